What follows belongs to an exercise in optimizing a design on an open flow for small area and a short achievable clock period; a production flow would make more cautious choices. Where RTL was checked, it was by simulation tests only, not by an equivalence proof against the original. Order is by start time. A run may have started before the one above it ended, and the first run may already hold edits. Some runs may be left out. An edit can pass the tests and still lose a function that they never use. The RTL of runs 2 to 5, 7 to 10, 12, 13 and 15 to 17 was laid out without a check of its function. Power is estimated from default activity; no workload was simulated.

==> design/flow/design.v <==
module register #
(
    parameter N = 32  
)
(
    input clk,
    input reset,
    input enable,
    input [N-1:0] dataIn,
    output [N-1:0] dataOut
);
    reg [N-1:0] my_register;  
    always @(posedge clk or posedge reset) begin
        if (reset) begin
            my_register <= 0;  
        end
        else if (enable) begin
            my_register <= dataIn;  
        end
    end
    assign dataOut = my_register;  
endmodule
module alu #(
    parameter dataSize = 8
) (
    input logic [2:0] operation_select,
    input logic [dataSize-1:0] operand1, operand2,
    output logic [dataSize-1:0] result,
    output logic negFlag, zeroFlag
);
    logic [dataSize-1:0] sum_res, sub_res, mult_res, rshift_res, lshift_res, 
        xor_res, inc_res;
    assign sum_res = operand1 + operand2;
    assign sub_res = operand1 - operand2; 
    assign mult_res = operand1 * operand2;
	 assign rshift_res = (operand1 >> (operand2 % 8)) | (operand1 << (8 - (operand2 % 8)));
    assign lshift_res = (operand1 << (operand2 % 8)) | (operand1 >> (8 - (operand2 % 8)));
    assign xor_res = operand1 ^ operand2;
    assign inc_res = operand1 + 4; 
    assign result = operation_select == 3'b001 ? xor_res :
                    operation_select == 3'b010 ? sum_res :
                    operation_select == 3'b011 ? sub_res :
                    operation_select == 3'b100 ? mult_res :
                    operation_select == 3'b101 ? rshift_res :
                    operation_select == 3'b110 ? lshift_res :
                    operation_select == 3'b111 ? inc_res :
                    3'b0;
    assign zeroFlag = result == 0;
    assign negFlag = (operand1[dataSize-1] != result[dataSize-1]) && !zeroFlag;
endmodule
module execute #(
	parameter regSize = 32,
	parameter vecSize = 4
)
(
	input logic clk, reset, overwriteFlags,
    input logic [2:0] pcWrEn,
    input logic [2:0] ExecuteOp,
	input logic [vecSize-1:0] [regSize-1:0] vect1, vect2,
	output logic [vecSize-1:0] [regSize-1:0] vectOut,
    output logic pcWrEnOut
);
    logic [1:0] NZ_flags;
    logic [vecSize-1:0] negativeFlags, zeroFlags;
    generate  
        genvar i;
        for (i = 0; i < vecSize; i = i + 1) begin : alu_block
            alu #(
                .dataSize(regSize)
            ) alu (
                .operation_select(ExecuteOp), .operand1(vect1[i]),
                .operand2(vect2[i]), .result(vectOut[i]),
                .negFlag(negativeFlags[i]), .zeroFlag(zeroFlags[i])
            );
        end
    endgenerate
    register #(1) negative_flag_register (
        .clk(clk), .reset(reset), .enable(overwriteFlags),
        .dataIn(|negativeFlags), .dataOut(NZ_flags[0])
    );
    register #(1) zeroFlag_register (
        .clk(clk), .reset(reset), .enable(overwriteFlags),
        .dataIn(&zeroFlags), .dataOut(NZ_flags[1])
    );
    assign pcWrEnOut = pcWrEn == 3'b100 ? ~NZ_flags[1] :
                        pcWrEn == 3'b010 ? NZ_flags[1] :
                        pcWrEn == 3'b001 ? NZ_flags[0] :
                        0;
endmodule
module simd_alu_top (
    input  logic         clk,
    input  logic         rst,
    input  logic         overwriteFlags,
    input  logic [2:0]   pcWrEn,
    input  logic [2:0]   ExecuteOp,
    input  logic [127:0] vect1,
    input  logic [127:0] vect2,
    output logic [127:0] vectOut,
    output logic         pcWrEnOut
);
    logic         overwriteFlags_q;
    logic [2:0]   pcWrEn_q, ExecuteOp_q;
    logic [127:0] vect1_q, vect2_q;
    logic [127:0] vectOut_d;
    always_ff @(posedge clk) begin
        overwriteFlags_q <= overwriteFlags;
        pcWrEn_q         <= pcWrEn;
        ExecuteOp_q      <= ExecuteOp;
        vect1_q          <= vect1;
        vect2_q          <= vect2;
        vectOut          <= vectOut_d;
    end
    execute #(
        .regSize(32),
        .vecSize(4)
    ) execute_stage (
        .clk(clk),
        .reset(rst),
        .overwriteFlags(overwriteFlags_q),
        .ExecuteOp(ExecuteOp_q),
        .pcWrEn(pcWrEn_q),
        .vect1(vect1_q),
        .vect2(vect2_q),
        .vectOut(vectOut_d),
        .pcWrEnOut(pcWrEnOut)
    );
endmodule
==> design/flow/run.sh <==
#!/bin/bash
# synth_recipe.tcl (not shown) runs the flow's synth.tcl, then flattens the netlist and writes it again
# the make line also repeats each setting of config.mk as NAME=value (left out here)
make -C /OpenROAD-flow-scripts/flow DESIGN_CONFIG=/design/flow/config.mk WORK_HOME=/design/flow/orfs CLKGATE_MAP_FILE= SYNTH_SCRIPT=/design/flow/synth_recipe.tcl finish
==> design/flow/config.mk <==
export PLATFORM = sky130hd
export DESIGN_NAME = simd_alu_top
export DESIGN_NICKNAME = simd_alu_top
export VERILOG_FILES = /design/flow/design.v
export SDC_FILE = /design/flow/constraint.sdc
export NUM_CORES = 4
export LEC_CHECK = 0
export CAP_MARGIN = 20
export CELL_PAD_IN_SITES_DETAIL_PLACEMENT = 2
export CELL_PAD_IN_SITES_GLOBAL_PLACEMENT = 4
export CORE_MARGIN = 2
export CORE_UTILIZATION = 30
export SLEW_MARGIN = 20
==> design/flow/constraint.sdc <==
create_clock -name core_clock -period 12.0 [get_ports {clk}]
set_input_delay 2.4000 -clock core_clock [delete_from_list [all_inputs] [get_ports {clk}]]
set_output_delay 2.4000 -clock core_clock [all_outputs]
set_load 0.01 [all_outputs]
==> run summary, run 1 <==
Slew Viols, Final=0; DR vias/cell=5.79; Hold Startpoint=ExecuteOp_q[2]$_DFF_P_; Yosys reg bits=393; fin crit share=93.9%; status=no timing/DRC/antenna violations; reg2reg path depth=30; clock latency (worst-skew pair)=0.83 ns; Clock transition at path regs=0.08 ns; Die Ht=618 um; Setup violations, final=0; sequential fraction of the synthesis area=6.97%; Remaining DRCs=0; hold endpoint=vectOut[35]$_DFF_P_; via count=108,679; core region area=376,000 um^2; adder-cell share of the synthesized area=37.4%; Worst Setup Start Kind=flop; clock root buffer=clkbuf_16; drt first-iter violations=8,717; routability cong.=0.932; Initial Utilization=30.1%; share of cells above drive strength 1=7.77%; RSZ-0062 raised after global routing=false; H-tree depth=2; Slew Limit Headroom=12.0%; Synth top area share=29.0%; crit path DAT=11.96 ns; asr flop ratio synth=0.509%; Ys Warns=2; area fraction in compound gates after synthesis=14.9%; nets@finish=16,320; Num CTS Buffers=60; CTS tree=built; port bufs=393; Layout area overhead=10.5%; total die area=382,000 um^2; CTS Sinks=393; Synth Area in XOR/XNOR=4.06%; Worst path slowest cell=nor4b_1; drt wl/cell=36.1 um; Remaining Overflow, GRT=0; CP endpoint kind=flop; HP Class=flop to flop; CP Max Fanout=18; Post-CTS Setup Repair Bufs=0; # IOs=394; Fmax=88.7 MHz; synthesized instance count=13,841; Syn Area/Cell=8.17 um^2; GRT Util Overall=35.0%; area leader, netlist=fa_1; drt pass-1 iters=5; max incr delay on CP=0.95 ns; synth top area cells=fa_1 29%, ha_1 8.3%, dfxtp_1 6.9%; Crit Path Class=flop to flop; Slew @ Worst Pin=1.30 ns; Worst Clk Skew=0.0568 ns; WL final=678,000 um; area share of and/or/nand/nor cells after synthesis=17.8%; PostCTS Resize Cnt=0; number of max-cap violations=0; Yosys cell types=98; most used flip-flop cell after synthesis=dfxtp_1; Crit path top cell by count=ha_1; min Tclk post-route=11.27 ns; CTS Hold Buffers Added=0; DP HPWL=520,000 um; initial antenna violation count=70; ANT nets after route=0; vias in the first global route=120,444; Setup TNS=0 ns; Worst Path Required=12.69 ns; first-pass GRT wire length=955,000 um; RR Endpoint=execute_stage.negative_flag_register.my_register$_DFFE_PP0P_; die span in x=618 um; Cell Rows=225; largest net degree at the start of global routing=76; post-synthesis net count=16,498; mux share of post-synthesis cell area=9.17%; Post-synth EDFFs=0; Reg-to-Reg Start=vect1_q[65]$_DFF_P_; Hold Path Depth=2; largest family of logic cells by synthesized area=adder cells; final hold violation count=0; Reg2Reg Setup Slack=0.73 ns; mapped cell area=113,000 um^2; Clock Tree Buf Depth=3
[flip-flops by register name (all words and copies together), names as in the netlist]
register / count
execute_stage.negative_flag_register.my_register: 1
vectOut: 128
ExecuteOp_q: 3
overwriteFlags_q: 1
vect2_q: 128
vect1_q: 128
pcWrEn_q: 3
execute_stage.zeroFlag_register.my_register: 1
[metal layers]
layer / part of all wire [%] / wire length (um) / global-route usage, % / vias up
met5: 0.021 / 143 / 0 / -
met4: 4.9 / 32900 / 15.0 / 22
met3: 5.4 / 36800 / 4.35 / 907
met2: 46 / 309000 / 56.2 / 3640
met1: 44 / 299000 / 47.1 / 58659
li1: - / - / - / 45451
[how the worst max path moves through the flow]
| stage | start | to | slack, ns | cells past startpoint |
|---|---|---|---|---|
| after floorplan | vect2_q[34]$_DFF_P_ | execute_stage.negative_flag_register.my_register$_DFFE_PP0P_ | 1.69 | 38 |
| after global placement | vect1_q[70]$_DFF_P_ | execute_stage.negative_flag_register.my_register$_DFFE_PP0P_ | 0.86 | 31 |
| after detailed placement | vect2_q[103]$_DFF_P_ | execute_stage.negative_flag_register.my_register$_DFFE_PP0P_ | 0.88 | 28 |
| after CTS | vect1_q[70]$_DFF_P_ | execute_stage.negative_flag_register.my_register$_DFFE_PP0P_ | 0.86 | 31 |
| after global routing | vect1_q[65]$_DFF_P_ | execute_stage.negative_flag_register.my_register$_DFFE_PP0P_ | 0.56 | 30 |
| final | vect1_q[65]$_DFF_P_ | execute_stage.negative_flag_register.my_register$_DFFE_PP0P_ | 0.73 | 30 |
[through the flow]
step / area, um^2 / worst slack [ns] / util, % / hold slack [ns] / instances
3_5_place_dp: 123000 / 0.876 / 32.7 / 0.747 / 18595
5_1_grt: 125000 / 0.564 / 33.3 / 0.786 / 18747
3_3_place_gp: 123000 / 0.864 / 32.7 / 0.750 / 18593
6_report: 125000 / 0.731 / 33.3 / 0.751 / 18769
4_1_cts: 125000 / 0.865 / 33.2 / 0.752 / 18708
2_1_floorplan: 113000 / 1.69 / - / 0.486 / 13841
[synth_stat cells (123+ instances only)]
library cell	instances
a211oi_1	148
a21oi_1	614
a31oi_1	123
and2_1	795
buf_1	148
clkbuf_1	838
dfxtp_1	391
fa_1	1640
ha_1	752
inv_1	1833
mux2_2	154
mux2i_1	397
mux4_2	204
nand2_1	1532
nand3_1	186
nor2_1	1109
nor3_1	171
o211ai_1	145
o21ai_0	553
xnor2_1	395
xor2_1	127
[cell type report]
| type | instances | area (um^2) |
|---|---|---|
| Inverter | 1865 | 7000 |
| Multi-Input combinational cell | 10543 | 94600 |
| Antenna cell | 61 | 153 |
| Fill cell | 42596 | 251000 |
| Sequential cell | 393 | 7980 |
| Timing Repair Buffer | 800 | 7030 |
| Clock inverter | 30 | 294 |
| Tap cell | 4994 | 6250 |
| Clock buffer | 83 | 1710 |
[critical path: cells and delay by family, from the launching register on]
family / cells / cell delay [ns]
AOI/OAI and AO/OA: 9 / 2.84
and+or+nand+nor: 6 / 2.73
DFF: 1 / 0.31
buffers and inverters: 5 / 1.65
adders and majority gates: 9 / 3.33
xor gates and xnor gates: 1 / 0.27
[cells in the final DEF (no fill, tap or decap), types with 145 or more instances in the layout]
cell             synthesis  routed
a211oi_1               148     148
a21oi_1                614     614
and2_1                 795     794
buf_4                    2     402
clkdlybuf4s50_1          0     393
dfxtp_1                391     338
fa_1                  1640    1640
ha_1                   752     748
inv_1                 1833    1823
mux2_2                 154     154
mux2i_1                397     397
mux4_2                 204     204
nand2_1               1532    1524
nand3_1                186     186
nor2_1                1109    1097
nor3_1                 171     168
o211ai_1               145     145
o21ai_0                553     550
xnor2_1                395     391
[logic make-up (layout without fill, tap and decap cells)]
logic type | count (synthesis) | after routing
XOR/XNOR | 523 | 523
AND/OR/NAND/NOR | 4307 | 4307
AO/OA/AOI/OAI | 2561 | 2561
flip-flops | 393 | 393
buffers and inverters | 2905 | 2778
other | 0 | 61
adder cells (fa/ha/maj) | 2392 | 2392
multiplexers | 760 | 760
Power of run 1 is not shown: default switching activity piles up to over one toggle a cycle in this logic, so the estimate is an artifact.
==> run 2, diff against run 1 <==
==> design/flow/design.v (replaced) <==
module register #(
    parameter N = 32
) (
    input  logic         clk,
    input  logic         reset,
    input  logic         enable,
    input  logic [N-1:0] dataIn,
    output logic [N-1:0] dataOut
);
    always_ff @(posedge clk or posedge reset) begin
        if (reset)       dataOut <= '0;
        else if (enable) dataOut <= dataIn;
    end
endmodule
module alu (
    input  logic [31:0] a, b,
    input  logic en_mul, en_xor, en_add, en_shr, en_shl, sub, inc,
    output logic [31:0] result
);
    logic [15:0] one, two, neg;
    wire [32:0] bx = {b, 1'b0};
    genvar j;
    generate for (j = 0; j < 16; j = j + 1) begin : enc
        wire b1 = bx[2*j+2], b0 = bx[2*j+1], bm = bx[2*j];
        assign one[j] = b0 ^ bm;
        assign two[j] = (b1 & ~b0 & ~bm) | (~b1 & b0 & bm);
        assign neg[j] = b1 & ~(b0 & bm);
    end endgenerate
    wire [32:0] ax = {a, 1'b0};
    wire [31:0] pp0 = (({32{one[0]}} & ax[32:1]) | ({32{two[0]}} & ax[31:0])) ^ {32{neg[0]}};
    wire [29:0] pp1 = (({30{one[1]}} & ax[30:1]) | ({30{two[1]}} & ax[29:0])) ^ {30{neg[1]}};
    wire [27:0] pp2 = (({28{one[2]}} & ax[28:1]) | ({28{two[2]}} & ax[27:0])) ^ {28{neg[2]}};
    wire [25:0] pp3 = (({26{one[3]}} & ax[26:1]) | ({26{two[3]}} & ax[25:0])) ^ {26{neg[3]}};
    wire [23:0] pp4 = (({24{one[4]}} & ax[24:1]) | ({24{two[4]}} & ax[23:0])) ^ {24{neg[4]}};
    wire [21:0] pp5 = (({22{one[5]}} & ax[22:1]) | ({22{two[5]}} & ax[21:0])) ^ {22{neg[5]}};
    wire [19:0] pp6 = (({20{one[6]}} & ax[20:1]) | ({20{two[6]}} & ax[19:0])) ^ {20{neg[6]}};
    wire [17:0] pp7 = (({18{one[7]}} & ax[18:1]) | ({18{two[7]}} & ax[17:0])) ^ {18{neg[7]}};
    wire [15:0] pp8 = (({16{one[8]}} & ax[16:1]) | ({16{two[8]}} & ax[15:0])) ^ {16{neg[8]}};
    wire [13:0] pp9 = (({14{one[9]}} & ax[14:1]) | ({14{two[9]}} & ax[13:0])) ^ {14{neg[9]}};
    wire [11:0] pp10 = (({12{one[10]}} & ax[12:1]) | ({12{two[10]}} & ax[11:0])) ^ {12{neg[10]}};
    wire [9:0] pp11 = (({10{one[11]}} & ax[10:1]) | ({10{two[11]}} & ax[9:0])) ^ {10{neg[11]}};
    wire [7:0] pp12 = (({8{one[12]}} & ax[8:1]) | ({8{two[12]}} & ax[7:0])) ^ {8{neg[12]}};
    wire [5:0] pp13 = (({6{one[13]}} & ax[6:1]) | ({6{two[13]}} & ax[5:0])) ^ {6{neg[13]}};
    wire [3:0] pp14 = (({4{one[14]}} & ax[4:1]) | ({4{two[14]}} & ax[3:0])) ^ {4{neg[14]}};
    wire [1:0] pp15 = (({2{one[15]}} & ax[2:1]) | ({2{two[15]}} & ax[1:0])) ^ {2{neg[15]}};
    logic [31:0] ms, mc;
    wire hs0, hc0;
    assign hs0 = neg[12] ^ pp0[24];
    assign hc0 = neg[12] & pp0[24];
    wire hs1, hc1;
    assign hs1 = pp0[25] ^ pp10[5];
    assign hc1 = pp0[25] & pp10[5];
    wire fs2, fc2;
    assign fs2 = neg[13] ^ pp0[26] ^ pp10[6];
    assign fc2 = (neg[13] & pp0[26]) | (pp10[6] & (neg[13] | pp0[26]));
    wire hs3, hc3;
    assign hs3 = pp11[4] ^ pp12[2];
    assign hc3 = pp11[4] & pp12[2];
    wire fs4, fc4;
    assign fs4 = pp0[27] ^ pp10[7] ^ pp11[5];
    assign fc4 = (pp0[27] & pp10[7]) | (pp11[5] & (pp0[27] | pp10[7]));
    wire hs5, hc5;
    assign hs5 = pp12[3] ^ pp13[1];
    assign hc5 = pp12[3] & pp13[1];
    wire fs6, fc6;
    assign fs6 = neg[14] ^ pp0[28] ^ pp10[8];
    assign fc6 = (neg[14] & pp0[28]) | (pp10[8] & (neg[14] | pp0[28]));
    wire fs7, fc7;
    assign fs7 = pp11[6] ^ pp12[4] ^ pp13[2];
    assign fc7 = (pp11[6] & pp12[4]) | (pp13[2] & (pp11[6] | pp12[4]));
    wire hs8, hc8;
    assign hs8 = pp14[0] ^ pp1[26];
    assign hc8 = pp14[0] & pp1[26];
    wire fs9, fc9;
    assign fs9 = pp0[29] ^ pp10[9] ^ pp11[7];
    assign fc9 = (pp0[29] & pp10[9]) | (pp11[7] & (pp0[29] | pp10[9]));
    wire fs10, fc10;
    assign fs10 = pp12[5] ^ pp13[3] ^ pp14[1];
    assign fc10 = (pp12[5] & pp13[3]) | (pp14[1] & (pp12[5] | pp13[3]));
    wire hs11, hc11;
    assign hs11 = pp1[27] ^ pp2[25];
    assign hc11 = pp1[27] & pp2[25];
    wire fs12, fc12;
    assign fs12 = neg[15] ^ pp0[30] ^ pp10[10];
    assign fc12 = (neg[15] & pp0[30]) | (pp10[10] & (neg[15] | pp0[30]));
    wire fs13, fc13;
    assign fs13 = pp11[8] ^ pp12[6] ^ pp13[4];
    assign fc13 = (pp11[8] & pp12[6]) | (pp13[4] & (pp11[8] | pp12[6]));
    wire fs14, fc14;
    assign fs14 = pp14[2] ^ pp15[0] ^ pp1[28];
    assign fc14 = (pp14[2] & pp15[0]) | (pp1[28] & (pp14[2] | pp15[0]));
    wire hs15, hc15;
    assign hs15 = pp2[26] ^ pp3[24];
    assign hc15 = pp2[26] & pp3[24];
    wire fs16, fc16;
    assign fs16 = pp0[31] ^ pp10[11] ^ pp11[9];
    assign fc16 = (pp0[31] & pp10[11]) | (pp11[9] & (pp0[31] | pp10[11]));
    wire fs17, fc17;
    assign fs17 = pp12[7] ^ pp13[5] ^ pp14[3];
    assign fc17 = (pp12[7] & pp13[5]) | (pp14[3] & (pp12[7] | pp13[5]));
    wire fs18, fc18;
    assign fs18 = pp15[1] ^ pp1[29] ^ pp2[27];
    assign fc18 = (pp15[1] & pp1[29]) | (pp2[27] & (pp15[1] | pp1[29]));
    wire hs19, hc19;
    assign hs19 = pp3[25] ^ pp4[23];
    assign hc19 = pp3[25] & pp4[23];
    wire hs20, hc20;
    assign hs20 = neg[8] ^ pp0[16];
    assign hc20 = neg[8] & pp0[16];
    wire hs21, hc21;
    assign hs21 = pp0[17] ^ pp1[15];
    assign hc21 = pp0[17] & pp1[15];
    wire fs22, fc22;
    assign fs22 = neg[9] ^ pp0[18] ^ pp1[16];
    assign fc22 = (neg[9] & pp0[18]) | (pp1[16] & (neg[9] | pp0[18]));
    wire hs23, hc23;
    assign hs23 = pp2[14] ^ pp3[12];
    assign hc23 = pp2[14] & pp3[12];
    wire fs24, fc24;
    assign fs24 = pp0[19] ^ pp1[17] ^ pp2[15];
    assign fc24 = (pp0[19] & pp1[17]) | (pp2[15] & (pp0[19] | pp1[17]));
    wire hs25, hc25;
    assign hs25 = pp3[13] ^ pp4[11];
    assign hc25 = pp3[13] & pp4[11];
    wire fs26, fc26;
    assign fs26 = neg[10] ^ pp0[20] ^ pp10[0];
    assign fc26 = (neg[10] & pp0[20]) | (pp10[0] & (neg[10] | pp0[20]));
    wire fs27, fc27;
    assign fs27 = pp1[18] ^ pp2[16] ^ pp3[14];
    assign fc27 = (pp1[18] & pp2[16]) | (pp3[14] & (pp1[18] | pp2[16]));
    wire hs28, hc28;
    assign hs28 = pp4[12] ^ pp5[10];
    assign hc28 = pp4[12] & pp5[10];
    wire fs29, fc29;
    assign fs29 = pp0[21] ^ pp10[1] ^ pp1[19];
    assign fc29 = (pp0[21] & pp10[1]) | (pp1[19] & (pp0[21] | pp10[1]));
    wire fs30, fc30;
    assign fs30 = pp2[17] ^ pp3[15] ^ pp4[13];
    assign fc30 = (pp2[17] & pp3[15]) | (pp4[13] & (pp2[17] | pp3[15]));
    wire hs31, hc31;
    assign hs31 = pp5[11] ^ pp6[9];
    assign hc31 = pp5[11] & pp6[9];
    wire fs32, fc32;
    assign fs32 = neg[11] ^ pp0[22] ^ pp10[2];
    assign fc32 = (neg[11] & pp0[22]) | (pp10[2] & (neg[11] | pp0[22]));
    wire fs33, fc33;
    assign fs33 = pp11[0] ^ pp1[20] ^ pp2[18];
    assign fc33 = (pp11[0] & pp1[20]) | (pp2[18] & (pp11[0] | pp1[20]));
    wire fs34, fc34;
    assign fs34 = pp3[16] ^ pp4[14] ^ pp5[12];
    assign fc34 = (pp3[16] & pp4[14]) | (pp5[12] & (pp3[16] | pp4[14]));
    wire hs35, hc35;
    assign hs35 = pp6[10] ^ pp7[8];
    assign hc35 = pp6[10] & pp7[8];
    wire fs36, fc36;
    assign fs36 = pp0[23] ^ pp10[3] ^ pp11[1];
    assign fc36 = (pp0[23] & pp10[3]) | (pp11[1] & (pp0[23] | pp10[3]));
    wire fs37, fc37;
    assign fs37 = pp1[21] ^ pp2[19] ^ pp3[17];
    assign fc37 = (pp1[21] & pp2[19]) | (pp3[17] & (pp1[21] | pp2[19]));
    wire fs38, fc38;
    assign fs38 = pp4[15] ^ pp5[13] ^ pp6[11];
    assign fc38 = (pp4[15] & pp5[13]) | (pp6[11] & (pp4[15] | pp5[13]));
    wire hs39, hc39;
    assign hs39 = pp7[9] ^ pp8[7];
    assign hc39 = pp7[9] & pp8[7];
    wire fs40, fc40;
    assign fs40 = pp10[4] ^ pp11[2] ^ pp12[0];
    assign fc40 = (pp10[4] & pp11[2]) | (pp12[0] & (pp10[4] | pp11[2]));
    wire fs41, fc41;
    assign fs41 = pp1[22] ^ pp2[20] ^ pp3[18];
    assign fc41 = (pp1[22] & pp2[20]) | (pp3[18] & (pp1[22] | pp2[20]));
    wire fs42, fc42;
    assign fs42 = pp4[16] ^ pp5[14] ^ pp6[12];
    assign fc42 = (pp4[16] & pp5[14]) | (pp6[12] & (pp4[16] | pp5[14]));
    wire fs43, fc43;
    assign fs43 = pp7[10] ^ pp8[8] ^ pp9[6];
    assign fc43 = (pp7[10] & pp8[8]) | (pp9[6] & (pp7[10] | pp8[8]));
    wire fs44, fc44;
    assign fs44 = pp11[3] ^ pp12[1] ^ pp1[23];
    assign fc44 = (pp11[3] & pp12[1]) | (pp1[23] & (pp11[3] | pp12[1]));
    wire fs45, fc45;
    assign fs45 = pp2[21] ^ pp3[19] ^ pp4[17];
    assign fc45 = (pp2[21] & pp3[19]) | (pp4[17] & (pp2[21] | pp3[19]));
    wire fs46, fc46;
    assign fs46 = pp5[15] ^ pp6[13] ^ pp7[11];
    assign fc46 = (pp5[15] & pp6[13]) | (pp7[11] & (pp5[15] | pp6[13]));
    wire fs47, fc47;
    assign fs47 = pp8[9] ^ pp9[7] ^ hc0;
    assign fc47 = (pp8[9] & pp9[7]) | (hc0 & (pp8[9] | pp9[7]));
    wire fs48, fc48;
    assign fs48 = pp13[0] ^ pp1[24] ^ pp2[22];
    assign fc48 = (pp13[0] & pp1[24]) | (pp2[22] & (pp13[0] | pp1[24]));
    wire fs49, fc49;
    assign fs49 = pp3[20] ^ pp4[18] ^ pp5[16];
    assign fc49 = (pp3[20] & pp4[18]) | (pp5[16] & (pp3[20] | pp4[18]));
    wire fs50, fc50;
    assign fs50 = pp6[14] ^ pp7[12] ^ pp8[10];
    assign fc50 = (pp6[14] & pp7[12]) | (pp8[10] & (pp6[14] | pp7[12]));
    wire fs51, fc51;
    assign fs51 = pp9[8] ^ hc1 ^ fs2;
    assign fc51 = (pp9[8] & hc1) | (fs2 & (pp9[8] | hc1));
    wire fs52, fc52;
    assign fs52 = pp1[25] ^ pp2[23] ^ pp3[21];
    assign fc52 = (pp1[25] & pp2[23]) | (pp3[21] & (pp1[25] | pp2[23]));
    wire fs53, fc53;
    assign fs53 = pp4[19] ^ pp5[17] ^ pp6[15];
    assign fc53 = (pp4[19] & pp5[17]) | (pp6[15] & (pp4[19] | pp5[17]));
    wire fs54, fc54;
    assign fs54 = pp7[13] ^ pp8[11] ^ pp9[9];
    assign fc54 = (pp7[13] & pp8[11]) | (pp9[9] & (pp7[13] | pp8[11]));
    wire fs55, fc55;
    assign fs55 = fc2 ^ hc3 ^ fs4;
    assign fc55 = (fc2 & hc3) | (fs4 & (fc2 | hc3));
    wire fs56, fc56;
    assign fs56 = pp2[24] ^ pp3[22] ^ pp4[20];
    assign fc56 = (pp2[24] & pp3[22]) | (pp4[20] & (pp2[24] | pp3[22]));
    wire fs57, fc57;
    assign fs57 = pp5[18] ^ pp6[16] ^ pp7[14];
    assign fc57 = (pp5[18] & pp6[16]) | (pp7[14] & (pp5[18] | pp6[16]));
    wire fs58, fc58;
    assign fs58 = pp8[12] ^ pp9[10] ^ fc4;
    assign fc58 = (pp8[12] & pp9[10]) | (fc4 & (pp8[12] | pp9[10]));
    wire fs59, fc59;
    assign fs59 = hc5 ^ fs6 ^ fs7;
    assign fc59 = (hc5 & fs6) | (fs7 & (hc5 | fs6));
    wire fs60, fc60;
    assign fs60 = pp3[23] ^ pp4[21] ^ pp5[19];
    assign fc60 = (pp3[23] & pp4[21]) | (pp5[19] & (pp3[23] | pp4[21]));
    wire fs61, fc61;
    assign fs61 = pp6[17] ^ pp7[15] ^ pp8[13];
    assign fc61 = (pp6[17] & pp7[15]) | (pp8[13] & (pp6[17] | pp7[15]));
    wire fs62, fc62;
    assign fs62 = pp9[11] ^ fc6 ^ fc7;
    assign fc62 = (pp9[11] & fc6) | (fc7 & (pp9[11] | fc6));
    wire fs63, fc63;
    assign fs63 = hc8 ^ fs10 ^ fs9;
    assign fc63 = (hc8 & fs10) | (fs9 & (hc8 | fs10));
    wire fs64, fc64;
    assign fs64 = pp4[22] ^ pp5[20] ^ pp6[18];
    assign fc64 = (pp4[22] & pp5[20]) | (pp6[18] & (pp4[22] | pp5[20]));
    wire fs65, fc65;
    assign fs65 = pp7[16] ^ pp8[14] ^ pp9[12];
    assign fc65 = (pp7[16] & pp8[14]) | (pp9[12] & (pp7[16] | pp8[14]));
    wire fs66, fc66;
    assign fs66 = fc10 ^ fc9 ^ hc11;
    assign fc66 = (fc10 & fc9) | (hc11 & (fc10 | fc9));
    wire fs67, fc67;
    assign fs67 = fs12 ^ fs13 ^ fs14;
    assign fc67 = (fs12 & fs13) | (fs14 & (fs12 | fs13));
    wire fs68, fc68;
    assign fs68 = pp5[21] ^ pp6[19] ^ pp7[17];
    assign fc68 = (pp5[21] & pp6[19]) | (pp7[17] & (pp5[21] | pp6[19]));
    wire fs69, fc69;
    assign fs69 = pp8[15] ^ pp9[13] ^ fc12;
    assign fc69 = (pp8[15] & pp9[13]) | (fc12 & (pp8[15] | pp9[13]));
    wire fs70, fc70;
    assign fs70 = fc13 ^ fc14 ^ hc15;
    assign fc70 = (fc13 & fc14) | (hc15 & (fc13 | fc14));
    wire fs71, fc71;
    assign fs71 = fs16 ^ fs17 ^ fs18;
    assign fc71 = (fs16 & fs17) | (fs18 & (fs16 | fs17));
    wire hs72, hc72;
    assign hs72 = neg[5] ^ pp0[10];
    assign hc72 = neg[5] & pp0[10];
    wire hs73, hc73;
    assign hs73 = pp0[11] ^ pp1[9];
    assign hc73 = pp0[11] & pp1[9];
    wire fs74, fc74;
    assign fs74 = neg[6] ^ pp0[12] ^ pp1[10];
    assign fc74 = (neg[6] & pp0[12]) | (pp1[10] & (neg[6] | pp0[12]));
    wire hs75, hc75;
    assign hs75 = pp2[8] ^ pp3[6];
    assign hc75 = pp2[8] & pp3[6];
    wire fs76, fc76;
    assign fs76 = pp0[13] ^ pp1[11] ^ pp2[9];
    assign fc76 = (pp0[13] & pp1[11]) | (pp2[9] & (pp0[13] | pp1[11]));
    wire hs77, hc77;
    assign hs77 = pp3[7] ^ pp4[5];
    assign hc77 = pp3[7] & pp4[5];
    wire fs78, fc78;
    assign fs78 = neg[7] ^ pp0[14] ^ pp1[12];
    assign fc78 = (neg[7] & pp0[14]) | (pp1[12] & (neg[7] | pp0[14]));
    wire fs79, fc79;
    assign fs79 = pp2[10] ^ pp3[8] ^ pp4[6];
    assign fc79 = (pp2[10] & pp3[8]) | (pp4[6] & (pp2[10] | pp3[8]));
    wire hs80, hc80;
    assign hs80 = pp5[4] ^ pp6[2];
    assign hc80 = pp5[4] & pp6[2];
    wire fs81, fc81;
    assign fs81 = pp0[15] ^ pp1[13] ^ pp2[11];
    assign fc81 = (pp0[15] & pp1[13]) | (pp2[11] & (pp0[15] | pp1[13]));
    wire fs82, fc82;
    assign fs82 = pp3[9] ^ pp4[7] ^ pp5[5];
    assign fc82 = (pp3[9] & pp4[7]) | (pp5[5] & (pp3[9] | pp4[7]));
    wire hs83, hc83;
    assign hs83 = pp6[3] ^ pp7[1];
    assign hc83 = pp6[3] & pp7[1];
    wire fs84, fc84;
    assign fs84 = pp1[14] ^ pp2[12] ^ pp3[10];
    assign fc84 = (pp1[14] & pp2[12]) | (pp3[10] & (pp1[14] | pp2[12]));
    wire fs85, fc85;
    assign fs85 = pp4[8] ^ pp5[6] ^ pp6[4];
    assign fc85 = (pp4[8] & pp5[6]) | (pp6[4] & (pp4[8] | pp5[6]));
    wire fs86, fc86;
    assign fs86 = pp7[2] ^ pp8[0] ^ hs20;
    assign fc86 = (pp7[2] & pp8[0]) | (hs20 & (pp7[2] | pp8[0]));
    wire fs87, fc87;
    assign fs87 = pp2[13] ^ pp3[11] ^ pp4[9];
    assign fc87 = (pp2[13] & pp3[11]) | (pp4[9] & (pp2[13] | pp3[11]));
    wire fs88, fc88;
    assign fs88 = pp5[7] ^ pp6[5] ^ pp7[3];
    assign fc88 = (pp5[7] & pp6[5]) | (pp7[3] & (pp5[7] | pp6[5]));
    wire fs89, fc89;
    assign fs89 = pp8[1] ^ hc20 ^ hs21;
    assign fc89 = (pp8[1] & hc20) | (hs21 & (pp8[1] | hc20));
    wire fs90, fc90;
    assign fs90 = pp4[10] ^ pp5[8] ^ pp6[6];
    assign fc90 = (pp4[10] & pp5[8]) | (pp6[6] & (pp4[10] | pp5[8]));
    wire fs91, fc91;
    assign fs91 = pp7[4] ^ pp8[2] ^ pp9[0];
    assign fc91 = (pp7[4] & pp8[2]) | (pp9[0] & (pp7[4] | pp8[2]));
    wire fs92, fc92;
    assign fs92 = hc21 ^ fs22 ^ hs23;
    assign fc92 = (hc21 & fs22) | (hs23 & (hc21 | fs22));
    wire fs93, fc93;
    assign fs93 = pp5[9] ^ pp6[7] ^ pp7[5];
    assign fc93 = (pp5[9] & pp6[7]) | (pp7[5] & (pp5[9] | pp6[7]));
    wire fs94, fc94;
    assign fs94 = pp8[3] ^ pp9[1] ^ fc22;
    assign fc94 = (pp8[3] & pp9[1]) | (fc22 & (pp8[3] | pp9[1]));
    wire fs95, fc95;
    assign fs95 = hc23 ^ fs24 ^ hs25;
    assign fc95 = (hc23 & fs24) | (hs25 & (hc23 | fs24));
    wire fs96, fc96;
    assign fs96 = pp6[8] ^ pp7[6] ^ pp8[4];
    assign fc96 = (pp6[8] & pp7[6]) | (pp8[4] & (pp6[8] | pp7[6]));
    wire fs97, fc97;
    assign fs97 = pp9[2] ^ fc24 ^ hc25;
    assign fc97 = (pp9[2] & fc24) | (hc25 & (pp9[2] | fc24));
    wire fs98, fc98;
    assign fs98 = fs26 ^ fs27 ^ hs28;
    assign fc98 = (fs26 & fs27) | (hs28 & (fs26 | fs27));
    wire fs99, fc99;
    assign fs99 = pp7[7] ^ pp8[5] ^ pp9[3];
    assign fc99 = (pp7[7] & pp8[5]) | (pp9[3] & (pp7[7] | pp8[5]));
    wire fs100, fc100;
    assign fs100 = fc26 ^ fc27 ^ hc28;
    assign fc100 = (fc26 & fc27) | (hc28 & (fc26 | fc27));
    wire fs101, fc101;
    assign fs101 = fs29 ^ fs30 ^ hs31;
    assign fc101 = (fs29 & fs30) | (hs31 & (fs29 | fs30));
    wire fs102, fc102;
    assign fs102 = pp8[6] ^ pp9[4] ^ fc29;
    assign fc102 = (pp8[6] & pp9[4]) | (fc29 & (pp8[6] | pp9[4]));
    wire fs103, fc103;
    assign fs103 = fc30 ^ hc31 ^ fs32;
    assign fc103 = (fc30 & hc31) | (fs32 & (fc30 | hc31));
    wire fs104, fc104;
    assign fs104 = fs33 ^ fs34 ^ hs35;
    assign fc104 = (fs33 & fs34) | (hs35 & (fs33 | fs34));
    wire fs105, fc105;
    assign fs105 = pp9[5] ^ fc32 ^ fc33;
    assign fc105 = (pp9[5] & fc32) | (fc33 & (pp9[5] | fc32));
    wire fs106, fc106;
    assign fs106 = fc34 ^ hc35 ^ fs36;
    assign fc106 = (fc34 & hc35) | (fs36 & (fc34 | hc35));
    wire fs107, fc107;
    assign fs107 = fs37 ^ fs38 ^ hs39;
    assign fc107 = (fs37 & fs38) | (hs39 & (fs37 | fs38));
    wire fs108, fc108;
    assign fs108 = fc36 ^ fc37 ^ fc38;
    assign fc108 = (fc36 & fc37) | (fc38 & (fc36 | fc37));
    wire fs109, fc109;
    assign fs109 = hc39 ^ fs40 ^ fs41;
    assign fc109 = (hc39 & fs40) | (fs41 & (hc39 | fs40));
    wire fs110, fc110;
    assign fs110 = fs42 ^ fs43 ^ hs0;
    assign fc110 = (fs42 & fs43) | (hs0 & (fs42 | fs43));
    wire fs111, fc111;
    assign fs111 = fc40 ^ fc41 ^ fc42;
    assign fc111 = (fc40 & fc41) | (fc42 & (fc40 | fc41));
    wire fs112, fc112;
    assign fs112 = fc43 ^ fs44 ^ fs45;
    assign fc112 = (fc43 & fs44) | (fs45 & (fc43 | fs44));
    wire fs113, fc113;
    assign fs113 = fs46 ^ hs1 ^ fs47;
    assign fc113 = (fs46 & hs1) | (fs47 & (fs46 | hs1));
    wire fs114, fc114;
    assign fs114 = fc44 ^ fc45 ^ fc46;
    assign fc114 = (fc44 & fc45) | (fc46 & (fc44 | fc45));
    wire fs115, fc115;
    assign fs115 = fs48 ^ fs49 ^ fs50;
    assign fc115 = (fs48 & fs49) | (fs50 & (fs48 | fs49));
    wire fs116, fc116;
    assign fs116 = hs3 ^ fc47 ^ fs51;
    assign fc116 = (hs3 & fc47) | (fs51 & (hs3 | fc47));
    wire fs117, fc117;
    assign fs117 = fc48 ^ fc49 ^ fc50;
    assign fc117 = (fc48 & fc49) | (fc50 & (fc48 | fc49));
    wire fs118, fc118;
    assign fs118 = fs52 ^ fs53 ^ fs54;
    assign fc118 = (fs52 & fs53) | (fs54 & (fs52 | fs53));
    wire fs119, fc119;
    assign fs119 = hs5 ^ fc51 ^ fs55;
    assign fc119 = (hs5 & fc51) | (fs55 & (hs5 | fc51));
    wire fs120, fc120;
    assign fs120 = fc52 ^ fc53 ^ fc54;
    assign fc120 = (fc52 & fc53) | (fc54 & (fc52 | fc53));
    wire fs121, fc121;
    assign fs121 = fs56 ^ fs57 ^ hs8;
    assign fc121 = (fs56 & fs57) | (hs8 & (fs56 | fs57));
    wire fs122, fc122;
    assign fs122 = fc55 ^ fs58 ^ fs59;
    assign fc122 = (fc55 & fs58) | (fs59 & (fc55 | fs58));
    wire fs123, fc123;
    assign fs123 = fc56 ^ fc57 ^ fs60;
    assign fc123 = (fc56 & fc57) | (fs60 & (fc56 | fc57));
    wire fs124, fc124;
    assign fs124 = fs61 ^ hs11 ^ fc58;
    assign fc124 = (fs61 & hs11) | (fc58 & (fs61 | hs11));
    wire fs125, fc125;
    assign fs125 = fc59 ^ fs62 ^ fs63;
    assign fc125 = (fc59 & fs62) | (fs63 & (fc59 | fs62));
    wire fs126, fc126;
    assign fs126 = fc60 ^ fc61 ^ fs64;
    assign fc126 = (fc60 & fc61) | (fs64 & (fc60 | fc61));
    wire fs127, fc127;
    assign fs127 = fs65 ^ hs15 ^ fc62;
    assign fc127 = (fs65 & hs15) | (fc62 & (fs65 | hs15));
    wire fs128, fc128;
    assign fs128 = fc63 ^ fs66 ^ fs67;
    assign fc128 = (fc63 & fs66) | (fs67 & (fc63 | fs66));
    wire fs129, fc129;
    assign fs129 = fc64 ^ fc65 ^ fs68;
    assign fc129 = (fc64 & fc65) | (fs68 & (fc64 | fc65));
    wire fs130, fc130;
    assign fs130 = hs19 ^ fc66 ^ fc67;
    assign fc130 = (hs19 & fc66) | (fc67 & (hs19 | fc66));
    wire fs131, fc131;
    assign fs131 = fs69 ^ fs70 ^ fs71;
    assign fc131 = (fs69 & fs70) | (fs71 & (fs69 | fs70));
    wire hs132, hc132;
    assign hs132 = neg[3] ^ pp0[6];
    assign hc132 = neg[3] & pp0[6];
    wire hs133, hc133;
    assign hs133 = pp0[7] ^ pp1[5];
    assign hc133 = pp0[7] & pp1[5];
    wire fs134, fc134;
    assign fs134 = neg[4] ^ pp0[8] ^ pp1[6];
    assign fc134 = (neg[4] & pp0[8]) | (pp1[6] & (neg[4] | pp0[8]));
    wire hs135, hc135;
    assign hs135 = pp2[4] ^ pp3[2];
    assign hc135 = pp2[4] & pp3[2];
    wire fs136, fc136;
    assign fs136 = pp0[9] ^ pp1[7] ^ pp2[5];
    assign fc136 = (pp0[9] & pp1[7]) | (pp2[5] & (pp0[9] | pp1[7]));
    wire hs137, hc137;
    assign hs137 = pp3[3] ^ pp4[1];
    assign hc137 = pp3[3] & pp4[1];
    wire fs138, fc138;
    assign fs138 = pp1[8] ^ pp2[6] ^ pp3[4];
    assign fc138 = (pp1[8] & pp2[6]) | (pp3[4] & (pp1[8] | pp2[6]));
    wire fs139, fc139;
    assign fs139 = pp4[2] ^ pp5[0] ^ hs72;
    assign fc139 = (pp4[2] & pp5[0]) | (hs72 & (pp4[2] | pp5[0]));
    wire fs140, fc140;
    assign fs140 = pp2[7] ^ pp3[5] ^ pp4[3];
    assign fc140 = (pp2[7] & pp3[5]) | (pp4[3] & (pp2[7] | pp3[5]));
    wire fs141, fc141;
    assign fs141 = pp5[1] ^ hc72 ^ hs73;
    assign fc141 = (pp5[1] & hc72) | (hs73 & (pp5[1] | hc72));
    wire fs142, fc142;
    assign fs142 = pp4[4] ^ pp5[2] ^ pp6[0];
    assign fc142 = (pp4[4] & pp5[2]) | (pp6[0] & (pp4[4] | pp5[2]));
    wire fs143, fc143;
    assign fs143 = hc73 ^ fs74 ^ hs75;
    assign fc143 = (hc73 & fs74) | (hs75 & (hc73 | fs74));
    wire fs144, fc144;
    assign fs144 = pp5[3] ^ pp6[1] ^ fc74;
    assign fc144 = (pp5[3] & pp6[1]) | (fc74 & (pp5[3] | pp6[1]));
    wire fs145, fc145;
    assign fs145 = hc75 ^ fs76 ^ hs77;
    assign fc145 = (hc75 & fs76) | (hs77 & (hc75 | fs76));
    wire fs146, fc146;
    assign fs146 = pp7[0] ^ fc76 ^ hc77;
    assign fc146 = (pp7[0] & fc76) | (hc77 & (pp7[0] | fc76));
    wire fs147, fc147;
    assign fs147 = fs78 ^ fs79 ^ hs80;
    assign fc147 = (fs78 & fs79) | (hs80 & (fs78 | fs79));
    wire fs148, fc148;
    assign fs148 = fc78 ^ fc79 ^ hc80;
    assign fc148 = (fc78 & fc79) | (hc80 & (fc78 | fc79));
    wire fs149, fc149;
    assign fs149 = fs81 ^ fs82 ^ hs83;
    assign fc149 = (fs81 & fs82) | (hs83 & (fs81 | fs82));
    wire fs150, fc150;
    assign fs150 = fc81 ^ fc82 ^ hc83;
    assign fc150 = (fc81 & fc82) | (hc83 & (fc81 | fc82));
    wire fs151, fc151;
    assign fs151 = fs84 ^ fs85 ^ fs86;
    assign fc151 = (fs84 & fs85) | (fs86 & (fs84 | fs85));
    wire fs152, fc152;
    assign fs152 = fc84 ^ fc85 ^ fs87;
    assign fc152 = (fc84 & fc85) | (fs87 & (fc84 | fc85));
    wire fs153, fc153;
    assign fs153 = fs88 ^ fc86 ^ fs89;
    assign fc153 = (fs88 & fc86) | (fs89 & (fs88 | fc86));
    wire fs154, fc154;
    assign fs154 = fc87 ^ fc88 ^ fs90;
    assign fc154 = (fc87 & fc88) | (fs90 & (fc87 | fc88));
    wire fs155, fc155;
    assign fs155 = fs91 ^ fc89 ^ fs92;
    assign fc155 = (fs91 & fc89) | (fs92 & (fs91 | fc89));
    wire fs156, fc156;
    assign fs156 = fc90 ^ fc91 ^ fs93;
    assign fc156 = (fc90 & fc91) | (fs93 & (fc90 | fc91));
    wire fs157, fc157;
    assign fs157 = fc92 ^ fs94 ^ fs95;
    assign fc157 = (fc92 & fs94) | (fs95 & (fc92 | fs94));
    wire fs158, fc158;
    assign fs158 = fc93 ^ fs96 ^ fc94;
    assign fc158 = (fc93 & fs96) | (fc94 & (fc93 | fs96));
    wire fs159, fc159;
    assign fs159 = fc95 ^ fs97 ^ fs98;
    assign fc159 = (fc95 & fs97) | (fs98 & (fc95 | fs97));
    wire fs160, fc160;
    assign fs160 = fc96 ^ fs99 ^ fc97;
    assign fc160 = (fc96 & fs99) | (fc97 & (fc96 | fs99));
    wire fs161, fc161;
    assign fs161 = fc98 ^ fs100 ^ fs101;
    assign fc161 = (fc98 & fs100) | (fs101 & (fc98 | fs100));
    wire fs162, fc162;
    assign fs162 = fc99 ^ fc100 ^ fc101;
    assign fc162 = (fc99 & fc100) | (fc101 & (fc99 | fc100));
    wire fs163, fc163;
    assign fs163 = fs102 ^ fs103 ^ fs104;
    assign fc163 = (fs102 & fs103) | (fs104 & (fs102 | fs103));
    wire fs164, fc164;
    assign fs164 = fc102 ^ fc103 ^ fc104;
    assign fc164 = (fc102 & fc103) | (fc104 & (fc102 | fc103));
    wire fs165, fc165;
    assign fs165 = fs105 ^ fs106 ^ fs107;
    assign fc165 = (fs105 & fs106) | (fs107 & (fs105 | fs106));
    wire fs166, fc166;
    assign fs166 = fc105 ^ fc106 ^ fc107;
    assign fc166 = (fc105 & fc106) | (fc107 & (fc105 | fc106));
    wire fs167, fc167;
    assign fs167 = fs108 ^ fs109 ^ fs110;
    assign fc167 = (fs108 & fs109) | (fs110 & (fs108 | fs109));
    wire fs168, fc168;
    assign fs168 = fc108 ^ fc109 ^ fc110;
    assign fc168 = (fc108 & fc109) | (fc110 & (fc108 | fc109));
    wire fs169, fc169;
    assign fs169 = fs111 ^ fs112 ^ fs113;
    assign fc169 = (fs111 & fs112) | (fs113 & (fs111 | fs112));
    wire fs170, fc170;
    assign fs170 = fc111 ^ fc112 ^ fs114;
    assign fc170 = (fc111 & fc112) | (fs114 & (fc111 | fc112));
    wire fs171, fc171;
    assign fs171 = fs115 ^ fc113 ^ fs116;
    assign fc171 = (fs115 & fc113) | (fs116 & (fs115 | fc113));
    wire fs172, fc172;
    assign fs172 = fc114 ^ fc115 ^ fs117;
    assign fc172 = (fc114 & fc115) | (fs117 & (fc114 | fc115));
    wire fs173, fc173;
    assign fs173 = fs118 ^ fc116 ^ fs119;
    assign fc173 = (fs118 & fc116) | (fs119 & (fs118 | fc116));
    wire fs174, fc174;
    assign fs174 = fc117 ^ fc118 ^ fs120;
    assign fc174 = (fc117 & fc118) | (fs120 & (fc117 | fc118));
    wire fs175, fc175;
    assign fs175 = fs121 ^ fc119 ^ fs122;
    assign fc175 = (fs121 & fc119) | (fs122 & (fs121 | fc119));
    wire fs176, fc176;
    assign fs176 = fc120 ^ fc121 ^ fs123;
    assign fc176 = (fc120 & fc121) | (fs123 & (fc120 | fc121));
    wire fs177, fc177;
    assign fs177 = fs124 ^ fc122 ^ fs125;
    assign fc177 = (fs124 & fc122) | (fs125 & (fs124 | fc122));
    wire fs178, fc178;
    assign fs178 = fc123 ^ fs126 ^ fc124;
    assign fc178 = (fc123 & fs126) | (fc124 & (fc123 | fs126));
    wire fs179, fc179;
    assign fs179 = fs127 ^ fc125 ^ fs128;
    assign fc179 = (fs127 & fc125) | (fs128 & (fs127 | fc125));
    wire fs180, fc180;
    assign fs180 = fc126 ^ fs129 ^ fc127;
    assign fc180 = (fc126 & fs129) | (fc127 & (fc126 | fs129));
    wire fs181, fc181;
    assign fs181 = fc128 ^ fs130 ^ fs131;
    assign fc181 = (fc128 & fs130) | (fs131 & (fc128 | fs130));
    wire hs182, hc182;
    assign hs182 = neg[2] ^ pp0[4];
    assign hc182 = neg[2] & pp0[4];
    wire hs183, hc183;
    assign hs183 = pp0[5] ^ pp1[3];
    assign hc183 = pp0[5] & pp1[3];
    wire fs184, fc184;
    assign fs184 = pp1[4] ^ pp2[2] ^ pp3[0];
    assign fc184 = (pp1[4] & pp2[2]) | (pp3[0] & (pp1[4] | pp2[2]));
    wire fs185, fc185;
    assign fs185 = pp2[3] ^ pp3[1] ^ hc132;
    assign fc185 = (pp2[3] & pp3[1]) | (hc132 & (pp2[3] | pp3[1]));
    wire fs186, fc186;
    assign fs186 = pp4[0] ^ hc133 ^ fs134;
    assign fc186 = (pp4[0] & hc133) | (fs134 & (pp4[0] | hc133));
    wire fs187, fc187;
    assign fs187 = fc134 ^ hc135 ^ fs136;
    assign fc187 = (fc134 & hc135) | (fs136 & (fc134 | hc135));
    wire fs188, fc188;
    assign fs188 = fc136 ^ hc137 ^ fs138;
    assign fc188 = (fc136 & hc137) | (fs138 & (fc136 | hc137));
    wire fs189, fc189;
    assign fs189 = fc138 ^ fs140 ^ fc139;
    assign fc189 = (fc138 & fs140) | (fc139 & (fc138 | fs140));
    wire fs190, fc190;
    assign fs190 = fc140 ^ fs142 ^ fc141;
    assign fc190 = (fc140 & fs142) | (fc141 & (fc140 | fs142));
    wire fs191, fc191;
    assign fs191 = fc142 ^ fc143 ^ fs144;
    assign fc191 = (fc142 & fc143) | (fs144 & (fc142 | fc143));
    wire fs192, fc192;
    assign fs192 = fc144 ^ fc145 ^ fs146;
    assign fc192 = (fc144 & fc145) | (fs146 & (fc144 | fc145));
    wire fs193, fc193;
    assign fs193 = fc146 ^ fc147 ^ fs148;
    assign fc193 = (fc146 & fc147) | (fs148 & (fc146 | fc147));
    wire fs194, fc194;
    assign fs194 = fc148 ^ fc149 ^ fs150;
    assign fc194 = (fc148 & fc149) | (fs150 & (fc148 | fc149));
    wire fs195, fc195;
    assign fs195 = fc150 ^ fs152 ^ fc151;
    assign fc195 = (fc150 & fs152) | (fc151 & (fc150 | fs152));
    wire fs196, fc196;
    assign fs196 = fc152 ^ fs154 ^ fc153;
    assign fc196 = (fc152 & fs154) | (fc153 & (fc152 | fs154));
    wire fs197, fc197;
    assign fs197 = fc154 ^ fs156 ^ fc155;
    assign fc197 = (fc154 & fs156) | (fc155 & (fc154 | fs156));
    wire fs198, fc198;
    assign fs198 = fc156 ^ fs158 ^ fc157;
    assign fc198 = (fc156 & fs158) | (fc157 & (fc156 | fs158));
    wire fs199, fc199;
    assign fs199 = fc158 ^ fs160 ^ fc159;
    assign fc199 = (fc158 & fs160) | (fc159 & (fc158 | fs160));
    wire fs200, fc200;
    assign fs200 = fc160 ^ fc161 ^ fs162;
    assign fc200 = (fc160 & fc161) | (fs162 & (fc160 | fc161));
    wire fs201, fc201;
    assign fs201 = fc162 ^ fc163 ^ fs164;
    assign fc201 = (fc162 & fc163) | (fs164 & (fc162 | fc163));
    wire fs202, fc202;
    assign fs202 = fc164 ^ fc165 ^ fs166;
    assign fc202 = (fc164 & fc165) | (fs166 & (fc164 | fc165));
    wire fs203, fc203;
    assign fs203 = fc166 ^ fc167 ^ fs168;
    assign fc203 = (fc166 & fc167) | (fs168 & (fc166 | fc167));
    wire fs204, fc204;
    assign fs204 = fc168 ^ fs170 ^ fc169;
    assign fc204 = (fc168 & fs170) | (fc169 & (fc168 | fs170));
    wire fs205, fc205;
    assign fs205 = fc170 ^ fs172 ^ fc171;
    assign fc205 = (fc170 & fs172) | (fc171 & (fc170 | fs172));
    wire fs206, fc206;
    assign fs206 = fc172 ^ fs174 ^ fc173;
    assign fc206 = (fc172 & fs174) | (fc173 & (fc172 | fs174));
    wire fs207, fc207;
    assign fs207 = fc174 ^ fs176 ^ fc175;
    assign fc207 = (fc174 & fs176) | (fc175 & (fc174 | fs176));
    wire fs208, fc208;
    assign fs208 = fc176 ^ fs178 ^ fc177;
    assign fc208 = (fc176 & fs178) | (fc177 & (fc176 | fs178));
    wire fs209, fc209;
    assign fs209 = fc178 ^ fs180 ^ fc179;
    assign fc209 = (fc178 & fs180) | (fc179 & (fc178 | fs180));
    wire hs210, hc210;
    assign hs210 = neg[1] ^ pp0[2];
    assign hc210 = neg[1] & pp0[2];
    wire hs211, hc211;
    assign hs211 = pp0[3] ^ pp1[1];
    assign hc211 = pp0[3] & pp1[1];
    wire fs212, fc212;
    assign fs212 = pp1[2] ^ pp2[0] ^ hs182;
    assign fc212 = (pp1[2] & pp2[0]) | (hs182 & (pp1[2] | pp2[0]));
    wire fs213, fc213;
    assign fs213 = pp2[1] ^ hc182 ^ hs183;
    assign fc213 = (pp2[1] & hc182) | (hs183 & (pp2[1] | hc182));
    wire fs214, fc214;
    assign fs214 = hc183 ^ fs184 ^ hs132;
    assign fc214 = (hc183 & fs184) | (hs132 & (hc183 | fs184));
    wire fs215, fc215;
    assign fs215 = fc184 ^ hs133 ^ fs185;
    assign fc215 = (fc184 & hs133) | (fs185 & (fc184 | hs133));
    wire fs216, fc216;
    assign fs216 = hs135 ^ fc185 ^ fs186;
    assign fc216 = (hs135 & fc185) | (fs186 & (hs135 | fc185));
    wire fs217, fc217;
    assign fs217 = hs137 ^ fc186 ^ fs187;
    assign fc217 = (hs137 & fc186) | (fs187 & (hs137 | fc186));
    wire fs218, fc218;
    assign fs218 = fc187 ^ fs139 ^ fs188;
    assign fc218 = (fc187 & fs139) | (fs188 & (fc187 | fs139));
    wire fs219, fc219;
    assign fs219 = fc188 ^ fs141 ^ fs189;
    assign fc219 = (fc188 & fs141) | (fs189 & (fc188 | fs141));
    wire fs220, fc220;
    assign fs220 = fs143 ^ fc189 ^ fs190;
    assign fc220 = (fs143 & fc189) | (fs190 & (fs143 | fc189));
    wire fs221, fc221;
    assign fs221 = fs145 ^ fc190 ^ fs191;
    assign fc221 = (fs145 & fc190) | (fs191 & (fs145 | fc190));
    wire fs222, fc222;
    assign fs222 = fs147 ^ fc191 ^ fs192;
    assign fc222 = (fs147 & fc191) | (fs192 & (fs147 | fc191));
    wire fs223, fc223;
    assign fs223 = fs149 ^ fc192 ^ fs193;
    assign fc223 = (fs149 & fc192) | (fs193 & (fs149 | fc192));
    wire fs224, fc224;
    assign fs224 = fc193 ^ fs194 ^ fs151;
    assign fc224 = (fc193 & fs194) | (fs151 & (fc193 | fs194));
    wire fs225, fc225;
    assign fs225 = fc194 ^ fs153 ^ fs195;
    assign fc225 = (fc194 & fs153) | (fs195 & (fc194 | fs153));
    wire fs226, fc226;
    assign fs226 = fs155 ^ fc195 ^ fs196;
    assign fc226 = (fs155 & fc195) | (fs196 & (fs155 | fc195));
    wire fs227, fc227;
    assign fs227 = fs157 ^ fc196 ^ fs197;
    assign fc227 = (fs157 & fc196) | (fs197 & (fs157 | fc196));
    wire fs228, fc228;
    assign fs228 = fs159 ^ fc197 ^ fs198;
    assign fc228 = (fs159 & fc197) | (fs198 & (fs159 | fc197));
    wire fs229, fc229;
    assign fs229 = fs161 ^ fc198 ^ fs199;
    assign fc229 = (fs161 & fc198) | (fs199 & (fs161 | fc198));
    wire fs230, fc230;
    assign fs230 = fs163 ^ fc199 ^ fs200;
    assign fc230 = (fs163 & fc199) | (fs200 & (fs163 | fc199));
    wire fs231, fc231;
    assign fs231 = fs165 ^ fc200 ^ fs201;
    assign fc231 = (fs165 & fc200) | (fs201 & (fs165 | fc200));
    wire fs232, fc232;
    assign fs232 = fs167 ^ fc201 ^ fs202;
    assign fc232 = (fs167 & fc201) | (fs202 & (fs167 | fc201));
    wire fs233, fc233;
    assign fs233 = fc202 ^ fs169 ^ fs203;
    assign fc233 = (fc202 & fs169) | (fs203 & (fc202 | fs169));
    wire fs234, fc234;
    assign fs234 = fc203 ^ fs171 ^ fs204;
    assign fc234 = (fc203 & fs171) | (fs204 & (fc203 | fs171));
    wire fs235, fc235;
    assign fs235 = fs173 ^ fc204 ^ fs205;
    assign fc235 = (fs173 & fc204) | (fs205 & (fs173 | fc204));
    wire fs236, fc236;
    assign fs236 = fs175 ^ fc205 ^ fs206;
    assign fc236 = (fs175 & fc205) | (fs206 & (fs175 | fc205));
    wire fs237, fc237;
    assign fs237 = fs177 ^ fc206 ^ fs207;
    assign fc237 = (fs177 & fc206) | (fs207 & (fs177 | fc206));
    wire fs238, fc238;
    assign fs238 = fs179 ^ fc207 ^ fs208;
    assign fc238 = (fs179 & fc207) | (fs208 & (fs179 | fc207));
    wire fs239, fc239;
    assign fs239 = fs181 ^ fc208 ^ fs209;
    assign fc239 = (fs181 & fc208) | (fs209 & (fs181 | fc208));
    assign ms[0] = neg[0];
    assign mc[0] = pp0[0];
    assign ms[1] = pp0[1];
    assign mc[1] = 1'b0;
    assign ms[2] = pp1[0];
    assign mc[2] = hs210;
    assign ms[3] = hc210;
    assign mc[3] = hs211;
    assign ms[4] = hc211;
    assign mc[4] = fs212;
    assign ms[5] = fc212;
    assign mc[5] = fs213;
    assign ms[6] = fc213;
    assign mc[6] = fs214;
    assign ms[7] = fc214;
    assign mc[7] = fs215;
    assign ms[8] = fc215;
    assign mc[8] = fs216;
    assign ms[9] = fc216;
    assign mc[9] = fs217;
    assign ms[10] = fc217;
    assign mc[10] = fs218;
    assign ms[11] = fc218;
    assign mc[11] = fs219;
    assign ms[12] = fc219;
    assign mc[12] = fs220;
    assign ms[13] = fc220;
    assign mc[13] = fs221;
    assign ms[14] = fc221;
    assign mc[14] = fs222;
    assign ms[15] = fc222;
    assign mc[15] = fs223;
    assign ms[16] = fc223;
    assign mc[16] = fs224;
    assign ms[17] = fc224;
    assign mc[17] = fs225;
    assign ms[18] = fc225;
    assign mc[18] = fs226;
    assign ms[19] = fc226;
    assign mc[19] = fs227;
    assign ms[20] = fc227;
    assign mc[20] = fs228;
    assign ms[21] = fc228;
    assign mc[21] = fs229;
    assign ms[22] = fc229;
    assign mc[22] = fs230;
    assign ms[23] = fc230;
    assign mc[23] = fs231;
    assign ms[24] = fc231;
    assign mc[24] = fs232;
    assign ms[25] = fc232;
    assign mc[25] = fs233;
    assign ms[26] = fc233;
    assign mc[26] = fs234;
    assign ms[27] = fc234;
    assign mc[27] = fs235;
    assign ms[28] = fc235;
    assign mc[28] = fs236;
    assign ms[29] = fc236;
    assign mc[29] = fs237;
    assign ms[30] = fc237;
    assign mc[30] = fs238;
    assign ms[31] = fc238;
    assign mc[31] = fs239;
    wire [31:0] m_p = ms ^ mc;
    wire [31:0] m_g0 = ms & mc;
    wire m_G0_1 = m_g0[1] | (m_p[1] & m_g0[0]);
    wire m_P0_1 = m_p[1] & m_p[0];
    wire m_G0_3 = m_g0[3] | (m_p[3] & m_g0[2]);
    wire m_P0_3 = m_p[3] & m_p[2];
    wire m_G0_5 = m_g0[5] | (m_p[5] & m_g0[4]);
    wire m_P0_5 = m_p[5] & m_p[4];
    wire m_G0_7 = m_g0[7] | (m_p[7] & m_g0[6]);
    wire m_P0_7 = m_p[7] & m_p[6];
    wire m_G0_9 = m_g0[9] | (m_p[9] & m_g0[8]);
    wire m_P0_9 = m_p[9] & m_p[8];
    wire m_G0_11 = m_g0[11] | (m_p[11] & m_g0[10]);
    wire m_P0_11 = m_p[11] & m_p[10];
    wire m_G0_13 = m_g0[13] | (m_p[13] & m_g0[12]);
    wire m_P0_13 = m_p[13] & m_p[12];
    wire m_G0_15 = m_g0[15] | (m_p[15] & m_g0[14]);
    wire m_P0_15 = m_p[15] & m_p[14];
    wire m_G0_17 = m_g0[17] | (m_p[17] & m_g0[16]);
    wire m_P0_17 = m_p[17] & m_p[16];
    wire m_G0_19 = m_g0[19] | (m_p[19] & m_g0[18]);
    wire m_P0_19 = m_p[19] & m_p[18];
    wire m_G0_21 = m_g0[21] | (m_p[21] & m_g0[20]);
    wire m_P0_21 = m_p[21] & m_p[20];
    wire m_G0_23 = m_g0[23] | (m_p[23] & m_g0[22]);
    wire m_P0_23 = m_p[23] & m_p[22];
    wire m_G0_25 = m_g0[25] | (m_p[25] & m_g0[24]);
    wire m_P0_25 = m_p[25] & m_p[24];
    wire m_G0_27 = m_g0[27] | (m_p[27] & m_g0[26]);
    wire m_P0_27 = m_p[27] & m_p[26];
    wire m_G0_29 = m_g0[29] | (m_p[29] & m_g0[28]);
    wire m_P0_29 = m_p[29] & m_p[28];
    wire m_G0_31 = m_g0[31] | (m_p[31] & m_g0[30]);
    wire m_P0_31 = m_p[31] & m_p[30];
    wire m_G1_2 = m_g0[2] | (m_p[2] & m_G0_1);
    wire m_P1_2 = m_p[2] & m_P0_1;
    wire m_G1_3 = m_G0_3 | (m_P0_3 & m_G0_1);
    wire m_P1_3 = m_P0_3 & m_P0_1;
    wire m_G1_6 = m_g0[6] | (m_p[6] & m_G0_5);
    wire m_P1_6 = m_p[6] & m_P0_5;
    wire m_G1_7 = m_G0_7 | (m_P0_7 & m_G0_5);
    wire m_P1_7 = m_P0_7 & m_P0_5;
    wire m_G1_10 = m_g0[10] | (m_p[10] & m_G0_9);
    wire m_P1_10 = m_p[10] & m_P0_9;
    wire m_G1_11 = m_G0_11 | (m_P0_11 & m_G0_9);
    wire m_P1_11 = m_P0_11 & m_P0_9;
    wire m_G1_14 = m_g0[14] | (m_p[14] & m_G0_13);
    wire m_P1_14 = m_p[14] & m_P0_13;
    wire m_G1_15 = m_G0_15 | (m_P0_15 & m_G0_13);
    wire m_P1_15 = m_P0_15 & m_P0_13;
    wire m_G1_18 = m_g0[18] | (m_p[18] & m_G0_17);
    wire m_P1_18 = m_p[18] & m_P0_17;
    wire m_G1_19 = m_G0_19 | (m_P0_19 & m_G0_17);
    wire m_P1_19 = m_P0_19 & m_P0_17;
    wire m_G1_22 = m_g0[22] | (m_p[22] & m_G0_21);
    wire m_P1_22 = m_p[22] & m_P0_21;
    wire m_G1_23 = m_G0_23 | (m_P0_23 & m_G0_21);
    wire m_P1_23 = m_P0_23 & m_P0_21;
    wire m_G1_26 = m_g0[26] | (m_p[26] & m_G0_25);
    wire m_P1_26 = m_p[26] & m_P0_25;
    wire m_G1_27 = m_G0_27 | (m_P0_27 & m_G0_25);
    wire m_P1_27 = m_P0_27 & m_P0_25;
    wire m_G1_30 = m_g0[30] | (m_p[30] & m_G0_29);
    wire m_P1_30 = m_p[30] & m_P0_29;
    wire m_G1_31 = m_G0_31 | (m_P0_31 & m_G0_29);
    wire m_P1_31 = m_P0_31 & m_P0_29;
    wire m_G2_4 = m_g0[4] | (m_p[4] & m_G1_3);
    wire m_P2_4 = m_p[4] & m_P1_3;
    wire m_G2_5 = m_G0_5 | (m_P0_5 & m_G1_3);
    wire m_P2_5 = m_P0_5 & m_P1_3;
    wire m_G2_6 = m_G1_6 | (m_P1_6 & m_G1_3);
    wire m_P2_6 = m_P1_6 & m_P1_3;
    wire m_G2_7 = m_G1_7 | (m_P1_7 & m_G1_3);
    wire m_P2_7 = m_P1_7 & m_P1_3;
    wire m_G2_12 = m_g0[12] | (m_p[12] & m_G1_11);
    wire m_P2_12 = m_p[12] & m_P1_11;
    wire m_G2_13 = m_G0_13 | (m_P0_13 & m_G1_11);
    wire m_P2_13 = m_P0_13 & m_P1_11;
    wire m_G2_14 = m_G1_14 | (m_P1_14 & m_G1_11);
    wire m_P2_14 = m_P1_14 & m_P1_11;
    wire m_G2_15 = m_G1_15 | (m_P1_15 & m_G1_11);
    wire m_P2_15 = m_P1_15 & m_P1_11;
    wire m_G2_20 = m_g0[20] | (m_p[20] & m_G1_19);
    wire m_P2_20 = m_p[20] & m_P1_19;
    wire m_G2_21 = m_G0_21 | (m_P0_21 & m_G1_19);
    wire m_P2_21 = m_P0_21 & m_P1_19;
    wire m_G2_22 = m_G1_22 | (m_P1_22 & m_G1_19);
    wire m_P2_22 = m_P1_22 & m_P1_19;
    wire m_G2_23 = m_G1_23 | (m_P1_23 & m_G1_19);
    wire m_P2_23 = m_P1_23 & m_P1_19;
    wire m_G2_28 = m_g0[28] | (m_p[28] & m_G1_27);
    wire m_P2_28 = m_p[28] & m_P1_27;
    wire m_G2_29 = m_G0_29 | (m_P0_29 & m_G1_27);
    wire m_P2_29 = m_P0_29 & m_P1_27;
    wire m_G2_30 = m_G1_30 | (m_P1_30 & m_G1_27);
    wire m_P2_30 = m_P1_30 & m_P1_27;
    wire m_G2_31 = m_G1_31 | (m_P1_31 & m_G1_27);
    wire m_P2_31 = m_P1_31 & m_P1_27;
    wire m_G3_8 = m_g0[8] | (m_p[8] & m_G2_7);
    wire m_P3_8 = m_p[8] & m_P2_7;
    wire m_G3_9 = m_G0_9 | (m_P0_9 & m_G2_7);
    wire m_P3_9 = m_P0_9 & m_P2_7;
    wire m_G3_10 = m_G1_10 | (m_P1_10 & m_G2_7);
    wire m_P3_10 = m_P1_10 & m_P2_7;
    wire m_G3_11 = m_G1_11 | (m_P1_11 & m_G2_7);
    wire m_P3_11 = m_P1_11 & m_P2_7;
    wire m_G3_12 = m_G2_12 | (m_P2_12 & m_G2_7);
    wire m_P3_12 = m_P2_12 & m_P2_7;
    wire m_G3_13 = m_G2_13 | (m_P2_13 & m_G2_7);
    wire m_P3_13 = m_P2_13 & m_P2_7;
    wire m_G3_14 = m_G2_14 | (m_P2_14 & m_G2_7);
    wire m_P3_14 = m_P2_14 & m_P2_7;
    wire m_G3_15 = m_G2_15 | (m_P2_15 & m_G2_7);
    wire m_P3_15 = m_P2_15 & m_P2_7;
    wire m_G3_24 = m_g0[24] | (m_p[24] & m_G2_23);
    wire m_P3_24 = m_p[24] & m_P2_23;
    wire m_G3_25 = m_G0_25 | (m_P0_25 & m_G2_23);
    wire m_P3_25 = m_P0_25 & m_P2_23;
    wire m_G3_26 = m_G1_26 | (m_P1_26 & m_G2_23);
    wire m_P3_26 = m_P1_26 & m_P2_23;
    wire m_G3_27 = m_G1_27 | (m_P1_27 & m_G2_23);
    wire m_P3_27 = m_P1_27 & m_P2_23;
    wire m_G3_28 = m_G2_28 | (m_P2_28 & m_G2_23);
    wire m_P3_28 = m_P2_28 & m_P2_23;
    wire m_G3_29 = m_G2_29 | (m_P2_29 & m_G2_23);
    wire m_P3_29 = m_P2_29 & m_P2_23;
    wire m_G3_30 = m_G2_30 | (m_P2_30 & m_G2_23);
    wire m_P3_30 = m_P2_30 & m_P2_23;
    wire m_G3_31 = m_G2_31 | (m_P2_31 & m_G2_23);
    wire m_P3_31 = m_P2_31 & m_P2_23;
    wire m_G4_16 = m_g0[16] | (m_p[16] & m_G3_15);
    wire m_P4_16 = m_p[16] & m_P3_15;
    wire m_G4_17 = m_G0_17 | (m_P0_17 & m_G3_15);
    wire m_P4_17 = m_P0_17 & m_P3_15;
    wire m_G4_18 = m_G1_18 | (m_P1_18 & m_G3_15);
    wire m_P4_18 = m_P1_18 & m_P3_15;
    wire m_G4_19 = m_G1_19 | (m_P1_19 & m_G3_15);
    wire m_P4_19 = m_P1_19 & m_P3_15;
    wire m_G4_20 = m_G2_20 | (m_P2_20 & m_G3_15);
    wire m_P4_20 = m_P2_20 & m_P3_15;
    wire m_G4_21 = m_G2_21 | (m_P2_21 & m_G3_15);
    wire m_P4_21 = m_P2_21 & m_P3_15;
    wire m_G4_22 = m_G2_22 | (m_P2_22 & m_G3_15);
    wire m_P4_22 = m_P2_22 & m_P3_15;
    wire m_G4_23 = m_G2_23 | (m_P2_23 & m_G3_15);
    wire m_P4_23 = m_P2_23 & m_P3_15;
    wire m_G4_24 = m_G3_24 | (m_P3_24 & m_G3_15);
    wire m_P4_24 = m_P3_24 & m_P3_15;
    wire m_G4_25 = m_G3_25 | (m_P3_25 & m_G3_15);
    wire m_P4_25 = m_P3_25 & m_P3_15;
    wire m_G4_26 = m_G3_26 | (m_P3_26 & m_G3_15);
    wire m_P4_26 = m_P3_26 & m_P3_15;
    wire m_G4_27 = m_G3_27 | (m_P3_27 & m_G3_15);
    wire m_P4_27 = m_P3_27 & m_P3_15;
    wire m_G4_28 = m_G3_28 | (m_P3_28 & m_G3_15);
    wire m_P4_28 = m_P3_28 & m_P3_15;
    wire m_G4_29 = m_G3_29 | (m_P3_29 & m_G3_15);
    wire m_P4_29 = m_P3_29 & m_P3_15;
    wire m_G4_30 = m_G3_30 | (m_P3_30 & m_G3_15);
    wire m_P4_30 = m_P3_30 & m_P3_15;
    wire m_G4_31 = m_G3_31 | (m_P3_31 & m_G3_15);
    wire m_P4_31 = m_P3_31 & m_P3_15;
    wire [31:0] m_s = m_p ^ {m_G4_30, m_G4_29, m_G4_28, m_G4_27, m_G4_26, m_G4_25, m_G4_24, m_G4_23, m_G4_22, m_G4_21, m_G4_20, m_G4_19, m_G4_18, m_G4_17, m_G4_16, m_G3_15, m_G3_14, m_G3_13, m_G3_12, m_G3_11, m_G3_10, m_G3_9, m_G3_8, m_G2_7, m_G2_6, m_G2_5, m_G2_4, m_G1_3, m_G1_2, m_G0_1, m_g0[0], 1'b0};
    wire [31:0] bb = inc ? 32'd4 : (b ^ {32{sub}});
    wire [31:0] ad_p = a ^ bb;
    wire [31:0] ad_g0 = a & bb;
    wire ad_gc0 = ad_g0[0] | (ad_p[0] & sub);
    wire ad_G0_1 = ad_g0[1] | (ad_p[1] & ad_gc0);
    wire ad_P0_1 = ad_p[1] & ad_p[0];
    wire ad_G0_3 = ad_g0[3] | (ad_p[3] & ad_g0[2]);
    wire ad_P0_3 = ad_p[3] & ad_p[2];
    wire ad_G0_5 = ad_g0[5] | (ad_p[5] & ad_g0[4]);
    wire ad_P0_5 = ad_p[5] & ad_p[4];
    wire ad_G0_7 = ad_g0[7] | (ad_p[7] & ad_g0[6]);
    wire ad_P0_7 = ad_p[7] & ad_p[6];
    wire ad_G0_9 = ad_g0[9] | (ad_p[9] & ad_g0[8]);
    wire ad_P0_9 = ad_p[9] & ad_p[8];
    wire ad_G0_11 = ad_g0[11] | (ad_p[11] & ad_g0[10]);
    wire ad_P0_11 = ad_p[11] & ad_p[10];
    wire ad_G0_13 = ad_g0[13] | (ad_p[13] & ad_g0[12]);
    wire ad_P0_13 = ad_p[13] & ad_p[12];
    wire ad_G0_15 = ad_g0[15] | (ad_p[15] & ad_g0[14]);
    wire ad_P0_15 = ad_p[15] & ad_p[14];
    wire ad_G0_17 = ad_g0[17] | (ad_p[17] & ad_g0[16]);
    wire ad_P0_17 = ad_p[17] & ad_p[16];
    wire ad_G0_19 = ad_g0[19] | (ad_p[19] & ad_g0[18]);
    wire ad_P0_19 = ad_p[19] & ad_p[18];
    wire ad_G0_21 = ad_g0[21] | (ad_p[21] & ad_g0[20]);
    wire ad_P0_21 = ad_p[21] & ad_p[20];
    wire ad_G0_23 = ad_g0[23] | (ad_p[23] & ad_g0[22]);
    wire ad_P0_23 = ad_p[23] & ad_p[22];
    wire ad_G0_25 = ad_g0[25] | (ad_p[25] & ad_g0[24]);
    wire ad_P0_25 = ad_p[25] & ad_p[24];
    wire ad_G0_27 = ad_g0[27] | (ad_p[27] & ad_g0[26]);
    wire ad_P0_27 = ad_p[27] & ad_p[26];
    wire ad_G0_29 = ad_g0[29] | (ad_p[29] & ad_g0[28]);
    wire ad_P0_29 = ad_p[29] & ad_p[28];
    wire ad_G0_31 = ad_g0[31] | (ad_p[31] & ad_g0[30]);
    wire ad_P0_31 = ad_p[31] & ad_p[30];
    wire ad_G1_2 = ad_g0[2] | (ad_p[2] & ad_G0_1);
    wire ad_P1_2 = ad_p[2] & ad_P0_1;
    wire ad_G1_3 = ad_G0_3 | (ad_P0_3 & ad_G0_1);
    wire ad_P1_3 = ad_P0_3 & ad_P0_1;
    wire ad_G1_6 = ad_g0[6] | (ad_p[6] & ad_G0_5);
    wire ad_P1_6 = ad_p[6] & ad_P0_5;
    wire ad_G1_7 = ad_G0_7 | (ad_P0_7 & ad_G0_5);
    wire ad_P1_7 = ad_P0_7 & ad_P0_5;
    wire ad_G1_10 = ad_g0[10] | (ad_p[10] & ad_G0_9);
    wire ad_P1_10 = ad_p[10] & ad_P0_9;
    wire ad_G1_11 = ad_G0_11 | (ad_P0_11 & ad_G0_9);
    wire ad_P1_11 = ad_P0_11 & ad_P0_9;
    wire ad_G1_14 = ad_g0[14] | (ad_p[14] & ad_G0_13);
    wire ad_P1_14 = ad_p[14] & ad_P0_13;
    wire ad_G1_15 = ad_G0_15 | (ad_P0_15 & ad_G0_13);
    wire ad_P1_15 = ad_P0_15 & ad_P0_13;
    wire ad_G1_18 = ad_g0[18] | (ad_p[18] & ad_G0_17);
    wire ad_P1_18 = ad_p[18] & ad_P0_17;
    wire ad_G1_19 = ad_G0_19 | (ad_P0_19 & ad_G0_17);
    wire ad_P1_19 = ad_P0_19 & ad_P0_17;
    wire ad_G1_22 = ad_g0[22] | (ad_p[22] & ad_G0_21);
    wire ad_P1_22 = ad_p[22] & ad_P0_21;
    wire ad_G1_23 = ad_G0_23 | (ad_P0_23 & ad_G0_21);
    wire ad_P1_23 = ad_P0_23 & ad_P0_21;
    wire ad_G1_26 = ad_g0[26] | (ad_p[26] & ad_G0_25);
    wire ad_P1_26 = ad_p[26] & ad_P0_25;
    wire ad_G1_27 = ad_G0_27 | (ad_P0_27 & ad_G0_25);
    wire ad_P1_27 = ad_P0_27 & ad_P0_25;
    wire ad_G1_30 = ad_g0[30] | (ad_p[30] & ad_G0_29);
    wire ad_P1_30 = ad_p[30] & ad_P0_29;
    wire ad_G1_31 = ad_G0_31 | (ad_P0_31 & ad_G0_29);
    wire ad_P1_31 = ad_P0_31 & ad_P0_29;
    wire ad_G2_4 = ad_g0[4] | (ad_p[4] & ad_G1_3);
    wire ad_P2_4 = ad_p[4] & ad_P1_3;
    wire ad_G2_5 = ad_G0_5 | (ad_P0_5 & ad_G1_3);
    wire ad_P2_5 = ad_P0_5 & ad_P1_3;
    wire ad_G2_6 = ad_G1_6 | (ad_P1_6 & ad_G1_3);
    wire ad_P2_6 = ad_P1_6 & ad_P1_3;
    wire ad_G2_7 = ad_G1_7 | (ad_P1_7 & ad_G1_3);
    wire ad_P2_7 = ad_P1_7 & ad_P1_3;
    wire ad_G2_12 = ad_g0[12] | (ad_p[12] & ad_G1_11);
    wire ad_P2_12 = ad_p[12] & ad_P1_11;
    wire ad_G2_13 = ad_G0_13 | (ad_P0_13 & ad_G1_11);
    wire ad_P2_13 = ad_P0_13 & ad_P1_11;
    wire ad_G2_14 = ad_G1_14 | (ad_P1_14 & ad_G1_11);
    wire ad_P2_14 = ad_P1_14 & ad_P1_11;
    wire ad_G2_15 = ad_G1_15 | (ad_P1_15 & ad_G1_11);
    wire ad_P2_15 = ad_P1_15 & ad_P1_11;
    wire ad_G2_20 = ad_g0[20] | (ad_p[20] & ad_G1_19);
    wire ad_P2_20 = ad_p[20] & ad_P1_19;
    wire ad_G2_21 = ad_G0_21 | (ad_P0_21 & ad_G1_19);
    wire ad_P2_21 = ad_P0_21 & ad_P1_19;
    wire ad_G2_22 = ad_G1_22 | (ad_P1_22 & ad_G1_19);
    wire ad_P2_22 = ad_P1_22 & ad_P1_19;
    wire ad_G2_23 = ad_G1_23 | (ad_P1_23 & ad_G1_19);
    wire ad_P2_23 = ad_P1_23 & ad_P1_19;
    wire ad_G2_28 = ad_g0[28] | (ad_p[28] & ad_G1_27);
    wire ad_P2_28 = ad_p[28] & ad_P1_27;
    wire ad_G2_29 = ad_G0_29 | (ad_P0_29 & ad_G1_27);
    wire ad_P2_29 = ad_P0_29 & ad_P1_27;
    wire ad_G2_30 = ad_G1_30 | (ad_P1_30 & ad_G1_27);
    wire ad_P2_30 = ad_P1_30 & ad_P1_27;
    wire ad_G2_31 = ad_G1_31 | (ad_P1_31 & ad_G1_27);
    wire ad_P2_31 = ad_P1_31 & ad_P1_27;
    wire ad_G3_8 = ad_g0[8] | (ad_p[8] & ad_G2_7);
    wire ad_P3_8 = ad_p[8] & ad_P2_7;
    wire ad_G3_9 = ad_G0_9 | (ad_P0_9 & ad_G2_7);
    wire ad_P3_9 = ad_P0_9 & ad_P2_7;
    wire ad_G3_10 = ad_G1_10 | (ad_P1_10 & ad_G2_7);
    wire ad_P3_10 = ad_P1_10 & ad_P2_7;
    wire ad_G3_11 = ad_G1_11 | (ad_P1_11 & ad_G2_7);
    wire ad_P3_11 = ad_P1_11 & ad_P2_7;
    wire ad_G3_12 = ad_G2_12 | (ad_P2_12 & ad_G2_7);
    wire ad_P3_12 = ad_P2_12 & ad_P2_7;
    wire ad_G3_13 = ad_G2_13 | (ad_P2_13 & ad_G2_7);
    wire ad_P3_13 = ad_P2_13 & ad_P2_7;
    wire ad_G3_14 = ad_G2_14 | (ad_P2_14 & ad_G2_7);
    wire ad_P3_14 = ad_P2_14 & ad_P2_7;
    wire ad_G3_15 = ad_G2_15 | (ad_P2_15 & ad_G2_7);
    wire ad_P3_15 = ad_P2_15 & ad_P2_7;
    wire ad_G3_24 = ad_g0[24] | (ad_p[24] & ad_G2_23);
    wire ad_P3_24 = ad_p[24] & ad_P2_23;
    wire ad_G3_25 = ad_G0_25 | (ad_P0_25 & ad_G2_23);
    wire ad_P3_25 = ad_P0_25 & ad_P2_23;
    wire ad_G3_26 = ad_G1_26 | (ad_P1_26 & ad_G2_23);
    wire ad_P3_26 = ad_P1_26 & ad_P2_23;
    wire ad_G3_27 = ad_G1_27 | (ad_P1_27 & ad_G2_23);
    wire ad_P3_27 = ad_P1_27 & ad_P2_23;
    wire ad_G3_28 = ad_G2_28 | (ad_P2_28 & ad_G2_23);
    wire ad_P3_28 = ad_P2_28 & ad_P2_23;
    wire ad_G3_29 = ad_G2_29 | (ad_P2_29 & ad_G2_23);
    wire ad_P3_29 = ad_P2_29 & ad_P2_23;
    wire ad_G3_30 = ad_G2_30 | (ad_P2_30 & ad_G2_23);
    wire ad_P3_30 = ad_P2_30 & ad_P2_23;
    wire ad_G3_31 = ad_G2_31 | (ad_P2_31 & ad_G2_23);
    wire ad_P3_31 = ad_P2_31 & ad_P2_23;
    wire ad_G4_16 = ad_g0[16] | (ad_p[16] & ad_G3_15);
    wire ad_P4_16 = ad_p[16] & ad_P3_15;
    wire ad_G4_17 = ad_G0_17 | (ad_P0_17 & ad_G3_15);
    wire ad_P4_17 = ad_P0_17 & ad_P3_15;
    wire ad_G4_18 = ad_G1_18 | (ad_P1_18 & ad_G3_15);
    wire ad_P4_18 = ad_P1_18 & ad_P3_15;
    wire ad_G4_19 = ad_G1_19 | (ad_P1_19 & ad_G3_15);
    wire ad_P4_19 = ad_P1_19 & ad_P3_15;
    wire ad_G4_20 = ad_G2_20 | (ad_P2_20 & ad_G3_15);
    wire ad_P4_20 = ad_P2_20 & ad_P3_15;
    wire ad_G4_21 = ad_G2_21 | (ad_P2_21 & ad_G3_15);
    wire ad_P4_21 = ad_P2_21 & ad_P3_15;
    wire ad_G4_22 = ad_G2_22 | (ad_P2_22 & ad_G3_15);
    wire ad_P4_22 = ad_P2_22 & ad_P3_15;
    wire ad_G4_23 = ad_G2_23 | (ad_P2_23 & ad_G3_15);
    wire ad_P4_23 = ad_P2_23 & ad_P3_15;
    wire ad_G4_24 = ad_G3_24 | (ad_P3_24 & ad_G3_15);
    wire ad_P4_24 = ad_P3_24 & ad_P3_15;
    wire ad_G4_25 = ad_G3_25 | (ad_P3_25 & ad_G3_15);
    wire ad_P4_25 = ad_P3_25 & ad_P3_15;
    wire ad_G4_26 = ad_G3_26 | (ad_P3_26 & ad_G3_15);
    wire ad_P4_26 = ad_P3_26 & ad_P3_15;
    wire ad_G4_27 = ad_G3_27 | (ad_P3_27 & ad_G3_15);
    wire ad_P4_27 = ad_P3_27 & ad_P3_15;
    wire ad_G4_28 = ad_G3_28 | (ad_P3_28 & ad_G3_15);
    wire ad_P4_28 = ad_P3_28 & ad_P3_15;
    wire ad_G4_29 = ad_G3_29 | (ad_P3_29 & ad_G3_15);
    wire ad_P4_29 = ad_P3_29 & ad_P3_15;
    wire ad_G4_30 = ad_G3_30 | (ad_P3_30 & ad_G3_15);
    wire ad_P4_30 = ad_P3_30 & ad_P3_15;
    wire ad_G4_31 = ad_G3_31 | (ad_P3_31 & ad_G3_15);
    wire ad_P4_31 = ad_P3_31 & ad_P3_15;
    wire [31:0] ad_s = ad_p ^ {ad_G4_30, ad_G4_29, ad_G4_28, ad_G4_27, ad_G4_26, ad_G4_25, ad_G4_24, ad_G4_23, ad_G4_22, ad_G4_21, ad_G4_20, ad_G4_19, ad_G4_18, ad_G4_17, ad_G4_16, ad_G3_15, ad_G3_14, ad_G3_13, ad_G3_12, ad_G3_11, ad_G3_10, ad_G3_9, ad_G3_8, ad_G2_7, ad_G2_6, ad_G2_5, ad_G2_4, ad_G1_3, ad_G1_2, ad_G0_1, ad_gc0, sub};
    wire [39:0] X = {a, 8'b0} | {8'b0, a};
    wire [39:0] xr = X >> b[2:0];
    wire [47:0] xl = {8'b0, X} << b[2:0];
    wire [31:0] other = ({32{en_xor}} & ad_p) | ({32{en_add}} & ad_s)
                      | ({32{en_shr}} & xr[31:0]) | ({32{en_shl}} & xl[39:8]);
    assign result = ({32{en_mul}} & m_s) | other;
endmodule
module execute (
    input  logic         clk, reset,
    input  logic         en_mul, en_xor, en_add, en_shr, en_shl, sub, inc,
    input  logic [127:0] vect1, vect2,
    output logic [127:0] vectOut_d,
    input  logic [127:0] vectOut_q,
    input  logic [3:0]   a31_q,
    input  logic         pend,
    input  logic         selNZ, selZ, selN,
    output logic         pcWrEnOut
);
    genvar i;
    generate for (i = 0; i < 4; i = i + 1) begin : alu_block
        alu alu (
            .a(vect1[32*i +: 32]), .b(vect2[32*i +: 32]),
            .en_mul(en_mul), .en_xor(en_xor), .en_add(en_add),
            .en_shr(en_shr), .en_shl(en_shl), .sub(sub), .inc(inc),
            .result(vectOut_d[32*i +: 32])
        );
    end endgenerate
    logic [3:0] zero, negf;
    generate for (i = 0; i < 4; i = i + 1) begin : flags
        assign zero[i] = vectOut_q[32*i +: 32] == 32'd0;
        assign negf[i] = (a31_q[i] != vectOut_q[32*i + 31]) && !zero[i];
    end endgenerate
    logic [1:0] NZ_new, NZ_stored, NZ;
    assign NZ_new = {&zero, |negf};
    assign NZ = pend ? NZ_new : NZ_stored;
    register #(2) nz_register (
        .clk(clk), .reset(reset), .enable(pend),
        .dataIn(NZ_new), .dataOut(NZ_stored)
    );
    assign pcWrEnOut = (selNZ & ~NZ[1]) | (selZ & NZ[1]) | (selN & NZ[0]);
endmodule
module simd_alu_top (
    input  logic         clk,
    input  logic         rst,
    input  logic         overwriteFlags,
    input  logic [2:0]   pcWrEn,
    input  logic [2:0]   ExecuteOp,
    input  logic [127:0] vect1,
    input  logic [127:0] vect2,
    output logic [127:0] vectOut,
    output logic         pcWrEnOut
);
    logic         ow_q;
    logic         en_mul, en_xor, en_add, en_shr, en_shl, sub, inc;
    logic         selNZ, selZ, selN;
    logic [127:0] vect1_q, vect2_q, vectOut_d;
    logic [3:0]   a31_q;
    logic         pend;
    always_ff @(posedge clk) begin
        ow_q    <= overwriteFlags;
        en_mul  <= ExecuteOp == 3'd4;
        en_xor  <= ExecuteOp == 3'd1;
        en_add  <= ExecuteOp == 3'd2 || ExecuteOp == 3'd3 || ExecuteOp == 3'd7;
        en_shr  <= ExecuteOp == 3'd5;
        en_shl  <= ExecuteOp == 3'd6;
        sub     <= ExecuteOp == 3'd3;
        inc     <= ExecuteOp == 3'd7;
        selNZ   <= pcWrEn == 3'b100;
        selZ    <= pcWrEn == 3'b010;
        selN    <= pcWrEn == 3'b001;
        vect1_q <= vect1;
        vect2_q <= vect2;
        vectOut <= vectOut_d;
        a31_q   <= {vect1_q[127], vect1_q[95], vect1_q[63], vect1_q[31]};
    end
    always_ff @(posedge clk or posedge rst) begin
        if (rst) pend <= 1'b0;
        else     pend <= ow_q;
    end
    execute execute_stage (
        .clk(clk), .reset(rst),
        .en_mul(en_mul), .en_xor(en_xor), .en_add(en_add),
        .en_shr(en_shr), .en_shl(en_shl), .sub(sub), .inc(inc),
        .vect1(vect1_q), .vect2(vect2_q), .vectOut_d(vectOut_d),
        .vectOut_q(vectOut), .a31_q(a31_q), .pend(pend),
        .selNZ(selNZ), .selZ(selZ), .selN(selN),
        .pcWrEnOut(pcWrEnOut)
    );
endmodule
==> run summary, run 2 <==
via count=70,065 (-36%); clock root buffer=clkbuf_16; Reg2Reg Setup Slack=4.04 ns (+3.31 ns); Setup TNS=0 ns (unchanged); number of max-cap violations=0 (unchanged); die span in x=503 um (-19%); drt pass-1 iters=7 (+2); status=no timing/DRC/antenna violations; CTS Hold Buffers Added=0 (unchanged); most frequent cells after synthesis=1,082 x xnor2_1, 934 x a22oi_1, 933 x inv_1, 820 x fa_1, 571 x clkbuf_1; initial antenna violation count=15 (-79%); area leader, netlist=fa_1; most frequent cells in the layout=1,082 x xnor2_1, 934 x a22oi_1, 928 x inv_1; Fmax=126 MHz (+42%); DR vias/cell=5.73 (-1.1%); first-pass GRT wire length=579,000 um (-39%); WL final=405,000 um (-40%); design area=84,100 um^2 (-33%); Cell Rows=183 (-19%); synthesized instance count=8,910 (-36%); Ys Warns=2 (unchanged); CTS tree=built; CP Max Fanout=38 (+20); largest family of logic cells by synthesized area=adder cells; Yosys reg bits=402 (+2.3%); HP Class=flop to flop; port bufs=393 (unchanged); synth top area cells=fa_1 22%, xnor2_1 13%, dfxtp_1 11%; area share of and/or/nand/nor cells after synthesis=10.6% (-7.1 points); PostCTS Resize Cnt=0 (unchanged); mux share of post-synthesis cell area=3.35% (-5.8 points); min Tclk post-route=7.96 ns (-3.31 ns); crit path DAT=8.55 ns (-3.41 ns); ANT nets after route=0 (unchanged); Syn Area/Cell=8.38 um^2 (+2.5%); Hold Path Depth=0 (-2); H-tree depth=2 (unchanged); vias in the first global route=76,403 (-37%); biggest regs=vect1_q (128), vect2_q (128), vectOut (128); GRT Util Overall=31.5% (-3.5 points); routability cong.=0.849 (-8.9%); Remaining DRCs=0 (unchanged); Remaining Overflow, GRT=0 (unchanged); Post-synth EDFFs=0 (unchanged); Final Util=33.9% (+0.63 points); nets@finish=10,353 (-37%); Synth Area in XOR/XNOR=16.3% (+12 points); Place WS=4.04 ns (+3.16 ns); asr flop ratio synth=0.746% (+0.24 points); Worst Setup Start Kind=flop; sequential fraction of the synthesis area=10.8% (+3.8 points); Yosys cell types=96 (-2.0%); Synth top area share=22.0% (-7.0 points); Clock Tree Buf Depth=3 (unchanged); Worst Clk Skew=0.0358 ns (-0.0210 ns); CP endpoint kind=flop; # IOs=394 (unchanged); RSZ-0062 raised after global routing=false; largest net degree at the start of global routing=68 (-11%); core region area=248,000 um^2 (-34%); area fraction in compound gates after synthesis=20.9% (+6.0 points); Setup violations, final=0 (unchanged); CTS Sinks=402 (+2.3%); Clock transition at path regs=0.06 ns (-0.02 ns); Worst Path Required=12.59 ns (-0.10 ns); most used flip-flop cell after synthesis=dfxtp_1; final hold violation count=0 (unchanged); Num CTS Buffers=59 (-1.7%); total die area=253,000 um^2 (-34%); Crit Path Class=flop to flop; post-synthesis net count=10,417 (-37%); mapped cell area=74,700 um^2 (-34%); adder-cell share of the synthesized area=29.1% (-8.3 points); count leader, synth=xnor2_1; clock latency (worst-skew pair)=0.75 ns (-0.08 ns); drt first-iter violations=5,659 (-35%); Slew Limit Headroom=22.6% (+11 points); fin crit share=66.3% (-28 points); Area after DPL=82,000 um^2 (-33%); Post-CTS Setup Repair Bufs=0 (unchanged); drt wl/cell=33.1 um (-8.3%); commonest non-fill, non-tap cell in the layout=xnor2_1; Slew Viols, Final=0 (unchanged); DP HPWL=295,000 um (-43%); share of cells above drive strength 1=6.85% (-0.93 points); Initial Utilization=30.1% (about the same); Layout area overhead=12.6%; fin worst setup slack=4.04 ns (+3.31 ns); Die Ht=503 um (-19%); Slew @ Worst Pin=1.16 ns (-0.142 ns); reg2reg path depth=21 (-30%)
## run 2: cell types whose count changed after synthesis, sizes merged, moves of 623 or more
cell   before   now
nand2    1532   537
inv      1841   951
a22oi      60   937
fa       1640   820
and2      796    14
xnor2     395  1083
nor2     1109   486
## run 2: worst paths after layout
path	start	to
setup / recovery	vect2_q[98]$_DFF_P_	vectOut[126]$_DFF_P_
hold / removal	ow_q$_DFF_P_	pend$_DFF_PP0_
setup reg to reg	vect2_q[98]$_DFF_P_	vectOut[126]$_DFF_P_
hold reg to reg	ow_q$_DFF_P_	pend$_DFF_PP0_
max in group asynchronous	rst	execute_stage.nz_register.dataOut[0]$_DFF_PP0_
min in group asynchronous	rst	execute_stage.nz_register.dataOut[1]$_DFF_PP0_
## run 2: layout make-up
type                    instances  area, um^2
diodes                          7        17.5
inverters                     963        3620
repair buffers                654        5890
clock buffers                  68        1570
multi-input cells            6766       60200
clock inverters                43         538
well taps                    3330        4170
fillers                     28015      164000
flip-flops and latches        402        8140
## run 2: per-stage QoR
step,instances,hold WS (ns)
floorplan,8910,0.316
global placement,12115,0.320
detailed placement,12115,0.329
CTS,12226,0.344
global route,12231,0.359
finish,12233,0.337
## run 2: logic make-up after synthesis
kind of cell               count (synthesis)
adders and majority gates               1242
xor gates and xnor gates                1392
and+or+nand+nor                         1714
AOI/OAI and AO/OA                       2199
buffers and inverters                   1742
DFF                                      402
muxes                                    219
## run 2: layer usage
layer | vias to the layer above | part of all wire [%] | global-route usage, % | routed length, um
met3 | 481 | 4.7 | 2.88 | 19000
met2 | 2123 | 48 | 52.6 | 192000
met4 | 2 | 3.7 | 10.8 | 15100
li1 | 30127 | - | - | -
met5 | - | 0.0032 | 0 | 13
met1 | 37332 | 44 | 42.3 | 178000
## run 2: worst max-delay path, cell delays in order, from the launching register on
cell and delay [ns]:
dfxtp_2 0.84, ha_1 0.26, nand2b_1 0.53, clkinv_1 0.73, xnor2_1 0.44, fa_1 0.46
inv_1 0.08, fa_1 0.43, fa_1 0.39, fa_1 0.49, inv_1 0.05, fa_1 0.52
ha_1 0.35, and3_1 0.21, and3_1 0.23, and4_1 0.20, a32oi_1 0.42, o211ai_1 0.18
a31oi_1 0.35, xnor2_1 0.20, a221oi_1 0.27, o21ai_0 0.12
Power of run 2 is not shown: the default activity estimate is doubtful for this run.
## Run 3: large edit since run 2, in outline
design/flow/design.v: 1247 -> 1209 lines; modules unchanged: 1
  booth_enc: new, 18 lines
  alu: edited, 1151 -> 1079 lines, shown in part
  execute: edited, 34 -> 36 lines
  simd_alu_top: edited, 48 -> 62 lines
==> module booth_enc as of run 3 <==
module booth_enc (
    input  logic [31:0] b,
    input  logic [2:0]  op,
    output logic [15:0] one, two, neg,
    output logic [31:0] bq
);
    wire is_mul = op == 3'd4;
    assign bq = is_mul ? 32'd0 : op == 3'd3 ? ~b : op == 3'd7 ? 32'd4 : b;
    wire [31:0] bm = is_mul ? b : 32'd1;
    wire [32:0] bx = {bm, 1'b0};
    genvar j;
    generate for (j = 0; j < 16; j = j + 1) begin : enc
        wire b1 = bx[2*j+2], b0 = bx[2*j+1], bl = bx[2*j];
        assign one[j] = b0 ^ bl;
        assign two[j] = (b1 & ~b0 & ~bl) | (~b1 & b0 & bl);
        assign neg[j] = b1 & ~(b0 & bl);
    end endgenerate
endmodule
==> module alu, changes in run 3, first 45 of 1678 lines <==
@@ -1,17 +1,11 @@
 module alu (
     input  logic [31:0] a, b,
-    input  logic en_mul, en_xor, en_add, en_shr, en_shl, sub, inc,
+    input  logic [15:0] one, two, neg,
+    input  logic en_mul, en_add, en_xor, en_shr, en_shl, sub, inc,
     output logic [31:0] result
 );
-    logic [15:0] one, two, neg;
-    wire [32:0] bx = {b, 1'b0};
-    genvar j;
-    generate for (j = 0; j < 16; j = j + 1) begin : enc
-        wire b1 = bx[2*j+2], b0 = bx[2*j+1], bm = bx[2*j];
-        assign one[j] = b0 ^ bm;
-        assign two[j] = (b1 & ~b0 & ~bm) | (~b1 & b0 & bm);
-        assign neg[j] = b1 & ~(b0 & bm);
-    end endgenerate
+    wire [31:0] bb = b;
+    wire cin = sub;
     wire [32:0] ax = {a, 1'b0};
     wire [31:0] pp0 = (({32{one[0]}} & ax[32:1]) | ({32{two[0]}} & ax[31:0])) ^ {32{neg[0]}};
     wire [29:0] pp1 = (({30{one[1]}} & ax[30:1]) | ({30{two[1]}} & ax[29:0])) ^ {30{neg[1]}};
@@ -30,790 +24,886 @@
     wire [3:0] pp14 = (({4{one[14]}} & ax[4:1]) | ({4{two[14]}} & ax[3:0])) ^ {4{neg[14]}};
     wire [1:0] pp15 = (({2{one[15]}} & ax[2:1]) | ({2{two[15]}} & ax[1:0])) ^ {2{neg[15]}};
     logic [31:0] ms, mc;
-    wire hs0, hc0;
-    assign hs0 = neg[12] ^ pp0[24];
-    assign hc0 = neg[12] & pp0[24];
+    wire fs0, fc0;
+    assign fs0 = bb[0] ^ cin ^ neg[0];
+    assign fc0 = (bb[0] & cin) | (neg[0] & (bb[0] | cin));
+    assign ms[0] = pp0[0];
+    assign mc[0] = fs0;
     wire hs1, hc1;
-    assign hs1 = pp0[25] ^ pp10[5];
-    assign hc1 = pp0[25] & pp10[5];
+    assign hs1 = bb[1] ^ fc0;
+    assign hc1 = bb[1] & fc0;
+    assign ms[1] = pp0[1];
+    assign mc[1] = hs1;
     wire fs2, fc2;
-    assign fs2 = neg[13] ^ pp0[26] ^ pp10[6];
-    assign fc2 = (neg[13] & pp0[26]) | (pp10[6] & (neg[13] | pp0[26]));
+    assign fs2 = bb[2] ^ neg[1] ^ pp0[2];
==> module execute, changes in run 3 <==
@@ -1,7 +1,8 @@
 module execute (
     input  logic         clk, reset,
-    input  logic         en_mul, en_xor, en_add, en_shr, en_shl, sub, inc,
+    input  logic         en_mul, en_add, en_xor, en_shr, en_shl, sub, inc,
     input  logic [127:0] vect1, vect2,
+    input  logic [63:0]  one, two, neg,
     output logic [127:0] vectOut_d,
     input  logic [127:0] vectOut_q,
     input  logic [3:0]   a31_q,
@@ -13,7 +14,8 @@
     generate for (i = 0; i < 4; i = i + 1) begin : alu_block
         alu alu (
             .a(vect1[32*i +: 32]), .b(vect2[32*i +: 32]),
-            .en_mul(en_mul), .en_xor(en_xor), .en_add(en_add),
+            .one(one[16*i +: 16]), .two(two[16*i +: 16]), .neg(neg[16*i +: 16]),
+            .en_mul(en_mul), .en_add(en_add), .en_xor(en_xor),
             .en_shr(en_shr), .en_shl(en_shl), .sub(sub), .inc(inc),
             .result(vectOut_d[32*i +: 32])
         );
==> module simd_alu_top as of run 3 <==
module simd_alu_top (
    input  logic         clk,
    input  logic         rst,
    input  logic         overwriteFlags,
    input  logic [2:0]   pcWrEn,
    input  logic [2:0]   ExecuteOp,
    input  logic [127:0] vect1,
    input  logic [127:0] vect2,
    output logic [127:0] vectOut,
    output logic         pcWrEnOut
);
    logic         ow_q;
    logic         en_mul, en_add, en_xor, en_shr, en_shl, sub, inc;
    logic         selNZ, selZ, selN;
    logic [127:0] vect1_q, vect2_q, vectOut_d, bq_d;
    logic [63:0]  one_d, two_d, neg_d, one_q, two_q, neg_q;
    logic [3:0]   a31_q;
    logic         pend;
    genvar i;
    generate for (i = 0; i < 4; i = i + 1) begin : enc
        booth_enc booth_enc (
            .b(vect2[32*i +: 32]), .op(ExecuteOp),
            .one(one_d[16*i +: 16]), .two(two_d[16*i +: 16]), .neg(neg_d[16*i +: 16]),
            .bq(bq_d[32*i +: 32])
        );
    end endgenerate
    always_ff @(posedge clk) begin
        ow_q    <= overwriteFlags;
        en_mul  <= ExecuteOp == 3'd4;
        en_add  <= ExecuteOp == 3'd2 || ExecuteOp == 3'd3 || ExecuteOp == 3'd7;
        en_xor  <= ExecuteOp == 3'd1;
        en_shr  <= ExecuteOp == 3'd5;
        en_shl  <= ExecuteOp == 3'd6;
        sub     <= ExecuteOp == 3'd3;
        inc     <= ExecuteOp == 3'd7;
        selNZ   <= pcWrEn == 3'b100;
        selZ    <= pcWrEn == 3'b010;
        selN    <= pcWrEn == 3'b001;
        vect1_q <= vect1;
        vect2_q <= bq_d;
        one_q   <= one_d;
        two_q   <= two_d;
        neg_q   <= neg_d;
        vectOut <= vectOut_d;
        a31_q   <= {vect1_q[127], vect1_q[95], vect1_q[63], vect1_q[31]};
    end
    always_ff @(posedge clk or posedge rst) begin
        if (rst) pend <= 1'b0;
        else     pend <= ow_q;
    end
    execute execute_stage (
        .clk(clk), .reset(rst),
        .en_mul(en_mul), .en_add(en_add), .en_xor(en_xor),
        .en_shr(en_shr), .en_shl(en_shl), .sub(sub), .inc(inc),
        .vect1(vect1_q), .vect2(vect2_q),
        .one(one_q), .two(two_q), .neg(neg_q),
        .vectOut_d(vectOut_d),
        .vectOut_q(vectOut), .a31_q(a31_q), .pend(pend),
        .selNZ(selNZ), .selZ(selZ), .selN(selN),
        .pcWrEnOut(pcWrEnOut)
    );
endmodule
--- a/design/flow/config.mk
+++ b/design/flow/config.mk
@@ -9,5 +9,6 @@
 export CELL_PAD_IN_SITES_DETAIL_PLACEMENT = 2
 export CELL_PAD_IN_SITES_GLOBAL_PLACEMENT = 4
 export CORE_MARGIN = 2
-export CORE_UTILIZATION = 30
+export CORE_UTILIZATION = 55
+export SETUP_SLACK_MARGIN = 5
 export SLEW_MARGIN = 20
==> run summary, run 3 <==
Synth top area share=24.0% (+2.0 points); Last stage=3_1_place_gp_skip_io; Yosys reg bits=593 (+48%); synth top area cells=fa_1 24%, dfxtp_1 15%, xnor2_1 11%; die span in x=378 um (-25%); stop err=[ERROR GPL-0301] Utilization 125.953 % exceeds 100%.; synthesized instance count=8,501 (-4.6%); Post-synth EDFFs=0 (unchanged); status=did not finish; asr flop ratio synth=0.506% (-0.24 points); post-synthesis net count=9,990 (-4.1%); most used flip-flop cell after synthesis=dfxtp_1; count leader, synth=a22oi_1; Syn Area/Cell=9.06 um^2 (+8.1%); sequential fraction of the synthesis area=15.4% (+4.6 points); Initial Utilization=55.3% (+25 points); most frequent cells after synthesis=1,026 x a22oi_1, 1,001 x xnor2_1, 924 x fa_1, 807 x inv_1, 590 x dfxtp_1; mapped cell area=77,000 um^2 (+3.1%); Ys Warns=3 (+1); Yosys cell types=80 (-17%); area leader, netlist=fa_1; Die Ht=378 um (-25%); Cell Rows=137 (-25%)
[run 3: cell types whose count changed after synthesis, moves of 82 or more]
cell      change
a21oi_1      +84
a22oi_1      +92
and2_1      +117
dfxtp_1     +191
fa_1        +104
ha_1        -122
inv_1       -126
mux2_2       +93
mux2i_1      +98
nand2_1     -160
nand2b_1    -196
nor2_1       -82
o21ai_0      -93
xor2_1      +119
[run 3: kinds of logic after synthesis]
| logic type | Yosys count | share of synthesized area [%] |
|---|---|---|
| multiplexers | 442 | 6.82 |
| XOR/XNOR | 1429 | 16.3 |
| flip-flops | 593 | 15.4 |
| AND/OR/NAND/NOR | 1222 | 7.26 |
| buffers and inverters | 1664 | 8.21 |
| AO/OA/AOI/OAI | 1927 | 17.1 |
| adder cells (fa/ha/maj) | 1224 | 28.9 |
--- run 4: outline of the changes from run 3 ---
design/flow/design.v: 1209 -> 883 lines; modules unchanged: 1
  alu_pre: new, 599 lines, shown in part
  alu_post: new, 197 lines, not shown
  execute: edited, 36 -> 29 lines
  simd_alu_top: edited, 62 -> 44 lines
  removed: booth_enc, alu
==> module alu_pre as of run 4, first 43 of 599 lines <==
module alu_pre (
    input  logic [31:0] a, b,
    input  logic [2:0]  op,
    output logic [124:0] q
);
    wire is_mul = op == 3'd4;
    wire is_add = op == 3'd2 || op == 3'd3 || op == 3'd7;
    wire [31:0] bm = is_mul ? b : {31'd0, is_add};
    wire [32:0] bx = {bm, 1'b0};
    logic [15:0] one, two, neg;
    genvar j;
    generate for (j = 0; j < 16; j = j + 1) begin : enc
        wire b1 = bx[2*j+2], b0 = bx[2*j+1], bl = bx[2*j];
        assign one[j] = b0 ^ bl;
        assign two[j] = (b1 & ~b0 & ~bl) | (~b1 & b0 & bl);
        assign neg[j] = b1 & ~(b0 & bl);
    end endgenerate
    wire [32:0] ax = {a, 1'b0};
    wire [39:0] X = {a, 8'b0} | {8'b0, a};
    logic [39:0] Xr;
    always_comb for (int m = 0; m < 40; m++) Xr[m] = X[39-m];
    wire [39:0] Y = op == 3'd6 ? Xr : X;
    wire [39:0] sh = Y >> b[2:0];
    logic [31:0] shl;
    always_comb for (int i = 0; i < 32; i++) shl[i] = sh[31-i];
    logic [31:0] bb;
    always_comb
        case (op)
            3'd1: bb = a ^ b;
            3'd2: bb = b;
            3'd3: bb = ~b;
            3'd5: bb = sh[31:0];
            3'd6: bb = shl;
            3'd7: bb = 32'd4;
            default: bb = 32'd0;
        endcase
    wire cin = op == 3'd3;
    wire [31:0] pp0 = (({32{one[0]}} & ax[32:1]) | ({32{two[0]}} & ax[31:0])) ^ {32{neg[0]}};
    wire [29:0] pp1 = (({30{one[1]}} & ax[30:1]) | ({30{two[1]}} & ax[29:0])) ^ {30{neg[1]}};
    wire [27:0] pp2 = (({28{one[2]}} & ax[28:1]) | ({28{two[2]}} & ax[27:0])) ^ {28{neg[2]}};
    wire [25:0] pp3 = (({26{one[3]}} & ax[26:1]) | ({26{two[3]}} & ax[25:0])) ^ {26{neg[3]}};
    wire [23:0] pp4 = (({24{one[4]}} & ax[24:1]) | ({24{two[4]}} & ax[23:0])) ^ {24{neg[4]}};
    wire [21:0] pp5 = (({22{one[5]}} & ax[22:1]) | ({22{two[5]}} & ax[21:0])) ^ {22{neg[5]}};
==> module execute as of run 4 <==
module execute #(
    parameter NQ = 125
) (
    input  logic            clk, reset, overwriteFlags,
    input  logic [2:0]      pcWrEn,
    input  logic [4*NQ-1:0] q,         
    input  logic [3:0]      a31,       
    output logic [127:0]    vectOut,
    output logic            pcWrEnOut
);
    logic [1:0] NZ_flags;
    logic [3:0] negativeFlags, zeroFlags;
    genvar i;
    generate for (i = 0; i < 4; i = i + 1) begin : alu_block
        alu_post alu (.q(q[NQ*i +: NQ]), .result(vectOut[32*i +: 32]));
        assign zeroFlags[i] = vectOut[32*i +: 32] == 32'd0;
        assign negativeFlags[i] = (a31[i] != vectOut[32*i + 31]) && !zeroFlags[i];
    end endgenerate
    register #(1) negative_flag_register (
        .clk(clk), .reset(reset), .enable(overwriteFlags),
        .dataIn(|negativeFlags), .dataOut(NZ_flags[0])
    );
    register #(1) zeroFlag_register (
        .clk(clk), .reset(reset), .enable(overwriteFlags),
        .dataIn(&zeroFlags), .dataOut(NZ_flags[1])
    );
    assign pcWrEnOut = (pcWrEn[2] & ~NZ_flags[1]) | (pcWrEn[1] & NZ_flags[1]) |
                       (pcWrEn[0] & NZ_flags[0]);
endmodule
==> module simd_alu_top as of run 4 <==
module simd_alu_top (
    input  logic         clk,
    input  logic         rst,
    input  logic         overwriteFlags,
    input  logic [2:0]   pcWrEn,
    input  logic [2:0]   ExecuteOp,
    input  logic [127:0] vect1,
    input  logic [127:0] vect2,
    output logic [127:0] vectOut,
    output logic         pcWrEnOut
);
    localparam NQ = 125;
    logic            overwriteFlags_q;
    logic [2:0]      pcWrEn_q;
    logic [4*NQ-1:0] q_d, q_q;
    logic [3:0]      a31_q;
    logic [127:0]    vectOut_d;
    genvar i;
    generate for (i = 0; i < 4; i = i + 1) begin : lane
        alu_pre alu_pre (
            .a(vect1[32*i +: 32]), .b(vect2[32*i +: 32]), .op(ExecuteOp),
            .q(q_d[NQ*i +: NQ])
        );
    end endgenerate
    always_ff @(posedge clk) begin
        overwriteFlags_q <= overwriteFlags;
        pcWrEn_q         <= {pcWrEn == 3'b100, pcWrEn == 3'b010, pcWrEn == 3'b001};
        q_q              <= q_d;
        a31_q            <= {vect1[127], vect1[95], vect1[63], vect1[31]};
        vectOut          <= vectOut_d;
    end
    execute #(
        .NQ(NQ)
    ) execute_stage (
        .clk(clk),
        .reset(rst),
        .overwriteFlags(overwriteFlags_q),
        .pcWrEn(pcWrEn_q),
        .q(q_q),
        .a31(a31_q),
        .vectOut(vectOut_d),
        .pcWrEnOut(pcWrEnOut)
    );
endmodule
--- a/design/flow/config.mk
+++ b/design/flow/config.mk
@@ -9,6 +9,6 @@
 export CELL_PAD_IN_SITES_DETAIL_PLACEMENT = 2
 export CELL_PAD_IN_SITES_GLOBAL_PLACEMENT = 4
 export CORE_MARGIN = 2
-export CORE_UTILIZATION = 55
+export CORE_UTILIZATION = 30
 export SETUP_SLACK_MARGIN = 5
 export SLEW_MARGIN = 20
==> run summary, run 4 <==
Slew @ Worst Pin=1.21 ns; status=no timing/DRC/antenna violations; drt first-iter violations=4,757; Reg-to-Reg Start=q_q[375]$_DFF_P_; hold endpoint=execute_stage.negative_flag_register.dataOut$_DFFE_PP0P_; GRT Util Overall=28.2%; synth top area cells=fa_1 22%, dfxtp_1 15%, xnor2_1 10%; sequential fraction of the synthesis area=15.5% (+0.091 points); Setup violations, final=0; most frequent cells in the layout=1,474 x inv_1, 965 x xnor2_1, 934 x a22oi_1; # IOs=394; power per standard cell area=206 nW/um^2; drt pass-1 iters=7; Post-synth EDFFs=0 (unchanged); Yosys cell types=92 (+15%); Hold Startpoint=overwriteFlags_q$_DFF_P_; area share of and/or/nand/nor cells after synthesis=8.75% (+1.5 points); fin crit share=57.1%; mapped cell area=81,900 um^2 (+6.4%); Remaining Overflow, GRT=0; DR vias/cell=5.48; Num CTS Buffers=97; crit path DAT=7.56 ns; biggest regs=q_q (497), vectOut (128), a31_q (4); share of cells above drive strength 1=7.43%; WL final=399,000 um; asr flop ratio synth=0.315% (-0.19 points); drt wl/cell=30.2 um; DP HPWL=292,000 um; Design Power=19,200 uW; vias in the first global route=79,253; total die area=277,000 um^2; CTS tree=built; routability cong.=0.855; synthesized instance count=9,632 (+13%); ANT nets after route=0; Syn Area/Cell=8.51 um^2 (-6.1%); Clock Tree Buf Depth=4; Hold Path Depth=2; Clock transition at path regs=0.07 ns; initial antenna violation count=47; final hold violation count=0; port bufs=393; CTS Sinks=635; Reg2Reg Setup Slack=5.33 ns; area leader, netlist=fa_1; Cell Rows=191 (+39%); clock root buffer=clkbuf_16; commonest non-fill, non-tap cell in the layout=inv_1; HP Class=flop to flop; Worst Path Required=12.71 ns; Crit Path Class=primary input to flop; Initial Utilization=30.2% (-25 points); Ys Warns=3 (unchanged); Lkg Pwr=0.0382 uW; VDD IR max=0.285 mV; Fmax=146 MHz; die span in x=527 um (+39%); clock latency (worst-skew pair)=0.88 ns; Die Ht=527 um (+39%); CP endpoint kind=flop; via count=72,477; Yosys reg bits=635 (+7.1%); largest family of logic cells by synthesized area=adder cells; Layout area overhead=14.1%; Synth Area in XOR/XNOR=13.3% (-3.0 points); count leader, synth=inv_1; first-pass GRT wire length=576,000 um; Slew Limit Headroom=18.8%; Synth top area share=22.1% (-1.9 points); post-synthesis net count=11,109 (+11%); most used flip-flop cell after synthesis=dfxtp_1; area fraction in compound gates after synthesis=18.6% (+1.4 points); CTS Hold Buffers Added=0; reg2reg path depth=15; Biggest register=q_q; RR Endpoint=execute_stage.negative_flag_register.dataOut$_DFFE_PP0P_; mux share of post-synthesis cell area=6.30% (-0.52 points); Worst Setup Start Kind=primary input; RSZ-0062 raised after global routing=true; most frequent cells after synthesis=1,478 x inv_1, 970 x xnor2_1, 936 x a22oi_1, 904 x fa_1, 733 x clkbuf_1; CP Max Fanout=69; crit path launch=ExecuteOp[1]; number of max-cap violations=0; core region area=271,000 um^2; max reg flops=497; design area=93,500 um^2; H-tree depth=3; Area after DPL=89,500 um^2; largest net degree at the start of global routing=81; Remaining DRCs=0; nets@finish=11,041; Slew Viols, Final=0; Worst Clk Skew=0.0689 ns; min Tclk post-route=6.85 ns; adder-cell share of the synthesized area=26.8% (-2.1 points); Setup TNS=0 ns
[run 4: final cells by class]
class                   count  area [um^2]
multi-input cells        6655        60900
fillers                 30168       178000
repair buffers            688         6330
well taps                3570         4470
repair inverters            2         10.0
inverters                1485         5600
flip-flops and latches    635        12700
clock buffers             133         2810
diodes                     18         45.0
clock inverters            38          559
[run 4: how the worst max path moves through the flow]
stage	to	slack (ns)	depth (start not counted)
after floorplan	q_q[124]$_DFF_P_	5.00	24
after global placement	q_q[374]$_DFF_P_	3.18	20
after detailed placement	q_q[374]$_DFF_P_	3.01	20
after CTS	q_q[374]$_DFF_P_	4.92	22
after global routing	q_q[374]$_DFF_P_	4.97	22
final	q_q[374]$_DFF_P_	5.15	22
[run 4: cell families (layout without fill, tap and decap cells)]
kind of cell	Yosys count	after routing
buffers and inverters	2345	2346
other	0	18
muxes	467	467
and+or+nand+nor	1521	1524
xor gates and xnor gates	1244	1244
AOI/OAI and AO/OA	2208	2208
DFF	635	635
adders and majority gates	1212	1212
[run 4: worst max-delay path, cell delays in order]
cell and delay, ns:
clkbuf_16 0.26, clkinv_2 0.21, nand2b_4 0.23, buf_16 0.25
nor2_1 0.08, ha_1 0.32, buf_8 0.23, a22oi_2 0.14
xnor2_2 0.25, fa_1 0.47, fa_1 0.56, inv_1 0.06
fa_2 0.35, xnor2_2 0.15, xnor2_1 0.22, xnor2_1 0.13
xnor2_1 0.22, xnor2_1 0.16, xnor2_1 0.17, xnor2_1 0.17
xnor2_1 0.16, xnor2_1 0.10
[run 4: through the flow]
| stage | instances | utilization, % | hold WS, ns | setup slack (ns) |
|---|---|---|---|---|
| 6_report | 13224 | 34.5 | 0.500 | 5.15 |
| 5_1_grt | 13214 | 34.4 | 0.522 | 4.97 |
| 4_1_cts | 13199 | 34.3 | 0.507 | 4.92 |
| 3_5_place_dp | 13016 | 33.0 | 0.500 | 3.01 |
| 3_3_place_gp | 13016 | 33.0 | 0.487 | 3.18 |
| 2_1_floorplan | 9632 | - | 0.457 | 5.00 |
[run 4: what timing repair did]
| action | CTS | global route |
|---|---|---|
| endpoints found under the setup margin | 75 | 13 |
| gates resized for setup | 27 | 57 |
| pin swaps | 1 | 5 |
| buffers inserted | 8 | 3 |
| cloned | 4 | 3 |
[run 4: power breakdown]
part           internal, uW  leakage (uW)  switching, uW  total, uW
sequential             2880       0.00529            236       3120
combinational          4780        0.0313           8200      13000
clock                  1880       0.00164           1230       3110
[run 4: layer usage]
layer	up-vias	part of all wire [%]	GRT usage (%)
met5	-	0.030	0
met4	20	2.9	7.49
met3	479	4.8	3.29
met2	1910	47	46.7
met1	38439	46	38.7
li1	31629	-	-
==> run 5, diff against run 4 <==
==> design/flow/config.mk (replaced) <==
export PLATFORM = sky130hd
export DESIGN_NAME = simd_alu_top
export DESIGN_NICKNAME = simd_alu_top
export VERILOG_FILES = /design/flow/design.v
export SDC_FILE = /design/flow/constraint.sdc
export NUM_CORES = 4
export LEC_CHECK = 0
export CAP_MARGIN = 20
export CELL_PAD_IN_SITES_DETAIL_PLACEMENT = 1
export CELL_PAD_IN_SITES_GLOBAL_PLACEMENT = 1
export CORE_MARGIN = 2
export CORE_UTILIZATION = 50
export SETUP_SLACK_MARGIN = 5
export SLEW_MARGIN = 20
==> run summary, run 5 <==
post-synthesis net count=11,109 (unchanged); Area after DPL=87,600 um^2 (-2.1%); # IOs=394 (unchanged); Clock transition at path regs=0.06 ns (about the same); port bufs=393 (unchanged); Die Ht=409 um (-22%); share of cells above drive strength 1=7.06% (-0.37 points); drt pass-1 iters=8 (+1); Synth top area share=22.1% (unchanged); Yosys cell types=92 (unchanged); Reg2Reg Setup Slack=5.27 ns (-0.06 ns); via count=74,324 (+2.5%); Yosys reg bits=635 (unchanged); GRT Util Overall=39.8% (+12 points); CP Max Fanout=34 (-51%); Post-synth EDFFs=0 (unchanged); Largest delay share family, worst path=adder cells; Reg-to-Reg Start=q_q[375]$_DFF_P_; Setup TNS=0 ns (unchanged); count leader, synth=inv_1; Clock Tree Buf Depth=3 (-1); Layout area overhead=11.5%; most frequent cells in the layout=1,474 x inv_1, 967 x xnor2_1, 934 x a22oi_1; WL final=339,000 um (-15%); Cell Rows=148 (-23%); fin crit share=58.2% (+1.1 points); Crit path top cell by count=xnor2_1; H-tree depth=3 (unchanged); Worst Clk Skew=0.0547 ns (-0.0143 ns); DP HPWL=240,000 um (-18%); Ys Warns=3 (unchanged); Biggest register=q_q; Crit Path Class=primary input to flop; Slew @ Worst Pin=1.21 ns (+0.0000410 ns); RSZ-0062 raised after global routing=true; Hold Startpoint=overwriteFlags_q$_DFF_P_; status=no timing/DRC/antenna violations; VDD IR max=0.424 mV (+49%); most frequent cells after synthesis=1,478 x inv_1, 970 x xnor2_1, 936 x a22oi_1, 904 x fa_1, 733 x clkbuf_1; clock latency (worst-skew pair)=0.78 ns (-0.10 ns); Remaining Overflow, GRT=0 (unchanged); final hold violation count=0 (unchanged); ANT nets after route=0 (unchanged); Hold Path Depth=2 (unchanged); CTS Sinks=635 (unchanged); routability cong.=0.957 (+12%); drt first-iter violations=7,428 (+56%); RR Endpoint=execute_stage.negative_flag_register.dataOut$_DFFE_PP0P_; Setup violations, final=0 (unchanged); Hold WS=0.494 ns (-0.00640 ns); crit path DAT=7.59 ns (+0.03 ns); reg2reg path depth=14 (-1); Remaining DRCs=0 (unchanged); most used flip-flop cell after synthesis=dfxtp_1; vias in the first global route=79,206 (-0.059%); clock root buffer=clkbuf_16; commonest non-fill, non-tap cell in the layout=inv_1; Slew Viols, Final=0 (unchanged); Initial Utilization=50.3% (+20 points); CTS tree=built; asr flop ratio synth=0.315% (unchanged); initial antenna violation count=42 (-11%); largest net degree at the start of global routing=205 (+150%); Lkg Pwr=0.0380 uW (-0.60%); CP Buf/Inv Count=3 (-2); Slew Limit Headroom=19.4% (+0.59 points); design area=91,400 um^2 (-2.2%); biggest regs=q_q (497), vectOut (128), a31_q (4); total die area=167,000 um^2 (-40%); die span in x=409 um (-22%); drt wl/cell=28.7 um (-5.0%); CP endpoint kind=flop; Fmax=143 MHz (-1.9%); Worst path slowest cell=ha_1; synth top area cells=fa_1 22%, dfxtp_1 15%, xnor2_1 10%; core region area=163,000 um^2 (-40%); Syn Area/Cell=8.51 um^2 (unchanged); Worst Setup Start Kind=primary input; max reg flops=497 (unchanged); Num CTS Buffers=83 (-14%); hold endpoint=execute_stage.negative_flag_register.dataOut$_DFFE_PP0P_; Worst Path Required=12.61 ns (-0.10 ns); DR vias/cell=6.29 (+15%); synthesized instance count=9,632 (unchanged); mapped cell area=81,900 um^2 (unchanged); area leader, netlist=fa_1; min Tclk post-route=6.98 ns (+0.132 ns); HP Class=flop to flop; number of max-cap violations=0 (unchanged); nets@finish=11,019 (-0.20%); max incr delay on CP=0.66 ns (+0.10 ns); sequential fraction of the synthesis area=15.5% (unchanged); power per standard cell area=203 nW/um^2 (-1.1%); CP cell instances=buf_6 > nand2b_4 > nor2_4 > buf_4 > and2_1 > ha_1 > a22oi_1 > xnor2_1 > fa_1 > fa_1 > inv_1 > fa_1 > xnor2_1 > xnor2_1 > xnor2_1 > xnor2_1 > xnor2_1 > xnor2_1 > xnor2_1 > xnor2_1 > xnor2_1; first-pass GRT wire length=506,000 um (-12%)
## run 5: stage by stage
| step | worst slack, ns | std cells | power (uW) | utilization [%] |
|---|---|---|---|---|
| finish | 5.02 | 11809 | 18600 | 56.1 |
| global route | 4.82 | 11804 | 19900 | 56.1 |
| CTS | 4.91 | 11769 | 18500 | 55.9 |
| detailed placement | 3.30 | 11594 | 15300 | 53.8 |
| global placement | 3.35 | 11594 | 15000 | 53.8 |
| floorplan | 5.00 | 9632 | 11100 | - |
## run 5: where the power goes
| group | switching, uW | total, uW | internal, uW |
|---|---|---|---|
| Sequential | 229 | 3110 | 2880 |
| Clock | 1130 | 2870 | 1740 |
| Combinational | 7840 | 12600 | 4770 |
## run 5: final cells by class
type / count / area (um^2)
Antenna cell: 23 / 57.6
Clock buffer: 114 / 2420
Clock inverter: 40 / 648
Fill cell: 18805 / 71400
Inverter: 1485 / 5600
Multi-Input combinational cell: 6659 / 61000
Sequential cell: 635 / 12700
Tap cell: 2175 / 2720
Timing Repair Buffer: 676 / 6240
Timing Repair inverter: 2 / 10.0
## run 5: metal layers
metal	vias to the layer above	GRT usage, %	part of all wire, %
met4	22	21.9	6.2
met1	37610	50.5	39
met3	1084	8.68	9.7
met5	-	0	0.038
li1	31637	-	-
met2	3971	63.2	45
## run 5: how the worst max path moves through the flow
stage                                  end         start  slack, ns  cells past startpoint
after floorplan           q_q[124]$_DFF_P_  ExecuteOp[0]       5.00                     24
after global placement    q_q[499]$_DFF_P_     vect2[97]       3.35                     21
after detailed placement  q_q[499]$_DFF_P_     vect2[97]       3.30                     21
after CTS                 q_q[499]$_DFF_P_  ExecuteOp[0]       4.91                     22
after global routing      q_q[499]$_DFF_P_  ExecuteOp[0]       4.82                     22
final                     q_q[499]$_DFF_P_  ExecuteOp[0]       5.02                     21
## run 5: tightest hold or removal path, delay by kind of cell (launching register included)
family / cells / cell delay, ns
AOI/OAI and AO/OA: 1 / 0.05
DFF: 1 / 0.32
and+or+nand+nor: 1 / 0.08
## run 5: kinds of logic (layout without fill, tap and decap cells)
group	count (synthesis)	after routing	share of synthesized area [%]
buffers and inverters	2345	2317	10.8
and+or+nand+nor	1521	1527	8.75
adders and majority gates	1212	1212	26.8
muxes	467	467	6.30
xor gates and xnor gates	1244	1244	13.3
AOI/OAI and AO/OA	2208	2209	18.6
DFF	635	635	15.5
other	0	23	0
## run 5: timing repair
| item | 4_1_cts | 5_1_grt |
|---|---|---|
| buffers inserted | 12 | 16 |
| pin swaps | 4 | 2 |
| setup endpoints to repair | 97 | 32 |
| hold buffers | 0 | 0 |
| gates cloned | 9 | 1 |
| gates resized for setup | 40 | 50 |
--- run 6: outline of the changes from run 5 ---
design/flow/design.v: 883 -> 1205 lines; modules unchanged: 1
  booth_enc: new, 15 lines
  alu: new, 1079 lines, shown in part
  execute: edited, 29 -> 36 lines
  simd_alu_top: edited, 44 -> 61 lines
  removed: alu_pre, alu_post
==> module booth_enc as of run 6 <==
module booth_enc (
    input  logic [31:0] b,
    input  logic        is_mul,
    output logic [15:0] one, two, neg
);
    wire [31:0] bm = is_mul ? b : 32'd1;
    wire [32:0] bx = {bm, 1'b0};
    genvar j;
    generate for (j = 0; j < 16; j = j + 1) begin : enc
        wire b1 = bx[2*j+2], b0 = bx[2*j+1], bl = bx[2*j];
        assign one[j] = b0 ^ bl;
        assign two[j] = (b1 & ~b0 & ~bl) | (~b1 & b0 & bl);
        assign neg[j] = b1 & ~(b0 & bl);
    end endgenerate
endmodule
==> module alu as of run 6, first 24 of 1079 lines <==
module alu (
    input  logic [31:0] a, b,
    input  logic [15:0] one, two, neg,
    input  logic en_mul, en_add, en_xor, en_shr, en_shl, sub, inc,
    output logic [31:0] result
);
    wire [31:0] bb = inc ? 32'd4 : ({32{en_add}} & (b ^ {32{sub}}));
    wire cin = sub;
    wire [32:0] ax = {a, 1'b0};
    wire [31:0] pp0 = (({32{one[0]}} & ax[32:1]) | ({32{two[0]}} & ax[31:0])) ^ {32{neg[0]}};
    wire [29:0] pp1 = (({30{one[1]}} & ax[30:1]) | ({30{two[1]}} & ax[29:0])) ^ {30{neg[1]}};
    wire [27:0] pp2 = (({28{one[2]}} & ax[28:1]) | ({28{two[2]}} & ax[27:0])) ^ {28{neg[2]}};
    wire [25:0] pp3 = (({26{one[3]}} & ax[26:1]) | ({26{two[3]}} & ax[25:0])) ^ {26{neg[3]}};
    wire [23:0] pp4 = (({24{one[4]}} & ax[24:1]) | ({24{two[4]}} & ax[23:0])) ^ {24{neg[4]}};
    wire [21:0] pp5 = (({22{one[5]}} & ax[22:1]) | ({22{two[5]}} & ax[21:0])) ^ {22{neg[5]}};
    wire [19:0] pp6 = (({20{one[6]}} & ax[20:1]) | ({20{two[6]}} & ax[19:0])) ^ {20{neg[6]}};
    wire [17:0] pp7 = (({18{one[7]}} & ax[18:1]) | ({18{two[7]}} & ax[17:0])) ^ {18{neg[7]}};
    wire [15:0] pp8 = (({16{one[8]}} & ax[16:1]) | ({16{two[8]}} & ax[15:0])) ^ {16{neg[8]}};
    wire [13:0] pp9 = (({14{one[9]}} & ax[14:1]) | ({14{two[9]}} & ax[13:0])) ^ {14{neg[9]}};
    wire [11:0] pp10 = (({12{one[10]}} & ax[12:1]) | ({12{two[10]}} & ax[11:0])) ^ {12{neg[10]}};
    wire [9:0] pp11 = (({10{one[11]}} & ax[10:1]) | ({10{two[11]}} & ax[9:0])) ^ {10{neg[11]}};
    wire [7:0] pp12 = (({8{one[12]}} & ax[8:1]) | ({8{two[12]}} & ax[7:0])) ^ {8{neg[12]}};
    wire [5:0] pp13 = (({6{one[13]}} & ax[6:1]) | ({6{two[13]}} & ax[5:0])) ^ {6{neg[13]}};
    wire [3:0] pp14 = (({4{one[14]}} & ax[4:1]) | ({4{two[14]}} & ax[3:0])) ^ {4{neg[14]}};
==> module execute as of run 6 <==
module execute (
    input  logic         clk, reset,
    input  logic         en_mul, en_add, en_xor, en_shr, en_shl, sub, inc,
    input  logic [127:0] vect1, vect2,
    input  logic [63:0]  one, two, neg,
    output logic [127:0] vectOut_d,
    input  logic [127:0] vectOut_q,
    input  logic [3:0]   a31_q,
    input  logic         pend,
    input  logic         selNZ, selZ, selN,
    output logic         pcWrEnOut
);
    genvar i;
    generate for (i = 0; i < 4; i = i + 1) begin : alu_block
        alu alu (
            .a(vect1[32*i +: 32]), .b(vect2[32*i +: 32]),
            .one(one[16*i +: 16]), .two(two[16*i +: 16]), .neg(neg[16*i +: 16]),
            .en_mul(en_mul), .en_add(en_add), .en_xor(en_xor),
            .en_shr(en_shr), .en_shl(en_shl), .sub(sub), .inc(inc),
            .result(vectOut_d[32*i +: 32])
        );
    end endgenerate
    logic [3:0] zero, negf;
    generate for (i = 0; i < 4; i = i + 1) begin : flags
        assign zero[i] = vectOut_q[32*i +: 32] == 32'd0;
        assign negf[i] = (a31_q[i] != vectOut_q[32*i + 31]) && !zero[i];
    end endgenerate
    logic [1:0] NZ_new, NZ_stored, NZ;
    assign NZ_new = {&zero, |negf};
    assign NZ = pend ? NZ_new : NZ_stored;
    register #(2) nz_register (
        .clk(clk), .reset(reset), .enable(pend),
        .dataIn(NZ_new), .dataOut(NZ_stored)
    );
    assign pcWrEnOut = (selNZ & ~NZ[1]) | (selZ & NZ[1]) | (selN & NZ[0]);
endmodule
==> module simd_alu_top as of run 6 <==
module simd_alu_top (
    input  logic         clk,
    input  logic         rst,
    input  logic         overwriteFlags,
    input  logic [2:0]   pcWrEn,
    input  logic [2:0]   ExecuteOp,
    input  logic [127:0] vect1,
    input  logic [127:0] vect2,
    output logic [127:0] vectOut,
    output logic         pcWrEnOut
);
    logic         ow_q;
    logic         en_mul, en_add, en_xor, en_shr, en_shl, sub, inc;
    logic         selNZ, selZ, selN;
    logic [127:0] vect1_q, vect2_q, vectOut_d;
    logic [63:0]  one_d, two_d, neg_d, one_q, two_q, neg_q;
    logic [3:0]   a31_q;
    logic         pend;
    genvar i;
    generate for (i = 0; i < 4; i = i + 1) begin : enc
        booth_enc booth_enc (
            .b(vect2[32*i +: 32]), .is_mul(ExecuteOp == 3'd4),
            .one(one_d[16*i +: 16]), .two(two_d[16*i +: 16]), .neg(neg_d[16*i +: 16])
        );
    end endgenerate
    always_ff @(posedge clk) begin
        ow_q    <= overwriteFlags;
        en_mul  <= ExecuteOp == 3'd4;
        en_add  <= ExecuteOp == 3'd2 || ExecuteOp == 3'd3 || ExecuteOp == 3'd7;
        en_xor  <= ExecuteOp == 3'd1;
        en_shr  <= ExecuteOp == 3'd5;
        en_shl  <= ExecuteOp == 3'd6;
        sub     <= ExecuteOp == 3'd3;
        inc     <= ExecuteOp == 3'd7;
        selNZ   <= pcWrEn == 3'b100;
        selZ    <= pcWrEn == 3'b010;
        selN    <= pcWrEn == 3'b001;
        vect1_q <= vect1;
        vect2_q <= vect2;
        one_q   <= one_d;
        two_q   <= two_d;
        neg_q   <= neg_d;
        vectOut <= vectOut_d;
        a31_q   <= {vect1_q[127], vect1_q[95], vect1_q[63], vect1_q[31]};
    end
    always_ff @(posedge clk or posedge rst) begin
        if (rst) pend <= 1'b0;
        else     pend <= ow_q;
    end
    execute execute_stage (
        .clk(clk), .reset(rst),
        .en_mul(en_mul), .en_add(en_add), .en_xor(en_xor),
        .en_shr(en_shr), .en_shl(en_shl), .sub(sub), .inc(inc),
        .vect1(vect1_q), .vect2(vect2_q),
        .one(one_q), .two(two_q), .neg(neg_q),
        .vectOut_d(vectOut_d),
        .vectOut_q(vectOut), .a31_q(a31_q), .pend(pend),
        .selNZ(selNZ), .selZ(selZ), .selN(selN),
        .pcWrEnOut(pcWrEnOut)
    );
endmodule
==> design/flow/config.mk (replaced) <==
export PLATFORM = sky130hd
export DESIGN_NAME = simd_alu_top
export DESIGN_NICKNAME = simd_alu_top
export VERILOG_FILES = /design/flow/design.v
export SDC_FILE = /design/flow/constraint.sdc
export NUM_CORES = 4
export LEC_CHECK = 0
export CAP_MARGIN = 20
export CELL_PAD_IN_SITES_DETAIL_PLACEMENT = 2
export CELL_PAD_IN_SITES_GLOBAL_PLACEMENT = 4
export CORE_MARGIN = 2
export CORE_UTILIZATION = 30
export SETUP_SLACK_MARGIN = 5
export SLEW_MARGIN = 20
==> run summary, run 6 <==
Worst path slowest cell=nor4_1; Multi-input gate area=58,000 um^2 (-4.8%); most frequent cells after synthesis=1,030 x a22oi_1, 940 x xnor2_1, 924 x fa_1, 697 x inv_1, 619 x xor2_1; HP Class=flop to flop; Clock Tree Buf Depth=3 (unchanged); Setup violations, final=0 (unchanged); Syn Area/Cell=9.31 um^2 (+9.5%); post-synthesis net count=9,610 (-13%); CP cell instances=nor4_1 > nand4_1 > nor2_2 > o22ai_1 > o32a_1 > a221o_1 > clkdlybuf4s50_1; mapped cell area=75,600 um^2 (-7.7%); power per standard cell area=204 nW/um^2 (+0.43%); commonest non-fill, non-tap cell in the layout=a22oi_1; status=no timing/DRC/antenna violations; drt pass-1 iters=8 (unchanged); Synth top area share=24.5% (+2.4 points); GRT Util Overall=30.6% (-9.2 points); Crit path depth=7 (-67%); via count=64,587 (-13%); Post-synth EDFFs=0 (unchanged); most used flip-flop cell after synthesis=dfxtp_1; # IOs=394 (unchanged); synth top area cells=fa_1 24%, dfxtp_1 16%, xnor2_1 11%; H-tree depth=3 (unchanged); Ys Warns=3 (unchanged); initial antenna violation count=9 (-79%); VDD IR max=0.202 mV (-52%); Yosys reg bits=594 (-6.5%); Initial Utilization=30.1% (-20 points); Num CTS Buffers=85 (+2.4%); CTS tree=built; ANT nets after route=0 (unchanged); Hold WS=0.365 ns (-0.129 ns); Clock transition at path regs=0.06 ns (about the same); Cell Rows=184 (+24%); WL final=400,000 um (+18%); Slew @ Worst Pin=1.11 ns (-0.0950 ns); largest net degree at the start of global routing=81 (-60%); nets@finish=9,511 (-14%); drt wl/cell=34.9 um (+22%); asr flop ratio synth=0.505% (+0.19 points); Remaining DRCs=0 (unchanged); Design Power=17,500 uW (-5.8%); Setup TNS=0 ns (unchanged); most frequent cells in the layout=1,030 x a22oi_1, 940 x xnor2_1, 924 x fa_1; crit path DAT=4.53 ns (-3.06 ns); routability cong.=0.852 (-11%); biggest regs=vect1_q (128), vect2_q (128), vectOut (128); final hold violation count=0 (unchanged); number of max-cap violations=0 (unchanged); Die Ht=506 um (+24%); Crit Path Class=flop to output port; CP Buf/Inv Count=1 (-2); reg2reg path depth=18 (+4); clock latency (worst-skew pair)=0.78 ns (about the same); Worst Clk Skew=0.0395 ns (-0.0152 ns); synthesized instance count=8,121 (-16%); Place WS=4.24 ns (+0.949 ns); DR vias/cell=5.64 (-10%); die span in x=506 um (+24%); port bufs=393 (unchanged); area leader, netlist=fa_1; Fmax=144 MHz (+0.68%); drt first-iter violations=5,184 (-30%); vias in the first global route=72,017 (-9.1%); Slew Limit Headroom=25.8% (+6.5 points); Remaining Overflow, GRT=0 (unchanged); Hold Path Depth=0 (-2); register area=12,000 um^2 (-5.5%); Worst Path Required=9.60 ns (-3.01 ns); core region area=251,000 um^2 (+54%); Lkg Pwr=0.0335 uW (-12%); Layout area overhead=13.4%; CP endpoint kind=output port; Worst Setup Start Kind=flop; RSZ-0062 raised after global routing=false; DP HPWL=281,000 um (+17%); sequential fraction of the synthesis area=15.7% (+0.22 points); Yosys cell types=69 (-25%); CTS Sinks=594 (-6.5%); fin worst setup slack=5.07 ns (+0.0474 ns); final-layout fill cell count=27,342 (+45%); Slew Viols, Final=0 (unchanged); fin crit share=57.8% (-0.39 points); CTS Hold Buffers Added=0 (unchanged); min Tclk post-route=6.93 ns (-0.0474 ns); total die area=256,000 um^2 (+53%); Finished Layout Cells=11,451 (-3.0%); count leader, synth=a22oi_1; CP Max Fanout=2 (-94%); share of cells above drive strength 1=7.45% (+0.39 points); clock root buffer=clkbuf_16; first-pass GRT wire length=564,000 um (+11%); Largest delay share family, worst path=simple AND/OR/NAND/NOR gates; max incr delay on CP=0.71 ns (+0.05 ns); placed cells=11,271 (-2.8%)
==> run 6: cells by family (layout without fill, tap and decap cells) <==
family | after synthesis | count (layout) | share of synthesized area [%]
AO/OA/AOI/OAI | 1820 | 1820 | 16.8
XOR/XNOR | 1559 | 1559 | 18.1
adder cells (fa/ha/maj) | 1224 | 1224 | 29.4
buffers and inverters | 1523 | 1491 | 7.61
flip-flops | 594 | 594 | 15.7
multiplexers | 327 | 327 | 5.04
other | 0 | 12 | 0
AND/OR/NAND/NOR | 1074 | 1076 | 7.33
==> run 6: per-stage QoR <==
stage / instance area, um^2 / util (%)
floorplan: 75600 / -
global placement: 82400 / 32.8
detailed placement: 82400 / 32.8
CTS: 85600 / 34.1
global route: 85700 / 34.2
finish: 85700 / 34.2
==> run 6: routing by layer <==
layer  vias to the layer above  wire length [um]  part of all wire, %  track usage [%]
met1                     34831            177000                   44             41.1
li1                      27187                 -                    -                -
met3                       529             19200                  4.8             3.42
met4                         0             15200                  3.8             11.1
met5                         -                 0                    0                0
met2                      2040            188000                   47             50.6
==> run 6: final timing paths <==
| path | startpoint | endpoint | slack, ns |
|---|---|---|---|
| worst max-delay path | vectOut[0]$_DFF_P_ | pcWrEnOut | 5.07 |
| worst min-delay path | ow_q$_DFF_P_ | pend$_DFF_PP0_ | 0.36 |
| worst max register to register | one_q[34]$_DFF_P_ | vectOut[95]$_DFF_P_ | 5.19 |
| worst min register to register | ow_q$_DFF_P_ | pend$_DFF_PP0_ | 0.36 |
| max in group asynchronous | rst | pend$_DFF_PP0_ | 10.03 |
| min in group asynchronous | rst | execute_stage.nz_register.dataOut[1]$_DFF_PP0_ | 1.82 |
==> run 6: repair_timing <==
action / 4_1_cts / 5_1_grt
setup buffers: 3 / 7
gates cloned: 2 / 0
pin swaps: 0 / 0
resized for setup: 12 / 21
setup endpoints to repair: 36 / 12
==> run 6: cell type report <==
type	instances	area share, %
antenna	12	0.0350
clock inverter	46	0.820
sequential	594	14.0
timing repair buffer	618	6.63
clock buffer	110	2.75
tap	3348	4.89
multi-input combinational	6006	67.7
inverter	717	3.15
==> run 6: power breakdown <==
group / internal, uW / leakage (uW) / switching [uW]
logic: 5020 / 0.0271 / 6950
clock network: 1620 / 0.00148 / 1200
registers: 2290 / 0.00498 / 436
total: 8930 / 0.0335 / 8590
==> run 7, diff against run 6 <==
==> design/flow/design.v (replaced) <==
module register #(
    parameter N = 32
) (
    input  logic         clk,
    input  logic         reset,
    input  logic         enable,
    input  logic [N-1:0] dataIn,
    output logic [N-1:0] dataOut
);
    always_ff @(posedge clk or posedge reset) begin
        if (reset)       dataOut <= '0;
        else if (enable) dataOut <= dataIn;
    end
endmodule
module alu_pre (
    input  logic [31:0] a, b,
    input  logic [2:0]  op,
    output logic [135:0] q
);
    wire is_mul = op == 3'd4;
    wire is_add = op == 3'd2 || op == 3'd3 || op == 3'd7;
    wire [32:0] bx = {b, 1'b0};
    logic [15:0] one, two, neg;
    genvar j;
    generate for (j = 0; j < 16; j = j + 1) begin : enc
        wire b1 = bx[2*j+2], b0 = bx[2*j+1], bl = bx[2*j];
        if (j == 0) assign one[j] = (is_mul & (b0 ^ bl)) | is_add;
        else        assign one[j] = is_mul & (b0 ^ bl);
        assign two[j] = is_mul & ((b1 & ~b0 & ~bl) | (~b1 & b0 & bl));
        assign neg[j] = is_mul & b1 & ~(b0 & bl);
    end endgenerate
    wire [32:0] ax = {a, 1'b0};
    wire [39:0] X = {a, 8'b0} | {8'b0, a};
    logic [39:0] Xr;
    always_comb for (int m = 0; m < 40; m++) Xr[m] = X[39-m];
    wire [39:0] Y = op == 3'd6 ? Xr : X;
    wire [39:0] sh = Y >> b[2:0];
    logic [31:0] shl;
    always_comb for (int i = 0; i < 32; i++) shl[i] = sh[31-i];
    logic [31:0] bb;
    always_comb
        case (op)
            3'd1: bb = a ^ b;
            3'd2: bb = b;
            3'd3: bb = ~b;
            3'd5: bb = sh[31:0];
            3'd6: bb = shl;
            3'd7: bb = 32'd4;
            default: bb = 32'd0;
        endcase
    wire cin = op == 3'd3;
    wire [31:0] pp0 = (({32{one[0]}} & ax[32:1]) | ({32{two[0]}} & ax[31:0])) ^ {32{neg[0]}};
    wire [29:0] pp1 = (({30{one[1]}} & ax[30:1]) | ({30{two[1]}} & ax[29:0])) ^ {30{neg[1]}};
    wire [27:0] pp2 = (({28{one[2]}} & ax[28:1]) | ({28{two[2]}} & ax[27:0])) ^ {28{neg[2]}};
    wire [25:0] pp3 = (({26{one[3]}} & ax[26:1]) | ({26{two[3]}} & ax[25:0])) ^ {26{neg[3]}};
    wire [23:0] pp4 = (({24{one[4]}} & ax[24:1]) | ({24{two[4]}} & ax[23:0])) ^ {24{neg[4]}};
    wire [21:0] pp5 = (({22{one[5]}} & ax[22:1]) | ({22{two[5]}} & ax[21:0])) ^ {22{neg[5]}};
    wire [19:0] pp6 = (({20{one[6]}} & ax[20:1]) | ({20{two[6]}} & ax[19:0])) ^ {20{neg[6]}};
    wire [17:0] pp7 = (({18{one[7]}} & ax[18:1]) | ({18{two[7]}} & ax[17:0])) ^ {18{neg[7]}};
    wire [15:0] pp8 = (({16{one[8]}} & ax[16:1]) | ({16{two[8]}} & ax[15:0])) ^ {16{neg[8]}};
    wire [13:0] pp9 = (({14{one[9]}} & ax[14:1]) | ({14{two[9]}} & ax[13:0])) ^ {14{neg[9]}};
    wire [11:0] pp10 = (({12{one[10]}} & ax[12:1]) | ({12{two[10]}} & ax[11:0])) ^ {12{neg[10]}};
    wire [9:0] pp11 = (({10{one[11]}} & ax[10:1]) | ({10{two[11]}} & ax[9:0])) ^ {10{neg[11]}};
    wire [7:0] pp12 = (({8{one[12]}} & ax[8:1]) | ({8{two[12]}} & ax[7:0])) ^ {8{neg[12]}};
    wire [5:0] pp13 = (({6{one[13]}} & ax[6:1]) | ({6{two[13]}} & ax[5:0])) ^ {6{neg[13]}};
    wire [3:0] pp14 = (({4{one[14]}} & ax[4:1]) | ({4{two[14]}} & ax[3:0])) ^ {4{neg[14]}};
    wire [1:0] pp15 = (({2{one[15]}} & ax[2:1]) | ({2{two[15]}} & ax[1:0])) ^ {2{neg[15]}};
    wire hs0 = neg[2] ^ pp0[4];
    wire hc0 = neg[2] & pp0[4];
    wire hs1 = pp0[5] ^ pp1[3];
    wire hc1 = pp0[5] & pp1[3];
    wire fs2 = neg[3] ^ pp0[6] ^ pp1[4];
    wire fc2 = (neg[3] & pp0[6]) | (pp1[4] & (neg[3] | pp0[6]));
    wire hs3 = pp2[2] ^ pp3[0];
    wire hc3 = pp2[2] & pp3[0];
    wire fs4 = pp0[7] ^ pp1[5] ^ pp2[3];
    wire fc4 = (pp0[7] & pp1[5]) | (pp2[3] & (pp0[7] | pp1[5]));
    wire hs5 = pp3[1] ^ hc3;
    wire hc5 = pp3[1] & hc3;
    wire fs6 = neg[4] ^ pp0[8] ^ pp1[6];
    wire fc6 = (neg[4] & pp0[8]) | (pp1[6] & (neg[4] | pp0[8]));
    wire fs7 = pp2[4] ^ pp3[2] ^ pp4[0];
    wire fc7 = (pp2[4] & pp3[2]) | (pp4[0] & (pp2[4] | pp3[2]));
    wire hs8 = bb[8] ^ fc4;
    wire hc8 = bb[8] & fc4;
    wire fs9 = pp0[9] ^ pp1[7] ^ pp2[5];
    wire fc9 = (pp0[9] & pp1[7]) | (pp2[5] & (pp0[9] | pp1[7]));
    wire fs10 = pp3[3] ^ pp4[1] ^ bb[9];
    wire fc10 = (pp3[3] & pp4[1]) | (bb[9] & (pp3[3] | pp4[1]));
    wire hs11 = fc6 ^ fc7;
    wire hc11 = fc6 & fc7;
    wire fs12 = neg[5] ^ pp0[10] ^ pp1[8];
    wire fc12 = (neg[5] & pp0[10]) | (pp1[8] & (neg[5] | pp0[10]));
    wire fs13 = pp2[6] ^ pp3[4] ^ pp4[2];
    wire fc13 = (pp2[6] & pp3[4]) | (pp4[2] & (pp2[6] | pp3[4]));
    wire fs14 = pp5[0] ^ bb[10] ^ fc9;
    wire fc14 = (pp5[0] & bb[10]) | (fc9 & (pp5[0] | bb[10]));
    wire hs15 = fs12 ^ fs13;
    wire hc15 = fs12 & fs13;
    wire fs16 = pp0[11] ^ pp1[9] ^ pp2[7];
    wire fc16 = (pp0[11] & pp1[9]) | (pp2[7] & (pp0[11] | pp1[9]));
    wire fs17 = pp3[5] ^ pp4[3] ^ pp5[1];
    wire fc17 = (pp3[5] & pp4[3]) | (pp5[1] & (pp3[5] | pp4[3]));
    wire fs18 = bb[11] ^ fc12 ^ fc13;
    wire fc18 = (bb[11] & fc12) | (fc13 & (bb[11] | fc12));
    wire hs19 = fs16 ^ fs17;
    wire hc19 = fs16 & fs17;
    wire fs20 = neg[6] ^ pp0[12] ^ pp1[10];
    wire fc20 = (neg[6] & pp0[12]) | (pp1[10] & (neg[6] | pp0[12]));
    wire fs21 = pp2[8] ^ pp3[6] ^ pp4[4];
    wire fc21 = (pp2[8] & pp3[6]) | (pp4[4] & (pp2[8] | pp3[6]));
    wire fs22 = pp5[2] ^ pp6[0] ^ bb[12];
    wire fc22 = (pp5[2] & pp6[0]) | (bb[12] & (pp5[2] | pp6[0]));
    wire fs23 = fc16 ^ fc17 ^ fs20;
    wire fc23 = (fc16 & fc17) | (fs20 & (fc16 | fc17));
    wire hs24 = fs21 ^ hc19;
    wire hc24 = fs21 & hc19;
    wire fs25 = pp0[13] ^ pp1[11] ^ pp2[9];
    wire fc25 = (pp0[13] & pp1[11]) | (pp2[9] & (pp0[13] | pp1[11]));
    wire fs26 = pp3[7] ^ pp4[5] ^ pp5[3];
    wire fc26 = (pp3[7] & pp4[5]) | (pp5[3] & (pp3[7] | pp4[5]));
    wire fs27 = pp6[1] ^ bb[13] ^ fc20;
    wire fc27 = (pp6[1] & bb[13]) | (fc20 & (pp6[1] | bb[13]));
    wire fs28 = fc21 ^ fs25 ^ fs26;
    wire fc28 = (fc21 & fs25) | (fs26 & (fc21 | fs25));
    wire hs29 = fc22 ^ fc23;
    wire hc29 = fc22 & fc23;
    wire fs30 = neg[7] ^ pp0[14] ^ pp1[12];
    wire fc30 = (neg[7] & pp0[14]) | (pp1[12] & (neg[7] | pp0[14]));
    wire fs31 = pp2[10] ^ pp3[8] ^ pp4[6];
    wire fc31 = (pp2[10] & pp3[8]) | (pp4[6] & (pp2[10] | pp3[8]));
    wire fs32 = pp5[4] ^ pp6[2] ^ pp7[0];
    wire fc32 = (pp5[4] & pp6[2]) | (pp7[0] & (pp5[4] | pp6[2]));
    wire fs33 = bb[14] ^ fc25 ^ fc26;
    wire fc33 = (bb[14] & fc25) | (fc26 & (bb[14] | fc25));
    wire fs34 = fs30 ^ fs31 ^ fs32;
    wire fc34 = (fs30 & fs31) | (fs32 & (fs30 | fs31));
    wire hs35 = fc27 ^ fc28;
    wire hc35 = fc27 & fc28;
    wire fs36 = pp0[15] ^ pp1[13] ^ pp2[11];
    wire fc36 = (pp0[15] & pp1[13]) | (pp2[11] & (pp0[15] | pp1[13]));
    wire fs37 = pp3[9] ^ pp4[7] ^ pp5[5];
    wire fc37 = (pp3[9] & pp4[7]) | (pp5[5] & (pp3[9] | pp4[7]));
    wire fs38 = pp6[3] ^ pp7[1] ^ bb[15];
    wire fc38 = (pp6[3] & pp7[1]) | (bb[15] & (pp6[3] | pp7[1]));
    wire fs39 = fc30 ^ fc31 ^ fc32;
    wire fc39 = (fc30 & fc31) | (fc32 & (fc30 | fc31));
    wire fs40 = fs36 ^ fs37 ^ fs38;
    wire fc40 = (fs36 & fs37) | (fs38 & (fs36 | fs37));
    wire hs41 = fc33 ^ fc34;
    wire hc41 = fc33 & fc34;
    wire fs42 = neg[8] ^ pp0[16] ^ pp1[14];
    wire fc42 = (neg[8] & pp0[16]) | (pp1[14] & (neg[8] | pp0[16]));
    wire fs43 = pp2[12] ^ pp3[10] ^ pp4[8];
    wire fc43 = (pp2[12] & pp3[10]) | (pp4[8] & (pp2[12] | pp3[10]));
    wire fs44 = pp5[6] ^ pp6[4] ^ pp7[2];
    wire fc44 = (pp5[6] & pp6[4]) | (pp7[2] & (pp5[6] | pp6[4]));
    wire fs45 = pp8[0] ^ bb[16] ^ fc36;
    wire fc45 = (pp8[0] & bb[16]) | (fc36 & (pp8[0] | bb[16]));
    wire fs46 = fc37 ^ fs42 ^ fs43;
    wire fc46 = (fc37 & fs42) | (fs43 & (fc37 | fs42));
    wire fs47 = fs44 ^ fc38 ^ fc39;
    wire fc47 = (fs44 & fc38) | (fc39 & (fs44 | fc38));
    wire hs48 = fs45 ^ fs46;
    wire hc48 = fs45 & fs46;
    wire fs49 = pp0[17] ^ pp1[15] ^ pp2[13];
    wire fc49 = (pp0[17] & pp1[15]) | (pp2[13] & (pp0[17] | pp1[15]));
    wire fs50 = pp3[11] ^ pp4[9] ^ pp5[7];
    wire fc50 = (pp3[11] & pp4[9]) | (pp5[7] & (pp3[11] | pp4[9]));
    wire fs51 = pp6[5] ^ pp7[3] ^ pp8[1];
    wire fc51 = (pp6[5] & pp7[3]) | (pp8[1] & (pp6[5] | pp7[3]));
    wire fs52 = bb[17] ^ fc42 ^ fc43;
    wire fc52 = (bb[17] & fc42) | (fc43 & (bb[17] | fc42));
    wire fs53 = fc44 ^ fs49 ^ fs50;
    wire fc53 = (fc44 & fs49) | (fs50 & (fc44 | fs49));
    wire fs54 = fs51 ^ fc45 ^ fc46;
    wire fc54 = (fs51 & fc45) | (fc46 & (fs51 | fc45));
    wire hs55 = fs52 ^ fs53;
    wire hc55 = fs52 & fs53;
    wire fs56 = neg[9] ^ pp0[18] ^ pp1[16];
    wire fc56 = (neg[9] & pp0[18]) | (pp1[16] & (neg[9] | pp0[18]));
    wire fs57 = pp2[14] ^ pp3[12] ^ pp4[10];
    wire fc57 = (pp2[14] & pp3[12]) | (pp4[10] & (pp2[14] | pp3[12]));
    wire fs58 = pp5[8] ^ pp6[6] ^ pp7[4];
    wire fc58 = (pp5[8] & pp6[6]) | (pp7[4] & (pp5[8] | pp6[6]));
    wire fs59 = pp8[2] ^ pp9[0] ^ bb[18];
    wire fc59 = (pp8[2] & pp9[0]) | (bb[18] & (pp8[2] | pp9[0]));
    wire fs60 = fc49 ^ fc50 ^ fc51;
    wire fc60 = (fc49 & fc50) | (fc51 & (fc49 | fc50));
    wire fs61 = fs56 ^ fs57 ^ fs58;
    wire fc61 = (fs56 & fs57) | (fs58 & (fs56 | fs57));
    wire fs62 = fs59 ^ fc52 ^ fc53;
    wire fc62 = (fs59 & fc52) | (fc53 & (fs59 | fc52));
    wire hs63 = fs60 ^ fs61;
    wire hc63 = fs60 & fs61;
    wire fs64 = pp0[19] ^ pp1[17] ^ pp2[15];
    wire fc64 = (pp0[19] & pp1[17]) | (pp2[15] & (pp0[19] | pp1[17]));
    wire fs65 = pp3[13] ^ pp4[11] ^ pp5[9];
    wire fc65 = (pp3[13] & pp4[11]) | (pp5[9] & (pp3[13] | pp4[11]));
    wire fs66 = pp6[7] ^ pp7[5] ^ pp8[3];
    wire fc66 = (pp6[7] & pp7[5]) | (pp8[3] & (pp6[7] | pp7[5]));
    wire fs67 = pp9[1] ^ bb[19] ^ fc56;
    wire fc67 = (pp9[1] & bb[19]) | (fc56 & (pp9[1] | bb[19]));
    wire fs68 = fc57 ^ fc58 ^ fs64;
    wire fc68 = (fc57 & fc58) | (fs64 & (fc57 | fc58));
    wire fs69 = fs65 ^ fs66 ^ fc59;
    wire fc69 = (fs65 & fs66) | (fc59 & (fs65 | fs66));
    wire fs70 = fc60 ^ fc61 ^ fs67;
    wire fc70 = (fc60 & fc61) | (fs67 & (fc60 | fc61));
    wire hs71 = fs68 ^ hc63;
    wire hc71 = fs68 & hc63;
    wire fs72 = neg[10] ^ pp0[20] ^ pp10[0];
    wire fc72 = (neg[10] & pp0[20]) | (pp10[0] & (neg[10] | pp0[20]));
    wire fs73 = pp1[18] ^ pp2[16] ^ pp3[14];
    wire fc73 = (pp1[18] & pp2[16]) | (pp3[14] & (pp1[18] | pp2[16]));
    wire fs74 = pp4[12] ^ pp5[10] ^ pp6[8];
    wire fc74 = (pp4[12] & pp5[10]) | (pp6[8] & (pp4[12] | pp5[10]));
    wire fs75 = pp7[6] ^ pp8[4] ^ pp9[2];
    wire fc75 = (pp7[6] & pp8[4]) | (pp9[2] & (pp7[6] | pp8[4]));
    wire fs76 = bb[20] ^ fc64 ^ fc65;
    wire fc76 = (bb[20] & fc64) | (fc65 & (bb[20] | fc64));
    wire fs77 = fc66 ^ fs72 ^ fs73;
    wire fc77 = (fc66 & fs72) | (fs73 & (fc66 | fs72));
    wire fs78 = fs74 ^ fs75 ^ fc67;
    wire fc78 = (fs74 & fs75) | (fc67 & (fs74 | fs75));
    wire fs79 = fc68 ^ fs76 ^ fs77;
    wire fc79 = (fc68 & fs76) | (fs77 & (fc68 | fs76));
    wire hs80 = fc69 ^ fc70;
    wire hc80 = fc69 & fc70;
    wire fs81 = pp0[21] ^ pp10[1] ^ pp1[19];
    wire fc81 = (pp0[21] & pp10[1]) | (pp1[19] & (pp0[21] | pp10[1]));
    wire fs82 = pp2[17] ^ pp3[15] ^ pp4[13];
    wire fc82 = (pp2[17] & pp3[15]) | (pp4[13] & (pp2[17] | pp3[15]));
    wire fs83 = pp5[11] ^ pp6[9] ^ pp7[7];
    wire fc83 = (pp5[11] & pp6[9]) | (pp7[7] & (pp5[11] | pp6[9]));
    wire fs84 = pp8[5] ^ pp9[3] ^ bb[21];
    wire fc84 = (pp8[5] & pp9[3]) | (bb[21] & (pp8[5] | pp9[3]));
    wire fs85 = fc72 ^ fc73 ^ fc74;
    wire fc85 = (fc72 & fc73) | (fc74 & (fc72 | fc73));
    wire fs86 = fc75 ^ fs81 ^ fs82;
    wire fc86 = (fc75 & fs81) | (fs82 & (fc75 | fs81));
    wire fs87 = fs83 ^ fs84 ^ fc76;
    wire fc87 = (fs83 & fs84) | (fc76 & (fs83 | fs84));
    wire fs88 = fc77 ^ fs85 ^ fs86;
    wire fc88 = (fc77 & fs85) | (fs86 & (fc77 | fs85));
    wire hs89 = fc78 ^ fs87;
    wire hc89 = fc78 & fs87;
    wire fs90 = neg[11] ^ pp0[22] ^ pp10[2];
    wire fc90 = (neg[11] & pp0[22]) | (pp10[2] & (neg[11] | pp0[22]));
    wire fs91 = pp11[0] ^ pp1[20] ^ pp2[18];
    wire fc91 = (pp11[0] & pp1[20]) | (pp2[18] & (pp11[0] | pp1[20]));
    wire fs92 = pp3[16] ^ pp4[14] ^ pp5[12];
    wire fc92 = (pp3[16] & pp4[14]) | (pp5[12] & (pp3[16] | pp4[14]));
    wire fs93 = pp6[10] ^ pp7[8] ^ pp8[6];
    wire fc93 = (pp6[10] & pp7[8]) | (pp8[6] & (pp6[10] | pp7[8]));
    wire fs94 = pp9[4] ^ bb[22] ^ fc81;
    wire fc94 = (pp9[4] & bb[22]) | (fc81 & (pp9[4] | bb[22]));
    wire fs95 = fc82 ^ fc83 ^ fs90;
    wire fc95 = (fc82 & fc83) | (fs90 & (fc82 | fc83));
    wire fs96 = fs91 ^ fs92 ^ fs93;
    wire fc96 = (fs91 & fs92) | (fs93 & (fs91 | fs92));
    wire fs97 = fc84 ^ fc85 ^ fc86;
    wire fc97 = (fc84 & fc85) | (fc86 & (fc84 | fc85));
    wire fs98 = fs94 ^ fs95 ^ fs96;
    wire fc98 = (fs94 & fs95) | (fs96 & (fs94 | fs95));
    wire hs99 = fc87 ^ fc88;
    wire hc99 = fc87 & fc88;
    wire fs100 = pp0[23] ^ pp10[3] ^ pp11[1];
    wire fc100 = (pp0[23] & pp10[3]) | (pp11[1] & (pp0[23] | pp10[3]));
    wire fs101 = pp1[21] ^ pp2[19] ^ pp3[17];
    wire fc101 = (pp1[21] & pp2[19]) | (pp3[17] & (pp1[21] | pp2[19]));
    wire fs102 = pp4[15] ^ pp5[13] ^ pp6[11];
    wire fc102 = (pp4[15] & pp5[13]) | (pp6[11] & (pp4[15] | pp5[13]));
    wire fs103 = pp7[9] ^ pp8[7] ^ pp9[5];
    wire fc103 = (pp7[9] & pp8[7]) | (pp9[5] & (pp7[9] | pp8[7]));
    wire fs104 = bb[23] ^ fc90 ^ fc91;
    wire fc104 = (bb[23] & fc90) | (fc91 & (bb[23] | fc90));
    wire fs105 = fc92 ^ fc93 ^ fs100;
    wire fc105 = (fc92 & fc93) | (fs100 & (fc92 | fc93));
    wire fs106 = fs101 ^ fs102 ^ fs103;
    wire fc106 = (fs101 & fs102) | (fs103 & (fs101 | fs102));
    wire fs107 = fc94 ^ fc95 ^ fc96;
    wire fc107 = (fc94 & fc95) | (fc96 & (fc94 | fc95));
    wire fs108 = fs104 ^ fs105 ^ fs106;
    wire fc108 = (fs104 & fs105) | (fs106 & (fs104 | fs105));
    wire hs109 = fc97 ^ fc98;
    wire hc109 = fc97 & fc98;
    wire fs110 = neg[12] ^ pp0[24] ^ pp10[4];
    wire fc110 = (neg[12] & pp0[24]) | (pp10[4] & (neg[12] | pp0[24]));
    wire fs111 = pp11[2] ^ pp12[0] ^ pp1[22];
    wire fc111 = (pp11[2] & pp12[0]) | (pp1[22] & (pp11[2] | pp12[0]));
    wire fs112 = pp2[20] ^ pp3[18] ^ pp4[16];
    wire fc112 = (pp2[20] & pp3[18]) | (pp4[16] & (pp2[20] | pp3[18]));
    wire fs113 = pp5[14] ^ pp6[12] ^ pp7[10];
    wire fc113 = (pp5[14] & pp6[12]) | (pp7[10] & (pp5[14] | pp6[12]));
    wire fs114 = pp8[8] ^ pp9[6] ^ bb[24];
    wire fc114 = (pp8[8] & pp9[6]) | (bb[24] & (pp8[8] | pp9[6]));
    wire fs115 = fc100 ^ fc101 ^ fc102;
    wire fc115 = (fc100 & fc101) | (fc102 & (fc100 | fc101));
    wire fs116 = fc103 ^ fs110 ^ fs111;
    wire fc116 = (fc103 & fs110) | (fs111 & (fc103 | fs110));
    wire fs117 = fs112 ^ fs113 ^ fs114;
    wire fc117 = (fs112 & fs113) | (fs114 & (fs112 | fs113));
    wire fs118 = fc104 ^ fc105 ^ fc106;
    wire fc118 = (fc104 & fc105) | (fc106 & (fc104 | fc105));
    wire fs119 = fs115 ^ fs116 ^ fs117;
    wire fc119 = (fs115 & fs116) | (fs117 & (fs115 | fs116));
    wire hs120 = fc107 ^ fc108;
    wire hc120 = fc107 & fc108;
    wire fs121 = pp0[25] ^ pp10[5] ^ pp11[3];
    wire fc121 = (pp0[25] & pp10[5]) | (pp11[3] & (pp0[25] | pp10[5]));
    wire fs122 = pp12[1] ^ pp1[23] ^ pp2[21];
    wire fc122 = (pp12[1] & pp1[23]) | (pp2[21] & (pp12[1] | pp1[23]));
    wire fs123 = pp3[19] ^ pp4[17] ^ pp5[15];
    wire fc123 = (pp3[19] & pp4[17]) | (pp5[15] & (pp3[19] | pp4[17]));
    wire fs124 = pp6[13] ^ pp7[11] ^ pp8[9];
    wire fc124 = (pp6[13] & pp7[11]) | (pp8[9] & (pp6[13] | pp7[11]));
    wire fs125 = pp9[7] ^ bb[25] ^ fc110;
    wire fc125 = (pp9[7] & bb[25]) | (fc110 & (pp9[7] | bb[25]));
    wire fs126 = fc111 ^ fc112 ^ fc113;
    wire fc126 = (fc111 & fc112) | (fc113 & (fc111 | fc112));
    wire fs127 = fs121 ^ fs122 ^ fs123;
    wire fc127 = (fs121 & fs122) | (fs123 & (fs121 | fs122));
    wire fs128 = fs124 ^ fc114 ^ fc115;
    wire fc128 = (fs124 & fc114) | (fc115 & (fs124 | fc114));
    wire fs129 = fc116 ^ fs125 ^ fs126;
    wire fc129 = (fc116 & fs125) | (fs126 & (fc116 | fs125));
    wire fs130 = fs127 ^ fc117 ^ fc118;
    wire fc130 = (fs127 & fc117) | (fc118 & (fs127 | fc117));
    wire hs131 = fs128 ^ fs129;
    wire hc131 = fs128 & fs129;
    wire fs132 = neg[13] ^ pp0[26] ^ pp10[6];
    wire fc132 = (neg[13] & pp0[26]) | (pp10[6] & (neg[13] | pp0[26]));
    wire fs133 = pp11[4] ^ pp12[2] ^ pp13[0];
    wire fc133 = (pp11[4] & pp12[2]) | (pp13[0] & (pp11[4] | pp12[2]));
    wire fs134 = pp1[24] ^ pp2[22] ^ pp3[20];
    wire fc134 = (pp1[24] & pp2[22]) | (pp3[20] & (pp1[24] | pp2[22]));
    wire fs135 = pp4[18] ^ pp5[16] ^ pp6[14];
    wire fc135 = (pp4[18] & pp5[16]) | (pp6[14] & (pp4[18] | pp5[16]));
    wire fs136 = pp7[12] ^ pp8[10] ^ pp9[8];
    wire fc136 = (pp7[12] & pp8[10]) | (pp9[8] & (pp7[12] | pp8[10]));
    wire fs137 = bb[26] ^ fc121 ^ fc122;
    wire fc137 = (bb[26] & fc121) | (fc122 & (bb[26] | fc121));
    wire fs138 = fc123 ^ fc124 ^ fs132;
    wire fc138 = (fc123 & fc124) | (fs132 & (fc123 | fc124));
    wire fs139 = fs133 ^ fs134 ^ fs135;
    wire fc139 = (fs133 & fs134) | (fs135 & (fs133 | fs134));
    wire fs140 = fs136 ^ fc125 ^ fc126;
    wire fc140 = (fs136 & fc125) | (fc126 & (fs136 | fc125));
    wire fs141 = fc127 ^ fs137 ^ fs138;
    wire fc141 = (fc127 & fs137) | (fs138 & (fc127 | fs137));
    wire fs142 = fs139 ^ fc128 ^ fc129;
    wire fc142 = (fs139 & fc128) | (fc129 & (fs139 | fc128));
    wire hs143 = fs140 ^ fs141;
    wire hc143 = fs140 & fs141;
    wire fs144 = pp0[27] ^ pp10[7] ^ pp11[5];
    wire fc144 = (pp0[27] & pp10[7]) | (pp11[5] & (pp0[27] | pp10[7]));
    wire fs145 = pp12[3] ^ pp13[1] ^ pp1[25];
    wire fc145 = (pp12[3] & pp13[1]) | (pp1[25] & (pp12[3] | pp13[1]));
    wire fs146 = pp2[23] ^ pp3[21] ^ pp4[19];
    wire fc146 = (pp2[23] & pp3[21]) | (pp4[19] & (pp2[23] | pp3[21]));
    wire fs147 = pp5[17] ^ pp6[15] ^ pp7[13];
    wire fc147 = (pp5[17] & pp6[15]) | (pp7[13] & (pp5[17] | pp6[15]));
    wire fs148 = pp8[11] ^ pp9[9] ^ bb[27];
    wire fc148 = (pp8[11] & pp9[9]) | (bb[27] & (pp8[11] | pp9[9]));
    wire fs149 = fc132 ^ fc133 ^ fc134;
    wire fc149 = (fc132 & fc133) | (fc134 & (fc132 | fc133));
    wire fs150 = fc135 ^ fc136 ^ fs144;
    wire fc150 = (fc135 & fc136) | (fs144 & (fc135 | fc136));
    wire fs151 = fs145 ^ fs146 ^ fs147;
    wire fc151 = (fs145 & fs146) | (fs147 & (fs145 | fs146));
    wire fs152 = fs148 ^ fc137 ^ fc138;
    wire fc152 = (fs148 & fc137) | (fc138 & (fs148 | fc137));
    wire fs153 = fc139 ^ fs149 ^ fs150;
    wire fc153 = (fc139 & fs149) | (fs150 & (fc139 | fs149));
    wire fs154 = fs151 ^ fc140 ^ fc141;
    wire fc154 = (fs151 & fc140) | (fc141 & (fs151 | fc140));
    wire hs155 = fs152 ^ fs153;
    wire hc155 = fs152 & fs153;
    wire fs156 = neg[14] ^ pp0[28] ^ pp10[8];
    wire fc156 = (neg[14] & pp0[28]) | (pp10[8] & (neg[14] | pp0[28]));
    wire fs157 = pp11[6] ^ pp12[4] ^ pp13[2];
    wire fc157 = (pp11[6] & pp12[4]) | (pp13[2] & (pp11[6] | pp12[4]));
    wire fs158 = pp14[0] ^ pp1[26] ^ pp2[24];
    wire fc158 = (pp14[0] & pp1[26]) | (pp2[24] & (pp14[0] | pp1[26]));
    wire fs159 = pp3[22] ^ pp4[20] ^ pp5[18];
    wire fc159 = (pp3[22] & pp4[20]) | (pp5[18] & (pp3[22] | pp4[20]));
    wire fs160 = pp6[16] ^ pp7[14] ^ pp8[12];
    wire fc160 = (pp6[16] & pp7[14]) | (pp8[12] & (pp6[16] | pp7[14]));
    wire fs161 = pp9[10] ^ bb[28] ^ fc144;
    wire fc161 = (pp9[10] & bb[28]) | (fc144 & (pp9[10] | bb[28]));
    wire fs162 = fc145 ^ fc146 ^ fc147;
    wire fc162 = (fc145 & fc146) | (fc147 & (fc145 | fc146));
    wire fs163 = fs156 ^ fs157 ^ fs158;
    wire fc163 = (fs156 & fs157) | (fs158 & (fs156 | fs157));
    wire fs164 = fs159 ^ fs160 ^ fc148;
    wire fc164 = (fs159 & fs160) | (fc148 & (fs159 | fs160));
    wire fs165 = fc149 ^ fc150 ^ fc151;
    wire fc165 = (fc149 & fc150) | (fc151 & (fc149 | fc150));
    wire fs166 = fs161 ^ fs162 ^ fs163;
    wire fc166 = (fs161 & fs162) | (fs163 & (fs161 | fs162));
    wire fs167 = fs164 ^ fc152 ^ fc153;
    wire fc167 = (fs164 & fc152) | (fc153 & (fs164 | fc152));
    wire hs168 = fs165 ^ fs166;
    wire hc168 = fs165 & fs166;
    wire fs169 = pp0[29] ^ pp10[9] ^ pp11[7];
    wire fc169 = (pp0[29] & pp10[9]) | (pp11[7] & (pp0[29] | pp10[9]));
    wire fs170 = pp12[5] ^ pp13[3] ^ pp14[1];
    wire fc170 = (pp12[5] & pp13[3]) | (pp14[1] & (pp12[5] | pp13[3]));
    wire fs171 = pp1[27] ^ pp2[25] ^ pp3[23];
    wire fc171 = (pp1[27] & pp2[25]) | (pp3[23] & (pp1[27] | pp2[25]));
    wire fs172 = pp4[21] ^ pp5[19] ^ pp6[17];
    wire fc172 = (pp4[21] & pp5[19]) | (pp6[17] & (pp4[21] | pp5[19]));
    wire fs173 = pp7[15] ^ pp8[13] ^ pp9[11];
    wire fc173 = (pp7[15] & pp8[13]) | (pp9[11] & (pp7[15] | pp8[13]));
    wire fs174 = bb[29] ^ fc156 ^ fc157;
    wire fc174 = (bb[29] & fc156) | (fc157 & (bb[29] | fc156));
    wire fs175 = fc158 ^ fc159 ^ fc160;
    wire fc175 = (fc158 & fc159) | (fc160 & (fc158 | fc159));
    wire fs176 = fs169 ^ fs170 ^ fs171;
    wire fc176 = (fs169 & fs170) | (fs171 & (fs169 | fs170));
    wire fs177 = fs172 ^ fs173 ^ fc161;
    wire fc177 = (fs172 & fs173) | (fc161 & (fs172 | fs173));
    wire fs178 = fc162 ^ fc163 ^ fs174;
    wire fc178 = (fc162 & fc163) | (fs174 & (fc162 | fc163));
    wire fs179 = fs175 ^ fs176 ^ fc164;
    wire fc179 = (fs175 & fs176) | (fc164 & (fs175 | fs176));
    wire fs180 = fc165 ^ fs177 ^ fc166;
    wire fc180 = (fc165 & fs177) | (fc166 & (fc165 | fs177));
    wire hs181 = fs178 ^ fs179;
    wire hc181 = fs178 & fs179;
    wire fs182 = neg[15] ^ pp0[30] ^ pp10[10];
    wire fc182 = (neg[15] & pp0[30]) | (pp10[10] & (neg[15] | pp0[30]));
    wire fs183 = pp11[8] ^ pp12[6] ^ pp13[4];
    wire fc183 = (pp11[8] & pp12[6]) | (pp13[4] & (pp11[8] | pp12[6]));
    wire fs184 = pp14[2] ^ pp15[0] ^ pp1[28];
    wire fc184 = (pp14[2] & pp15[0]) | (pp1[28] & (pp14[2] | pp15[0]));
    wire fs185 = pp2[26] ^ pp3[24] ^ pp4[22];
    wire fc185 = (pp2[26] & pp3[24]) | (pp4[22] & (pp2[26] | pp3[24]));
    wire fs186 = pp5[20] ^ pp6[18] ^ pp7[16];
    wire fc186 = (pp5[20] & pp6[18]) | (pp7[16] & (pp5[20] | pp6[18]));
    wire fs187 = pp8[14] ^ pp9[12] ^ bb[30];
    wire fc187 = (pp8[14] & pp9[12]) | (bb[30] & (pp8[14] | pp9[12]));
    wire fs188 = fc169 ^ fc170 ^ fc171;
    wire fc188 = (fc169 & fc170) | (fc171 & (fc169 | fc170));
    wire fs189 = fc172 ^ fc173 ^ fs182;
    wire fc189 = (fc172 & fc173) | (fs182 & (fc172 | fc173));
    wire fs190 = fs183 ^ fs184 ^ fs185;
    wire fc190 = (fs183 & fs184) | (fs185 & (fs183 | fs184));
    wire fs191 = fs186 ^ fs187 ^ fc174;
    wire fc191 = (fs186 & fs187) | (fc174 & (fs186 | fs187));
    wire fs192 = fc175 ^ fc176 ^ fs188;
    wire fc192 = (fc175 & fc176) | (fs188 & (fc175 | fc176));
    wire fs193 = fs189 ^ fs190 ^ fc177;
    wire fc193 = (fs189 & fs190) | (fc177 & (fs189 | fs190));
    wire fs194 = fc178 ^ fs191 ^ fs192;
    wire fc194 = (fc178 & fs191) | (fs192 & (fc178 | fs191));
    wire hs195 = fc179 ^ fs193;
    wire hc195 = fc179 & fs193;
    wire xs196 = pp0[31] ^ pp10[11] ^ pp11[9];
    wire xs197 = pp12[7] ^ pp13[5] ^ pp14[3];
    wire xs198 = pp15[1] ^ pp1[29] ^ pp2[27];
    wire xs199 = pp3[25] ^ pp4[23] ^ pp5[21];
    wire xs200 = pp6[19] ^ pp7[17] ^ pp8[15];
    wire xs201 = pp9[13] ^ bb[31] ^ xs196;
    wire xs202 = xs197 ^ xs198 ^ xs199;
    wire xs203 = xs200 ^ xs201 ^ xs202;
    assign q[0] = cin;
    assign q[1] = neg[0];
    assign q[2] = pp0[0];
    assign q[3] = bb[0];
    assign q[4] = pp0[1];
    assign q[5] = bb[1];
    assign q[6] = neg[1];
    assign q[7] = pp0[2];
    assign q[8] = pp1[0];
    assign q[9] = bb[2];
    assign q[10] = pp0[3];
    assign q[11] = pp1[1];
    assign q[12] = bb[3];
    assign q[13] = pp1[2];
    assign q[14] = pp2[0];
    assign q[15] = bb[4];
    assign q[16] = hs0;
    assign q[17] = pp2[1];
    assign q[18] = hc0;
    assign q[19] = bb[5];
    assign q[20] = hs1;
    assign q[21] = hc1;
    assign q[22] = bb[6];
    assign q[23] = hs3;
    assign q[24] = fs2;
    assign q[25] = bb[7];
    assign q[26] = fc2;
    assign q[27] = fs4;
    assign q[28] = hs5;
    assign q[29] = fs6;
    assign q[30] = fs7;
    assign q[31] = hc5;
    assign q[32] = hs8;
    assign q[33] = fs9;
    assign q[34] = hc8;
    assign q[35] = hs11;
    assign q[36] = fs10;
    assign q[37] = hc11;
    assign q[38] = fc10;
    assign q[39] = hs15;
    assign q[40] = fs14;
    assign q[41] = hc15;
    assign q[42] = hs19;
    assign q[43] = fc14;
    assign q[44] = fs18;
    assign q[45] = fs22;
    assign q[46] = fc18;
    assign q[47] = fs23;
    assign q[48] = hs24;
    assign q[49] = fs27;
    assign q[50] = fs28;
    assign q[51] = hc24;
    assign q[52] = hs29;
    assign q[53] = fs33;
    assign q[54] = fs34;
    assign q[55] = hc29;
    assign q[56] = hs35;
    assign q[57] = fs39;
    assign q[58] = hc35;
    assign q[59] = hs41;
    assign q[60] = fs40;
    assign q[61] = hc41;
    assign q[62] = fc40;
    assign q[63] = hs48;
    assign q[64] = fs47;
    assign q[65] = hc48;
    assign q[66] = fc47;
    assign q[67] = hs55;
    assign q[68] = fs54;
    assign q[69] = hc55;
    assign q[70] = hs63;
    assign q[71] = fc54;
    assign q[72] = fs62;
    assign q[73] = fs69;
    assign q[74] = fc62;
    assign q[75] = fs70;
    assign q[76] = hs71;
    assign q[77] = fs78;
    assign q[78] = fs79;
    assign q[79] = hc71;
    assign q[80] = hs80;
    assign q[81] = fc79;
    assign q[82] = fs88;
    assign q[83] = hc80;
    assign q[84] = hs89;
    assign q[85] = fs97;
    assign q[86] = fs98;
    assign q[87] = hc89;
    assign q[88] = hs99;
    assign q[89] = fs107;
    assign q[90] = fs108;
    assign q[91] = hc99;
    assign q[92] = hs109;
    assign q[93] = fs118;
    assign q[94] = hc109;
    assign q[95] = hs120;
    assign q[96] = fs119;
    assign q[97] = hc120;
    assign q[98] = fc119;
    assign q[99] = hs131;
    assign q[100] = fs130;
    assign q[101] = hc131;
    assign q[102] = fc130;
    assign q[103] = hs143;
    assign q[104] = fs142;
    assign q[105] = hc143;
    assign q[106] = fc142;
    assign q[107] = hs155;
    assign q[108] = fs154;
    assign q[109] = hc155;
    assign q[110] = hs168;
    assign q[111] = fc154;
    assign q[112] = fs167;
    assign q[113] = hc168;
    assign q[114] = fc167;
    assign q[115] = fs180;
    assign q[116] = hs181;
    assign q[117] = fc180;
    assign q[118] = fs194;
    assign q[119] = hc181;
    assign q[120] = hs195;
    assign q[121] = fc182;
    assign q[122] = fc183;
    assign q[123] = fc184;
    assign q[124] = fc185;
    assign q[125] = fc186;
    assign q[126] = fc187;
    assign q[127] = fc188;
    assign q[128] = fc189;
    assign q[129] = fc190;
    assign q[130] = fc191;
    assign q[131] = xs203;
    assign q[132] = fc192;
    assign q[133] = fc193;
    assign q[134] = fc194;
    assign q[135] = hc195;
endmodule
module alu_post (
    input  logic [135:0] q,
    output logic [31:0] result,
    output logic        zero
);
    wire hs204 = q[0] ^ q[1];
    wire hc204 = q[0] & q[1];
    wire hs205 = q[6] ^ q[7];
    wire hc205 = q[6] & q[7];
    wire hs206 = q[10] ^ q[11];
    wire hc206 = q[10] & q[11];
    wire fs207 = q[13] ^ q[14] ^ q[15];
    wire fc207 = (q[13] & q[14]) | (q[15] & (q[13] | q[14]));
    wire fs208 = q[17] ^ q[18] ^ q[19];
    wire fc208 = (q[17] & q[18]) | (q[19] & (q[17] | q[18]));
    wire fs209 = q[21] ^ q[22] ^ q[23];
    wire fc209 = (q[21] & q[22]) | (q[23] & (q[21] | q[22]));
    wire fs210 = q[25] ^ q[26] ^ q[27];
    wire fc210 = (q[25] & q[26]) | (q[27] & (q[25] | q[26]));
    wire fs211 = q[29] ^ q[30] ^ q[31];
    wire fc211 = (q[29] & q[30]) | (q[31] & (q[29] | q[30]));
    wire fs212 = q[33] ^ q[34] ^ q[35];
    wire fc212 = (q[33] & q[34]) | (q[35] & (q[33] | q[34]));
    wire fs213 = q[37] ^ q[38] ^ q[39];
    wire fc213 = (q[37] & q[38]) | (q[39] & (q[37] | q[38]));
    wire fs214 = q[41] ^ q[42] ^ q[43];
    wire fc214 = (q[41] & q[42]) | (q[43] & (q[41] | q[42]));
    wire fs215 = q[45] ^ q[46] ^ q[47];
    wire fc215 = (q[45] & q[46]) | (q[47] & (q[45] | q[46]));
    wire fs216 = q[49] ^ q[50] ^ q[51];
    wire fc216 = (q[49] & q[50]) | (q[51] & (q[49] | q[50]));
    wire fs217 = q[53] ^ q[54] ^ q[55];
    wire fc217 = (q[53] & q[54]) | (q[55] & (q[53] | q[54]));
    wire fs218 = q[57] ^ q[58] ^ q[59];
    wire fc218 = (q[57] & q[58]) | (q[59] & (q[57] | q[58]));
    wire fs219 = q[61] ^ q[62] ^ q[63];
    wire fc219 = (q[61] & q[62]) | (q[63] & (q[61] | q[62]));
    wire fs220 = q[65] ^ q[66] ^ q[67];
    wire fc220 = (q[65] & q[66]) | (q[67] & (q[65] | q[66]));
    wire fs221 = q[69] ^ q[70] ^ q[71];
    wire fc221 = (q[69] & q[70]) | (q[71] & (q[69] | q[70]));
    wire fs222 = q[73] ^ q[74] ^ q[75];
    wire fc222 = (q[73] & q[74]) | (q[75] & (q[73] | q[74]));
    wire fs223 = q[77] ^ q[78] ^ q[79];
    wire fc223 = (q[77] & q[78]) | (q[79] & (q[77] | q[78]));
    wire fs224 = q[81] ^ q[82] ^ q[83];
    wire fc224 = (q[81] & q[82]) | (q[83] & (q[81] | q[82]));
    wire fs225 = q[85] ^ q[86] ^ q[87];
    wire fc225 = (q[85] & q[86]) | (q[87] & (q[85] | q[86]));
    wire fs226 = q[89] ^ q[90] ^ q[91];
    wire fc226 = (q[89] & q[90]) | (q[91] & (q[89] | q[90]));
    wire fs227 = q[93] ^ q[94] ^ q[95];
    wire fc227 = (q[93] & q[94]) | (q[95] & (q[93] | q[94]));
    wire fs228 = q[100] ^ q[97] ^ q[98];
    wire fc228 = (q[100] & q[97]) | (q[98] & (q[100] | q[97]));
    wire fs229 = q[101] ^ q[102] ^ q[103];
    wire fc229 = (q[101] & q[102]) | (q[103] & (q[101] | q[102]));
    wire fs230 = q[105] ^ q[106] ^ q[107];
    wire fc230 = (q[105] & q[106]) | (q[107] & (q[105] | q[106]));
    wire fs231 = q[109] ^ q[110] ^ q[111];
    wire fc231 = (q[109] & q[110]) | (q[111] & (q[109] | q[110]));
    wire fs232 = q[113] ^ q[114] ^ q[115];
    wire fc232 = (q[113] & q[114]) | (q[115] & (q[113] | q[114]));
    wire fs233 = q[117] ^ q[118] ^ q[119];
    wire fc233 = (q[117] & q[118]) | (q[119] & (q[117] | q[118]));
    wire hs234 = q[2] ^ q[3];
    wire hc234 = q[2] & q[3];
    wire fs235 = q[4] ^ q[5] ^ hc204;
    wire fc235 = (q[4] & q[5]) | (hc204 & (q[4] | q[5]));
    wire fs236 = q[8] ^ q[9] ^ hs205;
    wire fc236 = (q[8] & q[9]) | (hs205 & (q[8] | q[9]));
    wire fs237 = q[12] ^ hc205 ^ hs206;
    wire fc237 = (q[12] & hc205) | (hs206 & (q[12] | hc205));
    wire fs238 = q[16] ^ hc206 ^ fs207;
    wire fc238 = (q[16] & hc206) | (fs207 & (q[16] | hc206));
    wire fs239 = q[20] ^ fc207 ^ fs208;
    wire fc239 = (q[20] & fc207) | (fs208 & (q[20] | fc207));
    wire fs240 = q[24] ^ fc208 ^ fs209;
    wire fc240 = (q[24] & fc208) | (fs209 & (q[24] | fc208));
    wire fs241 = q[28] ^ fc209 ^ fs210;
    wire fc241 = (q[28] & fc209) | (fs210 & (q[28] | fc209));
    wire fs242 = q[32] ^ fc210 ^ fs211;
    wire fc242 = (q[32] & fc210) | (fs211 & (q[32] | fc210));
    wire fs243 = q[36] ^ fc211 ^ fs212;
    wire fc243 = (q[36] & fc211) | (fs212 & (q[36] | fc211));
    wire fs244 = q[40] ^ fc212 ^ fs213;
    wire fc244 = (q[40] & fc212) | (fs213 & (q[40] | fc212));
    wire fs245 = q[44] ^ fc213 ^ fs214;
    wire fc245 = (q[44] & fc213) | (fs214 & (q[44] | fc213));
    wire fs246 = q[48] ^ fc214 ^ fs215;
    wire fc246 = (q[48] & fc214) | (fs215 & (q[48] | fc214));
    wire fs247 = q[52] ^ fc215 ^ fs216;
    wire fc247 = (q[52] & fc215) | (fs216 & (q[52] | fc215));
    wire fs248 = q[56] ^ fc216 ^ fs217;
    wire fc248 = (q[56] & fc216) | (fs217 & (q[56] | fc216));
    wire fs249 = q[60] ^ fc217 ^ fs218;
    wire fc249 = (q[60] & fc217) | (fs218 & (q[60] | fc217));
    wire fs250 = q[64] ^ fc218 ^ fs219;
    wire fc250 = (q[64] & fc218) | (fs219 & (q[64] | fc218));
    wire fs251 = q[68] ^ fc219 ^ fs220;
    wire fc251 = (q[68] & fc219) | (fs220 & (q[68] | fc219));
    wire fs252 = q[72] ^ fc220 ^ fs221;
    wire fc252 = (q[72] & fc220) | (fs221 & (q[72] | fc220));
    wire fs253 = q[76] ^ fc221 ^ fs222;
    wire fc253 = (q[76] & fc221) | (fs222 & (q[76] | fc221));
    wire fs254 = q[80] ^ fc222 ^ fs223;
    wire fc254 = (q[80] & fc222) | (fs223 & (q[80] | fc222));
    wire fs255 = q[84] ^ fc223 ^ fs224;
    wire fc255 = (q[84] & fc223) | (fs224 & (q[84] | fc223));
    wire fs256 = q[88] ^ fc224 ^ fs225;
    wire fc256 = (q[88] & fc224) | (fs225 & (q[88] | fc224));
    wire fs257 = q[92] ^ fc225 ^ fs226;
    wire fc257 = (q[92] & fc225) | (fs226 & (q[92] | fc225));
    wire fs258 = q[96] ^ fc226 ^ fs227;
    wire fc258 = (q[96] & fc226) | (fs227 & (q[96] | fc226));
    wire fs259 = q[99] ^ fc227 ^ fs228;
    wire fc259 = (q[99] & fc227) | (fs228 & (q[99] | fc227));
    wire fs260 = q[104] ^ fc228 ^ fs229;
    wire fc260 = (q[104] & fc228) | (fs229 & (q[104] | fc228));
    wire fs261 = q[108] ^ fc229 ^ fs230;
    wire fc261 = (q[108] & fc229) | (fs230 & (q[108] | fc229));
    wire fs262 = q[112] ^ fc230 ^ fs231;
    wire fc262 = (q[112] & fc230) | (fs231 & (q[112] | fc230));
    wire fs263 = q[116] ^ fc231 ^ fs232;
    wire fc263 = (q[116] & fc231) | (fs232 & (q[116] | fc231));
    wire fs264 = q[120] ^ fc232 ^ fs233;
    wire fc264 = (q[120] & fc232) | (fs233 & (q[120] | fc232));
    logic [31:0] ms, mc;
    wire top_par = q[121] ^ q[122] ^ q[123] ^ q[124] ^ q[125] ^ q[126] ^ q[127] ^ q[128] ^ q[129] ^ q[130] ^ q[131] ^ q[132] ^ q[133] ^ q[134] ^ q[135] ^ fc233 ^ fc264;
    assign ms[0] = hs204;
    assign mc[0] = hs234;
    assign ms[1] = hc234;
    assign mc[1] = fs235;
    assign ms[2] = fc235;
    assign mc[2] = fs236;
    assign ms[3] = fc236;
    assign mc[3] = fs237;
    assign ms[4] = fc237;
    assign mc[4] = fs238;
    assign ms[5] = fc238;
    assign mc[5] = fs239;
    assign ms[6] = fc239;
    assign mc[6] = fs240;
    assign ms[7] = fc240;
    assign mc[7] = fs241;
    assign ms[8] = fc241;
    assign mc[8] = fs242;
    assign ms[9] = fc242;
    assign mc[9] = fs243;
    assign ms[10] = fc243;
    assign mc[10] = fs244;
    assign ms[11] = fc244;
    assign mc[11] = fs245;
    assign ms[12] = fc245;
    assign mc[12] = fs246;
    assign ms[13] = fc246;
    assign mc[13] = fs247;
    assign ms[14] = fc247;
    assign mc[14] = fs248;
    assign ms[15] = fc248;
    assign mc[15] = fs249;
    assign ms[16] = fc249;
    assign mc[16] = fs250;
    assign ms[17] = fc250;
    assign mc[17] = fs251;
    assign ms[18] = fc251;
    assign mc[18] = fs252;
    assign ms[19] = fc252;
    assign mc[19] = fs253;
    assign ms[20] = fc253;
    assign mc[20] = fs254;
    assign ms[21] = fc254;
    assign mc[21] = fs255;
    assign ms[22] = fc255;
    assign mc[22] = fs256;
    assign ms[23] = fc256;
    assign mc[23] = fs257;
    assign ms[24] = fc257;
    assign mc[24] = fs258;
    assign ms[25] = fc258;
    assign mc[25] = fs259;
    assign ms[26] = fc259;
    assign mc[26] = fs260;
    assign ms[27] = fc260;
    assign mc[27] = fs261;
    assign ms[28] = fc261;
    assign mc[28] = fs262;
    assign ms[29] = fc262;
    assign mc[29] = fs263;
    assign ms[30] = fc263;
    assign mc[30] = fs264;
    assign ms[31] = top_par;
    assign mc[31] = 1'b0;
    assign result = ms + mc;
    assign zero = (ms ^ mc) == {ms[30:0] | mc[30:0], 1'b0};
endmodule
module execute #(
    parameter NQ = 136
) (
    input  logic            clk, reset, overwriteFlags,
    input  logic [2:0]      pcWrEn,
    input  logic [4*NQ-1:0] q,         
    input  logic [3:0]      a31,       
    output logic [127:0]    vectOut,
    output logic            pcWrEnOut
);
    logic [1:0] NZ_flags;
    logic [3:0] negativeFlags, zeroFlags;
    genvar i;
    generate for (i = 0; i < 4; i = i + 1) begin : alu_block
        alu_post alu (
            .q(q[NQ*i +: NQ]), .result(vectOut[32*i +: 32]), .zero(zeroFlags[i])
        );
        assign negativeFlags[i] = (a31[i] != vectOut[32*i + 31]) && !zeroFlags[i];
    end endgenerate
    register #(1) negative_flag_register (
        .clk(clk), .reset(reset), .enable(overwriteFlags),
        .dataIn(|negativeFlags), .dataOut(NZ_flags[0])
    );
    register #(1) zeroFlag_register (
        .clk(clk), .reset(reset), .enable(overwriteFlags),
        .dataIn(&zeroFlags), .dataOut(NZ_flags[1])
    );
    assign pcWrEnOut = (pcWrEn[2] & ~NZ_flags[1]) | (pcWrEn[1] & NZ_flags[1]) |
                       (pcWrEn[0] & NZ_flags[0]);
endmodule
module simd_alu_top (
    input  logic         clk,
    input  logic         rst,
    input  logic         overwriteFlags,
    input  logic [2:0]   pcWrEn,
    input  logic [2:0]   ExecuteOp,
    input  logic [127:0] vect1,
    input  logic [127:0] vect2,
    output logic [127:0] vectOut,
    output logic         pcWrEnOut
);
    localparam NQ = 136;
    logic            overwriteFlags_q;
    logic [2:0]      pcWrEn_q;
    logic [4*NQ-1:0] q_d, q_q;
    logic [3:0]      a31_q;
    logic [127:0]    vectOut_d;
    genvar i;
    generate for (i = 0; i < 4; i = i + 1) begin : lane
        alu_pre alu_pre (
            .a(vect1[32*i +: 32]), .b(vect2[32*i +: 32]), .op(ExecuteOp),
            .q(q_d[NQ*i +: NQ])
        );
    end endgenerate
    always_ff @(posedge clk) begin
        overwriteFlags_q <= overwriteFlags;
        pcWrEn_q         <= {pcWrEn == 3'b100, pcWrEn == 3'b010, pcWrEn == 3'b001};
        q_q              <= q_d;
        a31_q            <= {vect1[127], vect1[95], vect1[63], vect1[31]};
        vectOut          <= vectOut_d;
    end
    execute #(
        .NQ(NQ)
    ) execute_stage (
        .clk(clk),
        .reset(rst),
        .overwriteFlags(overwriteFlags_q),
        .pcWrEn(pcWrEn_q),
        .q(q_q),
        .a31(a31_q),
        .vectOut(vectOut_d),
        .pcWrEnOut(pcWrEnOut)
    );
endmodule
==> run summary, run 7 <==
nets@finish=10,951 (+15%); min Tclk post-route=6.79 ns (-0.143 ns); largest net degree at the start of global routing=171 (+110%); first-pass GRT wire length=594,000 um (+5.4%); Yosys cell types=88 (+28%); biggest regs=q_q (541), vectOut (128), a31_q (4); sequential fraction of the synthesis area=16.2% (+0.42 points); Remaining DRCs=0 (unchanged); port bufs=393 (unchanged); CP endpoint kind=flop; DR vias/cell=5.48 (-2.9%); clock root buffer=clkbuf_16; GRT Util Overall=28.6% (-2.0 points); most frequent cells after synthesis=1,386 x inv_1, 1,080 x xnor2_1, 910 x a22oi_1, 904 x fa_1, 717 x clkbuf_1; drt first-iter violations=5,143 (-0.79%); CP cell instances=buf_8 > inv_2 > buf_4 > nor2_2 > a21o_1 > buf_4 > and2_1 > buf_4 > a21oi_1 > fa_1 > inv_1 > fa_1 > fa_1 > ha_1; max incr delay on CP=0.58 ns (-0.13 ns); Initial Utilization=30.1% (about the same); most frequent cells in the layout=1,381 x inv_1, 1,080 x xnor2_1, 910 x a22oi_1; Setup violations, final=0 (unchanged); Slew Viols, Final=0 (unchanged); fin crit share=56.6% (-1.2 points); CP Max Fanout=37 (+35); drt wl/cell=31.7 um (-9.3%); RSZ-0062 raised after global routing=false; vias in the first global route=78,887 (+9.5%); drt pass-1 iters=6 (-2); HP Class=flop to flop; max reg flops=541; initial antenna violation count=41 (+32); Fmax=147 MHz (+2.1%); Cell Rows=194 (+5.4%); Post-synth EDFFs=0 (unchanged); mapped cell area=84,100 um^2 (+11%); Remaining Overflow, GRT=0 (unchanged); Yosys reg bits=679 (+14%); Biggest register=q_q; Worst Setup Start Kind=primary input; clock latency (worst-skew pair)=0.88 ns (+0.10 ns); Num CTS Buffers=102 (+20%); power per standard cell area=192 nW/um^2 (-6.1%); Slew @ Worst Pin=1.17 ns (+0.0633 ns); share of cells above drive strength 1=7.44% (-0.016 points); crit path DAT=7.56 ns (+3.03 ns); asr flop ratio synth=0.295% (-0.21 points); Die Ht=534 um (+5.4%); final hold violation count=0 (unchanged); Syn Area/Cell=8.92 um^2 (-4.2%); status=no timing/DRC/antenna violations; Setup TNS=0 ns (unchanged); most used flip-flop cell after synthesis=dfxtp_1; synthesized instance count=9,435 (+16%); Crit Path Class=primary input to flop; WL final=417,000 um (+4.3%); Lkg Pwr=0.0398 uW (+19%); H-tree depth=3 (unchanged); number of max-cap violations=0 (unchanged); VDD IR max=0.246 mV (+22%); DP HPWL=304,000 um (+8.0%); Clock transition at path regs=0.06 ns (about the same); post-synthesis net count=11,036 (+15%); CTS Sinks=679 (+14%); Worst path slowest cell=nor2_2; Ys Warns=3 (unchanged); die span in x=534 um (+5.4%); synth top area cells=fa_1 22%, dfxtp_1 16%, xnor2_1 11%; Final Util=34.1% (-0.040 points); count leader, synth=inv_1; CTS Hold Buffers Added=0 (unchanged); total die area=285,000 um^2 (+11%); routability cong.=0.834 (-2.1%); Worst Clk Skew=0.0837 ns (+0.0442 ns); via count=72,108 (+12%); Clock Tree Buf Depth=4 (+1); core region area=279,000 um^2 (+11%); ANT nets after route=0 (unchanged); # IOs=394 (unchanged); Worst Path Required=12.77 ns (+3.17 ns); area leader, netlist=fa_1; Synth top area share=21.5% (-3.0 points); CTS tree=built; Layout area overhead=13.2%; commonest non-fill, non-tap cell in the layout=inv_1; Slew Limit Headroom=21.7% (-4.1 points)
[run 7: changes by cell type after synthesis, sizes merged, moves of 91 or more]
cell	delta
xor2	-255
buf	-93
nor2	+134
a221oi	+129
clkbuf	+180
xnor2	+141
mux2i	+137
a22oi	-120
a21o	+91
inv	+684
ha	+132
o22ai	+163
[run 7: through the flow]
step / instance area [um^2] / total power [uW] / hold WS [ns] / cells / setup WS (ns)
finish: 95300 / 18300 / 0.543 / 13163 / 5.21
global route: 95200 / 19800 / 0.560 / 13158 / 5.01
CTS: 95100 / 18700 / 0.549 / 13139 / 5.07
detailed placement: 91700 / 15400 / 0.537 / 12959 / 3.91
global placement: 91700 / 15200 / 0.540 / 12958 / 3.92
floorplan: 84100 / 10300 / 0.456 / 9435 / 5.54
[run 7: worst max-delay path: cells and delay by family]
family,cells,cell delay [ns]
buf+inv,6,1.84
fa+ha+maj,4,1.73
simple gates,2,1.13
compound gates,2,0.35
[run 7: layout make-up]
type / count / area [um^2]
flip-flops and latches: 679 / 13600
well taps: 3724 / 4660
diodes: 13 / 32.5
multi-input cells: 6463 / 62000
inverters: 1400 / 5260
repair buffers: 704 / 6220
clock inverters: 55 / 659
clock buffers: 125 / 2790
fillers: 30775 / 184000
[run 7: report_power, final]
part / internal (uW) / switching [uW]
registers: 2950 / 208
clock network: 1890 / 1290
logic: 4520 / 7410
total: 9370 / 8910
[run 7: final timing paths]
kind | startpoint | to | slack [ns] | cells after the start
max in group asynchronous | rst | execute_stage.negative_flag_register.dataOut$_DFFE_PP0P_ | 10.17 | 2
min in group asynchronous | rst | execute_stage.zeroFlag_register.dataOut$_DFFE_PP0P_ | 1.72 | 2
worst max-delay path | ExecuteOp[1] | q_q[224]$_DFF_P_ | 5.21 | 14
worst min register to register | execute_stage.negative_flag_register.dataOut$_DFFE_PP0P_ | execute_stage.negative_flag_register.dataOut$_DFFE_PP0P_ | 0.54 | 1
worst max register to register | q_q[408]$_DFF_P_ | execute_stage.negative_flag_register.dataOut$_DFFE_PP0P_ | 5.79 | 14
worst min-delay path | execute_stage.negative_flag_register.dataOut$_DFFE_PP0P_ | execute_stage.negative_flag_register.dataOut$_DFFE_PP0P_ | 0.54 | 1
[run 7: logic make-up (layout without fill, tap and decap cells)]
kind of cell / count (synthesis) / count (layout) / synth area share [%]
adder cells (fa/ha/maj): 1336 / 1336 / 27.9
AND/OR/NAND/NOR: 1091 / 1091 / 6.23
AO/OA/AOI/OAI: 2117 / 2117 / 17.8
buffers and inverters: 2293 / 2284 / 10.4
flip-flops: 679 / 679 / 16.2
XOR/XNOR: 1450 / 1450 / 15.2
multiplexers: 469 / 469 / 6.33
other: 0 / 13 / 0
[run 7: routing by layer]
metal / part of all wire [%] / vias to the layer above / track usage, %
met5: 0.013 / - / 0
li1: - / 31147 / -
met1: 45 / 38287 / 38.9
met3: 5.0 / 517 / 3.41
met4: 3.1 / 8 / 8.51
met2: 47 / 2149 / 47.4
[run 7: what timing repair did]
item | CTS | global route
setup endpoints to repair | 10 | 18
pin swaps | 0 | 3
gates resized for setup | 2 | 4
setup buffers | 0 | 11
==> run 8, diff against run 7 <==
==> design/flow/flow/run.sh (new file) <==
#!/bin/bash
# Standard layout, with one netlist clean-up between synthesis and floorplan:
# flow/fixinv.py removes the inverters that Yosys's full-adder extraction
# leaves between full adders (a full adder is self-dual, so flipping the
# polarity of some adders cancels them). Registers are not touched.
set -euo pipefail
RES=orfs/results/$FLOW_PLATFORM/simd_alu_top/base
bash standard.sh synth > synth.log 2>&1
python3 flow/fixinv.py $RES/1_2_yosys.v $RES/1_2_yosys.fixinv.v > fixinv.log 2>&1
cp $RES/1_2_yosys.v $RES/1_2_yosys.orig.v
mv $RES/1_2_yosys.fixinv.v $RES/1_2_yosys.v
rm -f $RES/1_synth.odb $RES/1_synth.sdc
bash standard.sh > layout.log 2>&1
==> design/flow/flow/fixinv.py (new file) <==
#!/usr/bin/env python3
"""Removes inverters between full adders in a flat sky130 netlist written by Yosys.

A full adder is self-dual: FA(~a, ~b, ~c) = (~cout, ~sum). Each fa cell may
therefore be "flipped" (its outputs then carry the complements of their
values, and its inputs must be fed complemented) without changing the
circuit. This picks flips greedily to minimise the number of nets that need
an inverted copy, then rewrites the netlist with one inverter per such net.

usage: fixinv.py IN.v OUT.v"""
import re
import sys

INV = re.compile(r"sky130_fd_sc_hd__(clk)?inv_\d+$")
FA = re.compile(r"sky130_fd_sc_hd__fa_\d+$")
OUT_PINS = {"X", "Y", "Q", "Q_N", "SUM", "COUT", "HI", "LO"}

src = open(sys.argv[1]).read()
m = re.search(r"^module\s+(\S+)\s*\((.*?)\);", src, re.S | re.M)
head_end = src.index(";", m.end() - 1) + 1
end = src.rindex("endmodule")
body = re.sub(r"\(\*.*?\*\)", "", src[head_end:end], flags=re.S)

# split the body into statements
stmts = [s.strip() for s in re.split(r";\s*\n", body) if s.strip()]
cells = []          # [type, name, [(pin, net)]]
others = []         # declarations and assigns, kept verbatim
ports_out = set()
cell_re = re.compile(r"^(sky130_fd_sc_hd__\w+)\s+(\S+)\s*\((.*)\)\s*$", re.S)
pin_re = re.compile(r"\.(\w+)\(\s*((?:\\\S+\s)|[^()]*?)\s*\)")
for s in stmts:
    s2 = s.rstrip(";").strip()
    cm = cell_re.match(s2)
    if cm:
        pins = [(p, n.strip()) for p, n in pin_re.findall(cm.group(3))]
        cells.append([cm.group(1), cm.group(2), pins])
    else:
        others.append(s2)
        om = re.match(r"output\s+(?:\[(\d+):(\d+)\]\s+)?(\S+)", s2)
        if om:
            if om.group(1):
                hi, lo = int(om.group(1)), int(om.group(2))
                for i in range(min(hi, lo), max(hi, lo) + 1):
                    ports_out.add(f"{om.group(3)}[{i}]")
            else:
                ports_out.add(om.group(3))
# nets used by assign statements count as fixed loads/drivers: keep them untouched
assign_nets = set()
for s in others:
    if s.startswith("assign"):
        for tok in re.findall(r"\\\S+|[A-Za-z_][\w$]*(?:\[\d+\])?", s[6:]):
            assign_nets.add(tok)

# inverters we may remove: output not a port and not used by an assign
inv_of = {}
removable = set()
for i, (t, name, pins) in enumerate(cells):
    if INV.match(t):
        d = dict(pins)
        y, a = d.get("Y"), d.get("A")
        if y and a and y not in ports_out and y not in assign_nets and a not in assign_nets:
            inv_of[y] = a
            removable.add(i)

def lit(net):
    pol = 0
    seen = 0
    while net in inv_of and seen < 100:
        net = inv_of[net]
        pol ^= 1
        seen += 1
    return net, pol

driver_fa = {}      # base net -> fa cell index
fa_ids = []
for i, (t, name, pins) in enumerate(cells):
    if FA.match(t):
        fa_ids.append(i)
        for p, n in pins:
            if p in ("SUM", "COUT"):
                driver_fa[n] = i

# loads: (cell index, pin, base, pol)
loads = []
for i, (t, name, pins) in enumerate(cells):
    if i in removable:
        continue
    for p, n in pins:
        if p in OUT_PINS:
            continue
        b, pol = lit(n)
        loads.append((i, p, b, pol))

x = {i: 0 for i in fa_ids}
loads_by_net = {}
for k, (i, p, b, pol) in enumerate(loads):
    loads_by_net.setdefault(b, []).append(k)
nets_of_fa = {i: set() for i in fa_ids}
for k, (i, p, b, pol) in enumerate(loads):
    if i in x:
        nets_of_fa[i].add(b)
for b, i in driver_fa.items():
    nets_of_fa[i].add(b)

def need_inv(k):
    i, p, b, pol = loads[k]
    par = pol ^ x.get(driver_fa.get(b, -1), 0)
    if i in x:
        par ^= x[i]
    return par

def net_cost(b):
    return 1 if any(need_inv(k) for k in loads_by_net.get(b, ())) else 0

def total():
    return sum(net_cost(b) for b in loads_by_net)

before = total()
improved = True
rounds = 0
while improved and rounds < 50:
    improved = False
    rounds += 1
    for f in fa_ids:
        nets = nets_of_fa[f]
        c0 = sum(net_cost(b) for b in nets)
        x[f] ^= 1
        c1 = sum(net_cost(b) for b in nets)
        if c1 < c0:
            improved = True
        else:
            x[f] ^= 1
after = total()

# rewrite
new_inv = {}
out_cells = []
for i, (t, name, pins) in enumerate(cells):
    if i in removable:
        continue
    newpins = []
    for p, n in pins:
        if p in OUT_PINS:
            newpins.append((p, n))
            continue
        b, pol = lit(n)
        par = pol ^ x.get(driver_fa.get(b, -1), 0)
        if i in x:
            par ^= x[i]
        if par:
            if b not in new_inv:
                new_inv[b] = f"fixinv_n{len(new_inv)}"
            newpins.append((p, new_inv[b]))
        else:
            newpins.append((p, b))
    out_cells.append((t, name, newpins))

lines = [src[:head_end]]
for s in others:
    lines.append("  " + s + " ;")
for b, nn in new_inv.items():
    lines.append(f"  wire {nn};")
for t, name, pins in out_cells:
    ps = ",\n".join(f"    .{p}({n}{' ' if n.startswith(chr(92)) else ''})" for p, n in pins)
    lines.append(f"  {t} {name} (\n{ps}\n  );")
for k, (b, nn) in enumerate(new_inv.items()):
    bb = b + (" " if b.startswith("\\") else "")
    lines.append(f"  sky130_fd_sc_hd__inv_1 fixinv_{k} (\n    .A({bb}),\n    .Y({nn})\n  );")
lines.append("endmodule")
open(sys.argv[2], "w").write("\n".join(lines) + "\n")
sys.stderr.write(f"fixinv: {len(fa_ids)} full adders, {sum(x.values())} flipped; "
                 f"{len(removable)} inverters removed, {len(new_inv)} inserted "
                 f"(nets needing inversion {before} -> {after})\n")
==> design/flow/standard.sh (new file) <==
#!/bin/bash
# synth_recipe.tcl (not shown) runs the flow's synth.tcl, then flattens the netlist and writes it again
# the make line also repeats each setting of config.mk as NAME=value (left out here)
make -C /OpenROAD-flow-scripts/flow DESIGN_CONFIG=/design/flow/config.mk WORK_HOME=/design/flow/orfs CLKGATE_MAP_FILE= SYNTH_SCRIPT=/design/flow/synth_recipe.tcl "${@:-finish}"
removed: design/flow/run.sh
==> run summary, run 8 <==
max incr delay on CP=0.77 ns (+0.19 ns); Clock Tree Buf Depth=4 (unchanged); biggest regs=q_q (541), vectOut (128), a31_q (4); final hold violation count=0 (unchanged); CP Max Fanout=78 (+110%); GRT Util Overall=29.2% (+0.52 points); RSZ-0062 raised after global routing=true; Initial Utilization=30.1% (about the same); Crit Path Class=primary input to flop; Cell Rows=191 (-1.5%); CP Buf/Inv Count=3 (-3); fin worst setup slack=5.12 ns (-0.0864 ns); mapped cell area=81,400 um^2 (-3.3%); Largest delay share family, worst path=adder cells; Layout area overhead=13.6%; Slew @ Worst Pin=1.22 ns (+0.0471 ns); Remaining DRCs=0 (unchanged); number of max-cap violations=0 (unchanged); Design Power=18,100 uW (-0.77%); status=no timing/DRC/antenna violations; Hold Startpoint=execute_stage.negative_flag_register.dataOut$_DFFE_PP0P_; Die Ht=525 um (-1.6%); Worst Clk Skew=0.0783 ns (-0.00541 ns); sw power=8700 uW (-2.3%); commonest non-fill, non-tap cell in the layout=xnor2_1; drt wl/cell=33.5 um (+5.7%); crit path DAT=7.58 ns (+0.02 ns); port bufs=393 (unchanged); Comb pwr share=63.7% (-1.6 points); CTS Sinks=679 (unchanged); drt first-iter violations=5,088 (-1.1%); max reg flops=541 (unchanged); Clock power frac=18.2% (+0.8 points); largest net degree at the start of global routing=118 (-31%); Slew Limit Headroom=18.4% (-3.3 points); Fmax=145 MHz (-1.3%); post-synthesis net count=10,305 (-6.6%); via count=69,235 (-4.0%); Flop pwr share=18.1% (+0.8 points); Remaining Overflow, GRT=0 (unchanged); die span in x=525 um (-1.6%); Biggest register=q_q; CP cell instances=buf_8 > inv_2 > nand2_8 > or3_1 > inv_1 > xnor2_1 > fa_1 > fa_1 > fa_1 > fa_1; Worst Setup Start Kind=primary input; H-tree depth=3 (unchanged); Multi-input gate area=62,100 um^2 (about the same); Net Sw Frac=48.0% (-0.74 points); WL final=411,000 um (-1.4%); total internal power=9430 uW (+0.66%); Place WS=3.51 ns (-0.403 ns); fin crit share=57.3% (+0.72 points); CTS Hold Buffers Added=0 (unchanged); routability cong.=0.850 (+1.9%); Worst Path Required=12.70 ns (-0.07 ns); most frequent cells in the layout=1,080 x xnor2_1, 910 x a22oi_1, 904 x fa_1; Reg-to-Reg Start=q_q[408]$_DFF_P_; clock latency (worst-skew pair)=0.88 ns (about the same); CP endpoint kind=flop; initial antenna violation count=48 (+17%); Slew Viols, Final=0 (unchanged); DR vias/cell=5.64 (+2.9%); HP Class=flop to flop; ANT nets after route=0 (unchanged); Clock transition at path regs=0.06 ns (about the same); VDD IR max=0.623 mV (+150%); synthesized instance count=8,704 (-7.7%); Crit path top cell by count=fa_1; Lkg Pwr=0.0385 uW (-3.3%); Setup TNS=0 ns (unchanged); Syn Area/Cell=9.35 um^2 (+4.9%); share of cells above drive strength 1=7.77% (+0.33 points); crit path launch=ExecuteOp[1]; nets@finish=10,214 (-6.7%); drt pass-1 iters=6 (unchanged); vias in the first global route=75,783 (-3.9%); DP HPWL=298,000 um (-1.8%); Hold WS=0.520 ns (-0.0227 ns); core region area=270,000 um^2 (-3.2%); Ys Warns=3 (unchanged); min Tclk post-route=6.88 ns (+0.0864 ns); Num CTS Buffers=102 (unchanged); first-pass GRT wire length=585,000 um (-1.7%); Worst path slowest cell=or3_1; register area=13,600 um^2 (unchanged); total die area=275,000 um^2 (-3.2%); Setup violations, final=0 (unchanged); CTS tree=built; final-layout fill cell count=29,296 (-4.8%); # IOs=394 (unchanged); clock root buffer=clkbuf_16; power per standard cell area=196 nW/um^2 (+2.2%); Final Util=34.2% (+0.081 points)
==> run 8: changes by cell type in the layout (fill, tap and decap cells not counted), moves of 3 or more <==
cell	delta
clkdlybuf4s50_1	+4
buf_6	+4
a21oi_2	-3
clkbuf_8	+5
a21oi_4	+3
clkinvlp_4	-3
bufinv_16	+4
inv_1	-718
inv_2	-10
buf_4	-12
diode_2	+5
clkbuf_1	+4
clkinv_2	-10
buf_2	-3
==> run 8: path summary, 6_finish.rpt <==
| kind | to | slack [ns] | cells after the start |
|---|---|---|---|
| setup / recovery | q_q[251]$_DFF_P_ | 5.12 | 10 |
| hold / removal | execute_stage.negative_flag_register.dataOut$_DFFE_PP0P_ | 0.52 | 1 |
| setup reg to reg | execute_stage.negative_flag_register.dataOut$_DFFE_PP0P_ | 5.98 | 14 |
| hold reg to reg | execute_stage.negative_flag_register.dataOut$_DFFE_PP0P_ | 0.52 | 1 |
| max in group asynchronous | execute_stage.negative_flag_register.dataOut$_DFFE_PP0P_ | 10.13 | 2 |
| min in group asynchronous | execute_stage.zeroFlag_register.dataOut$_DFFE_PP0P_ | 1.75 | 2 |
==> run 8: power groups by stage <==
stage | clock, uW | sequential, uW | combinational [uW]
floorplan | 0 | 3350 | 6830
global placement | 0 | 3320 | 11500
detailed placement | 0 | 3340 | 11700
CTS | 3420 | 3300 | 11800
global route | 3500 | 3350 | 12700
finish | 3310 | 3270 | 11600
==> run 8: cell type report <==
| cell class | count | area share (%) |
|---|---|---|
| timing repair buffer | 695 | 6.68 |
| tap | 3570 | 4.83 |
| clock buffer | 134 | 3.11 |
| sequential | 679 | 14.7 |
| multi-input combinational | 6466 | 67.1 |
| inverter | 669 | 2.72 |
| antenna | 18 | 0.0487 |
| clock inverter | 49 | 0.774 |
==> run 8: stage by stage <==
step	instances	instance area, um^2
global route	12266	92400
detailed placement	12071	88700
global placement	12070	88700
finish	12280	92500
CTS	12261	92400
floorplan	8704	81400
==> run 8: routing by layer <==
layer | vias to the layer above | GRT usage, % | share of wire [%]
met5 | - | 0 | 0.026
met2 | 2148 | 48.8 | 48
met4 | 16 | 8.29 | 3.0
met3 | 529 | 3.38 | 5.0
li1 | 29674 | - | -
met1 | 36868 | 39.3 | 44
==> run 8: repair_timing <==
action,CTS,global route
setup buffers,5,0
pin swaps,2,1
cloned,2,1
setup endpoints to repair,114,32
resized for setup,3,8
==> run 9, diff against run 8 <==
==> design/flow/flow/run.sh (replaced) <==
#!/bin/bash
# Standard layout, with one netlist clean-up between synthesis and floorplan:
# flow/fixinv.py removes the inverters that Yosys's full-adder extraction
# leaves between full adders (a full adder is self-dual, so flipping the
# polarity of some adders cancels them). Registers are not touched.
# Timing repair aims at a setup slack of $MARGIN ns at the design's clock.
set -euo pipefail
MARGIN=6.5
RES=orfs/results/$FLOW_PLATFORM/simd_alu_top/base
bash standard.sh synth > synth.log 2>&1
python3 flow/fixinv.py $RES/1_2_yosys.v $RES/1_2_yosys.fixinv.v > fixinv.log 2>&1
cp $RES/1_2_yosys.v $RES/1_2_yosys.orig.v
mv $RES/1_2_yosys.fixinv.v $RES/1_2_yosys.v
rm -f $RES/1_synth.odb $RES/1_synth.sdc
bash standard.sh SETUP_SLACK_MARGIN=$MARGIN finish > layout.log 2>&1
--- a/design/flow/config.mk
+++ b/design/flow/config.mk
@@ -10,5 +10,4 @@
 export CELL_PAD_IN_SITES_GLOBAL_PLACEMENT = 4
 export CORE_MARGIN = 2
 export CORE_UTILIZATION = 30
-export SETUP_SLACK_MARGIN = 5
 export SLEW_MARGIN = 20
==> run summary, run 9 <==
status=no timing/DRC/antenna violations; Slew @ Worst Pin=1.08 ns (-0.142 ns); Lkg Pwr=0.0428 uW (+11%); register area=13,600 um^2 (unchanged); fin crit share=46.5% (-11 points); Num CTS Buffers=94 (-7.8%); Setup TNS=0 ns (unchanged); synthesized instance count=8,704 (unchanged); initial antenna violation count=54 (+13%); die span in x=525 um (unchanged); nets@finish=10,610 (+3.9%); clock root buffer=clkbuf_16; CP endpoint kind=flop; Cell Rows=191 (unchanged); number of max-cap violations=0 (unchanged); Die Ht=525 um (unchanged); Crit Path Class=primary input to flop; Worst Setup Start Kind=primary input; port bufs=393 (unchanged); largest net degree at the start of global routing=88 (-25%); via count=73,627 (+6.3%); VDD IR max=0.376 mV (-40%); drt first-iter violations=6,419 (+26%); max reg flops=541 (unchanged); first-pass GRT wire length=623,000 um (+6.5%); biggest regs=q_q (541), vectOut (128), a31_q (4); CTS Sinks=679 (unchanged); RSZ-0062 raised after global routing=true; CTS tree=built; mapped cell area=81,400 um^2 (unchanged); vias in the first global route=78,597 (+3.7%); Worst Clk Skew=0.0684 ns (-0.00995 ns); core region area=270,000 um^2 (unchanged); Remaining Overflow, GRT=0 (unchanged); H-tree depth=3 (unchanged); final hold violation count=0 (unchanged); routability cong.=0.852 (+0.31%); post-synthesis net count=10,305 (unchanged); placed cells=12,055 (-0.13%); drt wl/cell=35.8 um (+7.0%); Biggest register=q_q; Ys Warns=3 (unchanged); most frequent cells in the layout=1,061 x xnor2_1, 861 x a22oi_1, 768 x fa_1; Layout area overhead=26.7%; share of cells above drive strength 1=19.1% (+11 points); Worst Path Required=12.64 ns (-0.06 ns); Clock Tree Buf Depth=3 (-1); min Tclk post-route=5.58 ns (-1.30 ns); Slew Viols, Final=0 (unchanged); Syn Area/Cell=9.35 um^2 (unchanged); GRT Util Overall=31.4% (+2.2 points); drt pass-1 iters=6 (unchanged); Finished Layout Cells=12,671 (+3.2%); ANT nets after route=0 (unchanged); Remaining DRCs=0 (unchanged); # IOs=394 (unchanged); total die area=275,000 um^2 (unchanged); HP Class=flop to flop; clock latency (worst-skew pair)=0.79 ns (-0.09 ns); Initial Utilization=30.1% (unchanged); final-layout fill cell count=28,481 (-2.8%); DR vias/cell=5.81 (+3.1%); Multi-input gate area=65,200 um^2 (+5.1%); Setup violations, final=0 (unchanged); Fmax=179 MHz (+23%); WL final=454,000 um (+10%); commonest non-fill, non-tap cell in the layout=xnor2_1; CP Max Fanout=36 (-54%); power per standard cell area=180 nW/um^2 (-8.0%); Slew Limit Headroom=27.8% (+9.4 points); DP HPWL=293,000 um (-1.7%); CTS Hold Buffers Added=0 (unchanged); crit path DAT=6.21 ns (-1.37 ns); Clock transition at path regs=0.06 ns (about the same)
run 9: final timing paths:
kind | start | endpoint | slack [ns] | cells past startpoint
setup / recovery | vect1[2] | q_q[116]$_DFF_P_ | 6.42 | 16
hold / removal | overwriteFlags_q$_DFF_P_ | execute_stage.zeroFlag_register.dataOut$_DFFE_PP0P_ | 0.49 | 1
setup reg to reg | q_q[19]$_DFF_P_ | execute_stage.negative_flag_register.dataOut$_DFFE_PP0P_ | 6.54 | 13
hold reg to reg | overwriteFlags_q$_DFF_P_ | execute_stage.zeroFlag_register.dataOut$_DFFE_PP0P_ | 0.49 | 1
max in group asynchronous | rst | execute_stage.negative_flag_register.dataOut$_DFFE_PP0P_ | 10.04 | 2
min in group asynchronous | rst | execute_stage.zeroFlag_register.dataOut$_DFFE_PP0P_ | 1.84 | 2
run 9: per-stage QoR:
step	cell area, um^2	power, uW	utilization [%]	hold slack, ns	setup slack (ns)
floorplan	83300	10200	-	0.456	6.13
global placement	89400	14800	33.1	0.477	3.59
detailed placement	89400	15100	33.1	0.486	3.64
CTS	99900	18700	37.0	0.491	6.44
global route	103000	19900	38.1	0.519	6.38
finish	103000	18600	38.2	0.489	6.42
run 9: per-layer routing:
layer	track usage, %	routed length, um
met1	43.4	200000
met2	50.6	207000
met3	4.35	30800
met4	9.52	16800
met5	0	217
run 9: critical path: stages:
cell and delay [ns]:
buf_2 0.09, buf_4 0.52, nor2_1 0.19, a21oi_2 0.28, mux2i_2 0.15, nand2_1 0.12
o21ai_2 0.09, mux2i_2 0.31, nand2_1 0.11, o21ai_0 0.11, a22oi_2 0.19, fa_2 0.44
fa_2 0.41, inv_2 0.08, fa_1 0.39, ha_2 0.29
run 9: power breakdown:
part           switching [uW]  internal, uW  total [uW]
combinational            7410          4780       12200
sequential                331          2960        3290
clock                    1260          1860        3120
run 9: timing repair:
item | in CTS | in global routing
setup buffers | 199 | 106
resized for setup | 900 | 490
gates cloned | 90 | 33
pin swaps | 72 | 123
endpoints found under the setup margin | 434 | 129
run 9: cell type report:
class                   instances  share of cell area, %
clock inverters                49                  0.656
clock buffers                 123                   2.57
flip-flops and latches        679                   13.2
inverters                     669                   2.59
well taps                    3570                   4.33
repair buffers               1084                   13.3
multi-input cells            6475                   63.2
diodes                         16                 0.0388
repair inverters                6                 0.0425
==> run 10, diff against run 9 <==
--- a/design/flow/design.v
+++ b/design/flow/design.v
@@ -81,134 +81,134 @@
     wire fc6 = (neg[4] & pp0[8]) | (pp1[6] & (neg[4] | pp0[8]));
     wire fs7 = pp2[4] ^ pp3[2] ^ pp4[0];
     wire fc7 = (pp2[4] & pp3[2]) | (pp4[0] & (pp2[4] | pp3[2]));
-    wire hs8 = bb[8] ^ fc4;
-    wire hc8 = bb[8] & fc4;
+    wire hs8 = fc4 ^ fs6;
+    wire hc8 = fc4 & fs6;
     wire fs9 = pp0[9] ^ pp1[7] ^ pp2[5];
     wire fc9 = (pp0[9] & pp1[7]) | (pp2[5] & (pp0[9] | pp1[7]));
-    wire fs10 = pp3[3] ^ pp4[1] ^ bb[9];
-    wire fc10 = (pp3[3] & pp4[1]) | (bb[9] & (pp3[3] | pp4[1]));
-    wire hs11 = fc6 ^ fc7;
-    wire hc11 = fc6 & fc7;
+    wire fs10 = pp3[3] ^ pp4[1] ^ fc6;
+    wire fc10 = (pp3[3] & pp4[1]) | (fc6 & (pp3[3] | pp4[1]));
+    wire hs11 = fc7 ^ fs9;
+    wire hc11 = fc7 & fs9;
     wire fs12 = neg[5] ^ pp0[10] ^ pp1[8];
     wire fc12 = (neg[5] & pp0[10]) | (pp1[8] & (neg[5] | pp0[10]));
     wire fs13 = pp2[6] ^ pp3[4] ^ pp4[2];
     wire fc13 = (pp2[6] & pp3[4]) | (pp4[2] & (pp2[6] | pp3[4]));
-    wire fs14 = pp5[0] ^ bb[10] ^ fc9;
-    wire fc14 = (pp5[0] & bb[10]) | (fc9 & (pp5[0] | bb[10]));
-    wire hs15 = fs12 ^ fs13;
-    wire hc15 = fs12 & fs13;
+    wire fs14 = pp5[0] ^ fc9 ^ fs12;
+    wire fc14 = (pp5[0] & fc9) | (fs12 & (pp5[0] | fc9));
+    wire hs15 = fs13 ^ hc11;
+    wire hc15 = fs13 & hc11;
     wire fs16 = pp0[11] ^ pp1[9] ^ pp2[7];
     wire fc16 = (pp0[11] & pp1[9]) | (pp2[7] & (pp0[11] | pp1[9]));
     wire fs17 = pp3[5] ^ pp4[3] ^ pp5[1];
     wire fc17 = (pp3[5] & pp4[3]) | (pp5[1] & (pp3[5] | pp4[3]));
-    wire fs18 = bb[11] ^ fc12 ^ fc13;
-    wire fc18 = (bb[11] & fc12) | (fc13 & (bb[11] | fc12));
-    wire hs19 = fs16 ^ fs17;
-    wire hc19 = fs16 & fs17;
+    wire fs18 = fc12 ^ fc13 ^ fs16;
+    wire fc18 = (fc12 & fc13) | (fs16 & (fc12 | fc13));
+    wire hs19 = fs17 ^ fc14;
+    wire hc19 = fs17 & fc14;
     wire fs20 = neg[6] ^ pp0[12] ^ pp1[10];
     wire fc20 = (neg[6] & pp0[12]) | (pp1[10] & (neg[6] | pp0[12]));
     wire fs21 = pp2[8] ^ pp3[6] ^ pp4[4];
     wire fc21 = (pp2[8] & pp3[6]) | (pp4[4] & (pp2[8] | pp3[6]));
-    wire fs22 = pp5[2] ^ pp6[0] ^ bb[12];
-    wire fc22 = (pp5[2] & pp6[0]) | (bb[12] & (pp5[2] | pp6[0]));
-    wire fs23 = fc16 ^ fc17 ^ fs20;
-    wire fc23 = (fc16 & fc17) | (fs20 & (fc16 | fc17));
-    wire hs24 = fs21 ^ hc19;
-    wire hc24 = fs21 & hc19;
+    wire fs22 = pp5[2] ^ pp6[0] ^ fc16;
+    wire fc22 = (pp5[2] & pp6[0]) | (fc16 & (pp5[2] | pp6[0]));
+    wire fs23 = fc17 ^ fs20 ^ fs21;
+    wire fc23 = (fc17 & fs20) | (fs21 & (fc17 | fs20));
+    wire hs24 = fc18 ^ fs22;
+    wire hc24 = fc18 & fs22;
     wire fs25 = pp0[13] ^ pp1[11] ^ pp2[9];
     wire fc25 = (pp0[13] & pp1[11]) | (pp2[9] & (pp0[13] | pp1[11]));
     wire fs26 = pp3[7] ^ pp4[5] ^ pp5[3];
     wire fc26 = (pp3[7] & pp4[5]) | (pp5[3] & (pp3[7] | pp4[5]));
-    wire fs27 = pp6[1] ^ bb[13] ^ fc20;
-    wire fc27 = (pp6[1] & bb[13]) | (fc20 & (pp6[1] | bb[13]));
-    wire fs28 = fc21 ^ fs25 ^ fs26;
-    wire fc28 = (fc21 & fs25) | (fs26 & (fc21 | fs25));
-    wire hs29 = fc22 ^ fc23;
-    wire hc29 = fc22 & fc23;
+    wire fs27 = pp6[1] ^ fc20 ^ fc21;
+    wire fc27 = (pp6[1] & fc20) | (fc21 & (pp6[1] | fc20));
+    wire fs28 = fs25 ^ fs26 ^ fc22;
+    wire fc28 = (fs25 & fs26) | (fc22 & (fs25 | fs26));
+    wire hs29 = fc23 ^ fs27;
+    wire hc29 = fc23 & fs27;
     wire fs30 = neg[7] ^ pp0[14] ^ pp1[12];
     wire fc30 = (neg[7] & pp0[14]) | (pp1[12] & (neg[7] | pp0[14]));
     wire fs31 = pp2[10] ^ pp3[8] ^ pp4[6];
     wire fc31 = (pp2[10] & pp3[8]) | (pp4[6] & (pp2[10] | pp3[8]));
     wire fs32 = pp5[4] ^ pp6[2] ^ pp7[0];
     wire fc32 = (pp5[4] & pp6[2]) | (pp7[0] & (pp5[4] | pp6[2]));
-    wire fs33 = bb[14] ^ fc25 ^ fc26;
-    wire fc33 = (bb[14] & fc25) | (fc26 & (bb[14] | fc25));
-    wire fs34 = fs30 ^ fs31 ^ fs32;
-    wire fc34 = (fs30 & fs31) | (fs32 & (fs30 | fs31));
-    wire hs35 = fc27 ^ fc28;
-    wire hc35 = fc27 & fc28;
+    wire fs33 = fc25 ^ fc26 ^ fs30;
+    wire fc33 = (fc25 & fc26) | (fs30 & (fc25 | fc26));
+    wire fs34 = fs31 ^ fs32 ^ fc27;
+    wire fc34 = (fs31 & fs32) | (fc27 & (fs31 | fs32));
+    wire hs35 = fs33 ^ bb[14];
+    wire hc35 = fs33 & bb[14];
     wire fs36 = pp0[15] ^ pp1[13] ^ pp2[11];
     wire fc36 = (pp0[15] & pp1[13]) | (pp2[11] & (pp0[15] | pp1[13]));
     wire fs37 = pp3[9] ^ pp4[7] ^ pp5[5];
     wire fc37 = (pp3[9] & pp4[7]) | (pp5[5] & (pp3[9] | pp4[7]));
-    wire fs38 = pp6[3] ^ pp7[1] ^ bb[15];
-    wire fc38 = (pp6[3] & pp7[1]) | (bb[15] & (pp6[3] | pp7[1]));
-    wire fs39 = fc30 ^ fc31 ^ fc32;
-    wire fc39 = (fc30 & fc31) | (fc32 & (fc30 | fc31));
-    wire fs40 = fs36 ^ fs37 ^ fs38;
-    wire fc40 = (fs36 & fs37) | (fs38 & (fs36 | fs37));
-    wire hs41 = fc33 ^ fc34;
-    wire hc41 = fc33 & fc34;
+    wire fs38 = pp6[3] ^ pp7[1] ^ fc30;
+    wire fc38 = (pp6[3] & pp7[1]) | (fc30 & (pp6[3] | pp7[1]));
+    wire fs39 = fc31 ^ fc32 ^ fs36;
+    wire fc39 = (fc31 & fc32) | (fs36 & (fc31 | fc32));
+    wire fs40 = fs37 ^ fc33 ^ fs38;
+    wire fc40 = (fs37 & fc33) | (fs38 & (fs37 | fc33));
+    wire hs41 = fs39 ^ bb[15];
+    wire hc41 = fs39 & bb[15];
     wire fs42 = neg[8] ^ pp0[16] ^ pp1[14];
     wire fc42 = (neg[8] & pp0[16]) | (pp1[14] & (neg[8] | pp0[16]));
     wire fs43 = pp2[12] ^ pp3[10] ^ pp4[8];
     wire fc43 = (pp2[12] & pp3[10]) | (pp4[8] & (pp2[12] | pp3[10]));
     wire fs44 = pp5[6] ^ pp6[4] ^ pp7[2];
     wire fc44 = (pp5[6] & pp6[4]) | (pp7[2] & (pp5[6] | pp6[4]));
-    wire fs45 = pp8[0] ^ bb[16] ^ fc36;
-    wire fc45 = (pp8[0] & bb[16]) | (fc36 & (pp8[0] | bb[16]));
-    wire fs46 = fc37 ^ fs42 ^ fs43;
-    wire fc46 = (fc37 & fs42) | (fs43 & (fc37 | fs42));
-    wire fs47 = fs44 ^ fc38 ^ fc39;
-    wire fc47 = (fs44 & fc38) | (fc39 & (fs44 | fc38));
-    wire hs48 = fs45 ^ fs46;
-    wire hc48 = fs45 & fs46;
+    wire fs45 = pp8[0] ^ fc36 ^ fc37;
+    wire fc45 = (pp8[0] & fc36) | (fc37 & (pp8[0] | fc36));
+    wire fs46 = fs42 ^ fs43 ^ fs44;
+    wire fc46 = (fs42 & fs43) | (fs44 & (fs42 | fs43));
+    wire fs47 = fc38 ^ fc39 ^ fs45;
+    wire fc47 = (fc38 & fc39) | (fs45 & (fc38 | fc39));
+    wire hs48 = fs46 ^ bb[16];
+    wire hc48 = fs46 & bb[16];
     wire fs49 = pp0[17] ^ pp1[15] ^ pp2[13];
     wire fc49 = (pp0[17] & pp1[15]) | (pp2[13] & (pp0[17] | pp1[15]));
     wire fs50 = pp3[11] ^ pp4[9] ^ pp5[7];
     wire fc50 = (pp3[11] & pp4[9]) | (pp5[7] & (pp3[11] | pp4[9]));
     wire fs51 = pp6[5] ^ pp7[3] ^ pp8[1];
     wire fc51 = (pp6[5] & pp7[3]) | (pp8[1] & (pp6[5] | pp7[3]));
-    wire fs52 = bb[17] ^ fc42 ^ fc43;
-    wire fc52 = (bb[17] & fc42) | (fc43 & (bb[17] | fc42));
-    wire fs53 = fc44 ^ fs49 ^ fs50;
-    wire fc53 = (fc44 & fs49) | (fs50 & (fc44 | fs49));
-    wire fs54 = fs51 ^ fc45 ^ fc46;
-    wire fc54 = (fs51 & fc45) | (fc46 & (fs51 | fc45));
-    wire hs55 = fs52 ^ fs53;
-    wire hc55 = fs52 & fs53;
+    wire fs52 = fc42 ^ fc43 ^ fc44;
+    wire fc52 = (fc42 & fc43) | (fc44 & (fc42 | fc43));
+    wire fs53 = fs49 ^ fs50 ^ fs51;
+    wire fc53 = (fs49 & fs50) | (fs51 & (fs49 | fs50));
+    wire fs54 = fc45 ^ fc46 ^ fs52;
+    wire fc54 = (fc45 & fc46) | (fs52 & (fc45 | fc46));
+    wire hs55 = fs53 ^ bb[17];
+    wire hc55 = fs53 & bb[17];
     wire fs56 = neg[9] ^ pp0[18] ^ pp1[16];
     wire fc56 = (neg[9] & pp0[18]) | (pp1[16] & (neg[9] | pp0[18]));
     wire fs57 = pp2[14] ^ pp3[12] ^ pp4[10];
     wire fc57 = (pp2[14] & pp3[12]) | (pp4[10] & (pp2[14] | pp3[12]));
     wire fs58 = pp5[8] ^ pp6[6] ^ pp7[4];
     wire fc58 = (pp5[8] & pp6[6]) | (pp7[4] & (pp5[8] | pp6[6]));
-    wire fs59 = pp8[2] ^ pp9[0] ^ bb[18];
-    wire fc59 = (pp8[2] & pp9[0]) | (bb[18] & (pp8[2] | pp9[0]));
-    wire fs60 = fc49 ^ fc50 ^ fc51;
-    wire fc60 = (fc49 & fc50) | (fc51 & (fc49 | fc50));
-    wire fs61 = fs56 ^ fs57 ^ fs58;
-    wire fc61 = (fs56 & fs57) | (fs58 & (fs56 | fs57));
-    wire fs62 = fs59 ^ fc52 ^ fc53;
-    wire fc62 = (fs59 & fc52) | (fc53 & (fs59 | fc52));
-    wire hs63 = fs60 ^ fs61;
-    wire hc63 = fs60 & fs61;
+    wire fs59 = pp8[2] ^ pp9[0] ^ fc49;
+    wire fc59 = (pp8[2] & pp9[0]) | (fc49 & (pp8[2] | pp9[0]));
+    wire fs60 = fc50 ^ fc51 ^ fs56;
+    wire fc60 = (fc50 & fc51) | (fs56 & (fc50 | fc51));
+    wire fs61 = fs57 ^ fs58 ^ fc52;
+    wire fc61 = (fs57 & fs58) | (fc52 & (fs57 | fs58));
+    wire fs62 = fc53 ^ fs59 ^ fs60;
+    wire fc62 = (fc53 & fs59) | (fs60 & (fc53 | fs59));
+    wire hs63 = bb[18] ^ fc54;
+    wire hc63 = bb[18] & fc54;
     wire fs64 = pp0[19] ^ pp1[17] ^ pp2[15];
     wire fc64 = (pp0[19] & pp1[17]) | (pp2[15] & (pp0[19] | pp1[17]));
     wire fs65 = pp3[13] ^ pp4[11] ^ pp5[9];
     wire fc65 = (pp3[13] & pp4[11]) | (pp5[9] & (pp3[13] | pp4[11]));
     wire fs66 = pp6[7] ^ pp7[5] ^ pp8[3];
     wire fc66 = (pp6[7] & pp7[5]) | (pp8[3] & (pp6[7] | pp7[5]));
-    wire fs67 = pp9[1] ^ bb[19] ^ fc56;
-    wire fc67 = (pp9[1] & bb[19]) | (fc56 & (pp9[1] | bb[19]));
-    wire fs68 = fc57 ^ fc58 ^ fs64;
-    wire fc68 = (fc57 & fc58) | (fs64 & (fc57 | fc58));
-    wire fs69 = fs65 ^ fs66 ^ fc59;
-    wire fc69 = (fs65 & fs66) | (fc59 & (fs65 | fs66));
-    wire fs70 = fc60 ^ fc61 ^ fs67;
-    wire fc70 = (fc60 & fc61) | (fs67 & (fc60 | fc61));
-    wire hs71 = fs68 ^ hc63;
-    wire hc71 = fs68 & hc63;
+    wire fs67 = pp9[1] ^ fc56 ^ fc57;
+    wire fc67 = (pp9[1] & fc56) | (fc57 & (pp9[1] | fc56));
+    wire fs68 = fc58 ^ fs64 ^ fs65;
+    wire fc68 = (fc58 & fs64) | (fs65 & (fc58 | fs64));
+    wire fs69 = fs66 ^ fc59 ^ fc60;
+    wire fc69 = (fs66 & fc59) | (fc60 & (fs66 | fc59));
+    wire fs70 = fs67 ^ fs68 ^ bb[19];
+    wire fc70 = (fs67 & fs68) | (bb[19] & (fs67 | fs68));
+    wire hs71 = fc61 ^ fc62;
+    wire hc71 = fc61 & fc62;
     wire fs72 = neg[10] ^ pp0[20] ^ pp10[0];
     wire fc72 = (neg[10] & pp0[20]) | (pp10[0] & (neg[10] | pp0[20]));
     wire fs73 = pp1[18] ^ pp2[16] ^ pp3[14];
@@ -217,32 +217,32 @@
     wire fc74 = (pp4[12] & pp5[10]) | (pp6[8] & (pp4[12] | pp5[10]));
     wire fs75 = pp7[6] ^ pp8[4] ^ pp9[2];
     wire fc75 = (pp7[6] & pp8[4]) | (pp9[2] & (pp7[6] | pp8[4]));
-    wire fs76 = bb[20] ^ fc64 ^ fc65;
-    wire fc76 = (bb[20] & fc64) | (fc65 & (bb[20] | fc64));
-    wire fs77 = fc66 ^ fs72 ^ fs73;
-    wire fc77 = (fc66 & fs72) | (fs73 & (fc66 | fs72));
-    wire fs78 = fs74 ^ fs75 ^ fc67;
-    wire fc78 = (fs74 & fs75) | (fc67 & (fs74 | fs75));
-    wire fs79 = fc68 ^ fs76 ^ fs77;
-    wire fc79 = (fc68 & fs76) | (fs77 & (fc68 | fs76));
-    wire hs80 = fc69 ^ fc70;
-    wire hc80 = fc69 & fc70;
+    wire fs76 = fc64 ^ fc65 ^ fc66;
+    wire fc76 = (fc64 & fc65) | (fc66 & (fc64 | fc65));
+    wire fs77 = fs72 ^ fs73 ^ fs74;
+    wire fc77 = (fs72 & fs73) | (fs74 & (fs72 | fs73));
+    wire fs78 = fs75 ^ fc67 ^ fc68;
+    wire fc78 = (fs75 & fc67) | (fc68 & (fs75 | fc67));
+    wire fs79 = fs76 ^ fs77 ^ bb[20];
+    wire fc79 = (fs76 & fs77) | (bb[20] & (fs76 | fs77));
+    wire hs80 = fc69 ^ fs78;
+    wire hc80 = fc69 & fs78;
     wire fs81 = pp0[21] ^ pp10[1] ^ pp1[19];
     wire fc81 = (pp0[21] & pp10[1]) | (pp1[19] & (pp0[21] | pp10[1]));
     wire fs82 = pp2[17] ^ pp3[15] ^ pp4[13];
     wire fc82 = (pp2[17] & pp3[15]) | (pp4[13] & (pp2[17] | pp3[15]));
     wire fs83 = pp5[11] ^ pp6[9] ^ pp7[7];
     wire fc83 = (pp5[11] & pp6[9]) | (pp7[7] & (pp5[11] | pp6[9]));
-    wire fs84 = pp8[5] ^ pp9[3] ^ bb[21];
-    wire fc84 = (pp8[5] & pp9[3]) | (bb[21] & (pp8[5] | pp9[3]));
-    wire fs85 = fc72 ^ fc73 ^ fc74;
-    wire fc85 = (fc72 & fc73) | (fc74 & (fc72 | fc73));
-    wire fs86 = fc75 ^ fs81 ^ fs82;
-    wire fc86 = (fc75 & fs81) | (fs82 & (fc75 | fs81));
-    wire fs87 = fs83 ^ fs84 ^ fc76;
-    wire fc87 = (fs83 & fs84) | (fc76 & (fs83 | fs84));
-    wire fs88 = fc77 ^ fs85 ^ fs86;
-    wire fc88 = (fc77 & fs85) | (fs86 & (fc77 | fs85));
+    wire fs84 = pp8[5] ^ pp9[3] ^ fc72;
+    wire fc84 = (pp8[5] & pp9[3]) | (fc72 & (pp8[5] | pp9[3]));
+    wire fs85 = fc73 ^ fc74 ^ fc75;
+    wire fc85 = (fc73 & fc74) | (fc75 & (fc73 | fc74));
+    wire fs86 = fs81 ^ fs82 ^ fs83;
+    wire fc86 = (fs81 & fs82) | (fs83 & (fs81 | fs82));
+    wire fs87 = fc76 ^ fc77 ^ fs84;
+    wire fc87 = (fc76 & fc77) | (fs84 & (fc76 | fc77));
+    wire fs88 = fs85 ^ fs86 ^ bb[21];
+    wire fc88 = (fs85 & fs86) | (bb[21] & (fs85 | fs86));
     wire hs89 = fc78 ^ fs87;
     wire hc89 = fc78 & fs87;
     wire fs90 = neg[11] ^ pp0[22] ^ pp10[2];
@@ -253,18 +253,18 @@
     wire fc92 = (pp3[16] & pp4[14]) | (pp5[12] & (pp3[16] | pp4[14]));
     wire fs93 = pp6[10] ^ pp7[8] ^ pp8[6];
     wire fc93 = (pp6[10] & pp7[8]) | (pp8[6] & (pp6[10] | pp7[8]));
-    wire fs94 = pp9[4] ^ bb[22] ^ fc81;
-    wire fc94 = (pp9[4] & bb[22]) | (fc81 & (pp9[4] | bb[22]));
-    wire fs95 = fc82 ^ fc83 ^ fs90;
-    wire fc95 = (fc82 & fc83) | (fs90 & (fc82 | fc83));
-    wire fs96 = fs91 ^ fs92 ^ fs93;
-    wire fc96 = (fs91 & fs92) | (fs93 & (fs91 | fs92));
-    wire fs97 = fc84 ^ fc85 ^ fc86;
-    wire fc97 = (fc84 & fc85) | (fc86 & (fc84 | fc85));
-    wire fs98 = fs94 ^ fs95 ^ fs96;
-    wire fc98 = (fs94 & fs95) | (fs96 & (fs94 | fs95));
-    wire hs99 = fc87 ^ fc88;
-    wire hc99 = fc87 & fc88;
+    wire fs94 = pp9[4] ^ fc81 ^ fc82;
+    wire fc94 = (pp9[4] & fc81) | (fc82 & (pp9[4] | fc81));
+    wire fs95 = fc83 ^ fs90 ^ fs91;
+    wire fc95 = (fc83 & fs90) | (fs91 & (fc83 | fs90));
+    wire fs96 = fs92 ^ fs93 ^ fc84;
+    wire fc96 = (fs92 & fs93) | (fc84 & (fs92 | fs93));
+    wire fs97 = fc85 ^ fc86 ^ fs94;
+    wire fc97 = (fc85 & fc86) | (fs94 & (fc85 | fc86));
+    wire fs98 = fs95 ^ bb[22] ^ fc87;
+    wire fc98 = (fs95 & bb[22]) | (fc87 & (fs95 | bb[22]));
+    wire hs99 = fs96 ^ fs97;
+    wire hc99 = fs96 & fs97;
     wire fs100 = pp0[23] ^ pp10[3] ^ pp11[1];
     wire fc100 = (pp0[23] & pp10[3]) | (pp11[1] & (pp0[23] | pp10[3]));
     wire fs101 = pp1[21] ^ pp2[19] ^ pp3[17];
@@ -273,18 +273,18 @@
     wire fc102 = (pp4[15] & pp5[13]) | (pp6[11] & (pp4[15] | pp5[13]));
     wire fs103 = pp7[9] ^ pp8[7] ^ pp9[5];
     wire fc103 = (pp7[9] & pp8[7]) | (pp9[5] & (pp7[9] | pp8[7]));
-    wire fs104 = bb[23] ^ fc90 ^ fc91;
-    wire fc104 = (bb[23] & fc90) | (fc91 & (bb[23] | fc90));
-    wire fs105 = fc92 ^ fc93 ^ fs100;
-    wire fc105 = (fc92 & fc93) | (fs100 & (fc92 | fc93));
-    wire fs106 = fs101 ^ fs102 ^ fs103;
-    wire fc106 = (fs101 & fs102) | (fs103 & (fs101 | fs102));
-    wire fs107 = fc94 ^ fc95 ^ fc96;
-    wire fc107 = (fc94 & fc95) | (fc96 & (fc94 | fc95));
-    wire fs108 = fs104 ^ fs105 ^ fs106;
-    wire fc108 = (fs104 & fs105) | (fs106 & (fs104 | fs105));
-    wire hs109 = fc97 ^ fc98;
-    wire hc109 = fc97 & fc98;
+    wire fs104 = fc90 ^ fc91 ^ fc92;
+    wire fc104 = (fc90 & fc91) | (fc92 & (fc90 | fc91));
+    wire fs105 = fc93 ^ fs100 ^ fs101;
+    wire fc105 = (fc93 & fs100) | (fs101 & (fc93 | fs100));
+    wire fs106 = fs102 ^ fs103 ^ fc94;
+    wire fc106 = (fs102 & fs103) | (fc94 & (fs102 | fs103));
+    wire fs107 = fc95 ^ fs104 ^ fs105;
+    wire fc107 = (fc95 & fs104) | (fs105 & (fc95 | fs104));
+    wire fs108 = bb[23] ^ fc96 ^ fc97;
+    wire fc108 = (bb[23] & fc96) | (fc97 & (bb[23] | fc96));
+    wire hs109 = fs106 ^ fs107;
+    wire hc109 = fs106 & fs107;
     wire fs110 = neg[12] ^ pp0[24] ^ pp10[4];
     wire fc110 = (neg[12] & pp0[24]) | (pp10[4] & (neg[12] | pp0[24]));
     wire fs111 = pp11[2] ^ pp12[0] ^ pp1[22];
@@ -293,20 +293,20 @@
     wire fc112 = (pp2[20] & pp3[18]) | (pp4[16] & (pp2[20] | pp3[18]));
     wire fs113 = pp5[14] ^ pp6[12] ^ pp7[10];
     wire fc113 = (pp5[14] & pp6[12]) | (pp7[10] & (pp5[14] | pp6[12]));
-    wire fs114 = pp8[8] ^ pp9[6] ^ bb[24];
-    wire fc114 = (pp8[8] & pp9[6]) | (bb[24] & (pp8[8] | pp9[6]));
-    wire fs115 = fc100 ^ fc101 ^ fc102;
-    wire fc115 = (fc100 & fc101) | (fc102 & (fc100 | fc101));
-    wire fs116 = fc103 ^ fs110 ^ fs111;
-    wire fc116 = (fc103 & fs110) | (fs111 & (fc103 | fs110));
-    wire fs117 = fs112 ^ fs113 ^ fs114;
-    wire fc117 = (fs112 & fs113) | (fs114 & (fs112 | fs113));
-    wire fs118 = fc104 ^ fc105 ^ fc106;
-    wire fc118 = (fc104 & fc105) | (fc106 & (fc104 | fc105));
-    wire fs119 = fs115 ^ fs116 ^ fs117;
-    wire fc119 = (fs115 & fs116) | (fs117 & (fs115 | fs116));
-    wire hs120 = fc107 ^ fc108;
-    wire hc120 = fc107 & fc108;
+    wire fs114 = pp8[8] ^ pp9[6] ^ fc100;
+    wire fc114 = (pp8[8] & pp9[6]) | (fc100 & (pp8[8] | pp9[6]));
+    wire fs115 = fc101 ^ fc102 ^ fc103;
+    wire fc115 = (fc101 & fc102) | (fc103 & (fc101 | fc102));
+    wire fs116 = fs110 ^ fs111 ^ fs112;
+    wire fc116 = (fs110 & fs111) | (fs112 & (fs110 | fs111));
+    wire fs117 = fs113 ^ fc104 ^ fc105;
+    wire fc117 = (fs113 & fc104) | (fc105 & (fs113 | fc104));
+    wire fs118 = fs114 ^ fs115 ^ fs116;
+    wire fc118 = (fs114 & fs115) | (fs116 & (fs114 | fs115));
+    wire fs119 = bb[24] ^ fc106 ^ fc107;
+    wire fc119 = (bb[24] & fc106) | (fc107 & (bb[24] | fc106));
+    wire hs120 = fs117 ^ fs118;
+    wire hc120 = fs117 & fs118;
     wire fs121 = pp0[25] ^ pp10[5] ^ pp11[3];
     wire fc121 = (pp0[25] & pp10[5]) | (pp11[3] & (pp0[25] | pp10[5]));
     wire fs122 = pp12[1] ^ pp1[23] ^ pp2[21];
@@ -315,18 +315,18 @@
     wire fc123 = (pp3[19] & pp4[17]) | (pp5[15] & (pp3[19] | pp4[17]));
     wire fs124 = pp6[13] ^ pp7[11] ^ pp8[9];
     wire fc124 = (pp6[13] & pp7[11]) | (pp8[9] & (pp6[13] | pp7[11]));
-    wire fs125 = pp9[7] ^ bb[25] ^ fc110;
-    wire fc125 = (pp9[7] & bb[25]) | (fc110 & (pp9[7] | bb[25]));
-    wire fs126 = fc111 ^ fc112 ^ fc113;
-    wire fc126 = (fc111 & fc112) | (fc113 & (fc111 | fc112));
-    wire fs127 = fs121 ^ fs122 ^ fs123;
-    wire fc127 = (fs121 & fs122) | (fs123 & (fs121 | fs122));
-    wire fs128 = fs124 ^ fc114 ^ fc115;
-    wire fc128 = (fs124 & fc114) | (fc115 & (fs124 | fc114));
-    wire fs129 = fc116 ^ fs125 ^ fs126;
-    wire fc129 = (fc116 & fs125) | (fs126 & (fc116 | fs125));
-    wire fs130 = fs127 ^ fc117 ^ fc118;
-    wire fc130 = (fs127 & fc117) | (fc118 & (fs127 | fc117));
+    wire fs125 = pp9[7] ^ fc110 ^ fc111;
+    wire fc125 = (pp9[7] & fc110) | (fc111 & (pp9[7] | fc110));
+    wire fs126 = fc112 ^ fc113 ^ fs121;
+    wire fc126 = (fc112 & fc113) | (fs121 & (fc112 | fc113));
+    wire fs127 = fs122 ^ fs123 ^ fs124;
+    wire fc127 = (fs122 & fs123) | (fs124 & (fs122 | fs123));
+    wire fs128 = fc114 ^ fc115 ^ fc116;
+    wire fc128 = (fc114 & fc115) | (fc116 & (fc114 | fc115));
+    wire fs129 = fs125 ^ fs126 ^ fs127;
+    wire fc129 = (fs125 & fs126) | (fs127 & (fs125 | fs126));
+    wire fs130 = bb[25] ^ fc117 ^ fc118;
+    wire fc130 = (bb[25] & fc117) | (fc118 & (bb[25] | fc117));
     wire hs131 = fs128 ^ fs129;
     wire hc131 = fs128 & fs129;
     wire fs132 = neg[13] ^ pp0[26] ^ pp10[6];
@@ -339,18 +339,18 @@
     wire fc135 = (pp4[18] & pp5[16]) | (pp6[14] & (pp4[18] | pp5[16]));
     wire fs136 = pp7[12] ^ pp8[10] ^ pp9[8];
     wire fc136 = (pp7[12] & pp8[10]) | (pp9[8] & (pp7[12] | pp8[10]));
-    wire fs137 = bb[26] ^ fc121 ^ fc122;
-    wire fc137 = (bb[26] & fc121) | (fc122 & (bb[26] | fc121));
-    wire fs138 = fc123 ^ fc124 ^ fs132;
-    wire fc138 = (fc123 & fc124) | (fs132 & (fc123 | fc124));
-    wire fs139 = fs133 ^ fs134 ^ fs135;
-    wire fc139 = (fs133 & fs134) | (fs135 & (fs133 | fs134));
-    wire fs140 = fs136 ^ fc125 ^ fc126;
-    wire fc140 = (fs136 & fc125) | (fc126 & (fs136 | fc125));
-    wire fs141 = fc127 ^ fs137 ^ fs138;
-    wire fc141 = (fc127 & fs137) | (fs138 & (fc127 | fs137));
-    wire fs142 = fs139 ^ fc128 ^ fc129;
-    wire fc142 = (fs139 & fc128) | (fc129 & (fs139 | fc128));
+    wire fs137 = fc121 ^ fc122 ^ fc123;
+    wire fc137 = (fc121 & fc122) | (fc123 & (fc121 | fc122));
+    wire fs138 = fc124 ^ fs132 ^ fs133;
+    wire fc138 = (fc124 & fs132) | (fs133 & (fc124 | fs132));
+    wire fs139 = fs134 ^ fs135 ^ fs136;
+    wire fc139 = (fs134 & fs135) | (fs136 & (fs134 | fs135));
+    wire fs140 = fc125 ^ fc126 ^ fc127;
+    wire fc140 = (fc125 & fc126) | (fc127 & (fc125 | fc126));
+    wire fs141 = fs137 ^ fs138 ^ fs139;
+    wire fc141 = (fs137 & fs138) | (fs139 & (fs137 | fs138));
+    wire fs142 = bb[26] ^ fc128 ^ fc129;
+    wire fc142 = (bb[26] & fc128) | (fc129 & (bb[26] | fc128));
     wire hs143 = fs140 ^ fs141;
     wire hc143 = fs140 & fs141;
     wire fs144 = pp0[27] ^ pp10[7] ^ pp11[5];
@@ -361,20 +361,20 @@
     wire fc146 = (pp2[23] & pp3[21]) | (pp4[19] & (pp2[23] | pp3[21]));
     wire fs147 = pp5[17] ^ pp6[15] ^ pp7[13];
     wire fc147 = (pp5[17] & pp6[15]) | (pp7[13] & (pp5[17] | pp6[15]));
-    wire fs148 = pp8[11] ^ pp9[9] ^ bb[27];
-    wire fc148 = (pp8[11] & pp9[9]) | (bb[27] & (pp8[11] | pp9[9]));
-    wire fs149 = fc132 ^ fc133 ^ fc134;
-    wire fc149 = (fc132 & fc133) | (fc134 & (fc132 | fc133));
-    wire fs150 = fc135 ^ fc136 ^ fs144;
-    wire fc150 = (fc135 & fc136) | (fs144 & (fc135 | fc136));
-    wire fs151 = fs145 ^ fs146 ^ fs147;
-    wire fc151 = (fs145 & fs146) | (fs147 & (fs145 | fs146));
-    wire fs152 = fs148 ^ fc137 ^ fc138;
-    wire fc152 = (fs148 & fc137) | (fc138 & (fs148 | fc137));
-    wire fs153 = fc139 ^ fs149 ^ fs150;
-    wire fc153 = (fc139 & fs149) | (fs150 & (fc139 | fs149));
-    wire fs154 = fs151 ^ fc140 ^ fc141;
-    wire fc154 = (fs151 & fc140) | (fc141 & (fs151 | fc140));
+    wire fs148 = pp8[11] ^ pp9[9] ^ fc132;
+    wire fc148 = (pp8[11] & pp9[9]) | (fc132 & (pp8[11] | pp9[9]));
+    wire fs149 = fc133 ^ fc134 ^ fc135;
+    wire fc149 = (fc133 & fc134) | (fc135 & (fc133 | fc134));
+    wire fs150 = fc136 ^ fs144 ^ fs145;
+    wire fc150 = (fc136 & fs144) | (fs145 & (fc136 | fs144));
+    wire fs151 = fs146 ^ fs147 ^ fc137;
+    wire fc151 = (fs146 & fs147) | (fc137 & (fs146 | fs147));
+    wire fs152 = fc138 ^ fc139 ^ fs148;
+    wire fc152 = (fc138 & fc139) | (fs148 & (fc138 | fc139));
+    wire fs153 = fs149 ^ fs150 ^ bb[27];
+    wire fc153 = (fs149 & fs150) | (bb[27] & (fs149 | fs150));
+    wire fs154 = fc140 ^ fs151 ^ fc141;
+    wire fc154 = (fc140 & fs151) | (fc141 & (fc140 | fs151));
     wire hs155 = fs152 ^ fs153;
     wire hc155 = fs152 & fs153;
     wire fs156 = neg[14] ^ pp0[28] ^ pp10[8];
@@ -387,22 +387,22 @@
     wire fc159 = (pp3[22] & pp4[20]) | (pp5[18] & (pp3[22] | pp4[20]));
     wire fs160 = pp6[16] ^ pp7[14] ^ pp8[12];
     wire fc160 = (pp6[16] & pp7[14]) | (pp8[12] & (pp6[16] | pp7[14]));
-    wire fs161 = pp9[10] ^ bb[28] ^ fc144;
-    wire fc161 = (pp9[10] & bb[28]) | (fc144 & (pp9[10] | bb[28]));
-    wire fs162 = fc145 ^ fc146 ^ fc147;
-    wire fc162 = (fc145 & fc146) | (fc147 & (fc145 | fc146));
-    wire fs163 = fs156 ^ fs157 ^ fs158;
-    wire fc163 = (fs156 & fs157) | (fs158 & (fs156 | fs157));
-    wire fs164 = fs159 ^ fs160 ^ fc148;
-    wire fc164 = (fs159 & fs160) | (fc148 & (fs159 | fs160));
-    wire fs165 = fc149 ^ fc150 ^ fc151;
-    wire fc165 = (fc149 & fc150) | (fc151 & (fc149 | fc150));
-    wire fs166 = fs161 ^ fs162 ^ fs163;
-    wire fc166 = (fs161 & fs162) | (fs163 & (fs161 | fs162));
-    wire fs167 = fs164 ^ fc152 ^ fc153;
-    wire fc167 = (fs164 & fc152) | (fc153 & (fs164 | fc152));
-    wire hs168 = fs165 ^ fs166;
-    wire hc168 = fs165 & fs166;
+    wire fs161 = pp9[10] ^ fc144 ^ fc145;
+    wire fc161 = (pp9[10] & fc144) | (fc145 & (pp9[10] | fc144));
+    wire fs162 = fc146 ^ fc147 ^ fs156;
+    wire fc162 = (fc146 & fc147) | (fs156 & (fc146 | fc147));
+    wire fs163 = fs157 ^ fs158 ^ fs159;
+    wire fc163 = (fs157 & fs158) | (fs159 & (fs157 | fs158));
+    wire fs164 = fs160 ^ fc148 ^ fc149;
+    wire fc164 = (fs160 & fc148) | (fc149 & (fs160 | fc148));
+    wire fs165 = fc150 ^ fs161 ^ fs162;
+    wire fc165 = (fc150 & fs161) | (fs162 & (fc150 | fs161));
+    wire fs166 = fs163 ^ bb[28] ^ fc151;
+    wire fc166 = (fs163 & bb[28]) | (fc151 & (fs163 | bb[28]));
+    wire fs167 = fc152 ^ fs164 ^ fs165;
+    wire fc167 = (fc152 & fs164) | (fs165 & (fc152 | fs164));
+    wire hs168 = fc153 ^ fs166;
+    wire hc168 = fc153 & fs166;
     wire fs169 = pp0[29] ^ pp10[9] ^ pp11[7];
     wire fc169 = (pp0[29] & pp10[9]) | (pp11[7] & (pp0[29] | pp10[9]));
     wire fs170 = pp12[5] ^ pp13[3] ^ pp14[1];
@@ -413,22 +413,22 @@
     wire fc172 = (pp4[21] & pp5[19]) | (pp6[17] & (pp4[21] | pp5[19]));
     wire fs173 = pp7[15] ^ pp8[13] ^ pp9[11];
     wire fc173 = (pp7[15] & pp8[13]) | (pp9[11] & (pp7[15] | pp8[13]));
-    wire fs174 = bb[29] ^ fc156 ^ fc157;
-    wire fc174 = (bb[29] & fc156) | (fc157 & (bb[29] | fc156));
-    wire fs175 = fc158 ^ fc159 ^ fc160;
-    wire fc175 = (fc158 & fc159) | (fc160 & (fc158 | fc159));
-    wire fs176 = fs169 ^ fs170 ^ fs171;
-    wire fc176 = (fs169 & fs170) | (fs171 & (fs169 | fs170));
-    wire fs177 = fs172 ^ fs173 ^ fc161;
-    wire fc177 = (fs172 & fs173) | (fc161 & (fs172 | fs173));
-    wire fs178 = fc162 ^ fc163 ^ fs174;
-    wire fc178 = (fc162 & fc163) | (fs174 & (fc162 | fc163));
-    wire fs179 = fs175 ^ fs176 ^ fc164;
-    wire fc179 = (fs175 & fs176) | (fc164 & (fs175 | fs176));
-    wire fs180 = fc165 ^ fs177 ^ fc166;
-    wire fc180 = (fc165 & fs177) | (fc166 & (fc165 | fs177));
-    wire hs181 = fs178 ^ fs179;
-    wire hc181 = fs178 & fs179;
+    wire fs174 = fc156 ^ fc157 ^ fc158;
+    wire fc174 = (fc156 & fc157) | (fc158 & (fc156 | fc157));
+    wire fs175 = fc159 ^ fc160 ^ fs169;
+    wire fc175 = (fc159 & fc160) | (fs169 & (fc159 | fc160));
+    wire fs176 = fs170 ^ fs171 ^ fs172;
+    wire fc176 = (fs170 & fs171) | (fs172 & (fs170 | fs171));
+    wire fs177 = fs173 ^ fc161 ^ fc162;
+    wire fc177 = (fs173 & fc161) | (fc162 & (fs173 | fc161));
+    wire fs178 = fc163 ^ fs174 ^ fs175;
+    wire fc178 = (fc163 & fs174) | (fs175 & (fc163 | fs174));
+    wire fs179 = fs176 ^ bb[29] ^ fc164;
+    wire fc179 = (fs176 & bb[29]) | (fc164 & (fs176 | bb[29]));
+    wire fs180 = fc165 ^ fs177 ^ fs178;
+    wire fc180 = (fc165 & fs177) | (fs178 & (fc165 | fs177));
+    wire hs181 = fc166 ^ fs179;
+    wire hc181 = fc166 & fs179;
     wire fs182 = neg[15] ^ pp0[30] ^ pp10[10];
     wire fc182 = (neg[15] & pp0[30]) | (pp10[10] & (neg[15] | pp0[30]));
     wire fs183 = pp11[8] ^ pp12[6] ^ pp13[4];
@@ -439,20 +439,20 @@
     wire fc185 = (pp2[26] & pp3[24]) | (pp4[22] & (pp2[26] | pp3[24]));
     wire fs186 = pp5[20] ^ pp6[18] ^ pp7[16];
     wire fc186 = (pp5[20] & pp6[18]) | (pp7[16] & (pp5[20] | pp6[18]));
-    wire fs187 = pp8[14] ^ pp9[12] ^ bb[30];
-    wire fc187 = (pp8[14] & pp9[12]) | (bb[30] & (pp8[14] | pp9[12]));
-    wire fs188 = fc169 ^ fc170 ^ fc171;
-    wire fc188 = (fc169 & fc170) | (fc171 & (fc169 | fc170));
-    wire fs189 = fc172 ^ fc173 ^ fs182;
-    wire fc189 = (fc172 & fc173) | (fs182 & (fc172 | fc173));
-    wire fs190 = fs183 ^ fs184 ^ fs185;
-    wire fc190 = (fs183 & fs184) | (fs185 & (fs183 | fs184));
-    wire fs191 = fs186 ^ fs187 ^ fc174;
-    wire fc191 = (fs186 & fs187) | (fc174 & (fs186 | fs187));
-    wire fs192 = fc175 ^ fc176 ^ fs188;
-    wire fc192 = (fc175 & fc176) | (fs188 & (fc175 | fc176));
-    wire fs193 = fs189 ^ fs190 ^ fc177;
-    wire fc193 = (fs189 & fs190) | (fc177 & (fs189 | fs190));
+    wire fs187 = pp8[14] ^ pp9[12] ^ fc169;
+    wire fc187 = (pp8[14] & pp9[12]) | (fc169 & (pp8[14] | pp9[12]));
+    wire fs188 = fc170 ^ fc171 ^ fc172;
+    wire fc188 = (fc170 & fc171) | (fc172 & (fc170 | fc171));
+    wire fs189 = fc173 ^ fs182 ^ fs183;
+    wire fc189 = (fc173 & fs182) | (fs183 & (fc173 | fs182));
+    wire fs190 = fs184 ^ fs185 ^ fs186;
+    wire fc190 = (fs184 & fs185) | (fs186 & (fs184 | fs185));
+    wire fs191 = fc174 ^ fc175 ^ fc176;
+    wire fc191 = (fc174 & fc175) | (fc176 & (fc174 | fc175));
+    wire fs192 = fs187 ^ fs188 ^ fs189;
+    wire fc192 = (fs187 & fs188) | (fs189 & (fs187 | fs188));
+    wire fs193 = fs190 ^ bb[30] ^ fc177;
+    wire fc193 = (fs190 & bb[30]) | (fc177 & (fs190 | bb[30]));
     wire fs194 = fc178 ^ fs191 ^ fs192;
     wire fc194 = (fc178 & fs191) | (fs192 & (fc178 | fs191));
     wire hs195 = fc179 ^ fs193;
@@ -462,9 +462,9 @@
     wire xs198 = pp15[1] ^ pp1[29] ^ pp2[27];
     wire xs199 = pp3[25] ^ pp4[23] ^ pp5[21];
     wire xs200 = pp6[19] ^ pp7[17] ^ pp8[15];
-    wire xs201 = pp9[13] ^ bb[31] ^ xs196;
-    wire xs202 = xs197 ^ xs198 ^ xs199;
-    wire xs203 = xs200 ^ xs201 ^ xs202;
+    wire xs201 = pp9[13] ^ xs196 ^ xs197;
+    wire xs202 = xs198 ^ xs199 ^ xs200;
+    wire xs203 = xs201 ^ xs202 ^ bb[31];
     assign q[0] = cin;
     assign q[1] = neg[0];
     assign q[2] = pp0[0];
@@ -480,69 +480,69 @@
     assign q[12] = bb[3];
     assign q[13] = pp1[2];
     assign q[14] = pp2[0];
-    assign q[15] = bb[4];
-    assign q[16] = hs0;
+    assign q[15] = hs0;
+    assign q[16] = bb[4];
     assign q[17] = pp2[1];
     assign q[18] = hc0;
-    assign q[19] = bb[5];
-    assign q[20] = hs1;
+    assign q[19] = hs1;
+    assign q[20] = bb[5];
     assign q[21] = hc1;
-    assign q[22] = bb[6];
-    assign q[23] = hs3;
-    assign q[24] = fs2;
-    assign q[25] = bb[7];
-    assign q[26] = fc2;
-    assign q[27] = fs4;
-    assign q[28] = hs5;
-    assign q[29] = fs6;
-    assign q[30] = fs7;
-    assign q[31] = hc5;
-    assign q[32] = hs8;
-    assign q[33] = fs9;
-    assign q[34] = hc8;
-    assign q[35] = hs11;
-    assign q[36] = fs10;
-    assign q[37] = hc11;
-    assign q[38] = fc10;
+    assign q[22] = hs3;
+    assign q[23] = fs2;
+    assign q[24] = bb[6];
+    assign q[25] = fc2;
+    assign q[26] = fs4;
+    assign q[27] = hs5;
+    assign q[28] = bb[7];
+    assign q[29] = fs7;
+    assign q[30] = hc5;
+    assign q[31] = hs8;
+    assign q[32] = bb[8];
+    assign q[33] = hc8;
+    assign q[34] = hs11;
+    assign q[35] = fs10;
+    assign q[36] = bb[9];
+    assign q[37] = fc10;
+    assign q[38] = fs14;
     assign q[39] = hs15;
-    assign q[40] = fs14;
-    assign q[41] = hc15;
-    assign q[42] = hs19;
-    assign q[43] = fc14;
-    assign q[44] = fs18;
-    assign q[45] = fs22;
-    assign q[46] = fc18;
-    assign q[47] = fs23;
+    assign q[40] = bb[10];
+    assign q[41] = fs18;
+    assign q[42] = hc15;
+    assign q[43] = bb[11];
+    assign q[44] = hs19;
+    assign q[45] = fs23;
+    assign q[46] = bb[12];
+    assign q[47] = hc19;
     assign q[48] = hs24;
-    assign q[49] = fs27;
-    assign q[50] = fs28;
-    assign q[51] = hc24;
-    assign q[52] = hs29;
-    assign q[53] = fs33;
-    assign q[54] = fs34;
-    assign q[55] = hc29;
+    assign q[49] = bb[13];
+    assign q[50] = hc24;
+    assign q[51] = hs29;
+    assign q[52] = fs28;
+    assign q[53] = hc29;
+    assign q[54] = fc28;
+    assign q[55] = fs34;
     assign q[56] = hs35;
-    assign q[57] = fs39;
-    assign q[58] = hc35;
-    assign q[59] = hs41;
-    assign q[60] = fs40;
-    assign q[61] = hc41;
-    assign q[62] = fc40;
-    assign q[63] = hs48;
-    assign q[64] = fs47;
-    assign q[65] = hc48;
-    assign q[66] = fc47;
-    assign q[67] = hs55;
-    assign q[68] = fs54;
-    assign q[69] = hc55;
-    assign q[70] = hs63;
-    assign q[71] = fc54;
-    assign q[72] = fs62;
+    assign q[57] = fc34;
+    assign q[58] = fs40;
+    assign q[59] = hc35;
+    assign q[60] = hs41;
+    assign q[61] = fc40;
+    assign q[62] = fs47;
+    assign q[63] = hc41;
+    assign q[64] = hs48;
+    assign q[65] = fc47;
+    assign q[66] = fs54;
+    assign q[67] = hc48;
+    assign q[68] = hs55;
+    assign q[69] = fs61;
+    assign q[70] = fs62;
+    assign q[71] = hc55;
+    assign q[72] = hs63;
     assign q[73] = fs69;
-    assign q[74] = fc62;
+    assign q[74] = hc63;
     assign q[75] = fs70;
     assign q[76] = hs71;
-    assign q[77] = fs78;
+    assign q[77] = fc70;
     assign q[78] = fs79;
     assign q[79] = hc71;
     assign q[80] = hs80;
@@ -550,37 +550,37 @@
     assign q[82] = fs88;
     assign q[83] = hc80;
     assign q[84] = hs89;
-    assign q[85] = fs97;
-    assign q[86] = fs98;
-    assign q[87] = hc89;
-    assign q[88] = hs99;
-    assign q[89] = fs107;
-    assign q[90] = fs108;
-    assign q[91] = hc99;
-    assign q[92] = hs109;
-    assign q[93] = fs118;
-    assign q[94] = hc109;
+    assign q[85] = fc88;
+    assign q[86] = hc89;
+    assign q[87] = hs99;
+    assign q[88] = fs98;
+    assign q[89] = hc99;
+    assign q[90] = fc98;
+    assign q[91] = hs109;
+    assign q[92] = fs108;
+    assign q[93] = hc109;
+    assign q[94] = fc108;
     assign q[95] = hs120;
     assign q[96] = fs119;
     assign q[97] = hc120;
-    assign q[98] = fc119;
-    assign q[99] = hs131;
+    assign q[98] = hs131;
+    assign q[99] = fc119;
     assign q[100] = fs130;
     assign q[101] = hc131;
-    assign q[102] = fc130;
-    assign q[103] = hs143;
+    assign q[102] = hs143;
+    assign q[103] = fc130;
     assign q[104] = fs142;
     assign q[105] = hc143;
     assign q[106] = fc142;
-    assign q[107] = hs155;
-    assign q[108] = fs154;
-    assign q[109] = hc155;
-    assign q[110] = hs168;
-    assign q[111] = fc154;
-    assign q[112] = fs167;
-    assign q[113] = hc168;
-    assign q[114] = fc167;
-    assign q[115] = fs180;
+    assign q[107] = fs154;
+    assign q[108] = hs155;
+    assign q[109] = fc154;
+    assign q[110] = fs167;
+    assign q[111] = hc155;
+    assign q[112] = hs168;
+    assign q[113] = fc167;
+    assign q[114] = fs180;
+    assign q[115] = hc168;
     assign q[116] = hs181;
     assign q[117] = fc180;
     assign q[118] = fs194;
@@ -596,8 +596,8 @@
     assign q[128] = fc189;
     assign q[129] = fc190;
     assign q[130] = fc191;
-    assign q[131] = xs203;
-    assign q[132] = fc192;
+    assign q[131] = fc192;
+    assign q[132] = xs203;
     assign q[133] = fc193;
     assign q[134] = fc194;
     assign q[135] = hc195;
--- a/design/flow/flow/run.sh
+++ b/design/flow/flow/run.sh
@@ -3,6 +3,8 @@
 # flow/fixinv.py removes the inverters that Yosys's full-adder extraction
 # leaves between full adders (a full adder is self-dual, so flipping the
 # polarity of some adders cancels them). Registers are not touched.
+# Every port is buffered as in the standard flow, with the library's smallest
+# buffer (buf_1) rather than buffer_ports' default pick.
 # Timing repair aims at a setup slack of $MARGIN ns at the design's clock.
 set -euo pipefail
 MARGIN=6.5
@@ -12,4 +14,4 @@
 cp $RES/1_2_yosys.v $RES/1_2_yosys.orig.v
 mv $RES/1_2_yosys.fixinv.v $RES/1_2_yosys.v
 rm -f $RES/1_synth.odb $RES/1_synth.sdc
-bash standard.sh SETUP_SLACK_MARGIN=$MARGIN finish > layout.log 2>&1
+bash standard.sh SETUP_SLACK_MARGIN=$MARGIN "BUFFER_PORTS_ARGS=-buffer_cell sky130_fd_sc_hd__buf_1" finish > layout.log 2>&1
==> run summary, run 10 <==
Biggest register=q_q; post-synthesis net count=10,243 (-0.60%); synthesized instance count=8,642 (-0.71%); Worst Clk Skew=0.0857 ns (+0.0173 ns); commonest non-fill, non-tap cell in the layout=xnor2_1; Worst path slowest cell=clkbuf_2; most frequent cells in the layout=1,069 x xnor2_1, 781 x a22oi_1, 706 x fa_1; status=no timing/DRC/antenna violations; GRT Util Overall=30.4% (-1.1 points); H-tree depth=3 (unchanged); Die Ht=523 um (-0.37%); VDD IR max=0.342 mV (-9.1%); CP endpoint kind=flop; clock root buffer=clkbuf_16; Flop pwr share=18.5% (+0.8 points); final-layout fill cell count=29,080 (+2.1%); HP Class=flop to flop; Hold WS=0.503 ns (+0.0134 ns); Place WS=4.01 ns (+0.373 ns); min Tclk post-route=5.52 ns (-0.0540 ns); DP HPWL=297,000 um (+1.3%); Setup TNS=0 ns (unchanged); fin crit share=46.0% (-0.45 points); CTS tree=built; power per standard cell area=187 nW/um^2 (+3.5%); crit path DAT=6.28 ns (+0.07 ns); total internal power=8990 uW (-6.2%); CP cell instances=clkbuf_2 > inv_4 > buf_6 > mux2_2 > mux2i_1 > nand2_1 > o21ai_0 > nand2_1 > o21ai_0 > o2bb2ai_2 > fa_1 > ha_1; drt first-iter violations=5,571 (-13%); drt pass-1 iters=5 (-1); Syn Area/Cell=9.35 um^2 (about the same); WL final=426,000 um (-6.2%); final hold violation count=0 (unchanged); CTS Sinks=679 (unchanged); max reg flops=541 (unchanged); first-pass GRT wire length=598,000 um (-4.0%); Slew Viols, Final=0 (unchanged); Remaining DRCs=0 (unchanged); die span in x=523 um (-0.37%); CP Max Fanout=39 (+8.3%); routability cong.=0.826 (-3.1%); Clock power frac=17.2% (+0.4 points); largest net degree at the start of global routing=101 (+15%); vias in the first global route=77,158 (-1.8%); Initial Utilization=30.2% (+0.042 points); port bufs=393 (unchanged); Lkg Pwr=0.0390 uW (-8.9%); number of max-cap violations=0 (unchanged); via count=70,797 (-3.8%); DR vias/cell=5.70 (-1.9%); # IOs=394 (unchanged); Layout area overhead=17.2%; Slew Limit Headroom=20.9% (-6.9 points); Ys Warns=3 (unchanged); max incr delay on CP=0.51 ns (about the same); Cell Rows=190 (-0.52%); ANT nets after route=0 (unchanged); Fmax=181 MHz (+0.98%); Setup violations, final=0 (unchanged); Worst Path Required=12.75 ns (+0.11 ns); fin worst setup slack=6.48 ns (+0.0540 ns); Remaining Overflow, GRT=0 (unchanged); Num CTS Buffers=97 (+3.2%); Slew @ Worst Pin=1.19 ns (+0.108 ns); Clock transition at path regs=0.06 ns (about the same); nets@finish=10,366 (-2.3%); Clock Tree Buf Depth=4 (+1); Net Sw Frac=49.1% (+0.65 points); mapped cell area=80,800 um^2 (-0.74%); Crit Path Class=primary input to flop; sw power=8670 uW (-3.7%); CTS Hold Buffers Added=0 (unchanged); drt wl/cell=34.3 um (-4.3%); share of cells above drive strength 1=15.7% (-3.4 points); clock latency (worst-skew pair)=0.87 ns (+0.08 ns); RSZ-0062 raised after global routing=true; biggest regs=q_q (541), vectOut (128), a31_q (4); total die area=273,000 um^2 (-0.73%); Worst Setup Start Kind=primary input; Comb pwr share=64.3% (-1.3 points); initial antenna violation count=41 (-24%); core region area=268,000 um^2 (-0.88%)
run 10: layout make-up:
type / count / area, um^2 / share of cell area, %
diodes: 25 / 62.6 / 0.0661
clock inverters: 47 / 549 / 0.580
repair buffers: 890 / 7070 / 7.47
flip-flops and latches: 679 / 13600 / 14.4
inverters: 614 / 2500 / 2.64
multi-input cells: 6482 / 63700 / 67.3
well taps: 3552 / 4440 / 4.69
repair inverters: 1 / 8.76 / 0.00925
clock buffers: 127 / 2710 / 2.86
run 10: metal layers:
layer / share of wire (%) / track usage (%) / vias up
met1: 45 / 41.5 / 37890
met2: 47 / 49.8 / 2346
met5: 0.032 / 0 / -
met3: 5.3 / 4.10 / 527
li1: - / - / 30014
met4: 2.9 / 8.66 / 20
run 10: repair_timing:
item,CTS,global route
cloned,27,16
gates resized for setup,243,166
pin swaps,35,31
setup buffers,144,68
endpoints found under the setup margin,408,119
run 10: worst max-delay path, delay by kind of cell:
family          cells  cell delay, ns
mux                 2            0.67
fa+ha+maj           2            0.80
buf+inv             3            1.39
compound gates      3            0.67
simple gates        2            0.22
run 10: path summary, 6_finish.rpt:
check,startpoint,endpoint,slack [ns],cells after the start
worst max register to register,q_q[454]$_DFF_P_,execute_stage.negative_flag_register.dataOut$_DFFE_PP0P_,6.65,15
max in group asynchronous,rst,execute_stage.negative_flag_register.dataOut$_DFFE_PP0P_,10.50,2
worst min-delay path,overwriteFlags_q$_DFF_P_,execute_stage.zeroFlag_register.dataOut$_DFFE_PP0P_,0.50,1
worst min register to register,overwriteFlags_q$_DFF_P_,execute_stage.zeroFlag_register.dataOut$_DFFE_PP0P_,0.50,1
worst max-delay path,vect2[32],q_q[248]$_DFF_P_,6.48,12
min in group asynchronous,rst,execute_stage.zeroFlag_register.dataOut$_DFFE_PP0P_,1.39,2
run 10: through the flow:
| step | power, uW | instance area [um^2] | utilization (%) | cells |
|---|---|---|---|---|
| 5_1_grt | 19000 | 94600 | 35.3 | 12405 |
| 6_report | 17700 | 94700 | 35.3 | 12417 |
| 4_1_cts | 17900 | 93000 | 34.7 | 12307 |
| 2_1_floorplan | 10100 | 83400 | - | 8642 |
| 3_5_place_dp | 14400 | 86800 | 32.4 | 11962 |
| 3_3_place_gp | 14200 | 86800 | 32.4 | 11962 |
run 10: power groups by stage:
| stage | registers, uW | clock network (uW) | logic, uW |
|---|---|---|---|
| floorplan | 3340 | 0 | 6770 |
| detailed placement | 3330 | 0 | 11100 |
| finish | 3270 | 3040 | 11400 |
| CTS | 3290 | 3150 | 11400 |
| global placement | 3320 | 0 | 10900 |
| global route | 3340 | 3250 | 12400 |
==> run 11, diff against run 10 <==
==> design/flow/design.v: back to that of run 6 <==
==> design/flow/flow/run.sh (replaced) <==
#!/bin/bash
# Standard layout, with one netlist clean-up between synthesis and floorplan:
# flow/fixinv.py removes the inverters that Yosys's full-adder extraction
# leaves between full adders (a full adder is self-dual, so flipping the
# polarity of some adders cancels them). Registers are not touched.
# Every port is buffered as in the standard flow, with the library's smallest
# buffer (buf_1) rather than buffer_ports' default pick.
set -euo pipefail
RES=orfs/results/$FLOW_PLATFORM/simd_alu_top/base
bash standard.sh synth > synth.log 2>&1
python3 flow/fixinv.py $RES/1_2_yosys.v $RES/1_2_yosys.fixinv.v > fixinv.log 2>&1
cp $RES/1_2_yosys.v $RES/1_2_yosys.orig.v
mv $RES/1_2_yosys.fixinv.v $RES/1_2_yosys.v
rm -f $RES/1_synth.odb $RES/1_synth.sdc
bash standard.sh "BUFFER_PORTS_ARGS=-buffer_cell sky130_fd_sc_hd__buf_1" finish > layout.log 2>&1
--- a/design/flow/config.mk
+++ b/design/flow/config.mk
@@ -10,4 +10,5 @@
 export CELL_PAD_IN_SITES_GLOBAL_PLACEMENT = 4
 export CORE_MARGIN = 2
 export CORE_UTILIZATION = 30
+export SETUP_SLACK_MARGIN = 5
 export SLEW_MARGIN = 20
==> run summary, run 11 <==
Lkg Pwr=0.0314 uW (-19%); initial antenna violation count=23 (-44%); Num CTS Buffers=83 (-14%); Net Sw Frac=50.1% (+0.95 points); crit path DAT=7.54 ns (+1.26 ns); mapped cell area=74,600 um^2 (-7.6%); Die Ht=503 um (-3.9%); total die area=253,000 um^2 (-7.6%); Setup TNS=0 ns (unchanged); Flop pwr share=16.1% (-2.4 points); Comb pwr share=68.6% (+4.3 points); clock root buffer=clkbuf_16; routability cong.=0.840 (+1.6%); number of max-cap violations=0 (unchanged); sw power=8470 uW (-2.4%); min Tclk post-route=6.90 ns (+1.38 ns); Crit path top cell by count=fa_1; Clock Tree Buf Depth=3 (-1); # IOs=394 (unchanged); Slew Limit Headroom=28.8% (+7.9 points); CP Buf/Inv Count=2 (-1); Reg-to-Reg Start=en_add$_DFF_P_; Worst Setup Start Kind=flop; crit path launch=en_add$_DFF_P_; via count=63,117 (-11%); fin crit share=57.5% (+11 points); RSZ-0062 raised after global routing=true; first-pass GRT wire length=549,000 um (-8.1%); final hold violation count=0 (unchanged); Slew Viols, Final=0 (unchanged); HP Class=flop to flop; drt pass-1 iters=12 (+7); Initial Utilization=30.1% (-0.060 points); Hold WS=0.341 ns (-0.161 ns); drt first-iter violations=4,718 (-15%); nets@finish=9,253 (-11%); Worst Clk Skew=0.0365 ns (-0.0492 ns); Setup violations, final=0 (unchanged); CP endpoint kind=flop; CTS Sinks=594 (-13%); Cell Rows=183 (-3.7%); Fmax=145 MHz (-20%); Syn Area/Cell=9.50 um^2 (+1.6%); CP Max Fanout=26 (-33%); commonest non-fill, non-tap cell in the layout=a22oi_1; port bufs=393 (unchanged); Layout area overhead=9.87%; largest net degree at the start of global routing=77 (-24%); Largest delay share family, worst path=adder cells; ANT nets after route=0 (unchanged); Worst Path Required=12.64 ns (-0.11 ns); synthesized instance count=7,857 (-9.1%); biggest regs=vect1_q (128), vect2_q (128), vectOut (128); clock latency (worst-skew pair)=0.77 ns (-0.10 ns); Remaining DRCs=0 (unchanged); drt wl/cell=34.9 um (+1.7%); GRT Util Overall=30.3% (about the same); Clock transition at path regs=0.06 ns (about the same); Crit Path Class=flop to flop; Slew @ Worst Pin=1.06 ns (-0.130 ns); vias in the first global route=70,554 (-8.6%); core region area=248,000 um^2 (-7.4%); die span in x=503 um (-3.9%); VDD IR max=0.187 mV (-45%); Ys Warns=3 (unchanged); post-synthesis net count=9,346 (-8.8%); Clock power frac=15.2% (-2.0 points); Hold Startpoint=ow_q$_DFF_P_; DR vias/cell=5.65 (-0.85%); max incr delay on CP=0.56 ns (+0.05 ns); WL final=389,000 um (-8.6%); final-layout fill cell count=27,140 (-6.7%); CTS tree=built; share of cells above drive strength 1=7.51% (-8.2 points); Remaining Overflow, GRT=0 (unchanged); power per standard cell area=206 nW/um^2 (+11%); total internal power=8450 uW (-6.0%); CP cell instances=nor2b_4 > clkbuf_16 > nand2_1 > fa_1 > inv_1 > fa_1 > fa_1 > fa_1 > fa_1 > ha_1 > ha_1 > and2_4 > a221o_1 > a221o_1 > and3_1 > a221o_1 > o41ai_4 > nor2b_1 > or3_1 > a31o_1; status=no timing/DRC/antenna violations; most frequent cells in the layout=1,030 x a22oi_1, 940 x xnor2_1, 924 x fa_1; Worst path slowest cell=fa_1; H-tree depth=3 (unchanged); DP HPWL=277,000 um (-6.8%)
## run 11: layout make-up
class | instances | area [um^2] | share of cell area, %
Antenna cell | 5 | 12.5 | 0.0153
Multi-Input combinational cell | 6004 | 58000 | 70.7
Timing Repair Buffer | 628 | 3320 | 4.05
Clock inverter | 46 | 533 | 0.650
Clock buffer | 105 | 2220 | 2.71
Tap cell | 3330 | 4170 | 5.08
Inverter | 453 | 1720 | 2.10
Sequential cell | 594 | 12000 | 14.7
## run 11: power by group through the flow
stage               Clock [uW]  Sequential, uW  Combinational [uW]
global placement             0            2770               11500
detailed placement           0            2770               11600
CTS                       2660            2730               11700
finish                    2580            2730               11600
floorplan                    0            2550                7690
global route              2730            2750               12800
## run 11: what timing repair did
item	CTS	global route
hold buffers	0	0
setup endpoints to repair	7	24
setup buffers	1	23
gates cloned	0	1
hold endpoints to repair	0	0
gates resized for setup	1	29
## run 11: path summary, 6_finish.rpt
kind                       slack, ns                                        endpoint  cells past startpoint
setup / recovery                5.10                            vectOut[125]$_DFF_P_                     20
hold / removal                  0.34                                  pend$_DFF_PP0_                      0
setup reg to reg                5.10                            vectOut[125]$_DFF_P_                     20
hold reg to reg                 0.34                                  pend$_DFF_PP0_                      0
max in group asynchronous      10.38  execute_stage.nz_register.dataOut[0]$_DFF_PP0_                      2
min in group asynchronous       1.49                                  pend$_DFF_PP0_                      2
## run 11: worst register-to-register path, stage by stage (launching register included)
cell	delay (ns)
dfxtp_2	0.46
nor2b_4	0.34
clkbuf_16	0.39
nand2_1	0.16
fa_1	0.56
inv_1	0.06
fa_1	0.45
fa_1	0.45
fa_1	0.56
fa_1	0.42
ha_1	0.30
ha_1	0.32
and2_4	0.18
a221o_1	0.31
a221o_1	0.33
and3_1	0.18
a221o_1	0.32
o41ai_4	0.35
nor2b_1	0.10
or3_1	0.32
a31o_1	0.22
## run 11: per-stage QoR
| stage | area, um^2 | total power, uW | setup WS (ns) | std cells | util [%] |
|---|---|---|---|---|---|
| after floorplan | 74600 | 10200 | 5.15 | 7857 | - |
| after global placement | 78900 | 14200 | 4.74 | 10984 | 31.8 |
| after detailed placement | 78900 | 14400 | 4.60 | 10984 | 31.8 |
| after CTS | 81700 | 17100 | 4.91 | 11136 | 32.9 |
| after global routing | 82000 | 18300 | 4.86 | 11165 | 33.1 |
| final | 82000 | 16900 | 5.10 | 11165 | 33.1 |
## run 11: per-layer routing
metal | wire [um] | track usage [%]
met2 | 183000 | 50.4
met5 | 24 | 0
met1 | 175000 | 40.9
met3 | 16500 | 3.14
met4 | 15000 | 10.2
==> run 12, diff against run 11 <==
==> design/flow/design.v: back to that of run 10 <==
--- a/design/flow/flow/run.sh
+++ b/design/flow/flow/run.sh
@@ -5,11 +5,13 @@
 # polarity of some adders cancels them). Registers are not touched.
 # Every port is buffered as in the standard flow, with the library's smallest
 # buffer (buf_1) rather than buffer_ports' default pick.
+# Timing repair aims at a setup slack of $MARGIN ns at the design's clock.
 set -euo pipefail
+MARGIN=7.0
 RES=orfs/results/$FLOW_PLATFORM/simd_alu_top/base
 bash standard.sh synth > synth.log 2>&1
 python3 flow/fixinv.py $RES/1_2_yosys.v $RES/1_2_yosys.fixinv.v > fixinv.log 2>&1
 cp $RES/1_2_yosys.v $RES/1_2_yosys.orig.v
 mv $RES/1_2_yosys.fixinv.v $RES/1_2_yosys.v
 rm -f $RES/1_synth.odb $RES/1_synth.sdc
-bash standard.sh "BUFFER_PORTS_ARGS=-buffer_cell sky130_fd_sc_hd__buf_1" finish > layout.log 2>&1
+bash standard.sh SETUP_SLACK_MARGIN=$MARGIN "BUFFER_PORTS_ARGS=-buffer_cell sky130_fd_sc_hd__buf_1" finish > layout.log 2>&1
--- a/design/flow/config.mk
+++ b/design/flow/config.mk
@@ -10,5 +10,4 @@
 export CELL_PAD_IN_SITES_GLOBAL_PLACEMENT = 4
 export CORE_MARGIN = 2
 export CORE_UTILIZATION = 30
-export SETUP_SLACK_MARGIN = 5
 export SLEW_MARGIN = 20
==> run summary, run 12 <==
Setup violations, final=0 (unchanged); crit path launch=ExecuteOp[2]; power per standard cell area=178 nW/um^2 (-14%); share of cells above drive strength 1=27.1% (+20 points); min Tclk post-route=5.46 ns (-1.44 ns); clock latency (worst-skew pair)=0.91 ns (+0.14 ns); sw power=8940 uW (+5.5%); initial antenna violation count=45 (+96%); CP Max Fanout=5 (-81%); met3 usage=4.12% (+0.98 points); Slew Viols, Final=0 (unchanged); Setup TNS=0 ns (unchanged); clock root buffer=clkbuf_16; Flop pwr share=17.7% (+1.6 points); status=no timing/DRC/antenna violations; first-pass GRT wire length=628,000 um (+14%); # IOs=394 (unchanged); crit path DAT=6.24 ns (-1.30 ns); CTS Sinks=679 (+14%); Comb pwr share=64.4% (-4.2 points); post-synthesis net count=10,243 (+9.6%); HP Class=flop to flop; Reg-to-Reg Start=q_q[157]$_DFF_P_; Fmax=183 MHz (+26%); Initial Utilization=30.2% (+0.060 points); Syn Area/Cell=9.35 um^2 (-1.6%); Net Sw Frac=48.3% (-1.7 points); drt first-iter violations=5,808 (+23%); Worst path slowest cell=fa_2; Largest delay share family, worst path=adder cells; Num CTS Buffers=100 (+20%); met1 Usage GRT=43.4% (+2.5 points); Clock transition at path regs=0.06 ns (about the same); Cell Rows=190 (+3.8%); design area=104,000 um^2 (+27%); CP cell instances=clkbuf_16 > nor2b_4 > buf_4 > buf_12 > buf_16 > buf_12 > buf_6 > buf_6 > and3_4 > buf_12 > a22oi_2 > xor2_1 > fa_2 > inv_2 > fa_2 > fa_2 > fa_2; Ys Warns=3 (unchanged); synthesized instance count=8,642 (+10%); register area=13,600 um^2 (+13%); final-layout fill cell count=28,235 (+4.0%); Slew Limit Headroom=14.4% (-14 points); Clock Tree Buf Depth=4 (+1); max reg flops=541; H-tree depth=3 (unchanged); die span in x=523 um (+4.0%); DP HPWL=296,000 um (+7.0%); Lkg Pwr=0.0422 uW (+34%); ANT nets after route=0 (unchanged); Worst Clk Skew=0.104 ns (+0.0677 ns); Remaining DRCs=0 (unchanged); drt wl/cell=35.4 um (+1.4%); fin crit share=45.5% (-12 points); drt pass-1 iters=6 (-6); Design Power=18,500 uW (+9.3%); Crit Path Class=primary input to flop; most frequent cells in the layout=967 x xnor2_1, 676 x dfxtp_1, 661 x a22oi_1; Worst Path Required=12.78 ns (+0.14 ns); Slew @ Worst Pin=1.28 ns (+0.226 ns); nets@finish=10,752 (+16%); Hold Startpoint=overwriteFlags_q$_DFF_P_; CP endpoint kind=flop; Biggest register=q_q; Multi-input gate area=67,600 um^2 (+17%); Die Ht=523 um (+4.0%); Clock power frac=17.9% (+2.7 points); final hold violation count=0 (unchanged); GRT Util Overall=32.2% (+1.9 points); VDD IR max=0.247 mV (+32%); Area after DPL=87,100 um^2 (+10%); via count=73,365 (+16%); CP Buf/Inv Count=9 (+7); total die area=273,000 um^2 (+8.2%); Remaining Overflow, GRT=0 (unchanged); routability cong.=0.836 (-0.43%); commonest non-fill, non-tap cell in the layout=xnor2_1; most crowded layer after global routing=met2; total internal power=9550 uW (+13%); vias in the first global route=79,566 (+13%); number of max-cap violations=0 (unchanged); DR vias/cell=5.73 (+1.4%); core region area=268,000 um^2 (+8.0%); biggest regs=q_q (541), vectOut (128), a31_q (4); largest net degree at the start of global routing=92 (+19%); Crit path top cell by count=fa_2; Worst Setup Start Kind=primary input; max incr delay on CP=0.60 ns (+0.04 ns); CTS Hold Buffers Added=0 (unchanged); mapped cell area=80,800 um^2 (+8.3%); GR met2 Demand/Resource=52.9% (+2.6 points); WL final=453,000 um (+16%); Final Util=38.9% (+5.8 points); CTS tree=built; Layout area overhead=28.9%; port bufs=393 (unchanged); RSZ-0062 raised after global routing=true
run 12: per-layer routing:
layer  part of all wire (%)  vias up  wire (um)
met5                  0.021        -         94
met1                     43    39123     197000
met4                    4.1       16      18500
met3                    5.7      731      25900
li1                       -    30821          -
met2                     47     2674     211000
run 12: what timing repair did:
item | CTS | global route
pin swaps | 426 | 326
setup endpoints to repair | 524 | 272
gates resized for setup | 1040 | 399
buffers inserted | 417 | 127
cloned | 80 | 15
run 12: through the flow:
step           hold slack [ns]  setup WS [ns]  cells
2_1_floorplan            0.441           6.09   8642
5_1_grt                  0.520           6.51  12790
3_3_place_gp             0.477           3.67  11961
4_1_cts                  0.500           6.59  12639
6_report                 0.494           6.54  12801
3_5_place_dp             0.483           3.51  11962
run 12: worst paths after layout:
kind / end / slack (ns) / cells after the start
max in group asynchronous: execute_stage.zeroFlag_register.dataOut$_DFFE_PP0P_ / 10.46 / 2
min in group asynchronous: execute_stage.negative_flag_register.dataOut$_DFFE_PP0P_ / 1.42 / 2
worst max register to register: execute_stage.negative_flag_register.dataOut$_DFFE_PP0P_ / 7.16 / 13
worst min register to register: execute_stage.zeroFlag_register.dataOut$_DFFE_PP0P_ / 0.49 / 1
worst min-delay path: execute_stage.zeroFlag_register.dataOut$_DFFE_PP0P_ / 0.49 / 1
worst max-delay path: q_q[368]$_DFF_P_ / 6.54 / 17
run 12: area by class of cell:
type / instances / area share (%)
Timing Repair Buffer: 1261 / 11.8
Antenna cell: 20 / 0.0481
Sequential cell: 679 / 13.1
Clock buffer: 126 / 2.61
Clock inverter: 54 / 0.793
Timing Repair inverter: 3 / 0.0240
Tap cell: 3552 / 4.27
Inverter: 614 / 2.44
Multi-Input combinational cell: 6492 / 64.9
run 12: power groups by stage:
stage	combinational, uW	sequential [uW]	clock (uW)
final	11900	3270	3310
after detailed placement	11200	3330	0
after floorplan	6790	3340	0
after CTS	11900	3290	3410
after global routing	13000	3340	3500
after global placement	11000	3310	0
==> run 13, diff against run 12 <==
--- a/design/flow/flow/run.sh
+++ b/design/flow/flow/run.sh
@@ -7,7 +7,7 @@
 # buffer (buf_1) rather than buffer_ports' default pick.
 # Timing repair aims at a setup slack of $MARGIN ns at the design's clock.
 set -euo pipefail
-MARGIN=7.0
+MARGIN=6.5
 RES=orfs/results/$FLOW_PLATFORM/simd_alu_top/base
 bash standard.sh synth > synth.log 2>&1
 python3 flow/fixinv.py $RES/1_2_yosys.v $RES/1_2_yosys.fixinv.v > fixinv.log 2>&1
==> design/flow/config.mk (replaced) <==
export PLATFORM = sky130hd
export DESIGN_NAME = simd_alu_top
export DESIGN_NICKNAME = simd_alu_top
export VERILOG_FILES = /design/flow/design.v
export SDC_FILE = /design/flow/constraint.sdc
export NUM_CORES = 4
export LEC_CHECK = 0
export CAP_MARGIN = 20
export CELL_PAD_IN_SITES_DETAIL_PLACEMENT = 1
export CELL_PAD_IN_SITES_GLOBAL_PLACEMENT = 2
export CORE_MARGIN = 2
export CORE_UTILIZATION = 45
export SLEW_MARGIN = 20
==> run summary, run 13 <==
number of max-cap violations=0 (unchanged); CP Max Fanout=6 (+1); Setup TNS=0 ns (unchanged); total die area=183,000 um^2 (-33%); top layer in use=met5; CP cell instances=clkbuf_16 > buf_6 > nor2b_4 > buf_12 > nand2_8 > buf_12 > buf_16 > buf_12 > a21oi_4 > buf_4 > a22oi_1 > xor2_1 > fa_1 > inv_1 > fa_1 > fa_2 > fa_2; sw power=8070 uW (-9.7%); Hold Startpoint=overwriteFlags_q$_DFF_P_; fin worst setup slack=6.44 ns (-0.102 ns); HP Class=flop to flop; Flop pwr share=19.3% (+1.6 points); Biggest register=q_q; GRT Util Overall=39.4% (+7.3 points); reg2reg path depth=16 (+3); Worst Path Required=12.70 ns (-0.08 ns); vias in the first global route=75,718 (-4.8%); Setup violations, final=0 (unchanged); Crit Path Class=primary input to flop; Worst Clk Skew=0.0626 ns (-0.0415 ns); Lkg Pwr=0.0389 uW (-8.0%); routability cong.=0.917 (+9.7%); biggest regs=q_q (541), vectOut (128), a31_q (4); die span in x=428 um (-18%); ANT nets after route=0 (unchanged); Cell Rows=155 (-18%); Die Ht=428 um (-18%); core region area=178,000 um^2 (-33%); DR vias/cell=6.43 (+12%); Worst path slowest cell=fa_1; initial antenna violation count=48 (+6.7%); Remaining DRCs=0 (unchanged); via count=72,095 (-1.7%); max incr delay on CP=0.59 ns (about the same); status=no timing/DRC/antenna violations; Clock power frac=17.1% (-0.8 points); Remaining Overflow, GRT=0 (unchanged); Syn Area/Cell=9.35 um^2 (unchanged); Finished Layout Cells=11,204 (-12%); metal2 WL=168,000 um (-21%); RR Endpoint=execute_stage.negative_flag_register.dataOut$_DFFE_PP0P_; port bufs=393 (unchanged); CP Buf/Inv Count=8 (-1); Hold Path Depth=1 (unchanged); Ys Warns=3 (unchanged); Initial Utilization=45.3% (+15 points); commonest non-fill, non-tap cell in the layout=xnor2_1; H-tree depth=3 (unchanged); final-layout fill cell count=19,777 (-30%); drt wl/cell=32.8 um (-7.2%); Net Sw Frac=47.8% (-0.58 points); power per standard cell area=181 nW/um^2 (+1.8%); Worst Setup Start Kind=primary input; crit path DAT=6.26 ns (+0.02 ns); met1 WL=140,000 um (-29%); Largest delay share family, worst path=adder cells; Crit path top cell by count=buf_12; routed length on met3=35,500 um (+37%); Reg-to-Reg Start=q_q[408]$_DFF_P_; CP endpoint kind=flop; total internal power=8820 uW (-7.6%); WL final=367,000 um (-19%); largest net degree at the start of global routing=134 (+46%); Fmax=180 MHz (-1.8%); CTS Sinks=679 (unchanged); CTS Hold Buffers Added=0 (unchanged); clock latency (worst-skew pair)=0.80 ns (-0.11 ns); Place WS=3.56 ns (+0.0479 ns); most frequent cells in the layout=1,070 x xnor2_1, 780 x a22oi_1, 708 x fa_1; clock root buffer=clkbuf_16; RSZ-0062 raised after global routing=true; fin crit share=46.4% (+0.85 points); share of cells above drive strength 1=15.1% (-12 points); mapped cell area=80,800 um^2 (unchanged); Comb pwr share=63.7% (-0.7 points); Hold WS=0.492 ns (-0.00215 ns); Num CTS Buffers=85 (-15%); max reg flops=541 (unchanged); final hold violation count=0 (unchanged); Layout area overhead=15.6%; CTS tree=built; VDD IR max=0.444 mV (+80%); hold endpoint=execute_stage.zeroFlag_register.dataOut$_DFFE_PP0P_; Slew Viols, Final=0 (unchanged); placed cells=10,741 (-10%); Slew Limit Headroom=27.0% (+13 points); drt pass-1 iters=6 (unchanged); first-pass GRT wire length=528,000 um (-16%); Clock Tree Buf Depth=3 (-1); DP HPWL=245,000 um (-17%); Slew @ Worst Pin=1.10 ns (-0.188 ns); nets@finish=10,346 (-3.8%); min Tclk post-route=5.56 ns (+0.102 ns); post-synthesis net count=10,243 (unchanged); Reg2Reg Setup Slack=6.65 ns (-0.51 ns); drt first-iter violations=7,844 (+35%); Clock transition at path regs=0.06 ns (about the same); Final Util=52.3% (+13 points); synthesized instance count=8,642 (unchanged); # IOs=394 (unchanged)
[run 13: cell types whose count changed in the layout (fill, tap and decap cells not counted), moves of 66 or more]
cell / previous run / this run
a22oi_1: 661 / 780
a22oi_2: 195 / 76
buf_12: 155 / 89
buf_4: 499 / 323
buf_6: 105 / 25
fa_1: 478 / 708
fa_2: 426 / 196
xnor2_1: 967 / 1070
xnor2_2: 120 / 18
[run 13: how the worst max path moves through the flow]
stage / start / endpoint / slack [ns] / cells past startpoint
2_1_floorplan: ExecuteOp[2] / q_q[246]$_DFF_P_ / 6.09 / 17
3_3_place_gp: ExecuteOp[2] / q_q[256]$_DFF_P_ / 3.63 / 16
3_5_place_dp: ExecuteOp[2] / q_q[256]$_DFF_P_ / 3.56 / 16
4_1_cts: vect2[3] / q_q[104]$_DFF_P_ / 6.49 / 12
5_1_grt: ExecuteOp[0] / q_q[256]$_DFF_P_ / 6.38 / 18
6_report: ExecuteOp[0] / q_q[232]$_DFF_P_ / 6.44 / 17
[run 13: cell type report]
| class | instances | area (um^2) | area share (%) |
|---|---|---|---|
| sequential | 679 | 13600 | 14.6 |
| tap | 2355 | 2950 | 3.15 |
| antenna | 35 | 87.6 | 0.0938 |
| clock inverter | 43 | 638 | 0.683 |
| clock buffer | 113 | 2420 | 2.59 |
| timing repair buffer | 880 | 7380 | 7.90 |
| multi-input combinational | 6484 | 63800 | 68.4 |
| timing repair inverter | 1 | 8.76 | 0.00938 |
| inverter | 614 | 2480 | 2.65 |
[run 13: layer usage]
metal | GRT usage, % | vias to the layer above
met5 | 0 | -
met4 | 22.9 | 22
met3 | 8.95 | 1134
met2 | 62.1 | 4147
met1 | 49.6 | 36809
li1 | - | 29983
[run 13: timing repair]
action                                  4_1_cts  5_1_grt
gates resized for setup                     297      165
pin swaps                                    50       60
endpoints found under the setup margin      474      119
hold endpoints to repair                      0        0
setup buffers                               153       67
gates cloned                                 45        6
[run 13: power by group through the flow]
| stage | logic [uW] | registers [uW] | clock network [uW] |
|---|---|---|---|
| finish | 10800 | 3250 | 2880 |
| global route | 11800 | 3330 | 3020 |
| CTS | 10700 | 3260 | 2940 |
| detailed placement | 10400 | 3310 | 0 |
| global placement | 10200 | 3290 | 0 |
| floorplan | 6770 | 3340 | 0 |
[run 13: through the flow]
stage | instance area, um^2 | power [uW]
2_1_floorplan | 83400 | 10100
3_3_place_gp | 85100 | 13500
3_5_place_dp | 85100 | 13700
4_1_cts | 91900 | 16900
5_1_grt | 93400 | 18100
6_report | 93400 | 16900
[run 13: worst register-to-register path, delay by kind of cell (launching register included)]
kind	cells	cell delay (ns)
xor gates and xnor gates	2	1.03
buffers and inverters	2	0.38
adders and majority gates	3	0.99
and+or+nand+nor	1	0.09
DFF	1	0.66
AOI/OAI and AO/OA	8	2.06
==> run 14, diff against run 13 <==
--- a/design/flow/design.v
+++ b/design/flow/design.v
@@ -31,22 +31,22 @@
     end endgenerate
     wire [32:0] ax = {a, 1'b0};
     wire [39:0] X = {a, 8'b0} | {8'b0, a};
-    logic [39:0] Xr;
-    always_comb for (int m = 0; m < 40; m++) Xr[m] = X[39-m];
-    wire [39:0] Y = op == 3'd6 ? Xr : X;
-    wire [39:0] sh = Y >> b[2:0];
-    logic [31:0] shl;
-    always_comb for (int i = 0; i < 32; i++) shl[i] = sh[31-i];
+    logic [8:0] sel;
+    always_comb for (int k = 0; k < 9; k++)
+        sel[k] = (op == 3'd5 && b[2:0] == k) || (op == 3'd6 && 4'd8 - b[2:0] == k);
+    logic [31:0] sh;
+    always_comb for (int i = 0; i < 32; i++) begin
+        sh[i] = 1'b0;
+        for (int k = 0; k < 9; k++) sh[i] = sh[i] | (sel[k] & X[i+k]);
+    end
     logic [31:0] bb;
     always_comb
         case (op)
             3'd1: bb = a ^ b;
             3'd2: bb = b;
             3'd3: bb = ~b;
-            3'd5: bb = sh[31:0];
-            3'd6: bb = shl;
             3'd7: bb = 32'd4;
-            default: bb = 32'd0;
+            default: bb = sh;
         endcase
     wire cin = op == 3'd3;
     wire [31:0] pp0 = (({32{one[0]}} & ax[32:1]) | ({32{two[0]}} & ax[31:0])) ^ {32{neg[0]}};
==> design/flow/config.mk (replaced) <==
export PLATFORM = sky130hd
export DESIGN_NAME = simd_alu_top
export DESIGN_NICKNAME = simd_alu_top
export VERILOG_FILES = /design/flow/design.v
export SDC_FILE = /design/flow/constraint.sdc
export NUM_CORES = 4
export LEC_CHECK = 0
export CAP_MARGIN = 20
export CELL_PAD_IN_SITES_DETAIL_PLACEMENT = 2
export CELL_PAD_IN_SITES_GLOBAL_PLACEMENT = 4
export CORE_MARGIN = 2
export CORE_UTILIZATION = 30
export SLEW_MARGIN = 20
==> run summary, run 14 <==
Multi-input gate area=62,800 um^2 (-1.6%); Worst Clk Skew=0.0636 ns (+0.000969 ns); core region area=267,000 um^2 (+50%); status=no timing/DRC/antenna violations; HP Class=flop to flop; initial antenna violation count=59 (+23%); Crit Path Class=primary input to flop; Reg-to-Reg Start=q_q[454]$_DFF_P_; largest net degree at the start of global routing=95 (-29%); Slew Viols, Final=0 (unchanged); vias in the first global route=80,841 (+6.8%); Remaining Overflow, GRT=0 (unchanged); routability cong.=0.853 (-6.9%); via count=75,201 (+4.3%); register area=13,600 um^2 (about the same); Slew Limit Headroom=17.8% (-9.2 points); DP HPWL=298,000 um (+22%); Setup violations, final=0 (unchanged); Design Power=18,300 uW (+8.3%); drt first-iter violations=6,381 (-19%); Final Util=35.4% (-17 points); share of cells above drive strength 1=14.4% (-0.72 points); Initial Utilization=30.1% (-15 points); Die Ht=522 um (+22%); fin crit share=45.9% (-0.42 points); CTS Sinks=679 (unchanged); CP Max Fanout=13 (+7); Cell Rows=190 (+23%); die span in x=522 um (+22%); Setup TNS=0 ns (unchanged); synthesized instance count=9,044 (+4.7%); Worst Setup Start Kind=primary input; WL final=438,000 um (+19%); Hold Startpoint=execute_stage.negative_flag_register.dataOut$_DFFE_PP0P_; Num CTS Buffers=98 (+15%); final hold violation count=0 (unchanged); drt pass-1 iters=6 (unchanged); VDD IR max=0.298 mV (-33%); Syn Area/Cell=8.90 um^2 (-4.8%); # IOs=394 (unchanged); DR vias/cell=5.86 (-9.0%); number of max-cap violations=0 (unchanged); GRT Util Overall=31.1% (-8.4 points); power per standard cell area=193 nW/um^2 (+6.8%); CP endpoint kind=flop; Fmax=181 MHz (+0.91%); H-tree depth=3 (unchanged); crit path launch=ExecuteOp[1]; Lkg Pwr=0.0377 uW (-3.1%); max reg flops=541 (unchanged); final-layout fill cell count=29,287 (+48%); ANT nets after route=0 (unchanged); crit path DAT=6.23 ns (-0.03 ns); CTS tree=built; CTS Hold Buffers Added=0 (unchanged); port bufs=393 (unchanged); clock root buffer=clkbuf_16; biggest regs=q_q (541), vectOut (128), a31_q (4); most frequent cells in the layout=967 x xnor2_1, 857 x a22oi_1, 770 x fa_1; Hold WS=0.513 ns (+0.0206 ns); post-synthesis net count=10,657 (+4.0%); Biggest register=q_q; drt wl/cell=34.1 um (+4.1%); min Tclk post-route=5.51 ns (-0.0499 ns); commonest non-fill, non-tap cell in the layout=xnor2_1; Remaining DRCs=0 (unchanged); mapped cell area=80,500 um^2 (-0.34%); clock latency (worst-skew pair)=0.88 ns (+0.08 ns); Ys Warns=3 (unchanged); Layout area overhead=17.7%; nets@finish=10,795 (+4.3%); Clock transition at path regs=0.06 ns (about the same); Clock Tree Buf Depth=4 (+1); first-pass GRT wire length=616,000 um (+17%); total die area=273,000 um^2 (+49%); Slew @ Worst Pin=1.20 ns (+0.106 ns); Worst Path Required=12.71 ns (about the same); RSZ-0062 raised after global routing=true
## run 14: cell count changes in the layout (fill, tap and decap cells not counted), sizes merged, moves of 47 or more
cell    previous run  this run
a21oi            367       474
mux4              47         0
o22ai            170       263
inv              610       689
xnor2           1089       998
o221ai             0        76
nor3             107       167
o21ai            151       358
mux2i            382         5
a22o              85         9
nor2             407       488
## run 14: power breakdown
part	internal, uW	switching [uW]
Clock	1940	1280
Combinational	4460	7330
Sequential	2970	321
Total	9370	8930
## run 14: layout make-up
type,instances,share of cell area (%)
Timing Repair Buffer,947,8.07
Sequential cell,679,14.4
Inverter,694,2.86
Antenna cell,31,0.0819
Clock inverter,52,0.760
Tap cell,3552,4.69
Clock buffer,125,2.92
Multi-Input combinational cell,6762,66.3
## run 14: timing repair
action | 4_1_cts | 5_1_grt
pin swaps | 33 | 66
setup endpoints to repair | 403 | 113
cloned | 27 | 21
buffers inserted | 141 | 74
gates resized for setup | 294 | 189
## run 14: final timing paths
| path | to | slack (ns) | cells after the start |
|---|---|---|---|
| setup reg to reg | execute_stage.negative_flag_register.dataOut$_DFFE_PP0P_ | 6.64 | 13 |
| min in group asynchronous | execute_stage.zeroFlag_register.dataOut$_DFFE_PP0P_ | 1.41 | 2 |
| hold reg to reg | execute_stage.negative_flag_register.dataOut$_DFFE_PP0P_ | 0.51 | 1 |
| setup / recovery | q_q[344]$_DFF_P_ | 6.49 | 14 |
| max in group asynchronous | execute_stage.negative_flag_register.dataOut$_DFFE_PP0P_ | 10.48 | 2 |
| hold / removal | execute_stage.negative_flag_register.dataOut$_DFFE_PP0P_ | 0.51 | 1 |
## run 14: worst max-delay path, cell delays in order
cell,delay [ns]
clkbuf_16,0.15
and2b_4,0.27
buf_12,0.15
nand2_8,0.13
buf_12,0.18
clkbuf_16,0.19
buf_4,0.16
a21oi_4,0.49
a22oi_1,0.20
xnor2_1,0.20
fa_1,0.43
fa_1,0.53
fa_2,0.42
ha_1,0.28
## run 14: through the flow
step	cell area, um^2	worst slack, ns	instances
after global routing	94700	6.45	12825
after detailed placement	86300	3.91	12371
after CTS	92900	6.45	12716
final	94800	6.49	12842
after floorplan	82400	6.10	9044
after global placement	86300	3.74	12371
## run 14: layer usage
layer / part of all wire, % / GRT usage (%) / up-vias
met1: 44 / 41.7 / 40132
li1: - / - / 31753
met4: 3.6 / 10.9 / 34
met3: 5.7 / 4.08 / 617
met2: 47 / 51.1 / 2665
met5: 0.045 / 0 / -
==> run 15, diff against run 14 <==
==> design/flow/design.v (replaced) <==
module register #(
    parameter N = 32
) (
    input  logic         clk,
    input  logic         reset,
    input  logic         enable,
    input  logic [N-1:0] dataIn,
    output logic [N-1:0] dataOut
);
    always_ff @(posedge clk or posedge reset) begin
        if (reset)       dataOut <= '0;
        else if (enable) dataOut <= dataIn;
    end
endmodule
module alu_pre (
    input  logic [31:0] a, b,
    input  logic [2:0]  op,
    output logic [107:0] q
);
    wire is_mul = op == 3'd4;
    wire is_add = op == 3'd2 || op == 3'd3 || op == 3'd7;
    wire [32:0] bx = {b, 1'b0};
    logic [15:0] one, two, neg;
    genvar j;
    generate for (j = 0; j < 16; j = j + 1) begin : enc
        wire b1 = bx[2*j+2], b0 = bx[2*j+1], bl = bx[2*j];
        if (j == 0) assign one[j] = (is_mul & (b0 ^ bl)) | is_add;
        else        assign one[j] = is_mul & (b0 ^ bl);
        assign two[j] = is_mul & ((b1 & ~b0 & ~bl) | (~b1 & b0 & bl));
        assign neg[j] = is_mul & b1 & ~(b0 & bl);
    end endgenerate
    wire [32:0] ax = {a, 1'b0};
    wire [39:0] X = {a, 8'b0} | {8'b0, a};
    logic [8:0] sel;
    always_comb for (int k = 0; k < 9; k++)
        sel[k] = (op == 3'd5 && b[2:0] == k) || (op == 3'd6 && 4'd8 - b[2:0] == k);
    logic [31:0] sh;
    always_comb for (int i = 0; i < 32; i++) begin
        sh[i] = 1'b0;
        for (int k = 0; k < 9; k++) sh[i] = sh[i] | (sel[k] & X[i+k]);
    end
    logic [31:0] bb;
    always_comb
        case (op)
            3'd1: bb = a ^ b;
            3'd2: bb = b;
            3'd3: bb = ~b;
            3'd7: bb = 32'd4;
            default: bb = sh;
        endcase
    wire cin = op == 3'd3;
    wire [31:0] pp0 = (({32{one[0]}} & ax[32:1]) | ({32{two[0]}} & ax[31:0])) ^ {32{neg[0]}};
    wire [29:0] pp1 = (({30{one[1]}} & ax[30:1]) | ({30{two[1]}} & ax[29:0])) ^ {30{neg[1]}};
    wire [27:0] pp2 = (({28{one[2]}} & ax[28:1]) | ({28{two[2]}} & ax[27:0])) ^ {28{neg[2]}};
    wire [25:0] pp3 = (({26{one[3]}} & ax[26:1]) | ({26{two[3]}} & ax[25:0])) ^ {26{neg[3]}};
    wire [23:0] pp4 = (({24{one[4]}} & ax[24:1]) | ({24{two[4]}} & ax[23:0])) ^ {24{neg[4]}};
    wire [21:0] pp5 = (({22{one[5]}} & ax[22:1]) | ({22{two[5]}} & ax[21:0])) ^ {22{neg[5]}};
    wire [19:0] pp6 = (({20{one[6]}} & ax[20:1]) | ({20{two[6]}} & ax[19:0])) ^ {20{neg[6]}};
    wire [17:0] pp7 = (({18{one[7]}} & ax[18:1]) | ({18{two[7]}} & ax[17:0])) ^ {18{neg[7]}};
    wire [15:0] pp8 = (({16{one[8]}} & ax[16:1]) | ({16{two[8]}} & ax[15:0])) ^ {16{neg[8]}};
    wire [13:0] pp9 = (({14{one[9]}} & ax[14:1]) | ({14{two[9]}} & ax[13:0])) ^ {14{neg[9]}};
    wire [11:0] pp10 = (({12{one[10]}} & ax[12:1]) | ({12{two[10]}} & ax[11:0])) ^ {12{neg[10]}};
    wire [9:0] pp11 = (({10{one[11]}} & ax[10:1]) | ({10{two[11]}} & ax[9:0])) ^ {10{neg[11]}};
    wire [7:0] pp12 = (({8{one[12]}} & ax[8:1]) | ({8{two[12]}} & ax[7:0])) ^ {8{neg[12]}};
    wire [5:0] pp13 = (({6{one[13]}} & ax[6:1]) | ({6{two[13]}} & ax[5:0])) ^ {6{neg[13]}};
    wire [3:0] pp14 = (({4{one[14]}} & ax[4:1]) | ({4{two[14]}} & ax[3:0])) ^ {4{neg[14]}};
    wire [1:0] pp15 = (({2{one[15]}} & ax[2:1]) | ({2{two[15]}} & ax[1:0])) ^ {2{neg[15]}};
    wire fs0 = cin ^ neg[0] ^ pp0[0];
    wire fc0 = (cin & neg[0]) | (pp0[0] & (cin | neg[0]));
    wire fs1 = pp0[1] ^ fc0 ^ bb[1];
    wire fc1 = (pp0[1] & fc0) | (bb[1] & (pp0[1] | fc0));
    wire hs2 = neg[1] ^ pp0[2];
    wire hc2 = neg[1] & pp0[2];
    wire fs3 = pp1[0] ^ hs2 ^ bb[2];
    wire fc3 = (pp1[0] & hs2) | (bb[2] & (pp1[0] | hs2));
    wire hs4 = pp0[3] ^ pp1[1];
    wire hc4 = pp0[3] & pp1[1];
    wire fs5 = hc2 ^ hs4 ^ bb[3];
    wire fc5 = (hc2 & hs4) | (bb[3] & (hc2 | hs4));
    wire fs6 = neg[2] ^ pp0[4] ^ pp1[2];
    wire fc6 = (neg[2] & pp0[4]) | (pp1[2] & (neg[2] | pp0[4]));
    wire hs7 = pp2[0] ^ hc4;
    wire hc7 = pp2[0] & hc4;
    wire fs8 = fs6 ^ hs7 ^ bb[4];
    wire fc8 = (fs6 & hs7) | (bb[4] & (fs6 | hs7));
    wire fs9 = pp0[5] ^ pp1[3] ^ pp2[1];
    wire fc9 = (pp0[5] & pp1[3]) | (pp2[1] & (pp0[5] | pp1[3]));
    wire hs10 = fc6 ^ fs9;
    wire hc10 = fc6 & fs9;
    wire fs11 = hc7 ^ hs10 ^ bb[5];
    wire fc11 = (hc7 & hs10) | (bb[5] & (hc7 | hs10));
    wire fs12 = neg[3] ^ pp0[6] ^ pp1[4];
    wire fc12 = (neg[3] & pp0[6]) | (pp1[4] & (neg[3] | pp0[6]));
    wire fs13 = pp2[2] ^ pp3[0] ^ fc9;
    wire fc13 = (pp2[2] & pp3[0]) | (fc9 & (pp2[2] | pp3[0]));
    wire hs14 = fs12 ^ hc10;
    wire hc14 = fs12 & hc10;
    wire fs15 = fs13 ^ hs14 ^ bb[6];
    wire fc15 = (fs13 & hs14) | (bb[6] & (fs13 | hs14));
    wire fs16 = pp0[7] ^ pp1[5] ^ pp2[3];
    wire fc16 = (pp0[7] & pp1[5]) | (pp2[3] & (pp0[7] | pp1[5]));
    wire fs17 = pp3[1] ^ fc12 ^ fs16;
    wire fc17 = (pp3[1] & fc12) | (fs16 & (pp3[1] | fc12));
    wire hs18 = fc13 ^ fs17;
    wire hc18 = fc13 & fs17;
    wire fs19 = hc14 ^ bb[7] ^ hs18;
    wire fc19 = (hc14 & bb[7]) | (hs18 & (hc14 | bb[7]));
    wire fs20 = neg[4] ^ pp0[8] ^ pp1[6];
    wire fc20 = (neg[4] & pp0[8]) | (pp1[6] & (neg[4] | pp0[8]));
    wire fs21 = pp2[4] ^ pp3[2] ^ pp4[0];
    wire fc21 = (pp2[4] & pp3[2]) | (pp4[0] & (pp2[4] | pp3[2]));
    wire fs22 = fc16 ^ fs20 ^ fs21;
    wire fc22 = (fc16 & fs20) | (fs21 & (fc16 | fs20));
    wire hs23 = fc17 ^ fs22;
    wire hc23 = fc17 & fs22;
    wire fs24 = bb[8] ^ hc18 ^ hs23;
    wire fc24 = (bb[8] & hc18) | (hs23 & (bb[8] | hc18));
    wire fs25 = pp0[9] ^ pp1[7] ^ pp2[5];
    wire fc25 = (pp0[9] & pp1[7]) | (pp2[5] & (pp0[9] | pp1[7]));
    wire fs26 = pp3[3] ^ pp4[1] ^ fc20;
    wire fc26 = (pp3[3] & pp4[1]) | (fc20 & (pp3[3] | pp4[1]));
    wire fs27 = fc21 ^ fs25 ^ fc22;
    wire fc27 = (fc21 & fs25) | (fc22 & (fc21 | fs25));
    wire hs28 = fs26 ^ bb[9];
    wire hc28 = fs26 & bb[9];
    wire fs29 = hc23 ^ fs27 ^ hs28;
    wire fc29 = (hc23 & fs27) | (hs28 & (hc23 | fs27));
    wire fs30 = neg[5] ^ pp0[10] ^ pp1[8];
    wire fc30 = (neg[5] & pp0[10]) | (pp1[8] & (neg[5] | pp0[10]));
    wire fs31 = pp2[6] ^ pp3[4] ^ pp4[2];
    wire fc31 = (pp2[6] & pp3[4]) | (pp4[2] & (pp2[6] | pp3[4]));
    wire fs32 = pp5[0] ^ fc25 ^ fs30;
    wire fc32 = (pp5[0] & fc25) | (fs30 & (pp5[0] | fc25));
    wire fs33 = fs31 ^ fc26 ^ fs32;
    wire fc33 = (fs31 & fc26) | (fs32 & (fs31 | fc26));
    wire hs34 = bb[10] ^ fc27;
    wire hc34 = bb[10] & fc27;
    wire fs35 = fs33 ^ hc28 ^ hs34;
    wire fc35 = (fs33 & hc28) | (hs34 & (fs33 | hc28));
    wire fs36 = pp0[11] ^ pp1[9] ^ pp2[7];
    wire fc36 = (pp0[11] & pp1[9]) | (pp2[7] & (pp0[11] | pp1[9]));
    wire fs37 = pp3[5] ^ pp4[3] ^ pp5[1];
    wire fc37 = (pp3[5] & pp4[3]) | (pp5[1] & (pp3[5] | pp4[3]));
    wire fs38 = fc30 ^ fc31 ^ fs36;
    wire fc38 = (fc30 & fc31) | (fs36 & (fc30 | fc31));
    wire fs39 = fs37 ^ fc32 ^ fs38;
    wire fc39 = (fs37 & fc32) | (fs38 & (fs37 | fc32));
    wire hs40 = bb[11] ^ fc33;
    wire hc40 = bb[11] & fc33;
    wire fs41 = neg[6] ^ pp0[12] ^ pp1[10];
    wire fc41 = (neg[6] & pp0[12]) | (pp1[10] & (neg[6] | pp0[12]));
    wire fs42 = pp2[8] ^ pp3[6] ^ pp4[4];
    wire fc42 = (pp2[8] & pp3[6]) | (pp4[4] & (pp2[8] | pp3[6]));
    wire fs43 = pp5[2] ^ pp6[0] ^ fc36;
    wire fc43 = (pp5[2] & pp6[0]) | (fc36 & (pp5[2] | pp6[0]));
    wire fs44 = fc37 ^ fs41 ^ fs42;
    wire fc44 = (fc37 & fs41) | (fs42 & (fc37 | fs41));
    wire fs45 = fc38 ^ fs43 ^ fs44;
    wire fc45 = (fc38 & fs43) | (fs44 & (fc38 | fs43));
    wire fs46 = bb[12] ^ fc39 ^ fs45;
    wire fc46 = (bb[12] & fc39) | (fs45 & (bb[12] | fc39));
    wire fs47 = pp0[13] ^ pp1[11] ^ pp2[9];
    wire fc47 = (pp0[13] & pp1[11]) | (pp2[9] & (pp0[13] | pp1[11]));
    wire fs48 = pp3[7] ^ pp4[5] ^ pp5[3];
    wire fc48 = (pp3[7] & pp4[5]) | (pp5[3] & (pp3[7] | pp4[5]));
    wire fs49 = pp6[1] ^ fc41 ^ fc42;
    wire fc49 = (pp6[1] & fc41) | (fc42 & (pp6[1] | fc41));
    wire fs50 = fs47 ^ fs48 ^ fc43;
    wire fc50 = (fs47 & fs48) | (fc43 & (fs47 | fs48));
    wire fs51 = fc44 ^ fs49 ^ bb[13];
    wire fc51 = (fc44 & fs49) | (bb[13] & (fc44 | fs49));
    wire fs52 = neg[7] ^ pp0[14] ^ pp1[12];
    wire fc52 = (neg[7] & pp0[14]) | (pp1[12] & (neg[7] | pp0[14]));
    wire fs53 = pp2[10] ^ pp3[8] ^ pp4[6];
    wire fc53 = (pp2[10] & pp3[8]) | (pp4[6] & (pp2[10] | pp3[8]));
    wire fs54 = pp5[4] ^ pp6[2] ^ pp7[0];
    wire fc54 = (pp5[4] & pp6[2]) | (pp7[0] & (pp5[4] | pp6[2]));
    wire fs55 = fc47 ^ fc48 ^ fs52;
    wire fc55 = (fc47 & fc48) | (fs52 & (fc47 | fc48));
    wire fs56 = fs53 ^ fs54 ^ fc49;
    wire fc56 = (fs53 & fs54) | (fc49 & (fs53 | fs54));
    wire hs57 = fs55 ^ bb[14];
    wire hc57 = fs55 & bb[14];
    wire fs58 = fc50 ^ fs56 ^ hs57;
    wire fc58 = (fc50 & fs56) | (hs57 & (fc50 | fs56));
    wire fs59 = pp0[15] ^ pp1[13] ^ pp2[11];
    wire fc59 = (pp0[15] & pp1[13]) | (pp2[11] & (pp0[15] | pp1[13]));
    wire fs60 = pp3[9] ^ pp4[7] ^ pp5[5];
    wire fc60 = (pp3[9] & pp4[7]) | (pp5[5] & (pp3[9] | pp4[7]));
    wire fs61 = pp6[3] ^ pp7[1] ^ fc52;
    wire fc61 = (pp6[3] & pp7[1]) | (fc52 & (pp6[3] | pp7[1]));
    wire fs62 = fc53 ^ fc54 ^ fs59;
    wire fc62 = (fc53 & fc54) | (fs59 & (fc53 | fc54));
    wire fs63 = fs60 ^ fc55 ^ fs61;
    wire fc63 = (fs60 & fc55) | (fs61 & (fs60 | fc55));
    wire fs64 = fs62 ^ bb[15] ^ fc56;
    wire fc64 = (fs62 & bb[15]) | (fc56 & (fs62 | bb[15]));
    wire fs65 = neg[8] ^ pp0[16] ^ pp1[14];
    wire fc65 = (neg[8] & pp0[16]) | (pp1[14] & (neg[8] | pp0[16]));
    wire fs66 = pp2[12] ^ pp3[10] ^ pp4[8];
    wire fc66 = (pp2[12] & pp3[10]) | (pp4[8] & (pp2[12] | pp3[10]));
    wire fs67 = pp5[6] ^ pp6[4] ^ pp7[2];
    wire fc67 = (pp5[6] & pp6[4]) | (pp7[2] & (pp5[6] | pp6[4]));
    wire fs68 = pp8[0] ^ fc59 ^ fc60;
    wire fc68 = (pp8[0] & fc59) | (fc60 & (pp8[0] | fc59));
    wire fs69 = fs65 ^ fs66 ^ fs67;
    wire fc69 = (fs65 & fs66) | (fs67 & (fs65 | fs66));
    wire fs70 = fc61 ^ fc62 ^ fs68;
    wire fc70 = (fc61 & fc62) | (fs68 & (fc61 | fc62));
    wire hs71 = fs69 ^ bb[16];
    wire hc71 = fs69 & bb[16];
    wire fs72 = fc63 ^ fs70 ^ hs71;
    wire fc72 = (fc63 & fs70) | (hs71 & (fc63 | fs70));
    wire fs73 = pp0[17] ^ pp1[15] ^ pp2[13];
    wire fc73 = (pp0[17] & pp1[15]) | (pp2[13] & (pp0[17] | pp1[15]));
    wire fs74 = pp3[11] ^ pp4[9] ^ pp5[7];
    wire fc74 = (pp3[11] & pp4[9]) | (pp5[7] & (pp3[11] | pp4[9]));
    wire fs75 = pp6[5] ^ pp7[3] ^ pp8[1];
    wire fc75 = (pp6[5] & pp7[3]) | (pp8[1] & (pp6[5] | pp7[3]));
    wire fs76 = fc65 ^ fc66 ^ fc67;
    wire fc76 = (fc65 & fc66) | (fc67 & (fc65 | fc66));
    wire fs77 = fs73 ^ fs74 ^ fs75;
    wire fc77 = (fs73 & fs74) | (fs75 & (fs73 | fs74));
    wire fs78 = fc68 ^ fc69 ^ fs76;
    wire fc78 = (fc68 & fc69) | (fs76 & (fc68 | fc69));
    wire fs79 = fs77 ^ bb[17] ^ fc70;
    wire fc79 = (fs77 & bb[17]) | (fc70 & (fs77 | bb[17]));
    wire fs80 = neg[9] ^ pp0[18] ^ pp1[16];
    wire fc80 = (neg[9] & pp0[18]) | (pp1[16] & (neg[9] | pp0[18]));
    wire fs81 = pp2[14] ^ pp3[12] ^ pp4[10];
    wire fc81 = (pp2[14] & pp3[12]) | (pp4[10] & (pp2[14] | pp3[12]));
    wire fs82 = pp5[8] ^ pp6[6] ^ pp7[4];
    wire fc82 = (pp5[8] & pp6[6]) | (pp7[4] & (pp5[8] | pp6[6]));
    wire fs83 = pp8[2] ^ pp9[0] ^ fc73;
    wire fc83 = (pp8[2] & pp9[0]) | (fc73 & (pp8[2] | pp9[0]));
    wire fs84 = fc74 ^ fc75 ^ fs80;
    wire fc84 = (fc74 & fc75) | (fs80 & (fc74 | fc75));
    wire fs85 = fs81 ^ fs82 ^ fc76;
    wire fc85 = (fs81 & fs82) | (fc76 & (fs81 | fs82));
    wire fs86 = fc77 ^ fs83 ^ fs84;
    wire fc86 = (fc77 & fs83) | (fs84 & (fc77 | fs83));
    wire hs87 = bb[18] ^ fc78;
    wire hc87 = bb[18] & fc78;
    wire fs88 = fs85 ^ fs86 ^ hs87;
    wire fc88 = (fs85 & fs86) | (hs87 & (fs85 | fs86));
    wire fs89 = pp0[19] ^ pp1[17] ^ pp2[15];
    wire fc89 = (pp0[19] & pp1[17]) | (pp2[15] & (pp0[19] | pp1[17]));
    wire fs90 = pp3[13] ^ pp4[11] ^ pp5[9];
    wire fc90 = (pp3[13] & pp4[11]) | (pp5[9] & (pp3[13] | pp4[11]));
    wire fs91 = pp6[7] ^ pp7[5] ^ pp8[3];
    wire fc91 = (pp6[7] & pp7[5]) | (pp8[3] & (pp6[7] | pp7[5]));
    wire fs92 = pp9[1] ^ fc80 ^ fc81;
    wire fc92 = (pp9[1] & fc80) | (fc81 & (pp9[1] | fc80));
    wire fs93 = fc82 ^ fs89 ^ fs90;
    wire fc93 = (fc82 & fs89) | (fs90 & (fc82 | fs89));
    wire fs94 = fs91 ^ fc83 ^ fc84;
    wire fc94 = (fs91 & fc83) | (fc84 & (fs91 | fc83));
    wire fs95 = fs92 ^ fs93 ^ bb[19];
    wire fc95 = (fs92 & fs93) | (bb[19] & (fs92 | fs93));
    wire fs96 = fc85 ^ fc86 ^ fs94;
    wire fc96 = (fc85 & fc86) | (fs94 & (fc85 | fc86));
    wire fs97 = neg[10] ^ pp0[20] ^ pp10[0];
    wire fc97 = (neg[10] & pp0[20]) | (pp10[0] & (neg[10] | pp0[20]));
    wire fs98 = pp1[18] ^ pp2[16] ^ pp3[14];
    wire fc98 = (pp1[18] & pp2[16]) | (pp3[14] & (pp1[18] | pp2[16]));
    wire fs99 = pp4[12] ^ pp5[10] ^ pp6[8];
    wire fc99 = (pp4[12] & pp5[10]) | (pp6[8] & (pp4[12] | pp5[10]));
    wire fs100 = pp7[6] ^ pp8[4] ^ pp9[2];
    wire fc100 = (pp7[6] & pp8[4]) | (pp9[2] & (pp7[6] | pp8[4]));
    wire fs101 = fc89 ^ fc90 ^ fc91;
    wire fc101 = (fc89 & fc90) | (fc91 & (fc89 | fc90));
    wire fs102 = fs100 ^ fs97 ^ fs98;
    wire fc102 = (fs100 & fs97) | (fs98 & (fs100 | fs97));
    wire fs103 = fs99 ^ fc92 ^ fc93;
    wire fc103 = (fs99 & fc92) | (fc93 & (fs99 | fc92));
    wire fs104 = fs101 ^ fs102 ^ bb[20];
    wire fc104 = (fs101 & fs102) | (bb[20] & (fs101 | fs102));
    wire hs105 = fc94 ^ fs103;
    wire hc105 = fc94 & fs103;
    wire fs106 = pp0[21] ^ pp10[1] ^ pp1[19];
    wire fc106 = (pp0[21] & pp10[1]) | (pp1[19] & (pp0[21] | pp10[1]));
    wire fs107 = pp2[17] ^ pp3[15] ^ pp4[13];
    wire fc107 = (pp2[17] & pp3[15]) | (pp4[13] & (pp2[17] | pp3[15]));
    wire fs108 = pp5[11] ^ pp6[9] ^ pp7[7];
    wire fc108 = (pp5[11] & pp6[9]) | (pp7[7] & (pp5[11] | pp6[9]));
    wire fs109 = pp8[5] ^ pp9[3] ^ fc100;
    wire fc109 = (pp8[5] & pp9[3]) | (fc100 & (pp8[5] | pp9[3]));
    wire fs110 = fc97 ^ fc98 ^ fc99;
    wire fc110 = (fc97 & fc98) | (fc99 & (fc97 | fc98));
    wire fs111 = fs106 ^ fs107 ^ fs108;
    wire fc111 = (fs106 & fs107) | (fs108 & (fs106 | fs107));
    wire fs112 = fc101 ^ fc102 ^ fs109;
    wire fc112 = (fc101 & fc102) | (fs109 & (fc101 | fc102));
    wire fs113 = fs110 ^ fs111 ^ bb[21];
    wire fc113 = (fs110 & fs111) | (bb[21] & (fs110 | fs111));
    wire hs114 = fc103 ^ fs112;
    wire hc114 = fc103 & fs112;
    wire fs115 = neg[11] ^ pp0[22] ^ pp10[2];
    wire fc115 = (neg[11] & pp0[22]) | (pp10[2] & (neg[11] | pp0[22]));
    wire fs116 = pp11[0] ^ pp1[20] ^ pp2[18];
    wire fc116 = (pp11[0] & pp1[20]) | (pp2[18] & (pp11[0] | pp1[20]));
    wire fs117 = pp3[16] ^ pp4[14] ^ pp5[12];
    wire fc117 = (pp3[16] & pp4[14]) | (pp5[12] & (pp3[16] | pp4[14]));
    wire fs118 = pp6[10] ^ pp7[8] ^ pp8[6];
    wire fc118 = (pp6[10] & pp7[8]) | (pp8[6] & (pp6[10] | pp7[8]));
    wire fs119 = pp9[4] ^ fc106 ^ fc107;
    wire fc119 = (pp9[4] & fc106) | (fc107 & (pp9[4] | fc106));
    wire fs120 = fc108 ^ fs115 ^ fs116;
    wire fc120 = (fc108 & fs115) | (fs116 & (fc108 | fs115));
    wire fs121 = fs117 ^ fs118 ^ fc109;
    wire fc121 = (fs117 & fs118) | (fc109 & (fs117 | fs118));
    wire fs122 = fc110 ^ fc111 ^ fs119;
    wire fc122 = (fc110 & fc111) | (fs119 & (fc110 | fc111));
    wire fs123 = fs120 ^ bb[22] ^ fc112;
    wire fc123 = (fs120 & bb[22]) | (fc112 & (fs120 | bb[22]));
    wire hs124 = fs121 ^ fs122;
    wire hc124 = fs121 & fs122;
    wire fs125 = pp0[23] ^ pp10[3] ^ pp11[1];
    wire fc125 = (pp0[23] & pp10[3]) | (pp11[1] & (pp0[23] | pp10[3]));
    wire fs126 = pp1[21] ^ pp2[19] ^ pp3[17];
    wire fc126 = (pp1[21] & pp2[19]) | (pp3[17] & (pp1[21] | pp2[19]));
    wire fs127 = pp4[15] ^ pp5[13] ^ pp6[11];
    wire fc127 = (pp4[15] & pp5[13]) | (pp6[11] & (pp4[15] | pp5[13]));
    wire fs128 = pp7[9] ^ pp8[7] ^ pp9[5];
    wire fc128 = (pp7[9] & pp8[7]) | (pp9[5] & (pp7[9] | pp8[7]));
    wire fs129 = fc115 ^ fc116 ^ fc117;
    wire fc129 = (fc115 & fc116) | (fc117 & (fc115 | fc116));
    wire fs130 = fc118 ^ fs125 ^ fs126;
    wire fc130 = (fc118 & fs125) | (fs126 & (fc118 | fs125));
    wire fs131 = fs127 ^ fs128 ^ fc119;
    wire fc131 = (fs127 & fs128) | (fc119 & (fs127 | fs128));
    wire fs132 = fc120 ^ fs129 ^ fs130;
    wire fc132 = (fc120 & fs129) | (fs130 & (fc120 | fs129));
    wire fs133 = bb[23] ^ fc121 ^ fc122;
    wire fc133 = (bb[23] & fc121) | (fc122 & (bb[23] | fc121));
    wire hs134 = fs131 ^ fs132;
    wire hc134 = fs131 & fs132;
    wire fs135 = neg[12] ^ pp0[24] ^ pp10[4];
    wire fc135 = (neg[12] & pp0[24]) | (pp10[4] & (neg[12] | pp0[24]));
    wire fs136 = pp11[2] ^ pp12[0] ^ pp1[22];
    wire fc136 = (pp11[2] & pp12[0]) | (pp1[22] & (pp11[2] | pp12[0]));
    wire fs137 = pp2[20] ^ pp3[18] ^ pp4[16];
    wire fc137 = (pp2[20] & pp3[18]) | (pp4[16] & (pp2[20] | pp3[18]));
    wire fs138 = pp5[14] ^ pp6[12] ^ pp7[10];
    wire fc138 = (pp5[14] & pp6[12]) | (pp7[10] & (pp5[14] | pp6[12]));
    wire fs139 = pp8[8] ^ pp9[6] ^ fc125;
    wire fc139 = (pp8[8] & pp9[6]) | (fc125 & (pp8[8] | pp9[6]));
    wire fs140 = fc126 ^ fc127 ^ fc128;
    wire fc140 = (fc126 & fc127) | (fc128 & (fc126 | fc127));
    wire fs141 = fs135 ^ fs136 ^ fs137;
    wire fc141 = (fs135 & fs136) | (fs137 & (fs135 | fs136));
    wire fs142 = fs138 ^ fc129 ^ fc130;
    wire fc142 = (fs138 & fc129) | (fc130 & (fs138 | fc129));
    wire fs143 = fs139 ^ fs140 ^ fs141;
    wire fc143 = (fs139 & fs140) | (fs141 & (fs139 | fs140));
    wire fs144 = bb[24] ^ fc131 ^ fc132;
    wire fc144 = (bb[24] & fc131) | (fc132 & (bb[24] | fc131));
    wire hs145 = fs142 ^ fs143;
    wire hc145 = fs142 & fs143;
    wire fs146 = pp0[25] ^ pp10[5] ^ pp11[3];
    wire fc146 = (pp0[25] & pp10[5]) | (pp11[3] & (pp0[25] | pp10[5]));
    wire fs147 = pp12[1] ^ pp1[23] ^ pp2[21];
    wire fc147 = (pp12[1] & pp1[23]) | (pp2[21] & (pp12[1] | pp1[23]));
    wire fs148 = pp3[19] ^ pp4[17] ^ pp5[15];
    wire fc148 = (pp3[19] & pp4[17]) | (pp5[15] & (pp3[19] | pp4[17]));
    wire fs149 = pp6[13] ^ pp7[11] ^ pp8[9];
    wire fc149 = (pp6[13] & pp7[11]) | (pp8[9] & (pp6[13] | pp7[11]));
    wire fs150 = pp9[7] ^ fc135 ^ fc136;
    wire fc150 = (pp9[7] & fc135) | (fc136 & (pp9[7] | fc135));
    wire fs151 = fc137 ^ fc138 ^ fs146;
    wire fc151 = (fc137 & fc138) | (fs146 & (fc137 | fc138));
    wire fs152 = fs147 ^ fs148 ^ fs149;
    wire fc152 = (fs147 & fs148) | (fs149 & (fs147 | fs148));
    wire fs153 = fc139 ^ fc140 ^ fc141;
    wire fc153 = (fc139 & fc140) | (fc141 & (fc139 | fc140));
    wire fs154 = fs150 ^ fs151 ^ fs152;
    wire fc154 = (fs150 & fs151) | (fs152 & (fs150 | fs151));
    wire fs155 = bb[25] ^ fc142 ^ fc143;
    wire fc155 = (bb[25] & fc142) | (fc143 & (bb[25] | fc142));
    wire hs156 = fs153 ^ fs154;
    wire hc156 = fs153 & fs154;
    wire fs157 = neg[13] ^ pp0[26] ^ pp10[6];
    wire fc157 = (neg[13] & pp0[26]) | (pp10[6] & (neg[13] | pp0[26]));
    wire fs158 = pp11[4] ^ pp12[2] ^ pp13[0];
    wire fc158 = (pp11[4] & pp12[2]) | (pp13[0] & (pp11[4] | pp12[2]));
    wire fs159 = pp1[24] ^ pp2[22] ^ pp3[20];
    wire fc159 = (pp1[24] & pp2[22]) | (pp3[20] & (pp1[24] | pp2[22]));
    wire fs160 = pp4[18] ^ pp5[16] ^ pp6[14];
    wire fc160 = (pp4[18] & pp5[16]) | (pp6[14] & (pp4[18] | pp5[16]));
    wire fs161 = pp7[12] ^ pp8[10] ^ pp9[8];
    wire fc161 = (pp7[12] & pp8[10]) | (pp9[8] & (pp7[12] | pp8[10]));
    wire fs162 = fc146 ^ fc147 ^ fc148;
    wire fc162 = (fc146 & fc147) | (fc148 & (fc146 | fc147));
    wire fs163 = fc149 ^ fs157 ^ fs158;
    wire fc163 = (fc149 & fs157) | (fs158 & (fc149 | fs157));
    wire fs164 = fs159 ^ fs160 ^ fs161;
    wire fc164 = (fs159 & fs160) | (fs161 & (fs159 | fs160));
    wire fs165 = fc150 ^ fc151 ^ fc152;
    wire fc165 = (fc150 & fc151) | (fc152 & (fc150 | fc151));
    wire fs166 = fs162 ^ fs163 ^ fs164;
    wire fc166 = (fs162 & fs163) | (fs164 & (fs162 | fs163));
    wire fs167 = bb[26] ^ fc153 ^ fc154;
    wire fc167 = (bb[26] & fc153) | (fc154 & (bb[26] | fc153));
    wire hs168 = fs165 ^ fs166;
    wire hc168 = fs165 & fs166;
    wire fs169 = pp0[27] ^ pp10[7] ^ pp11[5];
    wire fc169 = (pp0[27] & pp10[7]) | (pp11[5] & (pp0[27] | pp10[7]));
    wire fs170 = pp12[3] ^ pp13[1] ^ pp1[25];
    wire fc170 = (pp12[3] & pp13[1]) | (pp1[25] & (pp12[3] | pp13[1]));
    wire fs171 = pp2[23] ^ pp3[21] ^ pp4[19];
    wire fc171 = (pp2[23] & pp3[21]) | (pp4[19] & (pp2[23] | pp3[21]));
    wire fs172 = pp5[17] ^ pp6[15] ^ pp7[13];
    wire fc172 = (pp5[17] & pp6[15]) | (pp7[13] & (pp5[17] | pp6[15]));
    wire fs173 = pp8[11] ^ pp9[9] ^ fc157;
    wire fc173 = (pp8[11] & pp9[9]) | (fc157 & (pp8[11] | pp9[9]));
    wire fs174 = fc158 ^ fc159 ^ fc160;
    wire fc174 = (fc158 & fc159) | (fc160 & (fc158 | fc159));
    wire fs175 = fc161 ^ fs169 ^ fs170;
    wire fc175 = (fc161 & fs169) | (fs170 & (fc161 | fs169));
    wire fs176 = fs171 ^ fs172 ^ fc162;
    wire fc176 = (fs171 & fs172) | (fc162 & (fs171 | fs172));
    wire fs177 = fc163 ^ fc164 ^ fs173;
    wire fc177 = (fc163 & fc164) | (fs173 & (fc163 | fc164));
    wire fs178 = fs174 ^ fs175 ^ bb[27];
    wire fc178 = (fs174 & fs175) | (bb[27] & (fs174 | fs175));
    wire fs179 = fc165 ^ fs176 ^ fc166;
    wire fc179 = (fc165 & fs176) | (fc166 & (fc165 | fs176));
    wire hs180 = fs177 ^ fs178;
    wire hc180 = fs177 & fs178;
    wire fs181 = neg[14] ^ pp0[28] ^ pp10[8];
    wire fc181 = (neg[14] & pp0[28]) | (pp10[8] & (neg[14] | pp0[28]));
    wire fs182 = pp11[6] ^ pp12[4] ^ pp13[2];
    wire fc182 = (pp11[6] & pp12[4]) | (pp13[2] & (pp11[6] | pp12[4]));
    wire fs183 = pp14[0] ^ pp1[26] ^ pp2[24];
    wire fc183 = (pp14[0] & pp1[26]) | (pp2[24] & (pp14[0] | pp1[26]));
    wire fs184 = pp3[22] ^ pp4[20] ^ pp5[18];
    wire fc184 = (pp3[22] & pp4[20]) | (pp5[18] & (pp3[22] | pp4[20]));
    wire fs185 = pp6[16] ^ pp7[14] ^ pp8[12];
    wire fc185 = (pp6[16] & pp7[14]) | (pp8[12] & (pp6[16] | pp7[14]));
    wire fs186 = pp9[10] ^ fc169 ^ fc170;
    wire fc186 = (pp9[10] & fc169) | (fc170 & (pp9[10] | fc169));
    wire fs187 = fc171 ^ fc172 ^ fs181;
    wire fc187 = (fc171 & fc172) | (fs181 & (fc171 | fc172));
    wire fs188 = fs182 ^ fs183 ^ fs184;
    wire fc188 = (fs182 & fs183) | (fs184 & (fs182 | fs183));
    wire fs189 = fs185 ^ fc173 ^ fc174;
    wire fc189 = (fs185 & fc173) | (fc174 & (fs185 | fc173));
    wire fs190 = fc175 ^ fs186 ^ fs187;
    wire fc190 = (fc175 & fs186) | (fs187 & (fc175 | fs186));
    wire fs191 = fs188 ^ bb[28] ^ fc176;
    wire fc191 = (fs188 & bb[28]) | (fc176 & (fs188 | bb[28]));
    wire fs192 = fc177 ^ fs189 ^ fs190;
    wire fc192 = (fc177 & fs189) | (fs190 & (fc177 | fs189));
    wire hs193 = fc178 ^ fs191;
    wire hc193 = fc178 & fs191;
    wire fs194 = pp0[29] ^ pp10[9] ^ pp11[7];
    wire fc194 = (pp0[29] & pp10[9]) | (pp11[7] & (pp0[29] | pp10[9]));
    wire fs195 = pp12[5] ^ pp13[3] ^ pp14[1];
    wire fc195 = (pp12[5] & pp13[3]) | (pp14[1] & (pp12[5] | pp13[3]));
    wire fs196 = pp1[27] ^ pp2[25] ^ pp3[23];
    wire fc196 = (pp1[27] & pp2[25]) | (pp3[23] & (pp1[27] | pp2[25]));
    wire fs197 = pp4[21] ^ pp5[19] ^ pp6[17];
    wire fc197 = (pp4[21] & pp5[19]) | (pp6[17] & (pp4[21] | pp5[19]));
    wire fs198 = pp7[15] ^ pp8[13] ^ pp9[11];
    wire fc198 = (pp7[15] & pp8[13]) | (pp9[11] & (pp7[15] | pp8[13]));
    wire fs199 = fc181 ^ fc182 ^ fc183;
    wire fc199 = (fc181 & fc182) | (fc183 & (fc181 | fc182));
    wire fs200 = fc184 ^ fc185 ^ fs194;
    wire fc200 = (fc184 & fc185) | (fs194 & (fc184 | fc185));
    wire fs201 = fs195 ^ fs196 ^ fs197;
    wire fc201 = (fs195 & fs196) | (fs197 & (fs195 | fs196));
    wire fs202 = fs198 ^ fc186 ^ fc187;
    wire fc202 = (fs198 & fc186) | (fc187 & (fs198 | fc186));
    wire fs203 = fc188 ^ fs199 ^ fs200;
    wire fc203 = (fc188 & fs199) | (fs200 & (fc188 | fs199));
    wire fs204 = fs201 ^ bb[29] ^ fc189;
    wire fc204 = (fs201 & bb[29]) | (fc189 & (fs201 | bb[29]));
    wire fs205 = fc190 ^ fs202 ^ fs203;
    wire fc205 = (fc190 & fs202) | (fs203 & (fc190 | fs202));
    wire hs206 = fc191 ^ fs204;
    wire hc206 = fc191 & fs204;
    wire fs207 = neg[15] ^ pp0[30] ^ pp10[10];
    wire fc207 = (neg[15] & pp0[30]) | (pp10[10] & (neg[15] | pp0[30]));
    wire fs208 = pp11[8] ^ pp12[6] ^ pp13[4];
    wire fc208 = (pp11[8] & pp12[6]) | (pp13[4] & (pp11[8] | pp12[6]));
    wire fs209 = pp14[2] ^ pp15[0] ^ pp1[28];
    wire fc209 = (pp14[2] & pp15[0]) | (pp1[28] & (pp14[2] | pp15[0]));
    wire fs210 = pp2[26] ^ pp3[24] ^ pp4[22];
    wire fc210 = (pp2[26] & pp3[24]) | (pp4[22] & (pp2[26] | pp3[24]));
    wire fs211 = pp5[20] ^ pp6[18] ^ pp7[16];
    wire fc211 = (pp5[20] & pp6[18]) | (pp7[16] & (pp5[20] | pp6[18]));
    wire fs212 = pp8[14] ^ pp9[12] ^ fc194;
    wire fc212 = (pp8[14] & pp9[12]) | (fc194 & (pp8[14] | pp9[12]));
    wire fs213 = fc195 ^ fc196 ^ fc197;
    wire fc213 = (fc195 & fc196) | (fc197 & (fc195 | fc196));
    wire fs214 = fc198 ^ fs207 ^ fs208;
    wire fc214 = (fc198 & fs207) | (fs208 & (fc198 | fs207));
    wire fs215 = fs209 ^ fs210 ^ fs211;
    wire fc215 = (fs209 & fs210) | (fs211 & (fs209 | fs210));
    wire fs216 = fc199 ^ fc200 ^ fc201;
    wire fc216 = (fc199 & fc200) | (fc201 & (fc199 | fc200));
    wire fs217 = fs212 ^ fs213 ^ fs214;
    wire fc217 = (fs212 & fs213) | (fs214 & (fs212 | fs213));
    wire fs218 = fs215 ^ bb[30] ^ fc202;
    wire fc218 = (fs215 & bb[30]) | (fc202 & (fs215 | bb[30]));
    wire fs219 = fc203 ^ fs216 ^ fs217;
    wire fc219 = (fc203 & fs216) | (fs217 & (fc203 | fs216));
    wire hs220 = fc204 ^ fs218;
    wire hc220 = fc204 & fs218;
    wire xs221 = pp0[31] ^ pp10[11] ^ pp11[9];
    wire xs222 = pp12[7] ^ pp13[5] ^ pp14[3];
    wire xs223 = pp15[1] ^ pp1[29] ^ pp2[27];
    wire xs224 = pp3[25] ^ pp4[23] ^ pp5[21];
    wire xs225 = pp6[19] ^ pp7[17] ^ pp8[15];
    wire xs226 = pp9[13] ^ xs221 ^ xs222;
    wire xs227 = xs223 ^ xs224 ^ xs225;
    wire xs228 = xs226 ^ xs227 ^ bb[31];
    assign q[0] = fs0;
    assign q[1] = bb[0];
    assign q[2] = fs1;
    assign q[3] = fc1;
    assign q[4] = fs3;
    assign q[5] = fc3;
    assign q[6] = fs5;
    assign q[7] = fc5;
    assign q[8] = fs8;
    assign q[9] = fc8;
    assign q[10] = fs11;
    assign q[11] = fc11;
    assign q[12] = fs15;
    assign q[13] = fc15;
    assign q[14] = fs19;
    assign q[15] = fc19;
    assign q[16] = fs24;
    assign q[17] = fc24;
    assign q[18] = fs29;
    assign q[19] = fc29;
    assign q[20] = fs35;
    assign q[21] = fs39;
    assign q[22] = hc34;
    assign q[23] = hs40;
    assign q[24] = fc35;
    assign q[25] = hc40;
    assign q[26] = fs46;
    assign q[27] = fs50;
    assign q[28] = fc45;
    assign q[29] = fs51;
    assign q[30] = fc46;
    assign q[31] = fc51;
    assign q[32] = fs58;
    assign q[33] = fs63;
    assign q[34] = hc57;
    assign q[35] = fs64;
    assign q[36] = fc58;
    assign q[37] = fc64;
    assign q[38] = fs72;
    assign q[39] = fs78;
    assign q[40] = hc71;
    assign q[41] = fs79;
    assign q[42] = fc72;
    assign q[43] = fc79;
    assign q[44] = fs88;
    assign q[45] = hc87;
    assign q[46] = fs95;
    assign q[47] = fs96;
    assign q[48] = fc88;
    assign q[49] = fc95;
    assign q[50] = fs104;
    assign q[51] = hs105;
    assign q[52] = fc96;
    assign q[53] = fc104;
    assign q[54] = fs113;
    assign q[55] = hc105;
    assign q[56] = hs114;
    assign q[57] = fc113;
    assign q[58] = hc114;
    assign q[59] = hs124;
    assign q[60] = fs123;
    assign q[61] = hc124;
    assign q[62] = fc123;
    assign q[63] = hs134;
    assign q[64] = fs133;
    assign q[65] = hc134;
    assign q[66] = fc133;
    assign q[67] = hs145;
    assign q[68] = fs144;
    assign q[69] = hc145;
    assign q[70] = hs156;
    assign q[71] = fc144;
    assign q[72] = fs155;
    assign q[73] = hc156;
    assign q[74] = hs168;
    assign q[75] = fc155;
    assign q[76] = fs167;
    assign q[77] = hc168;
    assign q[78] = fc167;
    assign q[79] = fs179;
    assign q[80] = hs180;
    assign q[81] = fc179;
    assign q[82] = fs192;
    assign q[83] = hc180;
    assign q[84] = hs193;
    assign q[85] = fc192;
    assign q[86] = fs205;
    assign q[87] = hc193;
    assign q[88] = hs206;
    assign q[89] = fc205;
    assign q[90] = fs219;
    assign q[91] = hc206;
    assign q[92] = hs220;
    assign q[93] = fc207;
    assign q[94] = fc208;
    assign q[95] = fc209;
    assign q[96] = fc210;
    assign q[97] = fc211;
    assign q[98] = fc212;
    assign q[99] = fc213;
    assign q[100] = fc214;
    assign q[101] = fc215;
    assign q[102] = fc216;
    assign q[103] = fc217;
    assign q[104] = xs228;
    assign q[105] = fc218;
    assign q[106] = fc219;
    assign q[107] = hc220;
endmodule
module alu_post (
    input  logic [107:0] q,
    output logic [31:0] result,
    output logic        zero
);
    wire hs229 = q[21] ^ q[22];
    wire hc229 = q[21] & q[22];
    wire hs230 = q[27] ^ q[28];
    wire hc230 = q[27] & q[28];
    wire hs231 = q[33] ^ q[34];
    wire hc231 = q[33] & q[34];
    wire hs232 = q[39] ^ q[40];
    wire hc232 = q[39] & q[40];
    wire hs233 = q[45] ^ q[46];
    wire hc233 = q[45] & q[46];
    wire fs234 = q[49] ^ q[50] ^ q[51];
    wire fc234 = (q[49] & q[50]) | (q[51] & (q[49] | q[50]));
    wire fs235 = q[53] ^ q[54] ^ q[55];
    wire fc235 = (q[53] & q[54]) | (q[55] & (q[53] | q[54]));
    wire fs236 = q[57] ^ q[58] ^ q[59];
    wire fc236 = (q[57] & q[58]) | (q[59] & (q[57] | q[58]));
    wire fs237 = q[61] ^ q[62] ^ q[63];
    wire fc237 = (q[61] & q[62]) | (q[63] & (q[61] | q[62]));
    wire fs238 = q[65] ^ q[66] ^ q[67];
    wire fc238 = (q[65] & q[66]) | (q[67] & (q[65] | q[66]));
    wire fs239 = q[69] ^ q[70] ^ q[71];
    wire fc239 = (q[69] & q[70]) | (q[71] & (q[69] | q[70]));
    wire fs240 = q[73] ^ q[74] ^ q[75];
    wire fc240 = (q[73] & q[74]) | (q[75] & (q[73] | q[74]));
    wire fs241 = q[77] ^ q[78] ^ q[79];
    wire fc241 = (q[77] & q[78]) | (q[79] & (q[77] | q[78]));
    wire fs242 = q[81] ^ q[82] ^ q[83];
    wire fc242 = (q[81] & q[82]) | (q[83] & (q[81] | q[82]));
    wire fs243 = q[85] ^ q[86] ^ q[87];
    wire fc243 = (q[85] & q[86]) | (q[87] & (q[85] | q[86]));
    wire fs244 = q[89] ^ q[90] ^ q[91];
    wire fc244 = (q[89] & q[90]) | (q[91] & (q[89] | q[90]));
    wire hs245 = q[23] ^ q[24];
    wire hc245 = q[23] & q[24];
    wire fs246 = q[25] ^ q[26] ^ hc229;
    wire fc246 = (q[25] & q[26]) | (hc229 & (q[25] | q[26]));
    wire fs247 = q[29] ^ q[30] ^ hs230;
    wire fc247 = (q[29] & q[30]) | (hs230 & (q[29] | q[30]));
    wire fs248 = q[31] ^ q[32] ^ hc230;
    wire fc248 = (q[31] & q[32]) | (hc230 & (q[31] | q[32]));
    wire fs249 = q[35] ^ q[36] ^ hs231;
    wire fc249 = (q[35] & q[36]) | (hs231 & (q[35] | q[36]));
    wire fs250 = q[37] ^ q[38] ^ hc231;
    wire fc250 = (q[37] & q[38]) | (hc231 & (q[37] | q[38]));
    wire fs251 = q[41] ^ q[42] ^ hs232;
    wire fc251 = (q[41] & q[42]) | (hs232 & (q[41] | q[42]));
    wire fs252 = q[43] ^ q[44] ^ hc232;
    wire fc252 = (q[43] & q[44]) | (hc232 & (q[43] | q[44]));
    wire fs253 = q[47] ^ q[48] ^ hs233;
    wire fc253 = (q[47] & q[48]) | (hs233 & (q[47] | q[48]));
    wire fs254 = q[52] ^ hc233 ^ fs234;
    wire fc254 = (q[52] & hc233) | (fs234 & (q[52] | hc233));
    wire fs255 = q[56] ^ fc234 ^ fs235;
    wire fc255 = (q[56] & fc234) | (fs235 & (q[56] | fc234));
    wire fs256 = q[60] ^ fc235 ^ fs236;
    wire fc256 = (q[60] & fc235) | (fs236 & (q[60] | fc235));
    wire fs257 = q[64] ^ fc236 ^ fs237;
    wire fc257 = (q[64] & fc236) | (fs237 & (q[64] | fc236));
    wire fs258 = q[68] ^ fc237 ^ fs238;
    wire fc258 = (q[68] & fc237) | (fs238 & (q[68] | fc237));
    wire fs259 = q[72] ^ fc238 ^ fs239;
    wire fc259 = (q[72] & fc238) | (fs239 & (q[72] | fc238));
    wire fs260 = q[76] ^ fc239 ^ fs240;
    wire fc260 = (q[76] & fc239) | (fs240 & (q[76] | fc239));
    wire fs261 = q[80] ^ fc240 ^ fs241;
    wire fc261 = (q[80] & fc240) | (fs241 & (q[80] | fc240));
    wire fs262 = q[84] ^ fc241 ^ fs242;
    wire fc262 = (q[84] & fc241) | (fs242 & (q[84] | fc241));
    wire fs263 = q[88] ^ fc242 ^ fs243;
    wire fc263 = (q[88] & fc242) | (fs243 & (q[88] | fc242));
    wire fs264 = q[92] ^ fc243 ^ fs244;
    wire fc264 = (q[92] & fc243) | (fs244 & (q[92] | fc243));
    logic [31:0] ms, mc;
    wire top_par = q[100] ^ q[101] ^ q[102] ^ q[103] ^ q[104] ^ q[105] ^ q[106] ^ q[107] ^ q[93] ^ q[94] ^ q[95] ^ q[96] ^ q[97] ^ q[98] ^ q[99] ^ fc244 ^ fc264;
    assign ms[0] = q[0];
    assign mc[0] = q[1];
    assign ms[1] = q[2];
    assign mc[1] = 1'b0;
    assign ms[2] = q[3];
    assign mc[2] = q[4];
    assign ms[3] = q[5];
    assign mc[3] = q[6];
    assign ms[4] = q[7];
    assign mc[4] = q[8];
    assign ms[5] = q[10];
    assign mc[5] = q[9];
    assign ms[6] = q[11];
    assign mc[6] = q[12];
    assign ms[7] = q[13];
    assign mc[7] = q[14];
    assign ms[8] = q[15];
    assign mc[8] = q[16];
    assign ms[9] = q[17];
    assign mc[9] = q[18];
    assign ms[10] = q[19];
    assign mc[10] = q[20];
    assign ms[11] = hs229;
    assign mc[11] = hs245;
    assign ms[12] = hc245;
    assign mc[12] = fs246;
    assign ms[13] = fc246;
    assign mc[13] = fs247;
    assign ms[14] = fc247;
    assign mc[14] = fs248;
    assign ms[15] = fc248;
    assign mc[15] = fs249;
    assign ms[16] = fc249;
    assign mc[16] = fs250;
    assign ms[17] = fc250;
    assign mc[17] = fs251;
    assign ms[18] = fc251;
    assign mc[18] = fs252;
    assign ms[19] = fc252;
    assign mc[19] = fs253;
    assign ms[20] = fc253;
    assign mc[20] = fs254;
    assign ms[21] = fc254;
    assign mc[21] = fs255;
    assign ms[22] = fc255;
    assign mc[22] = fs256;
    assign ms[23] = fc256;
    assign mc[23] = fs257;
    assign ms[24] = fc257;
    assign mc[24] = fs258;
    assign ms[25] = fc258;
    assign mc[25] = fs259;
    assign ms[26] = fc259;
    assign mc[26] = fs260;
    assign ms[27] = fc260;
    assign mc[27] = fs261;
    assign ms[28] = fc261;
    assign mc[28] = fs262;
    assign ms[29] = fc262;
    assign mc[29] = fs263;
    assign ms[30] = fc263;
    assign mc[30] = fs264;
    assign ms[31] = top_par;
    assign mc[31] = 1'b0;
    assign result = ms + mc;
    assign zero = (ms ^ mc) == {ms[30:0] | mc[30:0], 1'b0};
endmodule
module execute #(
    parameter NQ = 108
) (
    input  logic            clk, reset, overwriteFlags,
    input  logic [2:0]      pcWrEn,
    input  logic [4*NQ-1:0] q,         
    input  logic [3:0]      a31,       
    output logic [127:0]    vectOut,
    output logic            pcWrEnOut
);
    logic [1:0] NZ_flags;
    logic [3:0] negativeFlags, zeroFlags;
    genvar i;
    generate for (i = 0; i < 4; i = i + 1) begin : alu_block
        alu_post alu (
            .q(q[NQ*i +: NQ]), .result(vectOut[32*i +: 32]), .zero(zeroFlags[i])
        );
        assign negativeFlags[i] = (a31[i] != vectOut[32*i + 31]) && !zeroFlags[i];
    end endgenerate
    register #(1) negative_flag_register (
        .clk(clk), .reset(reset), .enable(overwriteFlags),
        .dataIn(|negativeFlags), .dataOut(NZ_flags[0])
    );
    register #(1) zeroFlag_register (
        .clk(clk), .reset(reset), .enable(overwriteFlags),
        .dataIn(&zeroFlags), .dataOut(NZ_flags[1])
    );
    assign pcWrEnOut = (pcWrEn[2] & ~NZ_flags[1]) | (pcWrEn[1] & NZ_flags[1]) |
                       (pcWrEn[0] & NZ_flags[0]);
endmodule
module simd_alu_top (
    input  logic         clk,
    input  logic         rst,
    input  logic         overwriteFlags,
    input  logic [2:0]   pcWrEn,
    input  logic [2:0]   ExecuteOp,
    input  logic [127:0] vect1,
    input  logic [127:0] vect2,
    output logic [127:0] vectOut,
    output logic         pcWrEnOut
);
    localparam NQ = 108;
    logic            overwriteFlags_q;
    logic [2:0]      pcWrEn_q;
    logic [4*NQ-1:0] q_d, q_q;
    logic [3:0]      a31_q;
    logic [127:0]    vectOut_d;
    genvar i;
    generate for (i = 0; i < 4; i = i + 1) begin : lane
        alu_pre alu_pre (
            .a(vect1[32*i +: 32]), .b(vect2[32*i +: 32]), .op(ExecuteOp),
            .q(q_d[NQ*i +: NQ])
        );
    end endgenerate
    always_ff @(posedge clk) begin
        overwriteFlags_q <= overwriteFlags;
        pcWrEn_q         <= {pcWrEn == 3'b100, pcWrEn == 3'b010, pcWrEn == 3'b001};
        q_q              <= q_d;
        a31_q            <= {vect1[127], vect1[95], vect1[63], vect1[31]};
        vectOut          <= vectOut_d;
    end
    execute #(
        .NQ(NQ)
    ) execute_stage (
        .clk(clk),
        .reset(rst),
        .overwriteFlags(overwriteFlags_q),
        .pcWrEn(pcWrEn_q),
        .q(q_q),
        .a31(a31_q),
        .vectOut(vectOut_d),
        .pcWrEnOut(pcWrEnOut)
    );
endmodule
==> run summary, run 15 <==
status=no timing/DRC/antenna violations; Initial Utilization=30.2% (+0.11 points); Num CTS Buffers=82 (-16%); number of max-cap violations=0 (unchanged); Worst Path Required=12.71 ns (about the same); H-tree depth=3 (unchanged); most frequent cells in the layout=1,019 x xnor2_1, 847 x a22oi_1, 650 x inv_1; Clock transition at path regs=0.06 ns (about the same); post-synthesis net count=10,519 (-1.3%); Biggest register=q_q; Crit Path Class=primary input to flop; # IOs=394 (unchanged); largest net degree at the start of global routing=143 (+51%); Clock Tree Buf Depth=3 (-1); die span in x=516 um (-1.2%); ANT nets after route=0 (unchanged); Layout area overhead=25.8%; Syn Area/Cell=8.81 um^2 (-1.0%); CP Max Fanout=5 (-8); mapped cell area=78,500 um^2 (-2.5%); Worst setup endpoint=q_q[368]$_DFF_P_; CTS tree=built; Net Sw Frac=49.9% (+1.1 points); total die area=266,000 um^2 (-2.4%); Lkg Pwr=0.0391 uW (+3.8%); Worst path slowest cell=fa_2; CP cell instances=clkbuf_16 > nand2b_4 > or2_4 > buf_12 > buf_12 > buf_16 > buf_12 > buf_8 > nor2_8 > clkinvlp_4 > fa_1 > inv_1 > fa_2 > fa_2 > fa_2; total internal power=8840 uW (-5.7%); synthesized instance count=8,914 (-1.4%); nets@finish=11,011 (+2.0%); WL final=454,000 um (+3.5%); min Tclk post-route=5.67 ns (+0.155 ns); crit path launch=ExecuteOp[0]; biggest regs=q_q (432), vectOut (128), a31_q (4); initial antenna violation count=53 (-10%); first-pass GRT wire length=629,000 um (+2.2%); via count=76,627 (+1.9%); core region area=260,000 um^2 (-2.8%); Worst Clk Skew=0.0540 ns (-0.00952 ns); fin crit share=47.2% (+1.3 points); final-layout fill cell count=28,132 (-3.9%); Ys Warns=3 (unchanged); vias in the first global route=81,500 (+0.82%); max reg flops=432 (-20%); placed cells=12,192 (-1.4%); sw power=8790 uW (-1.5%); Flop pwr share=17.0% (-1.0 points); Worst Setup Start Kind=primary input; drt wl/cell=34.9 um (+2.2%); RR Endpoint=execute_stage.negative_flag_register.dataOut$_DFFE_PP0P_; VDD IR max=0.405 mV (+36%); power per standard cell area=178 nW/um^2 (-7.6%); Setup TNS=0 ns (unchanged); Clock power frac=15.6% (-2.0 points); GRT Util Overall=32.8% (+1.7 points); DR vias/cell=5.89 (+0.64%); Slew @ Worst Pin=1.17 ns (-0.0299 ns); Remaining DRCs=0 (unchanged); Comb pwr share=67.4% (+3.0 points); RSZ-0062 raised after global routing=true; Remaining Overflow, GRT=0 (unchanged); crit path DAT=6.37 ns (+0.14 ns); routability cong.=0.860 (+0.75%); Reg-to-Reg Start=q_q[49]$_DFF_P_; CTS Sinks=570 (-16%); DP HPWL=289,000 um (-2.9%); Cell Rows=187 (-1.6%); drt first-iter violations=6,947 (+8.9%); Slew Viols, Final=0 (unchanged); Reg2Reg Setup Slack=6.72 ns (+0.08 ns); max incr delay on CP=0.55 ns (+0.02 ns); HP Class=flop to flop; share of cells above drive strength 1=22.6% (+8.2 points); Fmax=176 MHz (-2.7%); Die Ht=516 um (-1.2%); port bufs=393 (unchanged); drt pass-1 iters=5 (-1); clock latency (worst-skew pair)=0.80 ns (-0.08 ns); final hold violation count=0 (unchanged); Slew Limit Headroom=21.3% (+3.5 points); Finished Layout Cells=13,002 (+1.2%); clock root buffer=clkbuf_16; reg2reg path depth=14 (+1); commonest non-fill, non-tap cell in the layout=xnor2_1; CP endpoint kind=flop; Setup violations, final=0 (unchanged)
## run 15: cell types whose count changed in the layout (fill, tap and decap cells not counted), sizes merged, moves of 31 or more
cell    previous run  this run
xnor2            998      1100
clkbuf           213       181
and3              71        14
xor2             364       307
inv              689       721
and2              28        86
dfxtp            677       568
a221oi           162       122
a21o             131        90
buf              845      1179
a21oi            474       414
a22oi            891       967
o21ai            358       327
## run 15: worst min path at each step
| stage | from | to | slack [ns] | cells past startpoint |
|---|---|---|---|---|
| final | overwriteFlags_q$_DFF_P_ | execute_stage.zeroFlag_register.dataOut$_DFFE_PP0P_ | 0.50 | 1 |
| after global routing | overwriteFlags_q$_DFF_P_ | execute_stage.zeroFlag_register.dataOut$_DFFE_PP0P_ | 0.52 | 1 |
| after CTS | overwriteFlags_q$_DFF_P_ | execute_stage.zeroFlag_register.dataOut$_DFFE_PP0P_ | 0.50 | 1 |
| after detailed placement | overwriteFlags_q$_DFF_P_ | execute_stage.zeroFlag_register.dataOut$_DFFE_PP0P_ | 0.49 | 1 |
| after global placement | overwriteFlags_q$_DFF_P_ | execute_stage.zeroFlag_register.dataOut$_DFFE_PP0P_ | 0.49 | 1 |
| after floorplan | overwriteFlags_q$_DFF_P_ | execute_stage.zeroFlag_register.dataOut$_DFFE_PP0P_ | 0.46 | 1 |
## run 15: final cells by class
type | count | area [um^2] | share of cell area, %
Tap cell | 3496 | 4370 | 4.43
Antenna cell | 30 | 75.1 | 0.0760
Timing Repair Buffer | 1270 | 12100 | 12.2
Multi-Input combinational cell | 6745 | 65000 | 65.8
Sequential cell | 570 | 11400 | 11.6
Clock buffer | 106 | 2250 | 2.28
Clock inverter | 48 | 719 | 0.728
Inverter | 737 | 2900 | 2.94
## run 15: worst max-delay path, delay by kind of cell
| kind | cells | cell delay [ns] |
|---|---|---|
| adders and majority gates | 4 | 2.06 |
| and+or+nand+nor | 3 | 0.71 |
| buffers and inverters | 8 | 1.15 |
## run 15: what timing repair did
| item | in CTS | in global routing |
|---|---|---|
| pin swaps | 225 | 443 |
| gates resized for setup | 531 | 482 |
| buffers inserted | 359 | 174 |
| gates cloned | 65 | 27 |
| hold buffers | 0 | 0 |
| endpoints found under the setup margin | 391 | 185 |
| endpoints found under the hold margin | 0 | 0 |
## run 15: power groups by stage
stage / clock network [uW] / logic, uW / registers (uW)
2_1_floorplan: 0 / 7150 / 3050
3_3_place_gp: 0 / 11300 / 3030
3_5_place_dp: 0 / 11600 / 3050
4_1_cts: 2840 / 11900 / 3010
5_1_grt: 2910 / 13100 / 3070
6_report: 2750 / 11900 / 3000
## run 15: layer usage
layer	up-vias	wire [um]	track usage, %
met4	32	20600	12.4
met3	791	30800	5.01
met2	3173	211000	53.6
li1	31987	-	-
met5	-	206	0
met1	40644	191000	43.4
## run 15: stage by stage
stage	total power (uW)	instance area [um^2]	hold WS [ns]	utilization (%)	worst slack [ns]
floorplan	10200	80500	0.455	-	5.75
global placement	14400	84500	0.485	32.5	4.43
detailed placement	14600	84500	0.491	32.5	4.22
CTS	17800	94400	0.498	36.3	6.31
global route	19100	98800	0.518	38.0	6.29
finish	17600	98800	0.499	38.0	6.33
==> run 16: too many edits to list; what changed since run 15 <==
design/flow/design.v: 846 -> 879 lines; modules unchanged: 1
  alu_pre: edited, 612 -> 569 lines, shown in part
  alu_post: edited, 146 -> 212 lines, not shown
  execute: edited, 30 -> 39 lines
  simd_alu_top: edited, 44 -> 45 lines
==> module alu_pre as of run 16, first 42 of 569 lines <==
module alu_pre (
    input  logic [31:0] a, b,
    input  logic [2:0]  op,
    output logic [132:0] q
);
    wire is_mul = op == 3'd4;
    wire is_add = op == 3'd2 || op == 3'd3 || op == 3'd7;
    wire [32:0] bx = {b, 1'b0};
    logic [15:0] one, two, neg;
    genvar j;
    generate for (j = 0; j < 16; j = j + 1) begin : enc
        wire b1 = bx[2*j+2], b0 = bx[2*j+1], bl = bx[2*j];
        if (j == 0) assign one[j] = (is_mul & (b0 ^ bl)) | is_add;
        else        assign one[j] = is_mul & (b0 ^ bl);
        assign two[j] = is_mul & ((b1 & ~b0 & ~bl) | (~b1 & b0 & bl));
        assign neg[j] = is_mul & b1 & ~(b0 & bl);
    end endgenerate
    wire [32:0] ax = {a, 1'b0};
    wire [39:0] X = {a, 8'b0} | {8'b0, a};
    logic [8:0] sel;
    always_comb for (int k = 0; k < 9; k++)
        sel[k] = (op == 3'd5 && b[2:0] == k) || (op == 3'd6 && 4'd8 - b[2:0] == k);
    logic [31:0] sh;
    always_comb for (int i = 0; i < 32; i++) begin
        sh[i] = 1'b0;
        for (int k = 0; k < 9; k++) sh[i] = sh[i] | (sel[k] & X[i+k]);
    end
    logic [31:0] bb;
    always_comb
        case (op)
            3'd1: bb = a ^ b;
            3'd2: bb = b;
            3'd3: bb = ~b;
            3'd7: bb = 32'd4;
            default: bb = sh;
        endcase
    wire cin = op == 3'd3;
    wire [31:0] pp0 = (({32{one[0]}} & ax[32:1]) | ({32{two[0]}} & ax[31:0])) ^ {32{neg[0]}};
    wire [29:0] pp1 = (({30{one[1]}} & ax[30:1]) | ({30{two[1]}} & ax[29:0])) ^ {30{neg[1]}};
    wire [27:0] pp2 = (({28{one[2]}} & ax[28:1]) | ({28{two[2]}} & ax[27:0])) ^ {28{neg[2]}};
    wire [25:0] pp3 = (({26{one[3]}} & ax[26:1]) | ({26{two[3]}} & ax[25:0])) ^ {26{neg[3]}};
    wire [23:0] pp4 = (({24{one[4]}} & ax[24:1]) | ({24{two[4]}} & ax[23:0])) ^ {24{neg[4]}};
==> module execute as of run 16 <==
module execute #(
    parameter NQ = 133
) (
    input  logic            clk, reset, overwriteFlags,
    input  logic [2:0]      pcWrEn,    
    input  logic [4*NQ-1:0] q,         
    input  logic [3:0]      a31,       
    output logic [127:0]    vectOut_d,
    input  logic [127:0]    vectOut_q,
    output logic            pcWrEnOut
);
    logic [3:0] zeroFlags, zero_q, a31_q, negativeFlags;
    logic       Z, N_stored, N, pendN;
    genvar i;
    generate for (i = 0; i < 4; i = i + 1) begin : alu_block
        alu_post alu (
            .q(q[NQ*i +: NQ]), .result(vectOut_d[32*i +: 32]), .zero(zeroFlags[i])
        );
        assign negativeFlags[i] = (a31_q[i] != vectOut_q[32*i + 31]) && !zero_q[i];
    end endgenerate
    always_ff @(posedge clk) begin
        zero_q <= zeroFlags;
        a31_q  <= a31;
    end
    register #(1) zeroFlag_register (
        .clk(clk), .reset(reset), .enable(overwriteFlags),
        .dataIn(&zeroFlags), .dataOut(Z)
    );
    register #(1) pend_register (
        .clk(clk), .reset(reset), .enable(1'b1),
        .dataIn(overwriteFlags), .dataOut(pendN)
    );
    assign N = pendN ? |negativeFlags : N_stored;
    register #(1) negative_flag_register (
        .clk(clk), .reset(reset), .enable(pendN),
        .dataIn(|negativeFlags), .dataOut(N_stored)
    );
    assign pcWrEnOut = (pcWrEn[2] & ~Z) | (pcWrEn[1] & Z) | (pcWrEn[0] & N);
endmodule
==> module simd_alu_top, changes in run 16 <==
@@ -9,7 +9,7 @@
     output logic [127:0] vectOut,
     output logic         pcWrEnOut
 );
-    localparam NQ = 108;
+    localparam NQ = 133;
     logic            overwriteFlags_q;
     logic [2:0]      pcWrEn_q;
     logic [4*NQ-1:0] q_d, q_q;
@@ -38,7 +38,8 @@
         .pcWrEn(pcWrEn_q),
         .q(q_q),
         .a31(a31_q),
-        .vectOut(vectOut_d),
+        .vectOut_d(vectOut_d),
+        .vectOut_q(vectOut),
         .pcWrEnOut(pcWrEnOut)
     );
 endmodule
==> run summary, run 16 <==
nets@finish=10,556 (-4.1%); Cell Rows=189 (+1.1%); Slew @ Worst Pin=1.06 ns (-0.113 ns); Reg-to-Reg Start=q_q[22]$_DFF_P_; vias in the first global route=80,238 (-1.5%); min Tclk post-route=5.52 ns (-0.150 ns); clock latency (worst-skew pair)=0.91 ns (+0.11 ns); Setup violations, final=0 (unchanged); Crit path depth=11 (-4); CP Max Fanout=51 (+46); placed cells=12,257 (+0.53%); register area=13,600 um^2 (+19%); GRT Util Overall=30.6% (-2.2 points); HP Class=flop to flop; Num CTS Buffers=100 (+22%); Worst path slowest cell=or3b_4; crit path launch=ExecuteOp[0]; initial antenna violation count=58 (+9.4%); Layout area overhead=14.1%; status=no timing/DRC/antenna violations; RSZ-0062 raised after global routing=true; clock root buffer=clkbuf_16; Crit Path Class=primary input to flop; Hold Path Depth=0 (-1); VDD IR max=0.412 mV (+1.9%); CP Buf/Inv Count=4 (-4); max incr delay on CP=0.56 ns (about the same); CTS Hold Buffers Added=0 (unchanged); Worst setup endpoint=q_q[478]$_DFF_P_; Largest delay share family, worst path=adder cells; most frequent cells in the layout=896 x a22oi_1, 882 x xnor2_1, 804 x fa_1; power per standard cell area=207 nW/um^2 (+16%); # IOs=394 (unchanged); Clock transition at path regs=0.06 ns (about the same); Crit path top cell by count=fa_1; drt pass-1 iters=6 (+1); number of max-cap violations=0 (unchanged); fin crit share=46.0% (-1.2 points); Initial Utilization=30.2% (about the same); largest net degree at the start of global routing=81 (-43%); crit path DAT=6.30 ns (-0.07 ns); first-pass GRT wire length=607,000 um (-3.6%); max reg flops=532 (+23%); final-layout fill cell count=29,275 (+4.1%); DR vias/cell=5.86 (-0.64%); Biggest register=q_q; DP HPWL=295,000 um (+1.9%); Slew Viols, Final=0 (unchanged); Die Ht=521 um (+1.1%); H-tree depth=3 (unchanged); CTS Sinks=679 (+19%); CP endpoint kind=flop; routability cong.=0.828 (-3.7%); Clock Tree Buf Depth=4 (+1); Worst Setup Start Kind=primary input; Remaining DRCs=0 (unchanged); Worst Clk Skew=0.0973 ns (+0.0432 ns); Setup TNS=0 ns (unchanged); synthesized instance count=8,956 (+0.47%); Final Util=34.5% (-3.5 points); WL final=426,000 um (-6.1%); RR Endpoint=vectOut[28]$_DFF_P_; Worst Path Required=12.78 ns (+0.07 ns); drt first-iter violations=5,978 (-14%); Slew Limit Headroom=29.4% (+8.1 points); die span in x=521 um (+1.1%); port bufs=393 (unchanged); Syn Area/Cell=8.96 um^2 (+1.7%); Remaining Overflow, GRT=0 (unchanged); Finished Layout Cells=12,598 (-3.1%); reg2reg path depth=11 (-3); Multi-input gate area=62,100 um^2 (-4.5%); core region area=266,000 um^2 (+2.2%); Lkg Pwr=0.0363 uW (-7.0%); drt wl/cell=33.8 um (-3.0%); biggest regs=q_q (532), vectOut (128); via count=73,770 (-3.7%); total die area=272,000 um^2 (+2.1%); Ys Warns=4 (+1); commonest non-fill, non-tap cell in the layout=a22oi_1; post-synthesis net count=10,553 (+0.32%); ANT nets after route=0 (unchanged); CP cell instances=clkbuf_16 > or3b_4 > buf_12 > buf_16 > a21oi_4 > a22oi_1 > xnor2_2 > fa_1 > fa_1 > inv_1 > fa_2; Reg2Reg Setup Slack=6.89 ns (+0.17 ns); CTS tree=built; mapped cell area=80,200 um^2 (+2.1%); final hold violation count=0 (unchanged); Fmax=181 MHz (+2.7%); share of cells above drive strength 1=11.4% (-11 points)
==> run 16: layer usage <==
metal / share of wire, % / routed length [um] / GRT usage, %
met5: 0.027 / 113 / 0
met4: 3.0 / 13000 / 9.10
met3: 5.4 / 23200 / 3.57
met2: 47 / 200000 / 50.2
met1: 45 / 190000 / 41.9
==> run 16: area by class of cell <==
class	instances	area share (%)
Clock inverter	55	0.862
Timing Repair Buffer	801	5.83
Antenna cell	31	0.0847
Tap cell	3533	4.83
Sequential cell	679	14.9
Multi-Input combinational cell	6723	67.8
Clock buffer	122	2.98
Inverter	654	2.73
==> run 16: power breakdown <==
| group | internal, uW | leakage (uW) | total (uW) | switching, uW |
|---|---|---|---|---|
| Clock | 1970 | 0.00171 | 3280 | 1310 |
| Combinational | 4510 | 0.0290 | 12300 | 7790 |
| Sequential | 2990 | 0.00565 | 3330 | 339 |
| Total | 9470 | 0.0363 | 18900 | 9440 |
==> run 16: how the worst min path moves through the flow <==
stage | start | end | slack (ns)
global route | a31_q[1]$_DFF_P_ | execute_stage.a31_q[1]$_DFF_P_ | 0.34
detailed placement | a31_q[2]$_DFF_P_ | execute_stage.a31_q[2]$_DFF_P_ | 0.32
global placement | a31_q[2]$_DFF_P_ | execute_stage.a31_q[2]$_DFF_P_ | 0.31
floorplan | a31_q[0]$_DFF_P_ | execute_stage.a31_q[0]$_DFF_P_ | 0.31
finish | a31_q[2]$_DFF_P_ | execute_stage.a31_q[2]$_DFF_P_ | 0.33
CTS | a31_q[2]$_DFF_P_ | execute_stage.a31_q[2]$_DFF_P_ | 0.33
==> run 16: what timing repair did <==
item | 4_1_cts | 5_1_grt
cloned | 8 | 4
gates resized for setup | 110 | 54
hold endpoints to repair | 0 | 0
setup endpoints to repair | 480 | 112
buffers inserted | 62 | 59
pin swaps | 15 | 10
==> run 16: per-stage QoR <==
stage	power, uW	area (um^2)	hold slack (ns)	setup WS, ns
final	18900	91600	0.326	6.48
after global routing	20500	91500	0.342	6.45
after CTS	19300	90600	0.329	6.50
after detailed placement	15800	85900	0.315	3.98
after global placement	15500	85900	0.311	4.13
after floorplan	11000	82000	0.310	6.20
==> run 17: too many edits to list; what changed since run 16 <==
design/flow/design.v: 879 -> 884 lines; modules unchanged: 1
  alu_pre: edited, 569 -> 590 lines, shown in part
  alu_post: edited, 212 -> 196 lines, not shown
  execute: edited, 39 -> 39 lines
  simd_alu_top: edited, 45 -> 45 lines
==> module alu_pre as of run 17, first 42 of 590 lines <==
module alu_pre (
    input  logic [31:0] a, b,
    input  logic [2:0]  op,
    output logic [135:0] q
);
    wire is_mul = op == 3'd4;
    wire is_add = op == 3'd2 || op == 3'd3 || op == 3'd7;
    wire [32:0] bx = {b, 1'b0};
    logic [15:0] one, two, neg;
    genvar j;
    generate for (j = 0; j < 16; j = j + 1) begin : enc
        wire b1 = bx[2*j+2], b0 = bx[2*j+1], bl = bx[2*j];
        if (j == 0) assign one[j] = (is_mul & (b0 ^ bl)) | is_add;
        else        assign one[j] = is_mul & (b0 ^ bl);
        assign two[j] = is_mul & ((b1 & ~b0 & ~bl) | (~b1 & b0 & bl));
        assign neg[j] = is_mul & b1 & ~(b0 & bl);
    end endgenerate
    wire [32:0] ax = {a, 1'b0};
    wire [39:0] X = {a, 8'b0} | {8'b0, a};
    logic [8:0] sel;
    always_comb for (int k = 0; k < 9; k++)
        sel[k] = (op == 3'd5 && b[2:0] == k) || (op == 3'd6 && 4'd8 - b[2:0] == k);
    logic [31:0] sh;
    always_comb for (int i = 0; i < 32; i++) begin
        sh[i] = 1'b0;
        for (int k = 0; k < 9; k++) sh[i] = sh[i] | (sel[k] & X[i+k]);
    end
    logic [31:0] bb;
    always_comb
        case (op)
            3'd1: bb = a ^ b;
            3'd2: bb = b;
            3'd3: bb = ~b;
            3'd7: bb = 32'd4;
            default: bb = sh;
        endcase
    wire cin = op == 3'd3;
    wire [31:0] pp0 = (({32{one[0]}} & ax[32:1]) | ({32{two[0]}} & ax[31:0])) ^ {32{neg[0]}};
    wire [29:0] pp1 = (({30{one[1]}} & ax[30:1]) | ({30{two[1]}} & ax[29:0])) ^ {30{neg[1]}};
    wire [27:0] pp2 = (({28{one[2]}} & ax[28:1]) | ({28{two[2]}} & ax[27:0])) ^ {28{neg[2]}};
    wire [25:0] pp3 = (({26{one[3]}} & ax[26:1]) | ({26{two[3]}} & ax[25:0])) ^ {26{neg[3]}};
    wire [23:0] pp4 = (({24{one[4]}} & ax[24:1]) | ({24{two[4]}} & ax[23:0])) ^ {24{neg[4]}};
==> module execute, changes in run 17 <==
@@ -1,5 +1,5 @@
 module execute #(
-    parameter NQ = 133
+    parameter NQ = 136
 ) (
     input  logic            clk, reset, overwriteFlags,
     input  logic [2:0]      pcWrEn,    
==> module simd_alu_top, changes in run 17 <==
@@ -9,7 +9,7 @@
     output logic [127:0] vectOut,
     output logic         pcWrEnOut
 );
-    localparam NQ = 133;
+    localparam NQ = 136;
     logic            overwriteFlags_q;
     logic [2:0]      pcWrEn_q;
     logic [4*NQ-1:0] q_d, q_q;
==> run summary, run 17 <==
status=no timing/DRC/antenna violations; Slew Limit Headroom=17.3% (-12 points); most crowded layer after global routing=met2; Slew Viols, Final=0 (unchanged); design area=95,700 um^2 (+4.5%); RSZ-0062 raised after global routing=true; CP Max Fanout=23 (-55%); Clock transition at path regs=0.06 ns (about the same); mapped cell area=80,300 um^2 (about the same); Final Util=36.0% (+1.5 points); Worst Setup Start Kind=primary input; largest net degree at the start of global routing=112 (+38%); total die area=272,000 um^2 (about the same); fin crit share=46.7% (+0.76 points); min Tclk post-route=5.61 ns (+0.0910 ns); biggest regs=q_q (541), vectOut (128); power per standard cell area=188 nW/um^2 (-9.0%); crit path launch=ExecuteOp[0]; CTS tree=built; Fmax=178 MHz (-1.6%); VDD IR max=0.324 mV (-21%); drt wl/cell=34.0 um (+0.65%); number of max-cap violations=0 (unchanged); Setup violations, final=0 (unchanged); Worst Clk Skew=0.0720 ns (-0.0252 ns); Cell Rows=189 (unchanged); Worst Path Required=12.80 ns (+0.02 ns); initial antenna violation count=64 (+10%); via count=74,407 (+0.86%); Syn Area/Cell=9.04 um^2 (+0.87%); crit path DAT=6.41 ns (+0.11 ns); post-synthesis net count=10,500 (-0.50%); Remaining DRCs=0 (unchanged); Crit Path Class=primary input to flop; total internal power=9200 uW (-2.8%); Setup TNS=0 ns (unchanged); die span in x=521 um (about the same); drt first-iter violations=6,261 (+4.7%); Lkg Pwr=0.0378 uW (+3.9%); met3 usage=4.81% (+1.2 points); Initial Utilization=30.2% (about the same); sw power=8790 uW (-6.9%); most frequent cells in the layout=990 x xnor2_1, 844 x a22oi_1, 705 x fa_1; Die Ht=521 um (about the same); drt pass-1 iters=6 (unchanged); Hold Startpoint=a31_q[3]$_DFF_P_; Ys Warns=4 (unchanged); Flop pwr share=18.5% (+0.9 points); final-layout fill cell count=29,078 (-0.67%); GR met2 Demand/Resource=48.9% (-1.3 points); WL final=434,000 um (+2.0%); port bufs=393 (unchanged); HP Class=flop to flop; max reg flops=541 (+1.7%); Biggest register=q_q; core region area=266,000 um^2 (about the same); routability cong.=0.851 (+2.8%); ANT nets after route=0 (unchanged); Net Sw Frac=48.8% (-1.1 points); Slew @ Worst Pin=1.23 ns (+0.169 ns); Area after DPL=86,700 um^2 (+0.85%); synthesized instance count=8,887 (-0.77%); vias in the first global route=78,693 (-1.9%); H-tree depth=3 (unchanged); clock latency (worst-skew pair)=0.91 ns (about the same); fin worst setup slack=6.39 ns (-0.0910 ns); clock root buffer=clkbuf_16; Place WS=3.98 ns (-0.000750 ns); DR vias/cell=5.83 (-0.43%); final hold violation count=0 (unchanged); CTS Sinks=688 (+1.3%); Num CTS Buffers=102 (+2.0%); Layout area overhead=19.1%; Remaining Overflow, GRT=0 (unchanged); first-pass GRT wire length=603,000 um (-0.65%); share of cells above drive strength 1=15.9% (+4.5 points); GRT Util Overall=30.4% (-0.12 points); DP HPWL=293,000 um (-0.50%); commonest non-fill, non-tap cell in the layout=xnor2_1; met1 Usage GRT=41.9% (+0.072 points); Reg-to-Reg Start=q_q[408]$_DFF_P_; nets@finish=10,744 (+1.8%); # IOs=394 (unchanged); Clock power frac=17.2% (about the same); Comb pwr share=64.3% (-0.7 points); Hold WS=0.328 ns (+0.00212 ns); CP endpoint kind=flop; Clock Tree Buf Depth=4 (unchanged)
## run 17: through the flow
| stage | total power [uW] | instances |
|---|---|---|
| 2_1_floorplan | 10500 | 8887 |
| 3_3_place_gp | 14800 | 12234 |
| 3_5_place_dp | 14900 | 12234 |
| 4_1_cts | 18300 | 12542 |
| 5_1_grt | 19400 | 12748 |
| 6_report | 18000 | 12762 |
## run 17: worst max-delay path: stages
cell and delay (ns):
buf_8 0.16, nor3b_4 0.31, buf_4 0.17, buf_6 0.14, buf_16 0.16, buf_4 0.13
and2_2 0.22, buf_12 0.18, a22oi_1 0.11, xnor2_1 0.19, fa_2 0.42, fa_1 0.53
fa_1 0.59, inv_1 0.07, fa_2 0.56
## run 17: worst paths after layout
kind,to,slack (ns),cells after the start
setup / recovery,q_q[110]$_DFF_P_,6.39,15
hold / removal,execute_stage.a31_q[3]$_DFF_P_,0.33,0
setup reg to reg,vectOut[95]$_DFF_P_,6.67,14
hold reg to reg,execute_stage.a31_q[3]$_DFF_P_,0.33,0
max in group asynchronous,execute_stage.zeroFlag_register.dataOut$_DFFE_PP0P_,10.50,2
min in group asynchronous,execute_stage.negative_flag_register.dataOut$_DFF_PP0_,1.37,2
## run 17: cell type report
class	instances	area (um^2)	area share [%]
diodes	24	60.1	0.0628
repair buffers	1005	8470	8.86
clock inverters	38	468	0.489
inverters	662	2580	2.70
clock buffers	140	2860	2.98
flip-flops and latches	688	13800	14.4
well taps	3533	4420	4.62
multi-input cells	6672	63000	65.9
## run 17: repair_timing
item | in CTS | in global routing
setup buffers | 107 | 157
cloned | 23 | 39
gates resized for setup | 236 | 210
hold buffers | 0 | 0
setup endpoints to repair | 351 | 133
pin swaps | 24 | 70
## run 17: metal layers
metal  part of all wire [%]  up-vias
met2                     46     2619
met5                  0.078        -
li1                       -    31554
met1                     44    39565
met4                    3.1       52
met3                    6.1      617
## run 17: power groups by stage
stage	combinational (uW)	sequential [uW]	clock (uW)
global route	12700	3400	3280
finish	11600	3330	3090
global placement	11400	3370	0
CTS	11800	3340	3190
floorplan	7080	3400	0
detailed placement	11600	3380	0
--- run 18: outline of the changes from run 17 ---
design/flow/design.v: 884 -> 880 lines; modules unchanged: 1
  alu_pre: edited, 590 -> 570 lines, shown in part
  alu_post: edited, 196 -> 212 lines, not shown
  execute: edited, 39 -> 39 lines
  simd_alu_top: edited, 45 -> 45 lines
==> module alu_pre as of run 18, first 42 of 570 lines <==
module alu_pre (
    input  logic [31:0] a, b,
    input  logic [2:0]  op,
    output logic [132:0] q
);
    wire is_mul = op == 3'd4;
    wire is_add = op == 3'd2 || op == 3'd3 || op == 3'd7;
    wire [32:0] bx = {b, 1'b0};
    logic [15:0] one, two, neg;
    genvar j;
    generate for (j = 0; j < 16; j = j + 1) begin : enc
        wire b1 = bx[2*j+2], b0 = bx[2*j+1], bl = bx[2*j];
        if (j == 0) assign one[j] = (is_mul & (b0 ^ bl)) | is_add;
        else        assign one[j] = is_mul & (b0 ^ bl);
        assign two[j] = is_mul & ((b1 & ~b0 & ~bl) | (~b1 & b0 & bl));
        if (j == 0) assign neg[j] = is_mul & b1;
        else        assign neg[j] = b1 & ~(b0 & bl);
    end endgenerate
    wire [32:0] ax = {a, 1'b0};
    wire [39:0] X = {a, 8'b0} | {8'b0, a};
    logic [8:0] sel;
    always_comb for (int k = 0; k < 9; k++)
        sel[k] = (op == 3'd5 && b[2:0] == k) || (op == 3'd6 && 4'd8 - b[2:0] == k);
    logic [31:0] sh;
    always_comb for (int i = 0; i < 32; i++) begin
        sh[i] = 1'b0;
        for (int k = 0; k < 9; k++) sh[i] = sh[i] | (sel[k] & X[i+k]);
    end
    logic [31:0] bb;
    always_comb
        case (op)
            3'd1: bb = a ^ b;
            3'd2: bb = b;
            3'd3: bb = ~b;
            3'd7: bb = 32'd4;
            default: bb = sh;
        endcase
    wire cin = op == 3'd3;
    wire [31:0] pp0 = (({32{one[0]}} & ax[32:1]) | ({32{two[0]}} & ax[31:0])) ^ {32{neg[0]}};
    wire [29:0] pp1 = (({30{one[1]}} & ax[30:1]) | ({30{two[1]}} & ax[29:0])) ^ {30{neg[1]}};
    wire [27:0] pp2 = (({28{one[2]}} & ax[28:1]) | ({28{two[2]}} & ax[27:0])) ^ {28{neg[2]}};
    wire [25:0] pp3 = (({26{one[3]}} & ax[26:1]) | ({26{two[3]}} & ax[25:0])) ^ {26{neg[3]}};
==> module execute, changes in run 18 <==
@@ -1,5 +1,5 @@
 module execute #(
-    parameter NQ = 136
+    parameter NQ = 133
 ) (
     input  logic            clk, reset, overwriteFlags,
     input  logic [2:0]      pcWrEn,    
==> module simd_alu_top, changes in run 18 <==
@@ -9,7 +9,7 @@
     output logic [127:0] vectOut,
     output logic         pcWrEnOut
 );
-    localparam NQ = 136;
+    localparam NQ = 133;
     logic            overwriteFlags_q;
     logic [2:0]      pcWrEn_q;
     logic [4*NQ-1:0] q_d, q_q;
==> run summary, run 18 <==
Layout area overhead=13.8%; WL final=422,000 um (-2.9%); CTS Hold Buffers Added=0 (unchanged); Worst path slowest cell=or3b_4; Worst Path Required=12.64 ns (-0.16 ns); routability cong.=0.837 (-1.7%); Crit path top cell by count=fa_1; metal2 WL=198,000 um (-1.5%); drt first-iter violations=6,206 (-0.88%); Ys Warns=4 (unchanged); Slew Limit Headroom=17.2% (-0.071 points); DR vias/cell=5.83 (about the same); drt wl/cell=33.8 um (-0.84%); port bufs=393 (unchanged); fin crit share=46.3% (-0.44 points); final hold violation count=0 (unchanged); Fmax=180 MHz (+0.95%); max reg flops=532 (-1.7%); Syn Area/Cell=9.07 um^2 (+0.39%); Remaining Overflow, GRT=0 (unchanged); Setup TNS=0 ns (unchanged); Die Ht=521 um (-0.17%); number of max-cap violations=0 (unchanged); Num CTS Buffers=93 (-8.8%); post-synthesis net count=10,419 (-0.77%); HP Class=flop to flop; routed length on met3=22,800 um (-14%); Remaining DRCs=0 (unchanged); Initial Utilization=30.2% (-0.049 points); Worst Clk Skew=0.0596 ns (-0.0124 ns); min Tclk post-route=5.56 ns (-0.0525 ns); CP endpoint kind=flop; DP HPWL=286,000 um (-2.6%); initial antenna violation count=69 (+7.8%); core region area=265,000 um^2 (-0.18%); crit path DAT=6.19 ns (-0.22 ns); Slew Viols, Final=0 (unchanged); mapped cell area=80,000 um^2 (-0.34%); clock root buffer=clkbuf_16; via count=72,805 (-2.2%); Largest delay share family, worst path=adder cells; first-pass GRT wire length=600,000 um (-0.43%); commonest non-fill, non-tap cell in the layout=xnor2_1; CP cell instances=clkbuf_16 > buf_16 > or3b_4 > buf_12 > clkbuf_16 > buf_4 > a21oi_4 > buf_12 > buf_4 > a22oi_1 > xor2_1 > fa_1 > fa_1 > fa_1; met1 WL=188,000 um (-2.8%); total die area=271,000 um^2 (-0.34%); drt pass-1 iters=7 (+1); clock latency (worst-skew pair)=0.78 ns (-0.13 ns); Clock transition at path regs=0.06 ns (about the same); Clock Tree Buf Depth=3 (-1); CTS tree=built; ANT nets after route=0 (unchanged); Slew @ Worst Pin=1.24 ns (+0.0140 ns); CP Buf/Inv Count=7 (unchanged); Cell Rows=189 (unchanged); nets@finish=10,461 (-2.6%); H-tree depth=3 (unchanged); largest net degree at the start of global routing=64 (-43%); status=no timing/DRC/antenna violations; vias in the first global route=78,481 (-0.27%); CTS Sinks=679 (-1.3%); CP Max Fanout=36 (+57%); Worst Setup Start Kind=primary input; synthesized instance count=8,822 (-0.73%); share of cells above drive strength 1=10.3% (-5.6 points); Setup violations, final=0 (unchanged); Crit Path Class=primary input to flop; RSZ-0062 raised after global routing=true; max incr delay on CP=0.50 ns (-0.09 ns); Biggest register=q_q; GRT Util Overall=30.2% (-0.20 points); most frequent cells in the layout=961 x xnor2_1, 894 x a22oi_1, 882 x fa_1; top layer in use=met5; # IOs=394 (unchanged); die span in x=521 um (-0.17%); biggest regs=q_q (532), vectOut (128)
[run 18: cell count changes in the layout (fill, tap and decap cells not counted), moves of 25 or more]
cell	previous run	this run
a21o_1	135	110
a22oi_1	844	894
a22oi_2	48	5
buf_12	87	50
buf_4	428	350
clkbuf_16	135	103
fa_1	705	882
fa_2	199	14
inv_1	624	661
nor2_1	465	418
o22ai_1	335	291
xnor2_1	990	961
xor2_1	350	438
[run 18: cell type report]
class | instances | area, um^2
Antenna cell | 26 | 65.1
Clock buffer | 119 | 2550
Clock inverter | 50 | 652
Fill cell | 29273 | 174000
Inverter | 672 | 2540
Multi-Input combinational cell | 6587 | 61200
Sequential cell | 679 | 13600
Tap cell | 3533 | 4420
Timing Repair Buffer | 831 | 5970
[run 18: path summary, 6_finish.rpt]
kind,startpoint,end,slack [ns],cells after the start
worst max register to register,q_q[368]$_DFF_P_,execute_stage.zeroFlag_register.dataOut$_DFFE_PP0P_,6.78,10
min in group asynchronous,rst,execute_stage.pend_register.dataOut$_DFF_PP0_,1.49,2
worst max-delay path,ExecuteOp[1],q_q[117]$_DFF_P_,6.44,14
max in group asynchronous,rst,execute_stage.zeroFlag_register.dataOut$_DFFE_PP0P_,10.37,2
worst min-delay path,a31_q[1]$_DFF_P_,execute_stage.a31_q[1]$_DFF_P_,0.33,0
worst min register to register,a31_q[1]$_DFF_P_,execute_stage.a31_q[1]$_DFF_P_,0.33,0
[run 18: timing repair]
action | CTS | global route
endpoints found under the hold margin | 0 | 0
pin swaps | 12 | 24
buffers inserted | 113 | 42
resized for setup | 117 | 65
cloned | 21 | 9
endpoints found under the setup margin | 500 | 175
[run 18: layer usage]
layer | up-vias | global-route usage, %
li1 | 30845 | -
met1 | 38798 | 41.1
met2 | 2536 | 49.7
met3 | 604 | 4.07
met4 | 22 | 9.01
met5 | - | 0
[run 18: metrics by stage]
step / instances / setup WS, ns / util, % / instance area (um^2) / hold slack (ns)
2_1_floorplan: 8822 / 6.41 / - / 80800 / 0.310
3_3_place_gp: 12116 / 4.15 / 32.0 / 84800 / 0.310
3_5_place_dp: 12116 / 4.08 / 32.0 / 84800 / 0.315
4_1_cts: 12419 / 6.50 / 34.0 / 90100 / 0.328
5_1_grt: 12479 / 6.41 / 34.3 / 91000 / 0.334
6_report: 12497 / 6.44 / 34.3 / 91000 / 0.326
Power of run 18 is not shown: the default activity estimate is doubtful for this run.
==> run 19, diff against run 18 <==
--- a/design/flow/flow/run.sh
+++ b/design/flow/flow/run.sh
@@ -7,7 +7,7 @@
 # buffer (buf_1) rather than buffer_ports' default pick.
 # Timing repair aims at a setup slack of $MARGIN ns at the design's clock.
 set -euo pipefail
-MARGIN=6.5
+MARGIN=6.75
 RES=orfs/results/$FLOW_PLATFORM/simd_alu_top/base
 bash standard.sh synth > synth.log 2>&1
 python3 flow/fixinv.py $RES/1_2_yosys.v $RES/1_2_yosys.fixinv.v > fixinv.log 2>&1
==> run summary, run 19 <==
status=no timing/DRC/antenna violations; HP Class=flop to flop; largest net degree at the start of global routing=66 (+3.1%); RSZ-0062 raised after global routing=true; Worst Path Required=12.72 ns (+0.08 ns); drt wl/cell=34.2 um (+1.4%); drt first-iter violations=6,596 (+6.3%); mapped cell area=80,000 um^2 (unchanged); Crit path top cell by count=fa_1; Layout area overhead=15.7%; Setup TNS=0 ns (unchanged); nets@finish=10,535 (+0.71%); Syn Area/Cell=9.07 um^2 (unchanged); DR vias/cell=5.87 (+0.74%); DP HPWL=287,000 um (+0.33%); Slew Viols, Final=0 (unchanged); share of cells above drive strength 1=12.0% (+1.8 points); fin crit share=43.7% (-2.6 points); Remaining DRCs=0 (unchanged); initial antenna violation count=62 (-10%); WL final=430,000 um (+1.9%); Worst path slowest cell=nor2_4; Worst Clk Skew=0.110 ns (+0.0500 ns); Die Ht=521 um (unchanged); Remaining Overflow, GRT=0 (unchanged); H-tree depth=3 (unchanged); routability cong.=0.817 (-2.4%); Worst Setup Start Kind=primary input; Num CTS Buffers=98 (+5.4%); CP Max Fanout=13 (-64%); CTS Sinks=679 (unchanged); die span in x=521 um (unchanged); via count=73,721 (+1.3%); synthesized instance count=8,822 (unchanged); max incr delay on CP=0.55 ns (+0.05 ns); CP cell instances=clkbuf_16 > buf_16 > or3b_4 > buf_12 > buf_4 > nor2_4 > a22oi_1 > xor2_1 > fa_1 > fa_1 > fa_1; crit path DAT=5.96 ns (-0.23 ns); core region area=265,000 um^2 (unchanged); Biggest register=q_q; port bufs=393 (unchanged); max reg flops=532 (unchanged); Clock transition at path regs=0.05 ns (about the same); Largest delay share family, worst path=adder cells; clock root buffer=clkbuf_16; total die area=271,000 um^2 (unchanged); clock latency (worst-skew pair)=0.89 ns (+0.11 ns); CTS tree=built; commonest non-fill, non-tap cell in the layout=xnor2_1; Clock Tree Buf Depth=4 (+1); biggest regs=q_q (532), vectOut (128); Ys Warns=4 (unchanged); CP endpoint kind=flop; most frequent cells in the layout=958 x xnor2_1, 892 x a22oi_1, 834 x fa_1; number of max-cap violations=0 (unchanged); Slew @ Worst Pin=1.21 ns (-0.0297 ns); drt pass-1 iters=6 (-1); first-pass GRT wire length=607,000 um (+1.1%); Initial Utilization=30.2% (unchanged); # IOs=394 (unchanged); Slew Limit Headroom=19.2% (+2.0 points); GRT Util Overall=30.7% (+0.47 points); Crit Path Class=primary input to flop; Cell Rows=189 (unchanged); min Tclk post-route=5.24 ns (-0.313 ns); ANT nets after route=0 (unchanged); vias in the first global route=79,461 (+1.2%); Fmax=191 MHz (+6.0%); CP Buf/Inv Count=4 (-3); final hold violation count=0 (unchanged); post-synthesis net count=10,419 (unchanged); Setup violations, final=0 (unchanged)
run 19: cell type report:
cell class              count  area, um^2
clock inverters            50         618
well taps                3533        4420
inverters                 672        2560
clock buffers             122        2700
fillers                 29083      173000
diodes                     18        45.0
repair buffers            893        7040
multi-input cells        6594       61600
flip-flops and latches    679       13600
run 19: what timing repair did:
| item | CTS | global route |
|---|---|---|
| pin swaps | 25 | 23 |
| gates cloned | 38 | 13 |
| setup buffers | 148 | 57 |
| gates resized for setup | 211 | 110 |
| hold buffers | 0 | 0 |
| endpoints found under the setup margin | 519 | 173 |
run 19: per-stage QoR:
stage,setup slack [ns],instances,hold WS (ns),utilization [%],cell area [um^2]
after CTS,6.67,12473,0.326,34.5,91400
final,6.76,12561,0.327,34.9,92600
after detailed placement,4.24,12115,0.313,32.0,85000
after global routing,6.70,12552,0.342,34.9,92600
after floorplan,6.41,8822,0.310,-,81200
after global placement,4.27,12114,0.312,32.0,85000
run 19: worst paths after layout:
kind / end / cells past startpoint / startpoint / slack [ns]
max: q_q[148]$_DFF_P_ / 11 / ExecuteOp[1] / 6.76
min: execute_stage.a31_q[2]$_DFF_P_ / 0 / a31_q[2]$_DFF_P_ / 0.33
max reg2reg: execute_stage.zeroFlag_register.dataOut$_DFFE_PP0P_ / 10 / q_q[507]$_DFF_P_ / 6.99
min reg2reg: execute_stage.a31_q[2]$_DFF_P_ / 0 / a31_q[2]$_DFF_P_ / 0.33
max in group asynchronous: execute_stage.negative_flag_register.dataOut$_DFF_PP0_ / 2 / rst / 10.50
min in group asynchronous: execute_stage.zeroFlag_register.dataOut$_DFFE_PP0P_ / 2 / rst / 1.37
run 19: routing by layer:
| metal | vias to the layer above | track usage (%) | routed length [um] |
|---|---|---|---|
| met4 | 38 | 8.99 | 13800 |
| met5 | - | 0 | 241 |
| met2 | 2640 | 50.6 | 201000 |
| met3 | 666 | 4.04 | 24500 |
| met1 | 39351 | 41.8 | 190000 |
| li1 | 31026 | - | - |
Power of run 19 is not shown: the default activity estimate is doubtful for this run.
==> run 20, diff against run 19 <==
--- a/design/flow/flow/run.sh
+++ b/design/flow/flow/run.sh
@@ -7,7 +7,7 @@
 # buffer (buf_1) rather than buffer_ports' default pick.
 # Timing repair aims at a setup slack of $MARGIN ns at the design's clock.
 set -euo pipefail
-MARGIN=6.75
+MARGIN=7.0
 RES=orfs/results/$FLOW_PLATFORM/simd_alu_top/base
 bash standard.sh synth > synth.log 2>&1
 python3 flow/fixinv.py $RES/1_2_yosys.v $RES/1_2_yosys.fixinv.v > fixinv.log 2>&1
==> run summary, run 20 <==
drt wl/cell=35.5 um (+3.8%); Num CTS Buffers=97 (-1.0%); nets@finish=10,989 (+4.3%); share of cells above drive strength 1=23.8% (+12 points); port bufs=393 (unchanged); Crit Path Class=primary input to flop; Fmax=190 MHz (-0.47%); max incr delay on CP=0.63 ns (+0.08 ns); commonest non-fill, non-tap cell in the layout=xnor2_1; register area=13,600 um^2 (about the same); Syn Area/Cell=9.07 um^2 (unchanged); Layout area overhead=27.6%; Cell Rows=189 (unchanged); DP HPWL=287,000 um (+0.16%); Remaining Overflow, GRT=0 (unchanged); mapped cell area=80,000 um^2 (unchanged); clock root buffer=clkbuf_16; H-tree depth=3 (unchanged); # IOs=394 (unchanged); largest net degree at the start of global routing=68 (+3.0%); min Tclk post-route=5.27 ns (+0.0249 ns); core region area=265,000 um^2 (unchanged); CTS Sinks=679 (unchanged); Worst path slowest cell=fa_2; Worst Path Required=12.72 ns (about the same); Worst Setup Start Kind=primary input; Setup violations, final=0 (unchanged); Slew Viols, Final=0 (unchanged); final-layout fill cell count=28,446 (-2.2%); Slew Limit Headroom=16.9% (-2.3 points); initial antenna violation count=59 (-4.8%); Remaining DRCs=0 (unchanged); ANT nets after route=0 (unchanged); DR vias/cell=5.89 (+0.34%); CP Max Fanout=14 (+1); biggest regs=q_q (532), vectOut (128); Clock Tree Buf Depth=3 (-1); Clock transition at path regs=0.06 ns (about the same); fin crit share=43.9% (+0.21 points); first-pass GRT wire length=636,000 um (+4.8%); drt pass-1 iters=6 (unchanged); Biggest register=q_q; status=no timing/DRC/antenna violations; via count=76,733 (+4.1%); Setup TNS=0 ns (unchanged); post-synthesis net count=10,419 (unchanged); vias in the first global route=81,143 (+2.1%); total die area=271,000 um^2 (unchanged); synthesized instance count=8,822 (unchanged); Ys Warns=4 (unchanged); drt first-iter violations=7,019 (+6.4%); final hold violation count=0 (unchanged); WL final=463,000 um (+7.7%); CP endpoint kind=flop; Die Ht=521 um (unchanged); CP cell instances=clkbuf_16 > or3b_4 > buf_16 > buf_12 > a21oi_4 > buf_12 > buf_4 > a22oi_2 > xor2_1 > fa_2 > fa_1 > fa_2; crit path DAT=5.99 ns (+0.03 ns); CP Buf/Inv Count=5 (+1); Largest delay share family, worst path=adder cells; max reg flops=532 (unchanged); Slew @ Worst Pin=1.25 ns (+0.0342 ns); GRT Util Overall=32.4% (+1.7 points); most frequent cells in the layout=882 x xnor2_1, 707 x a22oi_1, 673 x dfxtp_1; HP Class=flop to flop; number of max-cap violations=0 (unchanged); Initial Utilization=30.2% (unchanged); RSZ-0062 raised after global routing=true; Worst Clk Skew=0.0481 ns (-0.0614 ns); Multi-input gate area=64,900 um^2 (+5.3%); clock latency (worst-skew pair)=0.80 ns (-0.09 ns); CTS tree=built; routability cong.=0.825 (+1.1%); die span in x=521 um (unchanged)
==> run 20: repair_timing <==
item	in CTS	in global routing
setup buffers	380	245
endpoints found under the setup margin	526	276
resized for setup	726	598
hold buffers	0	0
gates cloned	73	25
pin swaps	363	466
==> run 20: final timing paths <==
path | startpoint | end | slack, ns | cells past startpoint
worst max register to register | q_q[114]$_DFF_P_ | execute_stage.zeroFlag_register.dataOut$_DFFE_PP0P_ | 7.15 | 11
worst max-delay path | ExecuteOp[1] | q_q[176]$_DFF_P_ | 6.73 | 12
min in group asynchronous | rst | execute_stage.pend_register.dataOut$_DFF_PP0_ | 1.48 | 2
max in group asynchronous | rst | execute_stage.zeroFlag_register.dataOut$_DFFE_PP0P_ | 10.38 | 2
worst min-delay path | a31_q[2]$_DFF_P_ | execute_stage.a31_q[2]$_DFF_P_ | 0.32 | 0
worst min register to register | a31_q[2]$_DFF_P_ | execute_stage.a31_q[2]$_DFF_P_ | 0.32 | 0
==> run 20: layer usage <==
layer  GRT usage [%]  share of wire [%]
met1            43.0                 42
met2            53.2                 47
met3            5.22                7.0
met4            10.9                4.0
met5               0              0.044
==> run 20: cell type report <==
class                      instances  share of cell area (%)
timing repair buffer            1345                    12.9
multi-input combinational       6597                    63.5
tap                             3533                    4.33
sequential                       679                    13.3
inverter                         672                    2.52
clock buffer                     124                    2.61
clock inverter                    51                   0.740
antenna                           29                  0.0710
==> run 20: per-stage QoR <==
stage | area, um^2 | hold WS (ns) | instances | utilization [%] | setup WS, ns
after floorplan | 81300 | 0.310 | 8822 | - | 6.41
after global placement | 85000 | 0.312 | 12101 | 32.0 | 4.13
after detailed placement | 85000 | 0.313 | 12103 | 32.0 | 4.01
after CTS | 96700 | 0.324 | 12731 | 36.4 | 6.82
after global routing | 102000 | 0.328 | 13016 | 38.5 | 6.73
final | 102000 | 0.322 | 13030 | 38.5 | 6.73
Power of run 20 is not shown: the default activity estimate is doubtful for this run.
==> run 21, diff against run 20 <==
--- a/design/flow/flow/run.sh
+++ b/design/flow/flow/run.sh
@@ -2,12 +2,13 @@
 # Standard layout, with one netlist clean-up between synthesis and floorplan:
 # flow/fixinv.py removes the inverters that Yosys's full-adder extraction
 # leaves between full adders (a full adder is self-dual, so flipping the
-# polarity of some adders cancels them). Registers are not touched.
+# polarity of some adders cancels them; half adders whose inputs would both
+# need inverting become xor2 + nor2). Registers are not touched.
 # Every port is buffered as in the standard flow, with the library's smallest
 # buffer (buf_1) rather than buffer_ports' default pick.
 # Timing repair aims at a setup slack of $MARGIN ns at the design's clock.
 set -euo pipefail
-MARGIN=7.0
+MARGIN=6.75
 RES=orfs/results/$FLOW_PLATFORM/simd_alu_top/base
 bash standard.sh synth > synth.log 2>&1
 python3 flow/fixinv.py $RES/1_2_yosys.v $RES/1_2_yosys.fixinv.v > fixinv.log 2>&1
--- a/design/flow/flow/fixinv.py
+++ b/design/flow/flow/fixinv.py
@@ -6,6 +6,8 @@
 values, and its inputs must be fed complemented) without changing the
 circuit. This picks flips greedily to minimise the number of nets that need
 an inverted copy, then rewrites the netlist with one inverter per such net.
+A half adder whose two inputs would both need an inverter is instead built as
+xor2 + nor2 on the uninverted signals: HA(~a, ~b) = (a ^ b, ~(a | b)).
 
 usage: fixinv.py IN.v OUT.v"""
 import re
@@ -13,6 +15,7 @@
 
 INV = re.compile(r"sky130_fd_sc_hd__(clk)?inv_\d+$")
 FA = re.compile(r"sky130_fd_sc_hd__fa_\d+$")
+HA = re.compile(r"sky130_fd_sc_hd__ha_\d+$")
 OUT_PINS = {"X", "Y", "Q", "Q_N", "SUM", "COUT", "HI", "LO"}
 
 src = open(sys.argv[1]).read()
@@ -92,6 +95,17 @@
         loads.append((i, p, b, pol))
 
 x = {i: 0 for i in fa_ids}
+# a half adder whose two inputs both need inverting becomes xor2 + nor2 on the
+# uninverted signals: HA(~a, ~b) = (a ^ b, ~(a | b))
+partner = {}
+ha_pins = {}
+for k, (i, p, b, pol) in enumerate(loads):
+    if HA.match(cells[i][0]) and p in ("A", "B"):
+        ha_pins.setdefault(i, {})[p] = k
+for i, d in ha_pins.items():
+    if "A" in d and "B" in d:
+        partner[d["A"]] = d["B"]
+        partner[d["B"]] = d["A"]
 loads_by_net = {}
 for k, (i, p, b, pol) in enumerate(loads):
     loads_by_net.setdefault(b, []).append(k)
@@ -101,12 +115,25 @@
         nets_of_fa[i].add(b)
 for b, i in driver_fa.items():
     nets_of_fa[i].add(b)
-
-def need_inv(k):
+for i in fa_ids:
+    extra = set()
+    for b in nets_of_fa[i]:
+        for k in loads_by_net.get(b, ()):
+            if k in partner:
+                extra.add(loads[partner[k]][2])
+    nets_of_fa[i] |= extra
+
+def parity(k):
     i, p, b, pol = loads[k]
     par = pol ^ x.get(driver_fa.get(b, -1), 0)
     if i in x:
         par ^= x[i]
+    return par
+
+def need_inv(k):
+    par = parity(k)
+    if par and k in partner and parity(partner[k]):
+        return 0
     return par
 
 def net_cost(b):
@@ -135,18 +162,31 @@
 # rewrite
 new_inv = {}
 out_cells = []
+k_of = {}
+for k, (i, p, b, pol) in enumerate(loads):
+    k_of[(i, p)] = k
+n_ha = 0
 for i, (t, name, pins) in enumerate(cells):
     if i in removable:
         continue
+    if HA.match(t) and (i, "A") in k_of and k_of[(i, "A")] in partner:
+        ka = k_of[(i, "A")]
+        if parity(ka) and parity(partner[ka]):
+            d = dict(pins)
+            a = loads[ka][2]
+            bnet = loads[partner[ka]][2]
+            out_cells.append(("sky130_fd_sc_hd__xor2_1", f"fixha_x{n_ha}", [("A", a), ("B", bnet), ("X", d["SUM"])]))
+            if "COUT" in d:
+                out_cells.append(("sky130_fd_sc_hd__nor2_1", f"fixha_n{n_ha}", [("A", a), ("B", bnet), ("Y", d["COUT"])]))
+            n_ha += 1
+            continue
     newpins = []
     for p, n in pins:
         if p in OUT_PINS:
             newpins.append((p, n))
             continue
         b, pol = lit(n)
-        par = pol ^ x.get(driver_fa.get(b, -1), 0)
-        if i in x:
-            par ^= x[i]
+        par = need_inv(k_of[(i, p)])
         if par:
             if b not in new_inv:
                 new_inv[b] = f"fixinv_n{len(new_inv)}"
@@ -169,5 +209,5 @@
 lines.append("endmodule")
 open(sys.argv[2], "w").write("\n".join(lines) + "\n")
 sys.stderr.write(f"fixinv: {len(fa_ids)} full adders, {sum(x.values())} flipped; "
-                 f"{len(removable)} inverters removed, {len(new_inv)} inserted "
+                 f"{len(removable)} inverters removed, {len(new_inv)} inserted, {n_ha} half adders split "
                  f"(nets needing inversion {before} -> {after})\n")
--- a/design/flow/config.mk
+++ b/design/flow/config.mk
@@ -10,4 +10,7 @@
 export CELL_PAD_IN_SITES_GLOBAL_PLACEMENT = 4
 export CORE_MARGIN = 2
 export CORE_UTILIZATION = 30
+export CTS_BUF_LIST = sky130_fd_sc_hd__clkbuf_4 sky130_fd_sc_hd__clkbuf_8
+export CTS_CLUSTER_DIAMETER = 60
+export CTS_CLUSTER_SIZE = 20
 export SLEW_MARGIN = 20
==> run summary, run 21 <==
Setup violations, final=0 (unchanged); # IOs=394 (unchanged); ANT nets after route=0 (unchanged); CTS Sinks=679 (unchanged); Clock transition at path regs=0.08 ns (+0.02 ns); Worst Clk Skew=0.0827 ns (+0.0346 ns); CP cell instances=clkbuf_16 > buf_16 > or3b_4 > buf_6 > buf_16 > buf_16 > a21oi_2 > buf_4 > a22oi_1 > xor2_1 > fa_1 > fa_1 > fa_1; Initial Utilization=30.2% (+0.039 points); most frequent cells in the layout=956 x xnor2_1, 890 x a22oi_1, 833 x fa_1; Remaining Overflow, GRT=0 (unchanged); Cell Rows=187 (-1.1%); clock latency (worst-skew pair)=1.05 ns (+0.25 ns); Worst path slowest cell=fa_1; Remaining DRCs=0 (unchanged); first-pass GRT wire length=600,000 um (-5.6%); Layout area overhead=13.1%; Num CTS Buffers=113 (+16%); synthesized instance count=8,644 (-2.0%); Largest delay share family, worst path=adder cells; Crit path depth=13 (+1); DR vias/cell=5.96 (+1.2%); Fmax=189 MHz (-0.26%); share of cells above drive strength 1=11.5% (-12 points); core region area=260,000 um^2 (-2.1%); via count=72,722 (-5.2%); max reg flops=532 (unchanged); drt first-iter violations=6,744 (-3.9%); Slew Limit Headroom=22.8% (+5.8 points); Biggest register=q_q; die span in x=515 um (-0.99%); fin crit share=44.0% (+0.11 points); Clock Tree Buf Depth=4 (+1); HP Class=flop to flop; Worst Path Required=12.92 ns (+0.20 ns); biggest regs=q_q (532), vectOut (128); Slew @ Worst Pin=1.15 ns (-0.0915 ns); Ys Warns=4 (unchanged); CP Buf/Inv Count=6 (+1); min Tclk post-route=5.28 ns (+0.0136 ns); mapped cell area=78,400 um^2 (-2.0%); post-synthesis net count=10,107 (-3.0%); port bufs=393 (unchanged); Hold Path Depth=0 (unchanged); total die area=266,000 um^2 (-2.0%); initial antenna violation count=41 (-31%); CTS tree=built; vias in the first global route=78,343 (-3.5%); clock root buffer=clkbuf_8; drt pass-1 iters=6 (unchanged); crit path DAT=6.20 ns (+0.21 ns); GRT Util Overall=31.1% (-1.2 points); commonest non-fill, non-tap cell in the layout=xnor2_1; routability cong.=0.834 (+1.1%); WL final=425,000 um (-8.3%); max incr delay on CP=0.67 ns (+0.04 ns); status=no timing/DRC/antenna violations; reg2reg path depth=12 (+1); largest net degree at the start of global routing=75 (+10%); drt wl/cell=34.8 um (-2.1%); Die Ht=515 um (-0.99%); Worst Setup Start Kind=primary input; H-tree depth=3 (unchanged); Syn Area/Cell=9.07 um^2 (about the same); number of max-cap violations=0 (unchanged); Setup TNS=0 ns (unchanged); CP Max Fanout=13 (-1); nets@finish=10,153 (-7.6%); final-layout fill cell count=28,645 (+0.70%); final hold violation count=0 (unchanged); CP endpoint kind=flop; DP HPWL=285,000 um (-0.86%); Crit Path Class=primary input to flop; Slew Viols, Final=0 (unchanged); RSZ-0062 raised after global routing=true
[run 21: area by class of cell]
| type | instances | area, um^2 | area share, % |
|---|---|---|---|
| Multi-Input combinational cell | 6633 | 60700 | 68.4 |
| Sequential cell | 679 | 13600 | 15.3 |
| Timing Repair Buffer | 819 | 5690 | 6.42 |
| Tap cell | 3402 | 4260 | 4.80 |
| Inverter | 444 | 1690 | 1.91 |
| Clock buffer | 121 | 1640 | 1.85 |
| Clock inverter | 87 | 1100 | 1.24 |
| Antenna cell | 20 | 50.0 | 0.0564 |
[run 21: per-stage QoR]
stage | cells | area, um^2 | hold WS, ns | util (%) | setup slack, ns
2_1_floorplan | 8644 | 79600 | 0.310 | - | 6.40
3_5_place_dp | 11816 | 83400 | 0.313 | 32.1 | 4.07
4_1_cts | 12141 | 88000 | 0.331 | 33.9 | 6.75
6_report | 12205 | 88700 | 0.329 | 34.2 | 6.72
5_1_grt | 12197 | 88700 | 0.338 | 34.2 | 6.71
3_3_place_gp | 11814 | 83300 | 0.311 | 32.1 | 4.06
[run 21: final timing paths]
path,from,to,slack [ns]
worst max-delay path,ExecuteOp[2],q_q[361]$_DFF_P_,6.72
worst min-delay path,a31_q[0]$_DFF_P_,execute_stage.a31_q[0]$_DFF_P_,0.33
worst max register to register,q_q[380]$_DFF_P_,execute_stage.zeroFlag_register.dataOut$_DFFE_PP0P_,7.02
worst min register to register,a31_q[0]$_DFF_P_,execute_stage.a31_q[0]$_DFF_P_,0.33
max in group asynchronous,rst,execute_stage.pend_register.dataOut$_DFF_PP0_,10.68
min in group asynchronous,rst,execute_stage.negative_flag_register.dataOut$_DFF_PP0_,1.19
[run 21: metal layers]
metal  GRT usage, %  share of wire (%)  wire length (um)
met2           50.7                 47            198000
met1           42.6                 44            187000
met5              0              0.035               150
met3           4.12                6.1             26100
met4           9.76                3.2             13400
[run 21: timing repair]
item | CTS | global route
pin swaps | 12 | 9
gates resized for setup | 119 | 43
setup buffers | 101 | 38
cloned | 16 | 6
endpoints found under the setup margin | 501 | 124
endpoints found under the hold margin | 0 | 0
hold buffers | 0 | 0
[run 21: worst reg2reg max path: cells and delay by family (launching register included)]
family	cells	cell delay, ns
fa+ha+maj	3	1.50
xor+xnor	6	1.71
simple gates	2	1.11
mux	1	0.27
flops	1	0.32
Power of run 21 is not shown: the default activity estimate is doubtful for this run.
==> run 22, diff against run 21 <==
--- a/design/flow/flow/run.sh
+++ b/design/flow/flow/run.sh
@@ -2,8 +2,7 @@
 # Standard layout, with one netlist clean-up between synthesis and floorplan:
 # flow/fixinv.py removes the inverters that Yosys's full-adder extraction
 # leaves between full adders (a full adder is self-dual, so flipping the
-# polarity of some adders cancels them; half adders whose inputs would both
-# need inverting become xor2 + nor2). Registers are not touched.
+# polarity of some adders cancels them). Registers are not touched.
 # Every port is buffered as in the standard flow, with the library's smallest
 # buffer (buf_1) rather than buffer_ports' default pick.
 # Timing repair aims at a setup slack of $MARGIN ns at the design's clock.
==> design/flow/flow/fixinv.py: back to that of run 8 <==
==> run summary, run 22 <==
status=no timing/DRC/antenna violations; CTS Hold Buffers Added=0 (unchanged); Worst path slowest cell=fa_1; max incr delay on CP=0.62 ns (-0.05 ns); WL final=420,000 um (-1.1%); final hold violation count=0 (unchanged); routability cong.=0.817 (-2.1%); min Tclk post-route=5.28 ns (-0.000140 ns); biggest regs=q_q (532), vectOut (128); most frequent cells in the layout=960 x xnor2_1, 893 x a22oi_1, 838 x fa_1; Remaining Overflow, GRT=0 (unchanged); first-pass GRT wire length=595,000 um (-0.92%); vias in the first global route=78,605 (+0.33%); Clock Tree Buf Depth=4 (unchanged); largest net degree at the start of global routing=66 (-12%); number of max-cap violations=0 (unchanged); DP HPWL=287,000 um (+0.70%); Crit path top cell by count=fa_1; CTS Sinks=679 (unchanged); DR vias/cell=5.83 (-2.2%); post-synthesis net count=10,419 (+3.1%); fin crit share=44.0% (about the same); RSZ-0062 raised after global routing=true; Clock transition at path regs=0.09 ns (about the same); Ys Warns=4 (unchanged); mapped cell area=80,000 um^2 (+2.0%); register area=13,600 um^2 (unchanged); final-layout fill cell count=29,315 (+2.3%); die span in x=521 um (+1.0%); Crit Path Class=primary input to flop; Fmax=189 MHz (about the same); clock latency (worst-skew pair)=1.07 ns (+0.02 ns); Largest delay share family, worst path=adder cells; share of cells above drive strength 1=11.2% (-0.37 points); Setup TNS=0 ns (unchanged); port bufs=393 (unchanged); nets@finish=10,457 (+3.0%); Reg-to-Reg Start=q_q[368]$_DFF_P_; Slew @ Worst Pin=1.13 ns (-0.0293 ns); crit path launch=vect2[34]; Biggest register=q_q; drt pass-1 iters=6 (unchanged); Syn Area/Cell=9.07 um^2 (about the same); max reg flops=532 (unchanged); # IOs=394 (unchanged); Remaining DRCs=0 (unchanged); drt first-iter violations=6,151 (-8.8%); Worst Setup Start Kind=primary input; via count=72,847 (+0.17%); Initial Utilization=30.2% (-0.039 points); total die area=271,000 um^2 (+2.0%); Die Ht=521 um (+1.0%); HP Class=flop to flop; Cell Rows=189 (+1.1%); drt wl/cell=33.6 um (-3.4%); commonest non-fill, non-tap cell in the layout=xnor2_1; GRT Util Overall=30.0% (-1.1 points); Layout area overhead=13.0% (about the same); Slew Viols, Final=0 (unchanged); Hold WS=0.337 ns (+0.00848 ns); Worst Clk Skew=0.0961 ns (+0.0134 ns); Hold Startpoint=a31_q[0]$_DFF_P_; synthesized instance count=8,822 (+2.1%); Setup violations, final=0 (unchanged); ANT nets after route=0 (unchanged); CP endpoint kind=flop; CP Buf/Inv Count=2 (-4); Num CTS Buffers=111 (-1.8%); H-tree depth=3 (unchanged); clock root buffer=clkbuf_8; initial antenna violation count=67 (+63%); Worst Path Required=12.92 ns (about the same); CP Max Fanout=15 (+2); Slew Limit Headroom=24.9% (+2.1 points); core region area=265,000 um^2 (+2.2%); CP cell instances=buf_1 > inv_1 > ha_1 > and2_4 > a22oi_1 > xor2_1 > fa_1 > fa_1 > ha_4 > fa_1; CTS tree=built; Multi-input gate area=61,500 um^2 (+1.3%); crit path DAT=6.20 ns (about the same)
[run 22: worst register-to-register path, stage by stage (launching register included)]
cell and delay (ns):
dfxtp_1 0.32, fa_1 0.55, fa_1 0.54, fa_1 0.52, ha_1 0.38, xnor2_1 0.21
nor4_1 0.85, nand4_1 0.30, nor3_4 0.53, nand4_1 0.50, mux2i_1 0.30
[run 22: cell type report]
class / instances / area share (%)
timing repair buffer: 805 / 6.27
antenna: 19 / 0.0526
tap: 3533 / 4.89
multi-input combinational: 6591 / 68.0
clock buffer: 124 / 1.84
clock inverter: 78 / 1.12
inverter: 672 / 2.81
sequential: 679 / 15.0
[run 22: path summary, 6_finish.rpt]
path                                                                          endpoint  slack (ns)  cells past startpoint
worst max-delay path                                                  q_q[212]$_DFF_P_        6.72                     10
worst min-delay path                                    execute_stage.a31_q[0]$_DFF_P_        0.34                      0
worst max register to register     execute_stage.zeroFlag_register.dataOut$_DFFE_PP0P_        6.91                     10
worst min register to register                          execute_stage.a31_q[0]$_DFF_P_        0.34                      0
max in group asynchronous       execute_stage.negative_flag_register.dataOut$_DFF_PP0_       10.68                      2
min in group asynchronous                execute_stage.pend_register.dataOut$_DFF_PP0_        1.19                      2
[run 22: per-layer routing]
| metal | GRT usage (%) | part of all wire, % |
|---|---|---|
| met5 | 0 | 0.053 |
| met2 | 49.4 | 47 |
| met4 | 8.74 | 3.3 |
| met3 | 4.09 | 6.0 |
| met1 | 40.8 | 44 |
[run 22: stage by stage]
step                util (%)  worst slack, ns  cells  cell area, um^2
finish                  34.1             6.72  12501            90400
CTS                     33.9             6.67  12458            89900
floorplan                  -             6.41   8822            81200
global route            34.1             6.71  12492            90400
global placement        32.0             4.27  12114            85000
detailed placement      32.0             4.24  12115            85000
[run 22: repair_timing]
item	4_1_cts	5_1_grt
setup buffers	120	15
endpoints found under the setup margin	496	139
cloned	21	9
pin swaps	15	8
resized for setup	131	72
Power of run 22 is not shown: the default activity estimate is doubtful for this run.
==> run 23, diff against run 22 <==
--- a/design/flow/flow/run.sh
+++ b/design/flow/flow/run.sh
@@ -2,7 +2,8 @@
 # Standard layout, with one netlist clean-up between synthesis and floorplan:
 # flow/fixinv.py removes the inverters that Yosys's full-adder extraction
 # leaves between full adders (a full adder is self-dual, so flipping the
-# polarity of some adders cancels them). Registers are not touched.
+# polarity of some adders cancels them; half adders whose inputs would both
+# need inverting become xor2 + nor2). Registers are not touched.
 # Every port is buffered as in the standard flow, with the library's smallest
 # buffer (buf_1) rather than buffer_ports' default pick.
 # Timing repair aims at a setup slack of $MARGIN ns at the design's clock.
==> design/flow/flow/fixinv.py: back to that of run 21 <==
--- a/design/flow/config.mk
+++ b/design/flow/config.mk
@@ -5,7 +5,7 @@
 export SDC_FILE = /design/flow/constraint.sdc
 export NUM_CORES = 4
 export LEC_CHECK = 0
-export CAP_MARGIN = 20
+export CAP_MARGIN = 0
 export CELL_PAD_IN_SITES_DETAIL_PLACEMENT = 2
 export CELL_PAD_IN_SITES_GLOBAL_PLACEMENT = 4
 export CORE_MARGIN = 2
@@ -13,4 +13,4 @@
 export CTS_BUF_LIST = sky130_fd_sc_hd__clkbuf_4 sky130_fd_sc_hd__clkbuf_8
 export CTS_CLUSTER_DIAMETER = 60
 export CTS_CLUSTER_SIZE = 20
-export SLEW_MARGIN = 20
+export SLEW_MARGIN = 0
==> run summary, run 23 <==
synthesized instance count=8,644 (-2.0%); crit path launch=ExecuteOp[2]; drt pass-1 iters=6 (unchanged); share of cells above drive strength 1=11.7% (+0.52 points); max incr delay on CP=0.68 ns (+0.06 ns); max reg flops=532 (unchanged); CP Buf/Inv Count=6 (+4); Worst Setup Start Kind=primary input; Setup TNS=0 ns (unchanged); first-pass GRT wire length=603,000 um (+1.4%); ANT nets after route=0 (unchanged); CTS Hold Buffers Added=0 (unchanged); largest net degree at the start of global routing=75 (+14%); die span in x=515 um (-0.99%); # IOs=394 (unchanged); CP cell instances=clkbuf_16 > buf_16 > or3b_4 > buf_12 > buf_16 > buf_12 > a21oi_2 > buf_6 > a22oi_1 > xor2_1 > fa_1 > fa_1 > fa_1; WL final=426,000 um (+1.5%); via count=72,762 (-0.12%); Biggest register=q_q; crit path DAT=6.15 ns (-0.05 ns); number of max-cap violations=0 (unchanged); clock root buffer=clkbuf_8; Hold Startpoint=a31_q[0]$_DFF_P_; Slew Viols, Final=0 (unchanged); Die Ht=515 um (-0.99%); final-layout fill cell count=28,682 (-2.2%); Clock Tree Buf Depth=4 (unchanged); Slew Limit Headroom=1.41% (-23 points); Setup violations, final=0 (unchanged); Worst Clk Skew=0.0701 ns (-0.0260 ns); CTS Sinks=679 (unchanged); commonest non-fill, non-tap cell in the layout=xnor2_1; drt wl/cell=34.9 um (+3.8%); fin crit share=43.7% (-0.27 points); drt first-iter violations=6,498 (+5.6%); Layout area overhead=13.3%; RSZ-0062 raised after global routing=false; Largest delay share family, worst path=adder cells; total die area=266,000 um^2 (-2.0%); CP endpoint kind=flop; DR vias/cell=5.95 (+2.2%); final hold violation count=0 (unchanged); min Tclk post-route=5.25 ns (-0.0327 ns); Worst Path Required=12.90 ns (-0.02 ns); Initial Utilization=30.2% (+0.039 points); most frequent cells in the layout=958 x xnor2_1, 891 x a22oi_1, 830 x fa_1; GRT Util Overall=31.3% (+1.3 points); Remaining Overflow, GRT=0 (unchanged); Fmax=191 MHz (+0.62%); port bufs=393 (unchanged); post-synthesis net count=10,107 (-3.0%); vias in the first global route=78,490 (-0.15%); core region area=260,000 um^2 (-2.1%); Remaining DRCs=0 (unchanged); routability cong.=0.834 (+2.1%); Ys Warns=4 (unchanged); Clock transition at path regs=0.07 ns (-0.02 ns); Syn Area/Cell=9.07 um^2 (about the same); mapped cell area=78,400 um^2 (-2.0%); Reg-to-Reg Start=q_q[486]$_DFF_P_; Slew @ Worst Pin=1.48 ns (+0.353 ns); CTS tree=built; H-tree depth=3 (unchanged); biggest regs=q_q (532), vectOut (128); nets@finish=10,157 (-2.9%); CP Max Fanout=13 (-2); Num CTS Buffers=116 (+4.5%); HP Class=flop to flop; Worst path slowest cell=fa_1; Crit path top cell by count=fa_1; Cell Rows=187 (-1.1%); status=no timing/DRC/antenna violations; Crit Path Class=primary input to flop; clock latency (worst-skew pair)=1.06 ns (about the same); initial antenna violation count=41 (-39%); DP HPWL=284,000 um (-0.97%)
[run 23: stage by stage]
step	hold slack [ns]	utilization, %	cells	worst slack, ns	instance area (um^2)
floorplan	0.310	-	8644	6.40	79600
global placement	0.311	32.1	11814	4.06	83300
detailed placement	0.313	32.1	11814	3.98	83300
CTS	0.331	34.0	12161	6.75	88300
global route	0.336	34.2	12207	6.76	88800
finish	0.328	34.2	12221	6.75	88900
[run 23: what timing repair did]
item                       4_1_cts  5_1_grt
setup endpoints to repair      497      117
buffers inserted               114       26
cloned                          19        5
gates resized for setup        133       51
pin swaps                       15       10
[run 23: worst reg2reg max path, cell delays in order (launching register included)]
cell and delay [ns]:
dfxtp_1 0.56, fa_1 0.54, fa_1 0.46, fa_1 0.42
ha_1 0.43, xnor2_1 0.17, nor4_1 1.01, nand4_1 0.26
nor3_1 0.27, buf_4 0.23, nand4_1 0.40, mux2i_1 0.30
[run 23: per-layer routing]
metal | up-vias | share of wire, % | wire [um] | track usage, %
met5 | - | 0.024 | 103 | 0
met4 | 14 | 3.3 | 14000 | 10.1
met3 | 587 | 6.0 | 25700 | 4.17
met2 | 2735 | 46 | 198000 | 50.7
met1 | 38903 | 44 | 189000 | 42.7
li1 | 30523 | - | - | -
[run 23: final timing paths]
path,end,slack [ns],cells after the start
min in group asynchronous,execute_stage.negative_flag_register.dataOut$_DFF_PP0_,1.19,2
min,execute_stage.a31_q[0]$_DFF_P_,0.33,0
min reg2reg,execute_stage.a31_q[0]$_DFF_P_,0.33,0
max,q_q[361]$_DFF_P_,6.75,13
max reg2reg,execute_stage.zeroFlag_register.dataOut$_DFFE_PP0P_,6.85,11
max in group asynchronous,execute_stage.pend_register.dataOut$_DFF_PP0_,10.68,2
[run 23: layout make-up]
class                      instances  area, um^2  share of cell area, %
multi-input combinational       6636       60700                   68.3
sequential                       679       13600                   15.3
timing repair buffer             817        5720                   6.44
tap                             3402        4260                   4.79
clock buffer                     128        1730                   1.95
inverter                         444        1690                   1.90
clock inverter                    86        1110                   1.25
antenna                           29        72.6                 0.0816
Power of run 23 is not shown: the default activity estimate is doubtful for this run.

re-timing with driven ports:
The results above use ideal ports. As a check the final layouts listed here were re-extracted and re-timed, cells and wires unchanged. Step 1 (the two cells are an assumption about what drives the block):
set clk [get_ports {clk}]
set_driving_cell -lib_cell sky130_fd_sc_hd__clkbuf_16 $clk
set_driving_cell -lib_cell sky130_fd_sc_hd__buf_2 [delete_from_list [all_inputs] $clk]
Step 2, shift: input delay + t, output delay - t, t = (earliest + latest rising clock arrival at the registers) / 2. This alone moves slack from input paths to output paths. a / b / c = no drivers / after step 1 / after step 2; a / b = the first two.
| run | t (ns) | slack for setup (ns) | worst hold slack (ns) | latest minus earliest clock arrival (ns) | pins driven straight from the clock port |
|---|---|---|---|---|---|
| run 1 | 0.926 | 0.731 / 0.731 / 0.731 | 0.751 / 0.751 / 0.751 | 0.059 / 0.059 | 1 |
| run 2 | 0.821 | 4.038 / 4.038 / 4.038 | 0.337 / 0.337 / 0.337 | 0.042 / 0.041 | 1 |
| run 4 | 0.944 | 5.152 / 5.046 / 4.102 | 0.500 / 0.500 / 0.500 | 0.078 / 0.078 | 1 |
| run 5 | 0.848 | 5.020 / 4.927 / 4.079 | 0.494 / 0.494 / 0.494 | 0.059 / 0.060 | 1 |
| run 6 | 0.873 | 5.068 / 4.964 / 5.194 | 0.365 / 0.365 / 0.365 | 0.053 / 0.053 | 1 |
| run 7 | 0.941 | 5.210 / 5.115 / 4.174 | 0.543 / 0.543 / 0.543 | 0.100 / 0.101 | 1 |
| run 8 | 0.936 | 5.124 / 5.060 / 4.124 | 0.520 / 0.520 / 0.520 | 0.083 / 0.083 | 1 |
| run 9 | 0.859 | 6.422 / 6.188 / 5.328 | 0.489 / 0.489 / 0.489 | 0.069 / 0.069 | 1 |
| run 10 | 0.929 | 6.476 / 6.399 / 5.470 | 0.503 / 0.503 / 0.503 | 0.101 / 0.101 | 1 |
| run 11 | 0.858 | 5.101 / 5.101 / 5.101 | 0.341 / 0.341 / 0.341 | 0.050 / 0.050 | 1 |
| run 12 | 0.956 | 6.540 / 6.331 / 5.375 | 0.494 / 0.494 / 0.494 | 0.110 / 0.110 | 1 |
| run 13 | 0.855 | 6.438 / 6.195 / 5.340 | 0.492 / 0.492 / 0.492 | 0.063 / 0.062 | 1 |
| run 14 | 0.948 | 6.488 / 6.242 / 5.295 | 0.513 / 0.513 / 0.513 | 0.077 / 0.077 | 1 |
| run 15 | 0.848 | 6.332 / 6.345 / 5.497 | 0.499 / 0.499 / 0.499 | 0.093 / 0.093 | 1 |
| run 16 | 0.963 | 6.482 / 6.535 / 5.572 | 0.326 / 0.326 / 0.326 | 0.098 / 0.098 | 1 |
| run 17 | 0.971 | 6.391 / 6.287 / 5.316 | 0.328 / 0.328 / 0.328 | 0.090 / 0.090 | 1 |
| run 18 | 0.848 | 6.444 / 6.292 / 5.444 | 0.326 / 0.326 / 0.326 | 0.075 / 0.074 | 1 |
| run 19 | 0.940 | 6.757 / 6.524 / 5.585 | 0.327 / 0.327 / 0.327 | 0.113 / 0.113 | 1 |
| run 20 | 0.887 | 6.732 / 6.599 / 5.713 | 0.322 / 0.322 / 0.322 | 0.052 / 0.051 | 1 |
| run 21 | 1.108 | 6.718 / 6.465 / 5.357 | 0.329 / 0.329 / 0.329 | 0.088 / 0.088 | 1 |
| run 22 | 1.125 | 6.718 / 6.691 / 5.566 | 0.337 / 0.337 / 0.337 | 0.119 / 0.118 | 1 |
| run 23 | 1.120 | 6.751 / 6.513 / 5.393 | 0.328 / 0.328 / 0.328 | 0.082 / 0.082 | 1 |
After both steps setup and hold are still met in every run listed. For run 21, which loses most, drivers alone change the setup slack by -0.253 ns; drivers and shift together by -1.361 ns.
